Source: an optimization exercise on an open RTL-to-GDS flow (aim: small area). Production flows keep margins and buffers that such runs may drop.
At most, simulation tests tie the RTL to the original design; equivalence was not proved.
Order is by start time. A run may have started before the one above it ended, and the first run may already hold edits.
Not every run is shown, and edits may drop behaviour that the tests do not exercise.
For runs 2, 4, 5, 12, 13, 16, 20 and 21, only the layout was checked, not whether the RTL still works.

$ cat flow/design.v
module cordic(angle,out1,clk);
   parameter word_SZ = 32;    
	parameter frac_SZ = 15;
	input signed [word_SZ-1:0] angle;
	input clk;
	wire signed [word_SZ-1:0] out;
	output reg signed [15:0] out1;
	wire signed [word_SZ-1:0] x;
	wire signed [word_SZ-1:0] y;
	Cordic_hyp cordic_hyp(angle, clk, x, y);
	CORDIC_Div cordic_div(y, x, clk, out);
	always@(posedge clk)
	begin
	out1= out[15:0];
	end
endmodule
module Cordic_hyp (z_in, clk, x_out, y_out);
   parameter word_SZ = 32;    
	parameter frac_SZ = 15;
	localparam num_OfStage = frac_SZ;
	input signed [word_SZ-1:0] z_in;
	input clk;
	output signed [word_SZ-1:0] x_out;
	output signed [word_SZ-1:0] y_out;
	wire [word_SZ-1:0] x_stage_Out [num_OfStage-1:0];
	wire [word_SZ-1:0] y_stage_Out [num_OfStage-1:0];
	wire [word_SZ-1:0] z_stage_Out [num_OfStage-1:0];
	wire signed [word_SZ-1:0] x_in;
	wire signed [word_SZ-1:0] y_in;
	assign y_in = 0;
	assign x_in = 16'd32768;
	wire signed [31:0] atan_table [0:30];
   assign atan_table[00] = 32'b00100000000000000000000000000000;
   assign atan_table[01] = 32'b00010000000000000000000000000000;
   assign atan_table[02] = 32'b00001000000000000000000000000000;
   assign atan_table[03] = 32'b00000100000000000000000000000000; 
   assign atan_table[04] = 32'b00000010000000000000000000000000;
   assign atan_table[05] = 32'b00000001000000000000000000000000;
   assign atan_table[06] = 32'b00000000100000000000000000000000;
   assign atan_table[07] = 32'b00000000010000000000000000000000;
   assign atan_table[08] = 32'b00000000001000000000000000000000;
   assign atan_table[09] = 32'b00000000000100000000000000000000;
   assign atan_table[10] = 32'b00000000000010000000000000000000;
   assign atan_table[11] = 32'b00000000000001000000000000000000;
   assign atan_table[12] = 32'b00000000000000100000000000000000;
   assign atan_table[13] = 32'b00000000000000010000000000000000;
   assign atan_table[14] = 32'b00000000000000001000000000000000;
   assign atan_table[15] = 32'b00000000000000000100000000000000;
	Cordic_SubSection #(.word_SZ(word_SZ), .frac_SZ(frac_SZ), .stage(0)) subCore(x_in,y_in,z_in,atan_table[0],clk,x_stage_Out[0],y_stage_Out[0],z_stage_Out[0]);
	genvar i;
   generate
		for (i=1; i < (num_OfStage); i=i+1)
		begin: XYZ
			Cordic_SubSection #(.word_SZ(word_SZ), .frac_SZ(frac_SZ), .stage(i)) subCore(x_stage_Out[i-1],y_stage_Out[i-1],z_stage_Out[i-1],atan_table[i],clk,x_stage_Out[i],y_stage_Out[i],z_stage_Out[i]);
		end
   endgenerate
	assign x_out = x_stage_Out [num_OfStage-1];
	assign y_out = y_stage_Out [num_OfStage-1];
endmodule
module Cordic_SubSection(x_in,y_in,z_in,arcTan,clk,x_out,y_out,z_out);
   parameter word_SZ = 32;    
	parameter frac_SZ = 15;
	parameter stage = 0;
	input signed [word_SZ-1:0] y_in;
	input signed [word_SZ-1:0] x_in;
	input signed [word_SZ-1:0] z_in;
	input signed [word_SZ-1:0] arcTan;
	input clk;
	output reg signed [word_SZ-1:0] x_out;
	output reg signed [word_SZ-1:0] y_out;
	output reg signed [word_SZ-1:0] z_out;
	wire z_sign;
	assign z_sign = z_in[word_SZ-1];
	wire signed [word_SZ-1:0] x_shifted;
	wire signed [word_SZ-1:0] y_shifted;
	assign x_shifted = x_in >>> (stage+1);
	assign y_shifted = y_in >>> (stage+1);
	always @(posedge clk)
	begin
		x_out <= z_sign ? x_in - y_shifted    : x_in + y_shifted;
		y_out <= z_sign ? y_in - x_shifted    : y_in + x_shifted;
		z_out <= z_sign ? z_in + arcTan 	  : z_in - arcTan;
	end		
endmodule
module CORDIC_Div (y_in, x_in, clk, z_out);
   parameter word_SZ = 32;    
	parameter frac_SZ = 15;
	localparam num_OfStage = frac_SZ-1;
	input signed [word_SZ-1:0] y_in;
	input signed [word_SZ-1:0] x_in;
	input clk;
	output signed [word_SZ-1:0] z_out;
	wire [word_SZ-1:0] x_stage_Out [num_OfStage-1:0];
	wire [word_SZ-1:0] y_stage_Out [num_OfStage-1:0];
	wire [word_SZ-1:0] z_stage_Out [num_OfStage-1:0];
	wire signed [word_SZ-1:0] z_in;
	assign z_in = 0;
	CorDIC_Div_SubSection #(.word_SZ(word_SZ), .frac_SZ(frac_SZ), .stage(0)) subDiv(x_in,y_in,z_in,clk,z_stage_Out[0],y_stage_Out[0],x_stage_Out[0]);
	genvar i;
   generate
		for (i=1; i < (num_OfStage); i=i+1)
		begin: XYZ
			CorDIC_Div_SubSection #(.word_SZ(word_SZ), .frac_SZ(frac_SZ), .stage(i)) subDiv(x_stage_Out[i-1],y_stage_Out[i-1],z_stage_Out[i-1],clk,z_stage_Out[i],y_stage_Out[i],x_stage_Out[i]);
		end
   endgenerate
	assign z_out = z_stage_Out[num_OfStage-1];
endmodule
module CorDIC_Div_SubSection(x_in,y_in,z_in,clk,z_out,y_out,x_out);
   parameter word_SZ = 32;    
	parameter frac_SZ = 15;
	parameter stage = 0;
	input signed [word_SZ-1:0] y_in;
	input signed [word_SZ-1:0] x_in;
	input signed [word_SZ-1:0] z_in;
	input clk;
	output reg signed [word_SZ-1:0] z_out;
	output reg signed [word_SZ-1:0] y_out;
	output reg signed [word_SZ-1:0] x_out;
	wire y_sign;
	assign y_sign = y_in[word_SZ-1];
	wire signed [word_SZ-1:0] x_shifted;
	assign x_shifted = x_in >>> stage;
	localparam firstZero = stage+1;
	localparam lastZero = frac_SZ - stage;
	wire signed [word_SZ-1:0]z_shifted = {{firstZero{1'b0}},1'b1,{lastZero{1'b0}}};
	always @(posedge clk)
	begin
		y_out <= y_sign ? y_in + x_shifted    : y_in - x_shifted;
		z_out <= y_sign ? z_in - z_shifted 	  : z_in + z_shifted;
		x_out <= x_in;
	end
endmodule
$ cat flow/run.sh
#!/bin/bash
# synth_recipe.tcl (not shown) runs the flow's synth.tcl, then flattens the netlist and writes it again
# the make line also repeats each setting of config.mk as NAME=value (left out here)
make -C /OpenROAD-flow-scripts/flow DESIGN_CONFIG=/design/flow/config.mk WORK_HOME=/design/flow/orfs CLKGATE_MAP_FILE= SYNTH_SCRIPT=/design/flow/synth_recipe.tcl finish
$ cat flow/config.mk
export PLATFORM = sky130hd
export DESIGN_NAME = cordic
export DESIGN_NICKNAME = cordic
export VERILOG_FILES = /design/flow/design.v
export SDC_FILE = /design/flow/constraint.sdc
export NUM_CORES = 4
export LEC_CHECK = 0
export CAP_MARGIN = 20
export CORE_MARGIN = 2
export CORE_UTILIZATION = 40
export SLEW_MARGIN = 20
$ cat flow/constraint.sdc
create_clock -name core_clock -period 5.5 [get_ports {clk}]
set_input_delay 1.1000 -clock core_clock [delete_from_list [all_inputs] [get_ports {clk}]]
set_output_delay 1.1000 -clock core_clock [all_outputs]
set_load 0.01 [all_outputs]
==> results.json, run 1 <==
{
  "netlist_area_um2": 116000,
  "yosys-top-cells-area": "dfxtp_1 (31%), ha_1 (15%), xnor2_1 (8.8%), a21oi_1 (6.2%), xor2_1 (5.6%)",
  "cp.depth": 16,
  "cts-root-buf": "clkbuf_16",
  "clk_latency_ns": 0.88,
  "drc": 0,
  "place_ws_ns": 0.774,
  "seq_area_frac_synth_pct": 31.1,
  "portBuffers": 29,
  "wl_um": 286000,
  "cts_hold_buf": 0,
  "worst-setup-path-type": "register to register",
  "die_x_um": 542,
  "cp_max_fo": 5,
  "num_rows": 197,
  "nets": 14800,
  "cp_num_buf_inv": 0,
  "max_freq_ghz": 0.206,
  "crit_path_end_kind": "register",
  "ys.flop_type": "dfxtp_1",
  "cp.arrival_ns": 5.64,
  "synth.avg_cell_area_um2": 8.77,
  "grt.overflow.total": 0,
  "cts_inserted_buffers": 207,
  "dieArea_um2": 294000,
  "hpwl_um": 231000,
  "synth_cell_types": 100,
  "cts.repair.resized": 0,
  "max_cap_viol_count": 0,
  "fin_crit_sh_pct": 88.3,
  "vias_per_cell": 5.32,
  "status": "timing/DRC/antenna clean",
  "grt_max_degree": 52,
  "dr.pass1.iters": 8,
  "worst_slew_pin_slew_ns": 1.03,
  "start_util_pct": 40.2,
  "clk_path_buf_depth": 4,
  "yosysTopAreaCellShare_pct": 31.1,
  "crit_chain": "or4_1 > nor4_1 > and2_1 > a21oi_1 > xnor2_1 > ha_1 > a21o_1 > a21oi_1 > o21bai_1 > a211oi_1 > o21ai_0 > a211o_1 > a2111oi_2 > nor3_1 > o211a_1 > nor3_1",
  "crit_path_max_incr_delay_ns": 0.61,
  "yosys.cell_count.top_type": "dfxtp_1",
  "synthCells": 13200,
  "vias": 91600,
  "hold_class": "register to register",
  "grt_usage_pct": 18.8,
  "crit_path_start": "cordic_hyp.XYZ[5].subCore.x_out[13]$_DFF_P_",
  "postLayoutSetupSlackWorst_ns": 0.646,
  "wire_per_inst_um": 16.6,
  "cp-endpoint": "cordic_hyp.XYZ[6].subCore.y_out[31]$_DFF_P_",
  "setup_viol": 0,
  "rsz0062_at_grt": "no",
  "fin_area_um2": 128000,
  "rrSetupSlack_ns": 0.65,
  "grt_pass1_wl_um": 456000,
  "synthArstFlopShare_pct": 0,
  "ios": 49,
  "grt_pass1_vias": 86800,
  "drive_gt1_share_pct": 4.22,
  "ant_nets": 0,
  "die_h_um": 542,
  "yosysTopAreaCell": "dfxtp_1",
  "drt_iter0_drc": 5562,
  "crit_slowest_cell": "or4_1",
  "post_cts_buffers": 0,
  "min_period_ns": 4.85,
  "placed_cell_area_um2": 120000,
  "timing.rr.start": "cordic_hyp.XYZ[5].subCore.x_out[13]$_DFF_P_",
  "slew_violations": 0,
  "coreArea_um2": 288000,
  "synth_edf_count": 0,
  "synthTopCellsByCount": "dfxtp_1 (1802), a21oi_1 (1444), ha_1 (1425)",
  "critPathTopFamily": "compound AO/OA/AOI/OAI gates",
  "worst_r2r_path_depth": 16,
  "clock_skew_ns": 0.0353,
  "synth_warnings": 32,
  "antenna_found_initial": 3,
  "rr_endpoint": "cordic_hyp.XYZ[6].subCore.y_out[31]$_DFF_P_",
  "max_slew_margin_pct": 29.8,
  "h-tree-depth": 4,
  "path_clk_slew_ns": 0.06,
  "tns_ns": 0,
  "cts_sinks": 1802,
  "cts_tree": "built",
  "place.gp.congestion": 0.900,
  "final-hold-violation-count": 0,
  "syn2layout_area_growth_pct": 10.3,
  "ys_ff_latch": 1802,
  "cp.required_ns": 6.28,
  "start_kind": "register"
}
-- cells by family (layout without fill, tap and decap cells) --
kind of cell / after synthesis / count (layout) / synth area share (%)
XOR/XNOR: 1909 / 1909 / 14.4
other: 2 / 4 / 0.00648
adder cells (fa/ha/maj): 1475 / 1475 / 16.3
multiplexers: 130 / 130 / 1.15
AO/OA/AOI/OAI: 3766 / 3766 / 20.5
flip-flops: 1802 / 1802 / 31.1
AND/OR/NAND/NOR: 3275 / 3275 / 13.7
buffers and inverters: 839 / 1063 / 2.73
-- worst reg2reg max path: cells and delay by family (launching register included) --
family	cells	cell delay [ns]
compound gates	9	2.10
simple gates	5	1.78
flops	1	0.37
fa+ha+maj	1	0.35
xor+xnor	1	0.15
-- metrics by stage --
step,hold slack (ns),utilization [%],cells
after floorplan,0.310,-,13200
after global placement,0.311,41.8,16800
after detailed placement,0.312,41.8,16800
after CTS,0.298,44.3,17200
after global routing,0.314,44.3,17200
final,0.310,44.3,17200
-- layout make-up --
type / instances / area, um2
clock buffers: 268 / 5720
fillers: 28400 / 160000
flip-flops and latches: 1802 / 36100
diodes: 1 / 2.50
repair buffers: 99 / 816
clock inverters: 114 / 1600
inverters: 582 / 2180
multi-input cells: 10600 / 76600
well taps: 3781 / 4730
-- state kept, by name, indices dropped and copies added (netlist names) --
| register | count |
|---|---|
| cordic_div.XYZ.subDiv.x_out | 275 |
| cordic_div.XYZ.subDiv.z_out | 91 |
| cordic_div.subDiv.x_out | 31 |
| cordic_hyp.subCore.z_out | 16 |
| cordic_hyp.XYZ.subCore.y_out | 399 |
| cordic_hyp.subCore.y_out | 1 |
| cordic_hyp.XYZ.subCore.z_out | 193 |
| cordic_div.subDiv.y_out | 32 |
| out1 | 13 |
| cordic_div.XYZ.subDiv.y_out | 353 |
| cordic_hyp.XYZ.subCore.x_out | 398 |
-- how the worst min path moves through the flow --
stage                                                        startpoint                                      endpoint  slack [ns]  depth (start not counted)
after floorplan           cordic_div.XYZ[1].subDiv.z_out[15]$_SDFF_PN1_    cordic_div.XYZ[2].subDiv.z_out[15]$_DFF_P_        0.31                          0
after global placement       cordic_div.XYZ[13].subDiv.z_out[5]$_DFF_P_                               out1[5]$_DFF_P_        0.31                          0
after detailed placement    cordic_hyp.XYZ[9].subCore.z_out[18]$_DFF_P_  cordic_hyp.XYZ[10].subCore.z_out[18]$_DFF_P_        0.31                          0
after CTS                   cordic_hyp.XYZ[5].subCore.z_out[17]$_DFF_P_   cordic_hyp.XYZ[6].subCore.z_out[17]$_DFF_P_        0.30                          0
after global routing        cordic_hyp.XYZ[5].subCore.z_out[17]$_DFF_P_   cordic_hyp.XYZ[6].subCore.z_out[17]$_DFF_P_        0.31                          0
final                              cordic_hyp.subCore.z_out[23]$_DFF_P_   cordic_hyp.XYZ[1].subCore.z_out[23]$_DFF_P_        0.31                          0
-- layer usage --
| layer | wire, um | GRT usage (%) | up-vias |
|---|---|---|---|
| met4 | 7560 | 5.24 | 0 |
| met2 | 137000 | 33.2 | 1535 |
| li1 | - | - | 47100 |
| met5 | 0 | 0 | - |
| met1 | 130000 | 24.1 | 42500 |
| met3 | 10800 | 1.86 | 409 |
-- placed cells by master, fill, tap and decap left out, drive strengths merged, types with 71 or more instances in the layout --
cell type / netlist / routed
nand3: 200 / 200
a211oi: 90 / 90
nor2b: 174 / 174
nor3: 341 / 341
a21oi: 1450 / 1450
and3: 89 / 89
o21bai: 186 / 186
xnor2: 1170 / 1170
o21ai: 560 / 560
a31oi: 151 / 151
and2: 102 / 102
dfxtp: 1802 / 1802
mux2i: 102 / 102
clkbuf: 217 / 268
inv: 580 / 598
nor4: 99 / 99
nand2: 576 / 576
o21a: 169 / 169
a21o: 614 / 614
nor2: 1132 / 1132
xor2: 739 / 739
or3: 71 / 71
nand4: 111 / 111
ha: 1425 / 1425
nand2b: 180 / 180
Power of run 1 is not shown: default switching activity piles up to over one toggle a cycle in this logic, so the estimate is an artifact.
==> inputs of run 2 (changes only) <==
==> flow/design.v (replaced) <==
module cordic(angle, out1, clk);
  input signed [31:0] angle;
  input clk;
  output [15:0] out1;
  wire [15:0] a_hi = angle[31:16];
  wire [14:0] u_c = (a_hi[15] != a_hi[14]) ? {15{~a_hi[15]}} : {~a_hi[14], a_hi[13:0]};
  reg [14:0] u_r0;
  always @(posedge clk) u_r0 <= u_c;
  wire [15:0] x_1;
  wire signed [16:0] y_2;
  reg [15:0] x_1_t; reg signed [16:0] y_2_t;
  assign x_1 = x_1_t; assign y_2 = y_2_t;
  always @* case (u_r0[14:9])
    6'd0: begin x_1_t = 16'd43266; y_2_t = -17'sd33652; end
    6'd1: begin x_1_t = 16'd42234; y_2_t = -17'sd32318; end
    6'd2: begin x_1_t = 16'd41245; y_2_t = -17'sd31012; end
    6'd3: begin x_1_t = 16'd40295; y_2_t = -17'sd29738; end
    6'd4: begin x_1_t = 16'd39382; y_2_t = -17'sd28487; end
    6'd5: begin x_1_t = 16'd38510; y_2_t = -17'sd27271; end
    6'd6: begin x_1_t = 16'd37677; y_2_t = -17'sd26079; end
    6'd7: begin x_1_t = 16'd36879; y_2_t = -17'sd24915; end
    6'd8: begin x_1_t = 16'd36093; y_2_t = -17'sd23733; end
    6'd9: begin x_1_t = 16'd35367; y_2_t = -17'sd22617; end
    6'd10: begin x_1_t = 16'd34678; y_2_t = -17'sd21521; end
    6'd11: begin x_1_t = 16'd34022; y_2_t = -17'sd20449; end
    6'd12: begin x_1_t = 16'd33397; y_2_t = -17'sd19390; end
    6'd13: begin x_1_t = 16'd32807; y_2_t = -17'sd18356; end
    6'd14: begin x_1_t = 16'd32250; y_2_t = -17'sd17338; end
    6'd15: begin x_1_t = 16'd31722; y_2_t = -17'sd16340; end
    6'd16: begin x_1_t = 16'd31086; y_2_t = -17'sd15065; end
    6'd17: begin x_1_t = 16'd30630; y_2_t = -17'sd14101; end
    6'd18: begin x_1_t = 16'd30205; y_2_t = -17'sd13149; end
    6'd19: begin x_1_t = 16'd29807; y_2_t = -17'sd12213; end
    6'd20: begin x_1_t = 16'd29440; y_2_t = -17'sd11282; end
    6'd21: begin x_1_t = 16'd29100; y_2_t = -17'sd10368; end
    6'd22: begin x_1_t = 16'd28791; y_2_t = -17'sd9462; end
    6'd23: begin x_1_t = 16'd28509; y_2_t = -17'sd8568; end
    6'd24: begin x_1_t = 16'd28247; y_2_t = -17'sd7648; end
    6'd25: begin x_1_t = 16'd28021; y_2_t = -17'sd6770; end
    6'd26: begin x_1_t = 16'd27824; y_2_t = -17'sd5896; end
    6'd27: begin x_1_t = 16'd27652; y_2_t = -17'sd5030; end
    6'd28: begin x_1_t = 16'd27509; y_2_t = -17'sd4163; end
    6'd29: begin x_1_t = 16'd27391; y_2_t = -17'sd3307; end
    6'd30: begin x_1_t = 16'd27302; y_2_t = -17'sd2451; end
    6'd31: begin x_1_t = 16'd27238; y_2_t = -17'sd1599; end
    6'd32: begin x_1_t = 16'd27239; y_2_t = 17'sd1599; end
    6'd33: begin x_1_t = 16'd27301; y_2_t = 17'sd2451; end
    6'd34: begin x_1_t = 16'd27392; y_2_t = 17'sd3307; end
    6'd35: begin x_1_t = 16'd27508; y_2_t = 17'sd4163; end
    6'd36: begin x_1_t = 16'd27653; y_2_t = 17'sd5030; end
    6'd37: begin x_1_t = 16'd27823; y_2_t = 17'sd5896; end
    6'd38: begin x_1_t = 16'd28022; y_2_t = 17'sd6770; end
    6'd39: begin x_1_t = 16'd28246; y_2_t = 17'sd7648; end
    6'd40: begin x_1_t = 16'd28510; y_2_t = 17'sd8568; end
    6'd41: begin x_1_t = 16'd28790; y_2_t = 17'sd9462; end
    6'd42: begin x_1_t = 16'd29101; y_2_t = 17'sd10368; end
    6'd43: begin x_1_t = 16'd29439; y_2_t = 17'sd11282; end
    6'd44: begin x_1_t = 16'd29808; y_2_t = 17'sd12213; end
    6'd45: begin x_1_t = 16'd30204; y_2_t = 17'sd13149; end
    6'd46: begin x_1_t = 16'd30631; y_2_t = 17'sd14101; end
    6'd47: begin x_1_t = 16'd31085; y_2_t = 17'sd15065; end
    6'd48: begin x_1_t = 16'd31723; y_2_t = 17'sd16340; end
    6'd49: begin x_1_t = 16'd32249; y_2_t = 17'sd17338; end
    6'd50: begin x_1_t = 16'd32808; y_2_t = 17'sd18356; end
    6'd51: begin x_1_t = 16'd33396; y_2_t = 17'sd19390; end
    6'd52: begin x_1_t = 16'd34023; y_2_t = 17'sd20449; end
    6'd53: begin x_1_t = 16'd34677; y_2_t = 17'sd21521; end
    6'd54: begin x_1_t = 16'd35368; y_2_t = 17'sd22617; end
    6'd55: begin x_1_t = 16'd36092; y_2_t = 17'sd23733; end
    6'd56: begin x_1_t = 16'd36880; y_2_t = 17'sd24915; end
    6'd57: begin x_1_t = 16'd37676; y_2_t = 17'sd26079; end
    6'd58: begin x_1_t = 16'd38511; y_2_t = 17'sd27271; end
    6'd59: begin x_1_t = 16'd39381; y_2_t = 17'sd28487; end
    6'd60: begin x_1_t = 16'd40296; y_2_t = 17'sd29738; end
    6'd61: begin x_1_t = 16'd41244; y_2_t = 17'sd31012; end
    6'd62: begin x_1_t = 16'd42235; y_2_t = 17'sd32318; end
    6'd63: begin x_1_t = 16'd43265; y_2_t = 17'sd33652; end
    default: begin x_1_t = 16'd0; y_2_t = 17'sd0; end
  endcase
  wire [8:0] u_3 = u_r0[8:0];
  reg [8:0] u_r1;
  always @(posedge clk) u_r1 <= u_3;
  reg [15:0] x_r1;
  always @(posedge clk) x_r1 <= x_1;
  reg signed [16:0] y_r1;
  always @(posedge clk) y_r1 <= y_2;
  wire [15:0] x_4;
  wire signed [16:0] y_5;
  cordic_addsub_x #(16, 10, 1) a_x_4 (.a(x_r1), .b(y_r1[16:7]), .sub(~u_r1[8]), .s(x_4));
  cordic_addsub_x #(17, 9, 0) a_y_5 (.a(y_r1), .b(x_r1[15:7]), .sub(~u_r1[8]), .s(y_5));
  wire [7:0] u_6 = u_r1[7:0];
  reg [7:0] u_r2;
  always @(posedge clk) u_r2 <= u_6;
  reg [15:0] x_r2;
  always @(posedge clk) x_r2 <= x_4;
  reg signed [16:0] y_r2;
  always @(posedge clk) y_r2 <= y_5;
  wire [15:0] x_7;
  wire signed [16:0] y_8;
  cordic_addsub_x #(16, 9, 1) a_x_7 (.a(x_r2), .b(y_r2[16:8]), .sub(~u_r2[7]), .s(x_7));
  cordic_addsub_x #(17, 8, 0) a_y_8 (.a(y_r2), .b(x_r2[15:8]), .sub(~u_r2[7]), .s(y_8));
  wire [6:0] u_9 = u_r2[6:0];
  reg [6:0] u_r3;
  always @(posedge clk) u_r3 <= u_9;
  reg [15:0] x_r3;
  always @(posedge clk) x_r3 <= x_7;
  reg signed [16:0] y_r3;
  always @(posedge clk) y_r3 <= y_8;
  wire [15:0] x_10;
  wire signed [16:0] y_11;
  cordic_addsub_x #(16, 8, 1) a_x_10 (.a(x_r3), .b(y_r3[16:9]), .sub(~u_r3[6]), .s(x_10));
  cordic_addsub_x #(17, 7, 0) a_y_11 (.a(y_r3), .b(x_r3[15:9]), .sub(~u_r3[6]), .s(y_11));
  wire [5:0] u_12 = u_r3[5:0];
  reg [5:0] u_r4;
  always @(posedge clk) u_r4 <= u_12;
  reg [15:0] x_r4;
  always @(posedge clk) x_r4 <= x_10;
  reg signed [16:0] y_r4;
  always @(posedge clk) y_r4 <= y_11;
  wire [15:0] x_13;
  wire signed [16:0] y_14;
  cordic_addsub_x #(16, 7, 1) a_x_13 (.a(x_r4), .b(y_r4[16:10]), .sub(~u_r4[5]), .s(x_13));
  cordic_addsub_x #(17, 6, 0) a_y_14 (.a(y_r4), .b(x_r4[15:10]), .sub(~u_r4[5]), .s(y_14));
  wire [4:0] u_15 = u_r4[4:0];
  reg [4:0] u_r5;
  always @(posedge clk) u_r5 <= u_15;
  reg [15:0] x_r5;
  always @(posedge clk) x_r5 <= x_13;
  reg signed [16:0] y_r5;
  always @(posedge clk) y_r5 <= y_14;
  wire [15:0] x_16;
  wire signed [16:0] y_17;
  cordic_addsub_x #(16, 6, 1) a_x_16 (.a(x_r5), .b(y_r5[16:11]), .sub(~u_r5[4]), .s(x_16));
  cordic_addsub_x #(17, 5, 0) a_y_17 (.a(y_r5), .b(x_r5[15:11]), .sub(~u_r5[4]), .s(y_17));
  wire [3:0] u_18 = u_r5[3:0];
  reg [3:0] u_r6;
  always @(posedge clk) u_r6 <= u_18;
  reg [15:0] x_r6;
  always @(posedge clk) x_r6 <= x_16;
  reg signed [16:0] y_r6;
  always @(posedge clk) y_r6 <= y_17;
  wire [15:0] x_19;
  wire signed [16:0] y_20;
  cordic_addsub_x #(16, 5, 1) a_x_19 (.a(x_r6), .b(y_r6[16:12]), .sub(~u_r6[3]), .s(x_19));
  cordic_addsub_x #(17, 4, 0) a_y_20 (.a(y_r6), .b(x_r6[15:12]), .sub(~u_r6[3]), .s(y_20));
  wire [2:0] u_21 = u_r6[2:0];
  reg [2:0] u_r7;
  always @(posedge clk) u_r7 <= u_21;
  reg [15:0] x_r7;
  always @(posedge clk) x_r7 <= x_19;
  reg signed [16:0] y_r7;
  always @(posedge clk) y_r7 <= y_20;
  wire [15:0] x_22;
  wire signed [16:0] y_23;
  cordic_addsub_x #(16, 4, 1) a_x_22 (.a(x_r7), .b(y_r7[16:13]), .sub(~u_r7[2]), .s(x_22));
  cordic_addsub_x #(17, 3, 0) a_y_23 (.a(y_r7), .b(x_r7[15:13]), .sub(~u_r7[2]), .s(y_23));
  wire [1:0] u_24 = u_r7[1:0];
  reg [1:0] u_r8;
  always @(posedge clk) u_r8 <= u_24;
  reg [15:0] x_r8;
  always @(posedge clk) x_r8 <= x_22;
  reg signed [16:0] y_r8;
  always @(posedge clk) y_r8 <= y_23;
  wire [15:0] x_25;
  wire signed [16:0] y_26;
  cordic_addsub_x #(16, 3, 1) a_x_25 (.a(x_r8), .b(y_r8[16:14]), .sub(~u_r8[1]), .s(x_25));
  cordic_addsub_x #(17, 2, 0) a_y_26 (.a(y_r8), .b(x_r8[15:14]), .sub(~u_r8[1]), .s(y_26));
  wire [0:0] u_27 = u_r8[0:0];
  wire [15:0] x_28;
  wire signed [16:0] y_29;
  cordic_addsub_x #(16, 2, 1) a_x_28 (.a(x_25), .b(y_26[16:15]), .sub(~u_27[0]), .s(x_28));
  cordic_addsub_x #(17, 1, 0) a_y_29 (.a(y_26), .b(x_25[15:15]), .sub(~u_27[0]), .s(y_29));
  reg [15:0] x_r9;
  always @(posedge clk) x_r9 <= x_28;
  reg signed [16:0] y_r9;
  always @(posedge clk) y_r9 <= y_29;
  wire [0:0] sb_30 = ~y_r9[16];
  wire [15:0] op_31 = x_r9[15:0] ^ {16{sb_30}};
  wire [7:0] ql_32;
  wire [0:0] c_33;
  cordic_add #(8) a_ql_32 (.a(y_r9[7:0]), .b(op_31[7:0]), .ci(sb_30), .s(ql_32), .co(c_33));
  wire [7:0] qh_34 = y_r9[15:8];
  wire [0:0] oh_35 = sb_30;
  reg [15:0] x_r10;
  always @(posedge clk) x_r10 <= x_r9;
  reg [7:0] qh_r10;
  always @(posedge clk) qh_r10 <= qh_34;
  reg [0:0] oh_r10;
  always @(posedge clk) oh_r10 <= oh_35;
  reg [7:0] ql_r10;
  always @(posedge clk) ql_r10 <= ql_32;
  reg [0:0] cc_r10;
  always @(posedge clk) cc_r10 <= c_33;
  wire [15:0] op_36 = x_r10[15:0] ^ {16{oh_r10}};
  wire [7:0] qh_37;
  cordic_add #(8) a_qh_37 (.a(qh_r10), .b(op_36[15:8]), .ci(cc_r10), .s(qh_37), .co());
  wire [15:0] q_38 = {qh_37, ql_r10};
  wire [14:0] x_39 = x_r10[15:1];
  reg [14:0] x_r11;
  always @(posedge clk) x_r11 <= x_39;
  reg [15:0] q_r11;
  always @(posedge clk) q_r11 <= q_38;
  wire [0:0] sb_40 = ~q_r11[15];
  wire [14:0] op_41 = x_r11[14:0] ^ {15{sb_40}};
  wire [7:0] ql_42;
  wire [0:0] c_43;
  cordic_add #(8) a_ql_42 (.a(q_r11[7:0]), .b(op_41[7:0]), .ci(sb_40), .s(ql_42), .co(c_43));
  wire [6:0] qh_44 = q_r11[14:8];
  wire [0:0] oh_45 = sb_40;
  reg [14:0] x_r12;
  always @(posedge clk) x_r12 <= x_r11;
  reg [0:0] bits_r12;
  always @(posedge clk) bits_r12 <= sb_40;
  reg [6:0] qh_r12;
  always @(posedge clk) qh_r12 <= qh_44;
  reg [0:0] oh_r12;
  always @(posedge clk) oh_r12 <= oh_45;
  reg [7:0] ql_r12;
  always @(posedge clk) ql_r12 <= ql_42;
  reg [0:0] cc_r12;
  always @(posedge clk) cc_r12 <= c_43;
  wire [14:0] op_46 = x_r12[14:0] ^ {15{oh_r12}};
  wire [6:0] qh_47;
  cordic_add #(7) a_qh_47 (.a(qh_r12), .b(op_46[14:8]), .ci(cc_r12), .s(qh_47), .co());
  wire [14:0] q_48 = {qh_47, ql_r12};
  wire [13:0] x_49 = x_r12[14:1];
  reg [13:0] x_r13;
  always @(posedge clk) x_r13 <= x_49;
  reg [0:0] bits_r13;
  always @(posedge clk) bits_r13 <= bits_r12;
  reg [14:0] q_r13;
  always @(posedge clk) q_r13 <= q_48;
  wire [0:0] sb_50 = ~q_r13[14];
  wire [1:0] bits_51 = {bits_r13, sb_50};
  wire [13:0] op_52 = x_r13[13:0] ^ {14{sb_50}};
  wire [6:0] ql_53;
  wire [0:0] c_54;
  cordic_add #(7) a_ql_53 (.a(q_r13[6:0]), .b(op_52[6:0]), .ci(sb_50), .s(ql_53), .co(c_54));
  wire [6:0] qh_55 = q_r13[13:7];
  wire [0:0] oh_56 = sb_50;
  reg [13:0] x_r14;
  always @(posedge clk) x_r14 <= x_r13;
  reg [1:0] bits_r14;
  always @(posedge clk) bits_r14 <= bits_51;
  reg [6:0] qh_r14;
  always @(posedge clk) qh_r14 <= qh_55;
  reg [0:0] oh_r14;
  always @(posedge clk) oh_r14 <= oh_56;
  reg [6:0] ql_r14;
  always @(posedge clk) ql_r14 <= ql_53;
  reg [0:0] cc_r14;
  always @(posedge clk) cc_r14 <= c_54;
  wire [13:0] op_57 = x_r14[13:0] ^ {14{oh_r14}};
  wire [6:0] qh_58;
  cordic_add #(7) a_qh_58 (.a(qh_r14), .b(op_57[13:7]), .ci(cc_r14), .s(qh_58), .co());
  wire [13:0] q_59 = {qh_58, ql_r14};
  wire [12:0] x_60 = x_r14[13:1];
  reg [12:0] x_r15;
  always @(posedge clk) x_r15 <= x_60;
  reg [1:0] bits_r15;
  always @(posedge clk) bits_r15 <= bits_r14;
  reg [13:0] q_r15;
  always @(posedge clk) q_r15 <= q_59;
  wire [0:0] sb_61 = ~q_r15[13];
  wire [2:0] bits_62 = {bits_r15, sb_61};
  wire [13:0] op_63 = {1'b0, x_r15[12:0]} ^ {14{sb_61}};
  wire [6:0] ql_64;
  wire [0:0] c_65;
  cordic_add #(7) a_ql_64 (.a(q_r15[6:0]), .b(op_63[6:0]), .ci(sb_61), .s(ql_64), .co(c_65));
  wire [6:0] qh_66 = q_r15[13:7];
  wire [0:0] oh_67 = sb_61;
  reg [12:0] x_r16;
  always @(posedge clk) x_r16 <= x_r15;
  reg [2:0] bits_r16;
  always @(posedge clk) bits_r16 <= bits_62;
  reg [6:0] qh_r16;
  always @(posedge clk) qh_r16 <= qh_66;
  reg [0:0] oh_r16;
  always @(posedge clk) oh_r16 <= oh_67;
  reg [6:0] ql_r16;
  always @(posedge clk) ql_r16 <= ql_64;
  reg [0:0] cc_r16;
  always @(posedge clk) cc_r16 <= c_65;
  wire [13:0] op_68 = {1'b0, x_r16[12:0]} ^ {14{oh_r16}};
  wire [6:0] qh_69;
  cordic_add #(7) a_qh_69 (.a(qh_r16), .b(op_68[13:7]), .ci(cc_r16), .s(qh_69), .co());
  wire [13:0] q_70 = {qh_69, ql_r16};
  wire [11:0] x_71 = x_r16[12:1];
  reg [11:0] x_r17;
  always @(posedge clk) x_r17 <= x_71;
  reg [2:0] bits_r17;
  always @(posedge clk) bits_r17 <= bits_r16;
  reg [13:0] q_r17;
  always @(posedge clk) q_r17 <= q_70;
  wire [0:0] sb_72 = ~q_r17[13];
  wire [3:0] bits_73 = {bits_r17, sb_72};
  wire [12:0] op_74 = {1'b0, x_r17[11:0]} ^ {13{sb_72}};
  wire [12:0] ql_75;
  wire [0:0] c_76;
  cordic_add #(13) a_ql_75 (.a(q_r17[12:0]), .b(op_74[12:0]), .ci(sb_72), .s(ql_75), .co(c_76));
  wire [10:0] x_77 = x_r17[11:1];
  reg [10:0] x_r18;
  always @(posedge clk) x_r18 <= x_77;
  reg [3:0] bits_r18;
  always @(posedge clk) bits_r18 <= bits_73;
  reg [12:0] q_r18;
  always @(posedge clk) q_r18 <= ql_75;
  wire [0:0] sb_78 = ~q_r18[12];
  wire [4:0] bits_79 = {bits_r18, sb_78};
  wire [11:0] op_80 = {1'b0, x_r18[10:0]} ^ {12{sb_78}};
  wire [11:0] ql_81;
  wire [0:0] c_82;
  cordic_add #(12) a_ql_81 (.a(q_r18[11:0]), .b(op_80[11:0]), .ci(sb_78), .s(ql_81), .co(c_82));
  wire [9:0] x_83 = x_r18[10:1];
  reg [9:0] x_r19;
  always @(posedge clk) x_r19 <= x_83;
  reg [4:0] bits_r19;
  always @(posedge clk) bits_r19 <= bits_79;
  reg [11:0] q_r19;
  always @(posedge clk) q_r19 <= ql_81;
  wire [0:0] sb_84 = ~q_r19[11];
  wire [5:0] bits_85 = {bits_r19, sb_84};
  wire [10:0] op_86 = {1'b0, x_r19[9:0]} ^ {11{sb_84}};
  wire [10:0] ql_87;
  wire [0:0] c_88;
  cordic_add #(11) a_ql_87 (.a(q_r19[10:0]), .b(op_86[10:0]), .ci(sb_84), .s(ql_87), .co(c_88));
  wire [8:0] x_89 = x_r19[9:1];
  reg [8:0] x_r20;
  always @(posedge clk) x_r20 <= x_89;
  reg [5:0] bits_r20;
  always @(posedge clk) bits_r20 <= bits_85;
  reg [10:0] q_r20;
  always @(posedge clk) q_r20 <= ql_87;
  wire [0:0] sb_90 = ~q_r20[10];
  wire [6:0] bits_91 = {bits_r20, sb_90};
  wire [9:0] op_92 = {1'b0, x_r20[8:0]} ^ {10{sb_90}};
  wire [9:0] ql_93;
  wire [0:0] c_94;
  cordic_add #(10) a_ql_93 (.a(q_r20[9:0]), .b(op_92[9:0]), .ci(sb_90), .s(ql_93), .co(c_94));
  wire [7:0] x_95 = x_r20[8:1];
  wire [0:0] sb_96 = ~ql_93[9];
  wire [7:0] bits_97 = {bits_91, sb_96};
  wire [8:0] op_98 = {1'b0, x_95[7:0]} ^ {9{sb_96}};
  wire [8:0] ql_99;
  wire [0:0] c_100;
  cordic_add #(9) a_ql_99 (.a(ql_93[8:0]), .b(op_98[8:0]), .ci(sb_96), .s(ql_99), .co(c_100));
  wire [6:0] x_101 = x_95[7:1];
  reg [6:0] x_r21;
  always @(posedge clk) x_r21 <= x_101;
  reg [7:0] bits_r21;
  always @(posedge clk) bits_r21 <= bits_97;
  reg [8:0] q_r21;
  always @(posedge clk) q_r21 <= ql_99;
  wire [0:0] sb_102 = ~q_r21[8];
  wire [8:0] bits_103 = {bits_r21, sb_102};
  wire [7:0] op_104 = {1'b0, x_r21[6:0]} ^ {8{sb_102}};
  wire [7:0] ql_105;
  wire [0:0] c_106;
  cordic_add #(8) a_ql_105 (.a(q_r21[7:0]), .b(op_104[7:0]), .ci(sb_102), .s(ql_105), .co(c_106));
  wire [5:0] x_107 = x_r21[6:1];
  wire [0:0] sb_108 = ~ql_105[7];
  wire [9:0] bits_109 = {bits_103, sb_108};
  wire [6:0] op_110 = {1'b0, x_107[5:0]} ^ {7{sb_108}};
  wire [6:0] ql_111;
  wire [0:0] c_112;
  cordic_add #(7) a_ql_111 (.a(ql_105[6:0]), .b(op_110[6:0]), .ci(sb_108), .s(ql_111), .co(c_112));
  wire [4:0] x_113 = x_107[5:1];
  reg [4:0] x_r22;
  always @(posedge clk) x_r22 <= x_113;
  reg [9:0] bits_r22;
  always @(posedge clk) bits_r22 <= bits_109;
  reg [6:0] q_r22;
  always @(posedge clk) q_r22 <= ql_111;
  wire [0:0] sb_114 = ~q_r22[6];
  wire [10:0] bits_115 = {bits_r22, sb_114};
  wire [5:0] op_116 = {1'b0, x_r22[4:0]} ^ {6{sb_114}};
  wire [5:0] ql_117;
  wire [0:0] c_118;
  cordic_add #(6) a_ql_117 (.a(q_r22[5:0]), .b(op_116[5:0]), .ci(sb_114), .s(ql_117), .co(c_118));
  wire [3:0] x_119 = x_r22[4:1];
  wire [0:0] sb_120 = ~ql_117[5];
  wire [11:0] bits_121 = {bits_115, sb_120};
  wire [4:0] op_122 = {1'b0, x_119[3:0]} ^ {5{sb_120}};
  wire [4:0] ql_123;
  wire [0:0] c_124;
  cordic_add #(5) a_ql_123 (.a(ql_117[4:0]), .b(op_122[4:0]), .ci(sb_120), .s(ql_123), .co(c_124));
  wire [2:0] x_125 = x_119[3:1];
  wire [0:0] sb_126 = ~ql_123[4];
  wire [12:0] bits_127 = {bits_121, sb_126};
  reg [12:0] bits_r23;
  always @(posedge clk) bits_r23 <= bits_127;
  reg [12:0] bits_r24;
  always @(posedge clk) bits_r24 <= bits_r23;
  reg [12:0] bits_r25;
  always @(posedge clk) bits_r25 <= bits_r24;
  reg [12:0] bits_r26;
  always @(posedge clk) bits_r26 <= bits_r25;
  reg [12:0] bits_r27;
  always @(posedge clk) bits_r27 <= bits_r26;
  reg [12:0] bits_r28;
  always @(posedge clk) bits_r28 <= bits_r27;
  reg [12:0] bits_r29;
  always @(posedge clk) bits_r29 <= bits_r28;
  assign out1 = {bits_r29, 3'b100};
endmodule
module cordic_add #(parameter W = 8) (a, b, ci, s, co);
  input [W-1:0] a;
  input [W-1:0] b;
  input ci;
  output [W-1:0] s;
  output co;
  wire [W:0] c;
  assign c[0] = ci;
  genvar i;
  generate
    for (i = 0; i < W; i = i + 1) begin : bit_
      assign s[i] = a[i] ^ b[i] ^ c[i];
      assign c[i+1] = (a[i] & b[i]) | (c[i] & (a[i] ^ b[i]));
    end
  endgenerate
  assign co = c[W];
endmodule
module cordic_addsub_x #(parameter W = 16, parameter N = 8, parameter SX = 1) (a, b, sub, s);
  input [W-1:0] a;
  input [N-1:0] b;
  input sub;
  output [W-1:0] s;
  wire [N:0] c;
  wire [N-1:0] bx = b ^ {N{sub}};
  assign c[0] = sub;
  genvar i;
  generate
    for (i = 0; i < N; i = i + 1) begin : lo_
      wire [N-1:0] b = bx;
      assign s[i] = a[i] ^ b[i] ^ c[i];
      assign c[i+1] = (a[i] & b[i]) | (c[i] & (a[i] ^ b[i]));
    end
    if (W > N) begin : hi_
      wire e = (SX ? b[N-1] : 1'b0) ^ sub;
      wire inc = ~e & c[N];
      wire dec = e & ~c[N];
      wire [W:N] p1;
      wire [W:N] p0;
      assign p1[N] = 1'b1;
      assign p0[N] = 1'b1;
      for (i = N; i < W; i = i + 1) begin : hb_
        assign p1[i+1] = p1[i] & a[i];
        assign p0[i+1] = p0[i] & ~a[i];
        assign s[i] = a[i] ^ ((inc & p1[i]) | (dec & p0[i]));
      end
    end
  endgenerate
endmodule
==> run 2 against run 1 <==
Effect of this change:
- now fails the layout checks on negative setup slack
- critical path type unchanged
- synthesized cell count shrank 78%
- non-clock buffer count is 14 lower
- highest routed layer unchanged
- routed wire length down 81%
==> results.json, run 2 <==
{
  "status": "finished with violations",
  "so_faults": "negative setup slack",
  "post-route-util_pct": 46.5,
  "path_clk_slew_ns": 0.06,
  "crit_path_end_kind": "register",
  "fin_crit_sh_pct": 118,
  "yosysTopAreaCell": "dfxtp_1",
  "vias": 18600,
  "grt_pass1_wl_um": 92300,
  "yosys.cell_count.top_type": "dfxtp_1",
  "yosys-top-cells-area": "dfxtp_1 (51%), fa_1 (12%), xnor2_1 (6.3%), xor2_1 (5.8%), inv_1 (4.5%)",
  "whs_ns": 0.307,
  "h-tree-depth": 3,
  "clk_latency_ns": 0.63,
  "final_common_cell": "dfxtp_1",
  "cp_max_fo": 3,
  "place_ws_ns": -1.18,
  "portBuffers": 29,
  "seq_area_frac_synth_pct": 51.1,
  "wl_um": 54700,
  "drt_iter0_drc": 851,
  "cts_tree": "built",
  "diodes": 0,
  "synth.avg_cell_area_um2": 10.9,
  "antenna_found_initial": 2,
  "hold_class": "register to register",
  "setup_viol": 4,
  "clk_path_buf_depth": 3,
  "slew_violations": 0,
  "nets": 3260,
  "grt_usage_pct": 13.7,
  "postLayoutSetupSlackWorst_ns": -1.00,
  "cts_inserted_buffers": 84,
  "rsz0062_at_grt": "yes",
  "worst-setup-path-type": "register to register",
  "synth_warnings": 1,
  "ant_nets": 0,
  "cts-root-buf": "clkbuf_16",
  "yosysTopAreaCellShare_pct": 51.1,
  "cp.required_ns": 6.03,
  "ios": 49,
  "synth_cell_types": 80,
  "coreArea_um2": 79100,
  "start_kind": "register",
  "final_cell_mix": "dfxtp_1 (808), inv_1 (380), xnor2_1 (225)",
  "die_h_um": 287,
  "clock_skew_ns": 0.0239,
  "hpwl_um": 40200,
  "grt_pass1_vias": 18900,
  "start_util_pct": 40.5,
  "netlist_area_um2": 32000,
  "grt_max_degree": 87,
  "grt.overflow.total": 0,
  "max_cap_viol_count": 0,
  "cts_sinks": 817,
  "cp.arrival_ns": 7.03,
  "place.gp.congestion": 0.877,
  "ys.flop_type": "dfxtp_1",
  "worst_slew_pin_slew_ns": 0.898,
  "drive_gt1_share_pct": 9.58,
  "synthArstFlopShare_pct": 0,
  "synthCells": 2934,
  "synthTopCellsByCount": "dfxtp_1 (817), inv_1 (380), xnor2_1 (231)",
  "dr.pass1.iters": 7,
  "drc": 0,
  "final-hold-violation-count": 0,
  "num_rows": 103,
  "ys_ff_latch": 817,
  "wire_per_inst_um": 13.3,
  "max_freq_ghz": 0.154,
  "syn2layout_area_growth_pct": 15.0,
  "synth_edf_count": 0,
  "max_slew_margin_pct": 39.6,
  "dieArea_um2": 82300,
  "die_x_um": 287,
  "vias_per_cell": 4.55,
  "min_period_ns": 6.50
}
==> run 2: critical path: stages, from the launching register on <==
cell,delay (ns)
dfxtp_2,0.33
xnor2_1,0.13
fa_2,0.34
fa_2,0.34
fa_2,0.34
fa_2,0.34
fa_2,0.34
fa_2,0.34
fa_2,0.34
fa_2,0.38
xor2_4,0.18
buf_6,0.13
xnor2_2,0.13
fa_2,0.36
fa_2,0.34
fa_2,0.35
fa_2,0.34
fa_2,0.34
fa_2,0.34
fa_2,0.35
xor2_2,0.15
xnor2_1,0.12
==> run 2: layer usage <==
metal	vias up	share of wire [%]	global-route usage (%)	wire length [um]
li1	9352	-	-	-
met5	-	0	0	0
met2	297	49	23.6	26800
met4	0	3.2	5.35	1770
met1	8887	44	17.1	24100
met3	106	3.7	2.44	2020
==> run 2: final timing paths <==
path,slack [ns],cells after the start,to,startpoint
worst max-delay path,-1.00,21,q_r21[8]$_DFF_P_,q_r20[10]$_DFF_P_
worst max register to register,-1.00,21,q_r21[8]$_DFF_P_,q_r20[10]$_DFF_P_
worst min-delay path,0.31,0,bits_r19[3]$_DFF_P_,bits_r18[2]$_DFF_P_
worst min register to register,0.31,0,bits_r19[3]$_DFF_P_,bits_r18[2]$_DFF_P_
==> run 2: logic make-up after synthesis <==
group	count (synthesis)	synth area share (%)
muxes	40	1.43
xor gates and xnor gates	445	12.2
AOI/OAI and AO/OA	349	7.02
buffers and inverters	509	6.03
and+or+nand+nor	525	8.08
DFF	817	51.1
other	2	0.0234
adders and majority gates	247	14.2
==> run 2: area by class of cell <==
type,instances,area (um2)
fill,7269,42300
clock inverter,38,657
sequential,817,16400
timing repair buffer,85,718
inverter,383,1440
clock buffer,116,2380
tap,1050,1310
multi-input combinational,1609,14000
==> run 2: through the flow <==
stage,area [um2],instances,setup TNS [ns]
3_5_place_dp,33600,3938,-3.24
3_3_place_gp,33600,3938,-2.97
4_1_cts,36700,4094,-3.07
5_1_grt,36800,4098,-3.75
2_1_floorplan,32200,2935,-3.74
6_report,36800,4098,-2.53
==> run 2: timing repair <==
action / CTS / global route
setup buffers: 2 / 4
endpoints found under the setup margin: 6 / 35
cloned: 0 / 0
pin swaps: 5 / 6
resized for setup: 2 / 27
hold buffers: 0 / 0
Power of run 2 is not shown: the default activity estimate is doubtful for this run.
==> inputs of run 3 (changes only) <==
--- a/flow/design.v
+++ b/flow/design.v
@@ -338,26 +338,32 @@
   wire [0:0] c_94;
   cordic_add #(10) a_ql_93 (.a(q_r20[9:0]), .b(op_92[9:0]), .ci(sb_90), .s(ql_93), .co(c_94));
   wire [7:0] x_95 = x_r20[8:1];
-  wire [0:0] sb_96 = ~ql_93[9];
-  wire [7:0] bits_97 = {bits_91, sb_96};
-  wire [8:0] op_98 = {1'b0, x_95[7:0]} ^ {9{sb_96}};
+  reg [7:0] x_r21;
+  always @(posedge clk) x_r21 <= x_95;
+  reg [6:0] bits_r21;
+  always @(posedge clk) bits_r21 <= bits_91;
+  reg [9:0] q_r21;
+  always @(posedge clk) q_r21 <= ql_93;
+  wire [0:0] sb_96 = ~q_r21[9];
+  wire [7:0] bits_97 = {bits_r21, sb_96};
+  wire [8:0] op_98 = {1'b0, x_r21[7:0]} ^ {9{sb_96}};
   wire [8:0] ql_99;
   wire [0:0] c_100;
-  cordic_add #(9) a_ql_99 (.a(ql_93[8:0]), .b(op_98[8:0]), .ci(sb_96), .s(ql_99), .co(c_100));
-  wire [6:0] x_101 = x_95[7:1];
-  reg [6:0] x_r21;
-  always @(posedge clk) x_r21 <= x_101;
-  reg [7:0] bits_r21;
-  always @(posedge clk) bits_r21 <= bits_97;
-  reg [8:0] q_r21;
-  always @(posedge clk) q_r21 <= ql_99;
-  wire [0:0] sb_102 = ~q_r21[8];
-  wire [8:0] bits_103 = {bits_r21, sb_102};
-  wire [7:0] op_104 = {1'b0, x_r21[6:0]} ^ {8{sb_102}};
+  cordic_add #(9) a_ql_99 (.a(q_r21[8:0]), .b(op_98[8:0]), .ci(sb_96), .s(ql_99), .co(c_100));
+  wire [6:0] x_101 = x_r21[7:1];
+  reg [6:0] x_r22;
+  always @(posedge clk) x_r22 <= x_101;
+  reg [7:0] bits_r22;
+  always @(posedge clk) bits_r22 <= bits_97;
+  reg [8:0] q_r22;
+  always @(posedge clk) q_r22 <= ql_99;
+  wire [0:0] sb_102 = ~q_r22[8];
+  wire [8:0] bits_103 = {bits_r22, sb_102};
+  wire [7:0] op_104 = {1'b0, x_r22[6:0]} ^ {8{sb_102}};
   wire [7:0] ql_105;
   wire [0:0] c_106;
-  cordic_add #(8) a_ql_105 (.a(q_r21[7:0]), .b(op_104[7:0]), .ci(sb_102), .s(ql_105), .co(c_106));
-  wire [5:0] x_107 = x_r21[6:1];
+  cordic_add #(8) a_ql_105 (.a(q_r22[7:0]), .b(op_104[7:0]), .ci(sb_102), .s(ql_105), .co(c_106));
+  wire [5:0] x_107 = x_r22[6:1];
   wire [0:0] sb_108 = ~ql_105[7];
   wire [9:0] bits_109 = {bits_103, sb_108};
   wire [6:0] op_110 = {1'b0, x_107[5:0]} ^ {7{sb_108}};
@@ -365,19 +371,19 @@
   wire [0:0] c_112;
   cordic_add #(7) a_ql_111 (.a(ql_105[6:0]), .b(op_110[6:0]), .ci(sb_108), .s(ql_111), .co(c_112));
   wire [4:0] x_113 = x_107[5:1];
-  reg [4:0] x_r22;
-  always @(posedge clk) x_r22 <= x_113;
-  reg [9:0] bits_r22;
-  always @(posedge clk) bits_r22 <= bits_109;
-  reg [6:0] q_r22;
-  always @(posedge clk) q_r22 <= ql_111;
-  wire [0:0] sb_114 = ~q_r22[6];
-  wire [10:0] bits_115 = {bits_r22, sb_114};
-  wire [5:0] op_116 = {1'b0, x_r22[4:0]} ^ {6{sb_114}};
+  reg [4:0] x_r23;
+  always @(posedge clk) x_r23 <= x_113;
+  reg [9:0] bits_r23;
+  always @(posedge clk) bits_r23 <= bits_109;
+  reg [6:0] q_r23;
+  always @(posedge clk) q_r23 <= ql_111;
+  wire [0:0] sb_114 = ~q_r23[6];
+  wire [10:0] bits_115 = {bits_r23, sb_114};
+  wire [5:0] op_116 = {1'b0, x_r23[4:0]} ^ {6{sb_114}};
   wire [5:0] ql_117;
   wire [0:0] c_118;
-  cordic_add #(6) a_ql_117 (.a(q_r22[5:0]), .b(op_116[5:0]), .ci(sb_114), .s(ql_117), .co(c_118));
-  wire [3:0] x_119 = x_r22[4:1];
+  cordic_add #(6) a_ql_117 (.a(q_r23[5:0]), .b(op_116[5:0]), .ci(sb_114), .s(ql_117), .co(c_118));
+  wire [3:0] x_119 = x_r23[4:1];
   wire [0:0] sb_120 = ~ql_117[5];
   wire [11:0] bits_121 = {bits_115, sb_120};
   wire [4:0] op_122 = {1'b0, x_119[3:0]} ^ {5{sb_120}};
@@ -387,10 +393,8 @@
   wire [2:0] x_125 = x_119[3:1];
   wire [0:0] sb_126 = ~ql_123[4];
   wire [12:0] bits_127 = {bits_121, sb_126};
-  reg [12:0] bits_r23;
-  always @(posedge clk) bits_r23 <= bits_127;
   reg [12:0] bits_r24;
-  always @(posedge clk) bits_r24 <= bits_r23;
+  always @(posedge clk) bits_r24 <= bits_127;
   reg [12:0] bits_r25;
   always @(posedge clk) bits_r25 <= bits_r24;
   reg [12:0] bits_r26;
==> run 3 against run 2 <==
Effect of this change:
- the run now finishes clean
- via count shrank 1.1%
- synthesized cell count grew 1.1%
- utilization shrank 0.33 points
- setup slack gained 1.2 ns
- maximum frequency grew 22%
- critical path type unchanged
==> results.json, run 3 <==
{
  "status": "timing/DRC/antenna clean",
  "hpwl_um": 39500,
  "yosys-top-cells-area": "dfxtp_1 (51%), fa_1 (12%), xor2_1 (6.2%), xnor2_1 (6.0%), inv_1 (4.8%)",
  "cts-root-buf": "clkbuf_16",
  "place.gp.congestion": 0.894,
  "min_period_ns": 5.34,
  "drc": 0,
  "yosysTopAreaCellShare_pct": 51.3,
  "wl_um": 53800,
  "dieArea_um2": 83200,
  "synth_top_family_by_area": "adder cells",
  "max_slew_margin_pct": 51.2,
  "grt_pass1_wl_um": 91400,
  "drt_iter0_drc": 702,
  "cp.arrival_ns": 5.88,
  "fin_area_um2": 37100,
  "synthMuxAreaShare_pct": 1.41,
  "grt_usage_pct": 13.6,
  "seq_area_frac_synth_pct": 51.3,
  "final_cell_mix": "dfxtp_1 (821), inv_1 (411), xor2_1 (228)",
  "vias_per_cell": 4.45,
  "crit_path_end_kind": "register",
  "postLayoutSetupSlackWorst_ns": 0.161,
  "placed_cell_area_um2": 34000,
  "synth_warnings": 1,
  "place_ws_ns": -0.0154,
  "ys.flop_type": "dfxtp_1",
  "synth_fa_ha_area_share_pct": 14.0,
  "final_common_cell": "dfxtp_1",
  "synthCells": 2967,
  "antenna_found_initial": 0,
  "setup_viol": 0,
  "netlist_area_um2": 32400,
  "ant_nets": 0,
  "hold_class": "register to register",
  "max_freq_ghz": 0.187,
  "cts_sinks": 829,
  "drive_gt1_share_pct": 8.68,
  "synthTopCellsByCount": "dfxtp_1 (829), inv_1 (411), xor2_1 (230)",
  "cp_max_fo": 3,
  "yosys.cell_count.top_type": "dfxtp_1",
  "synthArstFlopShare_pct": 0,
  "nets": 3297,
  "die_h_um": 289,
  "die_x_um": 289,
  "start_util_pct": 40.3,
  "portBuffers": 29,
  "ys_ff_latch": 829,
  "vias": 18400,
  "grt_pass1_vias": 18900,
  "yosysTopAreaCell": "dfxtp_1",
  "synth_simple_gate_area_share_pct": 8.00,
  "slew_violations": 0,
  "worst_slew_pin_slew_ns": 0.733,
  "cts_inserted_buffers": 85,
  "start_kind": "register",
  "grt.overflow.total": 0,
  "coreArea_um2": 80300,
  "cp.required_ns": 6.04,
  "synth.avg_cell_area_um2": 10.9,
  "grt_max_degree": 71,
  "synth_edf_count": 0,
  "synth_cell_types": 87,
  "diodes": 0,
  "fin_crit_sh_pct": 97.1,
  "clk_path_buf_depth": 3,
  "path_clk_slew_ns": 0.06,
  "syn2layout_area_growth_pct": 14.6,
  "h-tree-depth": 3,
  "num_rows": 104,
  "clk_latency_ns": 0.64,
  "ios": 49,
  "synthXorXnorAreaFrac_pct": 12.4,
  "worst-setup-path-type": "register to register",
  "dr.pass1.iters": 5,
  "wire_per_inst_um": 13.0,
  "clock_skew_ns": 0.0283,
  "synth_compound_gate_area_share_pct": 6.53,
  "max_cap_viol_count": 0,
  "tns_ns": 0,
  "final-hold-violation-count": 0,
  "fillers": 7377,
  "post-route-util_pct": 46.2,
  "cts_tree": "built"
}
-- run 3: cell count changes after synthesis, moves of 6 or more --
| cell | change |
|---|---|
| and3_1 | +6 |
| inv_1 | +31 |
| and2_1 | -8 |
| dfxtp_1 | +12 |
| nor2_1 | -16 |
| xor2_1 | +17 |
| a21oi_1 | -7 |
| xnor2_1 | -9 |
| a211oi_1 | -9 |
| nand3_1 | +11 |
| o21ai_0 | +9 |
-- run 3: layout make-up --
| class | instances | area, um2 | area share [%] |
|---|---|---|---|
| well taps | 1060 | 1330 | 3.57 |
| clock buffers | 114 | 2380 | 6.41 |
| multi-input cells | 1600 | 13900 | 37.3 |
| flip-flops and latches | 829 | 16600 | 44.7 |
| repair buffers | 87 | 726 | 1.96 |
| inverters | 414 | 1550 | 4.19 |
| clock inverters | 42 | 662 | 1.78 |
-- run 3: critical path: stages (launching register included) --
cell and delay (ns):
dfxtp_2 0.35, xnor2_2 0.16, fa_2 0.41, fa_2 0.36, fa_2 0.35, fa_2 0.36, fa_2 0.35, fa_2 0.40
xor2_4 0.18, buf_4 0.15, xnor2_1 0.14, fa_2 0.38, fa_2 0.34, fa_2 0.34, fa_2 0.34, fa_2 0.34
xor2_1 0.16, xnor2_1 0.12
-- run 3: path summary, 6_finish.rpt --
check | from | to | slack, ns | depth (start not counted)
setup / recovery | q_r22[8]$_DFF_P_ | q_r23[6]$_DFF_P_ | 0.16 | 17
hold reg to reg | bits_r22[0]$_DFF_P_ | bits_r23[2]$_DFF_P_ | 0.30 | 0
setup reg to reg | q_r22[8]$_DFF_P_ | q_r23[6]$_DFF_P_ | 0.16 | 17
hold / removal | bits_r22[0]$_DFF_P_ | bits_r23[2]$_DFF_P_ | 0.30 | 0
-- run 3: timing repair --
action,4_1_cts,5_1_grt
cloned,0,0
buffers inserted,0,1
endpoints found under the setup margin,1,19
hold buffers,0,0
pin swaps,0,6
resized for setup,1,21
-- run 3: stage by stage --
step	hold slack, ns	instances
floorplan	0.310	2968
finish	0.304	4146
global route	0.324	4146
global placement	0.310	3989
CTS	0.311	4145
detailed placement	0.312	3989
-- run 3: kinds of logic (layout without fill, tap and decap cells) --
| logic type | after synthesis | after routing |
|---|---|---|
| buf+inv | 539 | 657 |
| xor+xnor | 455 | 455 |
| fa+ha+maj | 247 | 247 |
| other cells | 2 | 3 |
| compound gates | 339 | 339 |
| flops | 829 | 829 |
| mux | 39 | 39 |
| simple gates | 517 | 517 |
-- run 3: routing by layer --
metal  global-route usage, %  vias to the layer above  wire, um  share of wire (%)
met3                    2.41                       99      1890                3.5
met5                       0                        -         0                  0
met4                    6.39                        0      1950                3.6
li1                        -                     9443         -                  -
met2                    25.8                      271     28300                 53
met1                    14.5                     8625     21700                 40
Power of run 3 is not shown: the default activity estimate is doubtful for this run.
==> inputs of run 4 (changes only) <==
==> flow/design.v (replaced) <==
module cordic(angle, out1, clk);
  input signed [31:0] angle;
  input clk;
  output [15:0] out1;
  wire [15:0] a_hi = angle[31:16];
  wire [14:0] u_c = (a_hi[15] != a_hi[14]) ? {15{~a_hi[15]}} : {~a_hi[14], a_hi[13:0]};
  wire [15:0] x_1;
  wire signed [16:0] y_2;
  reg [15:0] x_1_t; reg signed [16:0] y_2_t;
  assign x_1 = x_1_t; assign y_2 = y_2_t;
  always @* case (u_c[14:9])
    6'd0: begin x_1_t = 16'd43266; y_2_t = -17'sd33652; end
    6'd1: begin x_1_t = 16'd42234; y_2_t = -17'sd32318; end
    6'd2: begin x_1_t = 16'd41245; y_2_t = -17'sd31012; end
    6'd3: begin x_1_t = 16'd40295; y_2_t = -17'sd29738; end
    6'd4: begin x_1_t = 16'd39382; y_2_t = -17'sd28487; end
    6'd5: begin x_1_t = 16'd38510; y_2_t = -17'sd27271; end
    6'd6: begin x_1_t = 16'd37677; y_2_t = -17'sd26079; end
    6'd7: begin x_1_t = 16'd36879; y_2_t = -17'sd24915; end
    6'd8: begin x_1_t = 16'd36093; y_2_t = -17'sd23733; end
    6'd9: begin x_1_t = 16'd35367; y_2_t = -17'sd22617; end
    6'd10: begin x_1_t = 16'd34678; y_2_t = -17'sd21521; end
    6'd11: begin x_1_t = 16'd34022; y_2_t = -17'sd20449; end
    6'd12: begin x_1_t = 16'd33397; y_2_t = -17'sd19390; end
    6'd13: begin x_1_t = 16'd32807; y_2_t = -17'sd18356; end
    6'd14: begin x_1_t = 16'd32250; y_2_t = -17'sd17338; end
    6'd15: begin x_1_t = 16'd31722; y_2_t = -17'sd16340; end
    6'd16: begin x_1_t = 16'd31086; y_2_t = -17'sd15065; end
    6'd17: begin x_1_t = 16'd30630; y_2_t = -17'sd14101; end
    6'd18: begin x_1_t = 16'd30205; y_2_t = -17'sd13149; end
    6'd19: begin x_1_t = 16'd29807; y_2_t = -17'sd12213; end
    6'd20: begin x_1_t = 16'd29440; y_2_t = -17'sd11282; end
    6'd21: begin x_1_t = 16'd29100; y_2_t = -17'sd10368; end
    6'd22: begin x_1_t = 16'd28791; y_2_t = -17'sd9462; end
    6'd23: begin x_1_t = 16'd28509; y_2_t = -17'sd8568; end
    6'd24: begin x_1_t = 16'd28247; y_2_t = -17'sd7648; end
    6'd25: begin x_1_t = 16'd28021; y_2_t = -17'sd6770; end
    6'd26: begin x_1_t = 16'd27824; y_2_t = -17'sd5896; end
    6'd27: begin x_1_t = 16'd27652; y_2_t = -17'sd5030; end
    6'd28: begin x_1_t = 16'd27509; y_2_t = -17'sd4163; end
    6'd29: begin x_1_t = 16'd27391; y_2_t = -17'sd3307; end
    6'd30: begin x_1_t = 16'd27302; y_2_t = -17'sd2451; end
    6'd31: begin x_1_t = 16'd27238; y_2_t = -17'sd1599; end
    6'd32: begin x_1_t = 16'd27239; y_2_t = 17'sd1599; end
    6'd33: begin x_1_t = 16'd27301; y_2_t = 17'sd2451; end
    6'd34: begin x_1_t = 16'd27392; y_2_t = 17'sd3307; end
    6'd35: begin x_1_t = 16'd27508; y_2_t = 17'sd4163; end
    6'd36: begin x_1_t = 16'd27653; y_2_t = 17'sd5030; end
    6'd37: begin x_1_t = 16'd27823; y_2_t = 17'sd5896; end
    6'd38: begin x_1_t = 16'd28022; y_2_t = 17'sd6770; end
    6'd39: begin x_1_t = 16'd28246; y_2_t = 17'sd7648; end
    6'd40: begin x_1_t = 16'd28510; y_2_t = 17'sd8568; end
    6'd41: begin x_1_t = 16'd28790; y_2_t = 17'sd9462; end
    6'd42: begin x_1_t = 16'd29101; y_2_t = 17'sd10368; end
    6'd43: begin x_1_t = 16'd29439; y_2_t = 17'sd11282; end
    6'd44: begin x_1_t = 16'd29808; y_2_t = 17'sd12213; end
    6'd45: begin x_1_t = 16'd30204; y_2_t = 17'sd13149; end
    6'd46: begin x_1_t = 16'd30631; y_2_t = 17'sd14101; end
    6'd47: begin x_1_t = 16'd31085; y_2_t = 17'sd15065; end
    6'd48: begin x_1_t = 16'd31723; y_2_t = 17'sd16340; end
    6'd49: begin x_1_t = 16'd32249; y_2_t = 17'sd17338; end
    6'd50: begin x_1_t = 16'd32808; y_2_t = 17'sd18356; end
    6'd51: begin x_1_t = 16'd33396; y_2_t = 17'sd19390; end
    6'd52: begin x_1_t = 16'd34023; y_2_t = 17'sd20449; end
    6'd53: begin x_1_t = 16'd34677; y_2_t = 17'sd21521; end
    6'd54: begin x_1_t = 16'd35368; y_2_t = 17'sd22617; end
    6'd55: begin x_1_t = 16'd36092; y_2_t = 17'sd23733; end
    6'd56: begin x_1_t = 16'd36880; y_2_t = 17'sd24915; end
    6'd57: begin x_1_t = 16'd37676; y_2_t = 17'sd26079; end
    6'd58: begin x_1_t = 16'd38511; y_2_t = 17'sd27271; end
    6'd59: begin x_1_t = 16'd39381; y_2_t = 17'sd28487; end
    6'd60: begin x_1_t = 16'd40296; y_2_t = 17'sd29738; end
    6'd61: begin x_1_t = 16'd41244; y_2_t = 17'sd31012; end
    6'd62: begin x_1_t = 16'd42235; y_2_t = 17'sd32318; end
    6'd63: begin x_1_t = 16'd43265; y_2_t = 17'sd33652; end
    default: begin x_1_t = 16'd0; y_2_t = 17'sd0; end
  endcase
  wire [8:0] u_3 = u_c[8:0];
  reg [8:0] u_r0;
  always @(posedge clk) u_r0 <= u_3;
  reg [15:0] x_r0;
  always @(posedge clk) x_r0 <= x_1;
  reg signed [16:0] y_r0;
  always @(posedge clk) y_r0 <= y_2;
  wire [15:0] x_4;
  wire signed [16:0] y_5;
  cordic_addsub_x #(16, 10, 1) a_x_4 (.a(x_r0), .b(y_r0[16:7]), .sub(~u_r0[8]), .s(x_4));
  cordic_addsub_x #(17, 9, 0) a_y_5 (.a(y_r0), .b(x_r0[15:7]), .sub(~u_r0[8]), .s(y_5));
  wire [7:0] u_6 = u_r0[7:0];
  reg [7:0] u_r1;
  always @(posedge clk) u_r1 <= u_6;
  reg [15:0] x_r1;
  always @(posedge clk) x_r1 <= x_4;
  reg signed [16:0] y_r1;
  always @(posedge clk) y_r1 <= y_5;
  wire [15:0] x_7;
  wire signed [16:0] y_8;
  cordic_addsub_x #(16, 9, 1) a_x_7 (.a(x_r1), .b(y_r1[16:8]), .sub(~u_r1[7]), .s(x_7));
  cordic_addsub_x #(17, 8, 0) a_y_8 (.a(y_r1), .b(x_r1[15:8]), .sub(~u_r1[7]), .s(y_8));
  wire [6:0] u_9 = u_r1[6:0];
  reg [6:0] u_r2;
  always @(posedge clk) u_r2 <= u_9;
  reg [15:0] x_r2;
  always @(posedge clk) x_r2 <= x_7;
  reg signed [16:0] y_r2;
  always @(posedge clk) y_r2 <= y_8;
  wire [15:0] x_10;
  wire signed [16:0] y_11;
  cordic_addsub_x #(16, 8, 1) a_x_10 (.a(x_r2), .b(y_r2[16:9]), .sub(~u_r2[6]), .s(x_10));
  cordic_addsub_x #(17, 7, 0) a_y_11 (.a(y_r2), .b(x_r2[15:9]), .sub(~u_r2[6]), .s(y_11));
  wire [5:0] u_12 = u_r2[5:0];
  reg [5:0] u_r3;
  always @(posedge clk) u_r3 <= u_12;
  reg [15:0] x_r3;
  always @(posedge clk) x_r3 <= x_10;
  reg signed [16:0] y_r3;
  always @(posedge clk) y_r3 <= y_11;
  wire [15:0] x_13;
  wire signed [16:0] y_14;
  cordic_addsub_x #(16, 7, 1) a_x_13 (.a(x_r3), .b(y_r3[16:10]), .sub(~u_r3[5]), .s(x_13));
  cordic_addsub_x #(17, 6, 0) a_y_14 (.a(y_r3), .b(x_r3[15:10]), .sub(~u_r3[5]), .s(y_14));
  wire [4:0] u_15 = u_r3[4:0];
  reg [4:0] u_r4;
  always @(posedge clk) u_r4 <= u_15;
  reg [15:0] x_r4;
  always @(posedge clk) x_r4 <= x_13;
  reg signed [16:0] y_r4;
  always @(posedge clk) y_r4 <= y_14;
  wire [15:0] x_16;
  wire signed [16:0] y_17;
  cordic_addsub_x #(16, 6, 1) a_x_16 (.a(x_r4), .b(y_r4[16:11]), .sub(~u_r4[4]), .s(x_16));
  cordic_addsub_x #(17, 5, 0) a_y_17 (.a(y_r4), .b(x_r4[15:11]), .sub(~u_r4[4]), .s(y_17));
  wire [3:0] u_18 = u_r4[3:0];
  reg [3:0] u_r5;
  always @(posedge clk) u_r5 <= u_18;
  reg [15:0] x_r5;
  always @(posedge clk) x_r5 <= x_16;
  reg signed [16:0] y_r5;
  always @(posedge clk) y_r5 <= y_17;
  wire [15:0] x_19;
  wire signed [16:0] y_20;
  cordic_addsub_x #(16, 5, 1) a_x_19 (.a(x_r5), .b(y_r5[16:12]), .sub(~u_r5[3]), .s(x_19));
  cordic_addsub_x #(17, 4, 0) a_y_20 (.a(y_r5), .b(x_r5[15:12]), .sub(~u_r5[3]), .s(y_20));
  wire [2:0] u_21 = u_r5[2:0];
  reg [2:0] u_r6;
  always @(posedge clk) u_r6 <= u_21;
  reg [15:0] x_r6;
  always @(posedge clk) x_r6 <= x_19;
  reg signed [16:0] y_r6;
  always @(posedge clk) y_r6 <= y_20;
  wire [15:0] x_22;
  wire signed [16:0] y_23;
  cordic_addsub_x #(16, 4, 1) a_x_22 (.a(x_r6), .b(y_r6[16:13]), .sub(~u_r6[2]), .s(x_22));
  cordic_addsub_x #(17, 3, 0) a_y_23 (.a(y_r6), .b(x_r6[15:13]), .sub(~u_r6[2]), .s(y_23));
  wire [1:0] u_24 = u_r6[1:0];
  reg [1:0] u_r7;
  always @(posedge clk) u_r7 <= u_24;
  reg [15:0] x_r7;
  always @(posedge clk) x_r7 <= x_22;
  reg signed [16:0] y_r7;
  always @(posedge clk) y_r7 <= y_23;
  wire [15:0] x_25;
  wire signed [16:0] y_26;
  cordic_addsub_x #(16, 3, 1) a_x_25 (.a(x_r7), .b(y_r7[16:14]), .sub(~u_r7[1]), .s(x_25));
  cordic_addsub_x #(17, 2, 0) a_y_26 (.a(y_r7), .b(x_r7[15:14]), .sub(~u_r7[1]), .s(y_26));
  wire [0:0] u_27 = u_r7[0:0];
  wire [15:0] x_28;
  wire signed [16:0] y_29;
  cordic_addsub_x #(16, 2, 1) a_x_28 (.a(x_25), .b(y_26[16:15]), .sub(~u_27[0]), .s(x_28));
  cordic_addsub_x #(17, 1, 0) a_y_29 (.a(y_26), .b(x_25[15:15]), .sub(~u_27[0]), .s(y_29));
  reg [15:0] x_r8;
  always @(posedge clk) x_r8 <= x_28;
  reg signed [16:0] y_r8;
  always @(posedge clk) y_r8 <= y_29;
  wire [0:0] sb_30 = ~y_r8[16];
  wire [15:0] op_31 = x_r8[15:0] ^ {16{sb_30}};
  wire [12:0] ql_32;
  wire [0:0] c_33;
  cordic_add #(13) a_ql_32 (.a(y_r8[12:0]), .b(op_31[12:0]), .ci(sb_30), .s(ql_32), .co(c_33));
  wire [2:0] qh_34 = y_r8[15:13];
  wire [0:0] oh_35 = sb_30;
  reg [15:0] x_r9;
  always @(posedge clk) x_r9 <= x_r8;
  reg [2:0] qh_r9;
  always @(posedge clk) qh_r9 <= qh_34;
  reg [0:0] oh_r9;
  always @(posedge clk) oh_r9 <= oh_35;
  reg [12:0] ql_r9;
  always @(posedge clk) ql_r9 <= ql_32;
  reg [0:0] cc_r9;
  always @(posedge clk) cc_r9 <= c_33;
  wire [15:0] op_36 = x_r9[15:0] ^ {16{oh_r9}};
  wire [2:0] qh_37;
  cordic_add #(3) a_qh_37 (.a(qh_r9), .b(op_36[15:13]), .ci(cc_r9), .s(qh_37), .co());
  wire [15:0] q_38 = {qh_37, ql_r9};
  wire [14:0] x_39 = x_r9[15:1];
  wire [0:0] sb_40 = ~q_38[15];
  wire [14:0] op_41 = x_39[14:0] ^ {15{sb_40}};
  wire [9:0] ql_42;
  wire [0:0] c_43;
  cordic_add #(10) a_ql_42 (.a(q_38[9:0]), .b(op_41[9:0]), .ci(sb_40), .s(ql_42), .co(c_43));
  wire [4:0] qh_44 = q_38[14:10];
  wire [0:0] oh_45 = sb_40;
  reg [14:0] x_r10;
  always @(posedge clk) x_r10 <= x_39;
  reg [0:0] bits_r10;
  always @(posedge clk) bits_r10 <= sb_40;
  reg [4:0] qh_r10;
  always @(posedge clk) qh_r10 <= qh_44;
  reg [0:0] oh_r10;
  always @(posedge clk) oh_r10 <= oh_45;
  reg [9:0] ql_r10;
  always @(posedge clk) ql_r10 <= ql_42;
  reg [0:0] cc_r10;
  always @(posedge clk) cc_r10 <= c_43;
  wire [14:0] op_46 = x_r10[14:0] ^ {15{oh_r10}};
  wire [4:0] qh_47;
  cordic_add #(5) a_qh_47 (.a(qh_r10), .b(op_46[14:10]), .ci(cc_r10), .s(qh_47), .co());
  wire [14:0] q_48 = {qh_47, ql_r10};
  wire [13:0] x_49 = x_r10[14:1];
  wire [0:0] sb_50 = ~q_48[14];
  wire [1:0] bits_51 = {bits_r10, sb_50};
  wire [13:0] op_52 = x_49[13:0] ^ {14{sb_50}};
  wire [7:0] ql_53;
  wire [0:0] c_54;
  cordic_add #(8) a_ql_53 (.a(q_48[7:0]), .b(op_52[7:0]), .ci(sb_50), .s(ql_53), .co(c_54));
  wire [5:0] qh_55 = q_48[13:8];
  wire [0:0] oh_56 = sb_50;
  reg [13:0] x_r11;
  always @(posedge clk) x_r11 <= x_49;
  reg [1:0] bits_r11;
  always @(posedge clk) bits_r11 <= bits_51;
  reg [5:0] qh_r11;
  always @(posedge clk) qh_r11 <= qh_55;
  reg [0:0] oh_r11;
  always @(posedge clk) oh_r11 <= oh_56;
  reg [7:0] ql_r11;
  always @(posedge clk) ql_r11 <= ql_53;
  reg [0:0] cc_r11;
  always @(posedge clk) cc_r11 <= c_54;
  wire [13:0] op_57 = x_r11[13:0] ^ {14{oh_r11}};
  wire [5:0] qh_58;
  cordic_add #(6) a_qh_58 (.a(qh_r11), .b(op_57[13:8]), .ci(cc_r11), .s(qh_58), .co());
  wire [13:0] q_59 = {qh_58, ql_r11};
  wire [12:0] x_60 = x_r11[13:1];
  wire [0:0] sb_61 = ~q_59[13];
  wire [2:0] bits_62 = {bits_r11, sb_61};
  wire [13:0] op_63 = {1'b0, x_60[12:0]} ^ {14{sb_61}};
  wire [6:0] ql_64;
  wire [0:0] c_65;
  cordic_add #(7) a_ql_64 (.a(q_59[6:0]), .b(op_63[6:0]), .ci(sb_61), .s(ql_64), .co(c_65));
  wire [6:0] qh_66 = q_59[13:7];
  wire [0:0] oh_67 = sb_61;
  reg [12:0] x_r12;
  always @(posedge clk) x_r12 <= x_60;
  reg [2:0] bits_r12;
  always @(posedge clk) bits_r12 <= bits_62;
  reg [6:0] qh_r12;
  always @(posedge clk) qh_r12 <= qh_66;
  reg [0:0] oh_r12;
  always @(posedge clk) oh_r12 <= oh_67;
  reg [6:0] ql_r12;
  always @(posedge clk) ql_r12 <= ql_64;
  reg [0:0] cc_r12;
  always @(posedge clk) cc_r12 <= c_65;
  wire [13:0] op_68 = {1'b0, x_r12[12:0]} ^ {14{oh_r12}};
  wire [6:0] qh_69;
  cordic_add #(7) a_qh_69 (.a(qh_r12), .b(op_68[13:7]), .ci(cc_r12), .s(qh_69), .co());
  wire [13:0] q_70 = {qh_69, ql_r12};
  wire [11:0] x_71 = x_r12[12:1];
  wire [0:0] sb_72 = ~q_70[13];
  wire [3:0] bits_73 = {bits_r12, sb_72};
  wire [12:0] op_74 = {1'b0, x_71[11:0]} ^ {13{sb_72}};
  wire [5:0] ql_75;
  wire [0:0] c_76;
  cordic_add #(6) a_ql_75 (.a(q_70[5:0]), .b(op_74[5:0]), .ci(sb_72), .s(ql_75), .co(c_76));
  wire [6:0] qh_77 = q_70[12:6];
  wire [0:0] oh_78 = sb_72;
  reg [11:0] x_r13;
  always @(posedge clk) x_r13 <= x_71;
  reg [3:0] bits_r13;
  always @(posedge clk) bits_r13 <= bits_73;
  reg [6:0] qh_r13;
  always @(posedge clk) qh_r13 <= qh_77;
  reg [0:0] oh_r13;
  always @(posedge clk) oh_r13 <= oh_78;
  reg [5:0] ql_r13;
  always @(posedge clk) ql_r13 <= ql_75;
  reg [0:0] cc_r13;
  always @(posedge clk) cc_r13 <= c_76;
  wire [12:0] op_79 = {1'b0, x_r13[11:0]} ^ {13{oh_r13}};
  wire [6:0] qh_80;
  cordic_add #(7) a_qh_80 (.a(qh_r13), .b(op_79[12:6]), .ci(cc_r13), .s(qh_80), .co());
  wire [12:0] q_81 = {qh_80, ql_r13};
  wire [10:0] x_82 = x_r13[11:1];
  wire [0:0] sb_83 = ~q_81[12];
  wire [4:0] bits_84 = {bits_r13, sb_83};
  wire [11:0] op_85 = {1'b0, x_82[10:0]} ^ {12{sb_83}};
  wire [5:0] ql_86;
  wire [0:0] c_87;
  cordic_add #(6) a_ql_86 (.a(q_81[5:0]), .b(op_85[5:0]), .ci(sb_83), .s(ql_86), .co(c_87));
  wire [5:0] qh_88 = q_81[11:6];
  wire [0:0] oh_89 = sb_83;
  reg [10:0] x_r14;
  always @(posedge clk) x_r14 <= x_82;
  reg [4:0] bits_r14;
  always @(posedge clk) bits_r14 <= bits_84;
  reg [5:0] qh_r14;
  always @(posedge clk) qh_r14 <= qh_88;
  reg [0:0] oh_r14;
  always @(posedge clk) oh_r14 <= oh_89;
  reg [5:0] ql_r14;
  always @(posedge clk) ql_r14 <= ql_86;
  reg [0:0] cc_r14;
  always @(posedge clk) cc_r14 <= c_87;
  wire [11:0] op_90 = {1'b0, x_r14[10:0]} ^ {12{oh_r14}};
  wire [5:0] qh_91;
  cordic_add #(6) a_qh_91 (.a(qh_r14), .b(op_90[11:6]), .ci(cc_r14), .s(qh_91), .co());
  wire [11:0] q_92 = {qh_91, ql_r14};
  wire [9:0] x_93 = x_r14[10:1];
  wire [0:0] sb_94 = ~q_92[11];
  wire [5:0] bits_95 = {bits_r14, sb_94};
  wire [10:0] op_96 = {1'b0, x_93[9:0]} ^ {11{sb_94}};
  wire [6:0] ql_97;
  wire [0:0] c_98;
  cordic_add #(7) a_ql_97 (.a(q_92[6:0]), .b(op_96[6:0]), .ci(sb_94), .s(ql_97), .co(c_98));
  wire [3:0] qh_99 = q_92[10:7];
  wire [0:0] oh_100 = sb_94;
  reg [9:0] x_r15;
  always @(posedge clk) x_r15 <= x_93;
  reg [5:0] bits_r15;
  always @(posedge clk) bits_r15 <= bits_95;
  reg [3:0] qh_r15;
  always @(posedge clk) qh_r15 <= qh_99;
  reg [0:0] oh_r15;
  always @(posedge clk) oh_r15 <= oh_100;
  reg [6:0] ql_r15;
  always @(posedge clk) ql_r15 <= ql_97;
  reg [0:0] cc_r15;
  always @(posedge clk) cc_r15 <= c_98;
  wire [10:0] op_101 = {1'b0, x_r15[9:0]} ^ {11{oh_r15}};
  wire [3:0] qh_102;
  cordic_add #(4) a_qh_102 (.a(qh_r15), .b(op_101[10:7]), .ci(cc_r15), .s(qh_102), .co());
  wire [10:0] q_103 = {qh_102, ql_r15};
  wire [8:0] x_104 = x_r15[9:1];
  wire [0:0] sb_105 = ~q_103[10];
  wire [6:0] bits_106 = {bits_r15, sb_105};
  wire [9:0] op_107 = {1'b0, x_104[8:0]} ^ {10{sb_105}};
  wire [9:0] ql_108;
  wire [0:0] c_109;
  cordic_add #(10) a_ql_108 (.a(q_103[9:0]), .b(op_107[9:0]), .ci(sb_105), .s(ql_108), .co(c_109));
  wire [7:0] x_110 = x_104[8:1];
  reg [7:0] x_r16;
  always @(posedge clk) x_r16 <= x_110;
  reg [6:0] bits_r16;
  always @(posedge clk) bits_r16 <= bits_106;
  reg [9:0] q_r16;
  always @(posedge clk) q_r16 <= ql_108;
  wire [0:0] sb_111 = ~q_r16[9];
  wire [7:0] bits_112 = {bits_r16, sb_111};
  wire [8:0] op_113 = {1'b0, x_r16[7:0]} ^ {9{sb_111}};
  wire [8:0] ql_114;
  wire [0:0] c_115;
  cordic_add #(9) a_ql_114 (.a(q_r16[8:0]), .b(op_113[8:0]), .ci(sb_111), .s(ql_114), .co(c_115));
  wire [6:0] x_116 = x_r16[7:1];
  wire [0:0] sb_117 = ~ql_114[8];
  wire [8:0] bits_118 = {bits_112, sb_117};
  wire [7:0] op_119 = {1'b0, x_116[6:0]} ^ {8{sb_117}};
  wire [3:0] ql_120;
  wire [0:0] c_121;
  cordic_add #(4) a_ql_120 (.a(ql_114[3:0]), .b(op_119[3:0]), .ci(sb_117), .s(ql_120), .co(c_121));
  wire [3:0] qh_122 = ql_114[7:4];
  wire [0:0] oh_123 = sb_117;
  reg [6:0] x_r17;
  always @(posedge clk) x_r17 <= x_116;
  reg [8:0] bits_r17;
  always @(posedge clk) bits_r17 <= bits_118;
  reg [3:0] qh_r17;
  always @(posedge clk) qh_r17 <= qh_122;
  reg [0:0] oh_r17;
  always @(posedge clk) oh_r17 <= oh_123;
  reg [3:0] ql_r17;
  always @(posedge clk) ql_r17 <= ql_120;
  reg [0:0] cc_r17;
  always @(posedge clk) cc_r17 <= c_121;
  wire [7:0] op_124 = {1'b0, x_r17[6:0]} ^ {8{oh_r17}};
  wire [3:0] qh_125;
  cordic_add #(4) a_qh_125 (.a(qh_r17), .b(op_124[7:4]), .ci(cc_r17), .s(qh_125), .co());
  wire [7:0] q_126 = {qh_125, ql_r17};
  wire [5:0] x_127 = x_r17[6:1];
  wire [0:0] sb_128 = ~q_126[7];
  wire [9:0] bits_129 = {bits_r17, sb_128};
  wire [6:0] op_130 = {1'b0, x_127[5:0]} ^ {7{sb_128}};
  wire [6:0] ql_131;
  wire [0:0] c_132;
  cordic_add #(7) a_ql_131 (.a(q_126[6:0]), .b(op_130[6:0]), .ci(sb_128), .s(ql_131), .co(c_132));
  wire [4:0] x_133 = x_127[5:1];
  reg [4:0] x_r18;
  always @(posedge clk) x_r18 <= x_133;
  reg [9:0] bits_r18;
  always @(posedge clk) bits_r18 <= bits_129;
  reg [6:0] q_r18;
  always @(posedge clk) q_r18 <= ql_131;
  wire [0:0] sb_134 = ~q_r18[6];
  wire [10:0] bits_135 = {bits_r18, sb_134};
  wire [5:0] op_136 = {1'b0, x_r18[4:0]} ^ {6{sb_134}};
  wire [5:0] ql_137;
  wire [0:0] c_138;
  cordic_add #(6) a_ql_137 (.a(q_r18[5:0]), .b(op_136[5:0]), .ci(sb_134), .s(ql_137), .co(c_138));
  wire [3:0] x_139 = x_r18[4:1];
  wire [0:0] sb_140 = ~ql_137[5];
  wire [11:0] bits_141 = {bits_135, sb_140};
  wire [4:0] op_142 = {1'b0, x_139[3:0]} ^ {5{sb_140}};
  wire [4:0] ql_143;
  wire [0:0] c_144;
  cordic_add #(5) a_ql_143 (.a(ql_137[4:0]), .b(op_142[4:0]), .ci(sb_140), .s(ql_143), .co(c_144));
  wire [2:0] x_145 = x_139[3:1];
  wire [0:0] sb_146 = ~ql_143[4];
  wire [12:0] bits_147 = {bits_141, sb_146};
  reg [12:0] bits_r19;
  always @(posedge clk) bits_r19 <= bits_147;
  reg [12:0] bits_r20;
  always @(posedge clk) bits_r20 <= bits_r19;
  reg [12:0] bits_r21;
  always @(posedge clk) bits_r21 <= bits_r20;
  reg [12:0] bits_r22;
  always @(posedge clk) bits_r22 <= bits_r21;
  reg [12:0] bits_r23;
  always @(posedge clk) bits_r23 <= bits_r22;
  reg [12:0] bits_r24;
  always @(posedge clk) bits_r24 <= bits_r23;
  reg [12:0] bits_r25;
  always @(posedge clk) bits_r25 <= bits_r24;
  reg [12:0] bits_r26;
  always @(posedge clk) bits_r26 <= bits_r25;
  reg [12:0] bits_r27;
  always @(posedge clk) bits_r27 <= bits_r26;
  reg [12:0] bits_r28;
  always @(posedge clk) bits_r28 <= bits_r27;
  reg [12:0] bits_r29;
  always @(posedge clk) bits_r29 <= bits_r28;
  assign out1 = {bits_r29, 3'b100};
endmodule
module cordic_add #(parameter W = 8) (a, b, ci, s, co);
  input [W-1:0] a;
  input [W-1:0] b;
  input ci;
  output [W-1:0] s;
  output co;
  wire [W:0] c;
  assign c[0] = ci;
  genvar i;
  generate
    for (i = 0; i < W; i = i + 1) begin : bit_
      assign s[i] = a[i] ^ b[i] ^ c[i];
      assign c[i+1] = (a[i] & b[i]) | (c[i] & (a[i] ^ b[i]));
    end
  endgenerate
  assign co = c[W];
endmodule
module cordic_addsub_x #(parameter W = 16, parameter N = 8, parameter SX = 1) (a, b, sub, s);
  input [W-1:0] a;
  input [N-1:0] b;
  input sub;
  output [W-1:0] s;
  wire [N:0] c;
  wire [N-1:0] bx = b ^ {N{sub}};
  assign c[0] = sub;
  genvar i;
  generate
    for (i = 0; i < N; i = i + 1) begin : lo_
      wire [N-1:0] b = bx;
      assign s[i] = a[i] ^ b[i] ^ c[i];
      assign c[i+1] = (a[i] & b[i]) | (c[i] & (a[i] ^ b[i]));
    end
    if (W > N) begin : hi_
      wire e = (SX ? b[N-1] : 1'b0) ^ sub;
      wire inc = ~e & c[N];
      wire dec = e & ~c[N];
      wire [W:N] p1;
      wire [W:N] p0;
      assign p1[N] = 1'b1;
      assign p0[N] = 1'b1;
      for (i = N; i < W; i = i + 1) begin : hb_
        assign p1[i+1] = p1[i] & a[i];
        assign p0[i+1] = p0[i] & ~a[i];
        assign s[i] = a[i] ^ ((inc & p1[i]) | (dec & p0[i]));
      end
    end
  endgenerate
endmodule
==> run 4 against run 3 <==
Effect of this change:
- still clean
- area after synthesis shrank 3.6%
- utilization grew 0.93 points
- synthesized cell count shrank 1.4%
- sequential share of layout area shrank 2.8 points
- critical endpoint is now q_r16[8]$_DFF_P_
- setup slack gained 0.042 ns
- register-to-register slack gained 0.04 ns
- maximum frequency grew 0.78%
- critical path type unchanged
- final area shrank 1.7%
==> results.json, run 4 <==
{
  "status": "timing/DRC/antenna clean",
  "cts_inserted_buffers": 78,
  "worst_r2r_path_depth": 16,
  "cp.required_ns": 5.99,
  "slew_violations": 0,
  "drt_iter0_drc": 875,
  "synth_cell_types": 91,
  "yosys-top-cells-area": "dfxtp_1 (49%), fa_1 (12%), xnor2_1 (6.7%), xor2_1 (6.0%), inv_1 (4.9%)",
  "cts_sinks": 763,
  "vias_per_cell": 4.62,
  "rsz0062_at_grt": "yes",
  "die_h_um": 283,
  "grt_usage_pct": 15.9,
  "min_period_ns": 5.30,
  "final_cell_mix": "dfxtp_1 (755), inv_1 (404), xnor2_1 (220)",
  "synth_edf_count": 0,
  "ys.flop_type": "dfxtp_1",
  "fin_crit_sh_pct": 96.3,
  "worst_slew_pin_slew_ns": 0.939,
  "timing.rr.start": "bits_r15[0]$_DFF_P_",
  "vias": 19100,
  "synthTopCellsByCount": "dfxtp_1 (763), inv_1 (409), xnor2_1 (239)",
  "setup_viol": 0,
  "cts-root-buf": "clkbuf_16",
  "wl_um": 62300,
  "clock_skew_ns": 0.0297,
  "synth_warnings": 1,
  "start_kind": "register",
  "grt_pass1_wl_um": 103000,
  "yosys.cell_count.top_type": "dfxtp_1",
  "cp_max_fo": 3,
  "coreArea_um2": 77300,
  "grt_max_degree": 50,
  "max_slew_margin_pct": 37.4,
  "ys_ff_latch": 763,
  "yosysTopAreaCell": "dfxtp_1",
  "cts_tree": "built",
  "max_cap_viol_count": 0,
  "worst-setup-path-type": "register to register",
  "drive_gt1_share_pct": 12.5,
  "die_x_um": 283,
  "cp-endpoint": "q_r16[8]$_DFF_P_",
  "clk_latency_ns": 0.62,
  "num_rows": 102,
  "syn2layout_area_growth_pct": 16.9,
  "wire_per_inst_um": 15.1,
  "grt.overflow.total": 0,
  "seq_area_frac_synth_pct": 49.0,
  "ant_nets": 0,
  "synth.avg_cell_area_um2": 10.7,
  "path_clk_slew_ns": 0.06,
  "crit_path_end_kind": "register",
  "dr.pass1.iters": 5,
  "rrSetupSlack_ns": 0.20,
  "portBuffers": 29,
  "clk_path_buf_depth": 3,
  "cp.arrival_ns": 5.79,
  "max_freq_ghz": 0.189,
  "netlist_area_um2": 31200,
  "place.gp.congestion": 0.859,
  "hpwl_um": 46500,
  "start_util_pct": 40.3,
  "synthCells": 2926,
  "antenna_found_initial": 1,
  "h-tree-depth": 3,
  "hold_class": "register to register",
  "rr_endpoint": "q_r16[8]$_DFF_P_",
  "whs_ns": 0.314,
  "yosysTopAreaCellShare_pct": 49.0,
  "synthArstFlopShare_pct": 0,
  "crit_path_start": "bits_r15[0]$_DFF_P_",
  "dieArea_um2": 80300,
  "final-hold-violation-count": 0,
  "nets": 3307,
  "ios": 49,
  "grt_pass1_vias": 20000,
  "final_common_cell": "dfxtp_1",
  "drc": 0
}
run 4: cells by family after synthesis:
kind of cell	share of synthesized area [%]
xor gates and xnor gates	12.7
other	0.0241
muxes	1.25
buffers and inverters	6.44
AOI/OAI and AO/OA	7.27
adders and majority gates	14.6
DFF	49.0
and+or+nand+nor	8.76
run 4: worst min-delay path by stage:
stage                                     from                    to  slack (ns)  depth (start not counted)
after detailed placement  bits_r21[12]$_DFF_P_  bits_r22[12]$_DFF_P_        0.31                          0
after CTS                  bits_r20[1]$_DFF_P_   bits_r21[1]$_DFF_P_        0.31                          0
after floorplan            bits_r11[1]$_DFF_P_   bits_r12[2]$_DFF_P_        0.31                          0
after global placement         u_r1[4]$_DFF_P_       u_r2[4]$_DFF_P_        0.31                          0
final                      bits_r28[2]$_DFF_P_   bits_r29[2]$_DFF_P_        0.31                          0
after global routing       bits_r21[6]$_DFF_P_   bits_r22[6]$_DFF_P_        0.32                          0
run 4: area by class of cell:
| type | instances | area (um2) |
|---|---|---|
| fillers | 7134 | 40900 |
| flip-flops and latches | 763 | 15300 |
| multi-input cells | 1635 | 14500 |
| clock buffers | 107 | 2140 |
| inverters | 411 | 1540 |
| well taps | 1040 | 1300 |
| repair buffers | 138 | 1140 |
| clock inverters | 36 | 556 |
| diodes | 1 | 2.50 |
run 4: worst max-delay path, stage by stage, from the launching register on:
cell	delay (ns)
dfxtp_2	0.32
xor2_1	0.20
fa_2	0.40
fa_2	0.37
fa_2	0.40
xor2_4	0.19
xnor2_4	0.16
xnor2_2	0.15
fa_2	0.40
fa_2	0.38
fa_2	0.38
fa_2	0.38
fa_2	0.38
fa_1	0.39
inv_1	0.08
fa_1	0.18
fa_2	0.44
run 4: repair_timing:
item | in CTS | in global routing
pin swaps | 6 | 40
endpoints found under the hold margin | 0 | 0
hold buffers | 0 | 0
buffers inserted | 0 | 12
gates resized for setup | 13 | 69
endpoints found under the setup margin | 12 | 28
run 4: stage by stage:
stage | TNS (ns) | std cells | setup slack [ns] | utilization (%) | instance area [um2]
3_3_place_gp | -0.617 | 3975 | -0.266 | 43.1 | 33400
2_1_floorplan | 0 | 2927 | 0.00314 | - | 31500
6_report | 0 | 4131 | 0.203 | 47.2 | 36500
5_1_grt | -0.0727 | 4130 | -0.0256 | 47.2 | 36500
3_5_place_dp | -0.962 | 3975 | -0.227 | 43.1 | 33400
4_1_cts | -0.0204 | 4118 | -0.0204 | 46.7 | 36100
run 4: layer usage:
layer / wire (um) / vias up / track usage, %
met5: 0 / - / 0
met3: 2320 / 128 / 2.64
li1: - / 9464 / -
met2: 29600 / 319 / 26.7
met1: 28300 / 9159 / 20.3
met4: 2070 / 0 / 6.23
Power of run 4 is not shown: default switching activity piles up to over one toggle a cycle in this logic, so the estimate is an artifact.
==> inputs of run 5 (changes only) <==
--- a/flow/config.mk
+++ b/flow/config.mk
@@ -8,4 +8,7 @@
 export CAP_MARGIN = 20
 export CORE_MARGIN = 2
 export CORE_UTILIZATION = 40
+export CTS_BUF_LIST = sky130_fd_sc_hd__clkbuf_8
+export CTS_CLUSTER_DIAMETER = 60
+export CTS_CLUSTER_SIZE = 20
 export SLEW_MARGIN = 20
==> run 5 against run 4 <==
Effect of this change:
- critical path depth rose by 6
- sequential share of layout area rose by 2.0 points
- global-route usage fell by 0.36 points
- die area did not move
- final area fell by 4.5%
- worst hold slack got worse by 0.020 ns
- setup slack got worse by 0.037 ns
- non-clock buffer count fell by 1
- flip-flop and latch count did not move
- still clean
- synthesized cell count did not move
==> results.json, run 5 <==
{
  "ant_nets": 0,
  "synth_edf_count": 0,
  "placed_cells": 3975,
  "crit_path_max_incr_delay_ns": 0.48,
  "cp.required_ns": 6.08,
  "synthArstFlopShare_pct": 0,
  "crit_chain": "inv_1 > mux2_4 > fa_2 > inv_2 > fa_2 > ha_4 > or4b_4 > or4_4 > nand2b_4 > nor3_4 > a31oi_2 > xnor2_2 > a21o_1 > ha_2 > or3b_4 > a211oi_4 > o2111ai_2 > or2_1 > buf_4 > or2_1 > mux2i_1 > xor2_1",
  "clk_path_buf_depth": 3,
  "min-delay-start": "bits_r26[11]$_DFF_P_",
  "post-route-util_pct": 45.0,
  "cts_sinks": 763,
  "synth.avg_cell_area_um2": 10.7,
  "cts_tree": "built",
  "start_util_pct": 40.3,
  "status": "timing/DRC/antenna clean",
  "cp_max_fo": 5,
  "max_slew_margin_pct": 40.4,
  "coreArea_um2": 77300,
  "wire_per_inst_um": 15.1,
  "h-tree-depth": 2,
  "synth_cell_types": 91,
  "grt.overflow.total": 0,
  "hpwl_um": 46500,
  "grt_pass1_vias": 19600,
  "synth_warnings": 1,
  "use_met2_pct": 26.0,
  "fin_crit_sh_pct": 97.0,
  "critPathTopFamily": "simple AND/OR/NAND/NOR gates",
  "worst_r2r_path_depth": 22,
  "num_rows": 102,
  "drc": 0,
  "grt-busiest-layer": "met2",
  "grt_max_degree": 50,
  "ys.flop_type": "dfxtp_1",
  "grt_usage_pct": 15.5,
  "dieArea_um2": 80300,
  "grt_use_met3_pct": 2.42,
  "cts-root-buf": "clkbuf_8",
  "clk_latency_ns": 0.70,
  "yosys-top-cells-area": "dfxtp_1 (49%), fa_1 (12%), xnor2_1 (6.7%), xor2_1 (6.0%), inv_1 (4.9%)",
  "grt_pass1_wl_um": 102000,
  "worst-setup-path-type": "register to register",
  "final-hold-violation-count": 0,
  "seq_area_frac_synth_pct": 49.0,
  "stdcell_count": 4070,
  "max_freq_ghz": 0.187,
  "yosysTopAreaCellShare_pct": 49.0,
  "rrSetupSlack_ns": 0.17,
  "drive_gt1_share_pct": 11.1,
  "crit_slowest_cell": "or4b_4",
  "slew_violations": 0,
  "die_h_um": 283,
  "portBuffers": 29,
  "cp.arrival_ns": 5.91,
  "synthCells": 2926,
  "vias_per_cell": 4.64,
  "syn2layout_area_growth_pct": 11.6,
  "rr_endpoint": "y_r8[14]$_DFF_P_",
  "ios": 49,
  "yosys.cell_count.top_type": "dfxtp_1",
  "final_cell_mix": "dfxtp_1 (750), inv_1 (411), xnor2_1 (220)",
  "nets": 3280,
  "cts_inserted_buffers": 52,
  "vias": 18900,
  "place.gp.congestion": 0.859,
  "wl_um": 61300,
  "final_common_cell": "dfxtp_1",
  "min_period_ns": 5.33,
  "synthTopCellsByCount": "dfxtp_1 (763), inv_1 (409), xnor2_1 (239)",
  "die_x_um": 283,
  "cp_num_buf_inv": 3,
  "hold_class": "register to register",
  "fillers": 7302,
  "setup_viol": 0,
  "grt_util_met1_pct": 20.3,
  "antenna_found_initial": 2,
  "clock_skew_ns": 0.0535,
  "rsz0062_at_grt": "yes",
  "max_cap_viol_count": 0,
  "timing.rr.start": "u_r7[1]$_DFF_P_",
  "whs_endpoint": "bits_r27[11]$_DFF_P_",
  "hold_path_depth": 0,
  "yosysTopAreaCell": "dfxtp_1",
  "worst_slew_pin_slew_ns": 0.894,
  "dr.pass1.iters": 7,
  "start_kind": "register",
  "drt_iter0_drc": 925,
  "path_clk_slew_ns": 0.11,
  "crit_path_end_kind": "register",
  "netlist_area_um2": 31200,
  "ys_ff_latch": 763
}
## run 5: final cells by class
class / count / area [um2] / share of cell area (%)
Antenna cell: 2 / 5.00 / 0.0144
Tap cell: 1040 / 1300 / 3.74
Sequential cell: 763 / 15300 / 43.9
Clock inverter: 26 / 305 / 0.877
Multi-Input combinational cell: 1635 / 14500 / 41.5
Timing Repair Buffer: 137 / 1140 / 3.27
Clock buffer: 56 / 771 / 2.21
Inverter: 411 / 1540 / 4.43
## run 5: worst register-to-register path, cell delays in order (launching register included)
cell and delay (ns):
dfxtp_2 0.34, inv_1 0.05, mux2_4 0.28, fa_2 0.36, inv_2 0.06, fa_2 0.22
ha_4 0.16, or4b_4 0.48, or4_4 0.44, nand2b_4 0.17, nor3_4 0.13, a31oi_2 0.07
xnor2_2 0.34, a21o_1 0.18, ha_2 0.17, or3b_4 0.40, a211oi_4 0.19, o2111ai_2 0.17
or2_1 0.28, buf_4 0.15, or2_1 0.25, mux2i_1 0.20, xor2_1 0.19
## run 5: metrics by stage
stage | area [um2] | hold WS, ns | TNS, ns | setup slack [ns]
6_report | 34800 | 0.294 | 0 | 0.165
4_1_cts | 34500 | 0.289 | -0.0324 | -0.0324
5_1_grt | 34800 | 0.295 | -0.241 | -0.0690
3_3_place_gp | 33400 | 0.310 | -0.617 | -0.266
2_1_floorplan | 31500 | 0.310 | 0 | 0.00314
3_5_place_dp | 33400 | 0.312 | -0.962 | -0.227
## run 5: how the worst max path moves through the flow
| stage | startpoint | to | slack, ns | cells after the start |
|---|---|---|---|---|
| after CTS | x_r9[13]$_DFF_P_ | ql_r10[9]$_DFF_P_ | -0.03 | 20 |
| after floorplan | bits_r11[0]$_DFF_P_ | ql_r12[6]$_DFF_P_ | 0.003 | 20 |
| after global routing | u_r7[1]$_DFF_P_ | y_r8[14]$_DFF_P_ | -0.07 | 22 |
| after detailed placement | x_r9[13]$_DFF_P_ | ql_r10[9]$_DFF_P_ | -0.23 | 20 |
| after global placement | x_r9[13]$_DFF_P_ | ql_r10[9]$_DFF_P_ | -0.27 | 20 |
| final | u_r7[1]$_DFF_P_ | y_r8[14]$_DFF_P_ | 0.17 | 22 |
## run 5: metal layers
metal / up-vias / share of wire [%]
li1: 9368 / -
met1: 9096 / 46
met2: 296 / 47
met3: 112 / 3.8
met4: 0 / 3.3
met5: - / 0
## run 5: cell families after synthesis
family / share of synthesized area [%]
and+or+nand+nor: 8.76
AOI/OAI and AO/OA: 7.27
other: 0.0241
DFF: 49.0
xor gates and xnor gates: 12.7
muxes: 1.25
buffers and inverters: 6.44
adders and majority gates: 14.6
## run 5: what timing repair did
item	4_1_cts	5_1_grt
buffers inserted	0	11
hold buffers	0	0
endpoints found under the hold margin	0	0
gates resized for setup	13	65
endpoints found under the setup margin	11	26
pin swaps	8	39
Power of run 5 is left out for the same reason.
==> inputs of run 6 (changes only) <==
==> flow/design.v (replaced) <==
module cordic(angle, out1, clk);
  input signed [31:0] angle;
  input clk;
  output [15:0] out1;
  wire [15:0] a_hi = angle[31:16];
  wire [14:0] u_c = (a_hi[15] != a_hi[14]) ? {15{~a_hi[15]}} : {~a_hi[14], a_hi[13:0]};
  wire [15:0] x_1;
  wire signed [16:0] y_2;
  reg [15:0] x_1_t; reg signed [16:0] y_2_t;
  assign x_1 = x_1_t; assign y_2 = y_2_t;
  always @* case (u_c[14:9])
    6'd0: begin x_1_t = 16'd43266; y_2_t = -17'sd33652; end
    6'd1: begin x_1_t = 16'd42234; y_2_t = -17'sd32318; end
    6'd2: begin x_1_t = 16'd41245; y_2_t = -17'sd31012; end
    6'd3: begin x_1_t = 16'd40295; y_2_t = -17'sd29738; end
    6'd4: begin x_1_t = 16'd39382; y_2_t = -17'sd28487; end
    6'd5: begin x_1_t = 16'd38510; y_2_t = -17'sd27271; end
    6'd6: begin x_1_t = 16'd37677; y_2_t = -17'sd26079; end
    6'd7: begin x_1_t = 16'd36879; y_2_t = -17'sd24915; end
    6'd8: begin x_1_t = 16'd36093; y_2_t = -17'sd23733; end
    6'd9: begin x_1_t = 16'd35367; y_2_t = -17'sd22617; end
    6'd10: begin x_1_t = 16'd34678; y_2_t = -17'sd21521; end
    6'd11: begin x_1_t = 16'd34022; y_2_t = -17'sd20449; end
    6'd12: begin x_1_t = 16'd33397; y_2_t = -17'sd19390; end
    6'd13: begin x_1_t = 16'd32807; y_2_t = -17'sd18356; end
    6'd14: begin x_1_t = 16'd32250; y_2_t = -17'sd17338; end
    6'd15: begin x_1_t = 16'd31722; y_2_t = -17'sd16340; end
    6'd16: begin x_1_t = 16'd31086; y_2_t = -17'sd15065; end
    6'd17: begin x_1_t = 16'd30630; y_2_t = -17'sd14101; end
    6'd18: begin x_1_t = 16'd30205; y_2_t = -17'sd13149; end
    6'd19: begin x_1_t = 16'd29807; y_2_t = -17'sd12213; end
    6'd20: begin x_1_t = 16'd29440; y_2_t = -17'sd11282; end
    6'd21: begin x_1_t = 16'd29100; y_2_t = -17'sd10368; end
    6'd22: begin x_1_t = 16'd28791; y_2_t = -17'sd9462; end
    6'd23: begin x_1_t = 16'd28509; y_2_t = -17'sd8568; end
    6'd24: begin x_1_t = 16'd28247; y_2_t = -17'sd7648; end
    6'd25: begin x_1_t = 16'd28021; y_2_t = -17'sd6770; end
    6'd26: begin x_1_t = 16'd27824; y_2_t = -17'sd5896; end
    6'd27: begin x_1_t = 16'd27652; y_2_t = -17'sd5030; end
    6'd28: begin x_1_t = 16'd27509; y_2_t = -17'sd4163; end
    6'd29: begin x_1_t = 16'd27391; y_2_t = -17'sd3307; end
    6'd30: begin x_1_t = 16'd27302; y_2_t = -17'sd2451; end
    6'd31: begin x_1_t = 16'd27238; y_2_t = -17'sd1599; end
    6'd32: begin x_1_t = 16'd27239; y_2_t = 17'sd1599; end
    6'd33: begin x_1_t = 16'd27301; y_2_t = 17'sd2451; end
    6'd34: begin x_1_t = 16'd27392; y_2_t = 17'sd3307; end
    6'd35: begin x_1_t = 16'd27508; y_2_t = 17'sd4163; end
    6'd36: begin x_1_t = 16'd27653; y_2_t = 17'sd5030; end
    6'd37: begin x_1_t = 16'd27823; y_2_t = 17'sd5896; end
    6'd38: begin x_1_t = 16'd28022; y_2_t = 17'sd6770; end
    6'd39: begin x_1_t = 16'd28246; y_2_t = 17'sd7648; end
    6'd40: begin x_1_t = 16'd28510; y_2_t = 17'sd8568; end
    6'd41: begin x_1_t = 16'd28790; y_2_t = 17'sd9462; end
    6'd42: begin x_1_t = 16'd29101; y_2_t = 17'sd10368; end
    6'd43: begin x_1_t = 16'd29439; y_2_t = 17'sd11282; end
    6'd44: begin x_1_t = 16'd29808; y_2_t = 17'sd12213; end
    6'd45: begin x_1_t = 16'd30204; y_2_t = 17'sd13149; end
    6'd46: begin x_1_t = 16'd30631; y_2_t = 17'sd14101; end
    6'd47: begin x_1_t = 16'd31085; y_2_t = 17'sd15065; end
    6'd48: begin x_1_t = 16'd31723; y_2_t = 17'sd16340; end
    6'd49: begin x_1_t = 16'd32249; y_2_t = 17'sd17338; end
    6'd50: begin x_1_t = 16'd32808; y_2_t = 17'sd18356; end
    6'd51: begin x_1_t = 16'd33396; y_2_t = 17'sd19390; end
    6'd52: begin x_1_t = 16'd34023; y_2_t = 17'sd20449; end
    6'd53: begin x_1_t = 16'd34677; y_2_t = 17'sd21521; end
    6'd54: begin x_1_t = 16'd35368; y_2_t = 17'sd22617; end
    6'd55: begin x_1_t = 16'd36092; y_2_t = 17'sd23733; end
    6'd56: begin x_1_t = 16'd36880; y_2_t = 17'sd24915; end
    6'd57: begin x_1_t = 16'd37676; y_2_t = 17'sd26079; end
    6'd58: begin x_1_t = 16'd38511; y_2_t = 17'sd27271; end
    6'd59: begin x_1_t = 16'd39381; y_2_t = 17'sd28487; end
    6'd60: begin x_1_t = 16'd40296; y_2_t = 17'sd29738; end
    6'd61: begin x_1_t = 16'd41244; y_2_t = 17'sd31012; end
    6'd62: begin x_1_t = 16'd42235; y_2_t = 17'sd32318; end
    6'd63: begin x_1_t = 16'd43265; y_2_t = 17'sd33652; end
    default: begin x_1_t = 16'd0; y_2_t = 17'sd0; end
  endcase
  wire [14:0] xk_3 = x_1[14:0];
  wire [15:0] yk_4 = y_2[15:0];
  wire [0:0] sg_5 = u_c[14];
  wire [8:0] u_6 = u_c[8:0];
  reg [8:0] u_r0;
  always @(posedge clk) u_r0 <= u_6;
  reg [14:0] x_r0;
  always @(posedge clk) x_r0 <= xk_3;
  reg [15:0] y_r0;
  always @(posedge clk) y_r0 <= yk_4;
  reg [0:0] sg_r0;
  always @(posedge clk) sg_r0 <= sg_5;
  wire [15:0] xf_7 = {~x_r0[14], x_r0};
  wire [16:0] yf_8 = {~sg_r0, y_r0};
  wire [14:0] x_9;
  wire [15:0] y_10;
  cordic_addsub_x #(15, 10, 1) a_x_9 (.a(x_r0), .b(yf_8[16:7]), .sub(~u_r0[8]), .s(x_9));
  cordic_addsub_x #(16, 9, 0) a_y_10 (.a(y_r0), .b(xf_7[15:7]), .sub(~u_r0[8]), .s(y_10));
  wire [7:0] u_11 = u_r0[7:0];
  reg [7:0] u_r1;
  always @(posedge clk) u_r1 <= u_11;
  reg [14:0] x_r1;
  always @(posedge clk) x_r1 <= x_9;
  reg [15:0] y_r1;
  always @(posedge clk) y_r1 <= y_10;
  reg [0:0] sg_r1;
  always @(posedge clk) sg_r1 <= sg_r0;
  wire [15:0] xf_12 = {~x_r1[14], x_r1};
  wire [16:0] yf_13 = {~sg_r1, y_r1};
  wire [14:0] x_14;
  wire [15:0] y_15;
  cordic_addsub_x #(15, 9, 1) a_x_14 (.a(x_r1), .b(yf_13[16:8]), .sub(~u_r1[7]), .s(x_14));
  cordic_addsub_x #(16, 8, 0) a_y_15 (.a(y_r1), .b(xf_12[15:8]), .sub(~u_r1[7]), .s(y_15));
  wire [6:0] u_16 = u_r1[6:0];
  reg [6:0] u_r2;
  always @(posedge clk) u_r2 <= u_16;
  reg [14:0] x_r2;
  always @(posedge clk) x_r2 <= x_14;
  reg [15:0] y_r2;
  always @(posedge clk) y_r2 <= y_15;
  reg [0:0] sg_r2;
  always @(posedge clk) sg_r2 <= sg_r1;
  wire [15:0] xf_17 = {~x_r2[14], x_r2};
  wire [16:0] yf_18 = {~sg_r2, y_r2};
  wire [14:0] x_19;
  wire [15:0] y_20;
  cordic_addsub_x #(15, 8, 1) a_x_19 (.a(x_r2), .b(yf_18[16:9]), .sub(~u_r2[6]), .s(x_19));
  cordic_addsub_x #(16, 7, 0) a_y_20 (.a(y_r2), .b(xf_17[15:9]), .sub(~u_r2[6]), .s(y_20));
  wire [5:0] u_21 = u_r2[5:0];
  reg [5:0] u_r3;
  always @(posedge clk) u_r3 <= u_21;
  reg [14:0] x_r3;
  always @(posedge clk) x_r3 <= x_19;
  reg [15:0] y_r3;
  always @(posedge clk) y_r3 <= y_20;
  reg [0:0] sg_r3;
  always @(posedge clk) sg_r3 <= sg_r2;
  wire [15:0] xf_22 = {~x_r3[14], x_r3};
  wire [16:0] yf_23 = {~sg_r3, y_r3};
  wire [14:0] x_24;
  wire [15:0] y_25;
  cordic_addsub_x #(15, 7, 1) a_x_24 (.a(x_r3), .b(yf_23[16:10]), .sub(~u_r3[5]), .s(x_24));
  cordic_addsub_x #(16, 6, 0) a_y_25 (.a(y_r3), .b(xf_22[15:10]), .sub(~u_r3[5]), .s(y_25));
  wire [4:0] u_26 = u_r3[4:0];
  reg [4:0] u_r4;
  always @(posedge clk) u_r4 <= u_26;
  reg [14:0] x_r4;
  always @(posedge clk) x_r4 <= x_24;
  reg [15:0] y_r4;
  always @(posedge clk) y_r4 <= y_25;
  reg [0:0] sg_r4;
  always @(posedge clk) sg_r4 <= sg_r3;
  wire [15:0] xf_27 = {~x_r4[14], x_r4};
  wire [16:0] yf_28 = {~sg_r4, y_r4};
  wire [14:0] x_29;
  wire [15:0] y_30;
  cordic_addsub_x #(15, 6, 1) a_x_29 (.a(x_r4), .b(yf_28[16:11]), .sub(~u_r4[4]), .s(x_29));
  cordic_addsub_x #(16, 5, 0) a_y_30 (.a(y_r4), .b(xf_27[15:11]), .sub(~u_r4[4]), .s(y_30));
  wire [3:0] u_31 = u_r4[3:0];
  reg [3:0] u_r5;
  always @(posedge clk) u_r5 <= u_31;
  reg [14:0] x_r5;
  always @(posedge clk) x_r5 <= x_29;
  reg [15:0] y_r5;
  always @(posedge clk) y_r5 <= y_30;
  reg [0:0] sg_r5;
  always @(posedge clk) sg_r5 <= sg_r4;
  wire [15:0] xf_32 = {~x_r5[14], x_r5};
  wire [16:0] yf_33 = {~sg_r5, y_r5};
  wire [14:0] x_34;
  wire [15:0] y_35;
  cordic_addsub_x #(15, 5, 1) a_x_34 (.a(x_r5), .b(yf_33[16:12]), .sub(~u_r5[3]), .s(x_34));
  cordic_addsub_x #(16, 4, 0) a_y_35 (.a(y_r5), .b(xf_32[15:12]), .sub(~u_r5[3]), .s(y_35));
  wire [2:0] u_36 = u_r5[2:0];
  reg [2:0] u_r6;
  always @(posedge clk) u_r6 <= u_36;
  reg [14:0] x_r6;
  always @(posedge clk) x_r6 <= x_34;
  reg [15:0] y_r6;
  always @(posedge clk) y_r6 <= y_35;
  reg [0:0] sg_r6;
  always @(posedge clk) sg_r6 <= sg_r5;
  wire [15:0] xf_37 = {~x_r6[14], x_r6};
  wire [16:0] yf_38 = {~sg_r6, y_r6};
  wire [14:0] x_39;
  wire [15:0] y_40;
  cordic_addsub_x #(15, 4, 1) a_x_39 (.a(x_r6), .b(yf_38[16:13]), .sub(~u_r6[2]), .s(x_39));
  cordic_addsub_x #(16, 3, 0) a_y_40 (.a(y_r6), .b(xf_37[15:13]), .sub(~u_r6[2]), .s(y_40));
  wire [1:0] u_41 = u_r6[1:0];
  reg [1:0] u_r7;
  always @(posedge clk) u_r7 <= u_41;
  reg [14:0] x_r7;
  always @(posedge clk) x_r7 <= x_39;
  reg [15:0] y_r7;
  always @(posedge clk) y_r7 <= y_40;
  reg [0:0] sg_r7;
  always @(posedge clk) sg_r7 <= sg_r6;
  wire [15:0] xf_42 = {~x_r7[14], x_r7};
  wire [16:0] yf_43 = {~sg_r7, y_r7};
  wire [14:0] x_44;
  wire [15:0] y_45;
  cordic_addsub_x #(15, 3, 1) a_x_44 (.a(x_r7), .b(yf_43[16:14]), .sub(~u_r7[1]), .s(x_44));
  cordic_addsub_x #(16, 2, 0) a_y_45 (.a(y_r7), .b(xf_42[15:14]), .sub(~u_r7[1]), .s(y_45));
  wire [0:0] u_46 = u_r7[0:0];
  wire [15:0] xf_47 = {~x_44[14], x_44};
  wire [16:0] yf_48 = {~sg_r7, y_45};
  wire [14:0] x_49;
  wire [15:0] y_50;
  cordic_addsub_x #(15, 2, 1) a_x_49 (.a(x_44), .b(yf_48[16:15]), .sub(~u_46[0]), .s(x_49));
  cordic_addsub_x #(16, 1, 0) a_y_50 (.a(y_45), .b(xf_47[15:15]), .sub(~u_46[0]), .s(y_50));
  reg [14:0] x_r8;
  always @(posedge clk) x_r8 <= x_49;
  reg [15:0] y_r8;
  always @(posedge clk) y_r8 <= y_50;
  reg [0:0] sg_r8;
  always @(posedge clk) sg_r8 <= sg_r7;
  wire [0:0] sb_51 = sg_r8;
  wire [15:0] xf_52 = {~x_r8[14], x_r8};
  wire [15:0] op_53 = xf_52[15:0] ^ {16{sb_51}};
  wire [12:0] ql_54;
  wire [0:0] c_55;
  cordic_add #(13) a_ql_54 (.a(y_r8[12:0]), .b(op_53[12:0]), .ci(sb_51), .s(ql_54), .co(c_55));
  wire [2:0] qh_56 = y_r8[15:13];
  wire [0:0] oh_57 = sb_51;
  reg [14:0] x_r9;
  always @(posedge clk) x_r9 <= x_r8;
  reg [2:0] qh_r9;
  always @(posedge clk) qh_r9 <= qh_56;
  reg [0:0] oh_r9;
  always @(posedge clk) oh_r9 <= oh_57;
  reg [12:0] ql_r9;
  always @(posedge clk) ql_r9 <= ql_54;
  reg [0:0] cc_r9;
  always @(posedge clk) cc_r9 <= c_55;
  wire [15:0] xf_58 = {~x_r9[14], x_r9};
  wire [15:0] op_59 = xf_58[15:0] ^ {16{oh_r9}};
  wire [2:0] qh_60;
  cordic_add #(3) a_qh_60 (.a(qh_r9), .b(op_59[15:13]), .ci(cc_r9), .s(qh_60), .co());
  wire [15:0] q_61 = {qh_60, ql_r9};
  wire [13:0] x_62 = x_r9[14:1];
  wire [0:0] sb_63 = ~q_61[15];
  wire [14:0] xf_64 = {~x_62[13], x_62};
  wire [14:0] op_65 = xf_64[14:0] ^ {15{sb_63}};
  wire [9:0] ql_66;
  wire [0:0] c_67;
  cordic_add #(10) a_ql_66 (.a(q_61[9:0]), .b(op_65[9:0]), .ci(sb_63), .s(ql_66), .co(c_67));
  wire [4:0] qh_68 = q_61[14:10];
  wire [0:0] oh_69 = sb_63;
  reg [13:0] x_r10;
  always @(posedge clk) x_r10 <= x_62;
  reg [0:0] bits_r10;
  always @(posedge clk) bits_r10 <= sb_63;
  reg [4:0] qh_r10;
  always @(posedge clk) qh_r10 <= qh_68;
  reg [0:0] oh_r10;
  always @(posedge clk) oh_r10 <= oh_69;
  reg [9:0] ql_r10;
  always @(posedge clk) ql_r10 <= ql_66;
  reg [0:0] cc_r10;
  always @(posedge clk) cc_r10 <= c_67;
  wire [14:0] xf_70 = {~x_r10[13], x_r10};
  wire [14:0] op_71 = xf_70[14:0] ^ {15{oh_r10}};
  wire [4:0] qh_72;
  cordic_add #(5) a_qh_72 (.a(qh_r10), .b(op_71[14:10]), .ci(cc_r10), .s(qh_72), .co());
  wire [14:0] q_73 = {qh_72, ql_r10};
  wire [12:0] x_74 = x_r10[13:1];
  wire [0:0] sb_75 = ~q_73[14];
  wire [1:0] bits_76 = {bits_r10, sb_75};
  wire [13:0] xf_77 = {~x_74[12], x_74};
  wire [13:0] op_78 = xf_77[13:0] ^ {14{sb_75}};
  wire [7:0] ql_79;
  wire [0:0] c_80;
  cordic_add #(8) a_ql_79 (.a(q_73[7:0]), .b(op_78[7:0]), .ci(sb_75), .s(ql_79), .co(c_80));
  wire [5:0] qh_81 = q_73[13:8];
  wire [0:0] oh_82 = sb_75;
  reg [12:0] x_r11;
  always @(posedge clk) x_r11 <= x_74;
  reg [1:0] bits_r11;
  always @(posedge clk) bits_r11 <= bits_76;
  reg [5:0] qh_r11;
  always @(posedge clk) qh_r11 <= qh_81;
  reg [0:0] oh_r11;
  always @(posedge clk) oh_r11 <= oh_82;
  reg [7:0] ql_r11;
  always @(posedge clk) ql_r11 <= ql_79;
  reg [0:0] cc_r11;
  always @(posedge clk) cc_r11 <= c_80;
  wire [13:0] xf_83 = {~x_r11[12], x_r11};
  wire [13:0] op_84 = xf_83[13:0] ^ {14{oh_r11}};
  wire [5:0] qh_85;
  cordic_add #(6) a_qh_85 (.a(qh_r11), .b(op_84[13:8]), .ci(cc_r11), .s(qh_85), .co());
  wire [13:0] q_86 = {qh_85, ql_r11};
  wire [11:0] x_87 = x_r11[12:1];
  wire [0:0] sb_88 = ~q_86[13];
  wire [2:0] bits_89 = {bits_r11, sb_88};
  wire [12:0] xf_90 = {~x_87[11], x_87};
  wire [13:0] op_91 = {1'b0, xf_90[12:0]} ^ {14{sb_88}};
  wire [6:0] ql_92;
  wire [0:0] c_93;
  cordic_add #(7) a_ql_92 (.a(q_86[6:0]), .b(op_91[6:0]), .ci(sb_88), .s(ql_92), .co(c_93));
  wire [6:0] qh_94 = q_86[13:7];
  wire [0:0] oh_95 = sb_88;
  reg [11:0] x_r12;
  always @(posedge clk) x_r12 <= x_87;
  reg [2:0] bits_r12;
  always @(posedge clk) bits_r12 <= bits_89;
  reg [6:0] qh_r12;
  always @(posedge clk) qh_r12 <= qh_94;
  reg [0:0] oh_r12;
  always @(posedge clk) oh_r12 <= oh_95;
  reg [6:0] ql_r12;
  always @(posedge clk) ql_r12 <= ql_92;
  reg [0:0] cc_r12;
  always @(posedge clk) cc_r12 <= c_93;
  wire [12:0] xf_96 = {~x_r12[11], x_r12};
  wire [13:0] op_97 = {1'b0, xf_96[12:0]} ^ {14{oh_r12}};
  wire [6:0] qh_98;
  cordic_add #(7) a_qh_98 (.a(qh_r12), .b(op_97[13:7]), .ci(cc_r12), .s(qh_98), .co());
  wire [13:0] q_99 = {qh_98, ql_r12};
  wire [10:0] x_100 = x_r12[11:1];
  wire [0:0] sb_101 = ~q_99[13];
  wire [3:0] bits_102 = {bits_r12, sb_101};
  wire [11:0] xf_103 = {~x_100[10], x_100};
  wire [12:0] op_104 = {1'b0, xf_103[11:0]} ^ {13{sb_101}};
  wire [5:0] ql_105;
  wire [0:0] c_106;
  cordic_add #(6) a_ql_105 (.a(q_99[5:0]), .b(op_104[5:0]), .ci(sb_101), .s(ql_105), .co(c_106));
  wire [6:0] qh_107 = q_99[12:6];
  wire [0:0] oh_108 = sb_101;
  reg [10:0] x_r13;
  always @(posedge clk) x_r13 <= x_100;
  reg [3:0] bits_r13;
  always @(posedge clk) bits_r13 <= bits_102;
  reg [6:0] qh_r13;
  always @(posedge clk) qh_r13 <= qh_107;
  reg [0:0] oh_r13;
  always @(posedge clk) oh_r13 <= oh_108;
  reg [5:0] ql_r13;
  always @(posedge clk) ql_r13 <= ql_105;
  reg [0:0] cc_r13;
  always @(posedge clk) cc_r13 <= c_106;
  wire [11:0] xf_109 = {~x_r13[10], x_r13};
  wire [12:0] op_110 = {1'b0, xf_109[11:0]} ^ {13{oh_r13}};
  wire [6:0] qh_111;
  cordic_add #(7) a_qh_111 (.a(qh_r13), .b(op_110[12:6]), .ci(cc_r13), .s(qh_111), .co());
  wire [12:0] q_112 = {qh_111, ql_r13};
  wire [9:0] x_113 = x_r13[10:1];
  wire [0:0] sb_114 = ~q_112[12];
  wire [4:0] bits_115 = {bits_r13, sb_114};
  wire [10:0] xf_116 = {~x_113[9], x_113};
  wire [11:0] op_117 = {1'b0, xf_116[10:0]} ^ {12{sb_114}};
  wire [5:0] ql_118;
  wire [0:0] c_119;
  cordic_add #(6) a_ql_118 (.a(q_112[5:0]), .b(op_117[5:0]), .ci(sb_114), .s(ql_118), .co(c_119));
  wire [5:0] qh_120 = q_112[11:6];
  wire [0:0] oh_121 = sb_114;
  reg [9:0] x_r14;
  always @(posedge clk) x_r14 <= x_113;
  reg [4:0] bits_r14;
  always @(posedge clk) bits_r14 <= bits_115;
  reg [5:0] qh_r14;
  always @(posedge clk) qh_r14 <= qh_120;
  reg [0:0] oh_r14;
  always @(posedge clk) oh_r14 <= oh_121;
  reg [5:0] ql_r14;
  always @(posedge clk) ql_r14 <= ql_118;
  reg [0:0] cc_r14;
  always @(posedge clk) cc_r14 <= c_119;
  wire [10:0] xf_122 = {~x_r14[9], x_r14};
  wire [11:0] op_123 = {1'b0, xf_122[10:0]} ^ {12{oh_r14}};
  wire [5:0] qh_124;
  cordic_add #(6) a_qh_124 (.a(qh_r14), .b(op_123[11:6]), .ci(cc_r14), .s(qh_124), .co());
  wire [11:0] q_125 = {qh_124, ql_r14};
  wire [8:0] x_126 = x_r14[9:1];
  wire [0:0] sb_127 = ~q_125[11];
  wire [5:0] bits_128 = {bits_r14, sb_127};
  wire [9:0] xf_129 = {~x_126[8], x_126};
  wire [10:0] op_130 = {1'b0, xf_129[9:0]} ^ {11{sb_127}};
  wire [6:0] ql_131;
  wire [0:0] c_132;
  cordic_add #(7) a_ql_131 (.a(q_125[6:0]), .b(op_130[6:0]), .ci(sb_127), .s(ql_131), .co(c_132));
  wire [3:0] qh_133 = q_125[10:7];
  wire [0:0] oh_134 = sb_127;
  reg [8:0] x_r15;
  always @(posedge clk) x_r15 <= x_126;
  reg [5:0] bits_r15;
  always @(posedge clk) bits_r15 <= bits_128;
  reg [3:0] qh_r15;
  always @(posedge clk) qh_r15 <= qh_133;
  reg [0:0] oh_r15;
  always @(posedge clk) oh_r15 <= oh_134;
  reg [6:0] ql_r15;
  always @(posedge clk) ql_r15 <= ql_131;
  reg [0:0] cc_r15;
  always @(posedge clk) cc_r15 <= c_132;
  wire [9:0] xf_135 = {~x_r15[8], x_r15};
  wire [10:0] op_136 = {1'b0, xf_135[9:0]} ^ {11{oh_r15}};
  wire [3:0] qh_137;
  cordic_add #(4) a_qh_137 (.a(qh_r15), .b(op_136[10:7]), .ci(cc_r15), .s(qh_137), .co());
  wire [10:0] q_138 = {qh_137, ql_r15};
  wire [7:0] x_139 = x_r15[8:1];
  wire [0:0] sb_140 = ~q_138[10];
  wire [6:0] bits_141 = {bits_r15, sb_140};
  wire [8:0] xf_142 = {~x_139[7], x_139};
  wire [9:0] op_143 = {1'b0, xf_142[8:0]} ^ {10{sb_140}};
  wire [9:0] ql_144;
  wire [0:0] c_145;
  cordic_add #(10) a_ql_144 (.a(q_138[9:0]), .b(op_143[9:0]), .ci(sb_140), .s(ql_144), .co(c_145));
  wire [6:0] x_146 = x_139[7:1];
  reg [6:0] x_r16;
  always @(posedge clk) x_r16 <= x_146;
  reg [6:0] bits_r16;
  always @(posedge clk) bits_r16 <= bits_141;
  reg [9:0] q_r16;
  always @(posedge clk) q_r16 <= ql_144;
  wire [0:0] sb_147 = ~q_r16[9];
  wire [7:0] bits_148 = {bits_r16, sb_147};
  wire [7:0] xf_149 = {~x_r16[6], x_r16};
  wire [8:0] op_150 = {1'b0, xf_149[7:0]} ^ {9{sb_147}};
  wire [8:0] ql_151;
  wire [0:0] c_152;
  cordic_add #(9) a_ql_151 (.a(q_r16[8:0]), .b(op_150[8:0]), .ci(sb_147), .s(ql_151), .co(c_152));
  wire [5:0] x_153 = x_r16[6:1];
  wire [0:0] sb_154 = ~ql_151[8];
  wire [8:0] bits_155 = {bits_148, sb_154};
  wire [6:0] xf_156 = {~x_153[5], x_153};
  wire [7:0] op_157 = {1'b0, xf_156[6:0]} ^ {8{sb_154}};
  wire [3:0] ql_158;
  wire [0:0] c_159;
  cordic_add #(4) a_ql_158 (.a(ql_151[3:0]), .b(op_157[3:0]), .ci(sb_154), .s(ql_158), .co(c_159));
  wire [3:0] qh_160 = ql_151[7:4];
  wire [0:0] oh_161 = sb_154;
  reg [5:0] x_r17;
  always @(posedge clk) x_r17 <= x_153;
  reg [8:0] bits_r17;
  always @(posedge clk) bits_r17 <= bits_155;
  reg [3:0] qh_r17;
  always @(posedge clk) qh_r17 <= qh_160;
  reg [0:0] oh_r17;
  always @(posedge clk) oh_r17 <= oh_161;
  reg [3:0] ql_r17;
  always @(posedge clk) ql_r17 <= ql_158;
  reg [0:0] cc_r17;
  always @(posedge clk) cc_r17 <= c_159;
  wire [6:0] xf_162 = {~x_r17[5], x_r17};
  wire [7:0] op_163 = {1'b0, xf_162[6:0]} ^ {8{oh_r17}};
  wire [3:0] qh_164;
  cordic_add #(4) a_qh_164 (.a(qh_r17), .b(op_163[7:4]), .ci(cc_r17), .s(qh_164), .co());
  wire [7:0] q_165 = {qh_164, ql_r17};
  wire [4:0] x_166 = x_r17[5:1];
  wire [0:0] sb_167 = ~q_165[7];
  wire [9:0] bits_168 = {bits_r17, sb_167};
  wire [5:0] xf_169 = {~x_166[4], x_166};
  wire [6:0] op_170 = {1'b0, xf_169[5:0]} ^ {7{sb_167}};
  wire [6:0] ql_171;
  wire [0:0] c_172;
  cordic_add #(7) a_ql_171 (.a(q_165[6:0]), .b(op_170[6:0]), .ci(sb_167), .s(ql_171), .co(c_172));
  wire [3:0] x_173 = x_166[4:1];
  reg [3:0] x_r18;
  always @(posedge clk) x_r18 <= x_173;
  reg [9:0] bits_r18;
  always @(posedge clk) bits_r18 <= bits_168;
  reg [6:0] q_r18;
  always @(posedge clk) q_r18 <= ql_171;
  wire [0:0] sb_174 = ~q_r18[6];
  wire [10:0] bits_175 = {bits_r18, sb_174};
  wire [4:0] xf_176 = {~x_r18[3], x_r18};
  wire [5:0] op_177 = {1'b0, xf_176[4:0]} ^ {6{sb_174}};
  wire [5:0] ql_178;
  wire [0:0] c_179;
  cordic_add #(6) a_ql_178 (.a(q_r18[5:0]), .b(op_177[5:0]), .ci(sb_174), .s(ql_178), .co(c_179));
  wire [2:0] x_180 = x_r18[3:1];
  wire [0:0] sb_181 = ~ql_178[5];
  wire [11:0] bits_182 = {bits_175, sb_181};
  wire [3:0] xf_183 = {~x_180[2], x_180};
  wire [4:0] op_184 = {1'b0, xf_183[3:0]} ^ {5{sb_181}};
  wire [4:0] ql_185;
  wire [0:0] c_186;
  cordic_add #(5) a_ql_185 (.a(ql_178[4:0]), .b(op_184[4:0]), .ci(sb_181), .s(ql_185), .co(c_186));
  wire [0:0] sb_187 = ~ql_185[4];
  wire [12:0] bits_188 = {bits_182, sb_187};
  reg [12:0] bits_r19;
  always @(posedge clk) bits_r19 <= bits_188;
  reg [12:0] bits_r20;
  always @(posedge clk) bits_r20 <= bits_r19;
  reg [12:0] bits_r21;
  always @(posedge clk) bits_r21 <= bits_r20;
  reg [12:0] bits_r22;
  always @(posedge clk) bits_r22 <= bits_r21;
  reg [12:0] bits_r23;
  always @(posedge clk) bits_r23 <= bits_r22;
  reg [12:0] bits_r24;
  always @(posedge clk) bits_r24 <= bits_r23;
  reg [12:0] bits_r25;
  always @(posedge clk) bits_r25 <= bits_r24;
  reg [12:0] bits_r26;
  always @(posedge clk) bits_r26 <= bits_r25;
  reg [12:0] bits_r27;
  always @(posedge clk) bits_r27 <= bits_r26;
  reg [12:0] bits_r28;
  always @(posedge clk) bits_r28 <= bits_r27;
  reg [12:0] bits_r29;
  always @(posedge clk) bits_r29 <= bits_r28;
  assign out1 = {bits_r29, 3'b100};
endmodule
module cordic_add #(parameter W = 8) (a, b, ci, s, co);
  input [W-1:0] a;
  input [W-1:0] b;
  input ci;
  output [W-1:0] s;
  output co;
  wire [W:0] c;
  assign c[0] = ci;
  genvar i;
  generate
    for (i = 0; i < W; i = i + 1) begin : bit_
      assign s[i] = a[i] ^ b[i] ^ c[i];
      assign c[i+1] = (a[i] & b[i]) | (c[i] & (a[i] ^ b[i]));
    end
  endgenerate
  assign co = c[W];
endmodule
module cordic_addsub_x #(parameter W = 16, parameter N = 8, parameter SX = 1) (a, b, sub, s);
  input [W-1:0] a;
  input [N-1:0] b;
  input sub;
  output [W-1:0] s;
  wire [N:0] c;
  wire [N-1:0] bx = b ^ {N{sub}};
  assign c[0] = sub;
  genvar i;
  generate
    for (i = 0; i < N; i = i + 1) begin : lo_
      wire [N-1:0] b = bx;
      assign s[i] = a[i] ^ b[i] ^ c[i];
      assign c[i+1] = (a[i] & b[i]) | (c[i] & (a[i] ^ b[i]));
    end
    if (W > N) begin : hi_
      wire e = (SX ? b[N-1] : 1'b0) ^ sub;
      wire inc = ~e & c[N];
      wire dec = e & ~c[N];
      wire [W:N] p1;
      wire [W:N] p0;
      assign p1[N] = 1'b1;
      assign p0[N] = 1'b1;
      for (i = N; i < W; i = i + 1) begin : hb_
        assign p1[i+1] = p1[i] & a[i];
        assign p0[i+1] = p0[i] & ~a[i];
        assign s[i] = a[i] ^ ((inc & p1[i]) | (dec & p0[i]));
      end
    end
  endgenerate
endmodule
==> run 6 against run 5 <==
Effect of this change:
- setup slack improved by 0.046 ns
- flip-flop and latch count down 19
- critical path type unchanged
- clock-buffer cell count fell by 2
- utilization is 0.20 points lower
- register-to-register slack better by 0.05 ns
- critical endpoint is now ql_r9[12]$_DFF_P_
- final area decreased by 4.0%
- still clean
- routed wire length is 4.5% lower
- global-route usage shrank 0.25 points
- die area decreased by 3.2%
- synthesized cell count is 3.8% lower
- clock skew up 0.0099 ns
- worst hold slack better by 0.011 ns
==> results.json, run 6 <==
{
  "final-hold-violation-count": 0,
  "portBuffers": 29,
  "max_freq_ghz": 0.189,
  "path_clk_slew_ns": 0.12,
  "crit_path_start": "sg_r8$_DFF_P_",
  "num_rows": 100,
  "coreArea_um2": 74600,
  "tns_ns": 0,
  "ant_nets": 0,
  "clock_skew_ns": 0.0635,
  "slew_violations": 0,
  "ys_ff_latch": 744,
  "grt_pass1_vias": 18800,
  "yosysTopAreaCellShare_pct": 49.3,
  "drive_gt1_share_pct": 10.1,
  "fin_crit_sh_pct": 96.2,
  "wire_per_inst_um": 15.1,
  "nets": 3155,
  "min-delay-start": "bits_r15[5]$_DFF_P_",
  "yosysTopAreaCell": "dfxtp_1",
  "status": "timing/DRC/antenna clean",
  "hold_path_depth": 0,
  "cts_tree": "built",
  "grt.overflow.total": 0,
  "grt_pass1_wl_um": 95400,
  "ys.flop_type": "dfxtp_1",
  "cp.arrival_ns": 5.85,
  "ios": 49,
  "grt_max_degree": 44,
  "synthCells": 2814,
  "clk_path_buf_depth": 3,
  "max_slew_margin_pct": 52.0,
  "clk_latency_ns": 0.69,
  "synthArstFlopShare_pct": 0,
  "cts_hold_buf": 0,
  "yosys.cell_count.top_type": "dfxtp_1",
  "die_x_um": 279,
  "worst_r2r_path_depth": 14,
  "seq_area_frac_synth_pct": 49.3,
  "min_period_ns": 5.29,
  "final_common_cell": "dfxtp_1",
  "die_h_um": 279,
  "max_cap_viol_count": 0,
  "drc": 0,
  "yosys-top-cells-area": "dfxtp_1 (49%), fa_1 (13%), xnor2_1 (6.8%), xor2_1 (5.4%), inv_1 (5.2%)",
  "place.gp.congestion": 0.864,
  "antenna_found_initial": 0,
  "worst-setup-path-type": "register to register",
  "synth_edf_count": 0,
  "cp_max_fo": 3,
  "rr_endpoint": "ql_r9[12]$_DFF_P_",
  "wl_um": 58500,
  "synth_cell_types": 76,
  "cts_inserted_buffers": 50,
  "setup_viol": 0,
  "cp.required_ns": 6.06,
  "start_kind": "register",
  "grt_usage_pct": 15.3,
  "crit_path_end_kind": "register",
  "timing.rr.start": "sg_r8$_DFF_P_",
  "hpwl_um": 44000,
  "vias_per_cell": 4.65,
  "h-tree-depth": 2,
  "syn2layout_area_growth_pct": 10.7,
  "netlist_area_um2": 30200,
  "synth_warnings": 1,
  "drt_iter0_drc": 905,
  "whs_endpoint": "bits_r16[6]$_DFF_P_",
  "start_util_pct": 40.5,
  "hold_class": "register to register",
  "cts_sinks": 744,
  "vias": 18000,
  "cts-root-buf": "clkbuf_8",
  "rrSetupSlack_ns": 0.21,
  "worst_slew_pin_slew_ns": 0.720,
  "synthTopCellsByCount": "dfxtp_1 (744), inv_1 (419), xnor2_1 (235)",
  "final_cell_mix": "dfxtp_1 (732), inv_1 (415), xnor2_1 (216)",
  "dr.pass1.iters": 7,
  "dieArea_um2": 77700,
  "synth.avg_cell_area_um2": 10.7
}
[run 6: cell types whose count changed after synthesis, sizes merged, moves of 8 or more]
cell / previous run / this run
and3: 26 / 13
dfxtp: 763 / 744
inv: 410 / 419
mux2i: 31 / 41
nand2: 135 / 118
nand4: 13 / 21
nor2: 135 / 125
nor3: 50 / 37
or3: 20 / 10
xor2: 213 / 187
[run 6: final cells by class]
class	count	area (um2)
Sequential cell	744	14900
Fill cell	6955	41100
Timing Repair Buffer	119	1000
Clock buffer	54	743
Tap cell	969	1210
Multi-Input combinational cell	1540	13700
Antenna cell	2	5.00
Clock inverter	20	277
Inverter	420	1580
[run 6: worst max path at each step]
| stage | to | depth (start not counted) |
|---|---|---|
| after floorplan | ql_r9[12]$_DFF_P_ | 16 |
| after global placement | ql_r10[9]$_DFF_P_ | 19 |
| after detailed placement | ql_r10[9]$_DFF_P_ | 19 |
| after CTS | q_r16[9]$_DFF_P_ | 18 |
| after global routing | y_r8[15]$_DFF_P_ | 20 |
| final | ql_r9[12]$_DFF_P_ | 14 |
[run 6: cells by family after synthesis]
kind of cell    synth area share [%]
fa+ha+maj                       15.0
flops                           49.3
simple gates                    7.93
other cells                   0.0249
buf+inv                         6.66
xor+xnor                        12.4
compound gates                  7.10
mux                             1.55
[run 6: repair_timing]
action	in CTS	in global routing
pin swaps	8	37
setup endpoints to repair	9	17
setup buffers	5	5
gates resized for setup	17	44
[run 6: through the flow]
step / cell area [um2] / util, % / setup WS, ns / hold WS, ns / instances
2_1_floorplan: 30500 / - / -0.132 / 0.310 / 2815
3_3_place_gp: 32100 / 43.1 / -0.199 / 0.310 / 3783
3_5_place_dp: 32100 / 43.1 / -0.251 / 0.312 / 3783
4_1_cts: 33300 / 44.6 / 0.00284 / 0.304 / 3862
5_1_grt: 33400 / 44.8 / -0.0618 / 0.310 / 3866
6_report: 33400 / 44.8 / 0.212 / 0.306 / 3868
[run 6: layer usage]
layer	global-route usage [%]	part of all wire (%)	vias up
met5	0	0	-
met4	5.29	3.1	0
met3	2.38	4.2	113
met2	27.8	51	368
met1	18.2	42	8569
li1	-	-	8944
[run 6: worst max-delay path, stage by stage (launching register included)]
cell	delay (ns)
dfxtp_2	0.35
xnor2_1	0.15
fa_2	0.40
fa_2	0.38
fa_1	0.43
fa_1	0.43
fa_2	0.38
fa_2	0.38
fa_2	0.39
fa_2	0.38
fa_2	0.37
fa_1	0.40
inv_1	0.08
fa_1	0.20
fa_1	0.44
Power of run 6 is left out for the same reason.
==> inputs of run 7 (changes only) <==
--- a/flow/config.mk
+++ b/flow/config.mk
@@ -7,8 +7,8 @@
 export LEC_CHECK = 0
 export CAP_MARGIN = 20
 export CORE_MARGIN = 2
-export CORE_UTILIZATION = 40
+export CORE_UTILIZATION = 55
 export CTS_BUF_LIST = sky130_fd_sc_hd__clkbuf_8
-export CTS_CLUSTER_DIAMETER = 60
-export CTS_CLUSTER_SIZE = 20
+export CTS_CLUSTER_DIAMETER = 50
+export CTS_CLUSTER_SIZE = 16
 export SLEW_MARGIN = 20
==> run 7 against run 6 <==
Effect of this change:
- first-iteration DRC count decreased by 22%
- clock skew decreased by 0.022 ns
- global-route usage increased by 5.6 points
- routed wire length decreased by 2.0%
- critical path depth unchanged
- flip-flop and latch count unchanged
- synthesized cell count unchanged
- clock-buffer cell count increased by 19
- utilization increased by 17 points
- non-clock buffer count decreased by 4
- highest routed layer unchanged
- final area about the same
- critical path type unchanged
==> results.json, run 7 <==
{
  "status": "timing/DRC/antenna clean",
  "hold_class": "register to register",
  "place_ws_ns": -0.172,
  "max_slew_margin_pct": 36.4,
  "final_common_cell": "dfxtp_1",
  "grt_pass1_vias": 18400,
  "final_cell_mix": "dfxtp_1 (738), inv_1 (420), xnor2_1 (213)",
  "postLayoutSetupSlackWorst_ns": 0.209,
  "num_rows": 85,
  "path_clk_slew_ns": 0.09,
  "clk_latency_ns": 0.67,
  "cts_tree": "built",
  "setup_viol": 0,
  "drt_iter0_drc": 709,
  "grt_usage_pct": 20.8,
  "synth_edf_count": 0,
  "cts-root-buf": "clkbuf_8",
  "place.gp.congestion": 0.902,
  "ys.flop_type": "dfxtp_1",
  "hpwl_um": 43200,
  "worst_slew_pin_slew_ns": 0.953,
  "ios": 49,
  "area.sequential_um2": 14900,
  "antenna_found_initial": 3,
  "clock_skew_ns": 0.0417,
  "cts_hold_buf": 0,
  "yosysTopAreaCell": "dfxtp_1",
  "final-hold-violation-count": 0,
  "grt.overflow.total": 0,
  "syn2layout_area_growth_pct": 10.8,
  "cp.arrival_ns": 5.83,
  "ys_ff_latch": 744,
  "synth.avg_cell_area_um2": 10.7,
  "vias": 18100,
  "whs_ns": 0.288,
  "coreArea_um2": 54000,
  "multi_input_area_um2": 13700,
  "die_h_um": 238,
  "start_util_pct": 55.9,
  "fillers": 4363,
  "slew_violations": 0,
  "drc": 0,
  "dr.pass1.iters": 5,
  "tns_ns": 0,
  "nets": 3168,
  "synthArstFlopShare_pct": 0,
  "synth_cell_types": 76,
  "cts_sinks": 744,
  "synth_warnings": 1,
  "synthTopCellsByCount": "dfxtp_1 (744), inv_1 (419), xnor2_1 (235)",
  "cp.required_ns": 6.04,
  "grt_max_degree": 42,
  "max_cap_viol_count": 0,
  "die_x_um": 238,
  "fin_crit_sh_pct": 96.2,
  "cts_inserted_buffers": 67,
  "seq_area_frac_synth_pct": 49.3,
  "max_freq_ghz": 0.189,
  "yosysTopAreaCellShare_pct": 49.3,
  "wire_per_inst_um": 15.8,
  "dieArea_um2": 56800,
  "h-tree-depth": 3,
  "worst-setup-path-type": "register to register",
  "placed_cells": 3509,
  "ant_nets": 0,
  "vias_per_cell": 4.99,
  "portBuffers": 29,
  "stdcell_count": 3623,
  "yosys-top-cells-area": "dfxtp_1 (49%), fa_1 (13%), xnor2_1 (6.8%), xor2_1 (5.4%), inv_1 (5.2%)",
  "cp_max_fo": 3,
  "yosys.cell_count.top_type": "dfxtp_1",
  "min_period_ns": 5.29,
  "start_kind": "register",
  "synthCells": 2814,
  "grt_pass1_wl_um": 93100,
  "netlist_area_um2": 30200,
  "clk_path_buf_depth": 3,
  "drive_gt1_share_pct": 10.7,
  "rsz0062_at_grt": "no",
  "wl_um": 57400,
  "crit_path_end_kind": "register"
}
-- run 7: cell counts after synthesis --
No cell type changed its count.
-- run 7: cells by family after synthesis --
logic type / after synthesis / synth area share [%]
compound gates: 341 / 7.10
xor+xnor: 425 / 12.4
fa+ha+maj: 247 / 15.0
buf+inv: 531 / 6.66
flops: 744 / 49.3
mux: 46 / 1.55
other cells: 2 / 0.0249
simple gates: 478 / 7.93
-- run 7: timing repair --
item,4_1_cts,5_1_grt
endpoints found under the setup margin,6,13
pin swaps,7,30
gates resized for setup,11,46
setup buffers,2,4
-- run 7: layout make-up --
| class | count | share of cell area (%) |
|---|---|---|
| tap | 696 | 2.60 |
| inverter | 420 | 4.71 |
| antenna | 1 | 0.00748 |
| multi-input combinational | 1540 | 41.1 |
| sequential | 744 | 44.6 |
| timing repair buffer | 115 | 2.87 |
| clock buffer | 73 | 3.00 |
| clock inverter | 34 | 1.18 |
-- run 7: through the flow --
step | utilization (%) | cell area (um2)
floorplan | - | 30500
global placement | 58.8 | 31800
detailed placement | 58.8 | 31800
CTS | 61.5 | 33200
global route | 61.9 | 33400
finish | 61.9 | 33400
-- run 7: metal layers --
layer / global-route usage (%) / share of wire (%) / vias up
li1: - / - / 9015
met1: 25.9 / 43 / 8601
met2: 35.7 / 49 / 340
met3: 4.20 / 4.6 / 121
met4: 8.09 / 3.5 / 0
met5: 0 / 0 / -
-- run 7: critical path, cell delays in order (launching register included) --
cell	delay, ns
dfxtp_1	0.34
xnor2_1	0.15
fa_2	0.40
fa_2	0.37
fa_2	0.37
fa_1	0.42
fa_1	0.43
fa_2	0.39
fa_2	0.37
fa_2	0.37
fa_1	0.42
fa_1	0.41
inv_1	0.10
fa_2	0.21
fa_1	0.41
-- run 7: path summary, 6_finish.rpt --
kind	start	endpoint	slack, ns	cells past startpoint
max	sg_r8$_DFF_P_	ql_r9[12]$_DFF_P_	0.21	14
min	y_r8[14]$_DFF_P_	qh_r9[1]$_DFF_P_	0.29	0
max reg2reg	sg_r8$_DFF_P_	ql_r9[12]$_DFF_P_	0.21	14
min reg2reg	y_r8[14]$_DFF_P_	qh_r9[1]$_DFF_P_	0.29	0
Power of run 7 is left out for the same reason.
==> inputs of run 8 (changes only) <==
==> flow/config.mk (replaced) <==
export PLATFORM = sky130hd
export DESIGN_NAME = cordic
export DESIGN_NICKNAME = cordic
export VERILOG_FILES = /design/flow/design.v
export SDC_FILE = /design/flow/constraint.sdc
export NUM_CORES = 4
export LEC_CHECK = 0
export CAP_MARGIN = 20
export CORE_MARGIN = 2
export CORE_UTILIZATION = 40
export CTS_BUF_LIST = sky130_fd_sc_hd__clkbuf_4 sky130_fd_sc_hd__clkbuf_8
export CTS_CLUSTER_DIAMETER = 40
export CTS_CLUSTER_SIZE = 12
export SLEW_MARGIN = 20
==> run 8 against run 7 <==
Effect of this change:
- still clean on timing, DRC and antenna
- first-iteration DRC count grew 54%
- flip-flop and latch count is the same
- critical path depth grew 5
- die area grew 37%
- via count grew 1.6%
- non-clock buffer count grew 5
- largest cell class unchanged
==> results.json, run 8 <==
{
  "die_x_um": 279,
  "max_cap_viol_count": 0,
  "post-route-util_pct": 46.3,
  "cts-root-buf": "clkbuf_8",
  "ys_ff_latch": 744,
  "cts_inserted_buffers": 95,
  "cp.required_ns": 6.09,
  "fin_crit_sh_pct": 96.3,
  "grt_pass1_wl_um": 96700,
  "grt_usage_pct": 15.5,
  "synth_fa_ha_area_share_pct": 15.0,
  "synthTopCellsByCount": "dfxtp_1 (744), inv_1 (419), xnor2_1 (235)",
  "cts_tree": "built",
  "grt_max_degree": 44,
  "min_period_ns": 5.30,
  "nets": 3201,
  "cts_hold_buf": 0,
  "dr.pass1.iters": 5,
  "crit_slowest_cell": "fa_1",
  "crit_path_end_kind": "register",
  "final_common_cell": "dfxtp_1",
  "hold_class": "register to register",
  "wire_per_inst_um": 15.0,
  "synth_warnings": 1,
  "critPathTopFamily": "adder cells",
  "drc": 0,
  "max_freq_ghz": 0.189,
  "die_h_um": 279,
  "dieArea_um2": 77700,
  "grt.overflow.total": 0,
  "path_clk_slew_ns": 0.08,
  "area.sequential_um2": 14900,
  "yosys.cell_count.top_type": "dfxtp_1",
  "clk_path_buf_depth": 3,
  "vias_per_cell": 4.64,
  "cp_common_cell": "fa_2",
  "place.gp.congestion": 0.864,
  "fillers": 6875,
  "drt_iter0_drc": 1094,
  "h-tree-depth": 3,
  "coreArea_um2": 74600,
  "cts_sinks": 744,
  "cp_max_fo": 4,
  "worst_slew_pin_slew_ns": 0.699,
  "cp_num_buf_inv": 4,
  "clock_skew_ns": 0.0453,
  "setup_viol": 0,
  "synth.avg_cell_area_um2": 10.7,
  "slew_violations": 0,
  "portBuffers": 29,
  "synth_edf_count": 0,
  "final_cell_mix": "dfxtp_1 (737), inv_1 (415), xnor2_1 (216)",
  "crit_chain": "xnor2_2 > fa_2 > fa_2 > fa_2 > fa_2 > fa_1 > inv_1 > fa_2 > xor2_4 > xnor2_4 > xnor2_2 > fa_2 > fa_1 > inv_1 > fa_1 > inv_1 > fa_1 > inv_1 > fa_1",
  "hpwl_um": 44000,
  "synth_cell_types": 76,
  "start_util_pct": 40.5,
  "drive_gt1_share_pct": 12.6,
  "synth_top_family_by_area": "adder cells",
  "cp.arrival_ns": 5.88,
  "num_rows": 100,
  "multi_input_area_um2": 13700,
  "antenna_found_initial": 1,
  "clk_latency_ns": 0.70,
  "wl_um": 59200,
  "synthCells": 2814,
  "synthArstFlopShare_pct": 0,
  "status": "timing/DRC/antenna clean",
  "ios": 49,
  "start_kind": "register",
  "netlist_area_um2": 30200,
  "synthXorXnorAreaFrac_pct": 12.4,
  "grt_pass1_vias": 19300,
  "worst-setup-path-type": "register to register",
  "vias": 18400,
  "yosysTopAreaCell": "dfxtp_1",
  "seq_area_frac_synth_pct": 49.3,
  "syn2layout_area_growth_pct": 14.4,
  "yosys-top-cells-area": "dfxtp_1 (49%), fa_1 (13%), xnor2_1 (6.8%), xor2_1 (5.4%), inv_1 (5.2%)",
  "synth_compound_gate_area_share_pct": 7.10,
  "ys.flop_type": "dfxtp_1",
  "yosysTopAreaCellShare_pct": 49.3,
  "synth_simple_gate_area_share_pct": 7.93,
  "max_slew_margin_pct": 53.4,
  "ant_nets": 0,
  "synthMuxAreaShare_pct": 1.55,
  "final-hold-violation-count": 0,
  "crit_path_max_incr_delay_ns": 0.42
}
-- run 8: cell count changes in the layout (fill, tap and decap cells not counted), sizes merged --
| cell | delta |
|---|---|
| clkinvlp | +6 |
| clkbuf | +43 |
| clkinv | +5 |
| bufinv | +4 |
| inv | -2 |
| buf | +5 |
| diode | +1 |
-- run 8: kinds of logic (layout without fill, tap and decap cells) --
family | Yosys count | count (layout)
adder cells (fa/ha/maj) | 247 | 247
flip-flops | 744 | 744
AND/OR/NAND/NOR | 478 | 478
multiplexers | 46 | 46
other | 2 | 5
buffers and inverters | 531 | 703
AO/OA/AOI/OAI | 341 | 341
XOR/XNOR | 425 | 425
-- run 8: layout make-up --
type | count | share of cell area [%]
Tap cell | 969 | 3.51
Clock buffer | 116 | 4.50
Timing Repair Buffer | 120 | 2.93
Multi-Input combinational cell | 1540 | 39.7
Inverter | 420 | 4.56
Antenna cell | 2 | 0.0145
Clock inverter | 47 | 1.69
Sequential cell | 744 | 43.1
-- run 8: layer usage --
layer	GRT usage, %	up-vias	share of wire (%)
li1	-	9093	-
met1	18.1	8689	41
met2	27.9	431	50
met3	2.84	152	4.3
met4	6.40	0	3.7
met5	0	-	0
-- run 8: stage by stage --
step           cell area (um2)  instances  hold slack (ns)  setup TNS [ns]  setup WS, ns
2_1_floorplan            30500       2815            0.310          -0.132        -0.132
3_3_place_gp             32100       3783            0.310          -0.385        -0.199
3_5_place_dp             32100       3783            0.312          -0.658        -0.251
4_1_cts                  34400       3951            0.303               0       0.00476
5_1_grt                  34500       3957            0.305         -0.0904       -0.0353
6_report                 34500       3958            0.317               0         0.204
-- run 8: final timing paths --
kind,depth (start not counted),to,from,slack (ns)
max,19,ql_r14[5]$_DFF_P_,bits_r13[0]$_DFF_P_,0.20
min,0,u_r2[2]$_DFF_P_,u_r1[2]$_DFF_P_,0.32
min reg2reg,0,u_r2[2]$_DFF_P_,u_r1[2]$_DFF_P_,0.32
max reg2reg,19,ql_r14[5]$_DFF_P_,bits_r13[0]$_DFF_P_,0.20
-- run 8: repair_timing --
action,CTS,global route
endpoints found under the setup margin,8,20
setup buffers,5,5
gates resized for setup,15,40
pin swaps,5,31
-- run 8: worst register-to-register path, stage by stage (launching register included) --
cell	delay, ns
dfxtp_2	0.34
xnor2_2	0.15
fa_2	0.37
fa_2	0.38
fa_2	0.37
fa_2	0.37
fa_1	0.40
inv_1	0.08
fa_2	0.24
xor2_4	0.24
xnor2_4	0.18
xnor2_2	0.10
fa_2	0.39
fa_1	0.39
inv_1	0.08
fa_1	0.17
inv_1	0.06
fa_1	0.39
inv_1	0.08
fa_1	0.42
Power of run 8 is left out for the same reason.
==> inputs of run 9 (changes only) <==
--- a/flow/config.mk
+++ b/flow/config.mk
@@ -8,7 +8,7 @@
 export CAP_MARGIN = 20
 export CORE_MARGIN = 2
 export CORE_UTILIZATION = 40
-export CTS_BUF_LIST = sky130_fd_sc_hd__clkbuf_4 sky130_fd_sc_hd__clkbuf_8
-export CTS_CLUSTER_DIAMETER = 40
-export CTS_CLUSTER_SIZE = 12
+export CTS_BUF_LIST = sky130_fd_sc_hd__clkbuf_8
+export CTS_CLUSTER_DIAMETER = 45
+export CTS_CLUSTER_SIZE = 18
 export SLEW_MARGIN = 20
==> run 9 against run 8 <==
Effect of this change:
- flip-flop and latch count did not move
- clock-buffer cell count fell by 28
- die area is the same
- maximum frequency shrank 0.33%
- routed wire length hardly changed
- utilization fell by 0.44 points
- critical path type unchanged
==> results.json, run 9 <==
{
  "rrSetupSlack_ns": 0.19,
  "netlist_area_um2": 30200,
  "die_h_um": 279,
  "die_x_um": 279,
  "yosys-top-cells-area": "dfxtp_1 (49%), fa_1 (13%), xnor2_1 (6.8%), xor2_1 (5.4%), inv_1 (5.2%)",
  "worst_slew_pin_slew_ns": 0.720,
  "yosysTopAreaCellShare_pct": 49.3,
  "place.gp.congestion": 0.864,
  "vias_per_cell": 4.64,
  "nets": 3187,
  "max_slew_margin_pct": 51.9,
  "ys_ff_latch": 744,
  "start_util_pct": 40.5,
  "ys.flop_type": "dfxtp_1",
  "synthArstFlopShare_pct": 0,
  "synth_edf_count": 0,
  "crit_chain": "xor2_1 > fa_2 > fa_2 > fa_2 > xor2_4 > xnor2_4 > mux2i_4 > fa_2 > fa_2 > fa_2 > fa_2 > fa_2 > fa_2 > inv_2 > fa_2 > fa_2 > xnor2_2 > xnor2_1",
  "hold_path_depth": 0,
  "antenna_found_initial": 0,
  "hold_class": "register to register",
  "rr_endpoint": "q_r16[9]$_DFF_P_",
  "final_common_cell": "dfxtp_1",
  "crit_path_end_kind": "register",
  "crit_slowest_cell": "fa_2",
  "use_met2_pct": 27.9,
  "fillers": 6889,
  "min-delay-start": "bits_r19[12]$_DFF_P_",
  "drc": 0,
  "cts-root-buf": "clkbuf_8",
  "cts_hold_buf": 0,
  "status": "timing/DRC/antenna clean",
  "timing.rr.start": "bits_r15[0]$_DFF_P_",
  "synthCells": 2814,
  "drive_gt1_share_pct": 12.0,
  "cts_inserted_buffers": 81,
  "max_cap_viol_count": 0,
  "cp_max_fo": 3,
  "grt.overflow.total": 0,
  "portBuffers": 29,
  "grt_util_met1_pct": 18.3,
  "syn2layout_area_growth_pct": 13.3,
  "synthTopCellsByCount": "dfxtp_1 (744), inv_1 (419), xnor2_1 (235)",
  "drt_iter0_drc": 923,
  "wl_um": 59200,
  "grt-busiest-layer": "met2",
  "setup_viol": 0,
  "grt_use_met3_pct": 2.92,
  "clock_skew_ns": 0.0582,
  "hpwl_um": 44000,
  "clk_latency_ns": 0.70,
  "worst_r2r_path_depth": 18,
  "synth_warnings": 1,
  "final-hold-violation-count": 0,
  "yosysTopAreaCell": "dfxtp_1",
  "whs_endpoint": "bits_r20[12]$_DFF_P_",
  "cp_common_cell": "fa_2",
  "dieArea_um2": 77700,
  "synth.avg_cell_area_um2": 10.7,
  "max_freq_ghz": 0.188,
  "ios": 49,
  "start_kind": "register",
  "synth_cell_types": 76,
  "fin_crit_sh_pct": 96.6,
  "grt_pass1_wl_um": 96900,
  "grt_pass1_vias": 19200,
  "min_period_ns": 5.31,
  "grt_usage_pct": 15.5,
  "yosys.cell_count.top_type": "dfxtp_1",
  "final_cell_mix": "dfxtp_1 (736), inv_1 (419), xnor2_1 (216)",
  "slew_violations": 0,
  "multi_input_area_um2": 13700,
  "crit_path_max_incr_delay_ns": 0.44,
  "ant_nets": 0,
  "wire_per_inst_um": 15.0,
  "dr.pass1.iters": 5,
  "clk_path_buf_depth": 3,
  "h-tree-depth": 3,
  "seq_area_frac_synth_pct": 49.3,
  "num_rows": 100,
  "cts_tree": "built",
  "coreArea_um2": 74600,
  "vias": 18300,
  "area.sequential_um2": 14900,
  "path_clk_slew_ns": 0.10,
  "grt_max_degree": 44,
  "worst-setup-path-type": "register to register",
  "post-route-util_pct": 45.9,
  "cts_sinks": 744,
  "cp.arrival_ns": 5.93,
  "cp.required_ns": 6.12
}
run 9: cell counts after synthesis:
No cell type changed its count.
run 9: worst max-delay path, delay by kind of cell (launching register included):
family / cells / cell delay, ns
buffers and inverters: 1 / 0.06
DFF: 1 / 0.34
muxes: 1 / 0.11
xor gates and xnor gates: 5 / 0.91
adders and majority gates: 11 / 3.80
run 9: per-layer routing:
| layer | vias to the layer above | share of wire [%] | wire length, um |
|---|---|---|---|
| li1 | 9071 | - | - |
| met1 | 8670 | 41 | 24500 |
| met2 | 398 | 51 | 30100 |
| met3 | 134 | 4.4 | 2600 |
| met4 | 0 | 3.3 | 1950 |
| met5 | - | 0 | 0 |
run 9: kinds of logic (layout without fill, tap and decap cells):
family                     after synthesis  after routing  synth area share [%]
AOI/OAI and AO/OA                      341            341                  7.10
xor gates and xnor gates               425            425                  12.4
adders and majority gates              247            247                  15.0
buffers and inverters                  531            687                  6.66
DFF                                    744            744                  49.3
muxes                                   46             46                  1.55
other                                    2              5                0.0249
and+or+nand+nor                        478            478                  7.93
run 9: final cells by class:
type | count | area share [%]
clock inverter | 59 | 1.74
clock buffer | 88 | 3.54
antenna | 2 | 0.0146
timing repair buffer | 120 | 2.96
multi-input combinational | 1540 | 40.0
tap | 969 | 3.54
sequential | 744 | 43.6
inverter | 420 | 4.61
run 9: what timing repair did:
item | in CTS | in global routing
setup buffers | 5 | 5
pin swaps | 5 | 35
gates resized for setup | 16 | 40
setup endpoints to repair | 7 | 17
run 9: worst max-delay path by stage:
| stage | startpoint | endpoint | cells after the start |
|---|---|---|---|
| 2_1_floorplan | sg_r8$_DFF_P_ | ql_r9[12]$_DFF_P_ | 16 |
| 3_3_place_gp | x_r9[13]$_DFF_P_ | ql_r10[9]$_DFF_P_ | 19 |
| 3_5_place_dp | x_r9[13]$_DFF_P_ | ql_r10[9]$_DFF_P_ | 19 |
| 4_1_cts | bits_r15[0]$_DFF_P_ | q_r16[9]$_DFF_P_ | 18 |
| 5_1_grt | y_r7[14]$_DFF_P_ | y_r8[15]$_DFF_P_ | 19 |
| 6_report | bits_r15[0]$_DFF_P_ | q_r16[9]$_DFF_P_ | 18 |
run 9: through the flow:
step	cell area, um2	setup WS (ns)	hold WS (ns)	std cells	setup TNS (ns)
final	34200	0.186	0.287	3942	0
after floorplan	30500	-0.132	0.310	2815	-0.132
after CTS	34100	0.00472	0.271	3935	0
after global routing	34200	-0.0287	0.283	3940	-0.0535
after detailed placement	32100	-0.251	0.312	3783	-0.658
after global placement	32100	-0.199	0.310	3783	-0.385
Power of run 9 is left out for the same reason.
==> inputs of run 10 (changes only) <==
--- a/flow/config.mk
+++ b/flow/config.mk
@@ -8,7 +8,7 @@
 export CAP_MARGIN = 20
 export CORE_MARGIN = 2
 export CORE_UTILIZATION = 40
-export CTS_BUF_LIST = sky130_fd_sc_hd__clkbuf_8
-export CTS_CLUSTER_DIAMETER = 45
-export CTS_CLUSTER_SIZE = 18
+export CTS_BUF_LIST = sky130_fd_sc_hd__clkbuf_8 sky130_fd_sc_hd__clkbuf_16
+export CTS_CLUSTER_DIAMETER = 80
+export CTS_CLUSTER_SIZE = 24
 export SLEW_MARGIN = 20
==> run 10 against run 9 <==
Effect of this change:
- flip-flop and latch count unchanged
- largest cell class unchanged
- clock-buffer cell count down 49
- cell count down 2.5%
- final area down 2.2%
- first-iteration DRC count up 11%
- area after synthesis unchanged
- still clean
- synthesized cell count unchanged
- highest routed layer unchanged
- critical endpoint unchanged
- via count down 1.5%
- clock skew down 0.034 ns
- register-to-register slack about the same
==> results.json, run 10 <==
{
  "fin_crit_sh_pct": 96.4,
  "worst-setup-path-type": "register to register",
  "h-tree-depth": 2,
  "grt_max_degree": 44,
  "timing.rr.start": "bits_r15[0]$_DFF_P_",
  "hpwl_um": 44000,
  "antenna_found_initial": 0,
  "cts-root-buf": "clkbuf_16",
  "synth_cell_types": 76,
  "place.gp.congestion": 0.864,
  "drc": 0,
  "setup_viol": 0,
  "clk_latency_ns": 0.58,
  "cp.required_ns": 6.01,
  "netlist_area_um2": 30200,
  "drive_gt1_share_pct": 9.05,
  "start_util_pct": 40.5,
  "synth_edf_count": 0,
  "yosysTopAreaCell": "dfxtp_1",
  "synthCells": 2814,
  "seq_area_frac_synth_pct": 49.3,
  "post-route-util_pct": 44.9,
  "cts_tree": "built",
  "drt_iter0_drc": 1022,
  "start_kind": "register",
  "max_slew_margin_pct": 54.7,
  "final_common_cell": "dfxtp_1",
  "yosys.cell_count.top_type": "dfxtp_1",
  "synthTopCellsByCount": "dfxtp_1 (744), inv_1 (419), xnor2_1 (235)",
  "crit_path_start": "bits_r15[0]$_DFF_P_",
  "ys_ff_latch": 744,
  "area.sequential_um2": 14900,
  "worst_slew_pin_slew_ns": 0.679,
  "cts_inserted_buffers": 38,
  "yosys-top-cells-area": "dfxtp_1 (49%), fa_1 (13%), xnor2_1 (6.8%), xor2_1 (5.4%), inv_1 (5.2%)",
  "cp-endpoint": "q_r16[9]$_DFF_P_",
  "rr_endpoint": "q_r16[9]$_DFF_P_",
  "max_freq_ghz": 0.189,
  "grt_pass1_wl_um": 95200,
  "wl_um": 58400,
  "slew_violations": 0,
  "num_rows": 100,
  "dieArea_um2": 77700,
  "die_h_um": 279,
  "dr.pass1.iters": 5,
  "vias": 18000,
  "fillers": 6961,
  "coreArea_um2": 74600,
  "rrSetupSlack_ns": 0.20,
  "final_cell_mix": "dfxtp_1 (734), inv_1 (418), xnor2_1 (217)",
  "grt_pass1_vias": 18800,
  "portBuffers": 29,
  "hold_class": "register to register",
  "die_x_um": 279,
  "cp.arrival_ns": 5.81,
  "worst_r2r_path_depth": 18,
  "vias_per_cell": 4.69,
  "crit_path_end_kind": "register",
  "grt.overflow.total": 0,
  "cts_hold_buf": 0,
  "grt_usage_pct": 15.2,
  "multi_input_area_um2": 13700,
  "nets": 3143,
  "clk_path_buf_depth": 3,
  "synthArstFlopShare_pct": 0,
  "min_period_ns": 5.30,
  "final-hold-violation-count": 0,
  "yosysTopAreaCellShare_pct": 49.3,
  "wire_per_inst_um": 15.2,
  "max_cap_viol_count": 0,
  "synth.avg_cell_area_um2": 10.7,
  "syn2layout_area_growth_pct": 10.9,
  "status": "timing/DRC/antenna clean",
  "ant_nets": 0,
  "cts_sinks": 744,
  "path_clk_slew_ns": 0.09,
  "synth_warnings": 1,
  "tns_ns": 0,
  "cp_max_fo": 3,
  "clock_skew_ns": 0.0239,
  "ys.flop_type": "dfxtp_1",
  "ios": 49
}
==> run 10: cell counts after synthesis <==
Identical to the previous run, type by type.
==> run 10: logic make-up after synthesis <==
group / share of synthesized area [%]
flops: 49.3
other cells: 0.0249
buf+inv: 6.66
fa+ha+maj: 15.0
mux: 1.55
xor+xnor: 12.4
simple gates: 7.93
compound gates: 7.10
==> run 10: final cells by class <==
class,count,area share [%]
diodes,1,0.00748
inverters,420,4.71
clock buffers,39,2.92
clock inverters,11,0.355
flip-flops and latches,744,44.5
multi-input cells,1540,40.9
well taps,969,3.62
repair buffers,119,3.00
==> run 10: worst min path at each step <==
| stage | depth (start not counted) | startpoint | to | slack, ns |
|---|---|---|---|---|
| 2_1_floorplan | 0 | bits_r11[1]$_DFF_P_ | bits_r12[2]$_DFF_P_ | 0.31 |
| 3_3_place_gp | 0 | bits_r19[6]$_DFF_P_ | bits_r20[6]$_DFF_P_ | 0.31 |
| 3_5_place_dp | 0 | bits_r20[2]$_DFF_P_ | bits_r21[2]$_DFF_P_ | 0.31 |
| 4_1_cts | 0 | bits_r15[5]$_DFF_P_ | bits_r16[6]$_DFF_P_ | 0.30 |
| 5_1_grt | 0 | bits_r15[5]$_DFF_P_ | bits_r16[6]$_DFF_P_ | 0.30 |
| 6_report | 0 | bits_r15[5]$_DFF_P_ | bits_r16[6]$_DFF_P_ | 0.30 |
==> run 10: worst max-delay path: stages (launching register included) <==
cell	delay, ns
dfxtp_2	0.34
xor2_1	0.19
fa_2	0.37
fa_2	0.38
fa_2	0.43
xor2_4	0.19
xnor2_4	0.25
xnor2_2	0.10
fa_2	0.40
fa_2	0.36
fa_2	0.37
fa_2	0.38
fa_2	0.37
fa_1	0.39
inv_1	0.08
fa_1	0.17
fa_1	0.18
xnor2_1	0.14
xnor2_1	0.15
==> run 10: what timing repair did <==
action / in CTS / in global routing
setup buffers: 5 / 4
endpoints found under the setup margin: 8 / 18
gates resized for setup: 17 / 36
pin swaps: 7 / 30
cloned: 0 / 0
==> run 10: routing by layer <==
layer	vias to the layer above	wire, um	track usage [%]
li1	8929	-	-
met1	8612	24400	18.2
met2	358	29900	27.8
met3	109	2240	2.16
met4	0	1860	5.20
met5	-	0	0
==> run 10: per-stage QoR <==
step | std cells | setup WS (ns) | hold slack [ns] | instance area, um2
after global placement | 3783 | -0.199 | 0.310 | 32100
after CTS | 3838 | 0.00218 | 0.298 | 33300
final | 3843 | 0.198 | 0.303 | 33500
after floorplan | 2815 | -0.132 | 0.310 | 30500
after detailed placement | 3783 | -0.251 | 0.312 | 32100
after global routing | 3842 | -0.0466 | 0.297 | 33500
Power of run 10 is left out for the same reason.
==> inputs of run 11 (changes only) <==
--- a/flow/config.mk
+++ b/flow/config.mk
@@ -8,7 +8,7 @@
 export CAP_MARGIN = 20
 export CORE_MARGIN = 2
 export CORE_UTILIZATION = 40
-export CTS_BUF_LIST = sky130_fd_sc_hd__clkbuf_8 sky130_fd_sc_hd__clkbuf_16
-export CTS_CLUSTER_DIAMETER = 80
-export CTS_CLUSTER_SIZE = 24
+export CTS_BUF_LIST = sky130_fd_sc_hd__clkbuf_16
+export CTS_CLUSTER_DIAMETER = 100
+export CTS_CLUSTER_SIZE = 30
 export SLEW_MARGIN = 20
==> run 11 against run 10 <==
Effect of this change:
- critical endpoint unchanged
- maximum frequency fell by 0.24%
- cell count fell by 0.44%
- flip-flop and latch count did not move
- still clean on timing, DRC and antenna
- clock-buffer cell count fell by 10
==> results.json, run 11 <==
{
  "cts_hold_buf": 0,
  "synth_compound_gate_area_share_pct": 7.10,
  "status": "timing/DRC/antenna clean",
  "final-hold-violation-count": 0,
  "drive_gt1_share_pct": 8.86,
  "dieArea_um2": 77700,
  "synth_fa_ha_area_share_pct": 15.0,
  "synthTopCellsByCount": "dfxtp_1 (744), inv_1 (419), xnor2_1 (235)",
  "ys.flop_type": "dfxtp_1",
  "clock_skew_ns": 0.0212,
  "worst_slew_pin_slew_ns": 0.704,
  "worst-setup-path-type": "register to register",
  "max_freq_ghz": 0.188,
  "placed_cell_area_um2": 32100,
  "yosys.cell_count.top_type": "dfxtp_1",
  "vias": 17900,
  "path_clk_slew_ns": 0.11,
  "nets": 3134,
  "yosysTopAreaCellShare_pct": 49.3,
  "vias_per_cell": 4.68,
  "cts_tree": "built",
  "ios": 49,
  "cp.required_ns": 6.06,
  "slew_violations": 0,
  "antenna_found_initial": 0,
  "placed_cells": 3783,
  "h-tree-depth": 1,
  "hold_class": "register to register",
  "final_common_cell": "dfxtp_1",
  "grt_pass1_vias": 18700,
  "max_cap_viol_count": 0,
  "synth.avg_cell_area_um2": 10.7,
  "grt_pass1_wl_um": 94800,
  "synthCells": 2814,
  "synthArstFlopShare_pct": 0,
  "dr.pass1.iters": 7,
  "final_cell_mix": "dfxtp_1 (732), inv_1 (414), xnor2_1 (216)",
  "synth_warnings": 1,
  "synthMuxAreaShare_pct": 1.55,
  "setup_viol": 0,
  "max_slew_margin_pct": 53.1,
  "start_util_pct": 40.5,
  "synthXorXnorAreaFrac_pct": 12.4,
  "clk_latency_ns": 0.62,
  "fin_crit_sh_pct": 96.6,
  "synth_top_family_by_area": "adder cells",
  "stdcell_count": 3826,
  "synth_cell_types": 76,
  "seq_area_frac_synth_pct": 49.3,
  "num_rows": 100,
  "clk_path_buf_depth": 3,
  "syn2layout_area_growth_pct": 9.94,
  "hpwl_um": 44000,
  "cts_sinks": 744,
  "grt_max_degree": 44,
  "synth_simple_gate_area_share_pct": 7.93,
  "ys_ff_latch": 744,
  "synth_edf_count": 0,
  "grt_usage_pct": 15.1,
  "crit_path_end_kind": "register",
  "die_x_um": 279,
  "place_ws_ns": -0.251,
  "drt_iter0_drc": 965,
  "ant_nets": 0,
  "post-route-util_pct": 44.5,
  "postLayoutSetupSlackWorst_ns": 0.185,
  "wl_um": 58200,
  "drc": 0,
  "yosysTopAreaCell": "dfxtp_1",
  "cts-root-buf": "clkbuf_16",
  "min_period_ns": 5.31,
  "fin_area_um2": 33200,
  "die_h_um": 279,
  "cp_max_fo": 3,
  "netlist_area_um2": 30200,
  "coreArea_um2": 74600,
  "portBuffers": 29,
  "wire_per_inst_um": 15.2,
  "cts_inserted_buffers": 29,
  "place.gp.congestion": 0.864,
  "grt.overflow.total": 0,
  "start_kind": "register",
  "yosys-top-cells-area": "dfxtp_1 (49%), fa_1 (13%), xnor2_1 (6.8%), xor2_1 (5.4%), inv_1 (5.2%)",
  "cp.arrival_ns": 5.87
}
==> run 11: stage by stage <==
stage / hold WS [ns] / setup TNS (ns)
after floorplan: 0.310 / -0.132
after global placement: 0.310 / -0.385
after detailed placement: 0.312 / -0.658
after CTS: 0.323 / 0
after global routing: 0.322 / -0.0858
final: 0.322 / 0
==> run 11: logic make-up (layout without fill, tap and decap cells) <==
family          after synthesis  in the layout
compound gates              341            341
flops                       744            744
buf+inv                     531            572
simple gates                478            478
other cells                   2              4
mux                          46             46
xor+xnor                    425            425
fa+ha+maj                   247            247
==> run 11: cell type report <==
| cell class | instances | area (um2) |
|---|---|---|
| antenna | 1 | 2.50 |
| clock buffer | 29 | 726 |
| fill | 6969 | 41400 |
| tap | 969 | 1210 |
| timing repair buffer | 119 | 1000 |
| inverter | 420 | 1580 |
| sequential | 744 | 14900 |
| multi-input combinational | 1540 | 13700 |
| clock inverter | 4 | 65.1 |
==> run 11: routing by layer <==
metal	vias up	global-route usage, %	part of all wire (%)
met5	-	0	0
li1	8892	-	-
met3	112	1.72	3.6
met4	0	4.69	3.3
met2	374	27.9	51
met1	8518	18.1	42
==> run 11: what timing repair did <==
| item | 4_1_cts | 5_1_grt |
|---|---|---|
| pin swaps | 8 | 36 |
| buffers inserted | 5 | 4 |
| cloned | 0 | 0 |
| resized for setup | 19 | 44 |
| endpoints found under the setup margin | 8 | 19 |
==> run 11: worst max-delay path: stages, from the launching register on <==
cell	delay, ns
dfxtp_2	0.34
xor2_1	0.18
fa_2	0.37
fa_2	0.41
fa_2	0.44
xor2_4	0.19
xnor2_4	0.27
mux2i_4	0.11
fa_2	0.37
fa_2	0.35
fa_2	0.36
fa_2	0.36
fa_2	0.36
fa_2	0.36
inv_2	0.06
fa_2	0.20
fa_2	0.23
xnor2_2	0.12
xnor2_1	0.14
==> run 11: final timing paths <==
| check | start | to | slack (ns) | cells past startpoint |
|---|---|---|---|---|
| setup / recovery | bits_r15[0]$_DFF_P_ | q_r16[9]$_DFF_P_ | 0.19 | 18 |
| hold / removal | bits_r26[10]$_DFF_P_ | bits_r27[10]$_DFF_P_ | 0.32 | 0 |
| setup reg to reg | bits_r15[0]$_DFF_P_ | q_r16[9]$_DFF_P_ | 0.19 | 18 |
| hold reg to reg | bits_r26[10]$_DFF_P_ | bits_r27[10]$_DFF_P_ | 0.32 | 0 |
Power of run 11 is left out for the same reason.
==> inputs of run 12 (changes only) <==
--- a/flow/design.v
+++ b/flow/design.v
@@ -166,75 +166,67 @@
   wire [16:0] yf_33 = {~sg_r5, y_r5};
   wire [14:0] x_34;
   wire [15:0] y_35;
-  cordic_addsub_x #(15, 5, 1) a_x_34 (.a(x_r5), .b(yf_33[16:12]), .sub(~u_r5[3]), .s(x_34));
-  cordic_addsub_x #(16, 4, 0) a_y_35 (.a(y_r5), .b(xf_32[15:12]), .sub(~u_r5[3]), .s(y_35));
+  cordic_addsub_f #(15, 5, 1) a_x_34 (.a(x_r5), .b(yf_33[16:12]), .sub(~u_r5[3]), .s(x_34));
+  cordic_addsub_f #(16, 4, 0) a_y_35 (.a(y_r5), .b(xf_32[15:12]), .sub(~u_r5[3]), .s(y_35));
   wire [2:0] u_36 = u_r5[2:0];
-  reg [2:0] u_r6;
-  always @(posedge clk) u_r6 <= u_36;
+  wire [15:0] xf_37 = {~x_34[14], x_34};
+  wire [16:0] yf_38 = {~sg_r5, y_35};
+  wire [14:0] x_39;
+  wire [15:0] y_40;
+  cordic_addsub_f #(15, 4, 1) a_x_39 (.a(x_34), .b(yf_38[16:13]), .sub(~u_36[2]), .s(x_39));
+  cordic_addsub_f #(16, 3, 0) a_y_40 (.a(y_35), .b(xf_37[15:13]), .sub(~u_36[2]), .s(y_40));
+  wire [1:0] u_41 = u_36[1:0];
+  reg [1:0] u_r6;
+  always @(posedge clk) u_r6 <= u_41;
   reg [14:0] x_r6;
-  always @(posedge clk) x_r6 <= x_34;
+  always @(posedge clk) x_r6 <= x_39;
   reg [15:0] y_r6;
-  always @(posedge clk) y_r6 <= y_35;
+  always @(posedge clk) y_r6 <= y_40;
   reg [0:0] sg_r6;
   always @(posedge clk) sg_r6 <= sg_r5;
-  wire [15:0] xf_37 = {~x_r6[14], x_r6};
-  wire [16:0] yf_38 = {~sg_r6, y_r6};
-  wire [14:0] x_39;
-  wire [15:0] y_40;
-  cordic_addsub_x #(15, 4, 1) a_x_39 (.a(x_r6), .b(yf_38[16:13]), .sub(~u_r6[2]), .s(x_39));
-  cordic_addsub_x #(16, 3, 0) a_y_40 (.a(y_r6), .b(xf_37[15:13]), .sub(~u_r6[2]), .s(y_40));
-  wire [1:0] u_41 = u_r6[1:0];
-  reg [1:0] u_r7;
-  always @(posedge clk) u_r7 <= u_41;
-  reg [14:0] x_r7;
-  always @(posedge clk) x_r7 <= x_39;
-  reg [15:0] y_r7;
-  always @(posedge clk) y_r7 <= y_40;
-  reg [0:0] sg_r7;
-  always @(posedge clk) sg_r7 <= sg_r6;
-  wire [15:0] xf_42 = {~x_r7[14], x_r7};
-  wire [16:0] yf_43 = {~sg_r7, y_r7};
+  wire [15:0] xf_42 = {~x_r6[14], x_r6};
+  wire [16:0] yf_43 = {~sg_r6, y_r6};
   wire [14:0] x_44;
   wire [15:0] y_45;
-  cordic_addsub_x #(15, 3, 1) a_x_44 (.a(x_r7), .b(yf_43[16:14]), .sub(~u_r7[1]), .s(x_44));
-  cordic_addsub_x #(16, 2, 0) a_y_45 (.a(y_r7), .b(xf_42[15:14]), .sub(~u_r7[1]), .s(y_45));
-  wire [0:0] u_46 = u_r7[0:0];
+  cordic_addsub_x #(15, 3, 1) a_x_44 (.a(x_r6), .b(yf_43[16:14]), .sub(~u_r6[1]), .s(x_44));
+  cordic_addsub_x #(16, 2, 0) a_y_45 (.a(y_r6), .b(xf_42[15:14]), .sub(~u_r6[1]), .s(y_45));
+  wire [0:0] u_46 = u_r6[0:0];
   wire [15:0] xf_47 = {~x_44[14], x_44};
-  wire [16:0] yf_48 = {~sg_r7, y_45};
+  wire [16:0] yf_48 = {~sg_r6, y_45};
   wire [14:0] x_49;
   wire [15:0] y_50;
   cordic_addsub_x #(15, 2, 1) a_x_49 (.a(x_44), .b(yf_48[16:15]), .sub(~u_46[0]), .s(x_49));
   cordic_addsub_x #(16, 1, 0) a_y_50 (.a(y_45), .b(xf_47[15:15]), .sub(~u_46[0]), .s(y_50));
-  reg [14:0] x_r8;
-  always @(posedge clk) x_r8 <= x_49;
-  reg [15:0] y_r8;
-  always @(posedge clk) y_r8 <= y_50;
-  reg [0:0] sg_r8;
-  always @(posedge clk) sg_r8 <= sg_r7;
-  wire [0:0] sb_51 = sg_r8;
-  wire [15:0] xf_52 = {~x_r8[14], x_r8};
+  reg [14:0] x_r7;
+  always @(posedge clk) x_r7 <= x_49;
+  reg [15:0] y_r7;
+  always @(posedge clk) y_r7 <= y_50;
+  reg [0:0] sg_r7;
+  always @(posedge clk) sg_r7 <= sg_r6;
+  wire [0:0] sb_51 = sg_r7;
+  wire [15:0] xf_52 = {~x_r7[14], x_r7};
   wire [15:0] op_53 = xf_52[15:0] ^ {16{sb_51}};
   wire [12:0] ql_54;
   wire [0:0] c_55;
-  cordic_add #(13) a_ql_54 (.a(y_r8[12:0]), .b(op_53[12:0]), .ci(sb_51), .s(ql_54), .co(c_55));
-  wire [2:0] qh_56 = y_r8[15:13];
+  cordic_add #(13) a_ql_54 (.a(y_r7[12:0]), .b(op_53[12:0]), .ci(sb_51), .s(ql_54), .co(c_55));
+  wire [2:0] qh_56 = y_r7[15:13];
   wire [0:0] oh_57 = sb_51;
-  reg [14:0] x_r9;
-  always @(posedge clk) x_r9 <= x_r8;
-  reg [2:0] qh_r9;
-  always @(posedge clk) qh_r9 <= qh_56;
-  reg [0:0] oh_r9;
-  always @(posedge clk) oh_r9 <= oh_57;
-  reg [12:0] ql_r9;
-  always @(posedge clk) ql_r9 <= ql_54;
-  reg [0:0] cc_r9;
-  always @(posedge clk) cc_r9 <= c_55;
-  wire [15:0] xf_58 = {~x_r9[14], x_r9};
-  wire [15:0] op_59 = xf_58[15:0] ^ {16{oh_r9}};
+  reg [14:0] x_r8;
+  always @(posedge clk) x_r8 <= x_r7;
+  reg [2:0] qh_r8;
+  always @(posedge clk) qh_r8 <= qh_56;
+  reg [0:0] oh_r8;
+  always @(posedge clk) oh_r8 <= oh_57;
+  reg [12:0] ql_r8;
+  always @(posedge clk) ql_r8 <= ql_54;
+  reg [0:0] cc_r8;
+  always @(posedge clk) cc_r8 <= c_55;
+  wire [15:0] xf_58 = {~x_r8[14], x_r8};
+  wire [15:0] op_59 = xf_58[15:0] ^ {16{oh_r8}};
   wire [2:0] qh_60;
-  cordic_add #(3) a_qh_60 (.a(qh_r9), .b(op_59[15:13]), .ci(cc_r9), .s(qh_60), .co());
-  wire [15:0] q_61 = {qh_60, ql_r9};
-  wire [13:0] x_62 = x_r9[14:1];
+  cordic_add #(3) a_qh_60 (.a(qh_r8), .b(op_59[15:13]), .ci(cc_r8), .s(qh_60), .co());
+  wire [15:0] q_61 = {qh_60, ql_r8};
+  wire [13:0] x_62 = x_r8[14:1];
   wire [0:0] sb_63 = ~q_61[15];
   wire [14:0] xf_64 = {~x_62[13], x_62};
   wire [14:0] op_65 = xf_64[14:0] ^ {15{sb_63}};
@@ -243,26 +235,26 @@
   cordic_add #(10) a_ql_66 (.a(q_61[9:0]), .b(op_65[9:0]), .ci(sb_63), .s(ql_66), .co(c_67));
   wire [4:0] qh_68 = q_61[14:10];
   wire [0:0] oh_69 = sb_63;
-  reg [13:0] x_r10;
-  always @(posedge clk) x_r10 <= x_62;
-  reg [0:0] bits_r10;
-  always @(posedge clk) bits_r10 <= sb_63;
-  reg [4:0] qh_r10;
-  always @(posedge clk) qh_r10 <= qh_68;
-  reg [0:0] oh_r10;
-  always @(posedge clk) oh_r10 <= oh_69;
-  reg [9:0] ql_r10;
-  always @(posedge clk) ql_r10 <= ql_66;
-  reg [0:0] cc_r10;
-  always @(posedge clk) cc_r10 <= c_67;
-  wire [14:0] xf_70 = {~x_r10[13], x_r10};
-  wire [14:0] op_71 = xf_70[14:0] ^ {15{oh_r10}};
+  reg [13:0] x_r9;
+  always @(posedge clk) x_r9 <= x_62;
+  reg [0:0] bits_r9;
+  always @(posedge clk) bits_r9 <= sb_63;
+  reg [4:0] qh_r9;
+  always @(posedge clk) qh_r9 <= qh_68;
+  reg [0:0] oh_r9;
+  always @(posedge clk) oh_r9 <= oh_69;
+  reg [9:0] ql_r9;
+  always @(posedge clk) ql_r9 <= ql_66;
+  reg [0:0] cc_r9;
+  always @(posedge clk) cc_r9 <= c_67;
+  wire [14:0] xf_70 = {~x_r9[13], x_r9};
+  wire [14:0] op_71 = xf_70[14:0] ^ {15{oh_r9}};
   wire [4:0] qh_72;
-  cordic_add #(5) a_qh_72 (.a(qh_r10), .b(op_71[14:10]), .ci(cc_r10), .s(qh_72), .co());
-  wire [14:0] q_73 = {qh_72, ql_r10};
-  wire [12:0] x_74 = x_r10[13:1];
+  cordic_add #(5) a_qh_72 (.a(qh_r9), .b(op_71[14:10]), .ci(cc_r9), .s(qh_72), .co());
+  wire [14:0] q_73 = {qh_72, ql_r9};
+  wire [12:0] x_74 = x_r9[13:1];
   wire [0:0] sb_75 = ~q_73[14];
-  wire [1:0] bits_76 = {bits_r10, sb_75};
+  wire [1:0] bits_76 = {bits_r9, sb_75};
   wire [13:0] xf_77 = {~x_74[12], x_74};
   wire [13:0] op_78 = xf_77[13:0] ^ {14{sb_75}};
   wire [7:0] ql_79;
@@ -270,26 +262,26 @@
   cordic_add #(8) a_ql_79 (.a(q_73[7:0]), .b(op_78[7:0]), .ci(sb_75), .s(ql_79), .co(c_80));
   wire [5:0] qh_81 = q_73[13:8];
   wire [0:0] oh_82 = sb_75;
-  reg [12:0] x_r11;
-  always @(posedge clk) x_r11 <= x_74;
-  reg [1:0] bits_r11;
-  always @(posedge clk) bits_r11 <= bits_76;
-  reg [5:0] qh_r11;
-  always @(posedge clk) qh_r11 <= qh_81;
-  reg [0:0] oh_r11;
-  always @(posedge clk) oh_r11 <= oh_82;
-  reg [7:0] ql_r11;
-  always @(posedge clk) ql_r11 <= ql_79;
-  reg [0:0] cc_r11;
-  always @(posedge clk) cc_r11 <= c_80;
-  wire [13:0] xf_83 = {~x_r11[12], x_r11};
-  wire [13:0] op_84 = xf_83[13:0] ^ {14{oh_r11}};
+  reg [12:0] x_r10;
+  always @(posedge clk) x_r10 <= x_74;
+  reg [1:0] bits_r10;
+  always @(posedge clk) bits_r10 <= bits_76;
+  reg [5:0] qh_r10;
+  always @(posedge clk) qh_r10 <= qh_81;
+  reg [0:0] oh_r10;
+  always @(posedge clk) oh_r10 <= oh_82;
+  reg [7:0] ql_r10;
+  always @(posedge clk) ql_r10 <= ql_79;
+  reg [0:0] cc_r10;
+  always @(posedge clk) cc_r10 <= c_80;
+  wire [13:0] xf_83 = {~x_r10[12], x_r10};
+  wire [13:0] op_84 = xf_83[13:0] ^ {14{oh_r10}};
   wire [5:0] qh_85;
-  cordic_add #(6) a_qh_85 (.a(qh_r11), .b(op_84[13:8]), .ci(cc_r11), .s(qh_85), .co());
-  wire [13:0] q_86 = {qh_85, ql_r11};
-  wire [11:0] x_87 = x_r11[12:1];
+  cordic_add #(6) a_qh_85 (.a(qh_r10), .b(op_84[13:8]), .ci(cc_r10), .s(qh_85), .co());
+  wire [13:0] q_86 = {qh_85, ql_r10};
+  wire [11:0] x_87 = x_r10[12:1];
   wire [0:0] sb_88 = ~q_86[13];
-  wire [2:0] bits_89 = {bits_r11, sb_88};
+  wire [2:0] bits_89 = {bits_r10, sb_88};
   wire [12:0] xf_90 = {~x_87[11], x_87};
   wire [13:0] op_91 = {1'b0, xf_90[12:0]} ^ {14{sb_88}};
   wire [6:0] ql_92;
@@ -297,26 +289,26 @@
   cordic_add #(7) a_ql_92 (.a(q_86[6:0]), .b(op_91[6:0]), .ci(sb_88), .s(ql_92), .co(c_93));
   wire [6:0] qh_94 = q_86[13:7];
   wire [0:0] oh_95 = sb_88;
-  reg [11:0] x_r12;
-  always @(posedge clk) x_r12 <= x_87;
-  reg [2:0] bits_r12;
-  always @(posedge clk) bits_r12 <= bits_89;
-  reg [6:0] qh_r12;
-  always @(posedge clk) qh_r12 <= qh_94;
-  reg [0:0] oh_r12;
-  always @(posedge clk) oh_r12 <= oh_95;
-  reg [6:0] ql_r12;
-  always @(posedge clk) ql_r12 <= ql_92;
-  reg [0:0] cc_r12;
-  always @(posedge clk) cc_r12 <= c_93;
-  wire [12:0] xf_96 = {~x_r12[11], x_r12};
-  wire [13:0] op_97 = {1'b0, xf_96[12:0]} ^ {14{oh_r12}};
+  reg [11:0] x_r11;
+  always @(posedge clk) x_r11 <= x_87;
+  reg [2:0] bits_r11;
+  always @(posedge clk) bits_r11 <= bits_89;
+  reg [6:0] qh_r11;
+  always @(posedge clk) qh_r11 <= qh_94;
+  reg [0:0] oh_r11;
+  always @(posedge clk) oh_r11 <= oh_95;
+  reg [6:0] ql_r11;
+  always @(posedge clk) ql_r11 <= ql_92;
+  reg [0:0] cc_r11;
+  always @(posedge clk) cc_r11 <= c_93;
+  wire [12:0] xf_96 = {~x_r11[11], x_r11};
+  wire [13:0] op_97 = {1'b0, xf_96[12:0]} ^ {14{oh_r11}};
   wire [6:0] qh_98;
-  cordic_add #(7) a_qh_98 (.a(qh_r12), .b(op_97[13:7]), .ci(cc_r12), .s(qh_98), .co());
-  wire [13:0] q_99 = {qh_98, ql_r12};
-  wire [10:0] x_100 = x_r12[11:1];
+  cordic_add #(7) a_qh_98 (.a(qh_r11), .b(op_97[13:7]), .ci(cc_r11), .s(qh_98), .co());
+  wire [13:0] q_99 = {qh_98, ql_r11};
+  wire [10:0] x_100 = x_r11[11:1];
   wire [0:0] sb_101 = ~q_99[13];
-  wire [3:0] bits_102 = {bits_r12, sb_101};
+  wire [3:0] bits_102 = {bits_r11, sb_101};
   wire [11:0] xf_103 = {~x_100[10], x_100};
   wire [12:0] op_104 = {1'b0, xf_103[11:0]} ^ {13{sb_101}};
   wire [5:0] ql_105;
@@ -324,26 +316,26 @@
   cordic_add #(6) a_ql_105 (.a(q_99[5:0]), .b(op_104[5:0]), .ci(sb_101), .s(ql_105), .co(c_106));
   wire [6:0] qh_107 = q_99[12:6];
   wire [0:0] oh_108 = sb_101;
-  reg [10:0] x_r13;
-  always @(posedge clk) x_r13 <= x_100;
-  reg [3:0] bits_r13;
-  always @(posedge clk) bits_r13 <= bits_102;
-  reg [6:0] qh_r13;
-  always @(posedge clk) qh_r13 <= qh_107;
-  reg [0:0] oh_r13;
-  always @(posedge clk) oh_r13 <= oh_108;
-  reg [5:0] ql_r13;
-  always @(posedge clk) ql_r13 <= ql_105;
-  reg [0:0] cc_r13;
-  always @(posedge clk) cc_r13 <= c_106;
-  wire [11:0] xf_109 = {~x_r13[10], x_r13};
-  wire [12:0] op_110 = {1'b0, xf_109[11:0]} ^ {13{oh_r13}};
+  reg [10:0] x_r12;
+  always @(posedge clk) x_r12 <= x_100;
+  reg [3:0] bits_r12;
+  always @(posedge clk) bits_r12 <= bits_102;
+  reg [6:0] qh_r12;
+  always @(posedge clk) qh_r12 <= qh_107;
+  reg [0:0] oh_r12;
+  always @(posedge clk) oh_r12 <= oh_108;
+  reg [5:0] ql_r12;
+  always @(posedge clk) ql_r12 <= ql_105;
+  reg [0:0] cc_r12;
+  always @(posedge clk) cc_r12 <= c_106;
+  wire [11:0] xf_109 = {~x_r12[10], x_r12};
+  wire [12:0] op_110 = {1'b0, xf_109[11:0]} ^ {13{oh_r12}};
   wire [6:0] qh_111;
-  cordic_add #(7) a_qh_111 (.a(qh_r13), .b(op_110[12:6]), .ci(cc_r13), .s(qh_111), .co());
-  wire [12:0] q_112 = {qh_111, ql_r13};
-  wire [9:0] x_113 = x_r13[10:1];
+  cordic_add #(7) a_qh_111 (.a(qh_r12), .b(op_110[12:6]), .ci(cc_r12), .s(qh_111), .co());
+  wire [12:0] q_112 = {qh_111, ql_r12};
+  wire [9:0] x_113 = x_r12[10:1];
   wire [0:0] sb_114 = ~q_112[12];
-  wire [4:0] bits_115 = {bits_r13, sb_114};
+  wire [4:0] bits_115 = {bits_r12, sb_114};
   wire [10:0] xf_116 = {~x_113[9], x_113};
   wire [11:0] op_117 = {1'b0, xf_116[10:0]} ^ {12{sb_114}};
   wire [5:0] ql_118;
@@ -351,26 +343,26 @@
   cordic_add #(6) a_ql_118 (.a(q_112[5:0]), .b(op_117[5:0]), .ci(sb_114), .s(ql_118), .co(c_119));
   wire [5:0] qh_120 = q_112[11:6];
   wire [0:0] oh_121 = sb_114;
-  reg [9:0] x_r14;
-  always @(posedge clk) x_r14 <= x_113;
-  reg [4:0] bits_r14;
-  always @(posedge clk) bits_r14 <= bits_115;
-  reg [5:0] qh_r14;
-  always @(posedge clk) qh_r14 <= qh_120;
-  reg [0:0] oh_r14;
-  always @(posedge clk) oh_r14 <= oh_121;
-  reg [5:0] ql_r14;
-  always @(posedge clk) ql_r14 <= ql_118;
-  reg [0:0] cc_r14;
-  always @(posedge clk) cc_r14 <= c_119;
-  wire [10:0] xf_122 = {~x_r14[9], x_r14};
-  wire [11:0] op_123 = {1'b0, xf_122[10:0]} ^ {12{oh_r14}};
+  reg [9:0] x_r13;
+  always @(posedge clk) x_r13 <= x_113;
+  reg [4:0] bits_r13;
+  always @(posedge clk) bits_r13 <= bits_115;
+  reg [5:0] qh_r13;
+  always @(posedge clk) qh_r13 <= qh_120;
+  reg [0:0] oh_r13;
+  always @(posedge clk) oh_r13 <= oh_121;
+  reg [5:0] ql_r13;
+  always @(posedge clk) ql_r13 <= ql_118;
+  reg [0:0] cc_r13;
+  always @(posedge clk) cc_r13 <= c_119;
+  wire [10:0] xf_122 = {~x_r13[9], x_r13};
+  wire [11:0] op_123 = {1'b0, xf_122[10:0]} ^ {12{oh_r13}};
   wire [5:0] qh_124;
-  cordic_add #(6) a_qh_124 (.a(qh_r14), .b(op_123[11:6]), .ci(cc_r14), .s(qh_124), .co());
-  wire [11:0] q_125 = {qh_124, ql_r14};
-  wire [8:0] x_126 = x_r14[9:1];
+  cordic_add #(6) a_qh_124 (.a(qh_r13), .b(op_123[11:6]), .ci(cc_r13), .s(qh_124), .co());
+  wire [11:0] q_125 = {qh_124, ql_r13};
+  wire [8:0] x_126 = x_r13[9:1];
   wire [0:0] sb_127 = ~q_125[11];
-  wire [5:0] bits_128 = {bits_r14, sb_127};
+  wire [5:0] bits_128 = {bits_r13, sb_127};
   wire [9:0] xf_129 = {~x_126[8], x_126};
   wire [10:0] op_130 = {1'b0, xf_129[9:0]} ^ {11{sb_127}};
   wire [6:0] ql_131;
@@ -378,46 +370,46 @@
   cordic_add #(7) a_ql_131 (.a(q_125[6:0]), .b(op_130[6:0]), .ci(sb_127), .s(ql_131), .co(c_132));
   wire [3:0] qh_133 = q_125[10:7];
   wire [0:0] oh_134 = sb_127;
-  reg [8:0] x_r15;
-  always @(posedge clk) x_r15 <= x_126;
-  reg [5:0] bits_r15;
-  always @(posedge clk) bits_r15 <= bits_128;
-  reg [3:0] qh_r15;
-  always @(posedge clk) qh_r15 <= qh_133;
-  reg [0:0] oh_r15;
-  always @(posedge clk) oh_r15 <= oh_134;
-  reg [6:0] ql_r15;
-  always @(posedge clk) ql_r15 <= ql_131;
-  reg [0:0] cc_r15;
-  always @(posedge clk) cc_r15 <= c_132;
-  wire [9:0] xf_135 = {~x_r15[8], x_r15};
-  wire [10:0] op_136 = {1'b0, xf_135[9:0]} ^ {11{oh_r15}};
+  reg [8:0] x_r14;
+  always @(posedge clk) x_r14 <= x_126;
+  reg [5:0] bits_r14;
+  always @(posedge clk) bits_r14 <= bits_128;
+  reg [3:0] qh_r14;
+  always @(posedge clk) qh_r14 <= qh_133;
+  reg [0:0] oh_r14;
+  always @(posedge clk) oh_r14 <= oh_134;
+  reg [6:0] ql_r14;
+  always @(posedge clk) ql_r14 <= ql_131;
+  reg [0:0] cc_r14;
+  always @(posedge clk) cc_r14 <= c_132;
+  wire [9:0] xf_135 = {~x_r14[8], x_r14};
+  wire [10:0] op_136 = {1'b0, xf_135[9:0]} ^ {11{oh_r14}};
   wire [3:0] qh_137;
-  cordic_add #(4) a_qh_137 (.a(qh_r15), .b(op_136[10:7]), .ci(cc_r15), .s(qh_137), .co());
-  wire [10:0] q_138 = {qh_137, ql_r15};
-  wire [7:0] x_139 = x_r15[8:1];
+  cordic_add #(4) a_qh_137 (.a(qh_r14), .b(op_136[10:7]), .ci(cc_r14), .s(qh_137), .co());
+  wire [10:0] q_138 = {qh_137, ql_r14};
+  wire [7:0] x_139 = x_r14[8:1];
   wire [0:0] sb_140 = ~q_138[10];
-  wire [6:0] bits_141 = {bits_r15, sb_140};
+  wire [6:0] bits_141 = {bits_r14, sb_140};
   wire [8:0] xf_142 = {~x_139[7], x_139};
   wire [9:0] op_143 = {1'b0, xf_142[8:0]} ^ {10{sb_140}};
   wire [9:0] ql_144;
   wire [0:0] c_145;
   cordic_add #(10) a_ql_144 (.a(q_138[9:0]), .b(op_143[9:0]), .ci(sb_140), .s(ql_144), .co(c_145));
   wire [6:0] x_146 = x_139[7:1];
-  reg [6:0] x_r16;
-  always @(posedge clk) x_r16 <= x_146;
-  reg [6:0] bits_r16;
-  always @(posedge clk) bits_r16 <= bits_141;
-  reg [9:0] q_r16;
-  always @(posedge clk) q_r16 <= ql_144;
-  wire [0:0] sb_147 = ~q_r16[9];
-  wire [7:0] bits_148 = {bits_r16, sb_147};
-  wire [7:0] xf_149 = {~x_r16[6], x_r16};
+  reg [6:0] x_r15;
+  always @(posedge clk) x_r15 <= x_146;
+  reg [6:0] bits_r15;
+  always @(posedge clk) bits_r15 <= bits_141;
+  reg [9:0] q_r15;
+  always @(posedge clk) q_r15 <= ql_144;
+  wire [0:0] sb_147 = ~q_r15[9];
+  wire [7:0] bits_148 = {bits_r15, sb_147};
+  wire [7:0] xf_149 = {~x_r15[6], x_r15};
   wire [8:0] op_150 = {1'b0, xf_149[7:0]} ^ {9{sb_147}};
   wire [8:0] ql_151;
   wire [0:0] c_152;
-  cordic_add #(9) a_ql_151 (.a(q_r16[8:0]), .b(op_150[8:0]), .ci(sb_147), .s(ql_151), .co(c_152));
-  wire [5:0] x_153 = x_r16[6:1];
+  cordic_add #(9) a_ql_151 (.a(q_r15[8:0]), .b(op_150[8:0]), .ci(sb_147), .s(ql_151), .co(c_152));
+  wire [5:0] x_153 = x_r15[6:1];
   wire [0:0] sb_154 = ~ql_151[8];
   wire [8:0] bits_155 = {bits_148, sb_154};
   wire [6:0] xf_156 = {~x_153[5], x_153};
@@ -427,46 +419,46 @@
   cordic_add #(4) a_ql_158 (.a(ql_151[3:0]), .b(op_157[3:0]), .ci(sb_154), .s(ql_158), .co(c_159));
   wire [3:0] qh_160 = ql_151[7:4];
   wire [0:0] oh_161 = sb_154;
-  reg [5:0] x_r17;
-  always @(posedge clk) x_r17 <= x_153;
-  reg [8:0] bits_r17;
-  always @(posedge clk) bits_r17 <= bits_155;
-  reg [3:0] qh_r17;
-  always @(posedge clk) qh_r17 <= qh_160;
-  reg [0:0] oh_r17;
-  always @(posedge clk) oh_r17 <= oh_161;
-  reg [3:0] ql_r17;
-  always @(posedge clk) ql_r17 <= ql_158;
-  reg [0:0] cc_r17;
-  always @(posedge clk) cc_r17 <= c_159;
-  wire [6:0] xf_162 = {~x_r17[5], x_r17};
-  wire [7:0] op_163 = {1'b0, xf_162[6:0]} ^ {8{oh_r17}};
+  reg [5:0] x_r16;
+  always @(posedge clk) x_r16 <= x_153;
+  reg [8:0] bits_r16;
+  always @(posedge clk) bits_r16 <= bits_155;
+  reg [3:0] qh_r16;
+  always @(posedge clk) qh_r16 <= qh_160;
+  reg [0:0] oh_r16;
+  always @(posedge clk) oh_r16 <= oh_161;
+  reg [3:0] ql_r16;
+  always @(posedge clk) ql_r16 <= ql_158;
+  reg [0:0] cc_r16;
+  always @(posedge clk) cc_r16 <= c_159;
+  wire [6:0] xf_162 = {~x_r16[5], x_r16};
+  wire [7:0] op_163 = {1'b0, xf_162[6:0]} ^ {8{oh_r16}};
   wire [3:0] qh_164;
-  cordic_add #(4) a_qh_164 (.a(qh_r17), .b(op_163[7:4]), .ci(cc_r17), .s(qh_164), .co());
-  wire [7:0] q_165 = {qh_164, ql_r17};
-  wire [4:0] x_166 = x_r17[5:1];
+  cordic_add #(4) a_qh_164 (.a(qh_r16), .b(op_163[7:4]), .ci(cc_r16), .s(qh_164), .co());
+  wire [7:0] q_165 = {qh_164, ql_r16};
+  wire [4:0] x_166 = x_r16[5:1];
   wire [0:0] sb_167 = ~q_165[7];
-  wire [9:0] bits_168 = {bits_r17, sb_167};
+  wire [9:0] bits_168 = {bits_r16, sb_167};
   wire [5:0] xf_169 = {~x_166[4], x_166};
   wire [6:0] op_170 = {1'b0, xf_169[5:0]} ^ {7{sb_167}};
   wire [6:0] ql_171;
   wire [0:0] c_172;
   cordic_add #(7) a_ql_171 (.a(q_165[6:0]), .b(op_170[6:0]), .ci(sb_167), .s(ql_171), .co(c_172));
   wire [3:0] x_173 = x_166[4:1];
-  reg [3:0] x_r18;
-  always @(posedge clk) x_r18 <= x_173;
-  reg [9:0] bits_r18;
-  always @(posedge clk) bits_r18 <= bits_168;
-  reg [6:0] q_r18;
-  always @(posedge clk) q_r18 <= ql_171;
-  wire [0:0] sb_174 = ~q_r18[6];
-  wire [10:0] bits_175 = {bits_r18, sb_174};
-  wire [4:0] xf_176 = {~x_r18[3], x_r18};
+  reg [3:0] x_r17;
+  always @(posedge clk) x_r17 <= x_173;
+  reg [9:0] bits_r17;
+  always @(posedge clk) bits_r17 <= bits_168;
+  reg [6:0] q_r17;
+  always @(posedge clk) q_r17 <= ql_171;
+  wire [0:0] sb_174 = ~q_r17[6];
+  wire [10:0] bits_175 = {bits_r17, sb_174};
+  wire [4:0] xf_176 = {~x_r17[3], x_r17};
   wire [5:0] op_177 = {1'b0, xf_176[4:0]} ^ {6{sb_174}};
   wire [5:0] ql_178;
   wire [0:0] c_179;
-  cordic_add #(6) a_ql_178 (.a(q_r18[5:0]), .b(op_177[5:0]), .ci(sb_174), .s(ql_178), .co(c_179));
-  wire [2:0] x_180 = x_r18[3:1];
+  cordic_add #(6) a_ql_178 (.a(q_r17[5:0]), .b(op_177[5:0]), .ci(sb_174), .s(ql_178), .co(c_179));
+  wire [2:0] x_180 = x_r17[3:1];
   wire [0:0] sb_181 = ~ql_178[5];
   wire [11:0] bits_182 = {bits_175, sb_181};
   wire [3:0] xf_183 = {~x_180[2], x_180};
@@ -476,8 +468,10 @@
   cordic_add #(5) a_ql_185 (.a(ql_178[4:0]), .b(op_184[4:0]), .ci(sb_181), .s(ql_185), .co(c_186));
   wire [0:0] sb_187 = ~ql_185[4];
   wire [12:0] bits_188 = {bits_182, sb_187};
+  reg [12:0] bits_r18;
+  always @(posedge clk) bits_r18 <= bits_188;
   reg [12:0] bits_r19;
-  always @(posedge clk) bits_r19 <= bits_188;
+  always @(posedge clk) bits_r19 <= bits_r18;
   reg [12:0] bits_r20;
   always @(posedge clk) bits_r20 <= bits_r19;
   reg [12:0] bits_r21;
@@ -534,6 +528,37 @@
     end
     if (W > N) begin : hi_
       wire e = (SX ? b[N-1] : 1'b0) ^ sub;
+      wire inc = ~e & c[N];
+      wire dec = e & ~c[N];
+      wire [W:N] p1;
+      wire [W:N] p0;
+      assign p1[N] = 1'b1;
+      assign p0[N] = 1'b1;
+      for (i = N; i < W; i = i + 1) begin : hb_
+        assign p1[i+1] = p1[i] & a[i];
+        assign p0[i+1] = p0[i] & ~a[i];
+        assign s[i] = a[i] ^ ((inc & p1[i]) | (dec & p0[i]));
+      end
+    end
+  endgenerate
+endmodule
+module cordic_addsub_f #(parameter W = 16, parameter N = 8, parameter SX = 1) (a, b, sub, s);
+  input [W-1:0] a;
+  input [N-1:0] b;
+  input sub;
+  output [W-1:0] s;
+  wire [N:0] c;
+  wire [N-1:0] bx = b ^ {N{sub}};
+  assign c[0] = sub;
+  genvar i;
+  generate
+    for (i = 0; i < N; i = i + 1) begin : lo_
+      wire [N-1:0] b = bx;
+      assign s[i] = a[i] ^ b[i] ^ c[i];
+      assign c[i+1] = (a[i] ^ b[i]) ? c[i] : a[i];
+    end
+    if (W > N) begin : hi_
+      wire e = (SX ? b[N-1] : 1'b0) ^ sub;
       wire inc = ~e & c[N];
       wire dec = e & ~c[N];
       wire [W:N] p1;
==> run 12 against run 11 <==
Effect of this change:
- worst hold slack worse by 0.013 ns
- routed wire length is 7.5% higher
- final area is 3.8% higher
- clock skew is 0.011 ns higher
- maximum frequency is 0.26% lower
- area after synthesis is 1.5% higher
- clock-buffer cell count stayed put
- via count is 8.0% higher
==> results.json, run 12 <==
{
  "grt_max_degree": 53,
  "netlist_area_um2": 30600,
  "max_slew_margin_pct": 41.1,
  "ios": 49,
  "hold_class": "register to register",
  "hpwl_um": 48700,
  "vias_per_cell": 4.75,
  "cts_sinks": 722,
  "seq_area_frac_synth_pct": 47.2,
  "nets": 3298,
  "cp_common_cell": "fa_2",
  "yosysTopAreaCellShare_pct": 47.2,
  "synth_edf_count": 0,
  "ys.flop_type": "dfxtp_1",
  "dieArea_um2": 78800,
  "die_h_um": 281,
  "worst-setup-path-type": "register to register",
  "clk_latency_ns": 0.61,
  "grt_pass1_wl_um": 101000,
  "critPathTopFamily": "adder cells",
  "wire_per_inst_um": 15.4,
  "tns_ns": 0,
  "clock_skew_ns": 0.0325,
  "cts_tree": "built",
  "rr_endpoint": "ql_r9[9]$_DFF_P_",
  "timing.rr.start": "x_r8[13]$_DFF_P_",
  "drt_iter0_drc": 908,
  "yosys.cell_count.top_type": "dfxtp_1",
  "cts-root-buf": "clkbuf_16",
  "cts_inserted_buffers": 29,
  "worst_r2r_path_depth": 19,
  "fillers": 7022,
  "die_x_um": 281,
  "rrSetupSlack_ns": 0.17,
  "wl_um": 62600,
  "synth_warnings": 1,
  "antenna_found_initial": 0,
  "h-tree-depth": 1,
  "dr.pass1.iters": 5,
  "cts_hold_buf": 0,
  "final_common_cell": "dfxtp_1",
  "num_rows": 101,
  "drc": 0,
  "final_cell_mix": "dfxtp_1 (706), inv_1 (399), xnor2_1 (243)",
  "grt_pass1_vias": 19800,
  "coreArea_um2": 75900,
  "whs_endpoint": "u_r5[3]$_DFF_P_",
  "synthArstFlopShare_pct": 0,
  "portBuffers": 29,
  "rsz0062_at_grt": "yes",
  "worst_slew_pin_slew_ns": 0.884,
  "yosys-top-cells-area": "dfxtp_1 (47%), fa_1 (12%), xnor2_1 (7.5%), xor2_1 (5.0%), inv_1 (4.9%)",
  "place.gp.congestion": 0.929,
  "crit_path_end_kind": "register",
  "synthTopCellsByCount": "dfxtp_1 (722), inv_1 (401), xnor2_1 (262)",
  "cp_num_buf_inv": 4,
  "min_period_ns": 5.33,
  "clk_path_buf_depth": 3,
  "ant_nets": 0,
  "ys_ff_latch": 722,
  "start_kind": "register",
  "grt_usage_pct": 15.9,
  "start_util_pct": 40.3,
  "path_clk_slew_ns": 0.11,
  "grt.overflow.total": 0,
  "cp_max_fo": 3,
  "crit_slowest_cell": "fa_1",
  "multi_input_area_um2": 14800,
  "cp.arrival_ns": 5.82,
  "max_cap_viol_count": 0,
  "synth_cell_types": 92,
  "final-hold-violation-count": 0,
  "min-delay-start": "u_r4[3]$_DFF_P_",
  "status": "timing/DRC/antenna clean",
  "vias": 19300,
  "setup_viol": 0,
  "synthCells": 2925,
  "area.sequential_um2": 14500,
  "synth.avg_cell_area_um2": 10.5,
  "hold_path_depth": 0,
  "drive_gt1_share_pct": 12.3,
  "yosysTopAreaCell": "dfxtp_1",
  "cp.required_ns": 5.99,
  "crit_path_max_incr_delay_ns": 0.40,
  "fin_crit_sh_pct": 96.9,
  "syn2layout_area_growth_pct": 12.5,
  "crit_chain": "xnor2_2 > fa_2 > inv_1 > fa_2 > xnor2_2 > xnor2_2 > mux2i_1 > fa_2 > fa_2 > fa_2 > fa_2 > fa_2 > fa_1 > inv_1 > fa_1 > inv_1 > fa_2 > inv_1 > fa_1",
  "slew_violations": 0,
  "max_freq_ghz": 0.188
}
run 12: per-stage QoR:
step	cells	area, um2	util [%]	hold slack [ns]	worst slack (ns)
global placement	4013	33100	43.6	0.310	-0.195
global route	4066	34500	45.4	0.313	-0.0667
finish	4067	34500	45.4	0.309	0.171
detailed placement	4013	33100	43.6	0.312	-0.217
CTS	4057	34100	44.9	0.314	-0.0326
floorplan	2926	30900	-	0.310	-0.132
run 12: how the worst max path moves through the flow:
stage / startpoint / endpoint / slack [ns] / cells past startpoint
after floorplan: sg_r7$_DFF_P_ / ql_r8[12]$_DFF_P_ / -0.13 / 16
after global placement: x_r8[13]$_DFF_P_ / ql_r9[9]$_DFF_P_ / -0.19 / 19
after detailed placement: sg_r7$_DFF_P_ / ql_r8[12]$_DFF_P_ / -0.22 / 14
after CTS: oh_r8$_DFF_P_ / ql_r9[9]$_DFF_P_ / -0.03 / 19
after global routing: y_r5[13]$_DFF_P_ / y_r6[6]$_DFF_P_ / -0.07 / 27
final: x_r8[13]$_DFF_P_ / ql_r9[9]$_DFF_P_ / 0.17 / 19
run 12: cells by family (layout without fill, tap and decap cells):
group	after synthesis	count (layout)	share of synthesized area (%)
AOI/OAI and AO/OA	410	410	8.71
xor gates and xnor gates	440	440	12.7
adders and majority gates	241	241	14.2
buffers and inverters	529	639	6.57
DFF	722	722	47.2
muxes	53	53	1.78
other	2	4	0.0245
and+or+nand+nor	528	528	8.79
run 12: area by class of cell:
cell class              instances  share of cell area [%]
inverters                     404                    4.40
flip-flops and latches        722                    42.0
diodes                          1                 0.00726
well taps                    1030                    3.74
clock inverters                 8                   0.240
multi-input cells            1675                    42.9
repair buffers                198                    4.60
clock buffers                  29                    2.11
run 12: metal layers:
metal,vias up,global-route usage (%),share of wire [%]
li1,9537,-,-
met1,9299,16.4,37
met2,362,32.2,56
met3,123,1.57,2.8
met4,0,6.99,4.6
met5,-,0,0
run 12: timing repair:
action | in CTS | in global routing
gates resized for setup | 33 | 76
pin swaps | 12 | 33
endpoints found under the setup margin | 21 | 40
setup buffers | 7 | 9
Power of run 12 is left out for the same reason.
==> inputs of run 13 (changes only) <==
==> flow/design.v (replaced) <==
module cordic(angle, out1, clk);
  input signed [31:0] angle;
  input clk;
  output [15:0] out1;
  wire [15:0] a_hi = angle[31:16];
  wire [14:0] u_c = (a_hi[15] != a_hi[14]) ? {15{~a_hi[15]}} : {~a_hi[14], a_hi[13:0]};
  wire [15:0] x_1;
  wire signed [16:0] y_2;
  reg [15:0] x_1_t; reg signed [16:0] y_2_t;
  assign x_1 = x_1_t; assign y_2 = y_2_t;
  always @* case (u_c[14:10])
    5'd0: begin x_1_t = 16'd42750; y_2_t = -17'sd32985; end
    5'd1: begin x_1_t = 16'd40770; y_2_t = -17'sd30375; end
    5'd2: begin x_1_t = 16'd38946; y_2_t = -17'sd27879; end
    5'd3: begin x_1_t = 16'd37278; y_2_t = -17'sd25497; end
    5'd4: begin x_1_t = 16'd35730; y_2_t = -17'sd23175; end
    5'd5: begin x_1_t = 16'd34350; y_2_t = -17'sd20985; end
    5'd6: begin x_1_t = 16'd33102; y_2_t = -17'sd18873; end
    5'd7: begin x_1_t = 16'd31986; y_2_t = -17'sd16839; end
    5'd8: begin x_1_t = 16'd30858; y_2_t = -17'sd14583; end
    5'd9: begin x_1_t = 16'd30006; y_2_t = -17'sd12681; end
    5'd10: begin x_1_t = 16'd29270; y_2_t = -17'sd10825; end
    5'd11: begin x_1_t = 16'd28650; y_2_t = -17'sd9015; end
    5'd12: begin x_1_t = 16'd28134; y_2_t = -17'sd7209; end
    5'd13: begin x_1_t = 16'd27738; y_2_t = -17'sd5463; end
    5'd14: begin x_1_t = 16'd27450; y_2_t = -17'sd3735; end
    5'd15: begin x_1_t = 16'd27270; y_2_t = -17'sd2025; end
    5'd16: begin x_1_t = 16'd27270; y_2_t = 17'sd2025; end
    5'd17: begin x_1_t = 16'd27450; y_2_t = 17'sd3735; end
    5'd18: begin x_1_t = 16'd27738; y_2_t = 17'sd5463; end
    5'd19: begin x_1_t = 16'd28134; y_2_t = 17'sd7209; end
    5'd20: begin x_1_t = 16'd28650; y_2_t = 17'sd9015; end
    5'd21: begin x_1_t = 16'd29270; y_2_t = 17'sd10825; end
    5'd22: begin x_1_t = 16'd30006; y_2_t = 17'sd12681; end
    5'd23: begin x_1_t = 16'd30858; y_2_t = 17'sd14583; end
    5'd24: begin x_1_t = 16'd31986; y_2_t = 17'sd16839; end
    5'd25: begin x_1_t = 16'd33102; y_2_t = 17'sd18873; end
    5'd26: begin x_1_t = 16'd34350; y_2_t = 17'sd20985; end
    5'd27: begin x_1_t = 16'd35730; y_2_t = 17'sd23175; end
    5'd28: begin x_1_t = 16'd37278; y_2_t = 17'sd25497; end
    5'd29: begin x_1_t = 16'd38946; y_2_t = 17'sd27879; end
    5'd30: begin x_1_t = 16'd40770; y_2_t = 17'sd30375; end
    5'd31: begin x_1_t = 16'd42750; y_2_t = 17'sd32985; end
    default: begin x_1_t = 16'd0; y_2_t = 17'sd0; end
  endcase
  wire [14:0] xk_3 = x_1[14:0];
  wire [15:0] yk_4 = y_2[15:0];
  wire [0:0] sg_5 = u_c[14];
  wire [9:0] u_6 = u_c[9:0];
  reg [9:0] u_r0;
  always @(posedge clk) u_r0 <= u_6;
  reg [14:0] x_r0;
  always @(posedge clk) x_r0 <= xk_3;
  reg [15:0] y_r0;
  always @(posedge clk) y_r0 <= yk_4;
  reg [0:0] sg_r0;
  always @(posedge clk) sg_r0 <= sg_5;
  wire [15:0] xf_7 = {~x_r0[14], x_r0};
  wire [16:0] yf_8 = {~sg_r0, y_r0};
  wire [14:0] x_9;
  wire [15:0] y_10;
  cordic_addsub_x #(15, 11, 1) a_x_9 (.a(x_r0), .b(yf_8[16:6]), .sub(~u_r0[9]), .s(x_9));
  cordic_addsub_x #(16, 10, 0) a_y_10 (.a(y_r0), .b(xf_7[15:6]), .sub(~u_r0[9]), .s(y_10));
  wire [8:0] u_11 = u_r0[8:0];
  reg [8:0] u_r1;
  always @(posedge clk) u_r1 <= u_11;
  reg [14:0] x_r1;
  always @(posedge clk) x_r1 <= x_9;
  reg [15:0] y_r1;
  always @(posedge clk) y_r1 <= y_10;
  reg [0:0] sg_r1;
  always @(posedge clk) sg_r1 <= sg_r0;
  wire [15:0] xf_12 = {~x_r1[14], x_r1};
  wire [16:0] yf_13 = {~sg_r1, y_r1};
  wire [14:0] x_14;
  wire [15:0] y_15;
  cordic_addsub_x #(15, 10, 1) a_x_14 (.a(x_r1), .b(yf_13[16:7]), .sub(~u_r1[8]), .s(x_14));
  cordic_addsub_x #(16, 9, 0) a_y_15 (.a(y_r1), .b(xf_12[15:7]), .sub(~u_r1[8]), .s(y_15));
  wire [7:0] u_16 = u_r1[7:0];
  reg [7:0] u_r2;
  always @(posedge clk) u_r2 <= u_16;
  reg [14:0] x_r2;
  always @(posedge clk) x_r2 <= x_14;
  reg [15:0] y_r2;
  always @(posedge clk) y_r2 <= y_15;
  reg [0:0] sg_r2;
  always @(posedge clk) sg_r2 <= sg_r1;
  wire [15:0] xf_17 = {~x_r2[14], x_r2};
  wire [16:0] yf_18 = {~sg_r2, y_r2};
  wire [14:0] x_19;
  wire [15:0] y_20;
  cordic_addsub_x #(15, 9, 1) a_x_19 (.a(x_r2), .b(yf_18[16:8]), .sub(~u_r2[7]), .s(x_19));
  cordic_addsub_x #(16, 8, 0) a_y_20 (.a(y_r2), .b(xf_17[15:8]), .sub(~u_r2[7]), .s(y_20));
  wire [6:0] u_21 = u_r2[6:0];
  reg [6:0] u_r3;
  always @(posedge clk) u_r3 <= u_21;
  reg [14:0] x_r3;
  always @(posedge clk) x_r3 <= x_19;
  reg [15:0] y_r3;
  always @(posedge clk) y_r3 <= y_20;
  reg [0:0] sg_r3;
  always @(posedge clk) sg_r3 <= sg_r2;
  wire [15:0] xf_22 = {~x_r3[14], x_r3};
  wire [16:0] yf_23 = {~sg_r3, y_r3};
  wire [14:0] x_24;
  wire [15:0] y_25;
  cordic_addsub_x #(15, 8, 1) a_x_24 (.a(x_r3), .b(yf_23[16:9]), .sub(~u_r3[6]), .s(x_24));
  cordic_addsub_x #(16, 7, 0) a_y_25 (.a(y_r3), .b(xf_22[15:9]), .sub(~u_r3[6]), .s(y_25));
  wire [5:0] u_26 = u_r3[5:0];
  reg [5:0] u_r4;
  always @(posedge clk) u_r4 <= u_26;
  reg [14:0] x_r4;
  always @(posedge clk) x_r4 <= x_24;
  reg [15:0] y_r4;
  always @(posedge clk) y_r4 <= y_25;
  reg [0:0] sg_r4;
  always @(posedge clk) sg_r4 <= sg_r3;
  wire [15:0] xf_27 = {~x_r4[14], x_r4};
  wire [16:0] yf_28 = {~sg_r4, y_r4};
  wire [14:0] x_29;
  wire [15:0] y_30;
  cordic_addsub_x #(15, 7, 1) a_x_29 (.a(x_r4), .b(yf_28[16:10]), .sub(~u_r4[5]), .s(x_29));
  cordic_addsub_x #(16, 6, 0) a_y_30 (.a(y_r4), .b(xf_27[15:10]), .sub(~u_r4[5]), .s(y_30));
  wire [4:0] u_31 = u_r4[4:0];
  reg [4:0] u_r5;
  always @(posedge clk) u_r5 <= u_31;
  reg [14:0] x_r5;
  always @(posedge clk) x_r5 <= x_29;
  reg [15:0] y_r5;
  always @(posedge clk) y_r5 <= y_30;
  reg [0:0] sg_r5;
  always @(posedge clk) sg_r5 <= sg_r4;
  wire [15:0] xf_32 = {~x_r5[14], x_r5};
  wire [16:0] yf_33 = {~sg_r5, y_r5};
  wire [14:0] x_34;
  wire [15:0] y_35;
  cordic_addsub_x #(15, 6, 1) a_x_34 (.a(x_r5), .b(yf_33[16:11]), .sub(~u_r5[4]), .s(x_34));
  cordic_addsub_x #(16, 5, 0) a_y_35 (.a(y_r5), .b(xf_32[15:11]), .sub(~u_r5[4]), .s(y_35));
  wire [3:0] u_36 = u_r5[3:0];
  reg [3:0] u_r6;
  always @(posedge clk) u_r6 <= u_36;
  reg [14:0] x_r6;
  always @(posedge clk) x_r6 <= x_34;
  reg [15:0] y_r6;
  always @(posedge clk) y_r6 <= y_35;
  reg [0:0] sg_r6;
  always @(posedge clk) sg_r6 <= sg_r5;
  wire [15:0] xf_37 = {~x_r6[14], x_r6};
  wire [16:0] yf_38 = {~sg_r6, y_r6};
  wire [14:0] x_39;
  wire [15:0] y_40;
  cordic_addsub_x #(15, 5, 1) a_x_39 (.a(x_r6), .b(yf_38[16:12]), .sub(~u_r6[3]), .s(x_39));
  cordic_addsub_x #(16, 4, 0) a_y_40 (.a(y_r6), .b(xf_37[15:12]), .sub(~u_r6[3]), .s(y_40));
  wire [2:0] u_41 = u_r6[2:0];
  reg [2:0] u_r7;
  always @(posedge clk) u_r7 <= u_41;
  reg [14:0] x_r7;
  always @(posedge clk) x_r7 <= x_39;
  reg [15:0] y_r7;
  always @(posedge clk) y_r7 <= y_40;
  reg [0:0] sg_r7;
  always @(posedge clk) sg_r7 <= sg_r6;
  wire [15:0] xf_42 = {~x_r7[14], x_r7};
  wire [16:0] yf_43 = {~sg_r7, y_r7};
  wire [14:0] x_44;
  wire [15:0] y_45;
  cordic_addsub_x #(15, 4, 1) a_x_44 (.a(x_r7), .b(yf_43[16:13]), .sub(~u_r7[2]), .s(x_44));
  cordic_addsub_x #(16, 3, 0) a_y_45 (.a(y_r7), .b(xf_42[15:13]), .sub(~u_r7[2]), .s(y_45));
  wire [1:0] u_46 = u_r7[1:0];
  reg [1:0] u_r8;
  always @(posedge clk) u_r8 <= u_46;
  reg [14:0] x_r8;
  always @(posedge clk) x_r8 <= x_44;
  reg [15:0] y_r8;
  always @(posedge clk) y_r8 <= y_45;
  reg [0:0] sg_r8;
  always @(posedge clk) sg_r8 <= sg_r7;
  wire [15:0] xf_47 = {~x_r8[14], x_r8};
  wire [16:0] yf_48 = {~sg_r8, y_r8};
  wire [14:0] x_49;
  wire [15:0] y_50;
  cordic_addsub_x #(15, 3, 1) a_x_49 (.a(x_r8), .b(yf_48[16:14]), .sub(~u_r8[1]), .s(x_49));
  cordic_addsub_x #(16, 2, 0) a_y_50 (.a(y_r8), .b(xf_47[15:14]), .sub(~u_r8[1]), .s(y_50));
  wire [0:0] u_51 = u_r8[0:0];
  wire [15:0] xf_52 = {~x_49[14], x_49};
  wire [16:0] yf_53 = {~sg_r8, y_50};
  wire [14:0] x_54;
  wire [15:0] y_55;
  cordic_addsub_x #(15, 2, 1) a_x_54 (.a(x_49), .b(yf_53[16:15]), .sub(~u_51[0]), .s(x_54));
  cordic_addsub_x #(16, 1, 0) a_y_55 (.a(y_50), .b(xf_52[15:15]), .sub(~u_51[0]), .s(y_55));
  reg [14:0] x_r9;
  always @(posedge clk) x_r9 <= x_54;
  reg [15:0] y_r9;
  always @(posedge clk) y_r9 <= y_55;
  reg [0:0] sg_r9;
  always @(posedge clk) sg_r9 <= sg_r8;
  wire [0:0] sb_56 = sg_r9;
  wire [15:0] xf_57 = {~x_r9[14], x_r9};
  wire [15:0] op_58 = xf_57[15:0] ^ {16{sb_56}};
  wire [12:0] ql_59;
  wire [0:0] c_60;
  cordic_add #(13) a_ql_59 (.a(y_r9[12:0]), .b(op_58[12:0]), .ci(sb_56), .s(ql_59), .co(c_60));
  wire [2:0] qh_61 = y_r9[15:13];
  wire [0:0] oh_62 = sb_56;
  reg [14:0] x_r10;
  always @(posedge clk) x_r10 <= x_r9;
  reg [2:0] qh_r10;
  always @(posedge clk) qh_r10 <= qh_61;
  reg [0:0] oh_r10;
  always @(posedge clk) oh_r10 <= oh_62;
  reg [12:0] ql_r10;
  always @(posedge clk) ql_r10 <= ql_59;
  reg [0:0] cc_r10;
  always @(posedge clk) cc_r10 <= c_60;
  wire [15:0] xf_63 = {~x_r10[14], x_r10};
  wire [15:0] op_64 = xf_63[15:0] ^ {16{oh_r10}};
  wire [2:0] qh_65;
  cordic_add #(3) a_qh_65 (.a(qh_r10), .b(op_64[15:13]), .ci(cc_r10), .s(qh_65), .co());
  wire [15:0] q_66 = {qh_65, ql_r10};
  wire [13:0] x_67 = x_r10[14:1];
  wire [0:0] sb_68 = ~q_66[15];
  wire [14:0] xf_69 = {~x_67[13], x_67};
  wire [14:0] op_70 = xf_69[14:0] ^ {15{sb_68}};
  wire [9:0] ql_71;
  wire [0:0] c_72;
  cordic_add #(10) a_ql_71 (.a(q_66[9:0]), .b(op_70[9:0]), .ci(sb_68), .s(ql_71), .co(c_72));
  wire [4:0] qh_73 = q_66[14:10];
  wire [0:0] oh_74 = sb_68;
  reg [13:0] x_r11;
  always @(posedge clk) x_r11 <= x_67;
  reg [0:0] bits_r11;
  always @(posedge clk) bits_r11 <= sb_68;
  reg [4:0] qh_r11;
  always @(posedge clk) qh_r11 <= qh_73;
  reg [0:0] oh_r11;
  always @(posedge clk) oh_r11 <= oh_74;
  reg [9:0] ql_r11;
  always @(posedge clk) ql_r11 <= ql_71;
  reg [0:0] cc_r11;
  always @(posedge clk) cc_r11 <= c_72;
  wire [14:0] xf_75 = {~x_r11[13], x_r11};
  wire [14:0] op_76 = xf_75[14:0] ^ {15{oh_r11}};
  wire [4:0] qh_77;
  cordic_add #(5) a_qh_77 (.a(qh_r11), .b(op_76[14:10]), .ci(cc_r11), .s(qh_77), .co());
  wire [14:0] q_78 = {qh_77, ql_r11};
  wire [12:0] x_79 = x_r11[13:1];
  wire [0:0] sb_80 = ~q_78[14];
  wire [1:0] bits_81 = {bits_r11, sb_80};
  wire [13:0] xf_82 = {~x_79[12], x_79};
  wire [13:0] op_83 = xf_82[13:0] ^ {14{sb_80}};
  wire [7:0] ql_84;
  wire [0:0] c_85;
  cordic_add #(8) a_ql_84 (.a(q_78[7:0]), .b(op_83[7:0]), .ci(sb_80), .s(ql_84), .co(c_85));
  wire [5:0] qh_86 = q_78[13:8];
  wire [0:0] oh_87 = sb_80;
  reg [12:0] x_r12;
  always @(posedge clk) x_r12 <= x_79;
  reg [1:0] bits_r12;
  always @(posedge clk) bits_r12 <= bits_81;
  reg [5:0] qh_r12;
  always @(posedge clk) qh_r12 <= qh_86;
  reg [0:0] oh_r12;
  always @(posedge clk) oh_r12 <= oh_87;
  reg [7:0] ql_r12;
  always @(posedge clk) ql_r12 <= ql_84;
  reg [0:0] cc_r12;
  always @(posedge clk) cc_r12 <= c_85;
  wire [13:0] xf_88 = {~x_r12[12], x_r12};
  wire [13:0] op_89 = xf_88[13:0] ^ {14{oh_r12}};
  wire [5:0] qh_90;
  cordic_add #(6) a_qh_90 (.a(qh_r12), .b(op_89[13:8]), .ci(cc_r12), .s(qh_90), .co());
  wire [13:0] q_91 = {qh_90, ql_r12};
  wire [11:0] x_92 = x_r12[12:1];
  wire [0:0] sb_93 = ~q_91[13];
  wire [2:0] bits_94 = {bits_r12, sb_93};
  wire [12:0] xf_95 = {~x_92[11], x_92};
  wire [13:0] op_96 = {1'b0, xf_95[12:0]} ^ {14{sb_93}};
  wire [6:0] ql_97;
  wire [0:0] c_98;
  cordic_add #(7) a_ql_97 (.a(q_91[6:0]), .b(op_96[6:0]), .ci(sb_93), .s(ql_97), .co(c_98));
  wire [6:0] qh_99 = q_91[13:7];
  wire [0:0] oh_100 = sb_93;
  reg [11:0] x_r13;
  always @(posedge clk) x_r13 <= x_92;
  reg [2:0] bits_r13;
  always @(posedge clk) bits_r13 <= bits_94;
  reg [6:0] qh_r13;
  always @(posedge clk) qh_r13 <= qh_99;
  reg [0:0] oh_r13;
  always @(posedge clk) oh_r13 <= oh_100;
  reg [6:0] ql_r13;
  always @(posedge clk) ql_r13 <= ql_97;
  reg [0:0] cc_r13;
  always @(posedge clk) cc_r13 <= c_98;
  wire [12:0] xf_101 = {~x_r13[11], x_r13};
  wire [13:0] op_102 = {1'b0, xf_101[12:0]} ^ {14{oh_r13}};
  wire [6:0] qh_103;
  cordic_add #(7) a_qh_103 (.a(qh_r13), .b(op_102[13:7]), .ci(cc_r13), .s(qh_103), .co());
  wire [13:0] q_104 = {qh_103, ql_r13};
  wire [10:0] x_105 = x_r13[11:1];
  wire [0:0] sb_106 = ~q_104[13];
  wire [3:0] bits_107 = {bits_r13, sb_106};
  wire [11:0] xf_108 = {~x_105[10], x_105};
  wire [12:0] op_109 = {1'b0, xf_108[11:0]} ^ {13{sb_106}};
  wire [5:0] ql_110;
  wire [0:0] c_111;
  cordic_add #(6) a_ql_110 (.a(q_104[5:0]), .b(op_109[5:0]), .ci(sb_106), .s(ql_110), .co(c_111));
  wire [6:0] qh_112 = q_104[12:6];
  wire [0:0] oh_113 = sb_106;
  reg [10:0] x_r14;
  always @(posedge clk) x_r14 <= x_105;
  reg [3:0] bits_r14;
  always @(posedge clk) bits_r14 <= bits_107;
  reg [6:0] qh_r14;
  always @(posedge clk) qh_r14 <= qh_112;
  reg [0:0] oh_r14;
  always @(posedge clk) oh_r14 <= oh_113;
  reg [5:0] ql_r14;
  always @(posedge clk) ql_r14 <= ql_110;
  reg [0:0] cc_r14;
  always @(posedge clk) cc_r14 <= c_111;
  wire [11:0] xf_114 = {~x_r14[10], x_r14};
  wire [12:0] op_115 = {1'b0, xf_114[11:0]} ^ {13{oh_r14}};
  wire [6:0] qh_116;
  cordic_add #(7) a_qh_116 (.a(qh_r14), .b(op_115[12:6]), .ci(cc_r14), .s(qh_116), .co());
  wire [12:0] q_117 = {qh_116, ql_r14};
  wire [9:0] x_118 = x_r14[10:1];
  wire [0:0] sb_119 = ~q_117[12];
  wire [4:0] bits_120 = {bits_r14, sb_119};
  wire [10:0] xf_121 = {~x_118[9], x_118};
  wire [11:0] op_122 = {1'b0, xf_121[10:0]} ^ {12{sb_119}};
  wire [5:0] ql_123;
  wire [0:0] c_124;
  cordic_add #(6) a_ql_123 (.a(q_117[5:0]), .b(op_122[5:0]), .ci(sb_119), .s(ql_123), .co(c_124));
  wire [5:0] qh_125 = q_117[11:6];
  wire [0:0] oh_126 = sb_119;
  reg [9:0] x_r15;
  always @(posedge clk) x_r15 <= x_118;
  reg [4:0] bits_r15;
  always @(posedge clk) bits_r15 <= bits_120;
  reg [5:0] qh_r15;
  always @(posedge clk) qh_r15 <= qh_125;
  reg [0:0] oh_r15;
  always @(posedge clk) oh_r15 <= oh_126;
  reg [5:0] ql_r15;
  always @(posedge clk) ql_r15 <= ql_123;
  reg [0:0] cc_r15;
  always @(posedge clk) cc_r15 <= c_124;
  wire [10:0] xf_127 = {~x_r15[9], x_r15};
  wire [11:0] op_128 = {1'b0, xf_127[10:0]} ^ {12{oh_r15}};
  wire [5:0] qh_129;
  cordic_add #(6) a_qh_129 (.a(qh_r15), .b(op_128[11:6]), .ci(cc_r15), .s(qh_129), .co());
  wire [11:0] q_130 = {qh_129, ql_r15};
  wire [8:0] x_131 = x_r15[9:1];
  wire [0:0] sb_132 = ~q_130[11];
  wire [5:0] bits_133 = {bits_r15, sb_132};
  wire [9:0] xf_134 = {~x_131[8], x_131};
  wire [10:0] op_135 = {1'b0, xf_134[9:0]} ^ {11{sb_132}};
  wire [6:0] ql_136;
  wire [0:0] c_137;
  cordic_add #(7) a_ql_136 (.a(q_130[6:0]), .b(op_135[6:0]), .ci(sb_132), .s(ql_136), .co(c_137));
  wire [3:0] qh_138 = q_130[10:7];
  wire [0:0] oh_139 = sb_132;
  reg [8:0] x_r16;
  always @(posedge clk) x_r16 <= x_131;
  reg [5:0] bits_r16;
  always @(posedge clk) bits_r16 <= bits_133;
  reg [3:0] qh_r16;
  always @(posedge clk) qh_r16 <= qh_138;
  reg [0:0] oh_r16;
  always @(posedge clk) oh_r16 <= oh_139;
  reg [6:0] ql_r16;
  always @(posedge clk) ql_r16 <= ql_136;
  reg [0:0] cc_r16;
  always @(posedge clk) cc_r16 <= c_137;
  wire [9:0] xf_140 = {~x_r16[8], x_r16};
  wire [10:0] op_141 = {1'b0, xf_140[9:0]} ^ {11{oh_r16}};
  wire [3:0] qh_142;
  cordic_add #(4) a_qh_142 (.a(qh_r16), .b(op_141[10:7]), .ci(cc_r16), .s(qh_142), .co());
  wire [10:0] q_143 = {qh_142, ql_r16};
  wire [7:0] x_144 = x_r16[8:1];
  wire [0:0] sb_145 = ~q_143[10];
  wire [6:0] bits_146 = {bits_r16, sb_145};
  wire [8:0] xf_147 = {~x_144[7], x_144};
  wire [9:0] op_148 = {1'b0, xf_147[8:0]} ^ {10{sb_145}};
  wire [9:0] ql_149;
  wire [0:0] c_150;
  cordic_add #(10) a_ql_149 (.a(q_143[9:0]), .b(op_148[9:0]), .ci(sb_145), .s(ql_149), .co(c_150));
  wire [6:0] x_151 = x_144[7:1];
  reg [6:0] x_r17;
  always @(posedge clk) x_r17 <= x_151;
  reg [6:0] bits_r17;
  always @(posedge clk) bits_r17 <= bits_146;
  reg [9:0] q_r17;
  always @(posedge clk) q_r17 <= ql_149;
  wire [0:0] sb_152 = ~q_r17[9];
  wire [7:0] bits_153 = {bits_r17, sb_152};
  wire [7:0] xf_154 = {~x_r17[6], x_r17};
  wire [8:0] op_155 = {1'b0, xf_154[7:0]} ^ {9{sb_152}};
  wire [8:0] ql_156;
  wire [0:0] c_157;
  cordic_add #(9) a_ql_156 (.a(q_r17[8:0]), .b(op_155[8:0]), .ci(sb_152), .s(ql_156), .co(c_157));
  wire [5:0] x_158 = x_r17[6:1];
  wire [0:0] sb_159 = ~ql_156[8];
  wire [8:0] bits_160 = {bits_153, sb_159};
  wire [6:0] xf_161 = {~x_158[5], x_158};
  wire [7:0] op_162 = {1'b0, xf_161[6:0]} ^ {8{sb_159}};
  wire [3:0] ql_163;
  wire [0:0] c_164;
  cordic_add #(4) a_ql_163 (.a(ql_156[3:0]), .b(op_162[3:0]), .ci(sb_159), .s(ql_163), .co(c_164));
  wire [3:0] qh_165 = ql_156[7:4];
  wire [0:0] oh_166 = sb_159;
  reg [5:0] x_r18;
  always @(posedge clk) x_r18 <= x_158;
  reg [8:0] bits_r18;
  always @(posedge clk) bits_r18 <= bits_160;
  reg [3:0] qh_r18;
  always @(posedge clk) qh_r18 <= qh_165;
  reg [0:0] oh_r18;
  always @(posedge clk) oh_r18 <= oh_166;
  reg [3:0] ql_r18;
  always @(posedge clk) ql_r18 <= ql_163;
  reg [0:0] cc_r18;
  always @(posedge clk) cc_r18 <= c_164;
  wire [6:0] xf_167 = {~x_r18[5], x_r18};
  wire [7:0] op_168 = {1'b0, xf_167[6:0]} ^ {8{oh_r18}};
  wire [3:0] qh_169;
  cordic_add #(4) a_qh_169 (.a(qh_r18), .b(op_168[7:4]), .ci(cc_r18), .s(qh_169), .co());
  wire [7:0] q_170 = {qh_169, ql_r18};
  wire [4:0] x_171 = x_r18[5:1];
  wire [0:0] sb_172 = ~q_170[7];
  wire [9:0] bits_173 = {bits_r18, sb_172};
  wire [5:0] xf_174 = {~x_171[4], x_171};
  wire [6:0] op_175 = {1'b0, xf_174[5:0]} ^ {7{sb_172}};
  wire [6:0] ql_176;
  wire [0:0] c_177;
  cordic_add #(7) a_ql_176 (.a(q_170[6:0]), .b(op_175[6:0]), .ci(sb_172), .s(ql_176), .co(c_177));
  wire [3:0] x_178 = x_171[4:1];
  reg [3:0] x_r19;
  always @(posedge clk) x_r19 <= x_178;
  reg [9:0] bits_r19;
  always @(posedge clk) bits_r19 <= bits_173;
  reg [6:0] q_r19;
  always @(posedge clk) q_r19 <= ql_176;
  wire [0:0] sb_179 = ~q_r19[6];
  wire [10:0] bits_180 = {bits_r19, sb_179};
  wire [4:0] xf_181 = {~x_r19[3], x_r19};
  wire [5:0] op_182 = {1'b0, xf_181[4:0]} ^ {6{sb_179}};
  wire [5:0] ql_183;
  wire [0:0] c_184;
  cordic_add #(6) a_ql_183 (.a(q_r19[5:0]), .b(op_182[5:0]), .ci(sb_179), .s(ql_183), .co(c_184));
  wire [2:0] x_185 = x_r19[3:1];
  wire [0:0] sb_186 = ~ql_183[5];
  wire [11:0] bits_187 = {bits_180, sb_186};
  wire [3:0] xf_188 = {~x_185[2], x_185};
  wire [4:0] op_189 = {1'b0, xf_188[3:0]} ^ {5{sb_186}};
  wire [4:0] ql_190;
  wire [0:0] c_191;
  cordic_add #(5) a_ql_190 (.a(ql_183[4:0]), .b(op_189[4:0]), .ci(sb_186), .s(ql_190), .co(c_191));
  wire [0:0] sb_192 = ~ql_190[4];
  wire [12:0] bits_193 = {bits_187, sb_192};
  reg [12:0] bits_r20;
  always @(posedge clk) bits_r20 <= bits_193;
  reg [12:0] bits_r21;
  always @(posedge clk) bits_r21 <= bits_r20;
  reg [12:0] bits_r22;
  always @(posedge clk) bits_r22 <= bits_r21;
  reg [12:0] bits_r23;
  always @(posedge clk) bits_r23 <= bits_r22;
  reg [12:0] bits_r24;
  always @(posedge clk) bits_r24 <= bits_r23;
  reg [12:0] bits_r25;
  always @(posedge clk) bits_r25 <= bits_r24;
  reg [12:0] bits_r26;
  always @(posedge clk) bits_r26 <= bits_r25;
  reg [12:0] bits_r27;
  always @(posedge clk) bits_r27 <= bits_r26;
  reg [12:0] bits_r28;
  always @(posedge clk) bits_r28 <= bits_r27;
  reg [12:0] bits_r29;
  always @(posedge clk) bits_r29 <= bits_r28;
  assign out1 = {bits_r29, 3'b100};
endmodule
module cordic_add #(parameter W = 8) (a, b, ci, s, co);
  input [W-1:0] a;
  input [W-1:0] b;
  input ci;
  output [W-1:0] s;
  output co;
  wire [W:0] c;
  assign c[0] = ci;
  genvar i;
  generate
    for (i = 0; i < W; i = i + 1) begin : bit_
      assign s[i] = a[i] ^ b[i] ^ c[i];
      assign c[i+1] = (a[i] & b[i]) | (c[i] & (a[i] ^ b[i]));
    end
  endgenerate
  assign co = c[W];
endmodule
module cordic_addsub_x #(parameter W = 16, parameter N = 8, parameter SX = 1) (a, b, sub, s);
  input [W-1:0] a;
  input [N-1:0] b;
  input sub;
  output [W-1:0] s;
  wire [N:0] c;
  wire [N-1:0] bx = b ^ {N{sub}};
  assign c[0] = sub;
  genvar i;
  generate
    for (i = 0; i < N; i = i + 1) begin : lo_
      wire [N-1:0] b = bx;
      assign s[i] = a[i] ^ b[i] ^ c[i];
      assign c[i+1] = (a[i] & b[i]) | (c[i] & (a[i] ^ b[i]));
    end
    if (W > N) begin : hi_
      wire e = (SX ? b[N-1] : 1'b0) ^ sub;
      wire inc = ~e & c[N];
      wire dec = e & ~c[N];
      wire [W:N] p1;
      wire [W:N] p0;
      assign p1[N] = 1'b1;
      assign p0[N] = 1'b1;
      for (i = N; i < W; i = i + 1) begin : hb_
        assign p1[i+1] = p1[i] & a[i];
        assign p0[i+1] = p0[i] & ~a[i];
        assign s[i] = a[i] ^ ((inc & p1[i]) | (dec & p0[i]));
      end
    end
  endgenerate
endmodule
==> run 13 against run 12 <==
Effect of this change:
- highest routed layer unchanged
- sequential share of layout area rose by 4.2 points
- first-iteration DRC count fell by 50%
- cell count fell by 8.8%
- clock-buffer cell count rose by 2
==> results.json, run 13 <==
{
  "synthArstFlopShare_pct": 0,
  "synthCells": 2674,
  "cts-root-buf": "clkbuf_16",
  "cp.required_ns": 6.01,
  "cp_max_fo": 3,
  "max_slew_margin_pct": 26.3,
  "syn2layout_area_growth_pct": 10.7,
  "ys.flop_type": "dfxtp_1",
  "die_x_um": 279,
  "hold_class": "register to register",
  "die_h_um": 279,
  "path_clk_slew_ns": 0.11,
  "grt-busiest-layer": "met2",
  "grt.overflow.total": 0,
  "rrSetupSlack_ns": 0.16,
  "place_ws_ns": -0.235,
  "slew_violations": 0,
  "cp-endpoint": "ql_r10[12]$_DFF_P_",
  "setup_viol": 0,
  "crit_path_max_incr_delay_ns": 0.46,
  "coreArea_um2": 74600,
  "timing.rr.start": "sg_r9$_DFF_P_",
  "grt_pass1_wl_um": 79000,
  "worst-setup-path-type": "register to register",
  "postLayoutSetupSlackWorst_ns": 0.161,
  "cp.arrival_ns": 5.84,
  "synth_edf_count": 0,
  "wl_um": 46700,
  "final_common_cell": "dfxtp_1",
  "h-tree-depth": 1,
  "fin_area_um2": 33400,
  "crit_slowest_cell": "fa_1",
  "worst_slew_pin_slew_ns": 1.10,
  "worst_r2r_path_depth": 14,
  "fin_crit_sh_pct": 97.1,
  "wire_per_inst_um": 12.6,
  "stdcell_count": 3710,
  "clock_skew_ns": 0.0363,
  "dieArea_um2": 77600,
  "synthTopCellsByCount": "dfxtp_1 (769), inv_1 (461), xnor2_1 (246)",
  "grt_use_met3_pct": 1.49,
  "drt_iter0_drc": 455,
  "dr.pass1.iters": 5,
  "cts_hold_buf": 0,
  "cts_inserted_buffers": 31,
  "placed_cell_area_um2": 32000,
  "grt_max_degree": 31,
  "min_period_ns": 5.34,
  "antenna_found_initial": 0,
  "portBuffers": 29,
  "max_cap_viol_count": 0,
  "min-delay-start": "u_r5[0]$_DFF_P_",
  "clk_latency_ns": 0.63,
  "final_cell_mix": "dfxtp_1 (751), inv_1 (457), xnor2_1 (226)",
  "hpwl_um": 36400,
  "drc": 0,
  "synth.avg_cell_area_um2": 11.3,
  "tns_ns": 0,
  "clk_path_buf_depth": 3,
  "place.gp.congestion": 0.879,
  "yosys.cell_count.top_type": "dfxtp_1",
  "cts_sinks": 769,
  "max_freq_ghz": 0.187,
  "crit_chain": "xnor2_1 > fa_1 > fa_1 > fa_2 > fa_2 > fa_2 > fa_2 > fa_2 > fa_1 > fa_2 > fa_1 > inv_1 > fa_1 > fa_1",
  "seq_area_frac_synth_pct": 51.0,
  "grt_util_met1_pct": 12.7,
  "grt_usage_pct": 12.2,
  "diodes": 0,
  "netlist_area_um2": 30200,
  "crit_path_start": "sg_r9$_DFF_P_",
  "final-hold-violation-count": 0,
  "vias_per_cell": 4.39,
  "yosysTopAreaCellShare_pct": 51.0,
  "cts_tree": "built",
  "placed_cells": 3654,
  "grt_pass1_vias": 16900,
  "synth_cell_types": 70,
  "synth_warnings": 1,
  "crit_path_end_kind": "register",
  "ios": 49,
  "drive_gt1_share_pct": 10.3,
  "rr_endpoint": "ql_r10[12]$_DFF_P_",
  "start_kind": "register",
  "start_util_pct": 40.5,
  "vias": 16300,
  "ant_nets": 0,
  "nets": 3034,
  "status": "timing/DRC/antenna clean",
  "num_rows": 100,
  "ys_ff_latch": 769,
  "yosys-top-cells-area": "dfxtp_1 (51%), fa_1 (14%), xnor2_1 (7.1%), xor2_1 (6.2%), inv_1 (5.7%)",
  "use_met2_pct": 25.3,
  "yosysTopAreaCell": "dfxtp_1"
}
-- run 13: cell types whose count changed in the layout (fill, tap and decap cells not counted), sizes merged, moves of 37 or more --
cell   change
buf       -89
inv       +62
o21ai     -56
a21oi     -52
dfxtp     +47
nand2     -47
xor2      +38
nor2      -37
-- run 13: layout make-up --
class,count,area (um2)
Clock inverter,8,109
Tap cell,969,1210
Inverter,462,1730
Sequential cell,769,15400
Fill cell,6880,41200
Multi-Input combinational cell,1362,13200
Timing Repair Buffer,109,895
Clock buffer,31,776
-- run 13: routing by layer --
layer	up-vias	wire, um	share of wire, %
met2	160	26600	57
li1	8241	-	-
met5	-	0	0
met4	0	1020	2.2
met1	7841	18000	39
met3	59	1080	2.3
-- run 13: how the worst min path moves through the flow --
stage | endpoint | slack, ns | cells after the start
CTS | u_r4[3]$_DFF_P_ | 0.33 | 0
finish | u_r6[0]$_DFF_P_ | 0.33 | 0
global route | u_r7[2]$_DFF_P_ | 0.34 | 0
detailed placement | bits_r18[4]$_DFF_P_ | 0.31 | 0
floorplan | bits_r13[2]$_DFF_P_ | 0.31 | 0
global placement | u_r1[6]$_DFF_P_ | 0.31 | 0
-- run 13: logic make-up (layout without fill, tap and decap cells) --
| kind of cell | count (synthesis) | in the layout | synth area share [%] |
|---|---|---|---|
| flops | 769 | 769 | 51.0 |
| buf+inv | 544 | 610 | 6.90 |
| xor+xnor | 461 | 461 | 13.4 |
| simple gates | 397 | 397 | 6.90 |
| fa+ha+maj | 266 | 266 | 16.3 |
| compound gates | 198 | 198 | 4.23 |
| mux | 37 | 37 | 1.24 |
| other cells | 2 | 3 | 0.0249 |
-- run 13: timing repair --
action	in CTS	in global routing
setup endpoints to repair	25	31
setup buffers	7	10
pin swaps	12	47
resized for setup	26	79
-- run 13: stage by stage --
step                      utilization (%)  hold WS (ns)
after floorplan                         -         0.310
after global placement               42.9         0.310
after CTS                            44.3         0.328
final                                44.8         0.326
after detailed placement             42.9         0.312
after global routing                 44.8         0.340
-- run 13: worst max-delay path: cells and delay by family, from the launching register on --
kind / cells / cell delay, ns
buf+inv: 1 / 0.09
xor+xnor: 1 / 0.14
fa+ha+maj: 12 / 4.64
flops: 1 / 0.35
Power of run 13 is left out for the same reason.
==> inputs of run 14 (changes only) <==
==> flow/design.v: back to that of run 6 <==
--- a/flow/config.mk
+++ b/flow/config.mk
@@ -5,6 +5,7 @@
 export SDC_FILE = /design/flow/constraint.sdc
 export NUM_CORES = 4
 export LEC_CHECK = 0
+export ABC_AREA = 1
 export CAP_MARGIN = 20
 export CORE_MARGIN = 2
 export CORE_UTILIZATION = 40
==> run 14 against run 13 <==
Effect of this change:
- still clean
- area after synthesis shrank 0.37%
- utilization shrank 0.20 points
- synthesized cell count grew 15%
- worst hold slack lost 0.0020 ns
- maximum frequency grew 0.60%
- critical path type unchanged
==> results.json, run 14 <==
{
  "yosys.cell_count.top_type": "dfxtp_1",
  "dieArea_um2": 77400,
  "grt_usage_pct": 13.9,
  "area.sequential_um2": 14900,
  "synth_edf_count": 0,
  "ys_ff_latch": 744,
  "coreArea_um2": 74400,
  "portBuffers": 29,
  "fin_crit_sh_pct": 96.5,
  "grt.overflow.total": 0,
  "yosysTopAreaCell": "dfxtp_1",
  "crit_slowest_cell": "fa_1",
  "die_x_um": 278,
  "setup_viol": 0,
  "clk_latency_ns": 0.64,
  "start_kind": "register",
  "cts_sinks": 744,
  "grt_max_degree": 41,
  "fillers": 7066,
  "clock_skew_ns": 0.0317,
  "vias": 17900,
  "cp_max_fo": 4,
  "drt_iter0_drc": 850,
  "ios": 49,
  "grt_pass1_wl_um": 87600,
  "max_slew_margin_pct": 38.3,
  "hold_class": "register to register",
  "hpwl_um": 42200,
  "final-hold-violation-count": 0,
  "start_util_pct": 40.4,
  "antenna_found_initial": 0,
  "path_clk_slew_ns": 0.11,
  "cp.required_ns": 6.03,
  "synthTopCellsByCount": "dfxtp_1 (744), inv_1 (639), nand2_1 (390)",
  "cp.arrival_ns": 5.83,
  "ant_nets": 0,
  "clk_path_buf_depth": 3,
  "cp_common_cell": "fa_1",
  "synth_warnings": 1,
  "wl_um": 53000,
  "wire_per_inst_um": 12.9,
  "drive_gt1_share_pct": 9.09,
  "die_h_um": 278,
  "vias_per_cell": 4.33,
  "max_freq_ghz": 0.188,
  "synth_cell_types": 57,
  "cts-root-buf": "clkbuf_16",
  "rrSetupSlack_ns": 0.19,
  "synthCells": 3064,
  "grt_pass1_vias": 18000,
  "status": "timing/DRC/antenna clean",
  "worst_slew_pin_slew_ns": 0.919,
  "tns_ns": 0,
  "seq_area_frac_synth_pct": 49.5,
  "synthArstFlopShare_pct": 0,
  "cts_hold_buf": 0,
  "whs_ns": 0.324,
  "critPathTopFamily": "adder cells",
  "crit_chain": "xnor2_1 > fa_1 > fa_1 > fa_1 > fa_2 > fa_2 > fa_2 > fa_2 > fa_1 > fa_2 > fa_1 > inv_1 > fa_1 > fa_1",
  "min_period_ns": 5.31,
  "cts_tree": "built",
  "netlist_area_um2": 30100,
  "num_rows": 100,
  "final_common_cell": "dfxtp_1",
  "crit_path_max_incr_delay_ns": 0.45,
  "multi_input_area_um2": 12900,
  "ys.flop_type": "dfxtp_1",
  "slew_violations": 0,
  "syn2layout_area_growth_pct": 10.4,
  "max_cap_viol_count": 0,
  "cts_inserted_buffers": 30,
  "nets": 3431,
  "drc": 0,
  "diodes": 0,
  "crit_path_end_kind": "register",
  "synth.avg_cell_area_um2": 9.81,
  "cp_num_buf_inv": 1,
  "dr.pass1.iters": 5,
  "yosysTopAreaCellShare_pct": 49.5,
  "yosys-top-cells-area": "dfxtp_1 (50%), fa_1 (13%), inv_1 (8.0%), xor2_1 (6.9%), nand2_1 (4.9%)",
  "place.gp.congestion": 0.839,
  "worst-setup-path-type": "register to register",
  "h-tree-depth": 1,
  "final_cell_mix": "dfxtp_1 (731), inv_1 (637), nand2_1 (387)"
}
==> run 14: cell types whose count changed after synthesis, sizes merged, moves of 24 or more <==
| cell | delta |
|---|---|
| clkbuf | -29 |
| dfxtp | -25 |
| inv | +185 |
| mux2i | -26 |
| nand2 | +312 |
| nand2b | -30 |
| nand3 | +66 |
| nor2 | +96 |
| o21ai | +92 |
| xnor2 | -122 |
| xor2 | +24 |
==> run 14: logic make-up (layout without fill, tap and decap cells) <==
kind of cell / Yosys count / in the layout / share of synthesized area (%)
AO/OA/AOI/OAI: 251 / 251 / 4.78
AND/OR/NAND/NOR: 754 / 754 / 10.9
multiplexers: 10 / 10 / 0.341
flip-flops: 744 / 744 / 49.5
buffers and inverters: 693 / 785 / 8.75
adder cells (fa/ha/maj): 247 / 247 / 15.1
XOR/XNOR: 363 / 363 / 10.6
other: 2 / 3 / 0.0250
==> run 14: final cells by class <==
cell class                 count  area share (%)
timing repair buffer         101            2.50
multi-input combinational   1628            39.0
sequential                   744            44.9
clock inverter                 8           0.362
inverter                     646            7.31
tap                          969            3.65
clock buffer                  30            2.26
==> run 14: through the flow <==
step,util (%),instances,setup slack (ns),area [um2]
floorplan,-,3065,-0.149,30300
global placement,43.1,4084,-0.283,32100
detailed placement,43.1,4084,-0.352,32100
CTS,44.3,4122,0.0139,33000
global route,44.6,4126,-0.0283,33200
finish,44.6,4126,0.193,33200
==> run 14: worst register-to-register path: cells and delay by family, from the launching register on <==
kind	cells	cell delay, ns
xor gates and xnor gates	1	0.14
adders and majority gates	12	4.63
buffers and inverters	1	0.08
DFF	1	0.35
==> run 14: worst paths after layout <==
check,from,to,cells after the start
max reg2reg,sg_r8$_DFF_P_,ql_r9[12]$_DFF_P_,14
min,bits_r28[2]$_DFF_P_,bits_r29[2]$_DFF_P_,0
max,sg_r8$_DFF_P_,ql_r9[12]$_DFF_P_,14
min reg2reg,bits_r28[2]$_DFF_P_,bits_r29[2]$_DFF_P_,0
==> run 14: timing repair <==
item / CTS / global route
buffers inserted: 0 / 4
gates cloned: 0 / 0
setup endpoints to repair: 5 / 17
resized for setup: 16 / 52
pin swaps: 2 / 32
hold endpoints to repair: 0 / 0
==> run 14: per-layer routing <==
layer  share of wire, %  wire, um  global-route usage [%]  vias to the layer above
met1                 40     21000                    15.3                     8235
met5                  0         0                       0                        -
met3                3.7      1950                    1.81                       83
met4                3.1      1630                    3.95                        0
li1                   -         -                       -                     9256
met2                 54     28500                    27.6                      307
Power of run 14 is left out for the same reason.
==> inputs of run 15 (changes only) <==
--- a/flow/config.mk
+++ b/flow/config.mk
@@ -5,11 +5,11 @@
 export SDC_FILE = /design/flow/constraint.sdc
 export NUM_CORES = 4
 export LEC_CHECK = 0
-export ABC_AREA = 1
 export CAP_MARGIN = 20
 export CORE_MARGIN = 2
-export CORE_UTILIZATION = 40
+export CORE_UTILIZATION = 60
 export CTS_BUF_LIST = sky130_fd_sc_hd__clkbuf_16
 export CTS_CLUSTER_DIAMETER = 100
 export CTS_CLUSTER_SIZE = 30
+export PLACE_DENSITY = 0.7
 export SLEW_MARGIN = 20
==> run 15 against run 14 <==
Effect of this change:
- synthesized cell count down 8.2%
- maximum frequency about the same
- register-to-register slack about the same
- non-clock buffer count is 20 higher
- routed wire length rose by 5.9%
- first-iteration DRC count rose by 9.8%
- area after synthesis up 0.44%
- critical path depth rose by 2
- final area is 1.1% lower
==> results.json, run 15 <==
{
  "status": "timing/DRC/antenna clean",
  "cts_inserted_buffers": 29,
  "rrSetupSlack_ns": 0.19,
  "ys.flop_type": "dfxtp_1",
  "final_common_cell": "dfxtp_1",
  "die_h_um": 228,
  "setup_viol": 0,
  "synthCells": 2814,
  "drt_iter0_drc": 933,
  "wire_per_inst_um": 15.9,
  "grt_pass1_vias": 18400,
  "min-delay-start": "bits_r17[6]$_DFF_P_",
  "yosys-top-cells-area": "dfxtp_1 (49%), fa_1 (13%), xnor2_1 (6.8%), xor2_1 (5.4%), inv_1 (5.2%)",
  "max_cap_viol_count": 0,
  "final_cell_mix": "dfxtp_1 (732), inv_1 (413), xnor2_1 (217)",
  "cp_num_buf_inv": 1,
  "crit_slowest_cell": "fa_2",
  "portBuffers": 29,
  "grt_util_met1_pct": 29.0,
  "synth_cell_types": 76,
  "yosysTopAreaCell": "dfxtp_1",
  "whs_endpoint": "bits_r18[7]$_DFF_P_",
  "rr_endpoint": "q_r16[8]$_DFF_P_",
  "grt_usage_pct": 22.2,
  "crit_path_end_kind": "register",
  "crit_path_start": "bits_r15[0]$_DFF_P_",
  "dieArea_um2": 52100,
  "vias": 17900,
  "grt_max_degree": 42,
  "place.gp.congestion": 0.877,
  "crit_chain": "xor2_1 > fa_2 > fa_2 > fa_2 > xor2_4 > xnor2_4 > xnor2_2 > fa_2 > fa_2 > fa_2 > fa_2 > fa_2 > fa_1 > inv_1 > fa_1 > fa_2",
  "slew_violations": 0,
  "grt_use_met3_pct": 2.54,
  "synth_warnings": 1,
  "clk_latency_ns": 0.59,
  "grt_pass1_wl_um": 94200,
  "coreArea_um2": 50000,
  "dr.pass1.iters": 5,
  "worst-setup-path-type": "register to register",
  "ios": 49,
  "hpwl_um": 43000,
  "clk_path_buf_depth": 3,
  "wl_um": 56200,
  "crit_path_max_incr_delay_ns": 0.43,
  "nets": 3136,
  "grt.overflow.total": 0,
  "placed_cell_area_um2": 31700,
  "h-tree-depth": 1,
  "seq_area_frac_synth_pct": 49.3,
  "critPathTopFamily": "adder cells",
  "cp.arrival_ns": 5.79,
  "worst_r2r_path_depth": 16,
  "cp_common_cell": "fa_2",
  "cts-root-buf": "clkbuf_16",
  "worst_slew_pin_slew_ns": 0.800,
  "cp.required_ns": 5.98,
  "hold_path_depth": 0,
  "ys_ff_latch": 744,
  "synth_fa_ha_area_share_pct": 15.0,
  "yosysTopAreaCellShare_pct": 49.3,
  "drc": 0,
  "fin_area_um2": 32800,
  "path_clk_slew_ns": 0.11,
  "grt-busiest-layer": "met2",
  "start_kind": "register",
  "netlist_area_um2": 30200,
  "vias_per_cell": 5.06,
  "num_rows": 82,
  "synth_top_family_by_area": "adder cells",
  "synth_compound_gate_area_share_pct": 7.10,
  "cts_tree": "built",
  "drive_gt1_share_pct": 8.92,
  "ant_nets": 0,
  "syn2layout_area_growth_pct": 8.70,
  "max_slew_margin_pct": 46.6,
  "cts_sinks": 744,
  "synthXorXnorAreaFrac_pct": 12.4,
  "max_freq_ghz": 0.188,
  "timing.rr.start": "bits_r15[0]$_DFF_P_",
  "use_met2_pct": 39.6,
  "synth_simple_gate_area_share_pct": 7.93,
  "fillers": 3922,
  "synth.avg_cell_area_um2": 10.7,
  "clock_skew_ns": 0.0272,
  "final-hold-violation-count": 0,
  "cp_max_fo": 3,
  "synthTopCellsByCount": "dfxtp_1 (744), inv_1 (419), xnor2_1 (235)",
  "fin_crit_sh_pct": 96.5,
  "min_period_ns": 5.31,
  "synthMuxAreaShare_pct": 1.55,
  "synth_edf_count": 0,
  "start_util_pct": 60.4,
  "cts_hold_buf": 0,
  "die_x_um": 228,
  "hold_class": "register to register",
  "antenna_found_initial": 0,
  "yosys.cell_count.top_type": "dfxtp_1",
  "synthArstFlopShare_pct": 0
}
## run 15: kinds of logic (layout without fill, tap and decap cells)
family          Yosys count  in the layout
buf+inv                 531            574
xor+xnor                425            425
flops                   744            744
compound gates          341            341
fa+ha+maj               247            247
simple gates            478            478
other cells               2              4
mux                      46             46
## run 15: area by class of cell
| type | instances | area, um2 | share of cell area, % |
|---|---|---|---|
| sequential | 744 | 14900 | 45.4 |
| inverter | 420 | 1580 | 4.80 |
| clock buffer | 29 | 726 | 2.21 |
| tap | 672 | 841 | 2.56 |
| timing repair buffer | 121 | 985 | 3.00 |
| antenna | 1 | 2.50 | 0.00762 |
| multi-input combinational | 1540 | 13700 | 41.8 |
| clock inverter | 4 | 68.8 | 0.210 |
## run 15: worst max path at each step
stage | end | slack [ns] | depth (start not counted)
global placement | ql_r10[9]$_DFF_P_ | -0.05 | 19
global route | q_r16[9]$_DFF_P_ | -0.02 | 18
CTS | ql_r12[6]$_DFF_P_ | 0.002 | 20
finish | q_r16[8]$_DFF_P_ | 0.19 | 16
floorplan | ql_r9[12]$_DFF_P_ | -0.13 | 16
detailed placement | ql_r9[12]$_DFF_P_ | -0.18 | 14
## run 15: worst reg2reg max path: cells and delay by family, from the launching register on
family | cells | cell delay, ns
xor+xnor | 4 | 0.76
buf+inv | 1 | 0.07
fa+ha+maj | 11 | 4.04
flops | 1 | 0.33
## run 15: stage by stage
step           hold slack [ns]  std cells  util (%)  setup slack [ns]  TNS [ns]
2_1_floorplan            0.310       2815         -            -0.132    -0.132
3_3_place_gp             0.310       3483      63.4           -0.0536   -0.0739
3_5_place_dp             0.312       3483      63.4            -0.177    -0.594
4_1_cts                  0.305       3519      65.3           0.00152         0
5_1_grt                  0.299       3530      65.7           -0.0193   -0.0272
6_report                 0.305       3531      65.7             0.191         0
## run 15: repair_timing
action	4_1_cts	5_1_grt
pin swaps	11	34
setup buffers	3	11
gates resized for setup	22	43
hold endpoints to repair	0	0
setup endpoints to repair	8	17
## run 15: routing by layer
layer | vias to the layer above | routed length [um]
li1 | 8910 | -
met3 | 85 | 1980
met4 | 0 | 1200
met2 | 305 | 28200
met5 | - | 0
met1 | 8565 | 24800
Power of run 15 is left out for the same reason.
==> inputs of run 16 (changes only) <==
==> flow/design.v (replaced) <==
module cordic(angle, out1, clk);
  input signed [31:0] angle;
  input clk;
  output [15:0] out1;
  wire [15:0] a_hi = angle[31:16];
  wire [14:0] u_c = (a_hi[15] != a_hi[14]) ? {15{~a_hi[15]}} : {~a_hi[14], a_hi[13:0]};
  wire [15:0] x_1;
  wire signed [16:0] y_2;
  reg [15:0] x_1_t; reg signed [16:0] y_2_t;
  assign x_1 = x_1_t; assign y_2 = y_2_t;
  always @* case (u_c[14:9])
    6'd0: begin x_1_t = 16'd43266; y_2_t = -17'sd33652; end
    6'd1: begin x_1_t = 16'd42234; y_2_t = -17'sd32318; end
    6'd2: begin x_1_t = 16'd41245; y_2_t = -17'sd31012; end
    6'd3: begin x_1_t = 16'd40295; y_2_t = -17'sd29738; end
    6'd4: begin x_1_t = 16'd39382; y_2_t = -17'sd28487; end
    6'd5: begin x_1_t = 16'd38510; y_2_t = -17'sd27271; end
    6'd6: begin x_1_t = 16'd37677; y_2_t = -17'sd26079; end
    6'd7: begin x_1_t = 16'd36879; y_2_t = -17'sd24915; end
    6'd8: begin x_1_t = 16'd36093; y_2_t = -17'sd23733; end
    6'd9: begin x_1_t = 16'd35367; y_2_t = -17'sd22617; end
    6'd10: begin x_1_t = 16'd34678; y_2_t = -17'sd21521; end
    6'd11: begin x_1_t = 16'd34022; y_2_t = -17'sd20449; end
    6'd12: begin x_1_t = 16'd33397; y_2_t = -17'sd19390; end
    6'd13: begin x_1_t = 16'd32807; y_2_t = -17'sd18356; end
    6'd14: begin x_1_t = 16'd32250; y_2_t = -17'sd17338; end
    6'd15: begin x_1_t = 16'd31722; y_2_t = -17'sd16340; end
    6'd16: begin x_1_t = 16'd31086; y_2_t = -17'sd15065; end
    6'd17: begin x_1_t = 16'd30630; y_2_t = -17'sd14101; end
    6'd18: begin x_1_t = 16'd30205; y_2_t = -17'sd13149; end
    6'd19: begin x_1_t = 16'd29807; y_2_t = -17'sd12213; end
    6'd20: begin x_1_t = 16'd29440; y_2_t = -17'sd11282; end
    6'd21: begin x_1_t = 16'd29100; y_2_t = -17'sd10368; end
    6'd22: begin x_1_t = 16'd28791; y_2_t = -17'sd9462; end
    6'd23: begin x_1_t = 16'd28509; y_2_t = -17'sd8568; end
    6'd24: begin x_1_t = 16'd28247; y_2_t = -17'sd7648; end
    6'd25: begin x_1_t = 16'd28021; y_2_t = -17'sd6770; end
    6'd26: begin x_1_t = 16'd27824; y_2_t = -17'sd5896; end
    6'd27: begin x_1_t = 16'd27652; y_2_t = -17'sd5030; end
    6'd28: begin x_1_t = 16'd27509; y_2_t = -17'sd4163; end
    6'd29: begin x_1_t = 16'd27391; y_2_t = -17'sd3307; end
    6'd30: begin x_1_t = 16'd27302; y_2_t = -17'sd2451; end
    6'd31: begin x_1_t = 16'd27238; y_2_t = -17'sd1599; end
    6'd32: begin x_1_t = 16'd27239; y_2_t = 17'sd1599; end
    6'd33: begin x_1_t = 16'd27301; y_2_t = 17'sd2451; end
    6'd34: begin x_1_t = 16'd27392; y_2_t = 17'sd3307; end
    6'd35: begin x_1_t = 16'd27508; y_2_t = 17'sd4163; end
    6'd36: begin x_1_t = 16'd27653; y_2_t = 17'sd5030; end
    6'd37: begin x_1_t = 16'd27823; y_2_t = 17'sd5896; end
    6'd38: begin x_1_t = 16'd28022; y_2_t = 17'sd6770; end
    6'd39: begin x_1_t = 16'd28246; y_2_t = 17'sd7648; end
    6'd40: begin x_1_t = 16'd28510; y_2_t = 17'sd8568; end
    6'd41: begin x_1_t = 16'd28790; y_2_t = 17'sd9462; end
    6'd42: begin x_1_t = 16'd29101; y_2_t = 17'sd10368; end
    6'd43: begin x_1_t = 16'd29439; y_2_t = 17'sd11282; end
    6'd44: begin x_1_t = 16'd29808; y_2_t = 17'sd12213; end
    6'd45: begin x_1_t = 16'd30204; y_2_t = 17'sd13149; end
    6'd46: begin x_1_t = 16'd30631; y_2_t = 17'sd14101; end
    6'd47: begin x_1_t = 16'd31085; y_2_t = 17'sd15065; end
    6'd48: begin x_1_t = 16'd31723; y_2_t = 17'sd16340; end
    6'd49: begin x_1_t = 16'd32249; y_2_t = 17'sd17338; end
    6'd50: begin x_1_t = 16'd32808; y_2_t = 17'sd18356; end
    6'd51: begin x_1_t = 16'd33396; y_2_t = 17'sd19390; end
    6'd52: begin x_1_t = 16'd34023; y_2_t = 17'sd20449; end
    6'd53: begin x_1_t = 16'd34677; y_2_t = 17'sd21521; end
    6'd54: begin x_1_t = 16'd35368; y_2_t = 17'sd22617; end
    6'd55: begin x_1_t = 16'd36092; y_2_t = 17'sd23733; end
    6'd56: begin x_1_t = 16'd36880; y_2_t = 17'sd24915; end
    6'd57: begin x_1_t = 16'd37676; y_2_t = 17'sd26079; end
    6'd58: begin x_1_t = 16'd38511; y_2_t = 17'sd27271; end
    6'd59: begin x_1_t = 16'd39381; y_2_t = 17'sd28487; end
    6'd60: begin x_1_t = 16'd40296; y_2_t = 17'sd29738; end
    6'd61: begin x_1_t = 16'd41244; y_2_t = 17'sd31012; end
    6'd62: begin x_1_t = 16'd42235; y_2_t = 17'sd32318; end
    6'd63: begin x_1_t = 16'd43265; y_2_t = 17'sd33652; end
    default: begin x_1_t = 16'd0; y_2_t = 17'sd0; end
  endcase
  wire [14:0] xk_3 = x_1[14:0];
  wire [15:0] yk_4 = y_2[15:0];
  wire [0:0] sg_5 = u_c[14];
  wire [8:0] u_6 = u_c[8:0];
  reg [8:0] u_r0;
  always @(posedge clk) u_r0 <= u_6;
  reg [14:0] x_r0;
  always @(posedge clk) x_r0 <= xk_3;
  reg [15:0] y_r0;
  always @(posedge clk) y_r0 <= yk_4;
  reg [0:0] sg_r0;
  always @(posedge clk) sg_r0 <= sg_5;
  wire [15:0] xf_7 = {~x_r0[14], x_r0};
  wire [16:0] yf_8 = {~sg_r0, y_r0};
  wire [14:0] x_9;
  wire [15:0] y_10;
  cordic_addsub_x #(15, 10, 1) a_x_9 (.a(x_r0), .b(yf_8[16:7]), .sub(~u_r0[8]), .s(x_9));
  cordic_addsub_x #(16, 9, 0) a_y_10 (.a(y_r0), .b(xf_7[15:7]), .sub(~u_r0[8]), .s(y_10));
  wire [7:0] u_11 = u_r0[7:0];
  reg [7:0] u_r1;
  always @(posedge clk) u_r1 <= u_11;
  reg [14:0] x_r1;
  always @(posedge clk) x_r1 <= x_9;
  reg [15:0] y_r1;
  always @(posedge clk) y_r1 <= y_10;
  reg [0:0] sg_r1;
  always @(posedge clk) sg_r1 <= sg_r0;
  wire [15:0] xf_12 = {~x_r1[14], x_r1};
  wire [16:0] yf_13 = {~sg_r1, y_r1};
  wire [14:0] x_14;
  wire [15:0] y_15;
  cordic_addsub_x #(15, 9, 1) a_x_14 (.a(x_r1), .b(yf_13[16:8]), .sub(~u_r1[7]), .s(x_14));
  cordic_addsub_x #(16, 8, 0) a_y_15 (.a(y_r1), .b(xf_12[15:8]), .sub(~u_r1[7]), .s(y_15));
  wire [6:0] u_16 = u_r1[6:0];
  reg [6:0] u_r2;
  always @(posedge clk) u_r2 <= u_16;
  reg [14:0] x_r2;
  always @(posedge clk) x_r2 <= x_14;
  reg [15:0] y_r2;
  always @(posedge clk) y_r2 <= y_15;
  reg [0:0] sg_r2;
  always @(posedge clk) sg_r2 <= sg_r1;
  wire [15:0] xf_17 = {~x_r2[14], x_r2};
  wire [16:0] yf_18 = {~sg_r2, y_r2};
  wire [14:0] x_19;
  wire [15:0] y_20;
  cordic_addsub_x #(15, 8, 1) a_x_19 (.a(x_r2), .b(yf_18[16:9]), .sub(~u_r2[6]), .s(x_19));
  cordic_addsub_x #(16, 7, 0) a_y_20 (.a(y_r2), .b(xf_17[15:9]), .sub(~u_r2[6]), .s(y_20));
  wire [5:0] u_21 = u_r2[5:0];
  reg [5:0] u_r3;
  always @(posedge clk) u_r3 <= u_21;
  reg [14:0] x_r3;
  always @(posedge clk) x_r3 <= x_19;
  reg [15:0] y_r3;
  always @(posedge clk) y_r3 <= y_20;
  reg [0:0] sg_r3;
  always @(posedge clk) sg_r3 <= sg_r2;
  wire [15:0] xf_22 = {~x_r3[14], x_r3};
  wire [16:0] yf_23 = {~sg_r3, y_r3};
  wire [14:0] x_24;
  wire [15:0] y_25;
  cordic_addsub_x #(15, 7, 1) a_x_24 (.a(x_r3), .b(yf_23[16:10]), .sub(~u_r3[5]), .s(x_24));
  cordic_addsub_x #(16, 6, 0) a_y_25 (.a(y_r3), .b(xf_22[15:10]), .sub(~u_r3[5]), .s(y_25));
  wire [4:0] u_26 = u_r3[4:0];
  reg [4:0] u_r4;
  always @(posedge clk) u_r4 <= u_26;
  reg [14:0] x_r4;
  always @(posedge clk) x_r4 <= x_24;
  reg [15:0] y_r4;
  always @(posedge clk) y_r4 <= y_25;
  reg [0:0] sg_r4;
  always @(posedge clk) sg_r4 <= sg_r3;
  wire [15:0] xf_27 = {~x_r4[14], x_r4};
  wire [16:0] yf_28 = {~sg_r4, y_r4};
  wire [14:0] x_29;
  wire [15:0] y_30;
  cordic_addsub_x #(15, 6, 1) a_x_29 (.a(x_r4), .b(yf_28[16:11]), .sub(~u_r4[4]), .s(x_29));
  cordic_addsub_x #(16, 5, 0) a_y_30 (.a(y_r4), .b(xf_27[15:11]), .sub(~u_r4[4]), .s(y_30));
  wire [3:0] u_31 = u_r4[3:0];
  reg [3:0] u_r5;
  always @(posedge clk) u_r5 <= u_31;
  reg [14:0] x_r5;
  always @(posedge clk) x_r5 <= x_29;
  reg [15:0] y_r5;
  always @(posedge clk) y_r5 <= y_30;
  reg [0:0] sg_r5;
  always @(posedge clk) sg_r5 <= sg_r4;
  wire [15:0] xf_32 = {~x_r5[14], x_r5};
  wire [16:0] yf_33 = {~sg_r5, y_r5};
  wire [14:0] x_34;
  wire [15:0] y_35;
  cordic_addsub_x #(15, 5, 1) a_x_34 (.a(x_r5), .b(yf_33[16:12]), .sub(~u_r5[3]), .s(x_34));
  cordic_addsub_x #(16, 4, 0) a_y_35 (.a(y_r5), .b(xf_32[15:12]), .sub(~u_r5[3]), .s(y_35));
  wire [2:0] u_36 = u_r5[2:0];
  reg [2:0] u_r6;
  always @(posedge clk) u_r6 <= u_36;
  reg [14:0] x_r6;
  always @(posedge clk) x_r6 <= x_34;
  reg [15:0] y_r6;
  always @(posedge clk) y_r6 <= y_35;
  reg [0:0] sg_r6;
  always @(posedge clk) sg_r6 <= sg_r5;
  wire [15:0] xf_37 = {~x_r6[14], x_r6};
  wire [16:0] yf_38 = {~sg_r6, y_r6};
  wire [14:0] x_39;
  wire [15:0] y_40;
  cordic_addsub_x #(15, 4, 1) a_x_39 (.a(x_r6), .b(yf_38[16:13]), .sub(~u_r6[2]), .s(x_39));
  cordic_addsub_x #(16, 3, 0) a_y_40 (.a(y_r6), .b(xf_37[15:13]), .sub(~u_r6[2]), .s(y_40));
  wire [1:0] u_41 = u_r6[1:0];
  reg [1:0] u_r7;
  always @(posedge clk) u_r7 <= u_41;
  reg [14:0] x_r7;
  always @(posedge clk) x_r7 <= x_39;
  reg [15:0] y_r7;
  always @(posedge clk) y_r7 <= y_40;
  reg [0:0] sg_r7;
  always @(posedge clk) sg_r7 <= sg_r6;
  wire [14:0] x_42;
  wire [15:0] y_43;
  cordic_tail2 t_x_42 (.xk(x_r7), .yk(y_r7), .sg(sg_r7), .d(u_r7[1:0]), .xo(x_42), .yo(y_43));
  reg [14:0] x_r8;
  always @(posedge clk) x_r8 <= x_42;
  reg [15:0] y_r8;
  always @(posedge clk) y_r8 <= y_43;
  reg [0:0] sg_r8;
  always @(posedge clk) sg_r8 <= sg_r7;
  wire [0:0] sb_44 = sg_r8;
  wire [15:0] xf_45 = {~x_r8[14], x_r8};
  wire [15:0] op_46 = xf_45[15:0] ^ {16{sb_44}};
  wire [12:0] ql_47;
  wire [0:0] c_48;
  cordic_add #(13) a_ql_47 (.a(y_r8[12:0]), .b(op_46[12:0]), .ci(sb_44), .s(ql_47), .co(c_48));
  wire [2:0] qh_49 = y_r8[15:13];
  wire [0:0] oh_50 = sb_44;
  reg [14:0] x_r9;
  always @(posedge clk) x_r9 <= x_r8;
  reg [2:0] qh_r9;
  always @(posedge clk) qh_r9 <= qh_49;
  reg [0:0] oh_r9;
  always @(posedge clk) oh_r9 <= oh_50;
  reg [12:0] ql_r9;
  always @(posedge clk) ql_r9 <= ql_47;
  reg [0:0] cc_r9;
  always @(posedge clk) cc_r9 <= c_48;
  wire [15:0] xf_51 = {~x_r9[14], x_r9};
  wire [15:0] op_52 = xf_51[15:0] ^ {16{oh_r9}};
  wire [2:0] qh_53;
  cordic_add #(3) a_qh_53 (.a(qh_r9), .b(op_52[15:13]), .ci(cc_r9), .s(qh_53), .co());
  wire [15:0] q_54 = {qh_53, ql_r9};
  wire [13:0] x_55 = x_r9[14:1];
  wire [0:0] sb_56 = ~q_54[15];
  wire [14:0] xf_57 = {~x_55[13], x_55};
  wire [14:0] op_58 = xf_57[14:0] ^ {15{sb_56}};
  wire [9:0] ql_59;
  wire [0:0] c_60;
  cordic_add #(10) a_ql_59 (.a(q_54[9:0]), .b(op_58[9:0]), .ci(sb_56), .s(ql_59), .co(c_60));
  wire [4:0] qh_61 = q_54[14:10];
  wire [0:0] oh_62 = sb_56;
  reg [13:0] x_r10;
  always @(posedge clk) x_r10 <= x_55;
  reg [0:0] bits_r10;
  always @(posedge clk) bits_r10 <= sb_56;
  reg [4:0] qh_r10;
  always @(posedge clk) qh_r10 <= qh_61;
  reg [0:0] oh_r10;
  always @(posedge clk) oh_r10 <= oh_62;
  reg [9:0] ql_r10;
  always @(posedge clk) ql_r10 <= ql_59;
  reg [0:0] cc_r10;
  always @(posedge clk) cc_r10 <= c_60;
  wire [14:0] xf_63 = {~x_r10[13], x_r10};
  wire [14:0] op_64 = xf_63[14:0] ^ {15{oh_r10}};
  wire [4:0] qh_65;
  cordic_add #(5) a_qh_65 (.a(qh_r10), .b(op_64[14:10]), .ci(cc_r10), .s(qh_65), .co());
  wire [14:0] q_66 = {qh_65, ql_r10};
  wire [12:0] x_67 = x_r10[13:1];
  wire [0:0] sb_68 = ~q_66[14];
  wire [1:0] bits_69 = {bits_r10, sb_68};
  wire [13:0] xf_70 = {~x_67[12], x_67};
  wire [13:0] op_71 = xf_70[13:0] ^ {14{sb_68}};
  wire [7:0] ql_72;
  wire [0:0] c_73;
  cordic_add #(8) a_ql_72 (.a(q_66[7:0]), .b(op_71[7:0]), .ci(sb_68), .s(ql_72), .co(c_73));
  wire [5:0] qh_74 = q_66[13:8];
  wire [0:0] oh_75 = sb_68;
  reg [12:0] x_r11;
  always @(posedge clk) x_r11 <= x_67;
  reg [1:0] bits_r11;
  always @(posedge clk) bits_r11 <= bits_69;
  reg [5:0] qh_r11;
  always @(posedge clk) qh_r11 <= qh_74;
  reg [0:0] oh_r11;
  always @(posedge clk) oh_r11 <= oh_75;
  reg [7:0] ql_r11;
  always @(posedge clk) ql_r11 <= ql_72;
  reg [0:0] cc_r11;
  always @(posedge clk) cc_r11 <= c_73;
  wire [13:0] xf_76 = {~x_r11[12], x_r11};
  wire [13:0] op_77 = xf_76[13:0] ^ {14{oh_r11}};
  wire [5:0] qh_78;
  cordic_add #(6) a_qh_78 (.a(qh_r11), .b(op_77[13:8]), .ci(cc_r11), .s(qh_78), .co());
  wire [13:0] q_79 = {qh_78, ql_r11};
  wire [11:0] x_80 = x_r11[12:1];
  wire [0:0] sb_81 = ~q_79[13];
  wire [2:0] bits_82 = {bits_r11, sb_81};
  wire [12:0] xf_83 = {~x_80[11], x_80};
  wire [13:0] op_84 = {1'b0, xf_83[12:0]} ^ {14{sb_81}};
  wire [6:0] ql_85;
  wire [0:0] c_86;
  cordic_add #(7) a_ql_85 (.a(q_79[6:0]), .b(op_84[6:0]), .ci(sb_81), .s(ql_85), .co(c_86));
  wire [6:0] qh_87 = q_79[13:7];
  wire [0:0] oh_88 = sb_81;
  reg [11:0] x_r12;
  always @(posedge clk) x_r12 <= x_80;
  reg [2:0] bits_r12;
  always @(posedge clk) bits_r12 <= bits_82;
  reg [6:0] qh_r12;
  always @(posedge clk) qh_r12 <= qh_87;
  reg [0:0] oh_r12;
  always @(posedge clk) oh_r12 <= oh_88;
  reg [6:0] ql_r12;
  always @(posedge clk) ql_r12 <= ql_85;
  reg [0:0] cc_r12;
  always @(posedge clk) cc_r12 <= c_86;
  wire [12:0] xf_89 = {~x_r12[11], x_r12};
  wire [13:0] op_90 = {1'b0, xf_89[12:0]} ^ {14{oh_r12}};
  wire [6:0] qh_91;
  cordic_add #(7) a_qh_91 (.a(qh_r12), .b(op_90[13:7]), .ci(cc_r12), .s(qh_91), .co());
  wire [13:0] q_92 = {qh_91, ql_r12};
  wire [10:0] x_93 = x_r12[11:1];
  wire [0:0] sb_94 = ~q_92[13];
  wire [3:0] bits_95 = {bits_r12, sb_94};
  wire [11:0] xf_96 = {~x_93[10], x_93};
  wire [12:0] op_97 = {1'b0, xf_96[11:0]} ^ {13{sb_94}};
  wire [5:0] ql_98;
  wire [0:0] c_99;
  cordic_add #(6) a_ql_98 (.a(q_92[5:0]), .b(op_97[5:0]), .ci(sb_94), .s(ql_98), .co(c_99));
  wire [6:0] qh_100 = q_92[12:6];
  wire [0:0] oh_101 = sb_94;
  reg [10:0] x_r13;
  always @(posedge clk) x_r13 <= x_93;
  reg [3:0] bits_r13;
  always @(posedge clk) bits_r13 <= bits_95;
  reg [6:0] qh_r13;
  always @(posedge clk) qh_r13 <= qh_100;
  reg [0:0] oh_r13;
  always @(posedge clk) oh_r13 <= oh_101;
  reg [5:0] ql_r13;
  always @(posedge clk) ql_r13 <= ql_98;
  reg [0:0] cc_r13;
  always @(posedge clk) cc_r13 <= c_99;
  wire [11:0] xf_102 = {~x_r13[10], x_r13};
  wire [12:0] op_103 = {1'b0, xf_102[11:0]} ^ {13{oh_r13}};
  wire [6:0] qh_104;
  cordic_add #(7) a_qh_104 (.a(qh_r13), .b(op_103[12:6]), .ci(cc_r13), .s(qh_104), .co());
  wire [12:0] q_105 = {qh_104, ql_r13};
  wire [9:0] x_106 = x_r13[10:1];
  wire [0:0] sb_107 = ~q_105[12];
  wire [4:0] bits_108 = {bits_r13, sb_107};
  wire [10:0] xf_109 = {~x_106[9], x_106};
  wire [11:0] op_110 = {1'b0, xf_109[10:0]} ^ {12{sb_107}};
  wire [5:0] ql_111;
  wire [0:0] c_112;
  cordic_add #(6) a_ql_111 (.a(q_105[5:0]), .b(op_110[5:0]), .ci(sb_107), .s(ql_111), .co(c_112));
  wire [5:0] qh_113 = q_105[11:6];
  wire [0:0] oh_114 = sb_107;
  reg [9:0] x_r14;
  always @(posedge clk) x_r14 <= x_106;
  reg [4:0] bits_r14;
  always @(posedge clk) bits_r14 <= bits_108;
  reg [5:0] qh_r14;
  always @(posedge clk) qh_r14 <= qh_113;
  reg [0:0] oh_r14;
  always @(posedge clk) oh_r14 <= oh_114;
  reg [5:0] ql_r14;
  always @(posedge clk) ql_r14 <= ql_111;
  reg [0:0] cc_r14;
  always @(posedge clk) cc_r14 <= c_112;
  wire [10:0] xf_115 = {~x_r14[9], x_r14};
  wire [11:0] op_116 = {1'b0, xf_115[10:0]} ^ {12{oh_r14}};
  wire [5:0] qh_117;
  cordic_add #(6) a_qh_117 (.a(qh_r14), .b(op_116[11:6]), .ci(cc_r14), .s(qh_117), .co());
  wire [11:0] q_118 = {qh_117, ql_r14};
  wire [8:0] x_119 = x_r14[9:1];
  wire [0:0] sb_120 = ~q_118[11];
  wire [5:0] bits_121 = {bits_r14, sb_120};
  wire [9:0] xf_122 = {~x_119[8], x_119};
  wire [10:0] op_123 = {1'b0, xf_122[9:0]} ^ {11{sb_120}};
  wire [6:0] ql_124;
  wire [0:0] c_125;
  cordic_add #(7) a_ql_124 (.a(q_118[6:0]), .b(op_123[6:0]), .ci(sb_120), .s(ql_124), .co(c_125));
  wire [3:0] qh_126 = q_118[10:7];
  wire [0:0] oh_127 = sb_120;
  reg [8:0] x_r15;
  always @(posedge clk) x_r15 <= x_119;
  reg [5:0] bits_r15;
  always @(posedge clk) bits_r15 <= bits_121;
  reg [3:0] qh_r15;
  always @(posedge clk) qh_r15 <= qh_126;
  reg [0:0] oh_r15;
  always @(posedge clk) oh_r15 <= oh_127;
  reg [6:0] ql_r15;
  always @(posedge clk) ql_r15 <= ql_124;
  reg [0:0] cc_r15;
  always @(posedge clk) cc_r15 <= c_125;
  wire [9:0] xf_128 = {~x_r15[8], x_r15};
  wire [10:0] op_129 = {1'b0, xf_128[9:0]} ^ {11{oh_r15}};
  wire [3:0] qh_130;
  cordic_add #(4) a_qh_130 (.a(qh_r15), .b(op_129[10:7]), .ci(cc_r15), .s(qh_130), .co());
  wire [10:0] q_131 = {qh_130, ql_r15};
  wire [7:0] x_132 = x_r15[8:1];
  wire [0:0] sb_133 = ~q_131[10];
  wire [6:0] bits_134 = {bits_r15, sb_133};
  wire [8:0] xf_135 = {~x_132[7], x_132};
  wire [9:0] op_136 = {1'b0, xf_135[8:0]} ^ {10{sb_133}};
  wire [9:0] ql_137;
  wire [0:0] c_138;
  cordic_add #(10) a_ql_137 (.a(q_131[9:0]), .b(op_136[9:0]), .ci(sb_133), .s(ql_137), .co(c_138));
  wire [6:0] x_139 = x_132[7:1];
  reg [6:0] x_r16;
  always @(posedge clk) x_r16 <= x_139;
  reg [6:0] bits_r16;
  always @(posedge clk) bits_r16 <= bits_134;
  reg [9:0] q_r16;
  always @(posedge clk) q_r16 <= ql_137;
  wire [0:0] sb_140 = ~q_r16[9];
  wire [7:0] bits_141 = {bits_r16, sb_140};
  wire [7:0] xf_142 = {~x_r16[6], x_r16};
  wire [8:0] op_143 = {1'b0, xf_142[7:0]} ^ {9{sb_140}};
  wire [8:0] ql_144;
  wire [0:0] c_145;
  cordic_add #(9) a_ql_144 (.a(q_r16[8:0]), .b(op_143[8:0]), .ci(sb_140), .s(ql_144), .co(c_145));
  wire [5:0] x_146 = x_r16[6:1];
  wire [0:0] sb_147 = ~ql_144[8];
  wire [8:0] bits_148 = {bits_141, sb_147};
  wire [6:0] xf_149 = {~x_146[5], x_146};
  wire [7:0] op_150 = {1'b0, xf_149[6:0]} ^ {8{sb_147}};
  wire [3:0] ql_151;
  wire [0:0] c_152;
  cordic_add #(4) a_ql_151 (.a(ql_144[3:0]), .b(op_150[3:0]), .ci(sb_147), .s(ql_151), .co(c_152));
  wire [3:0] qh_153 = ql_144[7:4];
  wire [0:0] oh_154 = sb_147;
  reg [5:0] x_r17;
  always @(posedge clk) x_r17 <= x_146;
  reg [8:0] bits_r17;
  always @(posedge clk) bits_r17 <= bits_148;
  reg [3:0] qh_r17;
  always @(posedge clk) qh_r17 <= qh_153;
  reg [0:0] oh_r17;
  always @(posedge clk) oh_r17 <= oh_154;
  reg [3:0] ql_r17;
  always @(posedge clk) ql_r17 <= ql_151;
  reg [0:0] cc_r17;
  always @(posedge clk) cc_r17 <= c_152;
  wire [6:0] xf_155 = {~x_r17[5], x_r17};
  wire [7:0] op_156 = {1'b0, xf_155[6:0]} ^ {8{oh_r17}};
  wire [3:0] qh_157;
  cordic_add #(4) a_qh_157 (.a(qh_r17), .b(op_156[7:4]), .ci(cc_r17), .s(qh_157), .co());
  wire [7:0] q_158 = {qh_157, ql_r17};
  wire [4:0] x_159 = x_r17[5:1];
  wire [0:0] sb_160 = ~q_158[7];
  wire [9:0] bits_161 = {bits_r17, sb_160};
  wire [5:0] xf_162 = {~x_159[4], x_159};
  wire [6:0] op_163 = {1'b0, xf_162[5:0]} ^ {7{sb_160}};
  wire [6:0] ql_164;
  wire [0:0] c_165;
  cordic_add #(7) a_ql_164 (.a(q_158[6:0]), .b(op_163[6:0]), .ci(sb_160), .s(ql_164), .co(c_165));
  wire [3:0] x_166 = x_159[4:1];
  reg [3:0] x_r18;
  always @(posedge clk) x_r18 <= x_166;
  reg [9:0] bits_r18;
  always @(posedge clk) bits_r18 <= bits_161;
  reg [6:0] q_r18;
  always @(posedge clk) q_r18 <= ql_164;
  wire [0:0] sb_167 = ~q_r18[6];
  wire [10:0] bits_168 = {bits_r18, sb_167};
  wire [4:0] xf_169 = {~x_r18[3], x_r18};
  wire [5:0] op_170 = {1'b0, xf_169[4:0]} ^ {6{sb_167}};
  wire [5:0] ql_171;
  wire [0:0] c_172;
  cordic_add #(6) a_ql_171 (.a(q_r18[5:0]), .b(op_170[5:0]), .ci(sb_167), .s(ql_171), .co(c_172));
  wire [2:0] x_173 = x_r18[3:1];
  wire [0:0] sb_174 = ~ql_171[5];
  wire [11:0] bits_175 = {bits_168, sb_174};
  wire [3:0] xf_176 = {~x_173[2], x_173};
  wire [4:0] op_177 = {1'b0, xf_176[3:0]} ^ {5{sb_174}};
  wire [4:0] ql_178;
  wire [0:0] c_179;
  cordic_add #(5) a_ql_178 (.a(ql_171[4:0]), .b(op_177[4:0]), .ci(sb_174), .s(ql_178), .co(c_179));
  wire [0:0] sb_180 = ~ql_178[4];
  wire [12:0] bits_181 = {bits_175, sb_180};
  reg [12:0] bits_r19;
  always @(posedge clk) bits_r19 <= bits_181;
  reg [12:0] bits_r20;
  always @(posedge clk) bits_r20 <= bits_r19;
  reg [12:0] bits_r21;
  always @(posedge clk) bits_r21 <= bits_r20;
  reg [12:0] bits_r22;
  always @(posedge clk) bits_r22 <= bits_r21;
  reg [12:0] bits_r23;
  always @(posedge clk) bits_r23 <= bits_r22;
  reg [12:0] bits_r24;
  always @(posedge clk) bits_r24 <= bits_r23;
  reg [12:0] bits_r25;
  always @(posedge clk) bits_r25 <= bits_r24;
  reg [12:0] bits_r26;
  always @(posedge clk) bits_r26 <= bits_r25;
  reg [12:0] bits_r27;
  always @(posedge clk) bits_r27 <= bits_r26;
  reg [12:0] bits_r28;
  always @(posedge clk) bits_r28 <= bits_r27;
  reg [12:0] bits_r29;
  always @(posedge clk) bits_r29 <= bits_r28;
  assign out1 = {bits_r29, 3'b100};
endmodule
module cordic_add #(parameter W = 8) (a, b, ci, s, co);
  input [W-1:0] a;
  input [W-1:0] b;
  input ci;
  output [W-1:0] s;
  output co;
  wire [W:0] c;
  assign c[0] = ci;
  genvar i;
  generate
    for (i = 0; i < W; i = i + 1) begin : bit_
      assign s[i] = a[i] ^ b[i] ^ c[i];
      assign c[i+1] = (a[i] & b[i]) | (c[i] & (a[i] ^ b[i]));
    end
  endgenerate
  assign co = c[W];
endmodule
module cordic_addsub_x #(parameter W = 16, parameter N = 8, parameter SX = 1) (a, b, sub, s);
  input [W-1:0] a;
  input [N-1:0] b;
  input sub;
  output [W-1:0] s;
  wire [N:0] c;
  wire [N-1:0] bx = b ^ {N{sub}};
  assign c[0] = sub;
  genvar i;
  generate
    for (i = 0; i < N; i = i + 1) begin : lo_
      wire [N-1:0] b = bx;
      assign s[i] = a[i] ^ b[i] ^ c[i];
      assign c[i+1] = (a[i] & b[i]) | (c[i] & (a[i] ^ b[i]));
    end
    if (W > N) begin : hi_
      wire e = (SX ? b[N-1] : 1'b0) ^ sub;
      wire inc = ~e & c[N];
      wire dec = e & ~c[N];
      wire [W:N] p1;
      wire [W:N] p0;
      assign p1[N] = 1'b1;
      assign p0[N] = 1'b1;
      for (i = N; i < W; i = i + 1) begin : hb_
        assign p1[i+1] = p1[i] & a[i];
        assign p0[i+1] = p0[i] & ~a[i];
        assign s[i] = a[i] ^ ((inc & p1[i]) | (dec & p0[i]));
      end
    end
  endgenerate
endmodule
module cordic_tail2 (xk, yk, sg, d, xo, yo);
  input [14:0] xk;
  input [15:0] yk;
  input sg;
  input [1:0] d;
  output [14:0] xo;
  output [15:0] yo;
  wire x15 = ~xk[14];
  wire y16 = ~sg;
  wire signed [3:0] ya = {y16, y16, yk[15:14]};    
  wire signed [3:0] xa = {2'b00, x15, xk[14]};      
  wire signed [3:0] dx1 = d[1] ? ya : -ya;
  wire signed [3:0] dy1 = d[1] ? xa : -xa;
  wire signed [4:0] lox = $signed({3'b000, xk[1:0]}) + dx1;
  wire signed [4:0] loy = $signed({3'b000, yk[1:0]}) + dy1;
  wire upx = (&xk[14:2]) & ~lox[4] & (lox[3] | lox[2]);
  wire dnx = (~|xk[14:2]) & lox[4];
  wire upy = (&yk[14:2]) & ~loy[4] & (loy[3] | loy[2]);
  wire dny = (~|yk[14:2]) & loy[4];
  wire xb = upx | (~dnx & x15);
  wire signed [3:0] xbs = {3'b000, xb};
  wire signed [3:0] yb = $signed({y16, y16, y16, yk[15]}) + $signed({3'b000, upy}) - $signed({3'b000, dny});
  wire signed [3:0] tx = dx1 + (d[0] ? yb : -yb);
  wire signed [3:0] ty = dy1 + (d[0] ? xbs : -xbs);
  cordic_addsub_x #(15, 4, 1) ax (.a(xk), .b(tx), .sub(1'b0), .s(xo));
  cordic_addsub_x #(16, 3, 1) ay (.a(yk), .b(ty[2:0]), .sub(1'b0), .s(yo));
endmodule
--- a/flow/config.mk
+++ b/flow/config.mk
@@ -7,9 +7,8 @@
 export LEC_CHECK = 0
 export CAP_MARGIN = 20
 export CORE_MARGIN = 2
-export CORE_UTILIZATION = 60
+export CORE_UTILIZATION = 40
 export CTS_BUF_LIST = sky130_fd_sc_hd__clkbuf_16
 export CTS_CLUSTER_DIAMETER = 100
 export CTS_CLUSTER_SIZE = 30
-export PLACE_DENSITY = 0.7
 export SLEW_MARGIN = 20
==> run 16 against run 15 <==
Effect of this change:
- the layout now fails its checks (negative setup slack)
- via count about the same
- global-route usage down 6.0 points
- final area up 1.2%
- non-clock buffer count up 30
- maximum frequency down 11%
- first-iteration DRC count up 3.1%
- synthesized cell count down 4.1%
- cell count up 6.3%
- setup slack worse by 0.63 ns
- worst hold slack better by 0.025 ns
- highest routed layer unchanged
==> results.json, run 16 <==
{
  "multi_input_area_um2": 13400,
  "wire_per_inst_um": 16.3,
  "grt_usage_pct": 16.1,
  "synth_cell_types": 76,
  "cts_tree": "built",
  "path_clk_slew_ns": 0.10,
  "setup_viol": 7,
  "antenna_found_initial": 0,
  "crit_slowest_cell": "or4b_4",
  "fin_crit_sh_pct": 108,
  "syn2layout_area_growth_pct": 11.6,
  "start_kind": "register",
  "wl_um": 61200,
  "max_cap_viol_count": 0,
  "die_x_um": 277,
  "hold_class": "register to register",
  "grt.overflow.total": 0,
  "nets": 3070,
  "vias_per_cell": 4.76,
  "synthArstFlopShare_pct": 0,
  "synth_fa_ha_area_share_pct": 15.8,
  "synthXorXnorAreaFrac_pct": 11.6,
  "status": "finished with violations",
  "dr.pass1.iters": 5,
  "cp_max_fo": 3,
  "drc": 0,
  "synth_simple_gate_area_share_pct": 7.37,
  "cp.arrival_ns": 6.46,
  "yosysTopAreaCell": "dfxtp_1",
  "cp_num_buf_inv": 4,
  "cts_sinks": 744,
  "start_util_pct": 40.2,
  "seq_area_frac_synth_pct": 50.0,
  "final_common_cell": "dfxtp_1",
  "grt_max_degree": 34,
  "so_faults": "negative setup slack",
  "rrSetupSlack_ns": -0.43,
  "netlist_area_um2": 29800,
  "worst_slew_pin_slew_ns": 0.982,
  "place.gp.congestion": 0.837,
  "max_freq_ghz": 0.169,
  "final-hold-violation-count": 0,
  "fillers": 6900,
  "rsz0062_at_grt": "yes",
  "cp.required_ns": 6.03,
  "ant_nets": 0,
  "min_period_ns": 5.93,
  "drive_gt1_share_pct": 11.5,
  "tns_ns": -2.22,
  "cp_common_cell": "inv_2",
  "diodes": 0,
  "postLayoutSetupSlackWorst_ns": -0.434,
  "cts-root-buf": "clkbuf_16",
  "yosysTopAreaCellShare_pct": 50.0,
  "synthTopCellsByCount": "dfxtp_1 (744), inv_1 (425), xnor2_1 (202)",
  "portBuffers": 29,
  "synthCells": 2700,
  "clk_latency_ns": 0.63,
  "yosys-top-cells-area": "dfxtp_1 (50%), fa_1 (13%), xnor2_1 (5.9%), xor2_1 (5.6%), inv_1 (5.4%)",
  "crit_path_end_kind": "register",
  "ys_ff_latch": 744,
  "grt_pass1_wl_um": 99400,
  "clock_skew_ns": 0.0129,
  "drt_iter0_drc": 962,
  "crit_path_max_incr_delay_ns": 0.47,
  "synth.avg_cell_area_um2": 11.0,
  "critPathTopFamily": "adder cells",
  "h-tree-depth": 1,
  "grt_pass1_vias": 18600,
  "ys.flop_type": "dfxtp_1",
  "slew_violations": 0,
  "die_h_um": 277,
  "ios": 49,
  "num_rows": 100,
  "final_cell_mix": "dfxtp_1 (731), inv_1 (417), xnor2_1 (185)",
  "worst-setup-path-type": "register to register",
  "hpwl_um": 46000,
  "synthMuxAreaShare_pct": 1.67,
  "area.sequential_um2": 14900,
  "clk_path_buf_depth": 3,
  "max_slew_margin_pct": 34.4,
  "synth_warnings": 1,
  "synth_top_family_by_area": "adder cells",
  "yosys.cell_count.top_type": "dfxtp_1",
  "coreArea_um2": 74100,
  "synth_compound_gate_area_share_pct": 6.69,
  "vias": 17900,
  "cts_inserted_buffers": 30,
  "whs_ns": 0.330,
  "dieArea_um2": 76600,
  "synth_edf_count": 0
}
==> run 16: cell count changes after synthesis, moves of 9 or more <==
| cell | previous run | this run |
|---|---|---|
| nor2_1 | 125 | 94 |
| nand2_1 | 118 | 91 |
| o21ai_0 | 87 | 71 |
| a21oi_1 | 100 | 79 |
| o211ai_1 | 16 | 6 |
| xnor2_1 | 235 | 202 |
| o21a_1 | 11 | 2 |
| clkbuf_1 | 93 | 82 |
| or4_1 | 14 | 3 |
==> run 16: stage by stage <==
step | worst slack, ns | util (%) | instances | cell area [um2]
after floorplan | -0.504 | - | 2701 | 30100
after global placement | -0.740 | 43.2 | 3701 | 32000
after detailed placement | -0.730 | 43.2 | 3701 | 32000
after CTS | -0.428 | 44.6 | 3747 | 33000
after global routing | -0.668 | 44.8 | 3754 | 33200
final | -0.434 | 44.8 | 3754 | 33200
==> run 16: area by class of cell <==
class                      instances  share of cell area, %
clock buffer                      30                   2.26
clock inverter                     9                  0.339
inverter                         427                   4.82
multi-input combinational       1424                   40.3
sequential                       744                   44.9
tap                              969                   3.65
timing repair buffer             151                   3.75
==> run 16: path summary, 6_finish.rpt <==
check                      start             endpoint  depth (start not counted)
max reg2reg      u_r7[1]$_DFF_P_     x_r8[14]$_DFF_P_                         25
min          bits_r20[8]$_DFF_P_  bits_r21[8]$_DFF_P_                          0
max              u_r7[1]$_DFF_P_     x_r8[14]$_DFF_P_                         25
min reg2reg  bits_r20[8]$_DFF_P_  bits_r21[8]$_DFF_P_                          0
==> run 16: layer usage <==
layer | routed length (um) | vias up | GRT usage, %
li1 | - | 8605 | -
met1 | 27400 | 8764 | 21.2
met2 | 29400 | 391 | 27.9
met3 | 2780 | 99 | 2.30
met4 | 1690 | 0 | 4.14
met5 | 0 | - | 0
==> run 16: timing repair <==
item | 4_1_cts | 5_1_grt
setup buffers | 7 | 7
pin swaps | 22 | 35
setup endpoints to repair | 15 | 25
gates resized for setup | 35 | 45
hold buffers | 0 | 0
==> run 16: cells by family (layout without fill, tap and decap cells) <==
group	count (synthesis)	after routing
DFF	744	744
buffers and inverters	533	617
and+or+nand+nor	411	411
xor gates and xnor gates	392	392
AOI/OAI and AO/OA	310	310
adders and majority gates	259	259
muxes	49	49
other	2	3
Power of run 16 is left out for the same reason.
==> inputs of run 17 (changes only) <==
--- a/flow/design.v
+++ b/flow/design.v
@@ -545,23 +545,256 @@
   input [1:0] d;
   output [14:0] xo;
   output [15:0] yo;
-  wire x15 = ~xk[14];
+  wire xk15 = ~xk[14];
   wire y16 = ~sg;
-  wire signed [3:0] ya = {y16, y16, yk[15:14]};    
-  wire signed [3:0] xa = {2'b00, x15, xk[14]};      
-  wire signed [3:0] dx1 = d[1] ? ya : -ya;
-  wire signed [3:0] dy1 = d[1] ? xa : -xa;
-  wire signed [4:0] lox = $signed({3'b000, xk[1:0]}) + dx1;
-  wire signed [4:0] loy = $signed({3'b000, yk[1:0]}) + dy1;
-  wire upx = (&xk[14:2]) & ~lox[4] & (lox[3] | lox[2]);
-  wire dnx = (~|xk[14:2]) & lox[4];
-  wire upy = (&yk[14:2]) & ~loy[4] & (loy[3] | loy[2]);
-  wire dny = (~|yk[14:2]) & loy[4];
-  wire xb = upx | (~dnx & x15);
-  wire signed [3:0] xbs = {3'b000, xb};
-  wire signed [3:0] yb = $signed({y16, y16, y16, yk[15]}) + $signed({3'b000, upy}) - $signed({3'b000, dny});
-  wire signed [3:0] tx = dx1 + (d[0] ? yb : -yb);
-  wire signed [3:0] ty = dy1 + (d[0] ? xbs : -xbs);
-  cordic_addsub_x #(15, 4, 1) ax (.a(xk), .b(tx), .sub(1'b0), .s(xo));
-  cordic_addsub_x #(16, 3, 1) ay (.a(yk), .b(ty[2:0]), .sub(1'b0), .s(yo));
+  wire [2:0] ya3 = {y16, yk[15:14]};
+  reg [1:0] ldx;
+  always @* case ({d[1], ya3, xk[1:0]})
+    6'd0: ldx = 2'd0;
+    6'd1: ldx = 2'd0;
+    6'd2: ldx = 2'd0;
+    6'd3: ldx = 2'd0;
+    6'd4: ldx = 2'd2;
+    6'd5: ldx = 2'd0;
+    6'd6: ldx = 2'd0;
+    6'd7: ldx = 2'd0;
+    6'd8: ldx = 2'd2;
+    6'd9: ldx = 2'd2;
+    6'd10: ldx = 2'd0;
+    6'd11: ldx = 2'd0;
+    6'd12: ldx = 2'd2;
+    6'd13: ldx = 2'd2;
+    6'd14: ldx = 2'd2;
+    6'd15: ldx = 2'd0;
+    6'd16: ldx = 2'd1;
+    6'd17: ldx = 2'd1;
+    6'd18: ldx = 2'd1;
+    6'd19: ldx = 2'd1;
+    6'd20: ldx = 2'd0;
+    6'd21: ldx = 2'd1;
+    6'd22: ldx = 2'd1;
+    6'd23: ldx = 2'd1;
+    6'd24: ldx = 2'd0;
+    6'd25: ldx = 2'd0;
+    6'd26: ldx = 2'd1;
+    6'd27: ldx = 2'd1;
+    6'd28: ldx = 2'd0;
+    6'd29: ldx = 2'd0;
+    6'd30: ldx = 2'd0;
+    6'd31: ldx = 2'd1;
+    6'd32: ldx = 2'd0;
+    6'd33: ldx = 2'd0;
+    6'd34: ldx = 2'd0;
+    6'd35: ldx = 2'd0;
+    6'd36: ldx = 2'd0;
+    6'd37: ldx = 2'd0;
+    6'd38: ldx = 2'd0;
+    6'd39: ldx = 2'd1;
+    6'd40: ldx = 2'd0;
+    6'd41: ldx = 2'd0;
+    6'd42: ldx = 2'd1;
+    6'd43: ldx = 2'd1;
+    6'd44: ldx = 2'd0;
+    6'd45: ldx = 2'd1;
+    6'd46: ldx = 2'd1;
+    6'd47: ldx = 2'd1;
+    6'd48: ldx = 2'd2;
+    6'd49: ldx = 2'd2;
+    6'd50: ldx = 2'd2;
+    6'd51: ldx = 2'd2;
+    6'd52: ldx = 2'd2;
+    6'd53: ldx = 2'd2;
+    6'd54: ldx = 2'd2;
+    6'd55: ldx = 2'd0;
+    6'd56: ldx = 2'd2;
+    6'd57: ldx = 2'd2;
+    6'd58: ldx = 2'd0;
+    6'd59: ldx = 2'd0;
+    6'd60: ldx = 2'd2;
+    6'd61: ldx = 2'd0;
+    6'd62: ldx = 2'd0;
+    6'd63: ldx = 2'd0;
+  endcase
+  reg [1:0] ldy;
+  always @* case ({d[1], xk15, xk[14], yk[1:0]})
+    5'd0: ldy = 2'd0;
+    5'd1: ldy = 2'd0;
+    5'd2: ldy = 2'd0;
+    5'd3: ldy = 2'd0;
+    5'd4: ldy = 2'd2;
+    5'd5: ldy = 2'd0;
+    5'd6: ldy = 2'd0;
+    5'd7: ldy = 2'd0;
+    5'd8: ldy = 2'd2;
+    5'd9: ldy = 2'd2;
+    5'd10: ldy = 2'd0;
+    5'd11: ldy = 2'd0;
+    5'd12: ldy = 2'd2;
+    5'd13: ldy = 2'd2;
+    5'd14: ldy = 2'd2;
+    5'd15: ldy = 2'd0;
+    5'd16: ldy = 2'd0;
+    5'd17: ldy = 2'd0;
+    5'd18: ldy = 2'd0;
+    5'd19: ldy = 2'd0;
+    5'd20: ldy = 2'd0;
+    5'd21: ldy = 2'd0;
+    5'd22: ldy = 2'd0;
+    5'd23: ldy = 2'd1;
+    5'd24: ldy = 2'd0;
+    5'd25: ldy = 2'd0;
+    5'd26: ldy = 2'd1;
+    5'd27: ldy = 2'd1;
+    5'd28: ldy = 2'd0;
+    5'd29: ldy = 2'd1;
+    5'd30: ldy = 2'd1;
+    5'd31: ldy = 2'd1;
+  endcase
+  reg [3:0] t0x;
+  always @* case ({d[1], d[0], y16, yk[15:14]})
+    5'd0: t0x = 4'd0;
+    5'd1: t0x = 4'd15;
+    5'd2: t0x = 4'd13;
+    5'd3: t0x = 4'd12;
+    5'd4: t0x = 4'd6;
+    5'd5: t0x = 4'd5;
+    5'd6: t0x = 4'd3;
+    5'd7: t0x = 4'd2;
+    5'd8: t0x = 4'd0;
+    5'd9: t0x = 4'd15;
+    5'd10: t0x = 4'd15;
+    5'd11: t0x = 4'd14;
+    5'd12: t0x = 4'd2;
+    5'd13: t0x = 4'd1;
+    5'd14: t0x = 4'd1;
+    5'd15: t0x = 4'd0;
+    5'd16: t0x = 4'd0;
+    5'd17: t0x = 4'd1;
+    5'd18: t0x = 4'd1;
+    5'd19: t0x = 4'd2;
+    5'd20: t0x = 4'd14;
+    5'd21: t0x = 4'd15;
+    5'd22: t0x = 4'd15;
+    5'd23: t0x = 4'd0;
+    5'd24: t0x = 4'd0;
+    5'd25: t0x = 4'd1;
+    5'd26: t0x = 4'd3;
+    5'd27: t0x = 4'd4;
+    5'd28: t0x = 4'd10;
+    5'd29: t0x = 4'd11;
+    5'd30: t0x = 4'd13;
+    5'd31: t0x = 4'd14;
+  endcase
+  reg [3:0] t0xm;
+  always @* case ({d[1], d[0], y16, yk[15:14]})
+    5'd0: t0xm = 4'd15;
+    5'd1: t0xm = 4'd14;
+    5'd2: t0xm = 4'd12;
+    5'd3: t0xm = 4'd11;
+    5'd4: t0xm = 4'd5;
+    5'd5: t0xm = 4'd4;
+    5'd6: t0xm = 4'd2;
+    5'd7: t0xm = 4'd1;
+    5'd8: t0xm = 4'd15;
+    5'd9: t0xm = 4'd14;
+    5'd10: t0xm = 4'd14;
+    5'd11: t0xm = 4'd13;
+    5'd12: t0xm = 4'd1;
+    5'd13: t0xm = 4'd0;
+    5'd14: t0xm = 4'd0;
+    5'd15: t0xm = 4'd15;
+    5'd16: t0xm = 4'd15;
+    5'd17: t0xm = 4'd0;
+    5'd18: t0xm = 4'd0;
+    5'd19: t0xm = 4'd1;
+    5'd20: t0xm = 4'd13;
+    5'd21: t0xm = 4'd14;
+    5'd22: t0xm = 4'd14;
+    5'd23: t0xm = 4'd15;
+    5'd24: t0xm = 4'd15;
+    5'd25: t0xm = 4'd0;
+    5'd26: t0xm = 4'd2;
+    5'd27: t0xm = 4'd3;
+    5'd28: t0xm = 4'd9;
+    5'd29: t0xm = 4'd10;
+    5'd30: t0xm = 4'd12;
+    5'd31: t0xm = 4'd13;
+  endcase
+  reg [2:0] t0y;
+  always @* case ({d[1], d[0], xk15, xk[14]})
+    4'd0: t0y = 3'd0;
+    4'd1: t0y = 3'd7;
+    4'd2: t0y = 3'd5;
+    4'd3: t0y = 3'd4;
+    4'd4: t0y = 3'd0;
+    4'd5: t0y = 3'd7;
+    4'd6: t0y = 3'd7;
+    4'd7: t0y = 3'd6;
+    4'd8: t0y = 3'd0;
+    4'd9: t0y = 3'd1;
+    4'd10: t0y = 3'd1;
+    4'd11: t0y = 3'd2;
+    4'd12: t0y = 3'd0;
+    4'd13: t0y = 3'd1;
+    4'd14: t0y = 3'd3;
+    4'd15: t0y = 3'd4;
+  endcase
+  reg [2:0] t0ym;
+  always @* case ({d[1], d[0], xk15, xk[14]})
+    4'd0: t0ym = 3'd7;
+    4'd1: t0ym = 3'd6;
+    4'd2: t0ym = 3'd4;
+    4'd3: t0ym = 3'd3;
+    4'd4: t0ym = 3'd7;
+    4'd5: t0ym = 3'd6;
+    4'd6: t0ym = 3'd6;
+    4'd7: t0ym = 3'd5;
+    4'd8: t0ym = 3'd7;
+    4'd9: t0ym = 3'd0;
+    4'd10: t0ym = 3'd0;
+    4'd11: t0ym = 3'd1;
+    4'd12: t0ym = 3'd7;
+    4'd13: t0ym = 3'd0;
+    4'd14: t0ym = 3'd2;
+    4'd15: t0ym = 3'd3;
+  endcase
+  wire upx = (&xk[14:2]) & ldx[0];
+  wire dnx = (~|xk[14:2]) & ldx[1];
+  wire upy = (&yk[14:2]) & ldy[0];
+  wire dny = (~|yk[14:2]) & ldy[1];
+  wire xneg = d[0] ? dny : upy;
+  wire xpos = d[0] ? upy : dny;
+  wire yneg = d[0] ? dnx : upx;
+  wire ypos = d[0] ? upx : dnx;
+  cordic_addc_x #(15, 4) ax (.a(xk), .b(xneg ? t0xm : t0x), .ci(xpos), .s(xo));
+  cordic_addc_x #(16, 3) ay (.a(yk), .b(yneg ? t0ym : t0y), .ci(ypos), .s(yo));
+endmodule
+module cordic_addc_x #(parameter W = 16, parameter N = 4) (a, b, ci, s);
+  input [W-1:0] a;
+  input [N-1:0] b;
+  input ci;
+  output [W-1:0] s;
+  wire [N:0] c;
+  assign c[0] = ci;
+  genvar i;
+  generate
+    for (i = 0; i < N; i = i + 1) begin : lo_
+      assign s[i] = a[i] ^ b[i] ^ c[i];
+      assign c[i+1] = (a[i] & b[i]) | (c[i] & (a[i] ^ b[i]));
+    end
+    if (W > N) begin : hi_
+      wire e = b[N-1];
+      wire inc = ~e & c[N];
+      wire dec = e & ~c[N];
+      wire [W:N] p1;
+      wire [W:N] p0;
+      assign p1[N] = 1'b1;
+      assign p0[N] = 1'b1;
+      for (i = N; i < W; i = i + 1) begin : hb_
+        assign p1[i+1] = p1[i] & a[i];
+        assign p0[i+1] = p0[i] & ~a[i];
+        assign s[i] = a[i] ^ ((inc & p1[i]) | (dec & p0[i]));
+      end
+    end
+  endgenerate
 endmodule
==> run 17 against run 16 <==
Effect of this change:
- now clean on timing, DRC and antenna
- critical path depth fell by 9
- sequential share of layout area is 0.57 points higher
- worst hold slack worse by 0.0031 ns
- area after synthesis rose by 0.35%
- setup slack better by 0.62 ns
- synthesized cell count grew 1.6%
- final area fell by 1.3%
- critical endpoint is now q_r16[8]$_DFF_P_
==> results.json, run 17 <==
{
  "status": "timing/DRC/antenna clean",
  "synth_cell_types": 79,
  "cp.required_ns": 6.01,
  "clk_latency_ns": 0.63,
  "hold_class": "register to register",
  "wire_per_inst_um": 15.8,
  "fin_crit_sh_pct": 96.6,
  "grt_pass1_wl_um": 96900,
  "start_util_pct": 40.3,
  "ios": 49,
  "synth.avg_cell_area_um2": 10.9,
  "worst_slew_pin_slew_ns": 0.844,
  "synthCells": 2743,
  "min_period_ns": 5.31,
  "crit_path_end_kind": "register",
  "fillers": 6934,
  "max_freq_ghz": 0.188,
  "ant_nets": 0,
  "ys.flop_type": "dfxtp_1",
  "post-route-util_pct": 44.2,
  "hold_path_depth": 0,
  "drc": 0,
  "portBuffers": 29,
  "worst_r2r_path_depth": 16,
  "syn2layout_area_growth_pct": 9.81,
  "final_cell_mix": "dfxtp_1 (733), inv_1 (420), xnor2_1 (186)",
  "final-hold-violation-count": 0,
  "max_slew_margin_pct": 43.5,
  "placed_cell_area_um2": 31700,
  "h-tree-depth": 1,
  "drt_iter0_drc": 908,
  "path_clk_slew_ns": 0.11,
  "yosysTopAreaCell": "dfxtp_1",
  "hpwl_um": 44900,
  "grt.overflow.total": 0,
  "synthTopCellsByCount": "dfxtp_1 (744), inv_1 (421), xnor2_1 (205)",
  "cp.arrival_ns": 5.83,
  "nets": 3065,
  "clk_path_buf_depth": 3,
  "ys_ff_latch": 744,
  "whs_ns": 0.327,
  "rsz0062_at_grt": "yes",
  "yosys-top-cells-area": "dfxtp_1 (50%), fa_1 (13%), xnor2_1 (6.0%), xor2_1 (5.3%), inv_1 (5.3%)",
  "cts_sinks": 744,
  "antenna_found_initial": 0,
  "cts_inserted_buffers": 29,
  "synth_warnings": 2,
  "start_kind": "register",
  "area.sequential_um2": 14900,
  "place.gp.congestion": 0.929,
  "synth_edf_count": 0,
  "wl_um": 59500,
  "vias_per_cell": 4.70,
  "yosysTopAreaCellShare_pct": 49.9,
  "multi_input_area_um2": 13300,
  "die_h_um": 277,
  "vias": 17600,
  "fin_area_um2": 32800,
  "worst-setup-path-type": "register to register",
  "cts_tree": "built",
  "dieArea_um2": 76900,
  "die_x_um": 277,
  "coreArea_um2": 74200,
  "diodes": 0,
  "yosys.cell_count.top_type": "dfxtp_1",
  "drive_gt1_share_pct": 8.47,
  "final_common_cell": "dfxtp_1",
  "max_cap_viol_count": 0,
  "seq_area_frac_synth_pct": 49.9,
  "grt_usage_pct": 15.5,
  "clock_skew_ns": 0.0175,
  "slew_violations": 0,
  "synthArstFlopShare_pct": 0,
  "num_rows": 100,
  "dr.pass1.iters": 5,
  "grt_max_degree": 39,
  "setup_viol": 0,
  "cts-root-buf": "clkbuf_16",
  "netlist_area_um2": 29900,
  "cp_max_fo": 4,
  "grt_pass1_vias": 18400
}
## run 17: cell types whose count changed in the layout (fill, tap and decap cells not counted), sizes merged, moves of 6 or more
cell / previous run / this run
nor2: 94 / 103
nand2: 91 / 100
nand2b: 26 / 35
or4: 3 / 10
a22oi: 5 / 11
nor2b: 19 / 28
buf: 122 / 83
a21oi: 79 / 86
o21ai: 72 / 80
xor2: 189 / 182
ha: 63 / 57
## run 17: path summary, 6_finish.rpt
kind | start | endpoint | slack, ns
worst max-delay path | bits_r15[0]$_DFF_P_ | q_r16[8]$_DFF_P_ | 0.19
worst min-delay path | bits_r19[12]$_DFF_P_ | bits_r20[12]$_DFF_P_ | 0.33
worst max register to register | bits_r15[0]$_DFF_P_ | q_r16[8]$_DFF_P_ | 0.19
worst min register to register | bits_r19[12]$_DFF_P_ | bits_r20[12]$_DFF_P_ | 0.33
## run 17: cells by family after synthesis
family,synth area share (%)
xor gates and xnor gates,11.4
adders and majority gates,15.5
DFF,49.9
muxes,1.88
AOI/OAI and AO/OA,6.87
buffers and inverters,6.77
other,0.0251
and+or+nand+nor,7.67
## run 17: cell type report
cell class	count	share of cell area, %
repair buffers	112	2.82
clock inverters	7	0.217
clock buffers	29	2.21
inverters	429	4.91
flip-flops and latches	744	45.5
well taps	969	3.70
multi-input cells	1464	40.7
## run 17: worst max-delay path, stage by stage (launching register included)
cell and delay (ns):
dfxtp_2 0.34, xor2_1 0.18, fa_2 0.37, fa_2 0.37, fa_2 0.39, xor2_4 0.19, xnor2_4 0.28, mux2i_2 0.14
fa_2 0.38, fa_2 0.36, fa_2 0.38, fa_2 0.37, fa_2 0.37, fa_1 0.40, inv_1 0.08, fa_2 0.20
fa_2 0.43
## run 17: through the flow
| step | std cells | setup TNS (ns) | setup slack [ns] |
|---|---|---|---|
| 5_1_grt | 3754 | -0.0627 | -0.0503 |
| 2_1_floorplan | 2744 | -0.132 | -0.132 |
| 6_report | 3754 | 0 | 0.189 |
| 3_5_place_dp | 3706 | -0.779 | -0.191 |
| 3_3_place_gp | 3706 | -0.316 | -0.117 |
| 4_1_cts | 3747 | 0 | 0.00185 |
## run 17: what timing repair did
action / 4_1_cts / 5_1_grt
hold buffers: 0 / 0
endpoints found under the setup margin: 10 / 12
setup buffers: 5 / 8
hold endpoints to repair: 0 / 0
resized for setup: 19 / 38
pin swaps: 8 / 26
## run 17: metal layers
| metal | up-vias | track usage [%] | wire (um) |
|---|---|---|---|
| li1 | 8658 | - | - |
| met1 | 8547 | 20.1 | 26600 |
| met4 | 0 | 4.43 | 1570 |
| met5 | - | 0 | 0 |
| met3 | 99 | 1.82 | 2260 |
| met2 | 344 | 27.3 | 29100 |
Power of run 17 is left out for the same reason.
==> inputs of run 18 (changes only) <==
--- a/flow/design.v
+++ b/flow/design.v
@@ -204,28 +204,30 @@
   wire [0:0] sb_44 = sg_r8;
   wire [15:0] xf_45 = {~x_r8[14], x_r8};
   wire [15:0] op_46 = xf_45[15:0] ^ {16{sb_44}};
-  wire [12:0] ql_47;
+  wire [11:0] ql_47;
   wire [0:0] c_48;
-  cordic_add #(13) a_ql_47 (.a(y_r8[12:0]), .b(op_46[12:0]), .ci(sb_44), .s(ql_47), .co(c_48));
-  wire [2:0] qh_49 = y_r8[15:13];
+  cordic_add #(12) a_ql_47 (.a(y_r8[11:0]), .b(op_46[11:0]), .ci(sb_44), .s(ql_47), .co(c_48));
+  wire [3:0] qh_49 = y_r8[15:12];
   wire [0:0] oh_50 = sb_44;
   reg [14:0] x_r9;
   always @(posedge clk) x_r9 <= x_r8;
-  reg [2:0] qh_r9;
+  reg [0:0] sg_r9;
+  always @(posedge clk) sg_r9 <= sg_r8;
+  reg [3:0] qh_r9;
   always @(posedge clk) qh_r9 <= qh_49;
   reg [0:0] oh_r9;
   always @(posedge clk) oh_r9 <= oh_50;
-  reg [12:0] ql_r9;
+  reg [11:0] ql_r9;
   always @(posedge clk) ql_r9 <= ql_47;
   reg [0:0] cc_r9;
   always @(posedge clk) cc_r9 <= c_48;
   wire [15:0] xf_51 = {~x_r9[14], x_r9};
   wire [15:0] op_52 = xf_51[15:0] ^ {16{oh_r9}};
-  wire [2:0] qh_53;
-  cordic_add #(3) a_qh_53 (.a(qh_r9), .b(op_52[15:13]), .ci(cc_r9), .s(qh_53), .co());
+  wire [3:0] qh_53;
+  cordic_add #(4) a_qh_53 (.a(qh_r9), .b(op_52[15:12]), .ci(cc_r9), .s(qh_53), .co());
   wire [15:0] q_54 = {qh_53, ql_r9};
   wire [13:0] x_55 = x_r9[14:1];
-  wire [0:0] sb_56 = ~q_54[15];
+  wire [0:0] sb_56 = ~sg_r9;
   wire [14:0] xf_57 = {~x_55[13], x_55};
   wire [14:0] op_58 = xf_57[14:0] ^ {15{sb_56}};
   wire [9:0] ql_59;
==> run 18 against run 17 <==
Effect of this change:
- utilization barely moved
- largest cell class unchanged
- routed wire length grew 0.90%
- highest routed layer is now met5
- die area is 0.15% lower
- via count is 1.1% higher
- register-to-register slack improved by 0.03 ns
- critical endpoint is now q_r16[9]$_DFF_P_
- final area hardly changed
- setup slack improved by 0.030 ns
==> results.json, run 18 <==
{
  "status": "timing/DRC/antenna clean",
  "fillers": 6938,
  "grt_max_degree": 33,
  "grt_pass1_wl_um": 98200,
  "cp_max_fo": 3,
  "hpwl_um": 45600,
  "post-route-util_pct": 44.2,
  "setup_viol": 0,
  "use_met2_pct": 28.3,
  "vias": 17800,
  "cts_hold_buf": 0,
  "coreArea_um2": 74100,
  "synth_warnings": 2,
  "yosys.cell_count.top_type": "dfxtp_1",
  "clk_latency_ns": 0.64,
  "final_common_cell": "dfxtp_1",
  "yosys-top-cells-area": "dfxtp_1 (50%), fa_1 (13%), xnor2_1 (5.8%), xor2_1 (5.6%), inv_1 (5.4%)",
  "diodes": 0,
  "cts_tree": "built",
  "grt-busiest-layer": "met2",
  "hold_class": "register to register",
  "placed_cell_area_um2": 31800,
  "drive_gt1_share_pct": 8.52,
  "ant_nets": 0,
  "multi_input_area_um2": 13300,
  "max_slew_margin_pct": 38.2,
  "crit_path_end_kind": "register",
  "cp.required_ns": 6.06,
  "portBuffers": 29,
  "grt_usage_pct": 15.7,
  "final_cell_mix": "dfxtp_1 (731), inv_1 (427), xor2_1 (187)",
  "fin_crit_sh_pct": 96.0,
  "cts_sinks": 742,
  "ios": 49,
  "ys.flop_type": "dfxtp_1",
  "grt_util_met1_pct": 19.5,
  "crit_path_max_incr_delay_ns": 0.44,
  "worst-setup-path-type": "register to register",
  "synthArstFlopShare_pct": 0,
  "worst_slew_pin_slew_ns": 0.921,
  "grt_use_met3_pct": 2.60,
  "tns_ns": 0,
  "clk_path_buf_depth": 3,
  "synth_cell_types": 77,
  "ys_ff_latch": 742,
  "synth_edf_count": 0,
  "min_period_ns": 5.28,
  "nets": 3063,
  "cp_common_cell": "fa_2",
  "drt_iter0_drc": 845,
  "place.gp.congestion": 0.848,
  "netlist_area_um2": 29800,
  "max_cap_viol_count": 0,
  "syn2layout_area_growth_pct": 9.86,
  "dieArea_um2": 76800,
  "drc": 0,
  "path_clk_slew_ns": 0.11,
  "grt_pass1_vias": 18900,
  "grt.overflow.total": 0,
  "area.sequential_um2": 14900,
  "synth.avg_cell_area_um2": 10.9,
  "cp.arrival_ns": 5.84,
  "h-tree-depth": 1,
  "num_rows": 100,
  "crit_chain": "xor2_1 > fa_2 > fa_2 > fa_2 > xor2_4 > xnor2_4 > xnor2_2 > fa_2 > fa_2 > fa_2 > fa_2 > fa_2 > fa_1 > inv_1 > fa_2 > fa_2 > xnor2_1 > xnor2_1",
  "slew_violations": 0,
  "seq_area_frac_synth_pct": 49.8,
  "cts_inserted_buffers": 29,
  "die_x_um": 277,
  "synthTopCellsByCount": "dfxtp_1 (742), inv_1 (428), xnor2_1 (197)",
  "place_ws_ns": -0.0162,
  "start_kind": "register",
  "fin_area_um2": 32800,
  "yosysTopAreaCellShare_pct": 49.8,
  "wl_um": 60000,
  "dr.pass1.iters": 5,
  "antenna_found_initial": 3,
  "wire_per_inst_um": 16.0,
  "cts-root-buf": "clkbuf_16",
  "yosysTopAreaCell": "dfxtp_1",
  "final-hold-violation-count": 0,
  "clock_skew_ns": 0.0258,
  "start_util_pct": 40.3,
  "postLayoutSetupSlackWorst_ns": 0.218,
  "crit_slowest_cell": "fa_2",
  "max_freq_ghz": 0.189,
  "vias_per_cell": 4.76,
  "die_h_um": 277,
  "synthCells": 2738
}
run 18: what timing repair did:
| item | in CTS | in global routing |
|---|---|---|
| resized for setup | 5 | 44 |
| setup endpoints to repair | 6 | 17 |
| setup buffers | 1 | 3 |
| hold endpoints to repair | 0 | 0 |
| pin swaps | 5 | 24 |
run 18: worst paths after layout:
check / startpoint / endpoint / slack [ns] / cells past startpoint
setup / recovery: bits_r15[0]$_DFF_P_ / q_r16[9]$_DFF_P_ / 0.22 / 18
hold / removal: bits_r19[3]$_DFF_P_ / bits_r20[3]$_DFF_P_ / 0.33 / 0
setup reg to reg: bits_r15[0]$_DFF_P_ / q_r16[9]$_DFF_P_ / 0.22 / 18
hold reg to reg: bits_r19[3]$_DFF_P_ / bits_r20[3]$_DFF_P_ / 0.33 / 0
run 18: routing by layer:
layer | vias up | wire length, um
met4 | 2 | 1560
met1 | 8742 | 25900
li1 | 8629 | -
met5 | - | 13
met3 | 110 | 2660
met2 | 355 | 29900
run 18: layout make-up:
cell class / instances / area share, %
Clock buffer: 29 / 2.21
Clock inverter: 5 / 0.206
Inverter: 431 / 4.94
Multi-Input combinational cell: 1457 / 40.5
Sequential cell: 742 / 45.4
Tap cell: 969 / 3.70
Timing Repair Buffer: 118 / 3.01
run 18: critical path, delay by kind of cell (launching register included):
family / cells / cell delay, ns
flops: 1 / 0.34
xor+xnor: 6 / 1.00
fa+ha+maj: 11 / 3.83
buf+inv: 1 / 0.08
run 18: cell families after synthesis:
group / share of synthesized area [%]
DFF: 49.8
buffers and inverters: 6.85
and+or+nand+nor: 7.63
xor gates and xnor gates: 11.5
AOI/OAI and AO/OA: 6.64
adders and majority gates: 15.5
muxes: 2.11
other: 0.0252
run 18: stage by stage:
stage / std cells / hold slack (ns)
after floorplan: 2739 / 0.310
after global placement: 3713 / 0.311
after detailed placement: 3713 / 0.312
after CTS: 3748 / 0.328
after global routing: 3751 / 0.328
final: 3751 / 0.326
Power of run 18 is not shown: the default activity estimate is doubtful for this run.
==> inputs of run 19 (changes only) <==
--- a/flow/design.v
+++ b/flow/design.v
@@ -124,352 +124,382 @@
   cordic_addsub_x #(15, 8, 1) a_x_19 (.a(x_r2), .b(yf_18[16:9]), .sub(~u_r2[6]), .s(x_19));
   cordic_addsub_x #(16, 7, 0) a_y_20 (.a(y_r2), .b(xf_17[15:9]), .sub(~u_r2[6]), .s(y_20));
   wire [5:0] u_21 = u_r2[5:0];
+  wire [15:0] xf_22 = {~x_19[14], x_19};
+  wire [16:0] yf_23 = {~sg_r2, y_20};
+  wire [14:0] x_24;
+  wire [15:0] y_25;
+  wire [14:0] xm_26;
+  wire [15:0] ym_27;
+  wire [0:0] cx_28;
+  wire [0:0] cy_29;
+  cordic_part_x #(15, 7, 1, 0, 1) a_xm_26 (.a(x_19), .b(yf_23[16:10]), .sub(~u_21[5]), .ci(~u_21[5]), .s(xm_26), .co(cx_28));
+  cordic_part_x #(16, 6, 0, 0, 1) a_ym_27 (.a(y_20), .b(xf_22[15:10]), .sub(~u_21[5]), .ci(~u_21[5]), .s(ym_27), .co(cy_29));
   reg [5:0] u_r3;
   always @(posedge clk) u_r3 <= u_21;
   reg [14:0] x_r3;
-  always @(posedge clk) x_r3 <= x_19;
+  always @(posedge clk) x_r3 <= xm_26;
   reg [15:0] y_r3;
-  always @(posedge clk) y_r3 <= y_20;
+  always @(posedge clk) y_r3 <= ym_27;
   reg [0:0] sg_r3;
   always @(posedge clk) sg_r3 <= sg_r2;
-  wire [15:0] xf_22 = {~x_r3[14], x_r3};
-  wire [16:0] yf_23 = {~sg_r3, y_r3};
-  wire [14:0] x_24;
-  wire [15:0] y_25;
-  cordic_addsub_x #(15, 7, 1) a_x_24 (.a(x_r3), .b(yf_23[16:10]), .sub(~u_r3[5]), .s(x_24));
-  cordic_addsub_x #(16, 6, 0) a_y_25 (.a(y_r3), .b(xf_22[15:10]), .sub(~u_r3[5]), .s(y_25));
-  wire [4:0] u_26 = u_r3[4:0];
+  reg [0:0] cx_r3;
+  always @(posedge clk) cx_r3 <= cx_28;
+  reg [0:0] cy_r3;
+  always @(posedge clk) cy_r3 <= cy_29;
+  wire [15:0] xf_30 = {~x_r3[14], x_r3};
+  wire [16:0] yf_31 = {~sg_r3, y_r3};
+  cordic_part_x #(15, 7, 1, 1, 15) a_x_24 (.a(x_r3), .b(yf_31[16:10]), .sub(~u_r3[5]), .ci(cx_r3), .s(x_24), .co());
+  cordic_part_x #(16, 6, 0, 1, 16) a_y_25 (.a(y_r3), .b(xf_30[15:10]), .sub(~u_r3[5]), .ci(cy_r3), .s(y_25), .co());
+  wire [4:0] u_32 = u_r3[4:0];
+  wire [15:0] xf_33 = {~x_24[14], x_24};
+  wire [16:0] yf_34 = {~sg_r3, y_25};
+  wire [14:0] x_35;
+  wire [15:0] y_36;
+  wire [14:0] xm_37;
+  wire [15:0] ym_38;
+  wire [0:0] cx_39;
+  wire [0:0] cy_40;
+  cordic_part_x #(15, 6, 1, 0, 4) a_xm_37 (.a(x_24), .b(yf_34[16:11]), .sub(~u_32[4]), .ci(~u_32[4]), .s(xm_37), .co(cx_39));
+  cordic_part_x #(16, 5, 0, 0, 4) a_ym_38 (.a(y_25), .b(xf_33[15:11]), .sub(~u_32[4]), .ci(~u_32[4]), .s(ym_38), .co(cy_40));
   reg [4:0] u_r4;
-  always @(posedge clk) u_r4 <= u_26;
+  always @(posedge clk) u_r4 <= u_32;
   reg [14:0] x_r4;
-  always @(posedge clk) x_r4 <= x_24;
+  always @(posedge clk) x_r4 <= xm_37;
   reg [15:0] y_r4;
-  always @(posedge clk) y_r4 <= y_25;
+  always @(posedge clk) y_r4 <= ym_38;
   reg [0:0] sg_r4;
   always @(posedge clk) sg_r4 <= sg_r3;
-  wire [15:0] xf_27 = {~x_r4[14], x_r4};
-  wire [16:0] yf_28 = {~sg_r4, y_r4};
-  wire [14:0] x_29;
-  wire [15:0] y_30;
-  cordic_addsub_x #(15, 6, 1) a_x_29 (.a(x_r4), .b(yf_28[16:11]), .sub(~u_r4[4]), .s(x_29));
-  cordic_addsub_x #(16, 5, 0) a_y_30 (.a(y_r4), .b(xf_27[15:11]), .sub(~u_r4[4]), .s(y_30));
-  wire [3:0] u_31 = u_r4[3:0];
+  reg [0:0] cx_r4;
+  always @(posedge clk) cx_r4 <= cx_39;
+  reg [0:0] cy_r4;
+  always @(posedge clk) cy_r4 <= cy_40;
+  wire [15:0] xf_41 = {~x_r4[14], x_r4};
+  wire [16:0] yf_42 = {~sg_r4, y_r4};
+  cordic_part_x #(15, 6, 1, 4, 15) a_x_35 (.a(x_r4), .b(yf_42[16:11]), .sub(~u_r4[4]), .ci(cx_r4), .s(x_35), .co());
+  cordic_part_x #(16, 5, 0, 4, 16) a_y_36 (.a(y_r4), .b(xf_41[15:11]), .sub(~u_r4[4]), .ci(cy_r4), .s(y_36), .co());
+  wire [3:0] u_43 = u_r4[3:0];
+  wire [15:0] xf_44 = {~x_35[14], x_35};
+  wire [16:0] yf_45 = {~sg_r4, y_36};
+  wire [14:0] x_46;
+  wire [15:0] y_47;
+  wire [14:0] xm_48;
+  wire [15:0] ym_49;
+  wire [0:0] cx_50;
+  wire [0:0] cy_51;
+  cordic_part_x #(15, 5, 1, 0, 4) a_xm_48 (.a(x_35), .b(yf_45[16:12]), .sub(~u_43[3]), .ci(~u_43[3]), .s(xm_48), .co(cx_50));
+  cordic_part_x #(16, 4, 0, 0, 4) a_ym_49 (.a(y_36), .b(xf_44[15:12]), .sub(~u_43[3]), .ci(~u_43[3]), .s(ym_49), .co(cy_51));
   reg [3:0] u_r5;
-  always @(posedge clk) u_r5 <= u_31;
+  always @(posedge clk) u_r5 <= u_43;
   reg [14:0] x_r5;
-  always @(posedge clk) x_r5 <= x_29;
+  always @(posedge clk) x_r5 <= xm_48;
   reg [15:0] y_r5;
-  always @(posedge clk) y_r5 <= y_30;
+  always @(posedge clk) y_r5 <= ym_49;
   reg [0:0] sg_r5;
   always @(posedge clk) sg_r5 <= sg_r4;
-  wire [15:0] xf_32 = {~x_r5[14], x_r5};
-  wire [16:0] yf_33 = {~sg_r5, y_r5};
-  wire [14:0] x_34;
-  wire [15:0] y_35;
-  cordic_addsub_x #(15, 5, 1) a_x_34 (.a(x_r5), .b(yf_33[16:12]), .sub(~u_r5[3]), .s(x_34));
-  cordic_addsub_x #(16, 4, 0) a_y_35 (.a(y_r5), .b(xf_32[15:12]), .sub(~u_r5[3]), .s(y_35));
-  wire [2:0] u_36 = u_r5[2:0];
-  reg [2:0] u_r6;
-  always @(posedge clk) u_r6 <= u_36;
+  reg [0:0] cx_r5;
+  always @(posedge clk) cx_r5 <= cx_50;
+  reg [0:0] cy_r5;
+  always @(posedge clk) cy_r5 <= cy_51;
+  wire [15:0] xf_52 = {~x_r5[14], x_r5};
+  wire [16:0] yf_53 = {~sg_r5, y_r5};
+  cordic_part_x #(15, 5, 1, 4, 15) a_x_46 (.a(x_r5), .b(yf_53[16:12]), .sub(~u_r5[3]), .ci(cx_r5), .s(x_46), .co());
+  cordic_part_x #(16, 4, 0, 4, 16) a_y_47 (.a(y_r5), .b(xf_52[15:12]), .sub(~u_r5[3]), .ci(cy_r5), .s(y_47), .co());
+  wire [2:0] u_54 = u_r5[2:0];
+  wire [15:0] xf_55 = {~x_46[14], x_46};
+  wire [16:0] yf_56 = {~sg_r5, y_47};
+  wire [14:0] x_57;
+  wire [15:0] y_58;
+  cordic_addsub_x #(15, 4, 1) a_x_57 (.a(x_46), .b(yf_56[16:13]), .sub(~u_54[2]), .s(x_57));
+  cordic_addsub_x #(16, 3, 0) a_y_58 (.a(y_47), .b(xf_55[15:13]), .sub(~u_54[2]), .s(y_58));
+  wire [1:0] u_59 = u_54[1:0];
+  reg [1:0] u_r6;
+  always @(posedge clk) u_r6 <= u_59;
   reg [14:0] x_r6;
-  always @(posedge clk) x_r6 <= x_34;
+  always @(posedge clk) x_r6 <= x_57;
   reg [15:0] y_r6;
-  always @(posedge clk) y_r6 <= y_35;
+  always @(posedge clk) y_r6 <= y_58;
   reg [0:0] sg_r6;
   always @(posedge clk) sg_r6 <= sg_r5;
-  wire [15:0] xf_37 = {~x_r6[14], x_r6};
-  wire [16:0] yf_38 = {~sg_r6, y_r6};
-  wire [14:0] x_39;
-  wire [15:0] y_40;
-  cordic_addsub_x #(15, 4, 1) a_x_39 (.a(x_r6), .b(yf_38[16:13]), .sub(~u_r6[2]), .s(x_39));
-  cordic_addsub_x #(16, 3, 0) a_y_40 (.a(y_r6), .b(xf_37[15:13]), .sub(~u_r6[2]), .s(y_40));
-  wire [1:0] u_41 = u_r6[1:0];
-  reg [1:0] u_r7;
-  always @(posedge clk) u_r7 <= u_41;
+  wire [14:0] x_60;
+  wire [15:0] y_61;
+  cordic_tail2 t_x_60 (.xk(x_r6), .yk(y_r6), .sg(sg_r6), .d(u_r6[1:0]), .xo(x_60), .yo(y_61));
   reg [14:0] x_r7;
-  always @(posedge clk) x_r7 <= x_39;
+  always @(posedge clk) x_r7 <= x_60;
   reg [15:0] y_r7;
-  always @(posedge clk) y_r7 <= y_40;
+  always @(posedge clk) y_r7 <= y_61;
   reg [0:0] sg_r7;
   always @(posedge clk) sg_r7 <= sg_r6;
-  wire [14:0] x_42;
-  wire [15:0] y_43;
-  cordic_tail2 t_x_42 (.xk(x_r7), .yk(y_r7), .sg(sg_r7), .d(u_r7[1:0]), .xo(x_42), .yo(y_43));
+  wire [0:0] sb_62 = sg_r7;
+  wire [15:0] xf_63 = {~x_r7[14], x_r7};
+  wire [15:0] op_64 = xf_63[15:0] ^ {16{sb_62}};
+  wire [11:0] ql_65;
+  wire [0:0] c_66;
+  cordic_add #(12) a_ql_65 (.a(y_r7[11:0]), .b(op_64[11:0]), .ci(sb_62), .s(ql_65), .co(c_66));
+  wire [3:0] qh_67 = y_r7[15:12];
+  wire [0:0] oh_68 = sb_62;
   reg [14:0] x_r8;
-  always @(posedge clk) x_r8 <= x_42;
-  reg [15:0] y_r8;
-  always @(posedge clk) y_r8 <= y_43;
+  always @(posedge clk) x_r8 <= x_r7;
   reg [0:0] sg_r8;
   always @(posedge clk) sg_r8 <= sg_r7;
-  wire [0:0] sb_44 = sg_r8;
-  wire [15:0] xf_45 = {~x_r8[14], x_r8};
-  wire [15:0] op_46 = xf_45[15:0] ^ {16{sb_44}};
-  wire [11:0] ql_47;
-  wire [0:0] c_48;
-  cordic_add #(12) a_ql_47 (.a(y_r8[11:0]), .b(op_46[11:0]), .ci(sb_44), .s(ql_47), .co(c_48));
-  wire [3:0] qh_49 = y_r8[15:12];
-  wire [0:0] oh_50 = sb_44;
-  reg [14:0] x_r9;
-  always @(posedge clk) x_r9 <= x_r8;
-  reg [0:0] sg_r9;
-  always @(posedge clk) sg_r9 <= sg_r8;
-  reg [3:0] qh_r9;
-  always @(posedge clk) qh_r9 <= qh_49;
+  reg [3:0] qh_r8;
+  always @(posedge clk) qh_r8 <= qh_67;
+  reg [0:0] oh_r8;
+  always @(posedge clk) oh_r8 <= oh_68;
+  reg [11:0] ql_r8;
+  always @(posedge clk) ql_r8 <= ql_65;
+  reg [0:0] cc_r8;
+  always @(posedge clk) cc_r8 <= c_66;
+  wire [15:0] xf_69 = {~x_r8[14], x_r8};
+  wire [15:0] op_70 = xf_69[15:0] ^ {16{oh_r8}};
+  wire [3:0] qh_71;
+  cordic_add #(4) a_qh_71 (.a(qh_r8), .b(op_70[15:12]), .ci(cc_r8), .s(qh_71), .co());
+  wire [15:0] q_72 = {qh_71, ql_r8};
+  wire [13:0] x_73 = x_r8[14:1];
+  wire [0:0] sb_74 = ~sg_r8;
+  wire [14:0] xf_75 = {~x_73[13], x_73};
+  wire [14:0] op_76 = xf_75[14:0] ^ {15{sb_74}};
+  wire [9:0] ql_77;
+  wire [0:0] c_78;
+  cordic_add #(10) a_ql_77 (.a(q_72[9:0]), .b(op_76[9:0]), .ci(sb_74), .s(ql_77), .co(c_78));
+  wire [4:0] qh_79 = q_72[14:10];
+  wire [0:0] oh_80 = sb_74;
+  reg [13:0] x_r9;
+  always @(posedge clk) x_r9 <= x_73;
+  reg [0:0] bits_r9;
+  always @(posedge clk) bits_r9 <= sb_74;
+  reg [4:0] qh_r9;
+  always @(posedge clk) qh_r9 <= qh_79;
   reg [0:0] oh_r9;
-  always @(posedge clk) oh_r9 <= oh_50;
-  reg [11:0] ql_r9;
-  always @(posedge clk) ql_r9 <= ql_47;
+  always @(posedge clk) oh_r9 <= oh_80;
+  reg [9:0] ql_r9;
+  always @(posedge clk) ql_r9 <= ql_77;
   reg [0:0] cc_r9;
-  always @(posedge clk) cc_r9 <= c_48;
-  wire [15:0] xf_51 = {~x_r9[14], x_r9};
-  wire [15:0] op_52 = xf_51[15:0] ^ {16{oh_r9}};
-  wire [3:0] qh_53;
-  cordic_add #(4) a_qh_53 (.a(qh_r9), .b(op_52[15:12]), .ci(cc_r9), .s(qh_53), .co());
-  wire [15:0] q_54 = {qh_53, ql_r9};
-  wire [13:0] x_55 = x_r9[14:1];
-  wire [0:0] sb_56 = ~sg_r9;
-  wire [14:0] xf_57 = {~x_55[13], x_55};
-  wire [14:0] op_58 = xf_57[14:0] ^ {15{sb_56}};
-  wire [9:0] ql_59;
-  wire [0:0] c_60;
-  cordic_add #(10) a_ql_59 (.a(q_54[9:0]), .b(op_58[9:0]), .ci(sb_56), .s(ql_59), .co(c_60));
-  wire [4:0] qh_61 = q_54[14:10];
-  wire [0:0] oh_62 = sb_56;
-  reg [13:0] x_r10;
-  always @(posedge clk) x_r10 <= x_55;
-  reg [0:0] bits_r10;
-  always @(posedge clk) bits_r10 <= sb_56;
-  reg [4:0] qh_r10;
-  always @(posedge clk) qh_r10 <= qh_61;
+  always @(posedge clk) cc_r9 <= c_78;
+  wire [14:0] xf_81 = {~x_r9[13], x_r9};
+  wire [14:0] op_82 = xf_81[14:0] ^ {15{oh_r9}};
+  wire [4:0] qh_83;
+  cordic_add #(5) a_qh_83 (.a(qh_r9), .b(op_82[14:10]), .ci(cc_r9), .s(qh_83), .co());
+  wire [14:0] q_84 = {qh_83, ql_r9};
+  wire [12:0] x_85 = x_r9[13:1];
+  wire [0:0] sb_86 = ~q_84[14];
+  wire [1:0] bits_87 = {bits_r9, sb_86};
+  wire [13:0] xf_88 = {~x_85[12], x_85};
+  wire [13:0] op_89 = xf_88[13:0] ^ {14{sb_86}};
+  wire [7:0] ql_90;
+  wire [0:0] c_91;
+  cordic_add #(8) a_ql_90 (.a(q_84[7:0]), .b(op_89[7:0]), .ci(sb_86), .s(ql_90), .co(c_91));
+  wire [5:0] qh_92 = q_84[13:8];
+  wire [0:0] oh_93 = sb_86;
+  reg [12:0] x_r10;
+  always @(posedge clk) x_r10 <= x_85;
+  reg [1:0] bits_r10;
+  always @(posedge clk) bits_r10 <= bits_87;
+  reg [5:0] qh_r10;
+  always @(posedge clk) qh_r10 <= qh_92;
   reg [0:0] oh_r10;
-  always @(posedge clk) oh_r10 <= oh_62;
-  reg [9:0] ql_r10;
-  always @(posedge clk) ql_r10 <= ql_59;
+  always @(posedge clk) oh_r10 <= oh_93;
+  reg [7:0] ql_r10;
+  always @(posedge clk) ql_r10 <= ql_90;
   reg [0:0] cc_r10;
-  always @(posedge clk) cc_r10 <= c_60;
-  wire [14:0] xf_63 = {~x_r10[13], x_r10};
-  wire [14:0] op_64 = xf_63[14:0] ^ {15{oh_r10}};
-  wire [4:0] qh_65;
-  cordic_add #(5) a_qh_65 (.a(qh_r10), .b(op_64[14:10]), .ci(cc_r10), .s(qh_65), .co());
-  wire [14:0] q_66 = {qh_65, ql_r10};
-  wire [12:0] x_67 = x_r10[13:1];
-  wire [0:0] sb_68 = ~q_66[14];
-  wire [1:0] bits_69 = {bits_r10, sb_68};
-  wire [13:0] xf_70 = {~x_67[12], x_67};
-  wire [13:0] op_71 = xf_70[13:0] ^ {14{sb_68}};
-  wire [7:0] ql_72;
-  wire [0:0] c_73;
-  cordic_add #(8) a_ql_72 (.a(q_66[7:0]), .b(op_71[7:0]), .ci(sb_68), .s(ql_72), .co(c_73));
-  wire [5:0] qh_74 = q_66[13:8];
-  wire [0:0] oh_75 = sb_68;
-  reg [12:0] x_r11;
-  always @(posedge clk) x_r11 <= x_67;
-  reg [1:0] bits_r11;
-  always @(posedge clk) bits_r11 <= bits_69;
-  reg [5:0] qh_r11;
-  always @(posedge clk) qh_r11 <= qh_74;
+  always @(posedge clk) cc_r10 <= c_91;
+  wire [13:0] xf_94 = {~x_r10[12], x_r10};
+  wire [13:0] op_95 = xf_94[13:0] ^ {14{oh_r10}};
+  wire [5:0] qh_96;
+  cordic_add #(6) a_qh_96 (.a(qh_r10), .b(op_95[13:8]), .ci(cc_r10), .s(qh_96), .co());
+  wire [13:0] q_97 = {qh_96, ql_r10};
+  wire [11:0] x_98 = x_r10[12:1];
+  wire [0:0] sb_99 = ~q_97[13];
+  wire [2:0] bits_100 = {bits_r10, sb_99};
+  wire [12:0] xf_101 = {~x_98[11], x_98};
+  wire [13:0] op_102 = {1'b0, xf_101[12:0]} ^ {14{sb_99}};
+  wire [6:0] ql_103;
+  wire [0:0] c_104;
+  cordic_add #(7) a_ql_103 (.a(q_97[6:0]), .b(op_102[6:0]), .ci(sb_99), .s(ql_103), .co(c_104));
+  wire [6:0] qh_105 = q_97[13:7];
+  wire [0:0] oh_106 = sb_99;
+  reg [11:0] x_r11;
+  always @(posedge clk) x_r11 <= x_98;
+  reg [2:0] bits_r11;
+  always @(posedge clk) bits_r11 <= bits_100;
+  reg [6:0] qh_r11;
+  always @(posedge clk) qh_r11 <= qh_105;
   reg [0:0] oh_r11;
-  always @(posedge clk) oh_r11 <= oh_75;
-  reg [7:0] ql_r11;
-  always @(posedge clk) ql_r11 <= ql_72;
+  always @(posedge clk) oh_r11 <= oh_106;
+  reg [6:0] ql_r11;
+  always @(posedge clk) ql_r11 <= ql_103;
   reg [0:0] cc_r11;
-  always @(posedge clk) cc_r11 <= c_73;
-  wire [13:0] xf_76 = {~x_r11[12], x_r11};
-  wire [13:0] op_77 = xf_76[13:0] ^ {14{oh_r11}};
-  wire [5:0] qh_78;
-  cordic_add #(6) a_qh_78 (.a(qh_r11), .b(op_77[13:8]), .ci(cc_r11), .s(qh_78), .co());
-  wire [13:0] q_79 = {qh_78, ql_r11};
-  wire [11:0] x_80 = x_r11[12:1];
-  wire [0:0] sb_81 = ~q_79[13];
-  wire [2:0] bits_82 = {bits_r11, sb_81};
-  wire [12:0] xf_83 = {~x_80[11], x_80};
-  wire [13:0] op_84 = {1'b0, xf_83[12:0]} ^ {14{sb_81}};
-  wire [6:0] ql_85;
-  wire [0:0] c_86;
-  cordic_add #(7) a_ql_85 (.a(q_79[6:0]), .b(op_84[6:0]), .ci(sb_81), .s(ql_85), .co(c_86));
-  wire [6:0] qh_87 = q_79[13:7];
-  wire [0:0] oh_88 = sb_81;
-  reg [11:0] x_r12;
-  always @(posedge clk) x_r12 <= x_80;
-  reg [2:0] bits_r12;
-  always @(posedge clk) bits_r12 <= bits_82;
+  always @(posedge clk) cc_r11 <= c_104;
+  wire [12:0] xf_107 = {~x_r11[11], x_r11};
+  wire [13:0] op_108 = {1'b0, xf_107[12:0]} ^ {14{oh_r11}};
+  wire [6:0] qh_109;
+  cordic_add #(7) a_qh_109 (.a(qh_r11), .b(op_108[13:7]), .ci(cc_r11), .s(qh_109), .co());
+  wire [13:0] q_110 = {qh_109, ql_r11};
+  wire [10:0] x_111 = x_r11[11:1];
+  wire [0:0] sb_112 = ~q_110[13];
+  wire [3:0] bits_113 = {bits_r11, sb_112};
+  wire [11:0] xf_114 = {~x_111[10], x_111};
+  wire [12:0] op_115 = {1'b0, xf_114[11:0]} ^ {13{sb_112}};
+  wire [5:0] ql_116;
+  wire [0:0] c_117;
+  cordic_add #(6) a_ql_116 (.a(q_110[5:0]), .b(op_115[5:0]), .ci(sb_112), .s(ql_116), .co(c_117));
+  wire [6:0] qh_118 = q_110[12:6];
+  wire [0:0] oh_119 = sb_112;
+  reg [10:0] x_r12;
+  always @(posedge clk) x_r12 <= x_111;
+  reg [3:0] bits_r12;
+  always @(posedge clk) bits_r12 <= bits_113;
   reg [6:0] qh_r12;
-  always @(posedge clk) qh_r12 <= qh_87;
+  always @(posedge clk) qh_r12 <= qh_118;
   reg [0:0] oh_r12;
-  always @(posedge clk) oh_r12 <= oh_88;
-  reg [6:0] ql_r12;
-  always @(posedge clk) ql_r12 <= ql_85;
+  always @(posedge clk) oh_r12 <= oh_119;
+  reg [5:0] ql_r12;
+  always @(posedge clk) ql_r12 <= ql_116;
   reg [0:0] cc_r12;
-  always @(posedge clk) cc_r12 <= c_86;
-  wire [12:0] xf_89 = {~x_r12[11], x_r12};
-  wire [13:0] op_90 = {1'b0, xf_89[12:0]} ^ {14{oh_r12}};
-  wire [6:0] qh_91;
-  cordic_add #(7) a_qh_91 (.a(qh_r12), .b(op_90[13:7]), .ci(cc_r12), .s(qh_91), .co());
-  wire [13:0] q_92 = {qh_91, ql_r12};
-  wire [10:0] x_93 = x_r12[11:1];
-  wire [0:0] sb_94 = ~q_92[13];
-  wire [3:0] bits_95 = {bits_r12, sb_94};
-  wire [11:0] xf_96 = {~x_93[10], x_93};
-  wire [12:0] op_97 = {1'b0, xf_96[11:0]} ^ {13{sb_94}};
-  wire [5:0] ql_98;
-  wire [0:0] c_99;
-  cordic_add #(6) a_ql_98 (.a(q_92[5:0]), .b(op_97[5:0]), .ci(sb_94), .s(ql_98), .co(c_99));
-  wire [6:0] qh_100 = q_92[12:6];
-  wire [0:0] oh_101 = sb_94;
-  reg [10:0] x_r13;
-  always @(posedge clk) x_r13 <= x_93;
-  reg [3:0] bits_r13;
-  always @(posedge clk) bits_r13 <= bits_95;
-  reg [6:0] qh_r13;
-  always @(posedge clk) qh_r13 <= qh_100;
+  always @(posedge clk) cc_r12 <= c_117;
+  wire [11:0] xf_120 = {~x_r12[10], x_r12};
+  wire [12:0] op_121 = {1'b0, xf_120[11:0]} ^ {13{oh_r12}};
+  wire [6:0] qh_122;
+  cordic_add #(7) a_qh_122 (.a(qh_r12), .b(op_121[12:6]), .ci(cc_r12), .s(qh_122), .co());
+  wire [12:0] q_123 = {qh_122, ql_r12};
+  wire [9:0] x_124 = x_r12[10:1];
+  wire [0:0] sb_125 = ~q_123[12];
+  wire [4:0] bits_126 = {bits_r12, sb_125};
+  wire [10:0] xf_127 = {~x_124[9], x_124};
+  wire [11:0] op_128 = {1'b0, xf_127[10:0]} ^ {12{sb_125}};
+  wire [5:0] ql_129;
+  wire [0:0] c_130;
+  cordic_add #(6) a_ql_129 (.a(q_123[5:0]), .b(op_128[5:0]), .ci(sb_125), .s(ql_129), .co(c_130));
+  wire [5:0] qh_131 = q_123[11:6];
+  wire [0:0] oh_132 = sb_125;
+  reg [9:0] x_r13;
+  always @(posedge clk) x_r13 <= x_124;
+  reg [4:0] bits_r13;
+  always @(posedge clk) bits_r13 <= bits_126;
+  reg [5:0] qh_r13;
+  always @(posedge clk) qh_r13 <= qh_131;
   reg [0:0] oh_r13;
-  always @(posedge clk) oh_r13 <= oh_101;
+  always @(posedge clk) oh_r13 <= oh_132;
   reg [5:0] ql_r13;
-  always @(posedge clk) ql_r13 <= ql_98;
+  always @(posedge clk) ql_r13 <= ql_129;
   reg [0:0] cc_r13;
-  always @(posedge clk) cc_r13 <= c_99;
-  wire [11:0] xf_102 = {~x_r13[10], x_r13};
-  wire [12:0] op_103 = {1'b0, xf_102[11:0]} ^ {13{oh_r13}};
-  wire [6:0] qh_104;
-  cordic_add #(7) a_qh_104 (.a(qh_r13), .b(op_103[12:6]), .ci(cc_r13), .s(qh_104), .co());
-  wire [12:0] q_105 = {qh_104, ql_r13};
-  wire [9:0] x_106 = x_r13[10:1];
-  wire [0:0] sb_107 = ~q_105[12];
-  wire [4:0] bits_108 = {bits_r13, sb_107};
-  wire [10:0] xf_109 = {~x_106[9], x_106};
-  wire [11:0] op_110 = {1'b0, xf_109[10:0]} ^ {12{sb_107}};
-  wire [5:0] ql_111;
-  wire [0:0] c_112;
-  cordic_add #(6) a_ql_111 (.a(q_105[5:0]), .b(op_110[5:0]), .ci(sb_107), .s(ql_111), .co(c_112));
-  wire [5:0] qh_113 = q_105[11:6];
-  wire [0:0] oh_114 = sb_107;
-  reg [9:0] x_r14;
-  always @(posedge clk) x_r14 <= x_106;
-  reg [4:0] bits_r14;
-  always @(posedge clk) bits_r14 <= bits_108;
-  reg [5:0] qh_r14;
-  always @(posedge clk) qh_r14 <= qh_113;
+  always @(posedge clk) cc_r13 <= c_130;
+  wire [10:0] xf_133 = {~x_r13[9], x_r13};
+  wire [11:0] op_134 = {1'b0, xf_133[10:0]} ^ {12{oh_r13}};
+  wire [5:0] qh_135;
+  cordic_add #(6) a_qh_135 (.a(qh_r13), .b(op_134[11:6]), .ci(cc_r13), .s(qh_135), .co());
+  wire [11:0] q_136 = {qh_135, ql_r13};
+  wire [8:0] x_137 = x_r13[9:1];
+  wire [0:0] sb_138 = ~q_136[11];
+  wire [5:0] bits_139 = {bits_r13, sb_138};
+  wire [9:0] xf_140 = {~x_137[8], x_137};
+  wire [10:0] op_141 = {1'b0, xf_140[9:0]} ^ {11{sb_138}};
+  wire [6:0] ql_142;
+  wire [0:0] c_143;
+  cordic_add #(7) a_ql_142 (.a(q_136[6:0]), .b(op_141[6:0]), .ci(sb_138), .s(ql_142), .co(c_143));
+  wire [3:0] qh_144 = q_136[10:7];
+  wire [0:0] oh_145 = sb_138;
+  reg [8:0] x_r14;
+  always @(posedge clk) x_r14 <= x_137;
+  reg [5:0] bits_r14;
+  always @(posedge clk) bits_r14 <= bits_139;
+  reg [3:0] qh_r14;
+  always @(posedge clk) qh_r14 <= qh_144;
   reg [0:0] oh_r14;
-  always @(posedge clk) oh_r14 <= oh_114;
-  reg [5:0] ql_r14;
-  always @(posedge clk) ql_r14 <= ql_111;
+  always @(posedge clk) oh_r14 <= oh_145;
+  reg [6:0] ql_r14;
+  always @(posedge clk) ql_r14 <= ql_142;
   reg [0:0] cc_r14;
-  always @(posedge clk) cc_r14 <= c_112;
-  wire [10:0] xf_115 = {~x_r14[9], x_r14};
-  wire [11:0] op_116 = {1'b0, xf_115[10:0]} ^ {12{oh_r14}};
-  wire [5:0] qh_117;
-  cordic_add #(6) a_qh_117 (.a(qh_r14), .b(op_116[11:6]), .ci(cc_r14), .s(qh_117), .co());
-  wire [11:0] q_118 = {qh_117, ql_r14};
-  wire [8:0] x_119 = x_r14[9:1];
-  wire [0:0] sb_120 = ~q_118[11];
-  wire [5:0] bits_121 = {bits_r14, sb_120};
-  wire [9:0] xf_122 = {~x_119[8], x_119};
-  wire [10:0] op_123 = {1'b0, xf_122[9:0]} ^ {11{sb_120}};
-  wire [6:0] ql_124;
-  wire [0:0] c_125;
-  cordic_add #(7) a_ql_124 (.a(q_118[6:0]), .b(op_123[6:0]), .ci(sb_120), .s(ql_124), .co(c_125));
-  wire [3:0] qh_126 = q_118[10:7];
-  wire [0:0] oh_127 = sb_120;
-  reg [8:0] x_r15;
-  always @(posedge clk) x_r15 <= x_119;
-  reg [5:0] bits_r15;
-  always @(posedge clk) bits_r15 <= bits_121;
-  reg [3:0] qh_r15;
-  always @(posedge clk) qh_r15 <= qh_126;
-  reg [0:0] oh_r15;
-  always @(posedge clk) oh_r15 <= oh_127;
-  reg [6:0] ql_r15;
-  always @(posedge clk) ql_r15 <= ql_124;
-  reg [0:0] cc_r15;
-  always @(posedge clk) cc_r15 <= c_125;
-  wire [9:0] xf_128 = {~x_r15[8], x_r15};
-  wire [10:0] op_129 = {1'b0, xf_128[9:0]} ^ {11{oh_r15}};
-  wire [3:0] qh_130;
-  cordic_add #(4) a_qh_130 (.a(qh_r15), .b(op_129[10:7]), .ci(cc_r15), .s(qh_130), .co());
-  wire [10:0] q_131 = {qh_130, ql_r15};
-  wire [7:0] x_132 = x_r15[8:1];
-  wire [0:0] sb_133 = ~q_131[10];
-  wire [6:0] bits_134 = {bits_r15, sb_133};
-  wire [8:0] xf_135 = {~x_132[7], x_132};
-  wire [9:0] op_136 = {1'b0, xf_135[8:0]} ^ {10{sb_133}};
-  wire [9:0] ql_137;
-  wire [0:0] c_138;
-  cordic_add #(10) a_ql_137 (.a(q_131[9:0]), .b(op_136[9:0]), .ci(sb_133), .s(ql_137), .co(c_138));
-  wire [6:0] x_139 = x_132[7:1];
-  reg [6:0] x_r16;
-  always @(posedge clk) x_r16 <= x_139;
-  reg [6:0] bits_r16;
-  always @(posedge clk) bits_r16 <= bits_134;
-  reg [9:0] q_r16;
-  always @(posedge clk) q_r16 <= ql_137;
-  wire [0:0] sb_140 = ~q_r16[9];
-  wire [7:0] bits_141 = {bits_r16, sb_140};
-  wire [7:0] xf_142 = {~x_r16[6], x_r16};
-  wire [8:0] op_143 = {1'b0, xf_142[7:0]} ^ {9{sb_140}};
-  wire [8:0] ql_144;
-  wire [0:0] c_145;
-  cordic_add #(9) a_ql_144 (.a(q_r16[8:0]), .b(op_143[8:0]), .ci(sb_140), .s(ql_144), .co(c_145));
-  wire [5:0] x_146 = x_r16[6:1];
-  wire [0:0] sb_147 = ~ql_144[8];
-  wire [8:0] bits_148 = {bits_141, sb_147};
-  wire [6:0] xf_149 = {~x_146[5], x_146};
-  wire [7:0] op_150 = {1'b0, xf_149[6:0]} ^ {8{sb_147}};
-  wire [3:0] ql_151;
-  wire [0:0] c_152;
-  cordic_add #(4) a_ql_151 (.a(ql_144[3:0]), .b(op_150[3:0]), .ci(sb_147), .s(ql_151), .co(c_152));
-  wire [3:0] qh_153 = ql_144[7:4];
-  wire [0:0] oh_154 = sb_147;
-  reg [5:0] x_r17;
-  always @(posedge clk) x_r17 <= x_146;
-  reg [8:0] bits_r17;
-  always @(posedge clk) bits_r17 <= bits_148;
-  reg [3:0] qh_r17;
-  always @(posedge clk) qh_r17 <= qh_153;
-  reg [0:0] oh_r17;
-  always @(posedge clk) oh_r17 <= oh_154;
-  reg [3:0] ql_r17;
-  always @(posedge clk) ql_r17 <= ql_151;
-  reg [0:0] cc_r17;
-  always @(posedge clk) cc_r17 <= c_152;
-  wire [6:0] xf_155 = {~x_r17[5], x_r17};
-  wire [7:0] op_156 = {1'b0, xf_155[6:0]} ^ {8{oh_r17}};
-  wire [3:0] qh_157;
-  cordic_add #(4) a_qh_157 (.a(qh_r17), .b(op_156[7:4]), .ci(cc_r17), .s(qh_157), .co());
-  wire [7:0] q_158 = {qh_157, ql_r17};
-  wire [4:0] x_159 = x_r17[5:1];
-  wire [0:0] sb_160 = ~q_158[7];
-  wire [9:0] bits_161 = {bits_r17, sb_160};
-  wire [5:0] xf_162 = {~x_159[4], x_159};
-  wire [6:0] op_163 = {1'b0, xf_162[5:0]} ^ {7{sb_160}};
-  wire [6:0] ql_164;
-  wire [0:0] c_165;
-  cordic_add #(7) a_ql_164 (.a(q_158[6:0]), .b(op_163[6:0]), .ci(sb_160), .s(ql_164), .co(c_165));
-  wire [3:0] x_166 = x_159[4:1];
-  reg [3:0] x_r18;
-  always @(posedge clk) x_r18 <= x_166;
-  reg [9:0] bits_r18;
-  always @(posedge clk) bits_r18 <= bits_161;
-  reg [6:0] q_r18;
-  always @(posedge clk) q_r18 <= ql_164;
-  wire [0:0] sb_167 = ~q_r18[6];
-  wire [10:0] bits_168 = {bits_r18, sb_167};
-  wire [4:0] xf_169 = {~x_r18[3], x_r18};
-  wire [5:0] op_170 = {1'b0, xf_169[4:0]} ^ {6{sb_167}};
-  wire [5:0] ql_171;
-  wire [0:0] c_172;
-  cordic_add #(6) a_ql_171 (.a(q_r18[5:0]), .b(op_170[5:0]), .ci(sb_167), .s(ql_171), .co(c_172));
-  wire [2:0] x_173 = x_r18[3:1];
-  wire [0:0] sb_174 = ~ql_171[5];
-  wire [11:0] bits_175 = {bits_168, sb_174};
-  wire [3:0] xf_176 = {~x_173[2], x_173};
-  wire [4:0] op_177 = {1'b0, xf_176[3:0]} ^ {5{sb_174}};
-  wire [4:0] ql_178;
-  wire [0:0] c_179;
-  cordic_add #(5) a_ql_178 (.a(ql_171[4:0]), .b(op_177[4:0]), .ci(sb_174), .s(ql_178), .co(c_179));
-  wire [0:0] sb_180 = ~ql_178[4];
-  wire [12:0] bits_181 = {bits_175, sb_180};
+  always @(posedge clk) cc_r14 <= c_143;
+  wire [9:0] xf_146 = {~x_r14[8], x_r14};
+  wire [10:0] op_147 = {1'b0, xf_146[9:0]} ^ {11{oh_r14}};
+  wire [3:0] qh_148;
+  cordic_add #(4) a_qh_148 (.a(qh_r14), .b(op_147[10:7]), .ci(cc_r14), .s(qh_148), .co());
+  wire [10:0] q_149 = {qh_148, ql_r14};
+  wire [7:0] x_150 = x_r14[8:1];
+  wire [0:0] sb_151 = ~q_149[10];
+  wire [6:0] bits_152 = {bits_r14, sb_151};
+  wire [8:0] xf_153 = {~x_150[7], x_150};
+  wire [9:0] op_154 = {1'b0, xf_153[8:0]} ^ {10{sb_151}};
+  wire [9:0] ql_155;
+  wire [0:0] c_156;
+  cordic_add #(10) a_ql_155 (.a(q_149[9:0]), .b(op_154[9:0]), .ci(sb_151), .s(ql_155), .co(c_156));
+  wire [6:0] x_157 = x_150[7:1];
+  reg [6:0] x_r15;
+  always @(posedge clk) x_r15 <= x_157;
+  reg [6:0] bits_r15;
+  always @(posedge clk) bits_r15 <= bits_152;
+  reg [9:0] q_r15;
+  always @(posedge clk) q_r15 <= ql_155;
+  wire [0:0] sb_158 = ~q_r15[9];
+  wire [7:0] bits_159 = {bits_r15, sb_158};
+  wire [7:0] xf_160 = {~x_r15[6], x_r15};
+  wire [8:0] op_161 = {1'b0, xf_160[7:0]} ^ {9{sb_158}};
+  wire [8:0] ql_162;
+  wire [0:0] c_163;
+  cordic_add #(9) a_ql_162 (.a(q_r15[8:0]), .b(op_161[8:0]), .ci(sb_158), .s(ql_162), .co(c_163));
+  wire [5:0] x_164 = x_r15[6:1];
+  wire [0:0] sb_165 = ~ql_162[8];
+  wire [8:0] bits_166 = {bits_159, sb_165};
+  wire [6:0] xf_167 = {~x_164[5], x_164};
+  wire [7:0] op_168 = {1'b0, xf_167[6:0]} ^ {8{sb_165}};
+  wire [3:0] ql_169;
+  wire [0:0] c_170;
+  cordic_add #(4) a_ql_169 (.a(ql_162[3:0]), .b(op_168[3:0]), .ci(sb_165), .s(ql_169), .co(c_170));
+  wire [3:0] qh_171 = ql_162[7:4];
+  wire [0:0] oh_172 = sb_165;
+  reg [5:0] x_r16;
+  always @(posedge clk) x_r16 <= x_164;
+  reg [8:0] bits_r16;
+  always @(posedge clk) bits_r16 <= bits_166;
+  reg [3:0] qh_r16;
+  always @(posedge clk) qh_r16 <= qh_171;
+  reg [0:0] oh_r16;
+  always @(posedge clk) oh_r16 <= oh_172;
+  reg [3:0] ql_r16;
+  always @(posedge clk) ql_r16 <= ql_169;
+  reg [0:0] cc_r16;
+  always @(posedge clk) cc_r16 <= c_170;
+  wire [6:0] xf_173 = {~x_r16[5], x_r16};
+  wire [7:0] op_174 = {1'b0, xf_173[6:0]} ^ {8{oh_r16}};
+  wire [3:0] qh_175;
+  cordic_add #(4) a_qh_175 (.a(qh_r16), .b(op_174[7:4]), .ci(cc_r16), .s(qh_175), .co());
+  wire [7:0] q_176 = {qh_175, ql_r16};
+  wire [4:0] x_177 = x_r16[5:1];
+  wire [0:0] sb_178 = ~q_176[7];
+  wire [9:0] bits_179 = {bits_r16, sb_178};
+  wire [5:0] xf_180 = {~x_177[4], x_177};
+  wire [6:0] op_181 = {1'b0, xf_180[5:0]} ^ {7{sb_178}};
+  wire [6:0] ql_182;
+  wire [0:0] c_183;
+  cordic_add #(7) a_ql_182 (.a(q_176[6:0]), .b(op_181[6:0]), .ci(sb_178), .s(ql_182), .co(c_183));
+  wire [3:0] x_184 = x_177[4:1];
+  reg [3:0] x_r17;
+  always @(posedge clk) x_r17 <= x_184;
+  reg [9:0] bits_r17;
+  always @(posedge clk) bits_r17 <= bits_179;
+  reg [6:0] q_r17;
+  always @(posedge clk) q_r17 <= ql_182;
+  wire [0:0] sb_185 = ~q_r17[6];
+  wire [10:0] bits_186 = {bits_r17, sb_185};
+  wire [4:0] xf_187 = {~x_r17[3], x_r17};
+  wire [5:0] op_188 = {1'b0, xf_187[4:0]} ^ {6{sb_185}};
+  wire [5:0] ql_189;
+  wire [0:0] c_190;
+  cordic_add #(6) a_ql_189 (.a(q_r17[5:0]), .b(op_188[5:0]), .ci(sb_185), .s(ql_189), .co(c_190));
+  wire [2:0] x_191 = x_r17[3:1];
+  wire [0:0] sb_192 = ~ql_189[5];
+  wire [11:0] bits_193 = {bits_186, sb_192};
+  wire [3:0] xf_194 = {~x_191[2], x_191};
+  wire [4:0] op_195 = {1'b0, xf_194[3:0]} ^ {5{sb_192}};
+  wire [4:0] ql_196;
+  wire [0:0] c_197;
+  cordic_add #(5) a_ql_196 (.a(ql_189[4:0]), .b(op_195[4:0]), .ci(sb_192), .s(ql_196), .co(c_197));
+  wire [0:0] sb_198 = ~ql_196[4];
+  wire [12:0] bits_199 = {bits_193, sb_198};
+  reg [12:0] bits_r18;
+  always @(posedge clk) bits_r18 <= bits_199;
   reg [12:0] bits_r19;
-  always @(posedge clk) bits_r19 <= bits_181;
+  always @(posedge clk) bits_r19 <= bits_r18;
   reg [12:0] bits_r20;
   always @(posedge clk) bits_r20 <= bits_r19;
   reg [12:0] bits_r21;
@@ -540,6 +570,46 @@
     end
   endgenerate
 endmodule
+module cordic_part_x #(parameter W = 16, parameter N = 8, parameter SX = 1,
+                       parameter LO = 0, parameter HI = 16) (a, b, sub, ci, s, co);
+  input [W-1:0] a;
+  input [N-1:0] b;
+  input sub;
+  input ci;
+  output [W-1:0] s;
+  output co;
+  localparam M = (HI < N) ? HI : N;
+  wire [N:0] c;
+  wire [N-1:0] bx = b ^ {N{sub}};
+  assign c[LO] = ci;
+  genvar i;
+  generate
+    for (i = 0; i < W; i = i + 1) begin : pass_
+      if (i < LO || (i >= M && i < N) || (i >= N && HI < W)) begin : p_
+        assign s[i] = a[i];
+      end
+    end
+    for (i = LO; i < M; i = i + 1) begin : lo_
+      assign s[i] = a[i] ^ bx[i] ^ c[i];
+      assign c[i+1] = (a[i] & bx[i]) | (c[i] & (a[i] ^ bx[i]));
+    end
+    if (HI >= W && W > N) begin : hi_
+      wire e = (SX ? b[N-1] : 1'b0) ^ sub;
+      wire inc = ~e & c[N];
+      wire dec = e & ~c[N];
+      wire [W:N] p1;
+      wire [W:N] p0;
+      assign p1[N] = 1'b1;
+      assign p0[N] = 1'b1;
+      for (i = N; i < W; i = i + 1) begin : hb_
+        assign p1[i+1] = p1[i] & a[i];
+        assign p0[i+1] = p0[i] & ~a[i];
+        assign s[i] = a[i] ^ ((inc & p1[i]) | (dec & p0[i]));
+      end
+    end
+  endgenerate
+  assign co = c[M];
+endmodule
 module cordic_tail2 (xk, yk, sg, d, xo, yo);
   input [14:0] xk;
   input [15:0] yk;
==> run 19 against run 18 <==
Effect of this change:
- final area shrank 0.66%
- still clean on timing, DRC and antenna
- critical endpoint is now ql_r13[5]$_DFF_P_
- largest cell class unchanged
- clock-buffer cell count unchanged
- routed wire length shrank 8.2%
- critical path type unchanged
- highest routed layer is now met4
- cell count decreased by 0.35%
==> results.json, run 19 <==
{
  "status": "timing/DRC/antenna clean",
  "final_common_cell": "dfxtp_1",
  "dieArea_um2": 75200,
  "drc": 0,
  "start_kind": "register",
  "grt_pass1_wl_um": 91500,
  "synthArstFlopShare_pct": 0,
  "cts_tree": "built",
  "max_cap_viol_count": 0,
  "cp.required_ns": 6.02,
  "crit_path_end_kind": "register",
  "cp_max_fo": 3,
  "syn2layout_area_growth_pct": 11.4,
  "die_h_um": 274,
  "grt_usage_pct": 15.0,
  "diodes": 0,
  "synthTopCellsByCount": "dfxtp_1 (726), inv_1 (400), xnor2_1 (221)",
  "ant_nets": 0,
  "coreArea_um2": 72600,
  "cts_inserted_buffers": 29,
  "wl_um": 55100,
  "vias_per_cell": 4.66,
  "wire_per_inst_um": 14.7,
  "cp.arrival_ns": 5.81,
  "portBuffers": 29,
  "synth_edf_count": 0,
  "grt_max_degree": 48,
  "hold_class": "register to register",
  "fillers": 6766,
  "placed_cells": 3685,
  "worst-setup-path-type": "register to register",
  "final-hold-violation-count": 0,
  "synth_cell_types": 76,
  "ys.flop_type": "dfxtp_1",
  "max_freq_ghz": 0.189,
  "hpwl_um": 41900,
  "dr.pass1.iters": 5,
  "seq_area_frac_synth_pct": 49.7,
  "worst_slew_pin_slew_ns": 0.862,
  "tns_ns": 0,
  "grt.overflow.total": 0,
  "stdcell_count": 3738,
  "rsz0062_at_grt": "yes",
  "slew_violations": 0,
  "final_cell_mix": "dfxtp_1 (715), inv_1 (401), xnor2_1 (206)",
  "vias": 17400,
  "synth_warnings": 2,
  "yosys.cell_count.top_type": "dfxtp_1",
  "postLayoutSetupSlackWorst_ns": 0.209,
  "start_util_pct": 40.3,
  "clk_path_buf_depth": 3,
  "yosysTopAreaCell": "dfxtp_1",
  "yosys-top-cells-area": "dfxtp_1 (50%), fa_1 (13%), xnor2_1 (6.6%), inv_1 (5.1%), xor2_1 (4.8%)",
  "clk_latency_ns": 0.63,
  "h-tree-depth": 1,
  "cts-root-buf": "clkbuf_16",
  "place.gp.congestion": 0.892,
  "cts_sinks": 726,
  "placed_cell_area_um2": 31300,
  "die_x_um": 274,
  "num_rows": 99,
  "synthCells": 2700,
  "drt_iter0_drc": 825,
  "ys_ff_latch": 726,
  "max_slew_margin_pct": 42.1,
  "setup_viol": 0,
  "place_ws_ns": -0.186,
  "yosysTopAreaCellShare_pct": 49.7,
  "netlist_area_um2": 29200,
  "fin_crit_sh_pct": 96.2,
  "synth.avg_cell_area_um2": 10.8,
  "ios": 49,
  "path_clk_slew_ns": 0.11,
  "antenna_found_initial": 0,
  "grt_pass1_vias": 18200,
  "drive_gt1_share_pct": 9.75,
  "fin_area_um2": 32600,
  "nets": 3058,
  "min_period_ns": 5.29,
  "clock_skew_ns": 0.0170
}
run 19: changes by cell type after synthesis, sizes merged, moves of 10 or more:
cell	previous run	this run
a21oi	74	86
dfxtp	742	726
inv	428	401
nand2	107	131
nand3	36	48
nand4	23	13
nor3	34	44
o221ai	11	1
xnor2	197	222
xor2	191	162
run 19: critical path: stages (launching register included):
cell     delay, ns
dfxtp_1       0.35
xnor2_2       0.15
fa_2          0.37
fa_2          0.37
fa_2          0.37
fa_2          0.37
fa_1          0.39
inv_1         0.08
fa_2          0.25
xor2_4        0.23
xnor2_4       0.13
xnor2_2       0.17
fa_2          0.40
fa_1          0.38
inv_1         0.09
fa_1          0.16
inv_1         0.05
fa_1          0.37
inv_1         0.08
fa_1          0.40
run 19: area by class of cell:
class                           count  area (um2)  area share [%]
Sequential cell                   726       14600            44.7
Multi-Input combinational cell   1471       13300            40.7
Inverter                          404        1520            4.66
Tap cell                          959        1200            3.69
Timing Repair Buffer              142        1200            3.67
Clock buffer                       29         726            2.23
Clock inverter                      7         111           0.342
run 19: what timing repair did:
action | CTS | global route
hold buffers | 0 | 0
gates cloned | 0 | 0
buffers inserted | 5 | 12
endpoints found under the setup margin | 9 | 24
gates resized for setup | 15 | 52
pin swaps | 6 | 23
run 19: per-layer routing:
metal | track usage (%) | vias to the layer above | wire length [um]
met5 | 0 | - | 0
met4 | 3.43 | 0 | 1200
met3 | 1.92 | 82 | 2040
met2 | 27.8 | 276 | 28100
met1 | 18.3 | 8466 | 23700
li1 | - | 8600 | -
run 19: cells by family (layout without fill, tap and decap cells):
kind of cell             after synthesis  after routing  share of synthesized area [%]
other                                  2              3                         0.0257
XOR/XNOR                             384            384                           11.6
adder cells (fa/ha/maj)              251            251                           15.7
AO/OA/AOI/OAI                        321            321                           6.84
multiplexers                          51             51                           1.85
flip-flops                           726            726                           49.7
AND/OR/NAND/NOR                      461            461                           7.75
buffers and inverters                504            582                           6.51
run 19: worst paths after layout:
kind | startpoint | end | slack [ns] | depth (start not counted)
worst max register to register | x_r12[6]$_DFF_P_ | ql_r13[5]$_DFF_P_ | 0.21 | 19
worst min-delay path | ql_r8[11]$_DFF_P_ | qh_r9[1]$_DFF_P_ | 0.33 | 0
worst max-delay path | x_r12[6]$_DFF_P_ | ql_r13[5]$_DFF_P_ | 0.21 | 19
worst min register to register | ql_r8[11]$_DFF_P_ | qh_r9[1]$_DFF_P_ | 0.33 | 0
run 19: per-stage QoR:
step / hold slack [ns] / utilization, %
5_1_grt: 0.337 / 44.8
4_1_cts: 0.335 / 44.5
3_3_place_gp: 0.310 / 43.1
2_1_floorplan: 0.310 / -
3_5_place_dp: 0.312 / 43.1
6_report: 0.331 / 44.8
Power of run 19 is not shown: the default activity estimate is doubtful for this run.
## Run 20: large edit since run 19, in outline
flow/design.v: 872 -> 892 lines; modules unchanged: 3
  cordic: edited, 524 -> 542 lines
  cordic_addsub_x: edited, 31 -> 32 lines
  cordic_part_x: edited, 40 -> 41 lines
==> module cordic as of run 20 <==
module cordic(angle, out1, clk);
  input signed [31:0] angle;
  input clk;
  output [15:0] out1;
  wire [15:0] a_hi = angle[31:16];
  wire [14:0] u_c = (a_hi[15] != a_hi[14]) ? {15{~a_hi[15]}} : {~a_hi[14], a_hi[13:0]};
  wire [15:0] x_1;
  wire signed [16:0] y_2;
  reg [15:0] x_1_t; reg signed [16:0] y_2_t;
  assign x_1 = x_1_t; assign y_2 = y_2_t;
  always @* case (u_c[14:9])
    6'd0: begin x_1_t = 16'd43266; y_2_t = -17'sd33652; end
    6'd1: begin x_1_t = 16'd42234; y_2_t = -17'sd32318; end
    6'd2: begin x_1_t = 16'd41245; y_2_t = -17'sd31012; end
    6'd3: begin x_1_t = 16'd40295; y_2_t = -17'sd29738; end
    6'd4: begin x_1_t = 16'd39382; y_2_t = -17'sd28487; end
    6'd5: begin x_1_t = 16'd38510; y_2_t = -17'sd27271; end
    6'd6: begin x_1_t = 16'd37677; y_2_t = -17'sd26079; end
    6'd7: begin x_1_t = 16'd36879; y_2_t = -17'sd24915; end
    6'd8: begin x_1_t = 16'd36093; y_2_t = -17'sd23733; end
    6'd9: begin x_1_t = 16'd35367; y_2_t = -17'sd22617; end
    6'd10: begin x_1_t = 16'd34678; y_2_t = -17'sd21521; end
    6'd11: begin x_1_t = 16'd34022; y_2_t = -17'sd20449; end
    6'd12: begin x_1_t = 16'd33397; y_2_t = -17'sd19390; end
    6'd13: begin x_1_t = 16'd32807; y_2_t = -17'sd18356; end
    6'd14: begin x_1_t = 16'd32250; y_2_t = -17'sd17338; end
    6'd15: begin x_1_t = 16'd31722; y_2_t = -17'sd16340; end
    6'd16: begin x_1_t = 16'd31086; y_2_t = -17'sd15065; end
    6'd17: begin x_1_t = 16'd30630; y_2_t = -17'sd14101; end
    6'd18: begin x_1_t = 16'd30205; y_2_t = -17'sd13149; end
    6'd19: begin x_1_t = 16'd29807; y_2_t = -17'sd12213; end
    6'd20: begin x_1_t = 16'd29440; y_2_t = -17'sd11282; end
    6'd21: begin x_1_t = 16'd29100; y_2_t = -17'sd10368; end
    6'd22: begin x_1_t = 16'd28791; y_2_t = -17'sd9462; end
    6'd23: begin x_1_t = 16'd28509; y_2_t = -17'sd8568; end
    6'd24: begin x_1_t = 16'd28247; y_2_t = -17'sd7648; end
    6'd25: begin x_1_t = 16'd28021; y_2_t = -17'sd6770; end
    6'd26: begin x_1_t = 16'd27824; y_2_t = -17'sd5896; end
    6'd27: begin x_1_t = 16'd27652; y_2_t = -17'sd5030; end
    6'd28: begin x_1_t = 16'd27509; y_2_t = -17'sd4163; end
    6'd29: begin x_1_t = 16'd27391; y_2_t = -17'sd3307; end
    6'd30: begin x_1_t = 16'd27302; y_2_t = -17'sd2451; end
    6'd31: begin x_1_t = 16'd27238; y_2_t = -17'sd1599; end
    6'd32: begin x_1_t = 16'd27239; y_2_t = 17'sd1599; end
    6'd33: begin x_1_t = 16'd27301; y_2_t = 17'sd2451; end
    6'd34: begin x_1_t = 16'd27392; y_2_t = 17'sd3307; end
    6'd35: begin x_1_t = 16'd27508; y_2_t = 17'sd4163; end
    6'd36: begin x_1_t = 16'd27653; y_2_t = 17'sd5030; end
    6'd37: begin x_1_t = 16'd27823; y_2_t = 17'sd5896; end
    6'd38: begin x_1_t = 16'd28022; y_2_t = 17'sd6770; end
    6'd39: begin x_1_t = 16'd28246; y_2_t = 17'sd7648; end
    6'd40: begin x_1_t = 16'd28510; y_2_t = 17'sd8568; end
    6'd41: begin x_1_t = 16'd28790; y_2_t = 17'sd9462; end
    6'd42: begin x_1_t = 16'd29101; y_2_t = 17'sd10368; end
    6'd43: begin x_1_t = 16'd29439; y_2_t = 17'sd11282; end
    6'd44: begin x_1_t = 16'd29808; y_2_t = 17'sd12213; end
    6'd45: begin x_1_t = 16'd30204; y_2_t = 17'sd13149; end
    6'd46: begin x_1_t = 16'd30631; y_2_t = 17'sd14101; end
    6'd47: begin x_1_t = 16'd31085; y_2_t = 17'sd15065; end
    6'd48: begin x_1_t = 16'd31723; y_2_t = 17'sd16340; end
    6'd49: begin x_1_t = 16'd32249; y_2_t = 17'sd17338; end
    6'd50: begin x_1_t = 16'd32808; y_2_t = 17'sd18356; end
    6'd51: begin x_1_t = 16'd33396; y_2_t = 17'sd19390; end
    6'd52: begin x_1_t = 16'd34023; y_2_t = 17'sd20449; end
    6'd53: begin x_1_t = 16'd34677; y_2_t = 17'sd21521; end
    6'd54: begin x_1_t = 16'd35368; y_2_t = 17'sd22617; end
    6'd55: begin x_1_t = 16'd36092; y_2_t = 17'sd23733; end
    6'd56: begin x_1_t = 16'd36880; y_2_t = 17'sd24915; end
    6'd57: begin x_1_t = 16'd37676; y_2_t = 17'sd26079; end
    6'd58: begin x_1_t = 16'd38511; y_2_t = 17'sd27271; end
    6'd59: begin x_1_t = 16'd39381; y_2_t = 17'sd28487; end
    6'd60: begin x_1_t = 16'd40296; y_2_t = 17'sd29738; end
    6'd61: begin x_1_t = 16'd41244; y_2_t = 17'sd31012; end
    6'd62: begin x_1_t = 16'd42235; y_2_t = 17'sd32318; end
    6'd63: begin x_1_t = 16'd43265; y_2_t = 17'sd33652; end
    default: begin x_1_t = 16'd0; y_2_t = 17'sd0; end
  endcase
  wire [14:0] xk_3 = x_1[14:0];
  wire [15:0] yk_4 = y_2[15:0];
  wire [0:0] sg_5 = u_c[14];
  wire [8:0] u_6 = u_c[8:0];
  wire [15:0] xf_7 = {~xk_3[14], xk_3};
  wire [16:0] yf_8 = {~sg_5, yk_4};
  wire [14:0] x_9;
  wire [15:0] y_10;
  wire [14:0] xm_11;
  wire [15:0] ym_12;
  wire [0:0] cx_13;
  wire [0:0] cy_14;
  cordic_part_x #(15, 9, 0, 3) a_xm_11 (.a(xk_3), .b(yk_4[15:7]), .ext(~sg_5), .sub(~u_6[8]), .ci(~u_6[8]), .s(xm_11), .co(cx_13));
  cordic_part_x #(16, 9, 0, 3) a_ym_12 (.a(yk_4), .b(xf_7[15:7]), .ext(1'b0), .sub(~u_6[8]), .ci(~u_6[8]), .s(ym_12), .co(cy_14));
  reg [8:0] u_r0;
  always @(posedge clk) u_r0 <= u_6;
  reg [14:0] x_r0;
  always @(posedge clk) x_r0 <= xm_11;
  reg [15:0] y_r0;
  always @(posedge clk) y_r0 <= ym_12;
  reg [0:0] sg_r0;
  always @(posedge clk) sg_r0 <= sg_5;
  reg [0:0] cx_r0;
  always @(posedge clk) cx_r0 <= cx_13;
  reg [0:0] cy_r0;
  always @(posedge clk) cy_r0 <= cy_14;
  wire [15:0] xf_15 = {~x_r0[14], x_r0};
  wire [16:0] yf_16 = {~sg_r0, y_r0};
  cordic_part_x #(15, 9, 3, 15) a_x_9 (.a(x_r0), .b(y_r0[15:7]), .ext(~sg_r0), .sub(~u_r0[8]), .ci(cx_r0), .s(x_9), .co());
  cordic_part_x #(16, 9, 3, 16) a_y_10 (.a(y_r0), .b(xf_15[15:7]), .ext(1'b0), .sub(~u_r0[8]), .ci(cy_r0), .s(y_10), .co());
  wire [7:0] u_17 = u_r0[7:0];
  wire [15:0] xf_18 = {~x_9[14], x_9};
  wire [16:0] yf_19 = {~sg_r0, y_10};
  wire [14:0] x_20;
  wire [15:0] y_21;
  wire [14:0] xm_22;
  wire [15:0] ym_23;
  wire [0:0] cx_24;
  wire [0:0] cy_25;
  cordic_part_x #(15, 8, 0, 4) a_xm_22 (.a(x_9), .b(y_10[15:8]), .ext(~sg_r0), .sub(~u_17[7]), .ci(~u_17[7]), .s(xm_22), .co(cx_24));
  cordic_part_x #(16, 8, 0, 4) a_ym_23 (.a(y_10), .b(xf_18[15:8]), .ext(1'b0), .sub(~u_17[7]), .ci(~u_17[7]), .s(ym_23), .co(cy_25));
  reg [7:0] u_r1;
  always @(posedge clk) u_r1 <= u_17;
  reg [14:0] x_r1;
  always @(posedge clk) x_r1 <= xm_22;
  reg [15:0] y_r1;
  always @(posedge clk) y_r1 <= ym_23;
  reg [0:0] sg_r1;
  always @(posedge clk) sg_r1 <= sg_r0;
  reg [0:0] cx_r1;
  always @(posedge clk) cx_r1 <= cx_24;
  reg [0:0] cy_r1;
  always @(posedge clk) cy_r1 <= cy_25;
  wire [15:0] xf_26 = {~x_r1[14], x_r1};
  wire [16:0] yf_27 = {~sg_r1, y_r1};
  cordic_part_x #(15, 8, 4, 15) a_x_20 (.a(x_r1), .b(y_r1[15:8]), .ext(~sg_r1), .sub(~u_r1[7]), .ci(cx_r1), .s(x_20), .co());
  cordic_part_x #(16, 8, 4, 16) a_y_21 (.a(y_r1), .b(xf_26[15:8]), .ext(1'b0), .sub(~u_r1[7]), .ci(cy_r1), .s(y_21), .co());
  wire [6:0] u_28 = u_r1[6:0];
  wire [15:0] xf_29 = {~x_20[14], x_20};
  wire [16:0] yf_30 = {~sg_r1, y_21};
  wire [14:0] x_31;
  wire [15:0] y_32;
  wire [14:0] xm_33;
  wire [15:0] ym_34;
  wire [0:0] cx_35;
  wire [0:0] cy_36;
  cordic_part_x #(15, 7, 0, 4) a_xm_33 (.a(x_20), .b(y_21[15:9]), .ext(~sg_r1), .sub(~u_28[6]), .ci(~u_28[6]), .s(xm_33), .co(cx_35));
  cordic_part_x #(16, 7, 0, 4) a_ym_34 (.a(y_21), .b(xf_29[15:9]), .ext(1'b0), .sub(~u_28[6]), .ci(~u_28[6]), .s(ym_34), .co(cy_36));
  reg [6:0] u_r2;
  always @(posedge clk) u_r2 <= u_28;
  reg [14:0] x_r2;
  always @(posedge clk) x_r2 <= xm_33;
  reg [15:0] y_r2;
  always @(posedge clk) y_r2 <= ym_34;
  reg [0:0] sg_r2;
  always @(posedge clk) sg_r2 <= sg_r1;
  reg [0:0] cx_r2;
  always @(posedge clk) cx_r2 <= cx_35;
  reg [0:0] cy_r2;
  always @(posedge clk) cy_r2 <= cy_36;
  wire [15:0] xf_37 = {~x_r2[14], x_r2};
  wire [16:0] yf_38 = {~sg_r2, y_r2};
  cordic_part_x #(15, 7, 4, 15) a_x_31 (.a(x_r2), .b(y_r2[15:9]), .ext(~sg_r2), .sub(~u_r2[6]), .ci(cx_r2), .s(x_31), .co());
  cordic_part_x #(16, 7, 4, 16) a_y_32 (.a(y_r2), .b(xf_37[15:9]), .ext(1'b0), .sub(~u_r2[6]), .ci(cy_r2), .s(y_32), .co());
  wire [5:0] u_39 = u_r2[5:0];
  wire [15:0] xf_40 = {~x_31[14], x_31};
  wire [16:0] yf_41 = {~sg_r2, y_32};
  wire [14:0] x_42;
  wire [15:0] y_43;
  wire [14:0] xm_44;
  wire [15:0] ym_45;
  wire [0:0] cx_46;
  wire [0:0] cy_47;
  cordic_part_x #(15, 6, 0, 6) a_xm_44 (.a(x_31), .b(y_32[15:10]), .ext(~sg_r2), .sub(~u_39[5]), .ci(~u_39[5]), .s(xm_44), .co(cx_46));
  cordic_part_x #(16, 6, 0, 6) a_ym_45 (.a(y_32), .b(xf_40[15:10]), .ext(1'b0), .sub(~u_39[5]), .ci(~u_39[5]), .s(ym_45), .co(cy_47));
  reg [5:0] u_r3;
  always @(posedge clk) u_r3 <= u_39;
  reg [14:0] x_r3;
  always @(posedge clk) x_r3 <= xm_44;
  reg [15:0] y_r3;
  always @(posedge clk) y_r3 <= ym_45;
  reg [0:0] sg_r3;
  always @(posedge clk) sg_r3 <= sg_r2;
  reg [0:0] cx_r3;
  always @(posedge clk) cx_r3 <= cx_46;
  reg [0:0] cy_r3;
  always @(posedge clk) cy_r3 <= cy_47;
  wire [15:0] xf_48 = {~x_r3[14], x_r3};
  wire [16:0] yf_49 = {~sg_r3, y_r3};
  cordic_part_x #(15, 6, 6, 15) a_x_42 (.a(x_r3), .b(y_r3[15:10]), .ext(~sg_r3), .sub(~u_r3[5]), .ci(cx_r3), .s(x_42), .co());
  cordic_part_x #(16, 6, 6, 16) a_y_43 (.a(y_r3), .b(xf_48[15:10]), .ext(1'b0), .sub(~u_r3[5]), .ci(cy_r3), .s(y_43), .co());
  wire [4:0] u_50 = u_r3[4:0];
  wire [15:0] xf_51 = {~x_42[14], x_42};
  wire [16:0] yf_52 = {~sg_r3, y_43};
  wire [14:0] x_53;
  wire [15:0] y_54;
  cordic_addsub_x #(15, 5) a_x_53 (.a(x_42), .b(y_43[15:11]), .ext(~sg_r3), .sub(~u_50[4]), .s(x_53));
  cordic_addsub_x #(16, 5) a_y_54 (.a(y_43), .b(xf_51[15:11]), .ext(1'b0), .sub(~u_50[4]), .s(y_54));
  wire [3:0] u_55 = u_50[3:0];
  wire [15:0] xf_56 = {~x_53[14], x_53};
  wire [16:0] yf_57 = {~sg_r3, y_54};
  wire [14:0] x_58;
  wire [15:0] y_59;
  wire [14:0] xm_60;
  wire [15:0] ym_61;
  wire [0:0] cx_62;
  wire [0:0] cy_63;
  cordic_part_x #(15, 4, 0, 2) a_xm_60 (.a(x_53), .b(y_54[15:12]), .ext(~sg_r3), .sub(~u_55[3]), .ci(~u_55[3]), .s(xm_60), .co(cx_62));
  cordic_part_x #(16, 4, 0, 2) a_ym_61 (.a(y_54), .b(xf_56[15:12]), .ext(1'b0), .sub(~u_55[3]), .ci(~u_55[3]), .s(ym_61), .co(cy_63));
  reg [3:0] u_r4;
  always @(posedge clk) u_r4 <= u_55;
  reg [14:0] x_r4;
  always @(posedge clk) x_r4 <= xm_60;
  reg [15:0] y_r4;
  always @(posedge clk) y_r4 <= ym_61;
  reg [0:0] sg_r4;
  always @(posedge clk) sg_r4 <= sg_r3;
  reg [0:0] cx_r4;
  always @(posedge clk) cx_r4 <= cx_62;
  reg [0:0] cy_r4;
  always @(posedge clk) cy_r4 <= cy_63;
  wire [15:0] xf_64 = {~x_r4[14], x_r4};
  wire [16:0] yf_65 = {~sg_r4, y_r4};
  cordic_part_x #(15, 4, 2, 15) a_x_58 (.a(x_r4), .b(y_r4[15:12]), .ext(~sg_r4), .sub(~u_r4[3]), .ci(cx_r4), .s(x_58), .co());
  cordic_part_x #(16, 4, 2, 16) a_y_59 (.a(y_r4), .b(xf_64[15:12]), .ext(1'b0), .sub(~u_r4[3]), .ci(cy_r4), .s(y_59), .co());
  wire [2:0] u_66 = u_r4[2:0];
  wire [15:0] xf_67 = {~x_58[14], x_58};
  wire [16:0] yf_68 = {~sg_r4, y_59};
  wire [14:0] x_69;
  wire [15:0] y_70;
  cordic_addsub_x #(15, 3) a_x_69 (.a(x_58), .b(y_59[15:13]), .ext(~sg_r4), .sub(~u_66[2]), .s(x_69));
  cordic_addsub_x #(16, 3) a_y_70 (.a(y_59), .b(xf_67[15:13]), .ext(1'b0), .sub(~u_66[2]), .s(y_70));
  wire [1:0] u_71 = u_66[1:0];
  reg [1:0] u_r5;
  always @(posedge clk) u_r5 <= u_71;
  reg [14:0] x_r5;
  always @(posedge clk) x_r5 <= x_69;
  reg [15:0] y_r5;
  always @(posedge clk) y_r5 <= y_70;
  reg [0:0] sg_r5;
  always @(posedge clk) sg_r5 <= sg_r4;
  wire [14:0] x_72;
  wire [15:0] y_73;
  cordic_tail2 t_x_72 (.xk(x_r5), .yk(y_r5), .sg(sg_r5), .d(u_r5[1:0]), .xo(x_72), .yo(y_73));
  reg [14:0] x_r6;
  always @(posedge clk) x_r6 <= x_72;
  reg [15:0] y_r6;
  always @(posedge clk) y_r6 <= y_73;
  reg [0:0] sg_r6;
  always @(posedge clk) sg_r6 <= sg_r5;
  wire [0:0] sb_74 = sg_r6;
  wire [15:0] xf_75 = {~x_r6[14], x_r6};
  wire [15:0] op_76 = xf_75[15:0] ^ {16{sb_74}};
  wire [11:0] ql_77;
  wire [0:0] c_78;
  cordic_add #(12) a_ql_77 (.a(y_r6[11:0]), .b(op_76[11:0]), .ci(sb_74), .s(ql_77), .co(c_78));
  wire [3:0] qh_79 = y_r6[15:12];
  wire [0:0] oh_80 = sb_74;
  reg [14:0] x_r7;
  always @(posedge clk) x_r7 <= x_r6;
  reg [0:0] sg_r7;
  always @(posedge clk) sg_r7 <= sg_r6;
  reg [3:0] qh_r7;
  always @(posedge clk) qh_r7 <= qh_79;
  reg [0:0] oh_r7;
  always @(posedge clk) oh_r7 <= oh_80;
  reg [11:0] ql_r7;
  always @(posedge clk) ql_r7 <= ql_77;
  reg [0:0] cc_r7;
  always @(posedge clk) cc_r7 <= c_78;
  wire [15:0] xf_81 = {~x_r7[14], x_r7};
  wire [15:0] op_82 = xf_81[15:0] ^ {16{oh_r7}};
  wire [3:0] qh_83;
  cordic_add #(4) a_qh_83 (.a(qh_r7), .b(op_82[15:12]), .ci(cc_r7), .s(qh_83), .co());
  wire [15:0] q_84 = {qh_83, ql_r7};
  wire [13:0] x_85 = x_r7[14:1];
  wire [0:0] sb_86 = ~sg_r7;
  wire [14:0] xf_87 = {~x_85[13], x_85};
  wire [14:0] op_88 = xf_87[14:0] ^ {15{sb_86}};
  wire [9:0] ql_89;
  wire [0:0] c_90;
  cordic_add #(10) a_ql_89 (.a(q_84[9:0]), .b(op_88[9:0]), .ci(sb_86), .s(ql_89), .co(c_90));
  wire [4:0] qh_91 = q_84[14:10];
  wire [0:0] oh_92 = sb_86;
  reg [13:0] x_r8;
  always @(posedge clk) x_r8 <= x_85;
  reg [0:0] bits_r8;
  always @(posedge clk) bits_r8 <= sb_86;
  reg [4:0] qh_r8;
  always @(posedge clk) qh_r8 <= qh_91;
  reg [0:0] oh_r8;
  always @(posedge clk) oh_r8 <= oh_92;
  reg [9:0] ql_r8;
  always @(posedge clk) ql_r8 <= ql_89;
  reg [0:0] cc_r8;
  always @(posedge clk) cc_r8 <= c_90;
  wire [14:0] xf_93 = {~x_r8[13], x_r8};
  wire [14:0] op_94 = xf_93[14:0] ^ {15{oh_r8}};
  wire [4:0] qh_95;
  cordic_add #(5) a_qh_95 (.a(qh_r8), .b(op_94[14:10]), .ci(cc_r8), .s(qh_95), .co());
  wire [14:0] q_96 = {qh_95, ql_r8};
  wire [12:0] x_97 = x_r8[13:1];
  wire [0:0] sb_98 = ~q_96[14];
  wire [1:0] bits_99 = {bits_r8, sb_98};
  wire [13:0] xf_100 = {~x_97[12], x_97};
  wire [13:0] op_101 = xf_100[13:0] ^ {14{sb_98}};
  wire [7:0] ql_102;
  wire [0:0] c_103;
  cordic_add #(8) a_ql_102 (.a(q_96[7:0]), .b(op_101[7:0]), .ci(sb_98), .s(ql_102), .co(c_103));
  wire [5:0] qh_104 = q_96[13:8];
  wire [0:0] oh_105 = sb_98;
  reg [12:0] x_r9;
  always @(posedge clk) x_r9 <= x_97;
  reg [1:0] bits_r9;
  always @(posedge clk) bits_r9 <= bits_99;
  reg [5:0] qh_r9;
  always @(posedge clk) qh_r9 <= qh_104;
  reg [0:0] oh_r9;
  always @(posedge clk) oh_r9 <= oh_105;
  reg [7:0] ql_r9;
  always @(posedge clk) ql_r9 <= ql_102;
  reg [0:0] cc_r9;
  always @(posedge clk) cc_r9 <= c_103;
  wire [13:0] xf_106 = {~x_r9[12], x_r9};
  wire [13:0] op_107 = xf_106[13:0] ^ {14{oh_r9}};
  wire [5:0] qh_108;
  cordic_add #(6) a_qh_108 (.a(qh_r9), .b(op_107[13:8]), .ci(cc_r9), .s(qh_108), .co());
  wire [13:0] q_109 = {qh_108, ql_r9};
  wire [11:0] x_110 = x_r9[12:1];
  wire [0:0] sb_111 = ~q_109[13];
  wire [2:0] bits_112 = {bits_r9, sb_111};
  wire [12:0] xf_113 = {~x_110[11], x_110};
  wire [13:0] op_114 = {1'b0, xf_113[12:0]} ^ {14{sb_111}};
  wire [6:0] ql_115;
  wire [0:0] c_116;
  cordic_add #(7) a_ql_115 (.a(q_109[6:0]), .b(op_114[6:0]), .ci(sb_111), .s(ql_115), .co(c_116));
  wire [6:0] qh_117 = q_109[13:7];
  wire [0:0] oh_118 = sb_111;
  reg [11:0] x_r10;
  always @(posedge clk) x_r10 <= x_110;
  reg [2:0] bits_r10;
  always @(posedge clk) bits_r10 <= bits_112;
  reg [6:0] qh_r10;
  always @(posedge clk) qh_r10 <= qh_117;
  reg [0:0] oh_r10;
  always @(posedge clk) oh_r10 <= oh_118;
  reg [6:0] ql_r10;
  always @(posedge clk) ql_r10 <= ql_115;
  reg [0:0] cc_r10;
  always @(posedge clk) cc_r10 <= c_116;
  wire [12:0] xf_119 = {~x_r10[11], x_r10};
  wire [13:0] op_120 = {1'b0, xf_119[12:0]} ^ {14{oh_r10}};
  wire [6:0] qh_121;
  cordic_add #(7) a_qh_121 (.a(qh_r10), .b(op_120[13:7]), .ci(cc_r10), .s(qh_121), .co());
  wire [13:0] q_122 = {qh_121, ql_r10};
  wire [10:0] x_123 = x_r10[11:1];
  wire [0:0] sb_124 = ~q_122[13];
  wire [3:0] bits_125 = {bits_r10, sb_124};
  wire [11:0] xf_126 = {~x_123[10], x_123};
  wire [12:0] op_127 = {1'b0, xf_126[11:0]} ^ {13{sb_124}};
  wire [5:0] ql_128;
  wire [0:0] c_129;
  cordic_add #(6) a_ql_128 (.a(q_122[5:0]), .b(op_127[5:0]), .ci(sb_124), .s(ql_128), .co(c_129));
  wire [6:0] qh_130 = q_122[12:6];
  wire [0:0] oh_131 = sb_124;
  reg [10:0] x_r11;
  always @(posedge clk) x_r11 <= x_123;
  reg [3:0] bits_r11;
  always @(posedge clk) bits_r11 <= bits_125;
  reg [6:0] qh_r11;
  always @(posedge clk) qh_r11 <= qh_130;
  reg [0:0] oh_r11;
  always @(posedge clk) oh_r11 <= oh_131;
  reg [5:0] ql_r11;
  always @(posedge clk) ql_r11 <= ql_128;
  reg [0:0] cc_r11;
  always @(posedge clk) cc_r11 <= c_129;
  wire [11:0] xf_132 = {~x_r11[10], x_r11};
  wire [12:0] op_133 = {1'b0, xf_132[11:0]} ^ {13{oh_r11}};
  wire [6:0] qh_134;
  cordic_add #(7) a_qh_134 (.a(qh_r11), .b(op_133[12:6]), .ci(cc_r11), .s(qh_134), .co());
  wire [12:0] q_135 = {qh_134, ql_r11};
  wire [9:0] x_136 = x_r11[10:1];
  wire [0:0] sb_137 = ~q_135[12];
  wire [4:0] bits_138 = {bits_r11, sb_137};
  wire [10:0] xf_139 = {~x_136[9], x_136};
  wire [11:0] op_140 = {1'b0, xf_139[10:0]} ^ {12{sb_137}};
  wire [5:0] ql_141;
  wire [0:0] c_142;
  cordic_add #(6) a_ql_141 (.a(q_135[5:0]), .b(op_140[5:0]), .ci(sb_137), .s(ql_141), .co(c_142));
  wire [5:0] qh_143 = q_135[11:6];
  wire [0:0] oh_144 = sb_137;
  reg [9:0] x_r12;
  always @(posedge clk) x_r12 <= x_136;
  reg [4:0] bits_r12;
  always @(posedge clk) bits_r12 <= bits_138;
  reg [5:0] qh_r12;
  always @(posedge clk) qh_r12 <= qh_143;
  reg [0:0] oh_r12;
  always @(posedge clk) oh_r12 <= oh_144;
  reg [5:0] ql_r12;
  always @(posedge clk) ql_r12 <= ql_141;
  reg [0:0] cc_r12;
  always @(posedge clk) cc_r12 <= c_142;
  wire [10:0] xf_145 = {~x_r12[9], x_r12};
  wire [11:0] op_146 = {1'b0, xf_145[10:0]} ^ {12{oh_r12}};
  wire [5:0] qh_147;
  cordic_add #(6) a_qh_147 (.a(qh_r12), .b(op_146[11:6]), .ci(cc_r12), .s(qh_147), .co());
  wire [11:0] q_148 = {qh_147, ql_r12};
  wire [8:0] x_149 = x_r12[9:1];
  wire [0:0] sb_150 = ~q_148[11];
  wire [5:0] bits_151 = {bits_r12, sb_150};
  wire [9:0] xf_152 = {~x_149[8], x_149};
  wire [10:0] op_153 = {1'b0, xf_152[9:0]} ^ {11{sb_150}};
  wire [6:0] ql_154;
  wire [0:0] c_155;
  cordic_add #(7) a_ql_154 (.a(q_148[6:0]), .b(op_153[6:0]), .ci(sb_150), .s(ql_154), .co(c_155));
  wire [3:0] qh_156 = q_148[10:7];
  wire [0:0] oh_157 = sb_150;
  reg [8:0] x_r13;
  always @(posedge clk) x_r13 <= x_149;
  reg [5:0] bits_r13;
  always @(posedge clk) bits_r13 <= bits_151;
  reg [3:0] qh_r13;
  always @(posedge clk) qh_r13 <= qh_156;
  reg [0:0] oh_r13;
  always @(posedge clk) oh_r13 <= oh_157;
  reg [6:0] ql_r13;
  always @(posedge clk) ql_r13 <= ql_154;
  reg [0:0] cc_r13;
  always @(posedge clk) cc_r13 <= c_155;
  wire [9:0] xf_158 = {~x_r13[8], x_r13};
  wire [10:0] op_159 = {1'b0, xf_158[9:0]} ^ {11{oh_r13}};
  wire [3:0] qh_160;
  cordic_add #(4) a_qh_160 (.a(qh_r13), .b(op_159[10:7]), .ci(cc_r13), .s(qh_160), .co());
  wire [10:0] q_161 = {qh_160, ql_r13};
  wire [7:0] x_162 = x_r13[8:1];
  wire [0:0] sb_163 = ~q_161[10];
  wire [6:0] bits_164 = {bits_r13, sb_163};
  wire [8:0] xf_165 = {~x_162[7], x_162};
  wire [9:0] op_166 = {1'b0, xf_165[8:0]} ^ {10{sb_163}};
  wire [9:0] ql_167;
  wire [0:0] c_168;
  cordic_add #(10) a_ql_167 (.a(q_161[9:0]), .b(op_166[9:0]), .ci(sb_163), .s(ql_167), .co(c_168));
  wire [6:0] x_169 = x_162[7:1];
  reg [6:0] x_r14;
  always @(posedge clk) x_r14 <= x_169;
  reg [6:0] bits_r14;
  always @(posedge clk) bits_r14 <= bits_164;
  reg [9:0] q_r14;
  always @(posedge clk) q_r14 <= ql_167;
  wire [0:0] sb_170 = ~q_r14[9];
  wire [7:0] bits_171 = {bits_r14, sb_170};
  wire [7:0] xf_172 = {~x_r14[6], x_r14};
  wire [8:0] op_173 = {1'b0, xf_172[7:0]} ^ {9{sb_170}};
  wire [8:0] ql_174;
  wire [0:0] c_175;
  cordic_add #(9) a_ql_174 (.a(q_r14[8:0]), .b(op_173[8:0]), .ci(sb_170), .s(ql_174), .co(c_175));
  wire [5:0] x_176 = x_r14[6:1];
  wire [0:0] sb_177 = ~ql_174[8];
  wire [8:0] bits_178 = {bits_171, sb_177};
  wire [6:0] xf_179 = {~x_176[5], x_176};
  wire [7:0] op_180 = {1'b0, xf_179[6:0]} ^ {8{sb_177}};
  wire [3:0] ql_181;
  wire [0:0] c_182;
  cordic_add #(4) a_ql_181 (.a(ql_174[3:0]), .b(op_180[3:0]), .ci(sb_177), .s(ql_181), .co(c_182));
  wire [3:0] qh_183 = ql_174[7:4];
  wire [0:0] oh_184 = sb_177;
  reg [5:0] x_r15;
  always @(posedge clk) x_r15 <= x_176;
  reg [8:0] bits_r15;
  always @(posedge clk) bits_r15 <= bits_178;
  reg [3:0] qh_r15;
  always @(posedge clk) qh_r15 <= qh_183;
  reg [0:0] oh_r15;
  always @(posedge clk) oh_r15 <= oh_184;
  reg [3:0] ql_r15;
  always @(posedge clk) ql_r15 <= ql_181;
  reg [0:0] cc_r15;
  always @(posedge clk) cc_r15 <= c_182;
  wire [6:0] xf_185 = {~x_r15[5], x_r15};
  wire [7:0] op_186 = {1'b0, xf_185[6:0]} ^ {8{oh_r15}};
  wire [3:0] qh_187;
  cordic_add #(4) a_qh_187 (.a(qh_r15), .b(op_186[7:4]), .ci(cc_r15), .s(qh_187), .co());
  wire [7:0] q_188 = {qh_187, ql_r15};
  wire [4:0] x_189 = x_r15[5:1];
  wire [0:0] sb_190 = ~q_188[7];
  wire [9:0] bits_191 = {bits_r15, sb_190};
  wire [5:0] xf_192 = {~x_189[4], x_189};
  wire [6:0] op_193 = {1'b0, xf_192[5:0]} ^ {7{sb_190}};
  wire [6:0] ql_194;
  wire [0:0] c_195;
  cordic_add #(7) a_ql_194 (.a(q_188[6:0]), .b(op_193[6:0]), .ci(sb_190), .s(ql_194), .co(c_195));
  wire [3:0] x_196 = x_189[4:1];
  reg [3:0] x_r16;
  always @(posedge clk) x_r16 <= x_196;
  reg [9:0] bits_r16;
  always @(posedge clk) bits_r16 <= bits_191;
  reg [6:0] q_r16;
  always @(posedge clk) q_r16 <= ql_194;
  wire [0:0] sb_197 = ~q_r16[6];
  wire [10:0] bits_198 = {bits_r16, sb_197};
  wire [4:0] xf_199 = {~x_r16[3], x_r16};
  wire [5:0] op_200 = {1'b0, xf_199[4:0]} ^ {6{sb_197}};
  wire [5:0] ql_201;
  wire [0:0] c_202;
  cordic_add #(6) a_ql_201 (.a(q_r16[5:0]), .b(op_200[5:0]), .ci(sb_197), .s(ql_201), .co(c_202));
  wire [2:0] x_203 = x_r16[3:1];
  wire [0:0] sb_204 = ~ql_201[5];
  wire [11:0] bits_205 = {bits_198, sb_204};
  wire [3:0] xf_206 = {~x_203[2], x_203};
  wire [4:0] op_207 = {1'b0, xf_206[3:0]} ^ {5{sb_204}};
  wire [4:0] ql_208;
  wire [0:0] c_209;
  cordic_add #(5) a_ql_208 (.a(ql_201[4:0]), .b(op_207[4:0]), .ci(sb_204), .s(ql_208), .co(c_209));
  wire [0:0] sb_210 = ~ql_208[4];
  wire [12:0] bits_211 = {bits_205, sb_210};
  reg [12:0] bits_r17;
  always @(posedge clk) bits_r17 <= bits_211;
  reg [12:0] bits_r18;
  always @(posedge clk) bits_r18 <= bits_r17;
  reg [12:0] bits_r19;
  always @(posedge clk) bits_r19 <= bits_r18;
  reg [12:0] bits_r20;
  always @(posedge clk) bits_r20 <= bits_r19;
  reg [12:0] bits_r21;
  always @(posedge clk) bits_r21 <= bits_r20;
  reg [12:0] bits_r22;
  always @(posedge clk) bits_r22 <= bits_r21;
  reg [12:0] bits_r23;
  always @(posedge clk) bits_r23 <= bits_r22;
  reg [12:0] bits_r24;
  always @(posedge clk) bits_r24 <= bits_r23;
  reg [12:0] bits_r25;
  always @(posedge clk) bits_r25 <= bits_r24;
  reg [12:0] bits_r26;
  always @(posedge clk) bits_r26 <= bits_r25;
  reg [12:0] bits_r27;
  always @(posedge clk) bits_r27 <= bits_r26;
  reg [12:0] bits_r28;
  always @(posedge clk) bits_r28 <= bits_r27;
  reg [12:0] bits_r29;
  always @(posedge clk) bits_r29 <= bits_r28;
  assign out1 = {bits_r29, 3'b100};
endmodule
==> module cordic_addsub_x, changes in run 20 <==
@@ -1,6 +1,7 @@
-module cordic_addsub_x #(parameter W = 16, parameter N = 8, parameter SX = 1) (a, b, sub, s);
+module cordic_addsub_x #(parameter W = 16, parameter N = 8) (a, b, ext, sub, s);
   input [W-1:0] a;
   input [N-1:0] b;
+  input ext;
   input sub;
   output [W-1:0] s;
   wire [N:0] c;
@@ -14,7 +15,7 @@
       assign c[i+1] = (a[i] & b[i]) | (c[i] & (a[i] ^ b[i]));
     end
     if (W > N) begin : hi_
-      wire e = (SX ? b[N-1] : 1'b0) ^ sub;
+      wire e = ext ^ sub;
       wire inc = ~e & c[N];
       wire dec = e & ~c[N];
       wire [W:N] p1;
==> module cordic_part_x, changes in run 20 <==
@@ -1,7 +1,8 @@
-module cordic_part_x #(parameter W = 16, parameter N = 8, parameter SX = 1,
-                       parameter LO = 0, parameter HI = 16) (a, b, sub, ci, s, co);
+module cordic_part_x #(parameter W = 16, parameter N = 8,
+                       parameter LO = 0, parameter HI = 16) (a, b, ext, sub, ci, s, co);
   input [W-1:0] a;
   input [N-1:0] b;
+  input ext;
   input sub;
   input ci;
   output [W-1:0] s;
@@ -22,7 +23,7 @@
       assign c[i+1] = (a[i] & bx[i]) | (c[i] & (a[i] ^ bx[i]));
     end
     if (HI >= W && W > N) begin : hi_
-      wire e = (SX ? b[N-1] : 1'b0) ^ sub;
+      wire e = ext ^ sub;
       wire inc = ~e & c[N];
       wire dec = e & ~c[N];
       wire [W:N] p1;
==> run 20 against run 19 <==
Effect of this change:
- critical endpoint is now x_r5[11]$_DFF_P_
- critical path depth up 6
- via count grew 3.9%
- setup slack got worse by 0.25 ns
- first-iteration DRC count is 5.1% higher
- now fails the layout checks on negative setup slack
- flip-flop and latch count is 20 lower
==> results.json, run 20 <==
{
  "status": "finished with violations",
  "so_faults": "negative setup slack",
  "max_freq_ghz": 0.180,
  "nets": 3130,
  "whs_endpoint": "u_r5[0]$_DFF_P_",
  "crit_slowest_cell": "or4b_4",
  "grt_util_met1_pct": 21.4,
  "drt_iter0_drc": 867,
  "rsz0062_at_grt": "yes",
  "worst_slew_pin_slew_ns": 0.934,
  "cp_common_cell": "fa_2",
  "cp_max_fo": 6,
  "cp.arrival_ns": 6.11,
  "slew_violations": 0,
  "syn2layout_area_growth_pct": 14.0,
  "yosys-top-cells-area": "dfxtp_1 (49%), fa_1 (13%), xnor2_1 (8.1%), inv_1 (4.9%), xor2_1 (3.8%)",
  "place_ws_ns": -0.297,
  "final-hold-violation-count": 0,
  "h-tree-depth": 1,
  "crit_path_max_incr_delay_ns": 0.50,
  "cts_hold_buf": 0,
  "ys.flop_type": "dfxtp_1",
  "max_cap_viol_count": 0,
  "yosysTopAreaCell": "dfxtp_1",
  "synth.avg_cell_area_um2": 10.7,
  "yosysTopAreaCellShare_pct": 48.5,
  "hold_path_depth": 0,
  "cts-root-buf": "clkbuf_16",
  "hpwl_um": 45300,
  "dieArea_um2": 75000,
  "clock_skew_ns": 0.0213,
  "setup_viol": 1,
  "synthTopCellsByCount": "dfxtp_1 (706), inv_1 (383), xnor2_1 (271)",
  "synth_warnings": 2,
  "min_period_ns": 5.54,
  "die_h_um": 274,
  "ys_ff_latch": 706,
  "coreArea_um2": 71700,
  "path_clk_slew_ns": 0.11,
  "crit_path_end_kind": "register",
  "final_common_cell": "dfxtp_1",
  "num_rows": 98,
  "wire_per_inst_um": 15.5,
  "start_util_pct": 40.6,
  "rr_endpoint": "x_r5[11]$_DFF_P_",
  "vias": 18100,
  "final_cell_mix": "dfxtp_1 (694), inv_1 (373), xnor2_1 (250)",
  "ant_nets": 0,
  "seq_area_frac_synth_pct": 48.5,
  "vias_per_cell": 4.76,
  "dr.pass1.iters": 5,
  "clk_path_buf_depth": 3,
  "antenna_found_initial": 1,
  "fin_area_um2": 33200,
  "yosys.cell_count.top_type": "dfxtp_1",
  "synth_cell_types": 81,
  "use_met2_pct": 26.6,
  "grt_use_met3_pct": 1.95,
  "grt_max_degree": 42,
  "rrSetupSlack_ns": -0.04,
  "grt_pass1_vias": 18300,
  "worst_r2r_path_depth": 25,
  "timing.rr.start": "u_r4[3]$_DFF_P_",
  "placed_cell_area_um2": 31600,
  "synthArstFlopShare_pct": 0,
  "max_slew_margin_pct": 37.6,
  "postLayoutSetupSlackWorst_ns": -0.0422,
  "netlist_area_um2": 29100,
  "grt-busiest-layer": "met2",
  "start_kind": "register",
  "grt_usage_pct": 15.9,
  "place.gp.congestion": 0.897,
  "die_x_um": 274,
  "cts_inserted_buffers": 29,
  "ios": 49,
  "synthCells": 2722,
  "wl_um": 59100,
  "fin_crit_sh_pct": 101,
  "synth_edf_count": 0,
  "grt.overflow.total": 0,
  "grt_pass1_wl_um": 95800,
  "hold_class": "register to register",
  "worst-setup-path-type": "register to register",
  "min-delay-start": "u_r4[0]$_DFF_P_",
  "cts_tree": "built",
  "drive_gt1_share_pct": 13.7,
  "diodes": 0,
  "clk_latency_ns": 0.63,
  "drc": 0,
  "post-route-util_pct": 46.3,
  "portBuffers": 29,
  "cts_sinks": 706,
  "cp.required_ns": 6.07
}
==> run 20: changes by cell type after synthesis, moves of 9 or more <==
cell / change
xnor2_1: +50
xor2_1: -36
dfxtp_1: -20
inv_1: -17
o21ai_0: +15
nand3_1: -14
a21oi_1: +12
nor2_1: +12
and3_1: +10
o31ai_1: -9
==> run 20: timing repair <==
action / CTS / global route
pin swaps: 18 / 47
endpoints found under the hold margin: 0 / 0
setup endpoints to repair: 23 / 25
setup buffers: 5 / 20
resized for setup: 27 / 97
==> run 20: worst max path at each step <==
stage                        startpoint               end
global placement        u_r4[3]$_DFF_P_  x_r5[14]$_DFF_P_
floorplan           bits_r13[0]$_DFF_P_  q_r14[8]$_DFF_P_
detailed placement      u_r4[3]$_DFF_P_  x_r5[14]$_DFF_P_
finish                  u_r4[3]$_DFF_P_  x_r5[11]$_DFF_P_
CTS                     u_r3[5]$_DFF_P_   x_r4[1]$_DFF_P_
global route            u_r3[5]$_DFF_P_   x_r4[1]$_DFF_P_
==> run 20: cell families after synthesis <==
| group | synth area share (%) |
|---|---|
| compound gates | 7.79 |
| other cells | 0.0258 |
| simple gates | 8.09 |
| flops | 48.5 |
| xor+xnor | 12.1 |
| buf+inv | 6.41 |
| fa+ha+maj | 15.4 |
| mux | 1.68 |
==> run 20: final cells by class <==
type / instances / area [um2]
clock buffers: 29 / 726
clock inverters: 8 / 110
fillers: 6626 / 38500
inverters: 386 / 1450
multi-input cells: 1525 / 13900
flip-flops and latches: 706 / 14200
well taps: 950 / 1190
repair buffers: 203 / 1630
==> run 20: worst max-delay path: cells and delay by family (launching register included) <==
kind	cells	cell delay [ns]
adder cells (fa/ha/maj)	6	1.41
multiplexers	1	0.18
XOR/XNOR	3	0.46
buffers and inverters	6	0.53
AND/OR/NAND/NOR	7	2.10
flip-flops	1	0.38
AO/OA/AOI/OAI	2	0.39
==> run 20: routing by layer <==
layer  part of all wire [%]  up-vias
met2                     47      352
met3                    4.0      104
li1                       -     8869
met4                    3.3        0
met1                     46     8782
met5                      0        -
==> run 20: through the flow <==
step                      std cells  hold WS [ns]  setup TNS [ns]
after floorplan                2723         0.310         -0.0165
after global placement         3745         0.311          -0.844
after detailed placement       3745         0.312           -2.17
after CTS                      3787         0.330         -0.0277
after global routing           3807         0.328           -1.67
final                          3807         0.325         -0.0422
Power of run 20 is not shown: the default activity estimate is doubtful for this run.
==> inputs of run 21 (changes only) <==
--- a/flow/design.v
+++ b/flow/design.v
@@ -141,8 +141,8 @@
   wire [15:0] ym_34;
   wire [0:0] cx_35;
   wire [0:0] cy_36;
-  cordic_part_x #(15, 7, 0, 4) a_xm_33 (.a(x_20), .b(y_21[15:9]), .ext(~sg_r1), .sub(~u_28[6]), .ci(~u_28[6]), .s(xm_33), .co(cx_35));
-  cordic_part_x #(16, 7, 0, 4) a_ym_34 (.a(y_21), .b(xf_29[15:9]), .ext(1'b0), .sub(~u_28[6]), .ci(~u_28[6]), .s(ym_34), .co(cy_36));
+  cordic_part_x #(15, 7, 0, 5) a_xm_33 (.a(x_20), .b(y_21[15:9]), .ext(~sg_r1), .sub(~u_28[6]), .ci(~u_28[6]), .s(xm_33), .co(cx_35));
+  cordic_part_x #(16, 7, 0, 5) a_ym_34 (.a(y_21), .b(xf_29[15:9]), .ext(1'b0), .sub(~u_28[6]), .ci(~u_28[6]), .s(ym_34), .co(cy_36));
   reg [6:0] u_r2;
   always @(posedge clk) u_r2 <= u_28;
   reg [14:0] x_r2;
@@ -157,8 +157,8 @@
   always @(posedge clk) cy_r2 <= cy_36;
   wire [15:0] xf_37 = {~x_r2[14], x_r2};
   wire [16:0] yf_38 = {~sg_r2, y_r2};
-  cordic_part_x #(15, 7, 4, 15) a_x_31 (.a(x_r2), .b(y_r2[15:9]), .ext(~sg_r2), .sub(~u_r2[6]), .ci(cx_r2), .s(x_31), .co());
-  cordic_part_x #(16, 7, 4, 16) a_y_32 (.a(y_r2), .b(xf_37[15:9]), .ext(1'b0), .sub(~u_r2[6]), .ci(cy_r2), .s(y_32), .co());
+  cordic_part_x #(15, 7, 5, 15) a_x_31 (.a(x_r2), .b(y_r2[15:9]), .ext(~sg_r2), .sub(~u_r2[6]), .ci(cx_r2), .s(x_31), .co());
+  cordic_part_x #(16, 7, 5, 16) a_y_32 (.a(y_r2), .b(xf_37[15:9]), .ext(1'b0), .sub(~u_r2[6]), .ci(cy_r2), .s(y_32), .co());
   wire [5:0] u_39 = u_r2[5:0];
   wire [15:0] xf_40 = {~x_31[14], x_31};
   wire [16:0] yf_41 = {~sg_r2, y_32};
==> run 21 against run 20 <==
Effect of this change:
- the run now finishes clean
- flip-flop and latch count unchanged
- non-clock buffer count fell by 24
- first-iteration DRC count up 4.0%
- via count fell by 0.87%
- register-to-register slack improved by 0.13 ns
- setup slack gained 0.13 ns
- maximum frequency rose by 2.4%
- final area fell by 0.18%
- worst hold slack got worse by 0.018 ns
- area after synthesis is 0.45% higher
==> results.json, run 21 <==
{
  "status": "timing/DRC/antenna clean",
  "cp.arrival_ns": 5.96,
  "path_clk_slew_ns": 0.11,
  "clk_latency_ns": 0.66,
  "yosysTopAreaCellShare_pct": 48.3,
  "die_h_um": 274,
  "h-tree-depth": 1,
  "cp_max_fo": 3,
  "dieArea_um2": 75300,
  "synthTopCellsByCount": "dfxtp_1 (706), inv_1 (388), xnor2_1 (256)",
  "synth_warnings": 2,
  "grt.overflow.total": 0,
  "vias": 18000,
  "max_slew_margin_pct": 43.3,
  "vias_per_cell": 4.71,
  "crit_path_max_incr_delay_ns": 0.47,
  "slew_violations": 0,
  "synth_edf_count": 0,
  "cts_tree": "built",
  "nets": 3123,
  "synthCells": 2740,
  "diodes": 0,
  "clk_path_buf_depth": 3,
  "yosys.cell_count.top_type": "dfxtp_1",
  "num_rows": 99,
  "placed_cells": 3750,
  "max_freq_ghz": 0.185,
  "start_util_pct": 40.2,
  "cp.required_ns": 6.05,
  "coreArea_um2": 72700,
  "min_period_ns": 5.41,
  "antenna_found_initial": 0,
  "drt_iter0_drc": 902,
  "ys_ff_latch": 706,
  "synthArstFlopShare_pct": 0,
  "max_cap_viol_count": 0,
  "crit_slowest_cell": "or4b_4",
  "rsz0062_at_grt": "yes",
  "ant_nets": 0,
  "drive_gt1_share_pct": 12.7,
  "seq_area_frac_synth_pct": 48.3,
  "yosysTopAreaCell": "dfxtp_1",
  "cts_inserted_buffers": 31,
  "portBuffers": 29,
  "cts_sinks": 706,
  "critPathTopFamily": "simple AND/OR/NAND/NOR gates",
  "grt_pass1_wl_um": 96000,
  "wl_um": 59400,
  "ios": 49,
  "syn2layout_area_growth_pct": 13.3,
  "cts_hold_buf": 0,
  "fin_crit_sh_pct": 98.4,
  "cp_num_buf_inv": 4,
  "crit_path_end_kind": "register",
  "hold_class": "register to register",
  "final-hold-violation-count": 0,
  "fillers": 6644,
  "start_kind": "register",
  "synth_cell_types": 85,
  "final_common_cell": "dfxtp_1",
  "clock_skew_ns": 0.0367,
  "dr.pass1.iters": 5,
  "die_x_um": 274,
  "ys.flop_type": "dfxtp_1",
  "cts-root-buf": "clkbuf_16",
  "grt_max_degree": 42,
  "wire_per_inst_um": 15.6,
  "final_cell_mix": "dfxtp_1 (695), inv_1 (382), xnor2_1 (235)",
  "drc": 0,
  "stdcell_count": 3814,
  "tns_ns": 0,
  "crit_chain": "xor2_2 > fa_2 > inv_2 > fa_2 > inv_2 > ha_4 > or4b_4 > nor3_4 > nand3b_1 > mux2i_1 > xor2_1 > xnor2_2 > fa_2 > inv_2 > fa_2 > inv_2 > ha_4 > or3b_4 > a211o_1 > a2111oi_4 > or3b_4 > mux2i_1 > xor2_1",
  "setup_viol": 0,
  "worst_slew_pin_slew_ns": 0.850,
  "yosys-top-cells-area": "dfxtp_1 (48%), fa_1 (13%), xnor2_1 (7.7%), inv_1 (5.0%), xor2_1 (4.0%)",
  "netlist_area_um2": 29300,
  "worst-setup-path-type": "register to register",
  "hpwl_um": 45600,
  "grt_pass1_vias": 18500,
  "place.gp.congestion": 0.889,
  "synth.avg_cell_area_um2": 10.7,
  "grt_usage_pct": 15.9
}
-- run 21: cell count changes after synthesis, sizes merged, moves of 11 or more --
cell,delta
xnor2,-15
mux2i,+14
a21oi,-15
xor2,+13
nand2,+15
nand3,+14
and3,-11
nor3,-20
-- run 21: worst paths after layout --
check | end | depth (start not counted) | startpoint | slack [ns]
min | bits_r23[11]$_DFF_P_ | 0 | bits_r22[11]$_DFF_P_ | 0.31
max | y_r5[14]$_DFF_P_ | 23 | y_r4[14]$_DFF_P_ | 0.09
min reg2reg | bits_r23[11]$_DFF_P_ | 0 | bits_r22[11]$_DFF_P_ | 0.31
max reg2reg | y_r5[14]$_DFF_P_ | 23 | y_r4[14]$_DFF_P_ | 0.09
-- run 21: logic make-up (layout without fill, tap and decap cells) --
kind of cell / Yosys count / after routing / share of synthesized area, %
other cells: 2 / 3 / 0.0257
buf+inv: 502 / 616 / 6.53
xor+xnor: 394 / 394 / 11.9
mux: 61 / 61 / 2.15
simple gates: 477 / 477 / 8.03
compound gates: 352 / 352 / 7.73
fa+ha+maj: 246 / 246 / 15.3
flops: 706 / 706 / 48.3
-- run 21: routing by layer --
layer | track usage, % | vias up | part of all wire (%)
li1 | - | 8840 | -
met1 | 19.3 | 8696 | 43
met2 | 28.9 | 309 | 50
met3 | 1.95 | 105 | 3.5
met4 | 5.42 | 0 | 3.8
met5 | 0 | - | 0
-- run 21: repair_timing --
item / CTS / global route
pin swaps: 25 / 50
resized for setup: 40 / 63
setup endpoints to repair: 16 / 23
setup buffers: 8 / 12
-- run 21: final cells by class --
cell class,instances,area [um2],share of cell area (%)
flip-flops and latches,706,14100,42.7
clock inverters,13,183,0.551
clock buffers,31,776,2.34
inverters,393,1480,4.45
well taps,959,1200,3.62
multi-input cells,1533,13900,42.0
repair buffers,179,1440,4.35
-- run 21: per-stage QoR --
stage | hold slack (ns) | setup WS [ns] | cell area [um2] | util (%)
5_1_grt | 0.304 | -0.167 | 33100 | 45.6
3_3_place_gp | 0.310 | -0.0456 | 31600 | 43.5
2_1_floorplan | 0.310 | -0.0165 | 29600 | -
3_5_place_dp | 0.312 | -0.133 | 31600 | 43.5
4_1_cts | 0.297 | -0.0219 | 32800 | 45.1
6_report | 0.306 | 0.0900 | 33100 | 45.6
Power of run 21 is not shown: the default activity estimate is doubtful for this run.
--- run 22: outline of the changes from run 21 ---
flow/design.v: 892 -> 874 lines; modules unchanged: 5
  cordic: edited, 542 -> 524 lines
==> module cordic as of run 22 <==
module cordic(angle, out1, clk);
  input signed [31:0] angle;
  input clk;
  output [15:0] out1;
  wire [15:0] a_hi = angle[31:16];
  wire [14:0] u_c = (a_hi[15] != a_hi[14]) ? {15{~a_hi[15]}} : {~a_hi[14], a_hi[13:0]};
  wire [15:0] x_1;
  wire signed [16:0] y_2;
  reg [15:0] x_1_t; reg signed [16:0] y_2_t;
  assign x_1 = x_1_t; assign y_2 = y_2_t;
  always @* case (u_c[14:9])
    6'd0: begin x_1_t = 16'd43266; y_2_t = -17'sd33652; end
    6'd1: begin x_1_t = 16'd42234; y_2_t = -17'sd32318; end
    6'd2: begin x_1_t = 16'd41245; y_2_t = -17'sd31012; end
    6'd3: begin x_1_t = 16'd40295; y_2_t = -17'sd29738; end
    6'd4: begin x_1_t = 16'd39382; y_2_t = -17'sd28487; end
    6'd5: begin x_1_t = 16'd38510; y_2_t = -17'sd27271; end
    6'd6: begin x_1_t = 16'd37677; y_2_t = -17'sd26079; end
    6'd7: begin x_1_t = 16'd36879; y_2_t = -17'sd24915; end
    6'd8: begin x_1_t = 16'd36093; y_2_t = -17'sd23733; end
    6'd9: begin x_1_t = 16'd35367; y_2_t = -17'sd22617; end
    6'd10: begin x_1_t = 16'd34678; y_2_t = -17'sd21521; end
    6'd11: begin x_1_t = 16'd34022; y_2_t = -17'sd20449; end
    6'd12: begin x_1_t = 16'd33397; y_2_t = -17'sd19390; end
    6'd13: begin x_1_t = 16'd32807; y_2_t = -17'sd18356; end
    6'd14: begin x_1_t = 16'd32250; y_2_t = -17'sd17338; end
    6'd15: begin x_1_t = 16'd31722; y_2_t = -17'sd16340; end
    6'd16: begin x_1_t = 16'd31086; y_2_t = -17'sd15065; end
    6'd17: begin x_1_t = 16'd30630; y_2_t = -17'sd14101; end
    6'd18: begin x_1_t = 16'd30205; y_2_t = -17'sd13149; end
    6'd19: begin x_1_t = 16'd29807; y_2_t = -17'sd12213; end
    6'd20: begin x_1_t = 16'd29440; y_2_t = -17'sd11282; end
    6'd21: begin x_1_t = 16'd29100; y_2_t = -17'sd10368; end
    6'd22: begin x_1_t = 16'd28791; y_2_t = -17'sd9462; end
    6'd23: begin x_1_t = 16'd28509; y_2_t = -17'sd8568; end
    6'd24: begin x_1_t = 16'd28247; y_2_t = -17'sd7648; end
    6'd25: begin x_1_t = 16'd28021; y_2_t = -17'sd6770; end
    6'd26: begin x_1_t = 16'd27824; y_2_t = -17'sd5896; end
    6'd27: begin x_1_t = 16'd27652; y_2_t = -17'sd5030; end
    6'd28: begin x_1_t = 16'd27509; y_2_t = -17'sd4163; end
    6'd29: begin x_1_t = 16'd27391; y_2_t = -17'sd3307; end
    6'd30: begin x_1_t = 16'd27302; y_2_t = -17'sd2451; end
    6'd31: begin x_1_t = 16'd27238; y_2_t = -17'sd1599; end
    6'd32: begin x_1_t = 16'd27239; y_2_t = 17'sd1599; end
    6'd33: begin x_1_t = 16'd27301; y_2_t = 17'sd2451; end
    6'd34: begin x_1_t = 16'd27392; y_2_t = 17'sd3307; end
    6'd35: begin x_1_t = 16'd27508; y_2_t = 17'sd4163; end
    6'd36: begin x_1_t = 16'd27653; y_2_t = 17'sd5030; end
    6'd37: begin x_1_t = 16'd27823; y_2_t = 17'sd5896; end
    6'd38: begin x_1_t = 16'd28022; y_2_t = 17'sd6770; end
    6'd39: begin x_1_t = 16'd28246; y_2_t = 17'sd7648; end
    6'd40: begin x_1_t = 16'd28510; y_2_t = 17'sd8568; end
    6'd41: begin x_1_t = 16'd28790; y_2_t = 17'sd9462; end
    6'd42: begin x_1_t = 16'd29101; y_2_t = 17'sd10368; end
    6'd43: begin x_1_t = 16'd29439; y_2_t = 17'sd11282; end
    6'd44: begin x_1_t = 16'd29808; y_2_t = 17'sd12213; end
    6'd45: begin x_1_t = 16'd30204; y_2_t = 17'sd13149; end
    6'd46: begin x_1_t = 16'd30631; y_2_t = 17'sd14101; end
    6'd47: begin x_1_t = 16'd31085; y_2_t = 17'sd15065; end
    6'd48: begin x_1_t = 16'd31723; y_2_t = 17'sd16340; end
    6'd49: begin x_1_t = 16'd32249; y_2_t = 17'sd17338; end
    6'd50: begin x_1_t = 16'd32808; y_2_t = 17'sd18356; end
    6'd51: begin x_1_t = 16'd33396; y_2_t = 17'sd19390; end
    6'd52: begin x_1_t = 16'd34023; y_2_t = 17'sd20449; end
    6'd53: begin x_1_t = 16'd34677; y_2_t = 17'sd21521; end
    6'd54: begin x_1_t = 16'd35368; y_2_t = 17'sd22617; end
    6'd55: begin x_1_t = 16'd36092; y_2_t = 17'sd23733; end
    6'd56: begin x_1_t = 16'd36880; y_2_t = 17'sd24915; end
    6'd57: begin x_1_t = 16'd37676; y_2_t = 17'sd26079; end
    6'd58: begin x_1_t = 16'd38511; y_2_t = 17'sd27271; end
    6'd59: begin x_1_t = 16'd39381; y_2_t = 17'sd28487; end
    6'd60: begin x_1_t = 16'd40296; y_2_t = 17'sd29738; end
    6'd61: begin x_1_t = 16'd41244; y_2_t = 17'sd31012; end
    6'd62: begin x_1_t = 16'd42235; y_2_t = 17'sd32318; end
    6'd63: begin x_1_t = 16'd43265; y_2_t = 17'sd33652; end
    default: begin x_1_t = 16'd0; y_2_t = 17'sd0; end
  endcase
  wire [14:0] xk_3 = x_1[14:0];
  wire [15:0] yk_4 = y_2[15:0];
  wire [0:0] sg_5 = u_c[14];
  wire [8:0] u_6 = u_c[8:0];
  reg [8:0] u_r0;
  always @(posedge clk) u_r0 <= u_6;
  reg [14:0] x_r0;
  always @(posedge clk) x_r0 <= xk_3;
  reg [15:0] y_r0;
  always @(posedge clk) y_r0 <= yk_4;
  reg [0:0] sg_r0;
  always @(posedge clk) sg_r0 <= sg_5;
  wire [15:0] xf_7 = {~x_r0[14], x_r0};
  wire [16:0] yf_8 = {~sg_r0, y_r0};
  wire [14:0] x_9;
  wire [15:0] y_10;
  cordic_addsub_x #(15, 9) a_x_9 (.a(x_r0), .b(y_r0[15:7]), .ext(~sg_r0), .sub(~u_r0[8]), .s(x_9));
  cordic_addsub_x #(16, 9) a_y_10 (.a(y_r0), .b(xf_7[15:7]), .ext(1'b0), .sub(~u_r0[8]), .s(y_10));
  wire [7:0] u_11 = u_r0[7:0];
  reg [7:0] u_r1;
  always @(posedge clk) u_r1 <= u_11;
  reg [14:0] x_r1;
  always @(posedge clk) x_r1 <= x_9;
  reg [15:0] y_r1;
  always @(posedge clk) y_r1 <= y_10;
  reg [0:0] sg_r1;
  always @(posedge clk) sg_r1 <= sg_r0;
  wire [15:0] xf_12 = {~x_r1[14], x_r1};
  wire [16:0] yf_13 = {~sg_r1, y_r1};
  wire [14:0] x_14;
  wire [15:0] y_15;
  cordic_addsub_x #(15, 8) a_x_14 (.a(x_r1), .b(y_r1[15:8]), .ext(~sg_r1), .sub(~u_r1[7]), .s(x_14));
  cordic_addsub_x #(16, 8) a_y_15 (.a(y_r1), .b(xf_12[15:8]), .ext(1'b0), .sub(~u_r1[7]), .s(y_15));
  wire [6:0] u_16 = u_r1[6:0];
  reg [6:0] u_r2;
  always @(posedge clk) u_r2 <= u_16;
  reg [14:0] x_r2;
  always @(posedge clk) x_r2 <= x_14;
  reg [15:0] y_r2;
  always @(posedge clk) y_r2 <= y_15;
  reg [0:0] sg_r2;
  always @(posedge clk) sg_r2 <= sg_r1;
  wire [15:0] xf_17 = {~x_r2[14], x_r2};
  wire [16:0] yf_18 = {~sg_r2, y_r2};
  wire [14:0] x_19;
  wire [15:0] y_20;
  cordic_addsub_x #(15, 7) a_x_19 (.a(x_r2), .b(y_r2[15:9]), .ext(~sg_r2), .sub(~u_r2[6]), .s(x_19));
  cordic_addsub_x #(16, 7) a_y_20 (.a(y_r2), .b(xf_17[15:9]), .ext(1'b0), .sub(~u_r2[6]), .s(y_20));
  wire [5:0] u_21 = u_r2[5:0];
  wire [15:0] xf_22 = {~x_19[14], x_19};
  wire [16:0] yf_23 = {~sg_r2, y_20};
  wire [14:0] x_24;
  wire [15:0] y_25;
  wire [14:0] xm_26;
  wire [15:0] ym_27;
  wire [0:0] cx_28;
  wire [0:0] cy_29;
  cordic_part_x #(15, 6, 0, 1) a_xm_26 (.a(x_19), .b(y_20[15:10]), .ext(~sg_r2), .sub(~u_21[5]), .ci(~u_21[5]), .s(xm_26), .co(cx_28));
  cordic_part_x #(16, 6, 0, 1) a_ym_27 (.a(y_20), .b(xf_22[15:10]), .ext(1'b0), .sub(~u_21[5]), .ci(~u_21[5]), .s(ym_27), .co(cy_29));
  reg [5:0] u_r3;
  always @(posedge clk) u_r3 <= u_21;
  reg [14:0] x_r3;
  always @(posedge clk) x_r3 <= xm_26;
  reg [15:0] y_r3;
  always @(posedge clk) y_r3 <= ym_27;
  reg [0:0] sg_r3;
  always @(posedge clk) sg_r3 <= sg_r2;
  reg [0:0] cx_r3;
  always @(posedge clk) cx_r3 <= cx_28;
  reg [0:0] cy_r3;
  always @(posedge clk) cy_r3 <= cy_29;
  wire [15:0] xf_30 = {~x_r3[14], x_r3};
  wire [16:0] yf_31 = {~sg_r3, y_r3};
  cordic_part_x #(15, 6, 1, 15) a_x_24 (.a(x_r3), .b(y_r3[15:10]), .ext(~sg_r3), .sub(~u_r3[5]), .ci(cx_r3), .s(x_24), .co());
  cordic_part_x #(16, 6, 1, 16) a_y_25 (.a(y_r3), .b(xf_30[15:10]), .ext(1'b0), .sub(~u_r3[5]), .ci(cy_r3), .s(y_25), .co());
  wire [4:0] u_32 = u_r3[4:0];
  wire [15:0] xf_33 = {~x_24[14], x_24};
  wire [16:0] yf_34 = {~sg_r3, y_25};
  wire [14:0] x_35;
  wire [15:0] y_36;
  wire [14:0] xm_37;
  wire [15:0] ym_38;
  wire [0:0] cx_39;
  wire [0:0] cy_40;
  cordic_part_x #(15, 5, 0, 4) a_xm_37 (.a(x_24), .b(y_25[15:11]), .ext(~sg_r3), .sub(~u_32[4]), .ci(~u_32[4]), .s(xm_37), .co(cx_39));
  cordic_part_x #(16, 5, 0, 4) a_ym_38 (.a(y_25), .b(xf_33[15:11]), .ext(1'b0), .sub(~u_32[4]), .ci(~u_32[4]), .s(ym_38), .co(cy_40));
  reg [4:0] u_r4;
  always @(posedge clk) u_r4 <= u_32;
  reg [14:0] x_r4;
  always @(posedge clk) x_r4 <= xm_37;
  reg [15:0] y_r4;
  always @(posedge clk) y_r4 <= ym_38;
  reg [0:0] sg_r4;
  always @(posedge clk) sg_r4 <= sg_r3;
  reg [0:0] cx_r4;
  always @(posedge clk) cx_r4 <= cx_39;
  reg [0:0] cy_r4;
  always @(posedge clk) cy_r4 <= cy_40;
  wire [15:0] xf_41 = {~x_r4[14], x_r4};
  wire [16:0] yf_42 = {~sg_r4, y_r4};
  cordic_part_x #(15, 5, 4, 15) a_x_35 (.a(x_r4), .b(y_r4[15:11]), .ext(~sg_r4), .sub(~u_r4[4]), .ci(cx_r4), .s(x_35), .co());
  cordic_part_x #(16, 5, 4, 16) a_y_36 (.a(y_r4), .b(xf_41[15:11]), .ext(1'b0), .sub(~u_r4[4]), .ci(cy_r4), .s(y_36), .co());
  wire [3:0] u_43 = u_r4[3:0];
  wire [15:0] xf_44 = {~x_35[14], x_35};
  wire [16:0] yf_45 = {~sg_r4, y_36};
  wire [14:0] x_46;
  wire [15:0] y_47;
  wire [14:0] xm_48;
  wire [15:0] ym_49;
  wire [0:0] cx_50;
  wire [0:0] cy_51;
  cordic_part_x #(15, 4, 0, 4) a_xm_48 (.a(x_35), .b(y_36[15:12]), .ext(~sg_r4), .sub(~u_43[3]), .ci(~u_43[3]), .s(xm_48), .co(cx_50));
  cordic_part_x #(16, 4, 0, 4) a_ym_49 (.a(y_36), .b(xf_44[15:12]), .ext(1'b0), .sub(~u_43[3]), .ci(~u_43[3]), .s(ym_49), .co(cy_51));
  reg [3:0] u_r5;
  always @(posedge clk) u_r5 <= u_43;
  reg [14:0] x_r5;
  always @(posedge clk) x_r5 <= xm_48;
  reg [15:0] y_r5;
  always @(posedge clk) y_r5 <= ym_49;
  reg [0:0] sg_r5;
  always @(posedge clk) sg_r5 <= sg_r4;
  reg [0:0] cx_r5;
  always @(posedge clk) cx_r5 <= cx_50;
  reg [0:0] cy_r5;
  always @(posedge clk) cy_r5 <= cy_51;
  wire [15:0] xf_52 = {~x_r5[14], x_r5};
  wire [16:0] yf_53 = {~sg_r5, y_r5};
  cordic_part_x #(15, 4, 4, 15) a_x_46 (.a(x_r5), .b(y_r5[15:12]), .ext(~sg_r5), .sub(~u_r5[3]), .ci(cx_r5), .s(x_46), .co());
  cordic_part_x #(16, 4, 4, 16) a_y_47 (.a(y_r5), .b(xf_52[15:12]), .ext(1'b0), .sub(~u_r5[3]), .ci(cy_r5), .s(y_47), .co());
  wire [2:0] u_54 = u_r5[2:0];
  wire [15:0] xf_55 = {~x_46[14], x_46};
  wire [16:0] yf_56 = {~sg_r5, y_47};
  wire [14:0] x_57;
  wire [15:0] y_58;
  cordic_addsub_x #(15, 3) a_x_57 (.a(x_46), .b(y_47[15:13]), .ext(~sg_r5), .sub(~u_54[2]), .s(x_57));
  cordic_addsub_x #(16, 3) a_y_58 (.a(y_47), .b(xf_55[15:13]), .ext(1'b0), .sub(~u_54[2]), .s(y_58));
  wire [1:0] u_59 = u_54[1:0];
  reg [1:0] u_r6;
  always @(posedge clk) u_r6 <= u_59;
  reg [14:0] x_r6;
  always @(posedge clk) x_r6 <= x_57;
  reg [15:0] y_r6;
  always @(posedge clk) y_r6 <= y_58;
  reg [0:0] sg_r6;
  always @(posedge clk) sg_r6 <= sg_r5;
  wire [14:0] x_60;
  wire [15:0] y_61;
  cordic_tail2 t_x_60 (.xk(x_r6), .yk(y_r6), .sg(sg_r6), .d(u_r6[1:0]), .xo(x_60), .yo(y_61));
  reg [14:0] x_r7;
  always @(posedge clk) x_r7 <= x_60;
  reg [15:0] y_r7;
  always @(posedge clk) y_r7 <= y_61;
  reg [0:0] sg_r7;
  always @(posedge clk) sg_r7 <= sg_r6;
  wire [0:0] sb_62 = sg_r7;
  wire [15:0] xf_63 = {~x_r7[14], x_r7};
  wire [15:0] op_64 = xf_63[15:0] ^ {16{sb_62}};
  wire [11:0] ql_65;
  wire [0:0] c_66;
  cordic_add #(12) a_ql_65 (.a(y_r7[11:0]), .b(op_64[11:0]), .ci(sb_62), .s(ql_65), .co(c_66));
  wire [3:0] qh_67 = y_r7[15:12];
  wire [0:0] oh_68 = sb_62;
  reg [14:0] x_r8;
  always @(posedge clk) x_r8 <= x_r7;
  reg [0:0] sg_r8;
  always @(posedge clk) sg_r8 <= sg_r7;
  reg [3:0] qh_r8;
  always @(posedge clk) qh_r8 <= qh_67;
  reg [0:0] oh_r8;
  always @(posedge clk) oh_r8 <= oh_68;
  reg [11:0] ql_r8;
  always @(posedge clk) ql_r8 <= ql_65;
  reg [0:0] cc_r8;
  always @(posedge clk) cc_r8 <= c_66;
  wire [15:0] xf_69 = {~x_r8[14], x_r8};
  wire [15:0] op_70 = xf_69[15:0] ^ {16{oh_r8}};
  wire [3:0] qh_71;
  cordic_add #(4) a_qh_71 (.a(qh_r8), .b(op_70[15:12]), .ci(cc_r8), .s(qh_71), .co());
  wire [15:0] q_72 = {qh_71, ql_r8};
  wire [13:0] x_73 = x_r8[14:1];
  wire [0:0] sb_74 = ~sg_r8;
  wire [14:0] xf_75 = {~x_73[13], x_73};
  wire [14:0] op_76 = xf_75[14:0] ^ {15{sb_74}};
  wire [9:0] ql_77;
  wire [0:0] c_78;
  cordic_add #(10) a_ql_77 (.a(q_72[9:0]), .b(op_76[9:0]), .ci(sb_74), .s(ql_77), .co(c_78));
  wire [4:0] qh_79 = q_72[14:10];
  wire [0:0] oh_80 = sb_74;
  reg [13:0] x_r9;
  always @(posedge clk) x_r9 <= x_73;
  reg [0:0] bits_r9;
  always @(posedge clk) bits_r9 <= sb_74;
  reg [4:0] qh_r9;
  always @(posedge clk) qh_r9 <= qh_79;
  reg [0:0] oh_r9;
  always @(posedge clk) oh_r9 <= oh_80;
  reg [9:0] ql_r9;
  always @(posedge clk) ql_r9 <= ql_77;
  reg [0:0] cc_r9;
  always @(posedge clk) cc_r9 <= c_78;
  wire [14:0] xf_81 = {~x_r9[13], x_r9};
  wire [14:0] op_82 = xf_81[14:0] ^ {15{oh_r9}};
  wire [4:0] qh_83;
  cordic_add #(5) a_qh_83 (.a(qh_r9), .b(op_82[14:10]), .ci(cc_r9), .s(qh_83), .co());
  wire [14:0] q_84 = {qh_83, ql_r9};
  wire [12:0] x_85 = x_r9[13:1];
  wire [0:0] sb_86 = ~q_84[14];
  wire [1:0] bits_87 = {bits_r9, sb_86};
  wire [13:0] xf_88 = {~x_85[12], x_85};
  wire [13:0] op_89 = xf_88[13:0] ^ {14{sb_86}};
  wire [7:0] ql_90;
  wire [0:0] c_91;
  cordic_add #(8) a_ql_90 (.a(q_84[7:0]), .b(op_89[7:0]), .ci(sb_86), .s(ql_90), .co(c_91));
  wire [5:0] qh_92 = q_84[13:8];
  wire [0:0] oh_93 = sb_86;
  reg [12:0] x_r10;
  always @(posedge clk) x_r10 <= x_85;
  reg [1:0] bits_r10;
  always @(posedge clk) bits_r10 <= bits_87;
  reg [5:0] qh_r10;
  always @(posedge clk) qh_r10 <= qh_92;
  reg [0:0] oh_r10;
  always @(posedge clk) oh_r10 <= oh_93;
  reg [7:0] ql_r10;
  always @(posedge clk) ql_r10 <= ql_90;
  reg [0:0] cc_r10;
  always @(posedge clk) cc_r10 <= c_91;
  wire [13:0] xf_94 = {~x_r10[12], x_r10};
  wire [13:0] op_95 = xf_94[13:0] ^ {14{oh_r10}};
  wire [5:0] qh_96;
  cordic_add #(6) a_qh_96 (.a(qh_r10), .b(op_95[13:8]), .ci(cc_r10), .s(qh_96), .co());
  wire [13:0] q_97 = {qh_96, ql_r10};
  wire [11:0] x_98 = x_r10[12:1];
  wire [0:0] sb_99 = ~q_97[13];
  wire [2:0] bits_100 = {bits_r10, sb_99};
  wire [12:0] xf_101 = {~x_98[11], x_98};
  wire [13:0] op_102 = {1'b0, xf_101[12:0]} ^ {14{sb_99}};
  wire [6:0] ql_103;
  wire [0:0] c_104;
  cordic_add #(7) a_ql_103 (.a(q_97[6:0]), .b(op_102[6:0]), .ci(sb_99), .s(ql_103), .co(c_104));
  wire [6:0] qh_105 = q_97[13:7];
  wire [0:0] oh_106 = sb_99;
  reg [11:0] x_r11;
  always @(posedge clk) x_r11 <= x_98;
  reg [2:0] bits_r11;
  always @(posedge clk) bits_r11 <= bits_100;
  reg [6:0] qh_r11;
  always @(posedge clk) qh_r11 <= qh_105;
  reg [0:0] oh_r11;
  always @(posedge clk) oh_r11 <= oh_106;
  reg [6:0] ql_r11;
  always @(posedge clk) ql_r11 <= ql_103;
  reg [0:0] cc_r11;
  always @(posedge clk) cc_r11 <= c_104;
  wire [12:0] xf_107 = {~x_r11[11], x_r11};
  wire [13:0] op_108 = {1'b0, xf_107[12:0]} ^ {14{oh_r11}};
  wire [6:0] qh_109;
  cordic_add #(7) a_qh_109 (.a(qh_r11), .b(op_108[13:7]), .ci(cc_r11), .s(qh_109), .co());
  wire [13:0] q_110 = {qh_109, ql_r11};
  wire [10:0] x_111 = x_r11[11:1];
  wire [0:0] sb_112 = ~q_110[13];
  wire [3:0] bits_113 = {bits_r11, sb_112};
  wire [11:0] xf_114 = {~x_111[10], x_111};
  wire [12:0] op_115 = {1'b0, xf_114[11:0]} ^ {13{sb_112}};
  wire [5:0] ql_116;
  wire [0:0] c_117;
  cordic_add #(6) a_ql_116 (.a(q_110[5:0]), .b(op_115[5:0]), .ci(sb_112), .s(ql_116), .co(c_117));
  wire [6:0] qh_118 = q_110[12:6];
  wire [0:0] oh_119 = sb_112;
  reg [10:0] x_r12;
  always @(posedge clk) x_r12 <= x_111;
  reg [3:0] bits_r12;
  always @(posedge clk) bits_r12 <= bits_113;
  reg [6:0] qh_r12;
  always @(posedge clk) qh_r12 <= qh_118;
  reg [0:0] oh_r12;
  always @(posedge clk) oh_r12 <= oh_119;
  reg [5:0] ql_r12;
  always @(posedge clk) ql_r12 <= ql_116;
  reg [0:0] cc_r12;
  always @(posedge clk) cc_r12 <= c_117;
  wire [11:0] xf_120 = {~x_r12[10], x_r12};
  wire [12:0] op_121 = {1'b0, xf_120[11:0]} ^ {13{oh_r12}};
  wire [6:0] qh_122;
  cordic_add #(7) a_qh_122 (.a(qh_r12), .b(op_121[12:6]), .ci(cc_r12), .s(qh_122), .co());
  wire [12:0] q_123 = {qh_122, ql_r12};
  wire [9:0] x_124 = x_r12[10:1];
  wire [0:0] sb_125 = ~q_123[12];
  wire [4:0] bits_126 = {bits_r12, sb_125};
  wire [10:0] xf_127 = {~x_124[9], x_124};
  wire [11:0] op_128 = {1'b0, xf_127[10:0]} ^ {12{sb_125}};
  wire [5:0] ql_129;
  wire [0:0] c_130;
  cordic_add #(6) a_ql_129 (.a(q_123[5:0]), .b(op_128[5:0]), .ci(sb_125), .s(ql_129), .co(c_130));
  wire [5:0] qh_131 = q_123[11:6];
  wire [0:0] oh_132 = sb_125;
  reg [9:0] x_r13;
  always @(posedge clk) x_r13 <= x_124;
  reg [4:0] bits_r13;
  always @(posedge clk) bits_r13 <= bits_126;
  reg [5:0] qh_r13;
  always @(posedge clk) qh_r13 <= qh_131;
  reg [0:0] oh_r13;
  always @(posedge clk) oh_r13 <= oh_132;
  reg [5:0] ql_r13;
  always @(posedge clk) ql_r13 <= ql_129;
  reg [0:0] cc_r13;
  always @(posedge clk) cc_r13 <= c_130;
  wire [10:0] xf_133 = {~x_r13[9], x_r13};
  wire [11:0] op_134 = {1'b0, xf_133[10:0]} ^ {12{oh_r13}};
  wire [5:0] qh_135;
  cordic_add #(6) a_qh_135 (.a(qh_r13), .b(op_134[11:6]), .ci(cc_r13), .s(qh_135), .co());
  wire [11:0] q_136 = {qh_135, ql_r13};
  wire [8:0] x_137 = x_r13[9:1];
  wire [0:0] sb_138 = ~q_136[11];
  wire [5:0] bits_139 = {bits_r13, sb_138};
  wire [9:0] xf_140 = {~x_137[8], x_137};
  wire [10:0] op_141 = {1'b0, xf_140[9:0]} ^ {11{sb_138}};
  wire [6:0] ql_142;
  wire [0:0] c_143;
  cordic_add #(7) a_ql_142 (.a(q_136[6:0]), .b(op_141[6:0]), .ci(sb_138), .s(ql_142), .co(c_143));
  wire [3:0] qh_144 = q_136[10:7];
  wire [0:0] oh_145 = sb_138;
  reg [8:0] x_r14;
  always @(posedge clk) x_r14 <= x_137;
  reg [5:0] bits_r14;
  always @(posedge clk) bits_r14 <= bits_139;
  reg [3:0] qh_r14;
  always @(posedge clk) qh_r14 <= qh_144;
  reg [0:0] oh_r14;
  always @(posedge clk) oh_r14 <= oh_145;
  reg [6:0] ql_r14;
  always @(posedge clk) ql_r14 <= ql_142;
  reg [0:0] cc_r14;
  always @(posedge clk) cc_r14 <= c_143;
  wire [9:0] xf_146 = {~x_r14[8], x_r14};
  wire [10:0] op_147 = {1'b0, xf_146[9:0]} ^ {11{oh_r14}};
  wire [3:0] qh_148;
  cordic_add #(4) a_qh_148 (.a(qh_r14), .b(op_147[10:7]), .ci(cc_r14), .s(qh_148), .co());
  wire [10:0] q_149 = {qh_148, ql_r14};
  wire [7:0] x_150 = x_r14[8:1];
  wire [0:0] sb_151 = ~q_149[10];
  wire [6:0] bits_152 = {bits_r14, sb_151};
  wire [8:0] xf_153 = {~x_150[7], x_150};
  wire [9:0] op_154 = {1'b0, xf_153[8:0]} ^ {10{sb_151}};
  wire [9:0] ql_155;
  wire [0:0] c_156;
  cordic_add #(10) a_ql_155 (.a(q_149[9:0]), .b(op_154[9:0]), .ci(sb_151), .s(ql_155), .co(c_156));
  wire [6:0] x_157 = x_150[7:1];
  reg [6:0] x_r15;
  always @(posedge clk) x_r15 <= x_157;
  reg [6:0] bits_r15;
  always @(posedge clk) bits_r15 <= bits_152;
  reg [9:0] q_r15;
  always @(posedge clk) q_r15 <= ql_155;
  wire [0:0] sb_158 = ~q_r15[9];
  wire [7:0] bits_159 = {bits_r15, sb_158};
  wire [7:0] xf_160 = {~x_r15[6], x_r15};
  wire [8:0] op_161 = {1'b0, xf_160[7:0]} ^ {9{sb_158}};
  wire [8:0] ql_162;
  wire [0:0] c_163;
  cordic_add #(9) a_ql_162 (.a(q_r15[8:0]), .b(op_161[8:0]), .ci(sb_158), .s(ql_162), .co(c_163));
  wire [5:0] x_164 = x_r15[6:1];
  wire [0:0] sb_165 = ~ql_162[8];
  wire [8:0] bits_166 = {bits_159, sb_165};
  wire [6:0] xf_167 = {~x_164[5], x_164};
  wire [7:0] op_168 = {1'b0, xf_167[6:0]} ^ {8{sb_165}};
  wire [3:0] ql_169;
  wire [0:0] c_170;
  cordic_add #(4) a_ql_169 (.a(ql_162[3:0]), .b(op_168[3:0]), .ci(sb_165), .s(ql_169), .co(c_170));
  wire [3:0] qh_171 = ql_162[7:4];
  wire [0:0] oh_172 = sb_165;
  reg [5:0] x_r16;
  always @(posedge clk) x_r16 <= x_164;
  reg [8:0] bits_r16;
  always @(posedge clk) bits_r16 <= bits_166;
  reg [3:0] qh_r16;
  always @(posedge clk) qh_r16 <= qh_171;
  reg [0:0] oh_r16;
  always @(posedge clk) oh_r16 <= oh_172;
  reg [3:0] ql_r16;
  always @(posedge clk) ql_r16 <= ql_169;
  reg [0:0] cc_r16;
  always @(posedge clk) cc_r16 <= c_170;
  wire [6:0] xf_173 = {~x_r16[5], x_r16};
  wire [7:0] op_174 = {1'b0, xf_173[6:0]} ^ {8{oh_r16}};
  wire [3:0] qh_175;
  cordic_add #(4) a_qh_175 (.a(qh_r16), .b(op_174[7:4]), .ci(cc_r16), .s(qh_175), .co());
  wire [7:0] q_176 = {qh_175, ql_r16};
  wire [4:0] x_177 = x_r16[5:1];
  wire [0:0] sb_178 = ~q_176[7];
  wire [9:0] bits_179 = {bits_r16, sb_178};
  wire [5:0] xf_180 = {~x_177[4], x_177};
  wire [6:0] op_181 = {1'b0, xf_180[5:0]} ^ {7{sb_178}};
  wire [6:0] ql_182;
  wire [0:0] c_183;
  cordic_add #(7) a_ql_182 (.a(q_176[6:0]), .b(op_181[6:0]), .ci(sb_178), .s(ql_182), .co(c_183));
  wire [3:0] x_184 = x_177[4:1];
  reg [3:0] x_r17;
  always @(posedge clk) x_r17 <= x_184;
  reg [9:0] bits_r17;
  always @(posedge clk) bits_r17 <= bits_179;
  reg [6:0] q_r17;
  always @(posedge clk) q_r17 <= ql_182;
  wire [0:0] sb_185 = ~q_r17[6];
  wire [10:0] bits_186 = {bits_r17, sb_185};
  wire [4:0] xf_187 = {~x_r17[3], x_r17};
  wire [5:0] op_188 = {1'b0, xf_187[4:0]} ^ {6{sb_185}};
  wire [5:0] ql_189;
  wire [0:0] c_190;
  cordic_add #(6) a_ql_189 (.a(q_r17[5:0]), .b(op_188[5:0]), .ci(sb_185), .s(ql_189), .co(c_190));
  wire [2:0] x_191 = x_r17[3:1];
  wire [0:0] sb_192 = ~ql_189[5];
  wire [11:0] bits_193 = {bits_186, sb_192};
  wire [3:0] xf_194 = {~x_191[2], x_191};
  wire [4:0] op_195 = {1'b0, xf_194[3:0]} ^ {5{sb_192}};
  wire [4:0] ql_196;
  wire [0:0] c_197;
  cordic_add #(5) a_ql_196 (.a(ql_189[4:0]), .b(op_195[4:0]), .ci(sb_192), .s(ql_196), .co(c_197));
  wire [0:0] sb_198 = ~ql_196[4];
  wire [12:0] bits_199 = {bits_193, sb_198};
  reg [12:0] bits_r18;
  always @(posedge clk) bits_r18 <= bits_199;
  reg [12:0] bits_r19;
  always @(posedge clk) bits_r19 <= bits_r18;
  reg [12:0] bits_r20;
  always @(posedge clk) bits_r20 <= bits_r19;
  reg [12:0] bits_r21;
  always @(posedge clk) bits_r21 <= bits_r20;
  reg [12:0] bits_r22;
  always @(posedge clk) bits_r22 <= bits_r21;
  reg [12:0] bits_r23;
  always @(posedge clk) bits_r23 <= bits_r22;
  reg [12:0] bits_r24;
  always @(posedge clk) bits_r24 <= bits_r23;
  reg [12:0] bits_r25;
  always @(posedge clk) bits_r25 <= bits_r24;
  reg [12:0] bits_r26;
  always @(posedge clk) bits_r26 <= bits_r25;
  reg [12:0] bits_r27;
  always @(posedge clk) bits_r27 <= bits_r26;
  reg [12:0] bits_r28;
  always @(posedge clk) bits_r28 <= bits_r27;
  reg [12:0] bits_r29;
  always @(posedge clk) bits_r29 <= bits_r28;
  assign out1 = {bits_r29, 3'b100};
endmodule
==> run 22 against run 21 <==
Effect of this change:
- still clean on timing, DRC and antenna
- utilization fell by 1.2 points
- critical path depth fell by 10
- die area rose by 0.84%
==> results.json, run 22 <==
{
  "status": "timing/DRC/antenna clean",
  "clk_path_buf_depth": 3,
  "vias": 17600,
  "hold_class": "register to register",
  "whs_endpoint": "u_r5[2]$_DFF_P_",
  "synth.avg_cell_area_um2": 10.8,
  "yosys.cell_count.top_type": "dfxtp_1",
  "timing.rr.start": "sg_r7$_DFF_P_",
  "ios": 49,
  "wl_um": 58700,
  "max_slew_margin_pct": 39.5,
  "synthTopCellsByCount": "dfxtp_1 (726), inv_1 (395), xnor2_1 (234)",
  "diodes": 0,
  "min-delay-start": "u_r4[2]$_DFF_P_",
  "portBuffers": 29,
  "cts_tree": "built",
  "die_x_um": 276,
  "final-hold-violation-count": 0,
  "yosysTopAreaCellShare_pct": 49.3,
  "cts_hold_buf": 0,
  "rr_endpoint": "ql_r8[11]$_DFF_P_",
  "hpwl_um": 44400,
  "coreArea_um2": 73000,
  "grt_util_met1_pct": 20.6,
  "rrSetupSlack_ns": 0.20,
  "path_clk_slew_ns": 0.11,
  "worst_slew_pin_slew_ns": 0.907,
  "cp.required_ns": 6.06,
  "worst_r2r_path_depth": 13,
  "crit_path_max_incr_delay_ns": 0.51,
  "drive_gt1_share_pct": 8.15,
  "final_cell_mix": "dfxtp_1 (720), inv_1 (394), xnor2_1 (216)",
  "hold_path_depth": 0,
  "cts_inserted_buffers": 30,
  "crit_path_end_kind": "register",
  "setup_viol": 0,
  "grt-busiest-layer": "met2",
  "h-tree-depth": 1,
  "final_common_cell": "dfxtp_1",
  "min_period_ns": 5.30,
  "drc": 0,
  "antenna_found_initial": 2,
  "start_kind": "register",
  "grt_pass1_wl_um": 95600,
  "max_freq_ghz": 0.189,
  "cts-root-buf": "clkbuf_16",
  "use_met2_pct": 27.0,
  "synthCells": 2739,
  "cp.arrival_ns": 5.86,
  "whs_ns": 0.321,
  "dr.pass1.iters": 5,
  "grt.overflow.total": 0,
  "ys_ff_latch": 726,
  "seq_area_frac_synth_pct": 49.3,
  "slew_violations": 0,
  "vias_per_cell": 4.72,
  "grt_max_degree": 39,
  "grt_pass1_vias": 18000,
  "synth_warnings": 2,
  "synth_cell_types": 81,
  "max_cap_viol_count": 0,
  "cp_common_cell": "fa_1",
  "syn2layout_area_growth_pct": 9.83,
  "crit_chain": "xnor2_1 > fa_2 > fa_2 > fa_1 > fa_1 > fa_1 > fa_1 > fa_2 > fa_1 > fa_1 > fa_1 > fa_1 > inv_1",
  "die_h_um": 276,
  "worst-setup-path-type": "register to register",
  "num_rows": 99,
  "ys.flop_type": "dfxtp_1",
  "place.gp.congestion": 0.868,
  "wire_per_inst_um": 15.7,
  "crit_slowest_cell": "fa_1",
  "cp_max_fo": 3,
  "clock_skew_ns": 0.0237,
  "synth_edf_count": 0,
  "clk_latency_ns": 0.64,
  "yosys-top-cells-area": "dfxtp_1 (49%), fa_1 (13%), xnor2_1 (6.9%), inv_1 (5.0%), xor2_1 (4.6%)",
  "start_util_pct": 40.4,
  "dieArea_um2": 75900,
  "nets": 3042,
  "yosysTopAreaCell": "dfxtp_1",
  "netlist_area_um2": 29500,
  "grt_usage_pct": 15.7,
  "drt_iter0_drc": 1065,
  "cts_sinks": 726,
  "fin_crit_sh_pct": 96.4,
  "grt_use_met3_pct": 2.07,
  "ant_nets": 0,
  "synthArstFlopShare_pct": 0
}
[run 22: changes by cell type after synthesis, sizes merged, moves of 17 or more]
cell	before	now
nor3	27	52
dfxtp	706	726
xnor2	256	237
xor2	138	157
a21oi	83	101
a31oi	18	35
[run 22: critical path: cells and delay by family (launching register included)]
kind | cells | cell delay (ns)
adder cells (fa/ha/maj) | 11 | 4.67
flip-flops | 1 | 0.35
XOR/XNOR | 1 | 0.15
buffers and inverters | 1 | 0.04
[run 22: worst max-delay path by stage]
stage / start / endpoint / slack (ns) / depth (start not counted)
finish: sg_r7$_DFF_P_ / ql_r8[11]$_DFF_P_ / 0.20 / 13
global route: x_r10[8]$_DFF_P_ / ql_r11[6]$_DFF_P_ / -0.008 / 20
CTS: bits_r14[0]$_DFF_P_ / q_r15[8]$_DFF_P_ / 0.006 / 16
detailed placement: sg_r7$_DFF_P_ / ql_r8[11]$_DFF_P_ / -0.04 / 13
global placement: sg_r7$_DFF_P_ / ql_r8[11]$_DFF_P_ / -0.01 / 13
floorplan: bits_r14[0]$_DFF_P_ / q_r15[8]$_DFF_P_ / -0.02 / 16
[run 22: timing repair]
item	CTS	global route
buffers inserted	2	2
gates resized for setup	6	35
endpoints found under the hold margin	0	0
endpoints found under the setup margin	6	15
pin swaps	6	12
[run 22: metrics by stage]
| stage | util (%) | std cells | worst slack [ns] | setup TNS [ns] | instance area [um2] |
|---|---|---|---|---|---|
| 4_1_cts | 44.2 | 3729 | 0.00645 | 0 | 32300 |
| 2_1_floorplan | - | 2740 | -0.0165 | -0.0165 | 29700 |
| 6_report | 44.4 | 3731 | 0.200 | 0 | 32400 |
| 3_3_place_gp | 42.9 | 3688 | -0.0121 | -0.0131 | 31300 |
| 5_1_grt | 44.4 | 3731 | -0.00824 | -0.0121 | 32400 |
| 3_5_place_dp | 42.9 | 3688 | -0.0445 | -0.0712 | 31300 |
[run 22: routing by layer]
layer | part of all wire, % | wire length [um]
met5 | 0.027 | 16
met4 | 3.0 | 1770
met3 | 4.0 | 2350
met2 | 48 | 28100
met1 | 45 | 26500
[run 22: final cells by class]
type / count / area, um2
Sequential cell: 726 / 14500
Clock buffer: 30 / 751
Multi-Input combinational cell: 1507 / 13400
Tap cell: 959 / 1200
Clock inverter: 9 / 145
Fill cell: 6757 / 40600
Inverter: 396 / 1490
Timing Repair Buffer: 104 / 866
[run 22: cell families (layout without fill, tap and decap cells)]
family,after synthesis,in the layout,synth area share [%]
flip-flops,726,726,49.3
buffers and inverters,507,539,6.53
AND/OR/NAND/NOR,474,474,8.17
XOR/XNOR,394,394,11.8
AO/OA/AOI/OAI,347,347,7.39
adder cells (fa/ha/maj),244,244,15.1
multiplexers,45,45,1.67
other,2,3,0.0255
Power of run 22 is not shown: the default activity estimate is doubtful for this run.
==> inputs of run 23 (changes only) <==
--- a/flow/config.mk
+++ b/flow/config.mk
@@ -5,10 +5,10 @@
 export SDC_FILE = /design/flow/constraint.sdc
 export NUM_CORES = 4
 export LEC_CHECK = 0
-export CAP_MARGIN = 20
+export CAP_MARGIN = 0
 export CORE_MARGIN = 2
 export CORE_UTILIZATION = 40
 export CTS_BUF_LIST = sky130_fd_sc_hd__clkbuf_16
 export CTS_CLUSTER_DIAMETER = 100
 export CTS_CLUSTER_SIZE = 30
-export SLEW_MARGIN = 20
+export SLEW_MARGIN = 0
==> run 23 against run 22 <==
Effect of this change:
- die area unchanged
- first-iteration DRC count unchanged
- critical path type unchanged
- setup slack unchanged
- largest cell class unchanged
- area after synthesis unchanged
==> results.json, run 23 <==
{
  "status": "timing/DRC/antenna clean",
  "ys.flop_type": "dfxtp_1",
  "area.sequential_um2": 14500,
  "wl_um": 58700,
  "synthArstFlopShare_pct": 0,
  "max_freq_ghz": 0.189,
  "rrSetupSlack_ns": 0.20,
  "clk_path_buf_depth": 3,
  "slew_violations": 0,
  "synth.avg_cell_area_um2": 10.8,
  "timing.rr.start": "sg_r7$_DFF_P_",
  "vias_per_cell": 4.72,
  "crit_path_end_kind": "register",
  "synthCells": 2739,
  "hold_class": "register to register",
  "h-tree-depth": 1,
  "portBuffers": 29,
  "yosys.cell_count.top_type": "dfxtp_1",
  "fin_crit_sh_pct": 96.4,
  "hold_path_depth": 0,
  "grt.overflow.total": 0,
  "final-hold-violation-count": 0,
  "grt_pass1_vias": 18000,
  "cts_sinks": 726,
  "vias": 17600,
  "coreArea_um2": 73000,
  "yosysTopAreaCell": "dfxtp_1",
  "drive_gt1_share_pct": 8.15,
  "die_x_um": 276,
  "ios": 49,
  "grt_max_degree": 39,
  "multi_input_area_um2": 13400,
  "synthTopCellsByCount": "dfxtp_1 (726), inv_1 (395), xnor2_1 (234)",
  "cts-root-buf": "clkbuf_16",
  "final_cell_mix": "dfxtp_1 (720), inv_1 (394), xnor2_1 (216)",
  "yosysTopAreaCellShare_pct": 49.3,
  "nets": 3042,
  "post-route-util_pct": 44.4,
  "yosys-top-cells-area": "dfxtp_1 (49%), fa_1 (13%), xnor2_1 (6.9%), inv_1 (5.0%), xor2_1 (4.6%)",
  "final_common_cell": "dfxtp_1",
  "rr_endpoint": "ql_r8[11]$_DFF_P_",
  "worst-setup-path-type": "register to register",
  "synth_warnings": 2,
  "fillers": 6757,
  "whs_endpoint": "u_r5[2]$_DFF_P_",
  "cp.required_ns": 6.06,
  "ys_ff_latch": 726,
  "start_kind": "register",
  "setup_viol": 0,
  "path_clk_slew_ns": 0.11,
  "dr.pass1.iters": 5,
  "drt_iter0_drc": 1065,
  "wire_per_inst_um": 15.7,
  "min-delay-start": "u_r4[2]$_DFF_P_",
  "clock_skew_ns": 0.0237,
  "max_cap_viol_count": 0,
  "die_h_um": 276,
  "min_period_ns": 5.30,
  "drc": 0,
  "start_util_pct": 40.4,
  "diodes": 0,
  "grt_usage_pct": 15.7,
  "synth_cell_types": 81,
  "cts_tree": "built",
  "ant_nets": 0,
  "worst_slew_pin_slew_ns": 0.907,
  "seq_area_frac_synth_pct": 49.3,
  "antenna_found_initial": 2,
  "cp.arrival_ns": 5.86,
  "clk_latency_ns": 0.64,
  "synth_edf_count": 0,
  "hpwl_um": 44400,
  "place.gp.congestion": 0.868,
  "whs_ns": 0.321,
  "cts_inserted_buffers": 30,
  "netlist_area_um2": 29500,
  "num_rows": 99,
  "max_slew_margin_pct": 39.5,
  "worst_r2r_path_depth": 13,
  "syn2layout_area_growth_pct": 9.83,
  "cp_max_fo": 3,
  "dieArea_um2": 75900,
  "grt_pass1_wl_um": 95600
}
run 23: cell counts after synthesis:
Identical to the previous run, type by type.
run 23: worst max-delay path: stages (launching register included):
cell and delay (ns):
dfxtp_2 0.35, xnor2_1 0.15, fa_2 0.41, fa_2 0.38, fa_1 0.42, fa_1 0.43, fa_1 0.43, fa_1 0.43
fa_2 0.39, fa_1 0.42, fa_1 0.43, fa_1 0.42, fa_1 0.51, inv_1 0.04
run 23: area by class of cell:
cell class / count / share of cell area [%]
Inverter: 396 / 4.59
Clock buffer: 30 / 2.32
Tap cell: 959 / 3.70
Sequential cell: 726 / 44.9
Timing Repair Buffer: 104 / 2.67
Multi-Input combinational cell: 1507 / 41.4
Clock inverter: 9 / 0.448
run 23: repair_timing:
action	CTS	global route
hold buffers	0	0
setup buffers	2	2
pin swaps	6	12
gates resized for setup	6	35
endpoints found under the setup margin	6	15
hold endpoints to repair	0	0
run 23: how the worst max path moves through the flow:
| stage | to | slack (ns) | cells after the start | from |
|---|---|---|---|---|
| after global placement | ql_r8[11]$_DFF_P_ | -0.01 | 13 | sg_r7$_DFF_P_ |
| after floorplan | q_r15[8]$_DFF_P_ | -0.02 | 16 | bits_r14[0]$_DFF_P_ |
| after CTS | q_r15[8]$_DFF_P_ | 0.006 | 16 | bits_r14[0]$_DFF_P_ |
| final | ql_r8[11]$_DFF_P_ | 0.20 | 13 | sg_r7$_DFF_P_ |
| after detailed placement | ql_r8[11]$_DFF_P_ | -0.04 | 13 | sg_r7$_DFF_P_ |
| after global routing | ql_r11[6]$_DFF_P_ | -0.008 | 20 | x_r10[8]$_DFF_P_ |
run 23: logic make-up (layout without fill, tap and decap cells):
group	count (synthesis)	after routing	synth area share, %
multiplexers	45	45	1.67
flip-flops	726	726	49.3
XOR/XNOR	394	394	11.8
other	2	3	0.0255
AO/OA/AOI/OAI	347	347	7.39
buffers and inverters	507	539	6.53
AND/OR/NAND/NOR	474	474	8.17
adder cells (fa/ha/maj)	244	244	15.1
run 23: per-stage QoR:
stage	std cells	TNS (ns)	instance area, um2	setup slack, ns
detailed placement	3688	-0.0712	31300	-0.0445
global placement	3688	-0.0131	31300	-0.0121
CTS	3729	0	32300	0.00645
floorplan	2740	-0.0165	29700	-0.0165
global route	3731	-0.0121	32400	-0.00824
finish	3731	0	32400	0.200
run 23: metal layers:
layer / up-vias / routed length (um) / global-route usage, %
met5: - / 16 / 0
met4: 2 / 1770 / 4.81
met3: 102 / 2350 / 2.07
met2: 339 / 28100 / 27.0
met1: 8480 / 26500 / 20.6
li1: 8673 / - / -
Power of run 23 is not shown: the default activity estimate is doubtful for this run.

afterwards: timing with drivers on the ports:
How much do the figures lean on ideal ports? The routed layouts below were timed once more, with nothing changed but the port constraints. Step 1 sets driving cells, clkbuf_16 on the clock port and buf_2 on the other inputs (assumed; they add their load-dependent delay and slew). Step 2 adds t to the input delays and takes it off the output delays; t is the mean of the earliest and latest rising clock arrival at the registers after step 1. Input paths then give back, and output paths get back, about the clock's delay inside the block. a / b / c = no drivers / after step 1 / after step 2; a / b = the first two.
run	shift t [ns]	setup WS [ns]	slew at the worst register clock pin (ns)	worst data-port slew with drivers (ns)
run 1	0.963	0.646 / 0.646 / 0.646	0.07 / 0.07	0.07
run 2	0.684	-1.005 / -1.005 / -1.005	0.06 / 0.06	0.03
run 3	0.694	0.161 / 0.161 / 0.161	0.07 / 0.07	0.03
run 4	0.674	0.203 / 0.203 / 0.203	0.07 / 0.07	0.04
run 5	0.736	0.165 / 0.165 / 0.165	0.12 / 0.12	0.04
run 6	0.719	0.212 / 0.212 / 0.212	0.12 / 0.12	0.04
run 7	0.706	0.209 / 0.209 / 0.209	0.10 / 0.10	0.04
run 8	0.736	0.204 / 0.204 / 0.204	0.08 / 0.08	0.04
run 9	0.734	0.186 / 0.186 / 0.186	0.10 / 0.10	0.04
run 10	0.630	0.198 / 0.198 / 0.198	0.10 / 0.10	0.04
run 11	0.676	0.185 / 0.185 / 0.185	0.11 / 0.11	0.04
run 12	0.658	0.171 / 0.171 / 0.171	0.12 / 0.12	0.06
run 13	0.682	0.161 / 0.161 / 0.161	0.11 / 0.11	0.04
run 14	0.679	0.193 / 0.193 / 0.193	0.11 / 0.11	0.04
run 15	0.643	0.191 / 0.191 / 0.191	0.11 / 0.11	0.07
run 16	0.680	-0.434 / -0.434 / -0.434	0.11 / 0.11	0.05
run 17	0.684	0.189 / 0.189 / 0.189	0.11 / 0.11	0.04
run 18	0.687	0.218 / 0.218 / 0.218	0.11 / 0.11	0.05
run 19	0.677	0.209 / 0.209 / 0.209	0.11 / 0.11	0.03
run 20	0.680	-0.042 / -0.042 / -0.042	0.11 / 0.11	0.03
run 21	0.696	0.090 / 0.090 / 0.090	0.11 / 0.11	0.04
run 22	0.698	0.200 / 0.200 / 0.200	0.11 / 0.11	0.03
run 23	0.698	0.200 / 0.200 / 0.200	0.11 / 0.11	0.03
